From an optimization exercise on the open Yosys and OpenROAD flow, aimed at small area; shortcuts taken in it are not production practice. In this exercise RTL edits were held to simulation tests only and were not proved equivalent to the original. The runs stand in the order in which they began. Some may have run side by side, so a run need not build on the results above it, and the first need not be the original design. Not every run is shown, and edits may drop behaviour that the tests do not exercise. Power and IR drop assume default switching activity.

==> design/flow/design.v <==
module PlotEnemyAircraft(
	input clk,
	input wire [9:0] tx,
	input wire [9:0] ty,
	input wire [9:0] characterPositionX,
	input wire [8:0] characterPositionY,
	output reg plot
);
	wire [9:0] x_d;
	wire [10:0] x_c;
	assign x_c[0] = 1'b1;
	assign x_d[0] = tx[0] ^ ~characterPositionX[0] ^ x_c[0];
	assign x_c[1] = (tx[0] & ~characterPositionX[0]) | (x_c[0] & (tx[0] | ~characterPositionX[0]));
	assign x_d[1] = tx[1] ^ ~characterPositionX[1] ^ x_c[1];
	assign x_c[2] = (tx[1] & ~characterPositionX[1]) | (x_c[1] & (tx[1] | ~characterPositionX[1]));
	assign x_d[2] = tx[2] ^ ~characterPositionX[2] ^ x_c[2];
	assign x_c[3] = (tx[2] & ~characterPositionX[2]) | (x_c[2] & (tx[2] | ~characterPositionX[2]));
	assign x_d[3] = tx[3] ^ ~characterPositionX[3] ^ x_c[3];
	assign x_c[4] = (tx[3] & ~characterPositionX[3]) | (x_c[3] & (tx[3] | ~characterPositionX[3]));
	assign x_d[4] = tx[4] ^ ~characterPositionX[4] ^ x_c[4];
	assign x_c[5] = (tx[4] & ~characterPositionX[4]) | (x_c[4] & (tx[4] | ~characterPositionX[4]));
	assign x_d[5] = tx[5] ^ ~characterPositionX[5] ^ x_c[5];
	assign x_c[6] = (tx[5] & ~characterPositionX[5]) | (x_c[5] & (tx[5] | ~characterPositionX[5]));
	assign x_d[6] = tx[6] ^ ~characterPositionX[6] ^ x_c[6];
	assign x_c[7] = (tx[6] & ~characterPositionX[6]) | (x_c[6] & (tx[6] | ~characterPositionX[6]));
	assign x_d[7] = tx[7] ^ ~characterPositionX[7] ^ x_c[7];
	assign x_c[8] = (tx[7] & ~characterPositionX[7]) | (x_c[7] & (tx[7] | ~characterPositionX[7]));
	assign x_d[8] = tx[8] ^ ~characterPositionX[8] ^ x_c[8];
	assign x_c[9] = (tx[8] & ~characterPositionX[8]) | (x_c[8] & (tx[8] | ~characterPositionX[8]));
	assign x_d[9] = tx[9] ^ ~characterPositionX[9] ^ x_c[9];
	assign x_c[10] = (tx[9] & ~characterPositionX[9]) | (x_c[9] & (tx[9] | ~characterPositionX[9]));
	wire [9:0] y_d;
	wire [10:0] y_c;
	assign y_c[0] = 1'b1;
	assign y_d[0] = ty[0] ^ ~characterPositionY[0] ^ y_c[0];
	assign y_c[1] = (ty[0] & ~characterPositionY[0]) | (y_c[0] & (ty[0] | ~characterPositionY[0]));
	assign y_d[1] = ty[1] ^ ~characterPositionY[1] ^ y_c[1];
	assign y_c[2] = (ty[1] & ~characterPositionY[1]) | (y_c[1] & (ty[1] | ~characterPositionY[1]));
	assign y_d[2] = ty[2] ^ ~characterPositionY[2] ^ y_c[2];
	assign y_c[3] = (ty[2] & ~characterPositionY[2]) | (y_c[2] & (ty[2] | ~characterPositionY[2]));
	assign y_d[3] = ty[3] ^ ~characterPositionY[3] ^ y_c[3];
	assign y_c[4] = (ty[3] & ~characterPositionY[3]) | (y_c[3] & (ty[3] | ~characterPositionY[3]));
	assign y_d[4] = ty[4] ^ ~characterPositionY[4] ^ y_c[4];
	assign y_c[5] = (ty[4] & ~characterPositionY[4]) | (y_c[4] & (ty[4] | ~characterPositionY[4]));
	assign y_d[5] = ty[5] ^ ~characterPositionY[5] ^ y_c[5];
	assign y_c[6] = (ty[5] & ~characterPositionY[5]) | (y_c[5] & (ty[5] | ~characterPositionY[5]));
	assign y_d[6] = ty[6] ^ ~characterPositionY[6] ^ y_c[6];
	assign y_c[7] = (ty[6] & ~characterPositionY[6]) | (y_c[6] & (ty[6] | ~characterPositionY[6]));
	assign y_d[7] = ty[7] ^ ~characterPositionY[7] ^ y_c[7];
	assign y_c[8] = (ty[7] & ~characterPositionY[7]) | (y_c[7] & (ty[7] | ~characterPositionY[7]));
	assign y_d[8] = ty[8] ^ ~characterPositionY[8] ^ y_c[8];
	assign y_c[9] = (ty[8] & ~characterPositionY[8]) | (y_c[8] & (ty[8] | ~characterPositionY[8]));
	assign y_d[9] = ty[9] ^ 1'b1 ^ y_c[9];
	assign y_c[10] = (ty[9] & 1'b1) | (y_c[9] & (ty[9] | 1'b1));
	reg [4:0] x;
	reg [5:0] y;
	reg in_box;
	wire f;
	always @(posedge clk) begin
		x <= x_d[4:0];
		y <= y_d[5:0];
		in_box <= ~|x_d[9:5] & ~|y_d[9:6];
		plot <= in_box & f;
	end
	PlotEnemyAircraft_bitmap u_bm(.x(x), .y(y), .f(f));
endmodule
module PlotEnemyAircraft_bitmap(input [4:0] x, input [5:0] y, output f);
  wire new_n13, new_n14, new_n15, new_n16, new_n17, new_n18, new_n19, new_n20;
  wire new_n21, new_n22, new_n23, new_n24, new_n25, new_n26, new_n27, new_n28;
  wire new_n29, new_n30, new_n31, new_n32, new_n33, new_n34, new_n35, new_n36;
  wire new_n37, new_n38, new_n39, new_n40, new_n41, new_n42, new_n43, new_n44;
  wire new_n45, new_n46, new_n47, new_n48, new_n49, new_n50, new_n51, new_n52;
  wire new_n53, new_n54, new_n55, new_n56, new_n57, new_n58, new_n59, new_n60;
  wire new_n61, new_n62, new_n63, new_n64, new_n65, new_n66, new_n67, new_n68;
  wire new_n69, new_n70, new_n71, new_n72, new_n73, new_n74, new_n75, new_n76;
  wire new_n77, new_n78, new_n79, new_n80, new_n81, new_n82, new_n83, new_n84;
  wire new_n85, new_n86, new_n87, new_n88, new_n89, new_n90, new_n91, new_n92;
  wire new_n93, new_n94, new_n95, new_n96, new_n97, new_n98, new_n99, new_n100;
  wire new_n101, new_n102, new_n103, new_n104, new_n105, new_n106, new_n107, new_n108;
  wire new_n109, new_n110, new_n111, new_n112, new_n113, new_n114, new_n115, new_n116;
  wire new_n117, new_n118, new_n119, new_n120, new_n121, new_n122, new_n123, new_n124;
  wire new_n125, new_n126, new_n127, new_n128, new_n129, new_n130, new_n131, new_n132;
  wire new_n133, new_n134, new_n135, new_n136, new_n137, new_n138, new_n139, new_n140;
  wire new_n141, new_n142, new_n143, new_n144, new_n145, new_n146, new_n147, new_n148;
  wire new_n149, new_n150;
  assign new_n13 = ~y[1] & ~y[2];
  assign new_n14 = y[3] & new_n13;
  assign new_n15 = ~y[3] & ~new_n13;
  assign new_n16 = ~new_n14 & ~new_n15;
  assign new_n17 = ~x[1] & ~new_n16;
  assign new_n18 = x[0] & ~x[2];
  assign new_n19 = ~new_n17 & new_n18;
  assign new_n20 = y[2] & y[3];
  assign new_n21 = ~x[2] & ~new_n20;
  assign new_n22 = ~x[0] & ~x[1];
  assign new_n23 = x[3] & new_n22;
  assign new_n24 = ~new_n21 & new_n23;
  assign new_n25 = ~new_n19 & ~new_n24;
  assign new_n26 = ~y[4] & y[5];
  assign new_n27 = ~y[3] & new_n26;
  assign new_n28 = y[1] & y[2];
  assign new_n29 = y[0] & y[2];
  assign new_n30 = ~new_n28 & ~new_n29;
  assign new_n31 = new_n27 & new_n30;
  assign new_n32 = y[4] & ~y[5];
  assign new_n33 = y[3] & new_n32;
  assign new_n34 = y[0] & y[1];
  assign new_n35 = ~y[2] & ~new_n34;
  assign new_n36 = new_n33 & ~new_n35;
  assign new_n37 = ~new_n31 & ~new_n36;
  assign new_n38 = ~new_n25 & ~new_n37;
  assign new_n39 = y[1] & new_n20;
  assign new_n40 = ~y[5] & new_n39;
  assign new_n41 = ~y[3] & new_n13;
  assign new_n42 = y[4] & new_n41;
  assign new_n43 = x[1] & ~new_n42;
  assign new_n44 = ~new_n40 & new_n43;
  assign new_n45 = y[2] & new_n33;
  assign new_n46 = ~new_n44 & new_n45;
  assign new_n47 = y[1] & ~y[2];
  assign new_n48 = ~y[0] & new_n47;
  assign new_n49 = new_n27 & ~new_n48;
  assign new_n50 = ~new_n46 & ~new_n49;
  assign new_n51 = x[1] & ~new_n50;
  assign new_n52 = ~y[0] & new_n13;
  assign new_n53 = ~y[3] & ~new_n47;
  assign new_n54 = ~new_n52 & ~new_n53;
  assign new_n55 = new_n26 & ~new_n54;
  assign new_n56 = ~new_n28 & ~new_n52;
  assign new_n57 = ~y[0] & ~new_n56;
  assign new_n58 = new_n33 & ~new_n57;
  assign new_n59 = ~new_n55 & ~new_n58;
  assign new_n60 = x[0] & ~new_n59;
  assign new_n61 = ~new_n51 & ~new_n60;
  assign new_n62 = x[2] & ~new_n61;
  assign new_n63 = x[0] & x[1];
  assign new_n64 = ~y[2] & ~y[3];
  assign new_n65 = ~new_n20 & ~new_n64;
  assign new_n66 = new_n63 & ~new_n65;
  assign new_n67 = new_n26 & ~new_n39;
  assign new_n68 = y[0] & new_n32;
  assign new_n69 = new_n16 & new_n68;
  assign new_n70 = ~new_n67 & ~new_n69;
  assign new_n71 = ~new_n66 & ~new_n70;
  assign new_n72 = x[1] & ~new_n33;
  assign new_n73 = ~y[3] & new_n52;
  assign new_n74 = y[5] & new_n73;
  assign new_n75 = x[0] & ~x[1];
  assign new_n76 = ~new_n26 & new_n75;
  assign new_n77 = ~new_n74 & new_n76;
  assign new_n78 = ~new_n72 & ~new_n77;
  assign new_n79 = ~new_n71 & ~new_n78;
  assign new_n80 = y[1] & ~y[5];
  assign new_n81 = ~y[1] & y[5];
  assign new_n82 = ~new_n80 & ~new_n81;
  assign new_n83 = new_n29 & ~new_n82;
  assign new_n84 = ~new_n48 & ~new_n83;
  assign new_n85 = ~y[3] & ~new_n84;
  assign new_n86 = y[3] & ~new_n35;
  assign new_n87 = new_n30 & new_n86;
  assign new_n88 = ~new_n14 & new_n26;
  assign new_n89 = new_n32 & ~new_n41;
  assign new_n90 = ~new_n88 & ~new_n89;
  assign new_n91 = ~new_n87 & ~new_n90;
  assign new_n92 = ~new_n85 & new_n91;
  assign new_n93 = y[5] & new_n42;
  assign new_n94 = new_n32 & new_n65;
  assign new_n95 = new_n22 & ~new_n94;
  assign new_n96 = ~new_n93 & new_n95;
  assign new_n97 = ~new_n92 & new_n96;
  assign new_n98 = ~x[2] & ~new_n97;
  assign new_n99 = ~new_n79 & new_n98;
  assign new_n100 = ~new_n62 & ~new_n99;
  assign new_n101 = y[3] & ~new_n30;
  assign new_n102 = x[2] & ~new_n73;
  assign new_n103 = ~new_n101 & new_n102;
  assign new_n104 = new_n63 & new_n103;
  assign new_n105 = ~x[3] & ~new_n104;
  assign new_n106 = ~new_n100 & new_n105;
  assign new_n107 = ~new_n38 & ~new_n106;
  assign new_n108 = x[4] & ~new_n107;
  assign new_n109 = new_n26 & ~new_n86;
  assign new_n110 = ~new_n33 & ~new_n109;
  assign new_n111 = ~y[0] & ~y[3];
  assign new_n112 = ~new_n56 & ~new_n111;
  assign new_n113 = y[5] & ~new_n53;
  assign new_n114 = ~x[0] & ~new_n113;
  assign new_n115 = ~new_n112 & new_n114;
  assign new_n116 = ~x[1] & ~new_n115;
  assign new_n117 = ~new_n110 & ~new_n116;
  assign new_n118 = new_n63 & ~new_n70;
  assign new_n119 = ~new_n92 & new_n118;
  assign new_n120 = ~new_n117 & ~new_n119;
  assign new_n121 = x[3] & ~new_n120;
  assign new_n122 = x[3] & ~new_n70;
  assign new_n123 = ~y[0] & ~new_n82;
  assign new_n124 = ~x[1] & ~new_n123;
  assign new_n125 = x[0] & ~new_n124;
  assign new_n126 = ~new_n22 & ~new_n37;
  assign new_n127 = ~new_n125 & new_n126;
  assign new_n128 = ~new_n122 & new_n127;
  assign new_n129 = ~new_n121 & ~new_n128;
  assign new_n130 = ~new_n103 & ~new_n129;
  assign new_n131 = new_n44 & ~new_n94;
  assign new_n132 = ~new_n75 & ~new_n131;
  assign new_n133 = x[3] & ~new_n74;
  assign new_n134 = ~new_n92 & new_n133;
  assign new_n135 = ~new_n132 & new_n134;
  assign new_n136 = ~new_n28 & new_n63;
  assign new_n137 = new_n13 & new_n22;
  assign new_n138 = ~new_n136 & ~new_n137;
  assign new_n139 = new_n49 & ~new_n138;
  assign new_n140 = ~x[3] & ~new_n139;
  assign new_n141 = ~new_n46 & new_n140;
  assign new_n142 = new_n20 & new_n34;
  assign new_n143 = new_n26 & ~new_n142;
  assign new_n144 = new_n22 & ~new_n45;
  assign new_n145 = ~new_n143 & new_n144;
  assign new_n146 = x[2] & ~new_n145;
  assign new_n147 = ~new_n141 & new_n146;
  assign new_n148 = ~new_n135 & new_n147;
  assign new_n149 = ~new_n130 & ~new_n148;
  assign new_n150 = ~x[4] & ~new_n149;
  assign f = new_n108 | new_n150;
endmodule
module PlotAircraft(
	input clk,
	input wire [9:0] tx,
	input wire [9:0] ty,
	input wire [9:0] characterPositionX,
	input wire [8:0] characterPositionY,
	output reg plot
);
	wire [9:0] x_d;
	wire [10:0] x_c;
	assign x_c[0] = 1'b1;
	assign x_d[0] = tx[0] ^ ~characterPositionX[0] ^ x_c[0];
	assign x_c[1] = (tx[0] & ~characterPositionX[0]) | (x_c[0] & (tx[0] | ~characterPositionX[0]));
	assign x_d[1] = tx[1] ^ ~characterPositionX[1] ^ x_c[1];
	assign x_c[2] = (tx[1] & ~characterPositionX[1]) | (x_c[1] & (tx[1] | ~characterPositionX[1]));
	assign x_d[2] = tx[2] ^ ~characterPositionX[2] ^ x_c[2];
	assign x_c[3] = (tx[2] & ~characterPositionX[2]) | (x_c[2] & (tx[2] | ~characterPositionX[2]));
	assign x_d[3] = tx[3] ^ ~characterPositionX[3] ^ x_c[3];
	assign x_c[4] = (tx[3] & ~characterPositionX[3]) | (x_c[3] & (tx[3] | ~characterPositionX[3]));
	assign x_d[4] = tx[4] ^ ~characterPositionX[4] ^ x_c[4];
	assign x_c[5] = (tx[4] & ~characterPositionX[4]) | (x_c[4] & (tx[4] | ~characterPositionX[4]));
	assign x_d[5] = tx[5] ^ ~characterPositionX[5] ^ x_c[5];
	assign x_c[6] = (tx[5] & ~characterPositionX[5]) | (x_c[5] & (tx[5] | ~characterPositionX[5]));
	assign x_d[6] = tx[6] ^ ~characterPositionX[6] ^ x_c[6];
	assign x_c[7] = (tx[6] & ~characterPositionX[6]) | (x_c[6] & (tx[6] | ~characterPositionX[6]));
	assign x_d[7] = tx[7] ^ ~characterPositionX[7] ^ x_c[7];
	assign x_c[8] = (tx[7] & ~characterPositionX[7]) | (x_c[7] & (tx[7] | ~characterPositionX[7]));
	assign x_d[8] = tx[8] ^ ~characterPositionX[8] ^ x_c[8];
	assign x_c[9] = (tx[8] & ~characterPositionX[8]) | (x_c[8] & (tx[8] | ~characterPositionX[8]));
	assign x_d[9] = tx[9] ^ ~characterPositionX[9] ^ x_c[9];
	assign x_c[10] = (tx[9] & ~characterPositionX[9]) | (x_c[9] & (tx[9] | ~characterPositionX[9]));
	wire [9:0] y_d;
	wire [10:0] y_c;
	assign y_c[0] = 1'b1;
	assign y_d[0] = ty[0] ^ ~characterPositionY[0] ^ y_c[0];
	assign y_c[1] = (ty[0] & ~characterPositionY[0]) | (y_c[0] & (ty[0] | ~characterPositionY[0]));
	assign y_d[1] = ty[1] ^ ~characterPositionY[1] ^ y_c[1];
	assign y_c[2] = (ty[1] & ~characterPositionY[1]) | (y_c[1] & (ty[1] | ~characterPositionY[1]));
	assign y_d[2] = ty[2] ^ ~characterPositionY[2] ^ y_c[2];
	assign y_c[3] = (ty[2] & ~characterPositionY[2]) | (y_c[2] & (ty[2] | ~characterPositionY[2]));
	assign y_d[3] = ty[3] ^ ~characterPositionY[3] ^ y_c[3];
	assign y_c[4] = (ty[3] & ~characterPositionY[3]) | (y_c[3] & (ty[3] | ~characterPositionY[3]));
	assign y_d[4] = ty[4] ^ ~characterPositionY[4] ^ y_c[4];
	assign y_c[5] = (ty[4] & ~characterPositionY[4]) | (y_c[4] & (ty[4] | ~characterPositionY[4]));
	assign y_d[5] = ty[5] ^ ~characterPositionY[5] ^ y_c[5];
	assign y_c[6] = (ty[5] & ~characterPositionY[5]) | (y_c[5] & (ty[5] | ~characterPositionY[5]));
	assign y_d[6] = ty[6] ^ ~characterPositionY[6] ^ y_c[6];
	assign y_c[7] = (ty[6] & ~characterPositionY[6]) | (y_c[6] & (ty[6] | ~characterPositionY[6]));
	assign y_d[7] = ty[7] ^ ~characterPositionY[7] ^ y_c[7];
	assign y_c[8] = (ty[7] & ~characterPositionY[7]) | (y_c[7] & (ty[7] | ~characterPositionY[7]));
	assign y_d[8] = ty[8] ^ ~characterPositionY[8] ^ y_c[8];
	assign y_c[9] = (ty[8] & ~characterPositionY[8]) | (y_c[8] & (ty[8] | ~characterPositionY[8]));
	assign y_d[9] = ty[9] ^ 1'b1 ^ y_c[9];
	assign y_c[10] = (ty[9] & 1'b1) | (y_c[9] & (ty[9] | 1'b1));
	reg [4:0] x;
	reg [4:0] y;
	reg in_box;
	wire f;
	always @(posedge clk) begin
		x <= x_d[4:0];
		y <= y_d[4:0];
		in_box <= ~|x_d[9:5] & ~|y_d[9:5];
		plot <= in_box & f;
	end
	PlotAircraft_bitmap u_bm(.x(x), .y(y), .f(f));
endmodule
module PlotAircraft_bitmap(input [4:0] x, input [4:0] y, output f);
  wire new_n12, new_n13, new_n14, new_n15, new_n16, new_n17, new_n18, new_n19;
  wire new_n20, new_n21, new_n22, new_n23, new_n24, new_n25, new_n26, new_n27;
  wire new_n28, new_n29, new_n30, new_n31, new_n32, new_n33, new_n34, new_n35;
  wire new_n36, new_n37, new_n38, new_n39, new_n40, new_n41, new_n42, new_n43;
  wire new_n44, new_n45, new_n46, new_n47, new_n48, new_n49, new_n50, new_n51;
  wire new_n52, new_n53, new_n54, new_n55, new_n56, new_n57, new_n58, new_n59;
  wire new_n60, new_n61, new_n62, new_n63, new_n64, new_n65, new_n66, new_n67;
  wire new_n68, new_n69, new_n70, new_n71, new_n72, new_n73, new_n74, new_n75;
  wire new_n76, new_n77, new_n78, new_n79, new_n80, new_n81, new_n82, new_n83;
  wire new_n84, new_n85, new_n86, new_n87, new_n88, new_n89, new_n90, new_n91;
  wire new_n92, new_n93, new_n94, new_n95;
  assign new_n12 = x[1] & x[2];
  assign new_n13 = x[0] & new_n12;
  assign new_n14 = y[3] & ~y[4];
  assign new_n15 = y[2] & new_n14;
  assign new_n16 = y[1] & new_n15;
  assign new_n17 = ~y[3] & y[4];
  assign new_n18 = ~y[2] & new_n17;
  assign new_n19 = ~x[0] & y[0];
  assign new_n20 = ~new_n15 & ~new_n18;
  assign new_n21 = ~new_n19 & ~new_n20;
  assign new_n22 = ~new_n18 & ~new_n21;
  assign new_n23 = ~x[0] & ~new_n22;
  assign new_n24 = x[1] & ~new_n23;
  assign new_n25 = new_n16 & new_n24;
  assign new_n26 = ~x[2] & ~new_n25;
  assign new_n27 = y[1] & new_n18;
  assign new_n28 = y[2] & ~y[4];
  assign new_n29 = ~y[0] & ~y[1];
  assign new_n30 = ~y[3] & ~new_n29;
  assign new_n31 = new_n28 & new_n30;
  assign new_n32 = ~y[2] & new_n14;
  assign new_n33 = ~new_n31 & ~new_n32;
  assign new_n34 = ~new_n27 & new_n33;
  assign new_n35 = ~x[0] & ~new_n34;
  assign new_n36 = new_n17 & new_n29;
  assign new_n37 = x[0] & new_n36;
  assign new_n38 = ~y[1] & new_n14;
  assign new_n39 = ~y[0] & ~new_n38;
  assign new_n40 = new_n21 & ~new_n39;
  assign new_n41 = ~new_n37 & ~new_n40;
  assign new_n42 = ~new_n35 & new_n41;
  assign new_n43 = ~y[1] & new_n18;
  assign new_n44 = x[1] & ~new_n43;
  assign new_n45 = ~new_n20 & new_n44;
  assign new_n46 = new_n42 & new_n45;
  assign new_n47 = ~new_n42 & ~new_n44;
  assign new_n48 = ~new_n46 & ~new_n47;
  assign new_n49 = new_n26 & new_n48;
  assign new_n50 = new_n16 & new_n19;
  assign new_n51 = y[0] & y[1];
  assign new_n52 = new_n18 & ~new_n51;
  assign new_n53 = x[2] & ~new_n37;
  assign new_n54 = ~new_n52 & new_n53;
  assign new_n55 = ~new_n50 & new_n54;
  assign new_n56 = x[4] & ~new_n55;
  assign new_n57 = ~new_n49 & new_n56;
  assign new_n58 = ~new_n13 & ~new_n57;
  assign new_n59 = ~y[1] & ~new_n19;
  assign new_n60 = new_n18 & ~new_n59;
  assign new_n61 = new_n12 & ~new_n60;
  assign new_n62 = ~x[3] & ~new_n61;
  assign new_n63 = ~new_n58 & new_n62;
  assign new_n64 = ~y[1] & new_n23;
  assign new_n65 = new_n31 & ~new_n51;
  assign new_n66 = ~new_n19 & ~new_n51;
  assign new_n67 = new_n32 & ~new_n66;
  assign new_n68 = y[3] & new_n29;
  assign new_n69 = x[0] & new_n28;
  assign new_n70 = ~new_n68 & new_n69;
  assign new_n71 = x[1] & ~new_n70;
  assign new_n72 = ~new_n67 & new_n71;
  assign new_n73 = ~new_n65 & new_n72;
  assign new_n74 = new_n54 & new_n73;
  assign new_n75 = ~new_n64 & new_n74;
  assign new_n76 = ~new_n26 & ~new_n75;
  assign new_n77 = ~new_n18 & ~new_n76;
  assign new_n78 = ~new_n34 & ~new_n65;
  assign new_n79 = y[2] & new_n36;
  assign new_n80 = x[2] & ~new_n38;
  assign new_n81 = ~new_n79 & new_n80;
  assign new_n82 = ~new_n78 & new_n81;
  assign new_n83 = new_n23 & new_n82;
  assign new_n84 = ~x[2] & ~new_n29;
  assign new_n85 = ~x[0] & ~new_n84;
  assign new_n86 = ~new_n82 & ~new_n85;
  assign new_n87 = ~x[1] & ~new_n86;
  assign new_n88 = ~new_n83 & new_n87;
  assign new_n89 = new_n18 & new_n84;
  assign new_n90 = new_n24 & new_n89;
  assign new_n91 = x[3] & ~new_n90;
  assign new_n92 = ~new_n75 & ~new_n91;
  assign new_n93 = ~x[4] & ~new_n92;
  assign new_n94 = ~new_n88 & new_n93;
  assign new_n95 = ~new_n77 & new_n94;
  assign f = new_n63 | new_n95;
endmodule
module PlotSmall(
	input clk,
	input wire [9:0] tx,
	input wire [9:0] ty,
	input wire [9:0] characterPositionX,
	input wire [8:0] characterPositionY,
	output reg plot
);
	wire [9:0] x_d;
	wire [10:0] x_c;
	assign x_c[0] = 1'b1;
	assign x_d[0] = tx[0] ^ ~characterPositionX[0] ^ x_c[0];
	assign x_c[1] = (tx[0] & ~characterPositionX[0]) | (x_c[0] & (tx[0] | ~characterPositionX[0]));
	assign x_d[1] = tx[1] ^ ~characterPositionX[1] ^ x_c[1];
	assign x_c[2] = (tx[1] & ~characterPositionX[1]) | (x_c[1] & (tx[1] | ~characterPositionX[1]));
	assign x_d[2] = tx[2] ^ ~characterPositionX[2] ^ x_c[2];
	assign x_c[3] = (tx[2] & ~characterPositionX[2]) | (x_c[2] & (tx[2] | ~characterPositionX[2]));
	assign x_d[3] = tx[3] ^ ~characterPositionX[3] ^ x_c[3];
	assign x_c[4] = (tx[3] & ~characterPositionX[3]) | (x_c[3] & (tx[3] | ~characterPositionX[3]));
	assign x_d[4] = tx[4] ^ ~characterPositionX[4] ^ x_c[4];
	assign x_c[5] = (tx[4] & ~characterPositionX[4]) | (x_c[4] & (tx[4] | ~characterPositionX[4]));
	assign x_d[5] = tx[5] ^ ~characterPositionX[5] ^ x_c[5];
	assign x_c[6] = (tx[5] & ~characterPositionX[5]) | (x_c[5] & (tx[5] | ~characterPositionX[5]));
	assign x_d[6] = tx[6] ^ ~characterPositionX[6] ^ x_c[6];
	assign x_c[7] = (tx[6] & ~characterPositionX[6]) | (x_c[6] & (tx[6] | ~characterPositionX[6]));
	assign x_d[7] = tx[7] ^ ~characterPositionX[7] ^ x_c[7];
	assign x_c[8] = (tx[7] & ~characterPositionX[7]) | (x_c[7] & (tx[7] | ~characterPositionX[7]));
	assign x_d[8] = tx[8] ^ ~characterPositionX[8] ^ x_c[8];
	assign x_c[9] = (tx[8] & ~characterPositionX[8]) | (x_c[8] & (tx[8] | ~characterPositionX[8]));
	assign x_d[9] = tx[9] ^ ~characterPositionX[9] ^ x_c[9];
	assign x_c[10] = (tx[9] & ~characterPositionX[9]) | (x_c[9] & (tx[9] | ~characterPositionX[9]));
	wire [9:0] y_d;
	wire [10:0] y_c;
	assign y_c[0] = 1'b1;
	assign y_d[0] = ty[0] ^ ~characterPositionY[0] ^ y_c[0];
	assign y_c[1] = (ty[0] & ~characterPositionY[0]) | (y_c[0] & (ty[0] | ~characterPositionY[0]));
	assign y_d[1] = ty[1] ^ ~characterPositionY[1] ^ y_c[1];
	assign y_c[2] = (ty[1] & ~characterPositionY[1]) | (y_c[1] & (ty[1] | ~characterPositionY[1]));
	assign y_d[2] = ty[2] ^ ~characterPositionY[2] ^ y_c[2];
	assign y_c[3] = (ty[2] & ~characterPositionY[2]) | (y_c[2] & (ty[2] | ~characterPositionY[2]));
	assign y_d[3] = ty[3] ^ ~characterPositionY[3] ^ y_c[3];
	assign y_c[4] = (ty[3] & ~characterPositionY[3]) | (y_c[3] & (ty[3] | ~characterPositionY[3]));
	assign y_d[4] = ty[4] ^ ~characterPositionY[4] ^ y_c[4];
	assign y_c[5] = (ty[4] & ~characterPositionY[4]) | (y_c[4] & (ty[4] | ~characterPositionY[4]));
	assign y_d[5] = ty[5] ^ ~characterPositionY[5] ^ y_c[5];
	assign y_c[6] = (ty[5] & ~characterPositionY[5]) | (y_c[5] & (ty[5] | ~characterPositionY[5]));
	assign y_d[6] = ty[6] ^ ~characterPositionY[6] ^ y_c[6];
	assign y_c[7] = (ty[6] & ~characterPositionY[6]) | (y_c[6] & (ty[6] | ~characterPositionY[6]));
	assign y_d[7] = ty[7] ^ ~characterPositionY[7] ^ y_c[7];
	assign y_c[8] = (ty[7] & ~characterPositionY[7]) | (y_c[7] & (ty[7] | ~characterPositionY[7]));
	assign y_d[8] = ty[8] ^ ~characterPositionY[8] ^ y_c[8];
	assign y_c[9] = (ty[8] & ~characterPositionY[8]) | (y_c[8] & (ty[8] | ~characterPositionY[8]));
	assign y_d[9] = ty[9] ^ 1'b1 ^ y_c[9];
	assign y_c[10] = (ty[9] & 1'b1) | (y_c[9] & (ty[9] | 1'b1));
	reg [4:0] x;
	reg [2:0] y;
	reg in_box;
	wire f;
	always @(posedge clk) begin
		x <= x_d[4:0];
		y <= y_d[2:0];
		in_box <= ~|x_d[9:5] & ~|y_d[9:3];
		plot <= in_box & f;
	end
	PlotSmall_bitmap u_bm(.x(x), .y(y), .f(f));
endmodule
module PlotSmall_bitmap(input [4:0] x, input [2:0] y, output f);
  wire new_n10, new_n11, new_n12, new_n13, new_n14, new_n15, new_n16, new_n17;
  wire new_n18, new_n19, new_n20, new_n21, new_n22, new_n23, new_n24, new_n25;
  wire new_n26, new_n27, new_n28, new_n29, new_n30, new_n31, new_n32, new_n33;
  wire new_n34, new_n35, new_n36;
  assign new_n10 = ~y[0] & y[1];
  assign new_n11 = x[0] & ~new_n10;
  assign new_n12 = ~x[1] & ~new_n11;
  assign new_n13 = ~y[1] & y[2];
  assign new_n14 = y[1] & ~y[2];
  assign new_n15 = ~new_n13 & ~new_n14;
  assign new_n16 = ~x[2] & ~new_n15;
  assign new_n17 = ~new_n12 & ~new_n16;
  assign new_n18 = x[2] & ~new_n14;
  assign new_n19 = ~x[3] & x[4];
  assign new_n20 = ~new_n18 & new_n19;
  assign new_n21 = ~new_n17 & new_n20;
  assign new_n22 = x[0] & new_n10;
  assign new_n23 = ~x[1] & ~new_n22;
  assign new_n24 = x[0] & new_n13;
  assign new_n25 = ~new_n14 & ~new_n24;
  assign new_n26 = ~new_n23 & ~new_n25;
  assign new_n27 = ~x[2] & ~new_n26;
  assign new_n28 = new_n15 & new_n23;
  assign new_n29 = x[3] & ~x[4];
  assign new_n30 = ~new_n28 & new_n29;
  assign new_n31 = ~new_n27 & new_n30;
  assign new_n32 = ~new_n21 & ~new_n31;
  assign new_n33 = y[0] & ~y[1];
  assign new_n34 = ~x[2] & ~new_n33;
  assign new_n35 = new_n11 & ~new_n34;
  assign new_n36 = new_n26 & new_n35;
  assign f = ~new_n32 & ~new_n36;
endmodule
module PlotBoss(
	input clk,
	input wire [9:0] tx,
	input wire [9:0] ty,
	input wire [9:0] characterPositionX,
	input wire [8:0] characterPositionY,
	output reg plot
);
	wire [9:0] x_d;
	wire [10:0] x_c;
	assign x_c[0] = 1'b1;
	assign x_d[0] = tx[0] ^ ~characterPositionX[0] ^ x_c[0];
	assign x_c[1] = (tx[0] & ~characterPositionX[0]) | (x_c[0] & (tx[0] | ~characterPositionX[0]));
	assign x_d[1] = tx[1] ^ ~characterPositionX[1] ^ x_c[1];
	assign x_c[2] = (tx[1] & ~characterPositionX[1]) | (x_c[1] & (tx[1] | ~characterPositionX[1]));
	assign x_d[2] = tx[2] ^ ~characterPositionX[2] ^ x_c[2];
	assign x_c[3] = (tx[2] & ~characterPositionX[2]) | (x_c[2] & (tx[2] | ~characterPositionX[2]));
	assign x_d[3] = tx[3] ^ ~characterPositionX[3] ^ x_c[3];
	assign x_c[4] = (tx[3] & ~characterPositionX[3]) | (x_c[3] & (tx[3] | ~characterPositionX[3]));
	assign x_d[4] = tx[4] ^ ~characterPositionX[4] ^ x_c[4];
	assign x_c[5] = (tx[4] & ~characterPositionX[4]) | (x_c[4] & (tx[4] | ~characterPositionX[4]));
	assign x_d[5] = tx[5] ^ ~characterPositionX[5] ^ x_c[5];
	assign x_c[6] = (tx[5] & ~characterPositionX[5]) | (x_c[5] & (tx[5] | ~characterPositionX[5]));
	assign x_d[6] = tx[6] ^ ~characterPositionX[6] ^ x_c[6];
	assign x_c[7] = (tx[6] & ~characterPositionX[6]) | (x_c[6] & (tx[6] | ~characterPositionX[6]));
	assign x_d[7] = tx[7] ^ ~characterPositionX[7] ^ x_c[7];
	assign x_c[8] = (tx[7] & ~characterPositionX[7]) | (x_c[7] & (tx[7] | ~characterPositionX[7]));
	assign x_d[8] = tx[8] ^ ~characterPositionX[8] ^ x_c[8];
	assign x_c[9] = (tx[8] & ~characterPositionX[8]) | (x_c[8] & (tx[8] | ~characterPositionX[8]));
	assign x_d[9] = tx[9] ^ ~characterPositionX[9] ^ x_c[9];
	assign x_c[10] = (tx[9] & ~characterPositionX[9]) | (x_c[9] & (tx[9] | ~characterPositionX[9]));
	wire [9:0] y_d;
	wire [10:0] y_c;
	assign y_c[0] = 1'b1;
	assign y_d[0] = ty[0] ^ ~characterPositionY[0] ^ y_c[0];
	assign y_c[1] = (ty[0] & ~characterPositionY[0]) | (y_c[0] & (ty[0] | ~characterPositionY[0]));
	assign y_d[1] = ty[1] ^ ~characterPositionY[1] ^ y_c[1];
	assign y_c[2] = (ty[1] & ~characterPositionY[1]) | (y_c[1] & (ty[1] | ~characterPositionY[1]));
	assign y_d[2] = ty[2] ^ ~characterPositionY[2] ^ y_c[2];
	assign y_c[3] = (ty[2] & ~characterPositionY[2]) | (y_c[2] & (ty[2] | ~characterPositionY[2]));
	assign y_d[3] = ty[3] ^ ~characterPositionY[3] ^ y_c[3];
	assign y_c[4] = (ty[3] & ~characterPositionY[3]) | (y_c[3] & (ty[3] | ~characterPositionY[3]));
	assign y_d[4] = ty[4] ^ ~characterPositionY[4] ^ y_c[4];
	assign y_c[5] = (ty[4] & ~characterPositionY[4]) | (y_c[4] & (ty[4] | ~characterPositionY[4]));
	assign y_d[5] = ty[5] ^ ~characterPositionY[5] ^ y_c[5];
	assign y_c[6] = (ty[5] & ~characterPositionY[5]) | (y_c[5] & (ty[5] | ~characterPositionY[5]));
	assign y_d[6] = ty[6] ^ ~characterPositionY[6] ^ y_c[6];
	assign y_c[7] = (ty[6] & ~characterPositionY[6]) | (y_c[6] & (ty[6] | ~characterPositionY[6]));
	assign y_d[7] = ty[7] ^ ~characterPositionY[7] ^ y_c[7];
	assign y_c[8] = (ty[7] & ~characterPositionY[7]) | (y_c[7] & (ty[7] | ~characterPositionY[7]));
	assign y_d[8] = ty[8] ^ ~characterPositionY[8] ^ y_c[8];
	assign y_c[9] = (ty[8] & ~characterPositionY[8]) | (y_c[8] & (ty[8] | ~characterPositionY[8]));
	assign y_d[9] = ty[9] ^ 1'b1 ^ y_c[9];
	assign y_c[10] = (ty[9] & 1'b1) | (y_c[9] & (ty[9] | 1'b1));
	reg [5:0] x;
	reg [5:0] y;
	reg in_box;
	wire f;
	always @(posedge clk) begin
		x <= x_d[5:0];
		y <= y_d[5:0];
		in_box <= ~|x_d[9:6] & ~|y_d[9:6];
		plot <= in_box & f;
	end
	PlotBoss_bitmap u_bm(.x(x), .y(y), .f(f));
endmodule
module PlotBoss_bitmap(input [5:0] x, input [5:0] y, output f);
  wire new_n14, new_n15, new_n16, new_n17, new_n18, new_n19, new_n20, new_n21;
  wire new_n22, new_n23, new_n24, new_n25, new_n26, new_n27, new_n28, new_n29;
  wire new_n30, new_n31, new_n32, new_n33, new_n34, new_n35, new_n36, new_n37;
  wire new_n38, new_n39, new_n40, new_n41, new_n42, new_n43, new_n44, new_n45;
  wire new_n46, new_n47, new_n48, new_n49, new_n50, new_n51, new_n52, new_n53;
  wire new_n54, new_n55, new_n56, new_n57, new_n58, new_n59, new_n60, new_n61;
  wire new_n62, new_n63, new_n64, new_n65, new_n66, new_n67, new_n68, new_n69;
  wire new_n70, new_n71, new_n72, new_n73, new_n74, new_n75, new_n76, new_n77;
  wire new_n78, new_n79, new_n80, new_n81, new_n82, new_n83, new_n84, new_n85;
  wire new_n86, new_n87, new_n88, new_n89, new_n90, new_n91, new_n92, new_n93;
  wire new_n94, new_n95, new_n96, new_n97, new_n98, new_n99, new_n100, new_n101;
  wire new_n102, new_n103, new_n104, new_n105, new_n106, new_n107, new_n108, new_n109;
  wire new_n110, new_n111, new_n112, new_n113, new_n114, new_n115, new_n116, new_n117;
  wire new_n118, new_n119, new_n120, new_n121, new_n122, new_n123, new_n124, new_n125;
  wire new_n126, new_n127, new_n128, new_n129, new_n130, new_n131, new_n132, new_n133;
  wire new_n134, new_n135, new_n136, new_n137, new_n138, new_n139, new_n140, new_n141;
  wire new_n142, new_n143, new_n144, new_n145, new_n146, new_n147, new_n148, new_n149;
  wire new_n150, new_n151, new_n152, new_n153, new_n154, new_n155, new_n156, new_n157;
  wire new_n158, new_n159, new_n160, new_n161, new_n162, new_n163, new_n164, new_n165;
  wire new_n166, new_n167, new_n168, new_n169, new_n170, new_n171, new_n172, new_n173;
  wire new_n174, new_n175, new_n176, new_n177, new_n178, new_n179, new_n180, new_n181;
  wire new_n182, new_n183, new_n184, new_n185, new_n186, new_n187, new_n188, new_n189;
  wire new_n190, new_n191, new_n192, new_n193, new_n194, new_n195, new_n196, new_n197;
  wire new_n198, new_n199, new_n200, new_n201, new_n202, new_n203, new_n204, new_n205;
  wire new_n206, new_n207, new_n208, new_n209, new_n210, new_n211, new_n212, new_n213;
  wire new_n214, new_n215, new_n216, new_n217, new_n218, new_n219, new_n220, new_n221;
  wire new_n222, new_n223, new_n224, new_n225, new_n226, new_n227, new_n228, new_n229;
  wire new_n230, new_n231, new_n232, new_n233, new_n234, new_n235, new_n236, new_n237;
  wire new_n238, new_n239, new_n240, new_n241, new_n242, new_n243, new_n244, new_n245;
  wire new_n246, new_n247, new_n248, new_n249, new_n250, new_n251, new_n252, new_n253;
  wire new_n254, new_n255, new_n256, new_n257, new_n258, new_n259, new_n260, new_n261;
  wire new_n262, new_n263, new_n264, new_n265, new_n266, new_n267, new_n268, new_n269;
  wire new_n270, new_n271, new_n272;
  assign new_n14 = x[2] & x[4];
  assign new_n15 = y[3] & y[4];
  assign new_n16 = ~y[1] & ~y[2];
  assign new_n17 = ~y[0] & new_n16;
  assign new_n18 = y[0] & y[1];
  assign new_n19 = y[2] & new_n18;
  assign new_n20 = ~y[5] & ~new_n19;
  assign new_n21 = ~new_n17 & ~new_n20;
  assign new_n22 = y[4] & ~new_n21;
  assign new_n23 = y[3] & ~new_n20;
  assign new_n24 = ~new_n22 & ~new_n23;
  assign new_n25 = ~new_n15 & ~new_n24;
  assign new_n26 = x[1] & new_n25;
  assign new_n27 = ~y[2] & ~new_n18;
  assign new_n28 = y[4] & ~y[5];
  assign new_n29 = y[3] & new_n28;
  assign new_n30 = ~new_n27 & new_n29;
  assign new_n31 = ~y[0] & ~y[1];
  assign new_n32 = ~y[4] & y[5];
  assign new_n33 = ~y[3] & new_n32;
  assign new_n34 = ~new_n31 & new_n33;
  assign new_n35 = ~new_n30 & ~new_n34;
  assign new_n36 = ~new_n25 & new_n35;
  assign new_n37 = ~y[5] & ~new_n36;
  assign new_n38 = ~y[3] & ~new_n18;
  assign new_n39 = ~new_n31 & new_n38;
  assign new_n40 = ~y[2] & new_n32;
  assign new_n41 = ~new_n39 & new_n40;
  assign new_n42 = ~new_n37 & ~new_n41;
  assign new_n43 = x[0] & ~x[1];
  assign new_n44 = ~new_n42 & new_n43;
  assign new_n45 = ~new_n26 & ~new_n44;
  assign new_n46 = new_n14 & ~new_n45;
  assign new_n47 = y[3] & ~new_n16;
  assign new_n48 = ~y[3] & new_n16;
  assign new_n49 = ~new_n47 & ~new_n48;
  assign new_n50 = new_n32 & new_n49;
  assign new_n51 = ~new_n28 & ~new_n50;
  assign new_n52 = ~x[2] & x[4];
  assign new_n53 = y[1] & y[2];
  assign new_n54 = x[0] & new_n17;
  assign new_n55 = ~new_n53 & ~new_n54;
  assign new_n56 = x[2] & ~new_n55;
  assign new_n57 = ~new_n18 & ~new_n31;
  assign new_n58 = x[0] & new_n57;
  assign new_n59 = ~new_n16 & ~new_n53;
  assign new_n60 = ~x[2] & new_n59;
  assign new_n61 = ~new_n58 & new_n60;
  assign new_n62 = x[1] & ~y[3];
  assign new_n63 = ~x[0] & new_n18;
  assign new_n64 = x[1] & ~y[2];
  assign new_n65 = ~new_n63 & new_n64;
  assign new_n66 = ~new_n62 & ~new_n65;
  assign new_n67 = ~y[2] & new_n38;
  assign new_n68 = new_n28 & ~new_n67;
  assign new_n69 = ~new_n66 & new_n68;
  assign new_n70 = ~new_n61 & new_n69;
  assign new_n71 = ~new_n56 & new_n70;
  assign new_n72 = ~new_n16 & ~new_n19;
  assign new_n73 = ~x[0] & ~new_n72;
  assign new_n74 = x[0] & ~y[1];
  assign new_n75 = y[4] & new_n74;
  assign new_n76 = ~y[3] & new_n74;
  assign new_n77 = ~x[1] & ~new_n76;
  assign new_n78 = ~new_n75 & ~new_n77;
  assign new_n79 = ~y[2] & y[3];
  assign new_n80 = new_n57 & new_n79;
  assign new_n81 = y[0] & ~y[1];
  assign new_n82 = ~y[3] & new_n81;
  assign new_n83 = new_n59 & ~new_n82;
  assign new_n84 = ~new_n80 & new_n83;
  assign new_n85 = ~new_n78 & ~new_n84;
  assign new_n86 = ~new_n73 & ~new_n85;
  assign new_n87 = ~new_n71 & ~new_n86;
  assign new_n88 = new_n52 & ~new_n87;
  assign new_n89 = ~x[0] & ~x[1];
  assign new_n90 = new_n14 & new_n89;
  assign new_n91 = ~new_n88 & ~new_n90;
  assign new_n92 = ~new_n51 & ~new_n91;
  assign new_n93 = x[1] & ~new_n72;
  assign new_n94 = ~y[3] & new_n17;
  assign new_n95 = y[4] & ~new_n80;
  assign new_n96 = ~new_n94 & new_n95;
  assign new_n97 = ~new_n93 & new_n96;
  assign new_n98 = ~y[2] & ~new_n15;
  assign new_n99 = ~x[0] & ~new_n98;
  assign new_n100 = ~new_n97 & new_n99;
  assign new_n101 = ~x[1] & new_n100;
  assign new_n102 = y[3] & new_n31;
  assign new_n103 = ~new_n74 & ~new_n102;
  assign new_n104 = x[1] & ~new_n103;
  assign new_n105 = new_n97 & new_n104;
  assign new_n106 = y[2] & y[3];
  assign new_n107 = ~y[4] & ~new_n106;
  assign new_n108 = ~y[5] & ~new_n107;
  assign new_n109 = ~y[0] & ~new_n74;
  assign new_n110 = x[1] & y[0];
  assign new_n111 = ~y[4] & ~new_n110;
  assign new_n112 = ~new_n109 & new_n111;
  assign new_n113 = y[1] & new_n79;
  assign new_n114 = x[2] & ~x[4];
  assign new_n115 = ~new_n113 & new_n114;
  assign new_n116 = ~new_n112 & new_n115;
  assign new_n117 = new_n108 & new_n116;
  assign new_n118 = ~new_n105 & new_n117;
  assign new_n119 = ~new_n101 & new_n118;
  assign new_n120 = ~x[1] & y[3];
  assign new_n121 = new_n53 & new_n120;
  assign new_n122 = ~new_n27 & ~new_n121;
  assign new_n123 = ~new_n73 & new_n122;
  assign new_n124 = new_n89 & new_n113;
  assign new_n125 = new_n27 & ~new_n74;
  assign new_n126 = new_n62 & ~new_n125;
  assign new_n127 = ~new_n124 & ~new_n126;
  assign new_n128 = ~new_n123 & new_n127;
  assign new_n129 = ~x[2] & ~x[4];
  assign new_n130 = new_n28 & new_n129;
  assign new_n131 = ~new_n128 & new_n130;
  assign new_n132 = ~x[5] & ~new_n131;
  assign new_n133 = ~new_n119 & new_n132;
  assign new_n134 = ~new_n92 & new_n133;
  assign new_n135 = ~new_n46 & new_n134;
  assign new_n136 = ~y[1] & new_n100;
  assign new_n137 = ~new_n17 & new_n29;
  assign new_n138 = new_n17 & new_n33;
  assign new_n139 = ~new_n137 & ~new_n138;
  assign new_n140 = x[0] & y[2];
  assign new_n141 = y[1] & new_n140;
  assign new_n142 = ~x[1] & new_n57;
  assign new_n143 = ~new_n141 & new_n142;
  assign new_n144 = ~new_n139 & ~new_n143;
  assign new_n145 = ~y[1] & new_n89;
  assign new_n146 = new_n33 & new_n145;
  assign new_n147 = ~new_n144 & ~new_n146;
  assign new_n148 = ~new_n136 & ~new_n147;
  assign new_n149 = ~new_n63 & ~new_n89;
  assign new_n150 = new_n139 & ~new_n149;
  assign new_n151 = y[2] & ~new_n31;
  assign new_n152 = ~new_n35 & ~new_n151;
  assign new_n153 = y[2] & ~new_n18;
  assign new_n154 = new_n89 & ~new_n153;
  assign new_n155 = ~new_n152 & ~new_n154;
  assign new_n156 = ~new_n150 & ~new_n155;
  assign new_n157 = ~new_n148 & new_n156;
  assign new_n158 = x[4] & ~new_n157;
  assign new_n159 = ~x[0] & new_n81;
  assign new_n160 = x[1] & ~new_n27;
  assign new_n161 = ~new_n159 & new_n160;
  assign new_n162 = ~new_n57 & new_n140;
  assign new_n163 = ~y[3] & ~new_n162;
  assign new_n164 = ~new_n161 & new_n163;
  assign new_n165 = x[0] & x[1];
  assign new_n166 = ~y[1] & ~new_n165;
  assign new_n167 = ~x[1] & y[2];
  assign new_n168 = ~new_n81 & ~new_n167;
  assign new_n169 = ~new_n166 & ~new_n168;
  assign new_n170 = ~y[0] & y[1];
  assign new_n171 = ~new_n165 & new_n170;
  assign new_n172 = y[4] & new_n47;
  assign new_n173 = ~new_n171 & new_n172;
  assign new_n174 = ~new_n169 & new_n173;
  assign new_n175 = ~y[4] & ~new_n165;
  assign new_n176 = x[2] & ~new_n175;
  assign new_n177 = new_n108 & new_n176;
  assign new_n178 = ~new_n174 & new_n177;
  assign new_n179 = ~new_n164 & new_n178;
  assign new_n180 = ~new_n158 & new_n179;
  assign new_n181 = new_n129 & new_n148;
  assign new_n182 = ~new_n49 & ~new_n59;
  assign new_n183 = new_n28 & ~new_n182;
  assign new_n184 = new_n35 & new_n183;
  assign new_n185 = new_n62 & ~new_n151;
  assign new_n186 = ~y[2] & ~new_n89;
  assign new_n187 = new_n171 & new_n186;
  assign new_n188 = new_n52 & ~new_n187;
  assign new_n189 = ~new_n185 & new_n188;
  assign new_n190 = new_n184 & new_n189;
  assign new_n191 = ~new_n105 & new_n190;
  assign new_n192 = x[5] & ~new_n191;
  assign new_n193 = ~new_n181 & new_n192;
  assign new_n194 = ~new_n180 & new_n193;
  assign new_n195 = ~new_n135 & ~new_n194;
  assign new_n196 = x[3] & ~new_n195;
  assign new_n197 = new_n19 & ~new_n51;
  assign new_n198 = ~new_n19 & new_n51;
  assign new_n199 = ~new_n197 & ~new_n198;
  assign new_n200 = new_n44 & new_n199;
  assign new_n201 = new_n42 & ~new_n102;
  assign new_n202 = new_n25 & new_n89;
  assign new_n203 = ~new_n201 & new_n202;
  assign new_n204 = x[0] & new_n182;
  assign new_n205 = x[1] & ~new_n51;
  assign new_n206 = ~new_n204 & new_n205;
  assign new_n207 = ~new_n100 & new_n206;
  assign new_n208 = new_n129 & ~new_n207;
  assign new_n209 = ~new_n203 & new_n208;
  assign new_n210 = ~new_n200 & new_n209;
  assign new_n211 = ~x[0] & new_n17;
  assign new_n212 = ~new_n37 & new_n211;
  assign new_n213 = x[0] & ~new_n38;
  assign new_n214 = ~new_n64 & ~new_n167;
  assign new_n215 = new_n33 & ~new_n214;
  assign new_n216 = ~x[0] & new_n62;
  assign new_n217 = ~new_n184 & ~new_n216;
  assign new_n218 = ~y[2] & ~new_n51;
  assign new_n219 = ~new_n217 & new_n218;
  assign new_n220 = ~new_n215 & ~new_n219;
  assign new_n221 = ~new_n213 & ~new_n220;
  assign new_n222 = ~new_n212 & new_n221;
  assign new_n223 = ~x[1] & new_n183;
  assign new_n224 = ~new_n62 & new_n152;
  assign new_n225 = ~new_n223 & ~new_n224;
  assign new_n226 = new_n114 & new_n225;
  assign new_n227 = ~new_n222 & new_n226;
  assign new_n228 = new_n97 & ~new_n121;
  assign new_n229 = ~new_n150 & ~new_n228;
  assign new_n230 = new_n63 & new_n120;
  assign new_n231 = ~x[2] & new_n108;
  assign new_n232 = ~new_n230 & new_n231;
  assign new_n233 = ~new_n229 & new_n232;
  assign new_n234 = ~new_n16 & ~new_n124;
  assign new_n235 = new_n109 & ~new_n234;
  assign new_n236 = ~y[3] & ~new_n89;
  assign new_n237 = ~new_n151 & new_n236;
  assign new_n238 = new_n177 & ~new_n237;
  assign new_n239 = ~new_n64 & ~new_n72;
  assign new_n240 = ~new_n110 & new_n166;
  assign new_n241 = new_n106 & ~new_n240;
  assign new_n242 = ~new_n239 & ~new_n241;
  assign new_n243 = new_n238 & new_n242;
  assign new_n244 = ~new_n235 & new_n243;
  assign new_n245 = x[4] & ~new_n244;
  assign new_n246 = ~new_n233 & new_n245;
  assign new_n247 = x[5] & ~new_n246;
  assign new_n248 = ~new_n227 & new_n247;
  assign new_n249 = ~new_n210 & new_n248;
  assign new_n250 = ~new_n17 & ~new_n19;
  assign new_n251 = ~new_n225 & ~new_n250;
  assign new_n252 = ~new_n89 & ~new_n139;
  assign new_n253 = new_n59 & ~new_n67;
  assign new_n254 = new_n89 & new_n108;
  assign new_n255 = ~new_n253 & new_n254;
  assign new_n256 = new_n52 & ~new_n255;
  assign new_n257 = ~new_n252 & new_n256;
  assign new_n258 = ~new_n251 & new_n257;
  assign new_n259 = ~x[5] & ~new_n258;
  assign new_n260 = ~x[1] & new_n49;
  assign new_n261 = new_n156 & ~new_n260;
  assign new_n262 = new_n14 & ~new_n261;
  assign new_n263 = x[2] & ~new_n141;
  assign new_n264 = ~new_n54 & ~new_n263;
  assign new_n265 = ~x[1] & ~new_n264;
  assign new_n266 = new_n184 & new_n265;
  assign new_n267 = ~x[4] & ~new_n71;
  assign new_n268 = ~new_n266 & new_n267;
  assign new_n269 = ~new_n262 & ~new_n268;
  assign new_n270 = new_n259 & new_n269;
  assign new_n271 = ~x[3] & ~new_n270;
  assign new_n272 = ~new_n249 & new_n271;
  assign f = ~new_n196 & ~new_n272;
endmodule
module PlotMissile(
	input clk,
	input wire [9:0] tx,
	input wire [9:0] ty,
	input wire [9:0] characterPositionX,
	input wire [8:0] characterPositionY,
	output reg plot
);
	wire [9:0] x_d;
	wire [10:0] x_c;
	assign x_c[0] = 1'b1;
	assign x_d[0] = tx[0] ^ ~characterPositionX[0] ^ x_c[0];
	assign x_c[1] = (tx[0] & ~characterPositionX[0]) | (x_c[0] & (tx[0] | ~characterPositionX[0]));
	assign x_d[1] = tx[1] ^ ~characterPositionX[1] ^ x_c[1];
	assign x_c[2] = (tx[1] & ~characterPositionX[1]) | (x_c[1] & (tx[1] | ~characterPositionX[1]));
	assign x_d[2] = tx[2] ^ ~characterPositionX[2] ^ x_c[2];
	assign x_c[3] = (tx[2] & ~characterPositionX[2]) | (x_c[2] & (tx[2] | ~characterPositionX[2]));
	assign x_d[3] = tx[3] ^ ~characterPositionX[3] ^ x_c[3];
	assign x_c[4] = (tx[3] & ~characterPositionX[3]) | (x_c[3] & (tx[3] | ~characterPositionX[3]));
	assign x_d[4] = tx[4] ^ ~characterPositionX[4] ^ x_c[4];
	assign x_c[5] = (tx[4] & ~characterPositionX[4]) | (x_c[4] & (tx[4] | ~characterPositionX[4]));
	assign x_d[5] = tx[5] ^ ~characterPositionX[5] ^ x_c[5];
	assign x_c[6] = (tx[5] & ~characterPositionX[5]) | (x_c[5] & (tx[5] | ~characterPositionX[5]));
	assign x_d[6] = tx[6] ^ ~characterPositionX[6] ^ x_c[6];
	assign x_c[7] = (tx[6] & ~characterPositionX[6]) | (x_c[6] & (tx[6] | ~characterPositionX[6]));
	assign x_d[7] = tx[7] ^ ~characterPositionX[7] ^ x_c[7];
	assign x_c[8] = (tx[7] & ~characterPositionX[7]) | (x_c[7] & (tx[7] | ~characterPositionX[7]));
	assign x_d[8] = tx[8] ^ ~characterPositionX[8] ^ x_c[8];
	assign x_c[9] = (tx[8] & ~characterPositionX[8]) | (x_c[8] & (tx[8] | ~characterPositionX[8]));
	assign x_d[9] = tx[9] ^ ~characterPositionX[9] ^ x_c[9];
	assign x_c[10] = (tx[9] & ~characterPositionX[9]) | (x_c[9] & (tx[9] | ~characterPositionX[9]));
	wire [9:0] y_d;
	wire [10:0] y_c;
	assign y_c[0] = 1'b1;
	assign y_d[0] = ty[0] ^ ~characterPositionY[0] ^ y_c[0];
	assign y_c[1] = (ty[0] & ~characterPositionY[0]) | (y_c[0] & (ty[0] | ~characterPositionY[0]));
	assign y_d[1] = ty[1] ^ ~characterPositionY[1] ^ y_c[1];
	assign y_c[2] = (ty[1] & ~characterPositionY[1]) | (y_c[1] & (ty[1] | ~characterPositionY[1]));
	assign y_d[2] = ty[2] ^ ~characterPositionY[2] ^ y_c[2];
	assign y_c[3] = (ty[2] & ~characterPositionY[2]) | (y_c[2] & (ty[2] | ~characterPositionY[2]));
	assign y_d[3] = ty[3] ^ ~characterPositionY[3] ^ y_c[3];
	assign y_c[4] = (ty[3] & ~characterPositionY[3]) | (y_c[3] & (ty[3] | ~characterPositionY[3]));
	assign y_d[4] = ty[4] ^ ~characterPositionY[4] ^ y_c[4];
	assign y_c[5] = (ty[4] & ~characterPositionY[4]) | (y_c[4] & (ty[4] | ~characterPositionY[4]));
	assign y_d[5] = ty[5] ^ ~characterPositionY[5] ^ y_c[5];
	assign y_c[6] = (ty[5] & ~characterPositionY[5]) | (y_c[5] & (ty[5] | ~characterPositionY[5]));
	assign y_d[6] = ty[6] ^ ~characterPositionY[6] ^ y_c[6];
	assign y_c[7] = (ty[6] & ~characterPositionY[6]) | (y_c[6] & (ty[6] | ~characterPositionY[6]));
	assign y_d[7] = ty[7] ^ ~characterPositionY[7] ^ y_c[7];
	assign y_c[8] = (ty[7] & ~characterPositionY[7]) | (y_c[7] & (ty[7] | ~characterPositionY[7]));
	assign y_d[8] = ty[8] ^ ~characterPositionY[8] ^ y_c[8];
	assign y_c[9] = (ty[8] & ~characterPositionY[8]) | (y_c[8] & (ty[8] | ~characterPositionY[8]));
	assign y_d[9] = ty[9] ^ 1'b1 ^ y_c[9];
	assign y_c[10] = (ty[9] & 1'b1) | (y_c[9] & (ty[9] | 1'b1));
	reg [4:0] x;
	reg [5:0] y;
	reg in_box;
	wire f;
	always @(posedge clk) begin
		x <= x_d[4:0];
		y <= y_d[5:0];
		in_box <= ~|x_d[9:5] & ~|y_d[9:6];
		plot <= in_box & f;
	end
	PlotMissile_bitmap u_bm(.x(x), .y(y), .f(f));
endmodule
module PlotMissile_bitmap(input [4:0] x, input [5:0] y, output f);
  wire new_n13, new_n14, new_n15, new_n16, new_n17, new_n18, new_n19, new_n20;
  wire new_n21, new_n22, new_n23, new_n24, new_n25, new_n26, new_n27, new_n28;
  wire new_n29, new_n30, new_n31, new_n32, new_n33, new_n34, new_n35, new_n36;
  wire new_n37, new_n38, new_n39, new_n40, new_n41, new_n42, new_n43, new_n44;
  wire new_n45, new_n46, new_n47, new_n48, new_n49, new_n50, new_n51, new_n52;
  wire new_n53, new_n54, new_n55, new_n56, new_n57, new_n58, new_n59, new_n60;
  wire new_n61, new_n62, new_n63, new_n64, new_n65, new_n66, new_n67, new_n68;
  wire new_n69, new_n70, new_n71, new_n72, new_n73, new_n74, new_n75, new_n76;
  wire new_n77, new_n78, new_n79, new_n80, new_n81, new_n82, new_n83, new_n84;
  wire new_n85, new_n86, new_n87, new_n88, new_n89, new_n90, new_n91, new_n92;
  wire new_n93, new_n94, new_n95, new_n96, new_n97, new_n98, new_n99, new_n100;
  wire new_n101, new_n102, new_n103, new_n104, new_n105, new_n106, new_n107, new_n108;
  wire new_n109, new_n110, new_n111, new_n112, new_n113, new_n114, new_n115, new_n116;
  wire new_n117, new_n118, new_n119, new_n120, new_n121, new_n122, new_n123, new_n124;
  wire new_n125, new_n126, new_n127, new_n128, new_n129, new_n130, new_n131, new_n132;
  wire new_n133, new_n134, new_n135, new_n136, new_n137, new_n138, new_n139, new_n140;
  wire new_n141, new_n142, new_n143;
  assign new_n13 = ~x[1] & ~y[3];
  assign new_n14 = x[1] & ~x[2];
  assign new_n15 = ~y[2] & new_n14;
  assign new_n16 = ~new_n13 & ~new_n15;
  assign new_n17 = ~x[0] & ~x[4];
  assign new_n18 = ~y[0] & ~y[1];
  assign new_n19 = x[0] & x[4];
  assign new_n20 = ~new_n18 & ~new_n19;
  assign new_n21 = ~new_n17 & new_n20;
  assign new_n22 = y[0] & y[1];
  assign new_n23 = ~new_n21 & ~new_n22;
  assign new_n24 = ~new_n16 & new_n23;
  assign new_n25 = ~x[2] & ~x[3];
  assign new_n26 = x[2] & x[3];
  assign new_n27 = ~new_n25 & ~new_n26;
  assign new_n28 = ~new_n14 & new_n27;
  assign new_n29 = ~x[3] & ~x[4];
  assign new_n30 = x[3] & x[4];
  assign new_n31 = ~new_n29 & ~new_n30;
  assign new_n32 = ~new_n28 & new_n31;
  assign new_n33 = y[2] & ~new_n14;
  assign new_n34 = ~y[3] & ~new_n33;
  assign new_n35 = ~y[4] & ~new_n34;
  assign new_n36 = new_n32 & new_n35;
  assign new_n37 = ~new_n24 & new_n36;
  assign new_n38 = ~new_n14 & new_n22;
  assign new_n39 = ~new_n27 & new_n38;
  assign new_n40 = x[2] & y[0];
  assign new_n41 = x[1] & x[2];
  assign new_n42 = x[0] & ~y[0];
  assign new_n43 = new_n41 & new_n42;
  assign new_n44 = ~y[0] & ~new_n43;
  assign new_n45 = ~x[4] & ~new_n44;
  assign new_n46 = ~x[0] & ~x[1];
  assign new_n47 = y[0] & new_n46;
  assign new_n48 = ~x[2] & new_n47;
  assign new_n49 = ~new_n43 & ~new_n48;
  assign new_n50 = ~new_n29 & new_n49;
  assign new_n51 = ~new_n45 & ~new_n50;
  assign new_n52 = ~new_n40 & ~new_n51;
  assign new_n53 = ~new_n39 & ~new_n52;
  assign new_n54 = ~x[1] & y[1];
  assign new_n55 = new_n49 & new_n54;
  assign new_n56 = ~y[3] & new_n32;
  assign new_n57 = ~new_n55 & new_n56;
  assign new_n58 = ~new_n53 & new_n57;
  assign new_n59 = y[3] & ~new_n39;
  assign new_n60 = ~y[2] & ~new_n59;
  assign new_n61 = ~new_n58 & new_n60;
  assign new_n62 = new_n29 & ~new_n41;
  assign new_n63 = y[4] & ~new_n30;
  assign new_n64 = ~new_n62 & new_n63;
  assign new_n65 = y[1] & ~new_n51;
  assign new_n66 = ~y[0] & ~new_n27;
  assign new_n67 = y[3] & new_n26;
  assign new_n68 = ~y[3] & ~new_n26;
  assign new_n69 = ~new_n67 & ~new_n68;
  assign new_n70 = ~new_n66 & ~new_n69;
  assign new_n71 = x[1] & ~new_n40;
  assign new_n72 = ~new_n67 & new_n71;
  assign new_n73 = y[3] & new_n25;
  assign new_n74 = new_n42 & new_n73;
  assign new_n75 = ~new_n72 & ~new_n74;
  assign new_n76 = ~new_n70 & new_n75;
  assign new_n77 = new_n65 & ~new_n76;
  assign new_n78 = ~x[2] & ~new_n46;
  assign new_n79 = ~y[0] & ~new_n78;
  assign new_n80 = ~x[1] & ~x[2];
  assign new_n81 = ~new_n41 & ~new_n80;
  assign new_n82 = ~x[3] & ~new_n46;
  assign new_n83 = ~new_n81 & new_n82;
  assign new_n84 = ~new_n79 & ~new_n83;
  assign new_n85 = x[2] & new_n46;
  assign new_n86 = ~y[3] & ~new_n85;
  assign new_n87 = ~new_n84 & new_n86;
  assign new_n88 = ~x[0] & ~x[2];
  assign new_n89 = ~x[1] & ~new_n88;
  assign new_n90 = x[2] & ~x[4];
  assign new_n91 = y[0] & y[3];
  assign new_n92 = ~new_n19 & new_n91;
  assign new_n93 = ~new_n90 & ~new_n92;
  assign new_n94 = new_n89 & ~new_n93;
  assign new_n95 = ~y[1] & ~new_n94;
  assign new_n96 = ~new_n87 & new_n95;
  assign new_n97 = y[2] & ~new_n96;
  assign new_n98 = ~new_n77 & new_n97;
  assign new_n99 = new_n64 & ~new_n98;
  assign new_n100 = ~new_n61 & new_n99;
  assign new_n101 = ~new_n37 & ~new_n100;
  assign new_n102 = ~y[5] & ~new_n101;
  assign new_n103 = new_n33 & new_n96;
  assign new_n104 = x[2] & ~y[2];
  assign new_n105 = ~new_n46 & ~new_n104;
  assign new_n106 = ~y[0] & ~new_n105;
  assign new_n107 = y[2] & new_n89;
  assign new_n108 = ~new_n106 & ~new_n107;
  assign new_n109 = y[1] & ~new_n108;
  assign new_n110 = ~y[1] & ~y[2];
  assign new_n111 = new_n80 & new_n110;
  assign new_n112 = ~y[3] & ~new_n111;
  assign new_n113 = ~new_n109 & new_n112;
  assign new_n114 = ~new_n103 & new_n113;
  assign new_n115 = new_n41 & ~new_n42;
  assign new_n116 = ~new_n47 & ~new_n115;
  assign new_n117 = ~new_n81 & new_n116;
  assign new_n118 = ~new_n85 & ~new_n117;
  assign new_n119 = y[1] & ~y[2];
  assign new_n120 = ~new_n118 & new_n119;
  assign new_n121 = ~new_n33 & ~new_n89;
  assign new_n122 = new_n18 & ~new_n85;
  assign new_n123 = ~new_n121 & new_n122;
  assign new_n124 = new_n110 & ~new_n116;
  assign new_n125 = y[3] & ~y[4];
  assign new_n126 = ~new_n124 & new_n125;
  assign new_n127 = ~new_n123 & new_n126;
  assign new_n128 = ~new_n120 & new_n127;
  assign new_n129 = ~new_n114 & ~new_n128;
  assign new_n130 = new_n32 & ~new_n129;
  assign new_n131 = ~new_n65 & ~new_n96;
  assign new_n132 = new_n61 & new_n131;
  assign new_n133 = new_n71 & new_n104;
  assign new_n134 = ~new_n51 & new_n133;
  assign new_n135 = y[0] & ~new_n118;
  assign new_n136 = ~new_n14 & new_n110;
  assign new_n137 = ~new_n135 & new_n136;
  assign new_n138 = y[3] & ~new_n137;
  assign new_n139 = ~new_n134 & new_n138;
  assign new_n140 = new_n64 & ~new_n139;
  assign new_n141 = ~new_n132 & new_n140;
  assign new_n142 = ~new_n130 & ~new_n141;
  assign new_n143 = y[5] & ~new_n142;
  assign f = new_n102 | new_n143;
endmodule
module PAUSE(
	input clk,
	input wire [9:0] tx,
	input wire [9:0] ty,
	input wire [9:0] characterPositionX,
	input wire [8:0] characterPositionY,
	output reg plot
);
	wire [9:0] x_d;
	wire [10:0] x_c;
	assign x_c[0] = 1'b1;
	assign x_d[0] = tx[0] ^ ~characterPositionX[0] ^ x_c[0];
	assign x_c[1] = (tx[0] & ~characterPositionX[0]) | (x_c[0] & (tx[0] | ~characterPositionX[0]));
	assign x_d[1] = tx[1] ^ ~characterPositionX[1] ^ x_c[1];
	assign x_c[2] = (tx[1] & ~characterPositionX[1]) | (x_c[1] & (tx[1] | ~characterPositionX[1]));
	assign x_d[2] = tx[2] ^ ~characterPositionX[2] ^ x_c[2];
	assign x_c[3] = (tx[2] & ~characterPositionX[2]) | (x_c[2] & (tx[2] | ~characterPositionX[2]));
	assign x_d[3] = tx[3] ^ ~characterPositionX[3] ^ x_c[3];
	assign x_c[4] = (tx[3] & ~characterPositionX[3]) | (x_c[3] & (tx[3] | ~characterPositionX[3]));
	assign x_d[4] = tx[4] ^ ~characterPositionX[4] ^ x_c[4];
	assign x_c[5] = (tx[4] & ~characterPositionX[4]) | (x_c[4] & (tx[4] | ~characterPositionX[4]));
	assign x_d[5] = tx[5] ^ ~characterPositionX[5] ^ x_c[5];
	assign x_c[6] = (tx[5] & ~characterPositionX[5]) | (x_c[5] & (tx[5] | ~characterPositionX[5]));
	assign x_d[6] = tx[6] ^ ~characterPositionX[6] ^ x_c[6];
	assign x_c[7] = (tx[6] & ~characterPositionX[6]) | (x_c[6] & (tx[6] | ~characterPositionX[6]));
	assign x_d[7] = tx[7] ^ ~characterPositionX[7] ^ x_c[7];
	assign x_c[8] = (tx[7] & ~characterPositionX[7]) | (x_c[7] & (tx[7] | ~characterPositionX[7]));
	assign x_d[8] = tx[8] ^ ~characterPositionX[8] ^ x_c[8];
	assign x_c[9] = (tx[8] & ~characterPositionX[8]) | (x_c[8] & (tx[8] | ~characterPositionX[8]));
	assign x_d[9] = tx[9] ^ ~characterPositionX[9] ^ x_c[9];
	assign x_c[10] = (tx[9] & ~characterPositionX[9]) | (x_c[9] & (tx[9] | ~characterPositionX[9]));
	wire [9:0] y_d;
	wire [10:0] y_c;
	assign y_c[0] = 1'b1;
	assign y_d[0] = ty[0] ^ ~characterPositionY[0] ^ y_c[0];
	assign y_c[1] = (ty[0] & ~characterPositionY[0]) | (y_c[0] & (ty[0] | ~characterPositionY[0]));
	assign y_d[1] = ty[1] ^ ~characterPositionY[1] ^ y_c[1];
	assign y_c[2] = (ty[1] & ~characterPositionY[1]) | (y_c[1] & (ty[1] | ~characterPositionY[1]));
	assign y_d[2] = ty[2] ^ ~characterPositionY[2] ^ y_c[2];
	assign y_c[3] = (ty[2] & ~characterPositionY[2]) | (y_c[2] & (ty[2] | ~characterPositionY[2]));
	assign y_d[3] = ty[3] ^ ~characterPositionY[3] ^ y_c[3];
	assign y_c[4] = (ty[3] & ~characterPositionY[3]) | (y_c[3] & (ty[3] | ~characterPositionY[3]));
	assign y_d[4] = ty[4] ^ ~characterPositionY[4] ^ y_c[4];
	assign y_c[5] = (ty[4] & ~characterPositionY[4]) | (y_c[4] & (ty[4] | ~characterPositionY[4]));
	assign y_d[5] = ty[5] ^ ~characterPositionY[5] ^ y_c[5];
	assign y_c[6] = (ty[5] & ~characterPositionY[5]) | (y_c[5] & (ty[5] | ~characterPositionY[5]));
	assign y_d[6] = ty[6] ^ ~characterPositionY[6] ^ y_c[6];
	assign y_c[7] = (ty[6] & ~characterPositionY[6]) | (y_c[6] & (ty[6] | ~characterPositionY[6]));
	assign y_d[7] = ty[7] ^ ~characterPositionY[7] ^ y_c[7];
	assign y_c[8] = (ty[7] & ~characterPositionY[7]) | (y_c[7] & (ty[7] | ~characterPositionY[7]));
	assign y_d[8] = ty[8] ^ ~characterPositionY[8] ^ y_c[8];
	assign y_c[9] = (ty[8] & ~characterPositionY[8]) | (y_c[8] & (ty[8] | ~characterPositionY[8]));
	assign y_d[9] = ty[9] ^ 1'b1 ^ y_c[9];
	assign y_c[10] = (ty[9] & 1'b1) | (y_c[9] & (ty[9] | 1'b1));
	reg [5:0] x;
	reg [4:0] y;
	reg in_box;
	wire f;
	always @(posedge clk) begin
		x <= x_d[5:0];
		y <= y_d[4:0];
		in_box <= ~|x_d[9:6] & ~|y_d[9:5];
		plot <= in_box & f;
	end
	PAUSE_bitmap u_bm(.x(x), .y(y), .f(f));
endmodule
module PAUSE_bitmap(input [5:0] x, input [4:0] y, output f);
  wire new_n13, new_n14, new_n15, new_n16, new_n17, new_n18, new_n19, new_n20;
  wire new_n21, new_n22, new_n23, new_n24, new_n25, new_n26, new_n27, new_n28;
  wire new_n29, new_n30, new_n31, new_n32, new_n33, new_n34, new_n35, new_n36;
  wire new_n37, new_n38, new_n39, new_n40, new_n41, new_n42, new_n43, new_n44;
  wire new_n45, new_n46, new_n47, new_n48, new_n49, new_n50, new_n51, new_n52;
  wire new_n53, new_n54, new_n55, new_n56, new_n57, new_n58, new_n59, new_n60;
  wire new_n61, new_n62, new_n63, new_n64, new_n65, new_n66, new_n67, new_n68;
  wire new_n69, new_n70, new_n71, new_n72, new_n73, new_n74, new_n75, new_n76;
  wire new_n77, new_n78, new_n79, new_n80, new_n81, new_n82, new_n83, new_n84;
  wire new_n85, new_n86, new_n87, new_n88, new_n89, new_n90, new_n91, new_n92;
  wire new_n93, new_n94, new_n95, new_n96, new_n97, new_n98, new_n99, new_n100;
  wire new_n101, new_n102, new_n103, new_n104, new_n105, new_n106;
  assign new_n13 = x[1] & x[2];
  assign new_n14 = y[0] & y[1];
  assign new_n15 = ~x[0] & ~new_n14;
  assign new_n16 = new_n13 & ~new_n15;
  assign new_n17 = y[2] & new_n14;
  assign new_n18 = ~y[1] & ~y[2];
  assign new_n19 = ~new_n17 & ~new_n18;
  assign new_n20 = ~y[0] & y[4];
  assign new_n21 = ~y[2] & new_n20;
  assign new_n22 = new_n19 & ~new_n21;
  assign new_n23 = y[4] & new_n22;
  assign new_n24 = y[1] & ~y[4];
  assign new_n25 = ~new_n18 & ~new_n24;
  assign new_n26 = ~new_n23 & new_n25;
  assign new_n27 = new_n16 & new_n26;
  assign new_n28 = ~y[1] & new_n20;
  assign new_n29 = y[2] & ~new_n28;
  assign new_n30 = y[4] & new_n29;
  assign new_n31 = x[0] & x[1];
  assign new_n32 = ~x[2] & ~new_n31;
  assign new_n33 = ~y[4] & new_n18;
  assign new_n34 = ~new_n32 & ~new_n33;
  assign new_n35 = ~new_n30 & new_n34;
  assign new_n36 = ~x[0] & x[2];
  assign new_n37 = ~x[1] & ~new_n36;
  assign new_n38 = ~new_n13 & ~new_n37;
  assign new_n39 = x[0] & ~y[4];
  assign new_n40 = new_n14 & new_n39;
  assign new_n41 = ~new_n38 & ~new_n40;
  assign new_n42 = ~new_n35 & ~new_n41;
  assign new_n43 = ~new_n14 & new_n32;
  assign new_n44 = new_n29 & new_n43;
  assign new_n45 = x[4] & ~new_n44;
  assign new_n46 = ~new_n42 & new_n45;
  assign new_n47 = ~new_n27 & new_n46;
  assign new_n48 = x[0] & ~x[2];
  assign new_n49 = ~new_n38 & ~new_n48;
  assign new_n50 = ~new_n30 & ~new_n49;
  assign new_n51 = y[4] & new_n32;
  assign new_n52 = ~new_n13 & ~new_n51;
  assign new_n53 = new_n22 & ~new_n52;
  assign new_n54 = ~new_n50 & ~new_n53;
  assign new_n55 = ~x[4] & ~new_n54;
  assign new_n56 = ~x[3] & ~new_n55;
  assign new_n57 = ~new_n47 & new_n56;
  assign new_n58 = y[4] & ~new_n18;
  assign new_n59 = ~y[2] & ~y[4];
  assign new_n60 = ~new_n32 & ~new_n59;
  assign new_n61 = ~new_n58 & new_n60;
  assign new_n62 = ~new_n16 & ~new_n61;
  assign new_n63 = x[4] & ~new_n62;
  assign new_n64 = ~new_n26 & ~new_n63;
  assign new_n65 = ~x[1] & ~y[4];
  assign new_n66 = ~new_n13 & ~new_n65;
  assign new_n67 = x[2] & ~y[4];
  assign new_n68 = ~x[4] & ~new_n67;
  assign new_n69 = ~new_n66 & new_n68;
  assign new_n70 = x[3] & ~new_n69;
  assign new_n71 = ~new_n64 & new_n70;
  assign new_n72 = x[5] & ~new_n71;
  assign new_n73 = ~new_n57 & new_n72;
  assign new_n74 = new_n23 & ~new_n32;
  assign new_n75 = x[1] & new_n33;
  assign new_n76 = ~x[3] & ~new_n75;
  assign new_n77 = x[4] & ~new_n76;
  assign new_n78 = ~new_n50 & new_n77;
  assign new_n79 = ~new_n74 & new_n78;
  assign new_n80 = ~new_n19 & new_n38;
  assign new_n81 = ~y[0] & new_n18;
  assign new_n82 = y[4] & ~new_n81;
  assign new_n83 = ~x[0] & ~new_n82;
  assign new_n84 = ~new_n80 & new_n83;
  assign new_n85 = ~new_n18 & new_n65;
  assign new_n86 = x[2] & ~new_n65;
  assign new_n87 = x[3] & ~x[4];
  assign new_n88 = ~new_n86 & new_n87;
  assign new_n89 = ~new_n85 & new_n88;
  assign new_n90 = ~new_n84 & new_n89;
  assign new_n91 = ~y[4] & new_n31;
  assign new_n92 = ~x[4] & ~new_n91;
  assign new_n93 = x[2] & ~new_n92;
  assign new_n94 = ~x[4] & new_n32;
  assign new_n95 = ~x[3] & new_n25;
  assign new_n96 = ~new_n94 & new_n95;
  assign new_n97 = ~new_n93 & new_n96;
  assign new_n98 = ~x[5] & ~new_n97;
  assign new_n99 = ~new_n90 & new_n98;
  assign new_n100 = ~new_n79 & new_n99;
  assign new_n101 = ~new_n73 & ~new_n100;
  assign new_n102 = y[3] & ~y[4];
  assign new_n103 = ~new_n81 & new_n102;
  assign new_n104 = ~y[3] & y[4];
  assign new_n105 = ~new_n17 & new_n104;
  assign new_n106 = ~new_n103 & ~new_n105;
  assign f = ~new_n101 & ~new_n106;
endmodule
module sss(
	input clk,
	input wire [9:0] tx,
	input wire [9:0] ty,
	input wire [9:0] characterPositionX,
	input wire [8:0] characterPositionY,
	output reg plot
);
	wire [9:0] x_d;
	wire [10:0] x_c;
	assign x_c[0] = 1'b1;
	assign x_d[0] = tx[0] ^ ~characterPositionX[0] ^ x_c[0];
	assign x_c[1] = (tx[0] & ~characterPositionX[0]) | (x_c[0] & (tx[0] | ~characterPositionX[0]));
	assign x_d[1] = tx[1] ^ ~characterPositionX[1] ^ x_c[1];
	assign x_c[2] = (tx[1] & ~characterPositionX[1]) | (x_c[1] & (tx[1] | ~characterPositionX[1]));
	assign x_d[2] = tx[2] ^ ~characterPositionX[2] ^ x_c[2];
	assign x_c[3] = (tx[2] & ~characterPositionX[2]) | (x_c[2] & (tx[2] | ~characterPositionX[2]));
	assign x_d[3] = tx[3] ^ ~characterPositionX[3] ^ x_c[3];
	assign x_c[4] = (tx[3] & ~characterPositionX[3]) | (x_c[3] & (tx[3] | ~characterPositionX[3]));
	assign x_d[4] = tx[4] ^ ~characterPositionX[4] ^ x_c[4];
	assign x_c[5] = (tx[4] & ~characterPositionX[4]) | (x_c[4] & (tx[4] | ~characterPositionX[4]));
	assign x_d[5] = tx[5] ^ ~characterPositionX[5] ^ x_c[5];
	assign x_c[6] = (tx[5] & ~characterPositionX[5]) | (x_c[5] & (tx[5] | ~characterPositionX[5]));
	assign x_d[6] = tx[6] ^ ~characterPositionX[6] ^ x_c[6];
	assign x_c[7] = (tx[6] & ~characterPositionX[6]) | (x_c[6] & (tx[6] | ~characterPositionX[6]));
	assign x_d[7] = tx[7] ^ ~characterPositionX[7] ^ x_c[7];
	assign x_c[8] = (tx[7] & ~characterPositionX[7]) | (x_c[7] & (tx[7] | ~characterPositionX[7]));
	assign x_d[8] = tx[8] ^ ~characterPositionX[8] ^ x_c[8];
	assign x_c[9] = (tx[8] & ~characterPositionX[8]) | (x_c[8] & (tx[8] | ~characterPositionX[8]));
	assign x_d[9] = tx[9] ^ ~characterPositionX[9] ^ x_c[9];
	assign x_c[10] = (tx[9] & ~characterPositionX[9]) | (x_c[9] & (tx[9] | ~characterPositionX[9]));
	wire [9:0] y_d;
	wire [10:0] y_c;
	assign y_c[0] = 1'b1;
	assign y_d[0] = ty[0] ^ ~characterPositionY[0] ^ y_c[0];
	assign y_c[1] = (ty[0] & ~characterPositionY[0]) | (y_c[0] & (ty[0] | ~characterPositionY[0]));
	assign y_d[1] = ty[1] ^ ~characterPositionY[1] ^ y_c[1];
	assign y_c[2] = (ty[1] & ~characterPositionY[1]) | (y_c[1] & (ty[1] | ~characterPositionY[1]));
	assign y_d[2] = ty[2] ^ ~characterPositionY[2] ^ y_c[2];
	assign y_c[3] = (ty[2] & ~characterPositionY[2]) | (y_c[2] & (ty[2] | ~characterPositionY[2]));
	assign y_d[3] = ty[3] ^ ~characterPositionY[3] ^ y_c[3];
	assign y_c[4] = (ty[3] & ~characterPositionY[3]) | (y_c[3] & (ty[3] | ~characterPositionY[3]));
	assign y_d[4] = ty[4] ^ ~characterPositionY[4] ^ y_c[4];
	assign y_c[5] = (ty[4] & ~characterPositionY[4]) | (y_c[4] & (ty[4] | ~characterPositionY[4]));
	assign y_d[5] = ty[5] ^ ~characterPositionY[5] ^ y_c[5];
	assign y_c[6] = (ty[5] & ~characterPositionY[5]) | (y_c[5] & (ty[5] | ~characterPositionY[5]));
	assign y_d[6] = ty[6] ^ ~characterPositionY[6] ^ y_c[6];
	assign y_c[7] = (ty[6] & ~characterPositionY[6]) | (y_c[6] & (ty[6] | ~characterPositionY[6]));
	assign y_d[7] = ty[7] ^ ~characterPositionY[7] ^ y_c[7];
	assign y_c[8] = (ty[7] & ~characterPositionY[7]) | (y_c[7] & (ty[7] | ~characterPositionY[7]));
	assign y_d[8] = ty[8] ^ ~characterPositionY[8] ^ y_c[8];
	assign y_c[9] = (ty[8] & ~characterPositionY[8]) | (y_c[8] & (ty[8] | ~characterPositionY[8]));
	assign y_d[9] = ty[9] ^ 1'b1 ^ y_c[9];
	assign y_c[10] = (ty[9] & 1'b1) | (y_c[9] & (ty[9] | 1'b1));
	reg [7:0] x;
	reg [7:0] y;
	reg in_box;
	wire f;
	always @(posedge clk) begin
		x <= x_d[7:0];
		y <= y_d[7:0];
		in_box <= ~|x_d[9:8] & ~|y_d[9:8];
		plot <= in_box & f;
	end
	sss_bitmap u_bm(.x(x), .y(y), .f(f));
endmodule
module sss_bitmap(input [7:0] x, input [7:0] y, output f);
  wire new_n18, new_n19, new_n20, new_n21, new_n22, new_n23, new_n24, new_n25;
  wire new_n26, new_n27, new_n28, new_n29, new_n30, new_n31, new_n32, new_n33;
  wire new_n34, new_n35, new_n36, new_n37, new_n38, new_n39, new_n40, new_n41;
  wire new_n42, new_n43, new_n44, new_n45, new_n46, new_n47, new_n48, new_n49;
  wire new_n50, new_n51, new_n52, new_n53, new_n54, new_n55, new_n56, new_n57;
  wire new_n58, new_n59, new_n60, new_n61, new_n62, new_n63, new_n64, new_n65;
  wire new_n66, new_n67, new_n68, new_n69, new_n70, new_n71, new_n72, new_n73;
  wire new_n74, new_n75, new_n76, new_n77, new_n78, new_n79, new_n80, new_n81;
  wire new_n82, new_n83, new_n84, new_n85, new_n86, new_n87, new_n88, new_n89;
  wire new_n90, new_n91, new_n92, new_n93, new_n94, new_n95, new_n96, new_n97;
  wire new_n98, new_n99, new_n100, new_n101, new_n102, new_n103, new_n104, new_n105;
  wire new_n106, new_n107, new_n108, new_n109, new_n110, new_n111, new_n112, new_n113;
  wire new_n114, new_n115, new_n116, new_n117, new_n118, new_n119, new_n120, new_n121;
  wire new_n122, new_n123, new_n124, new_n125, new_n126, new_n127, new_n128, new_n129;
  wire new_n130, new_n131, new_n132, new_n133, new_n134, new_n135, new_n136, new_n137;
  wire new_n138, new_n139, new_n140, new_n141, new_n142, new_n143, new_n144, new_n145;
  wire new_n146, new_n147, new_n148, new_n149, new_n150, new_n151, new_n152, new_n153;
  wire new_n154, new_n155, new_n156, new_n157, new_n158, new_n159, new_n160, new_n161;
  wire new_n162, new_n163, new_n164, new_n165, new_n166, new_n167, new_n168, new_n169;
  wire new_n170, new_n171, new_n172, new_n173, new_n174, new_n175, new_n176, new_n177;
  wire new_n178, new_n179, new_n180, new_n181, new_n182, new_n183, new_n184, new_n185;
  wire new_n186, new_n187, new_n188, new_n189, new_n190, new_n191, new_n192, new_n193;
  wire new_n194, new_n195, new_n196, new_n197, new_n198, new_n199, new_n200, new_n201;
  wire new_n202, new_n203, new_n204, new_n205, new_n206, new_n207, new_n208, new_n209;
  wire new_n210, new_n211, new_n212, new_n213, new_n214, new_n215, new_n216, new_n217;
  wire new_n218, new_n219, new_n220, new_n221, new_n222, new_n223, new_n224, new_n225;
  wire new_n226, new_n227, new_n228, new_n229, new_n230, new_n231, new_n232, new_n233;
  wire new_n234, new_n235, new_n236, new_n237, new_n238, new_n239, new_n240, new_n241;
  wire new_n242, new_n243, new_n244, new_n245, new_n246, new_n247, new_n248, new_n249;
  wire new_n250, new_n251, new_n252, new_n253, new_n254, new_n255, new_n256, new_n257;
  wire new_n258, new_n259, new_n260, new_n261, new_n262, new_n263, new_n264, new_n265;
  wire new_n266, new_n267, new_n268, new_n269, new_n270, new_n271, new_n272, new_n273;
  wire new_n274, new_n275, new_n276, new_n277, new_n278, new_n279, new_n280, new_n281;
  wire new_n282, new_n283, new_n284, new_n285, new_n286, new_n287, new_n288, new_n289;
  wire new_n290, new_n291, new_n292, new_n293, new_n294, new_n295, new_n296, new_n297;
  wire new_n298, new_n299, new_n300, new_n301, new_n302, new_n303, new_n304, new_n305;
  wire new_n306, new_n307, new_n308, new_n309, new_n310, new_n311, new_n312, new_n313;
  wire new_n314, new_n315, new_n316, new_n317, new_n318, new_n319, new_n320, new_n321;
  wire new_n322, new_n323, new_n324, new_n325, new_n326, new_n327, new_n328, new_n329;
  wire new_n330, new_n331, new_n332, new_n333, new_n334, new_n335, new_n336, new_n337;
  wire new_n338, new_n339, new_n340, new_n341, new_n342, new_n343, new_n344, new_n345;
  wire new_n346, new_n347, new_n348, new_n349, new_n350, new_n351, new_n352, new_n353;
  wire new_n354, new_n355, new_n356, new_n357, new_n358, new_n359, new_n360, new_n361;
  wire new_n362, new_n363, new_n364, new_n365, new_n366, new_n367, new_n368, new_n369;
  wire new_n370, new_n371, new_n372, new_n373, new_n374, new_n375, new_n376, new_n377;
  wire new_n378, new_n379, new_n380, new_n381, new_n382, new_n383, new_n384, new_n385;
  wire new_n386, new_n387, new_n388, new_n389, new_n390, new_n391, new_n392, new_n393;
  wire new_n394, new_n395, new_n396, new_n397, new_n398, new_n399, new_n400, new_n401;
  wire new_n402, new_n403, new_n404, new_n405, new_n406, new_n407, new_n408, new_n409;
  wire new_n410, new_n411, new_n412, new_n413, new_n414, new_n415, new_n416, new_n417;
  wire new_n418, new_n419, new_n420, new_n421, new_n422, new_n423, new_n424, new_n425;
  wire new_n426;
  assign new_n18 = y[5] & ~y[6];
  assign new_n19 = y[4] & ~y[7];
  assign new_n20 = new_n18 & new_n19;
  assign new_n21 = y[1] & y[2];
  assign new_n22 = ~y[3] & new_n21;
  assign new_n23 = new_n20 & new_n22;
  assign new_n24 = y[3] & new_n20;
  assign new_n25 = y[0] & y[1];
  assign new_n26 = y[2] & new_n25;
  assign new_n27 = ~y[0] & ~y[1];
  assign new_n28 = ~new_n25 & ~new_n27;
  assign new_n29 = ~new_n26 & ~new_n28;
  assign new_n30 = new_n24 & new_n29;
  assign new_n31 = ~new_n23 & ~new_n30;
  assign new_n32 = ~y[1] & ~y[2];
  assign new_n33 = new_n29 & ~new_n32;
  assign new_n34 = ~new_n31 & ~new_n33;
  assign new_n35 = ~y[0] & new_n32;
  assign new_n36 = ~y[3] & ~y[4];
  assign new_n37 = ~y[5] & y[6];
  assign new_n38 = ~y[7] & new_n37;
  assign new_n39 = new_n36 & new_n38;
  assign new_n40 = new_n35 & new_n39;
  assign new_n41 = ~new_n24 & ~new_n40;
  assign new_n42 = ~y[6] & ~new_n26;
  assign new_n43 = ~new_n41 & ~new_n42;
  assign new_n44 = ~new_n34 & ~new_n43;
  assign new_n45 = x[0] & ~x[1];
  assign new_n46 = y[0] & ~y[1];
  assign new_n47 = new_n45 & ~new_n46;
  assign new_n48 = y[7] & new_n18;
  assign new_n49 = y[4] & new_n48;
  assign new_n50 = ~y[3] & new_n49;
  assign new_n51 = new_n32 & new_n50;
  assign new_n52 = x[1] & ~x[2];
  assign new_n53 = ~y[2] & y[3];
  assign new_n54 = ~y[1] & new_n53;
  assign new_n55 = new_n49 & new_n54;
  assign new_n56 = y[3] & ~y[4];
  assign new_n57 = new_n26 & new_n56;
  assign new_n58 = new_n48 & new_n57;
  assign new_n59 = ~new_n50 & ~new_n58;
  assign new_n60 = ~new_n55 & new_n59;
  assign new_n61 = x[0] & ~new_n60;
  assign new_n62 = new_n52 & ~new_n61;
  assign new_n63 = ~x[1] & ~y[1];
  assign new_n64 = ~new_n62 & ~new_n63;
  assign new_n65 = ~new_n51 & ~new_n64;
  assign new_n66 = ~new_n47 & ~new_n65;
  assign new_n67 = new_n44 & ~new_n66;
  assign new_n68 = new_n31 & ~new_n43;
  assign new_n69 = y[1] & ~y[2];
  assign new_n70 = new_n50 & new_n69;
  assign new_n71 = ~new_n55 & ~new_n70;
  assign new_n72 = ~x[0] & new_n71;
  assign new_n73 = new_n68 & new_n72;
  assign new_n74 = ~x[2] & ~new_n73;
  assign new_n75 = ~x[1] & ~new_n74;
  assign new_n76 = ~x[0] & y[0];
  assign new_n77 = new_n43 & ~new_n76;
  assign new_n78 = ~y[2] & new_n24;
  assign new_n79 = x[2] & ~new_n78;
  assign new_n80 = ~new_n77 & new_n79;
  assign new_n81 = ~new_n75 & ~new_n80;
  assign new_n82 = ~new_n67 & new_n81;
  assign new_n83 = x[3] & ~new_n82;
  assign new_n84 = ~new_n23 & new_n41;
  assign new_n85 = x[2] & ~new_n84;
  assign new_n86 = x[1] & new_n68;
  assign new_n87 = new_n85 & ~new_n86;
  assign new_n88 = ~x[3] & ~new_n87;
  assign new_n89 = x[0] & new_n84;
  assign new_n90 = x[1] & ~new_n89;
  assign new_n91 = new_n21 & new_n50;
  assign new_n92 = x[2] & new_n61;
  assign new_n93 = ~new_n91 & ~new_n92;
  assign new_n94 = ~new_n90 & new_n93;
  assign new_n95 = x[1] & x[2];
  assign new_n96 = ~y[3] & new_n33;
  assign new_n97 = new_n49 & new_n96;
  assign new_n98 = ~x[0] & ~new_n97;
  assign new_n99 = y[0] & new_n23;
  assign new_n100 = new_n41 & ~new_n99;
  assign new_n101 = y[2] & new_n50;
  assign new_n102 = new_n28 & new_n101;
  assign new_n103 = x[1] & ~new_n102;
  assign new_n104 = new_n100 & new_n103;
  assign new_n105 = new_n98 & new_n104;
  assign new_n106 = ~new_n95 & ~new_n105;
  assign new_n107 = ~new_n94 & new_n106;
  assign new_n108 = new_n88 & ~new_n107;
  assign new_n109 = x[4] & ~new_n108;
  assign new_n110 = ~new_n83 & new_n109;
  assign new_n111 = ~x[1] & x[2];
  assign new_n112 = ~new_n70 & ~new_n97;
  assign new_n113 = ~x[0] & new_n50;
  assign new_n114 = new_n112 & new_n113;
  assign new_n115 = new_n111 & ~new_n114;
  assign new_n116 = new_n35 & new_n49;
  assign new_n117 = ~new_n58 & ~new_n116;
  assign new_n118 = ~new_n97 & new_n117;
  assign new_n119 = ~new_n55 & new_n118;
  assign new_n120 = x[0] & x[1];
  assign new_n121 = y[0] & new_n120;
  assign new_n122 = ~new_n58 & new_n121;
  assign new_n123 = ~new_n119 & ~new_n122;
  assign new_n124 = ~x[1] & ~x[2];
  assign new_n125 = ~x[0] & ~new_n41;
  assign new_n126 = new_n124 & new_n125;
  assign new_n127 = ~x[2] & ~new_n126;
  assign new_n128 = ~x[0] & ~x[1];
  assign new_n129 = new_n99 & new_n128;
  assign new_n130 = new_n127 & ~new_n129;
  assign new_n131 = ~new_n123 & new_n130;
  assign new_n132 = ~new_n115 & ~new_n131;
  assign new_n133 = ~new_n43 & ~new_n132;
  assign new_n134 = x[3] & ~x[4];
  assign new_n135 = ~x[0] & new_n40;
  assign new_n136 = new_n95 & ~new_n135;
  assign new_n137 = ~new_n61 & new_n136;
  assign new_n138 = new_n134 & ~new_n137;
  assign new_n139 = ~new_n133 & new_n138;
  assign new_n140 = x[0] & ~new_n118;
  assign new_n141 = ~y[1] & y[2];
  assign new_n142 = new_n113 & ~new_n141;
  assign new_n143 = ~new_n140 & ~new_n142;
  assign new_n144 = x[1] & ~new_n143;
  assign new_n145 = new_n41 & ~new_n129;
  assign new_n146 = ~new_n85 & new_n145;
  assign new_n147 = ~new_n144 & new_n146;
  assign new_n148 = ~x[3] & ~x[4];
  assign new_n149 = ~new_n52 & new_n148;
  assign new_n150 = ~new_n147 & new_n149;
  assign new_n151 = ~x[5] & ~new_n150;
  assign new_n152 = ~new_n139 & new_n151;
  assign new_n153 = ~new_n110 & new_n152;
  assign new_n154 = ~x[2] & ~new_n100;
  assign new_n155 = ~new_n25 & new_n53;
  assign new_n156 = ~new_n96 & ~new_n155;
  assign new_n157 = x[2] & new_n156;
  assign new_n158 = ~x[0] & ~new_n157;
  assign new_n159 = ~new_n31 & ~new_n158;
  assign new_n160 = ~new_n154 & ~new_n159;
  assign new_n161 = x[4] & ~new_n160;
  assign new_n162 = x[0] & new_n24;
  assign new_n163 = new_n32 & new_n162;
  assign new_n164 = y[1] & ~new_n24;
  assign new_n165 = ~new_n163 & ~new_n164;
  assign new_n166 = x[2] & ~x[4];
  assign new_n167 = x[1] & ~new_n31;
  assign new_n168 = ~new_n166 & ~new_n167;
  assign new_n169 = ~new_n165 & ~new_n168;
  assign new_n170 = ~new_n95 & ~new_n169;
  assign new_n171 = ~new_n161 & new_n170;
  assign new_n172 = x[3] & ~new_n84;
  assign new_n173 = ~new_n171 & new_n172;
  assign new_n174 = ~new_n41 & new_n120;
  assign new_n175 = ~new_n34 & new_n174;
  assign new_n176 = x[2] & ~new_n175;
  assign new_n177 = ~new_n129 & new_n176;
  assign new_n178 = ~x[3] & x[4];
  assign new_n179 = ~new_n31 & ~new_n165;
  assign new_n180 = new_n127 & ~new_n179;
  assign new_n181 = new_n178 & ~new_n180;
  assign new_n182 = ~new_n177 & new_n181;
  assign new_n183 = ~x[6] & ~new_n182;
  assign new_n184 = ~new_n173 & new_n183;
  assign new_n185 = ~x[1] & ~new_n32;
  assign new_n186 = ~new_n112 & new_n185;
  assign new_n187 = ~new_n27 & ~new_n69;
  assign new_n188 = ~new_n185 & new_n187;
  assign new_n189 = new_n113 & ~new_n188;
  assign new_n190 = ~new_n186 & new_n189;
  assign new_n191 = new_n45 & ~new_n112;
  assign new_n192 = new_n51 & new_n120;
  assign new_n193 = y[2] & ~new_n128;
  assign new_n194 = new_n24 & new_n193;
  assign new_n195 = x[2] & ~new_n58;
  assign new_n196 = ~new_n194 & new_n195;
  assign new_n197 = ~new_n192 & new_n196;
  assign new_n198 = ~new_n191 & new_n197;
  assign new_n199 = ~new_n190 & new_n198;
  assign new_n200 = ~x[1] & new_n59;
  assign new_n201 = ~new_n117 & ~new_n128;
  assign new_n202 = ~new_n200 & new_n201;
  assign new_n203 = ~x[2] & ~x[3];
  assign new_n204 = ~new_n78 & new_n203;
  assign new_n205 = ~new_n202 & new_n204;
  assign new_n206 = ~new_n199 & ~new_n205;
  assign new_n207 = new_n68 & ~new_n206;
  assign new_n208 = ~x[0] & ~new_n28;
  assign new_n209 = y[2] & new_n28;
  assign new_n210 = ~new_n23 & ~new_n209;
  assign new_n211 = ~new_n208 & new_n210;
  assign new_n212 = ~x[1] & ~new_n211;
  assign new_n213 = new_n154 & new_n212;
  assign new_n214 = x[3] & ~new_n213;
  assign new_n215 = ~x[4] & ~new_n214;
  assign new_n216 = ~new_n207 & new_n215;
  assign new_n217 = y[5] & y[6];
  assign new_n218 = new_n19 & new_n217;
  assign new_n219 = y[3] & new_n218;
  assign new_n220 = ~y[2] & new_n219;
  assign new_n221 = new_n84 & ~new_n220;
  assign new_n222 = new_n128 & new_n165;
  assign new_n223 = ~new_n221 & new_n222;
  assign new_n224 = new_n71 & new_n176;
  assign new_n225 = ~new_n223 & new_n224;
  assign new_n226 = x[3] & x[4];
  assign new_n227 = ~new_n225 & new_n226;
  assign new_n228 = ~x[0] & new_n44;
  assign new_n229 = ~y[3] & new_n218;
  assign new_n230 = new_n209 & new_n229;
  assign new_n231 = new_n221 & ~new_n230;
  assign new_n232 = ~new_n228 & ~new_n231;
  assign new_n233 = ~x[0] & ~new_n71;
  assign new_n234 = ~y[0] & new_n233;
  assign new_n235 = ~new_n76 & new_n187;
  assign new_n236 = ~new_n25 & new_n219;
  assign new_n237 = ~new_n235 & new_n236;
  assign new_n238 = new_n22 & new_n218;
  assign new_n239 = new_n124 & ~new_n238;
  assign new_n240 = ~new_n237 & new_n239;
  assign new_n241 = ~new_n234 & new_n240;
  assign new_n242 = ~new_n232 & new_n241;
  assign new_n243 = ~x[0] & ~new_n231;
  assign new_n244 = ~new_n50 & ~new_n218;
  assign new_n245 = ~new_n76 & ~new_n244;
  assign new_n246 = ~new_n156 & new_n245;
  assign new_n247 = new_n52 & ~new_n101;
  assign new_n248 = new_n100 & new_n247;
  assign new_n249 = ~new_n246 & new_n248;
  assign new_n250 = ~new_n243 & new_n249;
  assign new_n251 = ~new_n242 & ~new_n250;
  assign new_n252 = new_n227 & new_n251;
  assign new_n253 = x[1] & ~new_n125;
  assign new_n254 = new_n71 & new_n253;
  assign new_n255 = x[0] & ~new_n25;
  assign new_n256 = ~x[0] & ~new_n27;
  assign new_n257 = ~new_n209 & new_n256;
  assign new_n258 = ~new_n255 & ~new_n257;
  assign new_n259 = ~new_n33 & new_n219;
  assign new_n260 = ~new_n258 & new_n259;
  assign new_n261 = x[2] & ~new_n23;
  assign new_n262 = ~new_n43 & new_n261;
  assign new_n263 = ~new_n260 & new_n262;
  assign new_n264 = new_n254 & new_n263;
  assign new_n265 = ~new_n70 & ~new_n99;
  assign new_n266 = x[0] & ~new_n265;
  assign new_n267 = ~x[2] & ~new_n24;
  assign new_n268 = ~new_n266 & new_n267;
  assign new_n269 = new_n84 & new_n200;
  assign new_n270 = ~new_n124 & new_n178;
  assign new_n271 = ~new_n269 & new_n270;
  assign new_n272 = ~new_n268 & new_n271;
  assign new_n273 = ~new_n264 & new_n272;
  assign new_n274 = x[5] & x[6];
  assign new_n275 = ~new_n273 & new_n274;
  assign new_n276 = ~new_n252 & new_n275;
  assign new_n277 = ~new_n216 & new_n276;
  assign new_n278 = ~x[5] & ~x[6];
  assign new_n279 = ~x[7] & ~new_n278;
  assign new_n280 = ~new_n277 & new_n279;
  assign new_n281 = ~new_n184 & new_n280;
  assign new_n282 = ~new_n153 & new_n281;
  assign new_n283 = x[0] & new_n100;
  assign new_n284 = ~new_n253 & ~new_n283;
  assign new_n285 = x[2] & ~new_n284;
  assign new_n286 = ~new_n44 & ~new_n163;
  assign new_n287 = new_n124 & ~new_n286;
  assign new_n288 = ~new_n84 & ~new_n287;
  assign new_n289 = ~new_n285 & new_n288;
  assign new_n290 = ~x[1] & new_n97;
  assign new_n291 = ~new_n52 & ~new_n111;
  assign new_n292 = new_n84 & new_n291;
  assign new_n293 = ~new_n266 & new_n292;
  assign new_n294 = ~new_n290 & new_n293;
  assign new_n295 = ~x[4] & ~new_n294;
  assign new_n296 = ~new_n289 & ~new_n295;
  assign new_n297 = ~x[2] & ~new_n70;
  assign new_n298 = ~new_n284 & new_n297;
  assign new_n299 = ~new_n98 & ~new_n283;
  assign new_n300 = new_n111 & ~new_n299;
  assign new_n301 = ~new_n298 & ~new_n300;
  assign new_n302 = ~x[4] & ~new_n301;
  assign new_n303 = ~new_n296 & ~new_n302;
  assign new_n304 = x[3] & ~new_n303;
  assign new_n305 = new_n31 & ~new_n101;
  assign new_n306 = new_n72 & new_n305;
  assign new_n307 = new_n89 & ~new_n97;
  assign new_n308 = new_n95 & ~new_n307;
  assign new_n309 = ~new_n306 & new_n308;
  assign new_n310 = ~new_n31 & ~new_n32;
  assign new_n311 = ~new_n125 & ~new_n310;
  assign new_n312 = new_n111 & ~new_n311;
  assign new_n313 = new_n148 & ~new_n312;
  assign new_n314 = ~new_n309 & new_n313;
  assign new_n315 = new_n120 & new_n156;
  assign new_n316 = ~new_n71 & ~new_n315;
  assign new_n317 = ~new_n47 & ~new_n305;
  assign new_n318 = new_n41 & ~new_n317;
  assign new_n319 = new_n49 & new_n208;
  assign new_n320 = ~new_n49 & new_n128;
  assign new_n321 = ~new_n319 & ~new_n320;
  assign new_n322 = ~new_n318 & new_n321;
  assign new_n323 = ~new_n316 & ~new_n322;
  assign new_n324 = ~x[2] & ~new_n323;
  assign new_n325 = new_n314 & ~new_n324;
  assign new_n326 = new_n200 & new_n283;
  assign new_n327 = ~x[2] & ~new_n269;
  assign new_n328 = ~new_n254 & new_n327;
  assign new_n329 = ~new_n326 & new_n328;
  assign new_n330 = new_n111 & new_n234;
  assign new_n331 = new_n85 & ~new_n128;
  assign new_n332 = new_n178 & ~new_n331;
  assign new_n333 = ~new_n330 & new_n332;
  assign new_n334 = ~new_n329 & new_n333;
  assign new_n335 = ~new_n325 & ~new_n334;
  assign new_n336 = ~new_n304 & new_n335;
  assign new_n337 = x[5] & ~new_n336;
  assign new_n338 = ~new_n31 & ~new_n314;
  assign new_n339 = x[2] & ~new_n338;
  assign new_n340 = new_n41 & new_n124;
  assign new_n341 = ~new_n101 & new_n340;
  assign new_n342 = ~new_n299 & new_n341;
  assign new_n343 = x[0] & new_n69;
  assign new_n344 = ~new_n141 & ~new_n343;
  assign new_n345 = x[2] & ~new_n344;
  assign new_n346 = ~new_n84 & ~new_n345;
  assign new_n347 = x[1] & ~new_n346;
  assign new_n348 = new_n148 & ~new_n347;
  assign new_n349 = ~new_n342 & new_n348;
  assign new_n350 = ~new_n339 & new_n349;
  assign new_n351 = new_n84 & ~new_n233;
  assign new_n352 = new_n52 & ~new_n351;
  assign new_n353 = ~new_n71 & ~new_n76;
  assign new_n354 = new_n69 & new_n162;
  assign new_n355 = new_n31 & ~new_n354;
  assign new_n356 = new_n297 & new_n355;
  assign new_n357 = ~new_n103 & ~new_n356;
  assign new_n358 = ~new_n353 & ~new_n357;
  assign new_n359 = ~new_n41 & ~new_n141;
  assign new_n360 = ~new_n310 & new_n359;
  assign new_n361 = ~new_n91 & ~new_n360;
  assign new_n362 = x[0] & ~new_n361;
  assign new_n363 = ~x[0] & ~new_n84;
  assign new_n364 = ~new_n291 & ~new_n363;
  assign new_n365 = ~new_n362 & new_n364;
  assign new_n366 = ~new_n358 & ~new_n365;
  assign new_n367 = ~new_n352 & ~new_n366;
  assign new_n368 = new_n226 & ~new_n367;
  assign new_n369 = x[0] & ~new_n100;
  assign new_n370 = new_n50 & new_n187;
  assign new_n371 = new_n52 & ~new_n370;
  assign new_n372 = ~new_n369 & new_n371;
  assign new_n373 = ~new_n114 & new_n372;
  assign new_n374 = new_n119 & new_n124;
  assign new_n375 = ~x[1] & ~new_n255;
  assign new_n376 = new_n69 & ~new_n375;
  assign new_n377 = ~new_n120 & ~new_n376;
  assign new_n378 = ~new_n59 & ~new_n377;
  assign new_n379 = x[2] & new_n84;
  assign new_n380 = ~new_n378 & new_n379;
  assign new_n381 = new_n178 & ~new_n380;
  assign new_n382 = ~new_n374 & new_n381;
  assign new_n383 = ~new_n373 & new_n382;
  assign new_n384 = new_n95 & ~new_n119;
  assign new_n385 = new_n34 & new_n124;
  assign new_n386 = ~y[2] & ~new_n208;
  assign new_n387 = ~new_n26 & ~new_n386;
  assign new_n388 = new_n50 & new_n111;
  assign new_n389 = ~new_n387 & new_n388;
  assign new_n390 = ~new_n385 & ~new_n389;
  assign new_n391 = ~new_n384 & new_n390;
  assign new_n392 = new_n134 & ~new_n391;
  assign new_n393 = new_n278 & ~new_n392;
  assign new_n394 = ~new_n383 & new_n393;
  assign new_n395 = ~new_n368 & new_n394;
  assign new_n396 = ~new_n350 & new_n395;
  assign new_n397 = x[1] & ~new_n160;
  assign new_n398 = new_n24 & new_n45;
  assign new_n399 = new_n88 & ~new_n398;
  assign new_n400 = ~new_n397 & new_n399;
  assign new_n401 = ~new_n44 & ~new_n120;
  assign new_n402 = ~new_n31 & new_n128;
  assign new_n403 = ~new_n401 & ~new_n402;
  assign new_n404 = ~x[2] & ~new_n403;
  assign new_n405 = new_n85 & new_n120;
  assign new_n406 = ~new_n100 & new_n267;
  assign new_n407 = x[3] & ~new_n406;
  assign new_n408 = ~new_n405 & new_n407;
  assign new_n409 = ~new_n404 & new_n408;
  assign new_n410 = ~x[4] & ~new_n409;
  assign new_n411 = ~new_n400 & new_n410;
  assign new_n412 = ~new_n100 & ~new_n300;
  assign new_n413 = ~new_n34 & ~new_n412;
  assign new_n414 = ~x[2] & new_n174;
  assign new_n415 = ~x[3] & ~new_n414;
  assign new_n416 = ~new_n126 & ~new_n415;
  assign new_n417 = new_n95 & new_n283;
  assign new_n418 = x[4] & ~new_n417;
  assign new_n419 = ~new_n416 & new_n418;
  assign new_n420 = ~new_n413 & new_n419;
  assign new_n421 = x[6] & ~new_n420;
  assign new_n422 = ~new_n411 & new_n421;
  assign new_n423 = x[7] & ~new_n274;
  assign new_n424 = ~new_n422 & new_n423;
  assign new_n425 = ~new_n396 & new_n424;
  assign new_n426 = ~new_n337 & new_n425;
  assign f = new_n282 | new_n426;
endmodule
module b111(
	input clk,
	input wire [9:0] tx,
	input wire [9:0] ty,
	input wire [9:0] characterPositionX,
	input wire [8:0] characterPositionY,
	output reg plot
);
	wire [9:0] x_d;
	wire [10:0] x_c;
	assign x_c[0] = 1'b1;
	assign x_d[0] = tx[0] ^ ~characterPositionX[0] ^ x_c[0];
	assign x_c[1] = (tx[0] & ~characterPositionX[0]) | (x_c[0] & (tx[0] | ~characterPositionX[0]));
	assign x_d[1] = tx[1] ^ ~characterPositionX[1] ^ x_c[1];
	assign x_c[2] = (tx[1] & ~characterPositionX[1]) | (x_c[1] & (tx[1] | ~characterPositionX[1]));
	assign x_d[2] = tx[2] ^ ~characterPositionX[2] ^ x_c[2];
	assign x_c[3] = (tx[2] & ~characterPositionX[2]) | (x_c[2] & (tx[2] | ~characterPositionX[2]));
	assign x_d[3] = tx[3] ^ ~characterPositionX[3] ^ x_c[3];
	assign x_c[4] = (tx[3] & ~characterPositionX[3]) | (x_c[3] & (tx[3] | ~characterPositionX[3]));
	assign x_d[4] = tx[4] ^ ~characterPositionX[4] ^ x_c[4];
	assign x_c[5] = (tx[4] & ~characterPositionX[4]) | (x_c[4] & (tx[4] | ~characterPositionX[4]));
	assign x_d[5] = tx[5] ^ ~characterPositionX[5] ^ x_c[5];
	assign x_c[6] = (tx[5] & ~characterPositionX[5]) | (x_c[5] & (tx[5] | ~characterPositionX[5]));
	assign x_d[6] = tx[6] ^ ~characterPositionX[6] ^ x_c[6];
	assign x_c[7] = (tx[6] & ~characterPositionX[6]) | (x_c[6] & (tx[6] | ~characterPositionX[6]));
	assign x_d[7] = tx[7] ^ ~characterPositionX[7] ^ x_c[7];
	assign x_c[8] = (tx[7] & ~characterPositionX[7]) | (x_c[7] & (tx[7] | ~characterPositionX[7]));
	assign x_d[8] = tx[8] ^ ~characterPositionX[8] ^ x_c[8];
	assign x_c[9] = (tx[8] & ~characterPositionX[8]) | (x_c[8] & (tx[8] | ~characterPositionX[8]));
	assign x_d[9] = tx[9] ^ ~characterPositionX[9] ^ x_c[9];
	assign x_c[10] = (tx[9] & ~characterPositionX[9]) | (x_c[9] & (tx[9] | ~characterPositionX[9]));
	wire [9:0] y_d;
	wire [10:0] y_c;
	assign y_c[0] = 1'b1;
	assign y_d[0] = ty[0] ^ ~characterPositionY[0] ^ y_c[0];
	assign y_c[1] = (ty[0] & ~characterPositionY[0]) | (y_c[0] & (ty[0] | ~characterPositionY[0]));
	assign y_d[1] = ty[1] ^ ~characterPositionY[1] ^ y_c[1];
	assign y_c[2] = (ty[1] & ~characterPositionY[1]) | (y_c[1] & (ty[1] | ~characterPositionY[1]));
	assign y_d[2] = ty[2] ^ ~characterPositionY[2] ^ y_c[2];
	assign y_c[3] = (ty[2] & ~characterPositionY[2]) | (y_c[2] & (ty[2] | ~characterPositionY[2]));
	assign y_d[3] = ty[3] ^ ~characterPositionY[3] ^ y_c[3];
	assign y_c[4] = (ty[3] & ~characterPositionY[3]) | (y_c[3] & (ty[3] | ~characterPositionY[3]));
	assign y_d[4] = ty[4] ^ ~characterPositionY[4] ^ y_c[4];
	assign y_c[5] = (ty[4] & ~characterPositionY[4]) | (y_c[4] & (ty[4] | ~characterPositionY[4]));
	assign y_d[5] = ty[5] ^ ~characterPositionY[5] ^ y_c[5];
	assign y_c[6] = (ty[5] & ~characterPositionY[5]) | (y_c[5] & (ty[5] | ~characterPositionY[5]));
	assign y_d[6] = ty[6] ^ ~characterPositionY[6] ^ y_c[6];
	assign y_c[7] = (ty[6] & ~characterPositionY[6]) | (y_c[6] & (ty[6] | ~characterPositionY[6]));
	assign y_d[7] = ty[7] ^ ~characterPositionY[7] ^ y_c[7];
	assign y_c[8] = (ty[7] & ~characterPositionY[7]) | (y_c[7] & (ty[7] | ~characterPositionY[7]));
	assign y_d[8] = ty[8] ^ ~characterPositionY[8] ^ y_c[8];
	assign y_c[9] = (ty[8] & ~characterPositionY[8]) | (y_c[8] & (ty[8] | ~characterPositionY[8]));
	assign y_d[9] = ty[9] ^ 1'b1 ^ y_c[9];
	assign y_c[10] = (ty[9] & 1'b1) | (y_c[9] & (ty[9] | 1'b1));
	reg [5:0] x;
	reg [4:0] y;
	reg in_box;
	wire f;
	always @(posedge clk) begin
		x <= x_d[5:0];
		y <= y_d[4:0];
		in_box <= ~|x_d[9:6] & ~|y_d[9:5];
		plot <= in_box & f;
	end
	b111_bitmap u_bm(.x(x), .y(y), .f(f));
endmodule
module b111_bitmap(input [5:0] x, input [4:0] y, output f);
  wire new_n13, new_n14, new_n15, new_n16, new_n17, new_n18, new_n19, new_n20;
  wire new_n21, new_n22, new_n23, new_n24, new_n25, new_n26, new_n27, new_n28;
  wire new_n29, new_n30, new_n31, new_n32, new_n33, new_n34, new_n35, new_n36;
  wire new_n37, new_n38, new_n39, new_n40, new_n41, new_n42, new_n43, new_n44;
  wire new_n45, new_n46, new_n47, new_n48, new_n49, new_n50, new_n51, new_n52;
  wire new_n53, new_n54, new_n55, new_n56, new_n57, new_n58, new_n59, new_n60;
  wire new_n61, new_n62, new_n63, new_n64, new_n65, new_n66, new_n67, new_n68;
  wire new_n69, new_n70, new_n71, new_n72, new_n73, new_n74, new_n75, new_n76;
  wire new_n77, new_n78, new_n79, new_n80, new_n81, new_n82, new_n83, new_n84;
  wire new_n85, new_n86, new_n87, new_n88, new_n89, new_n90, new_n91, new_n92;
  wire new_n93, new_n94, new_n95, new_n96, new_n97, new_n98, new_n99, new_n100;
  wire new_n101, new_n102, new_n103, new_n104, new_n105, new_n106, new_n107, new_n108;
  wire new_n109, new_n110, new_n111, new_n112, new_n113, new_n114, new_n115, new_n116;
  wire new_n117, new_n118, new_n119, new_n120, new_n121, new_n122, new_n123, new_n124;
  wire new_n125, new_n126, new_n127, new_n128, new_n129, new_n130;
  assign new_n13 = ~x[0] & ~x[1];
  assign new_n14 = ~y[0] & ~y[1];
  assign new_n15 = ~y[2] & new_n14;
  assign new_n16 = new_n13 & ~new_n15;
  assign new_n17 = x[1] & ~y[2];
  assign new_n18 = y[4] & ~new_n17;
  assign new_n19 = y[3] & ~new_n18;
  assign new_n20 = y[1] & y[2];
  assign new_n21 = ~y[4] & new_n20;
  assign new_n22 = x[0] & x[1];
  assign new_n23 = y[0] & ~new_n22;
  assign new_n24 = new_n21 & new_n23;
  assign new_n25 = ~new_n19 & ~new_n24;
  assign new_n26 = ~new_n16 & ~new_n25;
  assign new_n27 = new_n13 & new_n20;
  assign new_n28 = ~y[4] & ~new_n27;
  assign new_n29 = ~y[1] & y[2];
  assign new_n30 = x[0] & y[0];
  assign new_n31 = ~x[1] & ~new_n30;
  assign new_n32 = new_n29 & new_n31;
  assign new_n33 = y[3] & y[4];
  assign new_n34 = y[0] & ~y[1];
  assign new_n35 = x[0] & ~y[2];
  assign new_n36 = ~new_n34 & new_n35;
  assign new_n37 = new_n33 & ~new_n36;
  assign new_n38 = ~new_n32 & new_n37;
  assign new_n39 = ~new_n28 & ~new_n38;
  assign new_n40 = ~new_n26 & ~new_n39;
  assign new_n41 = x[2] & ~new_n40;
  assign new_n42 = x[1] & new_n29;
  assign new_n43 = x[0] & new_n14;
  assign new_n44 = ~y[4] & new_n43;
  assign new_n45 = ~new_n22 & ~new_n44;
  assign new_n46 = ~new_n42 & ~new_n45;
  assign new_n47 = ~y[0] & y[1];
  assign new_n48 = new_n17 & new_n47;
  assign new_n49 = ~x[1] & y[2];
  assign new_n50 = new_n34 & ~new_n49;
  assign new_n51 = ~new_n48 & ~new_n50;
  assign new_n52 = ~new_n46 & new_n51;
  assign new_n53 = ~y[2] & y[4];
  assign new_n54 = ~y[3] & new_n53;
  assign new_n55 = ~y[3] & ~y[4];
  assign new_n56 = y[0] & y[1];
  assign new_n57 = x[0] & new_n33;
  assign new_n58 = ~new_n56 & new_n57;
  assign new_n59 = ~new_n55 & ~new_n58;
  assign new_n60 = y[2] & ~new_n59;
  assign new_n61 = ~new_n54 & ~new_n60;
  assign new_n62 = ~x[2] & ~new_n61;
  assign new_n63 = ~new_n52 & new_n62;
  assign new_n64 = ~new_n41 & ~new_n63;
  assign new_n65 = ~x[3] & ~new_n64;
  assign new_n66 = ~x[0] & ~y[4];
  assign new_n67 = y[0] & ~new_n66;
  assign new_n68 = ~y[1] & ~new_n67;
  assign new_n69 = x[1] & ~new_n68;
  assign new_n70 = ~new_n33 & ~new_n69;
  assign new_n71 = y[2] & ~new_n70;
  assign new_n72 = y[2] & ~new_n14;
  assign new_n73 = ~x[1] & ~new_n72;
  assign new_n74 = ~y[1] & new_n35;
  assign new_n75 = x[2] & ~new_n74;
  assign new_n76 = ~new_n73 & new_n75;
  assign new_n77 = new_n55 & ~new_n76;
  assign new_n78 = ~new_n26 & new_n77;
  assign new_n79 = ~new_n71 & new_n78;
  assign new_n80 = new_n13 & new_n56;
  assign new_n81 = ~new_n49 & ~new_n80;
  assign new_n82 = ~x[2] & ~new_n81;
  assign new_n83 = ~new_n72 & ~new_n82;
  assign new_n84 = new_n33 & ~new_n83;
  assign new_n85 = x[3] & ~new_n84;
  assign new_n86 = ~new_n79 & new_n85;
  assign new_n87 = ~new_n65 & ~new_n86;
  assign new_n88 = x[4] & ~new_n87;
  assign new_n89 = ~y[4] & ~new_n56;
  assign new_n90 = ~new_n28 & ~new_n89;
  assign new_n91 = ~y[1] & new_n17;
  assign new_n92 = y[3] & ~new_n91;
  assign new_n93 = ~new_n90 & ~new_n92;
  assign new_n94 = new_n33 & ~new_n42;
  assign new_n95 = ~y[2] & ~new_n22;
  assign new_n96 = ~new_n43 & ~new_n95;
  assign new_n97 = new_n94 & new_n96;
  assign new_n98 = ~x[3] & ~new_n97;
  assign new_n99 = ~new_n93 & new_n98;
  assign new_n100 = y[1] & ~new_n31;
  assign new_n101 = y[3] & ~y[4];
  assign new_n102 = ~new_n14 & new_n101;
  assign new_n103 = new_n95 & new_n102;
  assign new_n104 = ~new_n100 & new_n103;
  assign new_n105 = x[0] & ~x[1];
  assign new_n106 = ~y[0] & ~new_n105;
  assign new_n107 = new_n54 & ~new_n106;
  assign new_n108 = y[1] & new_n107;
  assign new_n109 = x[2] & ~new_n108;
  assign new_n110 = ~new_n104 & new_n109;
  assign new_n111 = ~new_n99 & new_n110;
  assign new_n112 = new_n22 & new_n107;
  assign new_n113 = new_n111 & new_n112;
  assign new_n114 = ~new_n88 & ~new_n113;
  assign new_n115 = ~x[5] & ~new_n114;
  assign new_n116 = new_n13 & new_n14;
  assign new_n117 = new_n33 & ~new_n116;
  assign new_n118 = ~new_n55 & ~new_n117;
  assign new_n119 = new_n89 & new_n95;
  assign new_n120 = ~new_n91 & ~new_n119;
  assign new_n121 = new_n118 & new_n120;
  assign new_n122 = ~new_n71 & new_n121;
  assign new_n123 = ~new_n21 & ~new_n53;
  assign new_n124 = ~new_n118 & new_n123;
  assign new_n125 = ~x[3] & ~new_n124;
  assign new_n126 = ~x[2] & ~new_n125;
  assign new_n127 = ~new_n122 & new_n126;
  assign new_n128 = ~x[4] & x[5];
  assign new_n129 = ~new_n111 & new_n128;
  assign new_n130 = ~new_n127 & new_n129;
  assign f = new_n115 | new_n130;
endmodule
module b222(
	input clk,
	input wire [9:0] tx,
	input wire [9:0] ty,
	input wire [9:0] characterPositionX,
	input wire [8:0] characterPositionY,
	output reg plot
);
	wire [9:0] x_d;
	wire [10:0] x_c;
	assign x_c[0] = 1'b1;
	assign x_d[0] = tx[0] ^ ~characterPositionX[0] ^ x_c[0];
	assign x_c[1] = (tx[0] & ~characterPositionX[0]) | (x_c[0] & (tx[0] | ~characterPositionX[0]));
	assign x_d[1] = tx[1] ^ ~characterPositionX[1] ^ x_c[1];
	assign x_c[2] = (tx[1] & ~characterPositionX[1]) | (x_c[1] & (tx[1] | ~characterPositionX[1]));
	assign x_d[2] = tx[2] ^ ~characterPositionX[2] ^ x_c[2];
	assign x_c[3] = (tx[2] & ~characterPositionX[2]) | (x_c[2] & (tx[2] | ~characterPositionX[2]));
	assign x_d[3] = tx[3] ^ ~characterPositionX[3] ^ x_c[3];
	assign x_c[4] = (tx[3] & ~characterPositionX[3]) | (x_c[3] & (tx[3] | ~characterPositionX[3]));
	assign x_d[4] = tx[4] ^ ~characterPositionX[4] ^ x_c[4];
	assign x_c[5] = (tx[4] & ~characterPositionX[4]) | (x_c[4] & (tx[4] | ~characterPositionX[4]));
	assign x_d[5] = tx[5] ^ ~characterPositionX[5] ^ x_c[5];
	assign x_c[6] = (tx[5] & ~characterPositionX[5]) | (x_c[5] & (tx[5] | ~characterPositionX[5]));
	assign x_d[6] = tx[6] ^ ~characterPositionX[6] ^ x_c[6];
	assign x_c[7] = (tx[6] & ~characterPositionX[6]) | (x_c[6] & (tx[6] | ~characterPositionX[6]));
	assign x_d[7] = tx[7] ^ ~characterPositionX[7] ^ x_c[7];
	assign x_c[8] = (tx[7] & ~characterPositionX[7]) | (x_c[7] & (tx[7] | ~characterPositionX[7]));
	assign x_d[8] = tx[8] ^ ~characterPositionX[8] ^ x_c[8];
	assign x_c[9] = (tx[8] & ~characterPositionX[8]) | (x_c[8] & (tx[8] | ~characterPositionX[8]));
	assign x_d[9] = tx[9] ^ ~characterPositionX[9] ^ x_c[9];
	assign x_c[10] = (tx[9] & ~characterPositionX[9]) | (x_c[9] & (tx[9] | ~characterPositionX[9]));
	wire [9:0] y_d;
	wire [10:0] y_c;
	assign y_c[0] = 1'b1;
	assign y_d[0] = ty[0] ^ ~characterPositionY[0] ^ y_c[0];
	assign y_c[1] = (ty[0] & ~characterPositionY[0]) | (y_c[0] & (ty[0] | ~characterPositionY[0]));
	assign y_d[1] = ty[1] ^ ~characterPositionY[1] ^ y_c[1];
	assign y_c[2] = (ty[1] & ~characterPositionY[1]) | (y_c[1] & (ty[1] | ~characterPositionY[1]));
	assign y_d[2] = ty[2] ^ ~characterPositionY[2] ^ y_c[2];
	assign y_c[3] = (ty[2] & ~characterPositionY[2]) | (y_c[2] & (ty[2] | ~characterPositionY[2]));
	assign y_d[3] = ty[3] ^ ~characterPositionY[3] ^ y_c[3];
	assign y_c[4] = (ty[3] & ~characterPositionY[3]) | (y_c[3] & (ty[3] | ~characterPositionY[3]));
	assign y_d[4] = ty[4] ^ ~characterPositionY[4] ^ y_c[4];
	assign y_c[5] = (ty[4] & ~characterPositionY[4]) | (y_c[4] & (ty[4] | ~characterPositionY[4]));
	assign y_d[5] = ty[5] ^ ~characterPositionY[5] ^ y_c[5];
	assign y_c[6] = (ty[5] & ~characterPositionY[5]) | (y_c[5] & (ty[5] | ~characterPositionY[5]));
	assign y_d[6] = ty[6] ^ ~characterPositionY[6] ^ y_c[6];
	assign y_c[7] = (ty[6] & ~characterPositionY[6]) | (y_c[6] & (ty[6] | ~characterPositionY[6]));
	assign y_d[7] = ty[7] ^ ~characterPositionY[7] ^ y_c[7];
	assign y_c[8] = (ty[7] & ~characterPositionY[7]) | (y_c[7] & (ty[7] | ~characterPositionY[7]));
	assign y_d[8] = ty[8] ^ ~characterPositionY[8] ^ y_c[8];
	assign y_c[9] = (ty[8] & ~characterPositionY[8]) | (y_c[8] & (ty[8] | ~characterPositionY[8]));
	assign y_d[9] = ty[9] ^ 1'b1 ^ y_c[9];
	assign y_c[10] = (ty[9] & 1'b1) | (y_c[9] & (ty[9] | 1'b1));
	reg [5:0] x;
	reg [5:0] y;
	reg in_box;
	wire f;
	always @(posedge clk) begin
		x <= x_d[5:0];
		y <= y_d[5:0];
		in_box <= ~|x_d[9:6] & ~|y_d[9:6];
		plot <= in_box & f;
	end
	b222_bitmap u_bm(.x(x), .y(y), .f(f));
endmodule
module b222_bitmap(input [5:0] x, input [5:0] y, output f);
  wire new_n14, new_n15, new_n16, new_n17, new_n18, new_n19, new_n20, new_n21;
  wire new_n22, new_n23, new_n24, new_n25, new_n26, new_n27, new_n28, new_n29;
  wire new_n30, new_n31, new_n32, new_n33, new_n34, new_n35, new_n36, new_n37;
  wire new_n38, new_n39, new_n40, new_n41, new_n42, new_n43, new_n44, new_n45;
  wire new_n46, new_n47, new_n48, new_n49, new_n50, new_n51, new_n52, new_n53;
  wire new_n54, new_n55, new_n56, new_n57, new_n58, new_n59, new_n60, new_n61;
  wire new_n62, new_n63, new_n64, new_n65, new_n66, new_n67, new_n68, new_n69;
  wire new_n70, new_n71, new_n72, new_n73, new_n74, new_n75, new_n76, new_n77;
  wire new_n78, new_n79, new_n80, new_n81, new_n82, new_n83, new_n84, new_n85;
  wire new_n86, new_n87, new_n88, new_n89, new_n90, new_n91, new_n92, new_n93;
  wire new_n94, new_n95, new_n96, new_n97, new_n98, new_n99, new_n100, new_n101;
  wire new_n102, new_n103, new_n104, new_n105, new_n106, new_n107, new_n108, new_n109;
  wire new_n110, new_n111, new_n112, new_n113, new_n114, new_n115, new_n116, new_n117;
  wire new_n118, new_n119, new_n120, new_n121, new_n122, new_n123, new_n124, new_n125;
  wire new_n126, new_n127, new_n128, new_n129, new_n130, new_n131, new_n132, new_n133;
  wire new_n134, new_n135, new_n136, new_n137, new_n138, new_n139, new_n140, new_n141;
  wire new_n142, new_n143, new_n144, new_n145, new_n146, new_n147, new_n148, new_n149;
  wire new_n150, new_n151, new_n152, new_n153, new_n154, new_n155, new_n156, new_n157;
  wire new_n158, new_n159, new_n160, new_n161, new_n162, new_n163, new_n164, new_n165;
  wire new_n166, new_n167, new_n168, new_n169, new_n170, new_n171, new_n172, new_n173;
  wire new_n174, new_n175, new_n176, new_n177, new_n178, new_n179, new_n180, new_n181;
  wire new_n182, new_n183, new_n184, new_n185, new_n186, new_n187, new_n188, new_n189;
  wire new_n190, new_n191, new_n192, new_n193, new_n194, new_n195, new_n196, new_n197;
  wire new_n198, new_n199, new_n200, new_n201, new_n202, new_n203, new_n204, new_n205;
  wire new_n206, new_n207, new_n208, new_n209, new_n210, new_n211, new_n212, new_n213;
  wire new_n214, new_n215, new_n216, new_n217, new_n218, new_n219, new_n220, new_n221;
  wire new_n222, new_n223, new_n224, new_n225, new_n226, new_n227, new_n228, new_n229;
  wire new_n230, new_n231, new_n232, new_n233, new_n234, new_n235, new_n236, new_n237;
  wire new_n238, new_n239, new_n240, new_n241, new_n242, new_n243, new_n244, new_n245;
  wire new_n246, new_n247, new_n248, new_n249, new_n250, new_n251, new_n252, new_n253;
  wire new_n254, new_n255, new_n256, new_n257, new_n258, new_n259, new_n260, new_n261;
  wire new_n262, new_n263, new_n264, new_n265, new_n266, new_n267, new_n268, new_n269;
  wire new_n270, new_n271, new_n272, new_n273, new_n274, new_n275, new_n276, new_n277;
  wire new_n278, new_n279, new_n280, new_n281, new_n282, new_n283, new_n284, new_n285;
  wire new_n286, new_n287, new_n288, new_n289, new_n290, new_n291, new_n292, new_n293;
  wire new_n294, new_n295, new_n296, new_n297, new_n298, new_n299, new_n300, new_n301;
  wire new_n302, new_n303, new_n304;
  assign new_n14 = y[0] & ~y[1];
  assign new_n15 = x[4] & ~x[5];
  assign new_n16 = ~x[1] & ~x[2];
  assign new_n17 = ~x[3] & new_n16;
  assign new_n18 = new_n15 & new_n17;
  assign new_n19 = new_n14 & ~new_n18;
  assign new_n20 = x[0] & x[1];
  assign new_n21 = x[2] & new_n20;
  assign new_n22 = ~x[3] & new_n21;
  assign new_n23 = ~x[4] & x[5];
  assign new_n24 = new_n22 & new_n23;
  assign new_n25 = ~y[0] & ~y[1];
  assign new_n26 = ~x[2] & ~x[3];
  assign new_n27 = new_n15 & new_n26;
  assign new_n28 = new_n25 & ~new_n27;
  assign new_n29 = ~new_n24 & new_n28;
  assign new_n30 = ~new_n19 & ~new_n29;
  assign new_n31 = x[1] & x[2];
  assign new_n32 = ~x[4] & ~x[5];
  assign new_n33 = x[3] & new_n32;
  assign new_n34 = new_n31 & new_n33;
  assign new_n35 = x[3] & new_n23;
  assign new_n36 = ~new_n31 & new_n35;
  assign new_n37 = ~new_n34 & ~new_n36;
  assign new_n38 = ~new_n30 & new_n37;
  assign new_n39 = ~x[0] & new_n17;
  assign new_n40 = new_n15 & new_n39;
  assign new_n41 = ~new_n16 & ~new_n21;
  assign new_n42 = new_n35 & new_n41;
  assign new_n43 = ~y[0] & y[1];
  assign new_n44 = x[0] & x[2];
  assign new_n45 = ~new_n31 & ~new_n44;
  assign new_n46 = new_n33 & ~new_n45;
  assign new_n47 = new_n43 & ~new_n46;
  assign new_n48 = ~new_n42 & new_n47;
  assign new_n49 = ~new_n40 & new_n48;
  assign new_n50 = ~new_n38 & ~new_n49;
  assign new_n51 = x[2] & x[3];
  assign new_n52 = ~x[5] & new_n51;
  assign new_n53 = x[4] & new_n52;
  assign new_n54 = ~new_n20 & new_n53;
  assign new_n55 = ~new_n50 & ~new_n54;
  assign new_n56 = y[0] & y[1];
  assign new_n57 = x[1] & x[4];
  assign new_n58 = x[4] & x[5];
  assign new_n59 = new_n51 & ~new_n58;
  assign new_n60 = ~new_n57 & new_n59;
  assign new_n61 = new_n20 & new_n35;
  assign new_n62 = ~new_n60 & ~new_n61;
  assign new_n63 = new_n56 & new_n62;
  assign new_n64 = ~x[4] & ~new_n20;
  assign new_n65 = new_n25 & new_n64;
  assign new_n66 = ~new_n45 & new_n65;
  assign new_n67 = ~new_n63 & ~new_n66;
  assign new_n68 = ~y[2] & ~y[3];
  assign new_n69 = new_n67 & new_n68;
  assign new_n70 = ~new_n55 & new_n69;
  assign new_n71 = new_n20 & new_n23;
  assign new_n72 = x[3] & ~new_n16;
  assign new_n73 = x[1] & ~y[0];
  assign new_n74 = y[1] & ~new_n73;
  assign new_n75 = x[2] & ~new_n74;
  assign new_n76 = new_n72 & ~new_n75;
  assign new_n77 = x[3] & ~new_n45;
  assign new_n78 = ~new_n76 & new_n77;
  assign new_n79 = new_n71 & new_n78;
  assign new_n80 = y[1] & ~new_n79;
  assign new_n81 = y[0] & new_n16;
  assign new_n82 = x[0] & new_n33;
  assign new_n83 = new_n81 & new_n82;
  assign new_n84 = ~new_n20 & new_n26;
  assign new_n85 = new_n58 & ~new_n73;
  assign new_n86 = new_n84 & new_n85;
  assign new_n87 = ~new_n83 & ~new_n86;
  assign new_n88 = new_n80 & new_n87;
  assign new_n89 = ~x[0] & ~x[2];
  assign new_n90 = ~new_n16 & ~new_n89;
  assign new_n91 = new_n45 & new_n90;
  assign new_n92 = new_n33 & new_n91;
  assign new_n93 = new_n31 & new_n35;
  assign new_n94 = ~new_n92 & ~new_n93;
  assign new_n95 = new_n39 & new_n58;
  assign new_n96 = new_n14 & ~new_n95;
  assign new_n97 = x[0] & ~x[1];
  assign new_n98 = new_n25 & ~new_n97;
  assign new_n99 = ~new_n96 & ~new_n98;
  assign new_n100 = new_n94 & ~new_n99;
  assign new_n101 = y[2] & ~y[3];
  assign new_n102 = new_n25 & new_n62;
  assign new_n103 = new_n101 & ~new_n102;
  assign new_n104 = ~new_n100 & new_n103;
  assign new_n105 = ~new_n88 & new_n104;
  assign new_n106 = ~y[2] & y[3];
  assign new_n107 = ~x[0] & ~y[0];
  assign new_n108 = x[3] & new_n16;
  assign new_n109 = new_n107 & ~new_n108;
  assign new_n110 = ~x[3] & new_n31;
  assign new_n111 = ~new_n107 & ~new_n110;
  assign new_n112 = ~y[1] & new_n32;
  assign new_n113 = ~new_n111 & new_n112;
  assign new_n114 = ~new_n109 & new_n113;
  assign new_n115 = new_n14 & new_n45;
  assign new_n116 = ~new_n43 & ~new_n115;
  assign new_n117 = ~x[3] & new_n90;
  assign new_n118 = new_n85 & new_n117;
  assign new_n119 = ~new_n116 & new_n118;
  assign new_n120 = ~new_n114 & ~new_n119;
  assign new_n121 = new_n106 & ~new_n120;
  assign new_n122 = y[4] & ~new_n121;
  assign new_n123 = ~new_n105 & new_n122;
  assign new_n124 = ~new_n70 & new_n123;
  assign new_n125 = ~x[1] & new_n89;
  assign new_n126 = ~x[3] & new_n23;
  assign new_n127 = new_n125 & new_n126;
  assign new_n128 = x[1] & new_n53;
  assign new_n129 = ~new_n127 & ~new_n128;
  assign new_n130 = new_n52 & new_n97;
  assign new_n131 = ~new_n32 & new_n90;
  assign new_n132 = ~new_n130 & new_n131;
  assign new_n133 = new_n56 & new_n58;
  assign new_n134 = new_n89 & ~new_n133;
  assign new_n135 = ~new_n25 & ~new_n56;
  assign new_n136 = new_n20 & ~new_n135;
  assign new_n137 = ~new_n134 & ~new_n136;
  assign new_n138 = new_n76 & new_n137;
  assign new_n139 = ~new_n132 & new_n138;
  assign new_n140 = new_n129 & ~new_n139;
  assign new_n141 = new_n21 & ~new_n25;
  assign new_n142 = ~y[1] & ~new_n90;
  assign new_n143 = ~y[3] & ~new_n142;
  assign new_n144 = ~new_n141 & new_n143;
  assign new_n145 = y[2] & ~new_n144;
  assign new_n146 = ~new_n140 & new_n145;
  assign new_n147 = y[0] & new_n125;
  assign new_n148 = x[3] & new_n147;
  assign new_n149 = ~y[0] & new_n22;
  assign new_n150 = ~new_n148 & ~new_n149;
  assign new_n151 = new_n32 & ~new_n150;
  assign new_n152 = new_n129 & ~new_n151;
  assign new_n153 = new_n15 & ~new_n107;
  assign new_n154 = ~y[1] & ~new_n153;
  assign new_n155 = new_n106 & ~new_n154;
  assign new_n156 = ~new_n152 & new_n155;
  assign new_n157 = ~y[5] & ~new_n156;
  assign new_n158 = ~new_n146 & new_n157;
  assign new_n159 = new_n23 & new_n62;
  assign new_n160 = new_n43 & ~new_n159;
  assign new_n161 = ~new_n95 & new_n160;
  assign new_n162 = new_n14 & ~new_n23;
  assign new_n163 = ~new_n130 & new_n162;
  assign new_n164 = ~new_n161 & ~new_n163;
  assign new_n165 = new_n15 & ~new_n26;
  assign new_n166 = ~new_n71 & ~new_n165;
  assign new_n167 = ~new_n164 & new_n166;
  assign new_n168 = ~y[0] & new_n42;
  assign new_n169 = new_n15 & ~new_n84;
  assign new_n170 = new_n23 & ~new_n72;
  assign new_n171 = ~new_n135 & ~new_n170;
  assign new_n172 = ~new_n169 & new_n171;
  assign new_n173 = ~new_n168 & new_n172;
  assign new_n174 = new_n106 & ~new_n173;
  assign new_n175 = ~new_n167 & new_n174;
  assign new_n176 = ~x[3] & new_n45;
  assign new_n177 = ~new_n23 & ~new_n51;
  assign new_n178 = ~new_n176 & ~new_n177;
  assign new_n179 = ~new_n23 & new_n176;
  assign new_n180 = ~new_n178 & ~new_n179;
  assign new_n181 = ~new_n67 & new_n180;
  assign new_n182 = new_n15 & ~new_n22;
  assign new_n183 = ~new_n39 & new_n182;
  assign new_n184 = new_n160 & ~new_n183;
  assign new_n185 = y[0] & new_n97;
  assign new_n186 = ~new_n125 & ~new_n185;
  assign new_n187 = new_n108 & new_n186;
  assign new_n188 = new_n170 & ~new_n187;
  assign new_n189 = new_n15 & ~new_n17;
  assign new_n190 = ~y[1] & ~new_n189;
  assign new_n191 = ~new_n188 & new_n190;
  assign new_n192 = new_n23 & ~new_n51;
  assign new_n193 = ~new_n15 & ~new_n192;
  assign new_n194 = y[2] & y[3];
  assign new_n195 = ~new_n193 & new_n194;
  assign new_n196 = ~new_n191 & new_n195;
  assign new_n197 = ~new_n184 & new_n196;
  assign new_n198 = ~new_n181 & new_n197;
  assign new_n199 = ~new_n58 & new_n94;
  assign new_n200 = ~new_n25 & ~new_n199;
  assign new_n201 = new_n17 & ~new_n185;
  assign new_n202 = x[4] & ~new_n201;
  assign new_n203 = new_n14 & new_n84;
  assign new_n204 = new_n202 & ~new_n203;
  assign new_n205 = ~x[5] & ~new_n204;
  assign new_n206 = new_n58 & ~new_n84;
  assign new_n207 = new_n101 & ~new_n206;
  assign new_n208 = ~new_n205 & new_n207;
  assign new_n209 = ~new_n200 & new_n208;
  assign new_n210 = ~new_n73 & ~new_n135;
  assign new_n211 = ~x[3] & ~y[0];
  assign new_n212 = ~new_n84 & ~new_n211;
  assign new_n213 = ~new_n210 & new_n212;
  assign new_n214 = new_n43 & new_n44;
  assign new_n215 = new_n32 & ~new_n51;
  assign new_n216 = ~new_n214 & new_n215;
  assign new_n217 = ~new_n213 & new_n216;
  assign new_n218 = x[3] & new_n21;
  assign new_n219 = ~x[4] & ~new_n218;
  assign new_n220 = x[5] & ~y[1];
  assign new_n221 = ~new_n219 & new_n220;
  assign new_n222 = ~x[0] & y[0];
  assign new_n223 = new_n31 & new_n222;
  assign new_n224 = x[3] & new_n58;
  assign new_n225 = ~new_n223 & new_n224;
  assign new_n226 = ~new_n147 & new_n225;
  assign new_n227 = new_n68 & ~new_n226;
  assign new_n228 = ~new_n221 & new_n227;
  assign new_n229 = ~new_n217 & new_n228;
  assign new_n230 = ~y[4] & y[5];
  assign new_n231 = ~new_n229 & new_n230;
  assign new_n232 = ~new_n209 & new_n231;
  assign new_n233 = ~new_n198 & new_n232;
  assign new_n234 = ~new_n175 & new_n233;
  assign new_n235 = ~new_n158 & ~new_n234;
  assign new_n236 = ~new_n124 & new_n235;
  assign new_n237 = new_n80 & ~new_n219;
  assign new_n238 = new_n25 & new_n72;
  assign new_n239 = new_n45 & new_n238;
  assign new_n240 = x[5] & ~new_n202;
  assign new_n241 = ~new_n239 & new_n240;
  assign new_n242 = ~y[2] & ~new_n241;
  assign new_n243 = ~new_n237 & ~new_n242;
  assign new_n244 = ~new_n169 & ~new_n243;
  assign new_n245 = new_n23 & ~new_n78;
  assign new_n246 = y[2] & ~new_n189;
  assign new_n247 = ~new_n245 & new_n246;
  assign new_n248 = y[3] & ~new_n247;
  assign new_n249 = ~new_n244 & new_n248;
  assign new_n250 = y[0] & new_n20;
  assign new_n251 = x[2] & new_n250;
  assign new_n252 = new_n26 & ~new_n250;
  assign new_n253 = ~new_n147 & ~new_n252;
  assign new_n254 = ~new_n251 & new_n253;
  assign new_n255 = x[5] & ~new_n254;
  assign new_n256 = y[1] & ~new_n189;
  assign new_n257 = ~new_n255 & new_n256;
  assign new_n258 = new_n14 & ~new_n202;
  assign new_n259 = new_n58 & ~new_n176;
  assign new_n260 = ~new_n258 & ~new_n259;
  assign new_n261 = ~new_n257 & new_n260;
  assign new_n262 = ~new_n126 & ~new_n261;
  assign new_n263 = ~new_n84 & ~new_n125;
  assign new_n264 = new_n23 & ~new_n263;
  assign new_n265 = x[4] & ~new_n110;
  assign new_n266 = new_n263 & new_n265;
  assign new_n267 = ~new_n264 & ~new_n266;
  assign new_n268 = new_n29 & new_n267;
  assign new_n269 = new_n101 & ~new_n268;
  assign new_n270 = ~new_n262 & new_n269;
  assign new_n271 = x[3] & ~new_n186;
  assign new_n272 = ~x[5] & ~new_n81;
  assign new_n273 = ~new_n271 & new_n272;
  assign new_n274 = new_n77 & new_n273;
  assign new_n275 = x[5] & ~new_n148;
  assign new_n276 = y[0] & new_n22;
  assign new_n277 = ~new_n187 & ~new_n276;
  assign new_n278 = new_n275 & new_n277;
  assign new_n279 = x[4] & ~new_n273;
  assign new_n280 = ~new_n278 & new_n279;
  assign new_n281 = ~new_n274 & ~new_n280;
  assign new_n282 = ~y[1] & ~new_n281;
  assign new_n283 = x[2] & ~x[3];
  assign new_n284 = ~x[5] & ~new_n283;
  assign new_n285 = ~new_n148 & new_n284;
  assign new_n286 = ~y[0] & new_n91;
  assign new_n287 = ~new_n219 & ~new_n286;
  assign new_n288 = new_n285 & new_n287;
  assign new_n289 = x[2] & new_n58;
  assign new_n290 = ~new_n35 & ~new_n289;
  assign new_n291 = ~y[0] & ~new_n57;
  assign new_n292 = x[1] & ~new_n107;
  assign new_n293 = ~new_n51 & ~new_n292;
  assign new_n294 = ~new_n291 & new_n293;
  assign new_n295 = ~new_n290 & new_n294;
  assign new_n296 = ~new_n288 & ~new_n295;
  assign new_n297 = y[1] & ~new_n296;
  assign new_n298 = ~new_n127 & ~new_n297;
  assign new_n299 = ~new_n282 & new_n298;
  assign new_n300 = new_n68 & ~new_n299;
  assign new_n301 = ~new_n270 & ~new_n300;
  assign new_n302 = ~new_n249 & new_n301;
  assign new_n303 = y[4] & ~y[5];
  assign new_n304 = ~new_n302 & new_n303;
  assign f = new_n236 | new_n304;
endmodule
module b333(
	input clk,
	input wire [9:0] tx,
	input wire [9:0] ty,
	input wire [9:0] characterPositionX,
	input wire [8:0] characterPositionY,
	output reg plot
);
	wire [9:0] x_d;
	wire [10:0] x_c;
	assign x_c[0] = 1'b1;
	assign x_d[0] = tx[0] ^ ~characterPositionX[0] ^ x_c[0];
	assign x_c[1] = (tx[0] & ~characterPositionX[0]) | (x_c[0] & (tx[0] | ~characterPositionX[0]));
	assign x_d[1] = tx[1] ^ ~characterPositionX[1] ^ x_c[1];
	assign x_c[2] = (tx[1] & ~characterPositionX[1]) | (x_c[1] & (tx[1] | ~characterPositionX[1]));
	assign x_d[2] = tx[2] ^ ~characterPositionX[2] ^ x_c[2];
	assign x_c[3] = (tx[2] & ~characterPositionX[2]) | (x_c[2] & (tx[2] | ~characterPositionX[2]));
	assign x_d[3] = tx[3] ^ ~characterPositionX[3] ^ x_c[3];
	assign x_c[4] = (tx[3] & ~characterPositionX[3]) | (x_c[3] & (tx[3] | ~characterPositionX[3]));
	assign x_d[4] = tx[4] ^ ~characterPositionX[4] ^ x_c[4];
	assign x_c[5] = (tx[4] & ~characterPositionX[4]) | (x_c[4] & (tx[4] | ~characterPositionX[4]));
	assign x_d[5] = tx[5] ^ ~characterPositionX[5] ^ x_c[5];
	assign x_c[6] = (tx[5] & ~characterPositionX[5]) | (x_c[5] & (tx[5] | ~characterPositionX[5]));
	assign x_d[6] = tx[6] ^ ~characterPositionX[6] ^ x_c[6];
	assign x_c[7] = (tx[6] & ~characterPositionX[6]) | (x_c[6] & (tx[6] | ~characterPositionX[6]));
	assign x_d[7] = tx[7] ^ ~characterPositionX[7] ^ x_c[7];
	assign x_c[8] = (tx[7] & ~characterPositionX[7]) | (x_c[7] & (tx[7] | ~characterPositionX[7]));
	assign x_d[8] = tx[8] ^ ~characterPositionX[8] ^ x_c[8];
	assign x_c[9] = (tx[8] & ~characterPositionX[8]) | (x_c[8] & (tx[8] | ~characterPositionX[8]));
	assign x_d[9] = tx[9] ^ ~characterPositionX[9] ^ x_c[9];
	assign x_c[10] = (tx[9] & ~characterPositionX[9]) | (x_c[9] & (tx[9] | ~characterPositionX[9]));
	wire [9:0] y_d;
	wire [10:0] y_c;
	assign y_c[0] = 1'b1;
	assign y_d[0] = ty[0] ^ ~characterPositionY[0] ^ y_c[0];
	assign y_c[1] = (ty[0] & ~characterPositionY[0]) | (y_c[0] & (ty[0] | ~characterPositionY[0]));
	assign y_d[1] = ty[1] ^ ~characterPositionY[1] ^ y_c[1];
	assign y_c[2] = (ty[1] & ~characterPositionY[1]) | (y_c[1] & (ty[1] | ~characterPositionY[1]));
	assign y_d[2] = ty[2] ^ ~characterPositionY[2] ^ y_c[2];
	assign y_c[3] = (ty[2] & ~characterPositionY[2]) | (y_c[2] & (ty[2] | ~characterPositionY[2]));
	assign y_d[3] = ty[3] ^ ~characterPositionY[3] ^ y_c[3];
	assign y_c[4] = (ty[3] & ~characterPositionY[3]) | (y_c[3] & (ty[3] | ~characterPositionY[3]));
	assign y_d[4] = ty[4] ^ ~characterPositionY[4] ^ y_c[4];
	assign y_c[5] = (ty[4] & ~characterPositionY[4]) | (y_c[4] & (ty[4] | ~characterPositionY[4]));
	assign y_d[5] = ty[5] ^ ~characterPositionY[5] ^ y_c[5];
	assign y_c[6] = (ty[5] & ~characterPositionY[5]) | (y_c[5] & (ty[5] | ~characterPositionY[5]));
	assign y_d[6] = ty[6] ^ ~characterPositionY[6] ^ y_c[6];
	assign y_c[7] = (ty[6] & ~characterPositionY[6]) | (y_c[6] & (ty[6] | ~characterPositionY[6]));
	assign y_d[7] = ty[7] ^ ~characterPositionY[7] ^ y_c[7];
	assign y_c[8] = (ty[7] & ~characterPositionY[7]) | (y_c[7] & (ty[7] | ~characterPositionY[7]));
	assign y_d[8] = ty[8] ^ ~characterPositionY[8] ^ y_c[8];
	assign y_c[9] = (ty[8] & ~characterPositionY[8]) | (y_c[8] & (ty[8] | ~characterPositionY[8]));
	assign y_d[9] = ty[9] ^ 1'b1 ^ y_c[9];
	assign y_c[10] = (ty[9] & 1'b1) | (y_c[9] & (ty[9] | 1'b1));
	reg [6:0] x;
	reg [5:0] y;
	reg in_box;
	wire f;
	always @(posedge clk) begin
		x <= x_d[6:0];
		y <= y_d[5:0];
		in_box <= ~|x_d[9:7] & ~|y_d[9:6];
		plot <= in_box & f;
	end
	b333_bitmap u_bm(.x(x), .y(y), .f(f));
endmodule
module b333_bitmap(input [6:0] x, input [5:0] y, output f);
  wire new_n15, new_n16, new_n17, new_n18, new_n19, new_n20, new_n21, new_n22;
  wire new_n23, new_n24, new_n25, new_n26, new_n27, new_n28, new_n29, new_n30;
  wire new_n31, new_n32, new_n33, new_n34, new_n35, new_n36, new_n37, new_n38;
  wire new_n39, new_n40, new_n41, new_n42, new_n43, new_n44, new_n45, new_n46;
  wire new_n47, new_n48, new_n49, new_n50, new_n51, new_n52, new_n53, new_n54;
  wire new_n55, new_n56, new_n57, new_n58, new_n59, new_n60, new_n61, new_n62;
  wire new_n63, new_n64, new_n65, new_n66, new_n67, new_n68, new_n69, new_n70;
  wire new_n71, new_n72, new_n73, new_n74, new_n75, new_n76, new_n77, new_n78;
  wire new_n79, new_n80, new_n81, new_n82, new_n83, new_n84, new_n85, new_n86;
  wire new_n87, new_n88, new_n89, new_n90, new_n91, new_n92, new_n93, new_n94;
  wire new_n95, new_n96, new_n97, new_n98, new_n99, new_n100, new_n101, new_n102;
  wire new_n103, new_n104, new_n105, new_n106, new_n107, new_n108, new_n109, new_n110;
  wire new_n111, new_n112, new_n113, new_n114, new_n115, new_n116, new_n117, new_n118;
  wire new_n119, new_n120, new_n121, new_n122, new_n123, new_n124, new_n125, new_n126;
  wire new_n127, new_n128, new_n129, new_n130, new_n131, new_n132, new_n133, new_n134;
  wire new_n135, new_n136, new_n137, new_n138, new_n139, new_n140, new_n141, new_n142;
  wire new_n143, new_n144, new_n145, new_n146, new_n147, new_n148, new_n149, new_n150;
  wire new_n151, new_n152, new_n153, new_n154, new_n155, new_n156, new_n157, new_n158;
  wire new_n159, new_n160, new_n161, new_n162, new_n163, new_n164, new_n165, new_n166;
  wire new_n167, new_n168, new_n169, new_n170, new_n171, new_n172, new_n173, new_n174;
  wire new_n175, new_n176, new_n177, new_n178, new_n179, new_n180, new_n181, new_n182;
  wire new_n183, new_n184, new_n185, new_n186, new_n187, new_n188, new_n189, new_n190;
  wire new_n191, new_n192, new_n193, new_n194, new_n195, new_n196, new_n197, new_n198;
  wire new_n199, new_n200, new_n201, new_n202, new_n203, new_n204, new_n205, new_n206;
  wire new_n207, new_n208, new_n209, new_n210, new_n211, new_n212, new_n213, new_n214;
  wire new_n215, new_n216, new_n217, new_n218, new_n219, new_n220, new_n221, new_n222;
  wire new_n223, new_n224, new_n225, new_n226, new_n227, new_n228, new_n229, new_n230;
  wire new_n231, new_n232, new_n233, new_n234, new_n235, new_n236, new_n237, new_n238;
  wire new_n239, new_n240, new_n241, new_n242, new_n243, new_n244, new_n245, new_n246;
  wire new_n247, new_n248, new_n249, new_n250, new_n251, new_n252, new_n253, new_n254;
  wire new_n255, new_n256, new_n257, new_n258, new_n259, new_n260, new_n261, new_n262;
  wire new_n263, new_n264, new_n265, new_n266;
  assign new_n15 = ~x[4] & ~x[6];
  assign new_n16 = ~y[4] & y[5];
  assign new_n17 = y[1] & y[2];
  assign new_n18 = y[3] & new_n17;
  assign new_n19 = ~y[4] & ~new_n18;
  assign new_n20 = ~y[5] & ~new_n19;
  assign new_n21 = ~new_n16 & ~new_n20;
  assign new_n22 = y[0] & y[1];
  assign new_n23 = ~y[3] & y[5];
  assign new_n24 = ~y[2] & new_n23;
  assign new_n25 = ~new_n22 & new_n24;
  assign new_n26 = new_n21 & ~new_n25;
  assign new_n27 = y[3] & ~y[5];
  assign new_n28 = ~y[0] & ~y[1];
  assign new_n29 = y[2] & ~new_n28;
  assign new_n30 = new_n27 & new_n29;
  assign new_n31 = new_n26 & ~new_n30;
  assign new_n32 = ~x[2] & ~new_n31;
  assign new_n33 = ~x[0] & ~x[1];
  assign new_n34 = x[0] & x[1];
  assign new_n35 = ~y[5] & ~new_n34;
  assign new_n36 = ~new_n33 & new_n35;
  assign new_n37 = ~new_n26 & ~new_n36;
  assign new_n38 = x[2] & ~new_n33;
  assign new_n39 = y[2] & new_n22;
  assign new_n40 = new_n27 & new_n39;
  assign new_n41 = y[4] & ~y[5];
  assign new_n42 = ~new_n40 & ~new_n41;
  assign new_n43 = ~new_n24 & new_n42;
  assign new_n44 = new_n38 & ~new_n43;
  assign new_n45 = ~x[5] & ~new_n44;
  assign new_n46 = ~new_n37 & new_n45;
  assign new_n47 = ~new_n32 & new_n46;
  assign new_n48 = ~y[3] & ~new_n39;
  assign new_n49 = new_n16 & new_n48;
  assign new_n50 = ~y[2] & new_n28;
  assign new_n51 = x[1] & new_n50;
  assign new_n52 = new_n49 & new_n51;
  assign new_n53 = ~y[4] & new_n27;
  assign new_n54 = ~x[1] & y[2];
  assign new_n55 = new_n28 & new_n54;
  assign new_n56 = new_n53 & new_n55;
  assign new_n57 = ~new_n52 & ~new_n56;
  assign new_n58 = y[4] & new_n39;
  assign new_n59 = new_n27 & new_n58;
  assign new_n60 = new_n57 & ~new_n59;
  assign new_n61 = new_n38 & ~new_n60;
  assign new_n62 = ~y[3] & new_n50;
  assign new_n63 = y[4] & ~new_n62;
  assign new_n64 = x[1] & y[3];
  assign new_n65 = ~x[0] & ~new_n64;
  assign new_n66 = ~x[2] & ~new_n34;
  assign new_n67 = ~new_n65 & new_n66;
  assign new_n68 = ~new_n42 & new_n67;
  assign new_n69 = ~new_n63 & new_n68;
  assign new_n70 = ~x[1] & ~x[2];
  assign new_n71 = y[3] & y[5];
  assign new_n72 = ~y[2] & y[4];
  assign new_n73 = new_n71 & new_n72;
  assign new_n74 = ~x[0] & y[0];
  assign new_n75 = y[1] & ~new_n74;
  assign new_n76 = new_n73 & new_n75;
  assign new_n77 = ~x[0] & ~y[2];
  assign new_n78 = ~y[1] & new_n77;
  assign new_n79 = ~y[3] & new_n41;
  assign new_n80 = new_n78 & new_n79;
  assign new_n81 = ~new_n76 & ~new_n80;
  assign new_n82 = new_n70 & ~new_n81;
  assign new_n83 = x[5] & ~new_n82;
  assign new_n84 = ~new_n69 & new_n83;
  assign new_n85 = ~new_n61 & new_n84;
  assign new_n86 = x[3] & ~new_n85;
  assign new_n87 = ~new_n47 & new_n86;
  assign new_n88 = ~y[2] & ~new_n22;
  assign new_n89 = y[1] & new_n88;
  assign new_n90 = new_n71 & new_n89;
  assign new_n91 = ~new_n23 & ~new_n27;
  assign new_n92 = y[0] & ~y[1];
  assign new_n93 = ~y[2] & new_n92;
  assign new_n94 = new_n91 & new_n93;
  assign new_n95 = ~new_n40 & ~new_n94;
  assign new_n96 = ~new_n90 & new_n95;
  assign new_n97 = ~x[0] & new_n96;
  assign new_n98 = ~y[1] & new_n73;
  assign new_n99 = y[1] & new_n27;
  assign new_n100 = new_n21 & new_n99;
  assign new_n101 = ~new_n98 & ~new_n100;
  assign new_n102 = ~new_n97 & ~new_n101;
  assign new_n103 = new_n28 & new_n102;
  assign new_n104 = ~new_n17 & ~new_n92;
  assign new_n105 = ~new_n88 & new_n104;
  assign new_n106 = ~y[4] & new_n105;
  assign new_n107 = new_n22 & new_n71;
  assign new_n108 = ~y[3] & new_n89;
  assign new_n109 = ~new_n107 & ~new_n108;
  assign new_n110 = new_n106 & ~new_n109;
  assign new_n111 = new_n23 & new_n58;
  assign new_n112 = ~y[1] & y[2];
  assign new_n113 = ~new_n105 & ~new_n112;
  assign new_n114 = ~x[0] & new_n79;
  assign new_n115 = ~new_n113 & new_n114;
  assign new_n116 = ~new_n111 & ~new_n115;
  assign new_n117 = ~new_n110 & new_n116;
  assign new_n118 = ~new_n103 & new_n117;
  assign new_n119 = ~x[1] & ~new_n118;
  assign new_n120 = x[0] & y[4];
  assign new_n121 = ~new_n96 & new_n120;
  assign new_n122 = x[1] & new_n121;
  assign new_n123 = x[2] & x[5];
  assign new_n124 = ~new_n122 & new_n123;
  assign new_n125 = ~new_n119 & new_n124;
  assign new_n126 = x[2] & ~x[5];
  assign new_n127 = ~y[1] & ~y[3];
  assign new_n128 = ~new_n74 & new_n127;
  assign new_n129 = ~x[1] & ~new_n128;
  assign new_n130 = new_n21 & new_n129;
  assign new_n131 = ~new_n31 & ~new_n130;
  assign new_n132 = new_n126 & ~new_n131;
  assign new_n133 = ~y[3] & ~new_n28;
  assign new_n134 = new_n54 & new_n91;
  assign new_n135 = ~new_n133 & new_n134;
  assign new_n136 = new_n109 & ~new_n135;
  assign new_n137 = ~new_n97 & ~new_n136;
  assign new_n138 = y[2] & ~y[5];
  assign new_n139 = ~y[0] & ~new_n17;
  assign new_n140 = ~new_n138 & ~new_n139;
  assign new_n141 = new_n34 & ~new_n140;
  assign new_n142 = x[1] & ~new_n50;
  assign new_n143 = y[5] & ~new_n17;
  assign new_n144 = ~new_n142 & new_n143;
  assign new_n145 = y[2] & new_n23;
  assign new_n146 = ~new_n99 & ~new_n145;
  assign new_n147 = ~new_n144 & new_n146;
  assign new_n148 = ~new_n141 & ~new_n147;
  assign new_n149 = ~x[1] & y[0];
  assign new_n150 = ~new_n138 & ~new_n149;
  assign new_n151 = ~y[3] & new_n33;
  assign new_n152 = ~new_n22 & ~new_n151;
  assign new_n153 = ~new_n150 & new_n152;
  assign new_n154 = ~new_n148 & ~new_n153;
  assign new_n155 = ~new_n137 & ~new_n154;
  assign new_n156 = ~x[2] & x[5];
  assign new_n157 = ~new_n155 & new_n156;
  assign new_n158 = new_n70 & new_n88;
  assign new_n159 = ~new_n33 & new_n41;
  assign new_n160 = ~new_n78 & new_n159;
  assign new_n161 = ~x[2] & ~new_n160;
  assign new_n162 = ~new_n158 & ~new_n161;
  assign new_n163 = new_n41 & ~new_n104;
  assign new_n164 = new_n22 & new_n24;
  assign new_n165 = ~new_n163 & ~new_n164;
  assign new_n166 = new_n33 & ~new_n165;
  assign new_n167 = y[4] & new_n27;
  assign new_n168 = ~new_n16 & ~new_n167;
  assign new_n169 = new_n18 & new_n149;
  assign new_n170 = ~new_n168 & ~new_n169;
  assign new_n171 = ~new_n166 & ~new_n170;
  assign new_n172 = ~new_n162 & new_n171;
  assign new_n173 = ~x[3] & ~new_n172;
  assign new_n174 = ~new_n157 & new_n173;
  assign new_n175 = ~new_n132 & new_n174;
  assign new_n176 = ~new_n125 & new_n175;
  assign new_n177 = ~new_n87 & ~new_n176;
  assign new_n178 = ~new_n15 & ~new_n177;
  assign new_n179 = new_n27 & new_n50;
  assign new_n180 = ~new_n168 & ~new_n179;
  assign new_n181 = ~new_n112 & ~new_n180;
  assign new_n182 = new_n27 & ~new_n181;
  assign new_n183 = ~new_n49 & ~new_n111;
  assign new_n184 = ~new_n182 & new_n183;
  assign new_n185 = new_n34 & ~new_n184;
  assign new_n186 = ~x[2] & ~x[5];
  assign new_n187 = ~new_n185 & new_n186;
  assign new_n188 = y[4] & new_n29;
  assign new_n189 = ~new_n106 & ~new_n188;
  assign new_n190 = x[1] & new_n27;
  assign new_n191 = ~new_n189 & new_n190;
  assign new_n192 = ~new_n102 & new_n191;
  assign new_n193 = ~x[1] & new_n102;
  assign new_n194 = ~new_n192 & ~new_n193;
  assign new_n195 = new_n187 & new_n194;
  assign new_n196 = ~y[3] & ~new_n29;
  assign new_n197 = y[3] & new_n29;
  assign new_n198 = ~new_n196 & ~new_n197;
  assign new_n199 = x[1] & ~new_n198;
  assign new_n200 = ~x[0] & ~new_n42;
  assign new_n201 = ~new_n199 & new_n200;
  assign new_n202 = y[2] & new_n107;
  assign new_n203 = new_n180 & ~new_n202;
  assign new_n204 = x[1] & new_n24;
  assign new_n205 = new_n75 & new_n204;
  assign new_n206 = ~new_n203 & ~new_n205;
  assign new_n207 = ~new_n201 & new_n206;
  assign new_n208 = x[2] & ~new_n207;
  assign new_n209 = ~new_n27 & ~new_n50;
  assign new_n210 = ~new_n179 & ~new_n209;
  assign new_n211 = ~x[1] & ~new_n210;
  assign new_n212 = new_n74 & new_n202;
  assign new_n213 = ~x[2] & ~new_n212;
  assign new_n214 = ~new_n211 & ~new_n213;
  assign new_n215 = ~new_n21 & ~new_n214;
  assign new_n216 = x[5] & ~new_n215;
  assign new_n217 = ~new_n208 & new_n216;
  assign new_n218 = x[0] & new_n92;
  assign new_n219 = ~new_n17 & ~new_n50;
  assign new_n220 = ~new_n218 & new_n219;
  assign new_n221 = x[1] & ~new_n220;
  assign new_n222 = new_n48 & ~new_n221;
  assign new_n223 = new_n92 & new_n138;
  assign new_n224 = ~new_n23 & ~new_n167;
  assign new_n225 = ~new_n223 & new_n224;
  assign new_n226 = new_n33 & ~new_n225;
  assign new_n227 = ~new_n159 & ~new_n226;
  assign new_n228 = ~new_n222 & ~new_n227;
  assign new_n229 = new_n29 & new_n33;
  assign new_n230 = new_n225 & new_n229;
  assign new_n231 = y[5] & new_n19;
  assign new_n232 = ~new_n230 & new_n231;
  assign new_n233 = new_n126 & ~new_n232;
  assign new_n234 = ~new_n228 & new_n233;
  assign new_n235 = x[3] & ~x[4];
  assign new_n236 = ~new_n234 & new_n235;
  assign new_n237 = ~new_n217 & new_n236;
  assign new_n238 = ~new_n195 & new_n237;
  assign new_n239 = new_n53 & new_n78;
  assign new_n240 = ~new_n121 & ~new_n239;
  assign new_n241 = x[1] & x[2];
  assign new_n242 = ~y[0] & new_n241;
  assign new_n243 = ~new_n240 & new_n242;
  assign new_n244 = new_n41 & ~new_n70;
  assign new_n245 = new_n18 & new_n244;
  assign new_n246 = ~new_n38 & new_n245;
  assign new_n247 = ~x[5] & ~new_n246;
  assign new_n248 = ~new_n243 & new_n247;
  assign new_n249 = x[0] & ~new_n133;
  assign new_n250 = ~y[5] & ~new_n151;
  assign new_n251 = ~new_n249 & new_n250;
  assign new_n252 = new_n158 & new_n251;
  assign new_n253 = ~new_n77 & new_n241;
  assign new_n254 = y[4] & ~new_n253;
  assign new_n255 = new_n196 & new_n254;
  assign new_n256 = x[5] & ~new_n255;
  assign new_n257 = ~new_n252 & new_n256;
  assign new_n258 = new_n26 & new_n257;
  assign new_n259 = ~x[3] & ~x[4];
  assign new_n260 = ~new_n258 & new_n259;
  assign new_n261 = ~new_n248 & new_n260;
  assign new_n262 = ~new_n238 & ~new_n261;
  assign new_n263 = ~new_n178 & new_n262;
  assign new_n264 = ~new_n57 & new_n259;
  assign new_n265 = new_n187 & new_n264;
  assign new_n266 = x[6] & ~new_n265;
  assign f = ~new_n263 & ~new_n266;
endmodule
module ywinn(
	input clk,
	input wire [9:0] tx,
	input wire [9:0] ty,
	input wire [9:0] characterPositionX,
	input wire [8:0] characterPositionY,
	output reg plot
);
	wire [9:0] x_d;
	wire [10:0] x_c;
	assign x_c[0] = 1'b1;
	assign x_d[0] = tx[0] ^ ~characterPositionX[0] ^ x_c[0];
	assign x_c[1] = (tx[0] & ~characterPositionX[0]) | (x_c[0] & (tx[0] | ~characterPositionX[0]));
	assign x_d[1] = tx[1] ^ ~characterPositionX[1] ^ x_c[1];
	assign x_c[2] = (tx[1] & ~characterPositionX[1]) | (x_c[1] & (tx[1] | ~characterPositionX[1]));
	assign x_d[2] = tx[2] ^ ~characterPositionX[2] ^ x_c[2];
	assign x_c[3] = (tx[2] & ~characterPositionX[2]) | (x_c[2] & (tx[2] | ~characterPositionX[2]));
	assign x_d[3] = tx[3] ^ ~characterPositionX[3] ^ x_c[3];
	assign x_c[4] = (tx[3] & ~characterPositionX[3]) | (x_c[3] & (tx[3] | ~characterPositionX[3]));
	assign x_d[4] = tx[4] ^ ~characterPositionX[4] ^ x_c[4];
	assign x_c[5] = (tx[4] & ~characterPositionX[4]) | (x_c[4] & (tx[4] | ~characterPositionX[4]));
	assign x_d[5] = tx[5] ^ ~characterPositionX[5] ^ x_c[5];
	assign x_c[6] = (tx[5] & ~characterPositionX[5]) | (x_c[5] & (tx[5] | ~characterPositionX[5]));
	assign x_d[6] = tx[6] ^ ~characterPositionX[6] ^ x_c[6];
	assign x_c[7] = (tx[6] & ~characterPositionX[6]) | (x_c[6] & (tx[6] | ~characterPositionX[6]));
	assign x_d[7] = tx[7] ^ ~characterPositionX[7] ^ x_c[7];
	assign x_c[8] = (tx[7] & ~characterPositionX[7]) | (x_c[7] & (tx[7] | ~characterPositionX[7]));
	assign x_d[8] = tx[8] ^ ~characterPositionX[8] ^ x_c[8];
	assign x_c[9] = (tx[8] & ~characterPositionX[8]) | (x_c[8] & (tx[8] | ~characterPositionX[8]));
	assign x_d[9] = tx[9] ^ ~characterPositionX[9] ^ x_c[9];
	assign x_c[10] = (tx[9] & ~characterPositionX[9]) | (x_c[9] & (tx[9] | ~characterPositionX[9]));
	wire [9:0] y_d;
	wire [10:0] y_c;
	assign y_c[0] = 1'b1;
	assign y_d[0] = ty[0] ^ ~characterPositionY[0] ^ y_c[0];
	assign y_c[1] = (ty[0] & ~characterPositionY[0]) | (y_c[0] & (ty[0] | ~characterPositionY[0]));
	assign y_d[1] = ty[1] ^ ~characterPositionY[1] ^ y_c[1];
	assign y_c[2] = (ty[1] & ~characterPositionY[1]) | (y_c[1] & (ty[1] | ~characterPositionY[1]));
	assign y_d[2] = ty[2] ^ ~characterPositionY[2] ^ y_c[2];
	assign y_c[3] = (ty[2] & ~characterPositionY[2]) | (y_c[2] & (ty[2] | ~characterPositionY[2]));
	assign y_d[3] = ty[3] ^ ~characterPositionY[3] ^ y_c[3];
	assign y_c[4] = (ty[3] & ~characterPositionY[3]) | (y_c[3] & (ty[3] | ~characterPositionY[3]));
	assign y_d[4] = ty[4] ^ ~characterPositionY[4] ^ y_c[4];
	assign y_c[5] = (ty[4] & ~characterPositionY[4]) | (y_c[4] & (ty[4] | ~characterPositionY[4]));
	assign y_d[5] = ty[5] ^ ~characterPositionY[5] ^ y_c[5];
	assign y_c[6] = (ty[5] & ~characterPositionY[5]) | (y_c[5] & (ty[5] | ~characterPositionY[5]));
	assign y_d[6] = ty[6] ^ ~characterPositionY[6] ^ y_c[6];
	assign y_c[7] = (ty[6] & ~characterPositionY[6]) | (y_c[6] & (ty[6] | ~characterPositionY[6]));
	assign y_d[7] = ty[7] ^ ~characterPositionY[7] ^ y_c[7];
	assign y_c[8] = (ty[7] & ~characterPositionY[7]) | (y_c[7] & (ty[7] | ~characterPositionY[7]));
	assign y_d[8] = ty[8] ^ ~characterPositionY[8] ^ y_c[8];
	assign y_c[9] = (ty[8] & ~characterPositionY[8]) | (y_c[8] & (ty[8] | ~characterPositionY[8]));
	assign y_d[9] = ty[9] ^ 1'b1 ^ y_c[9];
	assign y_c[10] = (ty[9] & 1'b1) | (y_c[9] & (ty[9] | 1'b1));
	reg [7:0] x;
	reg [6:0] y;
	reg in_box;
	wire f;
	always @(posedge clk) begin
		x <= x_d[7:0];
		y <= y_d[6:0];
		in_box <= ~|x_d[9:8] & ~|y_d[9:7];
		plot <= in_box & f;
	end
	ywinn_bitmap u_bm(.x(x), .y(y), .f(f));
endmodule
module ywinn_bitmap(input [7:0] x, input [6:0] y, output f);
  wire new_n17, new_n18, new_n19, new_n20, new_n21, new_n22, new_n23, new_n24;
  wire new_n25, new_n26, new_n27, new_n28, new_n29, new_n30, new_n31, new_n32;
  wire new_n33, new_n34, new_n35, new_n36, new_n37, new_n38, new_n39, new_n40;
  wire new_n41, new_n42, new_n43, new_n44, new_n45, new_n46, new_n47, new_n48;
  wire new_n49, new_n50, new_n51, new_n52, new_n53, new_n54, new_n55, new_n56;
  wire new_n57, new_n58, new_n59, new_n60, new_n61, new_n62, new_n63, new_n64;
  wire new_n65, new_n66, new_n67, new_n68, new_n69, new_n70, new_n71, new_n72;
  wire new_n73, new_n74, new_n75, new_n76, new_n77, new_n78, new_n79, new_n80;
  wire new_n81, new_n82, new_n83, new_n84, new_n85, new_n86, new_n87, new_n88;
  wire new_n89, new_n90, new_n91, new_n92, new_n93, new_n94, new_n95, new_n96;
  wire new_n97, new_n98, new_n99, new_n100, new_n101, new_n102, new_n103, new_n104;
  wire new_n105, new_n106, new_n107, new_n108, new_n109, new_n110, new_n111, new_n112;
  wire new_n113, new_n114, new_n115, new_n116, new_n117, new_n118, new_n119, new_n120;
  wire new_n121, new_n122, new_n123, new_n124, new_n125, new_n126, new_n127, new_n128;
  wire new_n129, new_n130, new_n131, new_n132, new_n133, new_n134, new_n135, new_n136;
  wire new_n137, new_n138, new_n139, new_n140, new_n141, new_n142, new_n143, new_n144;
  wire new_n145, new_n146, new_n147, new_n148, new_n149, new_n150, new_n151, new_n152;
  wire new_n153, new_n154, new_n155, new_n156, new_n157, new_n158, new_n159, new_n160;
  wire new_n161, new_n162, new_n163, new_n164, new_n165, new_n166, new_n167, new_n168;
  wire new_n169, new_n170, new_n171, new_n172, new_n173, new_n174, new_n175, new_n176;
  wire new_n177, new_n178, new_n179, new_n180, new_n181, new_n182, new_n183, new_n184;
  wire new_n185, new_n186, new_n187, new_n188, new_n189, new_n190, new_n191, new_n192;
  wire new_n193, new_n194, new_n195, new_n196, new_n197, new_n198, new_n199, new_n200;
  wire new_n201, new_n202, new_n203, new_n204, new_n205, new_n206, new_n207, new_n208;
  wire new_n209, new_n210, new_n211, new_n212, new_n213, new_n214, new_n215, new_n216;
  wire new_n217, new_n218, new_n219, new_n220, new_n221, new_n222, new_n223, new_n224;
  wire new_n225, new_n226, new_n227, new_n228, new_n229, new_n230, new_n231, new_n232;
  wire new_n233, new_n234, new_n235, new_n236, new_n237, new_n238, new_n239, new_n240;
  wire new_n241, new_n242, new_n243, new_n244, new_n245, new_n246, new_n247, new_n248;
  wire new_n249, new_n250, new_n251, new_n252, new_n253, new_n254, new_n255, new_n256;
  wire new_n257, new_n258, new_n259, new_n260, new_n261, new_n262, new_n263, new_n264;
  wire new_n265, new_n266, new_n267, new_n268, new_n269, new_n270, new_n271, new_n272;
  wire new_n273, new_n274, new_n275, new_n276, new_n277, new_n278, new_n279, new_n280;
  wire new_n281, new_n282, new_n283, new_n284, new_n285, new_n286, new_n287, new_n288;
  wire new_n289, new_n290, new_n291, new_n292, new_n293, new_n294, new_n295, new_n296;
  wire new_n297, new_n298, new_n299, new_n300, new_n301, new_n302, new_n303, new_n304;
  wire new_n305, new_n306, new_n307, new_n308, new_n309, new_n310, new_n311, new_n312;
  wire new_n313, new_n314, new_n315, new_n316, new_n317, new_n318, new_n319, new_n320;
  wire new_n321, new_n322, new_n323, new_n324, new_n325, new_n326, new_n327, new_n328;
  wire new_n329, new_n330, new_n331, new_n332, new_n333, new_n334, new_n335, new_n336;
  wire new_n337, new_n338, new_n339, new_n340, new_n341, new_n342, new_n343, new_n344;
  wire new_n345, new_n346, new_n347, new_n348, new_n349, new_n350, new_n351, new_n352;
  wire new_n353, new_n354, new_n355, new_n356, new_n357, new_n358, new_n359, new_n360;
  wire new_n361, new_n362, new_n363, new_n364, new_n365, new_n366, new_n367, new_n368;
  wire new_n369, new_n370, new_n371, new_n372, new_n373, new_n374, new_n375, new_n376;
  wire new_n377, new_n378, new_n379, new_n380;
  assign new_n17 = y[5] & y[6];
  assign new_n18 = ~y[4] & new_n17;
  assign new_n19 = y[3] & new_n18;
  assign new_n20 = y[1] & y[2];
  assign new_n21 = new_n19 & ~new_n20;
  assign new_n22 = ~y[3] & new_n18;
  assign new_n23 = new_n20 & new_n22;
  assign new_n24 = ~new_n21 & ~new_n23;
  assign new_n25 = ~y[2] & ~y[3];
  assign new_n26 = ~y[0] & ~y[1];
  assign new_n27 = y[2] & y[3];
  assign new_n28 = ~new_n26 & new_n27;
  assign new_n29 = ~new_n25 & ~new_n28;
  assign new_n30 = ~y[3] & new_n26;
  assign new_n31 = new_n29 & ~new_n30;
  assign new_n32 = new_n18 & new_n31;
  assign new_n33 = ~y[3] & new_n32;
  assign new_n34 = x[1] & new_n33;
  assign new_n35 = new_n24 & ~new_n34;
  assign new_n36 = ~new_n21 & ~new_n22;
  assign new_n37 = ~y[1] & ~y[2];
  assign new_n38 = ~y[3] & new_n37;
  assign new_n39 = ~new_n36 & ~new_n38;
  assign new_n40 = ~new_n30 & new_n39;
  assign new_n41 = y[2] & new_n40;
  assign new_n42 = ~x[0] & ~x[1];
  assign new_n43 = y[3] & new_n42;
  assign new_n44 = new_n41 & new_n43;
  assign new_n45 = x[0] & x[1];
  assign new_n46 = ~new_n41 & new_n45;
  assign new_n47 = x[2] & ~new_n46;
  assign new_n48 = ~new_n44 & new_n47;
  assign new_n49 = ~new_n35 & new_n48;
  assign new_n50 = y[4] & ~y[5];
  assign new_n51 = ~y[6] & new_n50;
  assign new_n52 = ~y[3] & new_n51;
  assign new_n53 = ~y[0] & new_n37;
  assign new_n54 = ~y[4] & ~y[6];
  assign new_n55 = y[3] & ~y[5];
  assign new_n56 = new_n54 & new_n55;
  assign new_n57 = ~new_n53 & new_n56;
  assign new_n58 = ~new_n52 & ~new_n57;
  assign new_n59 = new_n37 & new_n51;
  assign new_n60 = new_n58 & ~new_n59;
  assign new_n61 = ~x[2] & ~new_n42;
  assign new_n62 = ~new_n48 & ~new_n61;
  assign new_n63 = ~new_n29 & ~new_n58;
  assign new_n64 = ~y[1] & new_n52;
  assign new_n65 = ~new_n63 & ~new_n64;
  assign new_n66 = ~new_n45 & ~new_n48;
  assign new_n67 = new_n65 & ~new_n66;
  assign new_n68 = ~new_n62 & ~new_n67;
  assign new_n69 = ~new_n60 & ~new_n68;
  assign new_n70 = ~new_n49 & ~new_n69;
  assign new_n71 = ~x[3] & new_n70;
  assign new_n72 = ~new_n60 & new_n65;
  assign new_n73 = ~x[2] & new_n58;
  assign new_n74 = ~x[1] & new_n41;
  assign new_n75 = ~new_n42 & ~new_n45;
  assign new_n76 = ~new_n24 & new_n75;
  assign new_n77 = ~new_n74 & ~new_n76;
  assign new_n78 = new_n73 & new_n77;
  assign new_n79 = x[2] & x[3];
  assign new_n80 = new_n25 & new_n26;
  assign new_n81 = y[4] & new_n17;
  assign new_n82 = new_n80 & new_n81;
  assign new_n83 = ~new_n19 & ~new_n82;
  assign new_n84 = ~new_n33 & new_n83;
  assign new_n85 = ~new_n25 & ~new_n27;
  assign new_n86 = ~y[0] & y[1];
  assign new_n87 = ~new_n85 & new_n86;
  assign new_n88 = y[0] & ~y[1];
  assign new_n89 = ~new_n45 & new_n88;
  assign new_n90 = ~y[3] & new_n89;
  assign new_n91 = ~y[1] & y[2];
  assign new_n92 = x[0] & ~new_n91;
  assign new_n93 = ~x[1] & ~new_n92;
  assign new_n94 = ~new_n90 & ~new_n93;
  assign new_n95 = ~new_n87 & new_n94;
  assign new_n96 = ~new_n84 & new_n95;
  assign new_n97 = new_n79 & ~new_n96;
  assign new_n98 = ~new_n78 & ~new_n97;
  assign new_n99 = ~new_n72 & ~new_n98;
  assign new_n100 = x[4] & ~new_n99;
  assign new_n101 = ~new_n71 & new_n100;
  assign new_n102 = x[1] & ~new_n60;
  assign new_n103 = ~x[2] & ~new_n102;
  assign new_n104 = new_n77 & new_n103;
  assign new_n105 = ~new_n88 & new_n96;
  assign new_n106 = ~x[1] & new_n60;
  assign new_n107 = x[1] & ~new_n32;
  assign new_n108 = ~new_n45 & ~new_n107;
  assign new_n109 = ~new_n106 & new_n108;
  assign new_n110 = new_n26 & ~new_n42;
  assign new_n111 = ~new_n45 & ~new_n110;
  assign new_n112 = ~new_n95 & new_n111;
  assign new_n113 = new_n19 & ~new_n112;
  assign new_n114 = new_n52 & ~new_n53;
  assign new_n115 = x[2] & ~new_n114;
  assign new_n116 = ~new_n113 & new_n115;
  assign new_n117 = ~new_n109 & new_n116;
  assign new_n118 = ~new_n105 & new_n117;
  assign new_n119 = ~new_n104 & ~new_n118;
  assign new_n120 = ~x[3] & ~new_n119;
  assign new_n121 = y[0] & new_n20;
  assign new_n122 = ~y[4] & ~new_n121;
  assign new_n123 = ~new_n65 & ~new_n122;
  assign new_n124 = y[0] & y[1];
  assign new_n125 = ~y[2] & ~new_n124;
  assign new_n126 = new_n19 & ~new_n125;
  assign new_n127 = ~x[0] & new_n82;
  assign new_n128 = ~x[1] & ~new_n127;
  assign new_n129 = ~new_n126 & new_n128;
  assign new_n130 = ~new_n123 & new_n129;
  assign new_n131 = ~x[0] & new_n19;
  assign new_n132 = ~new_n114 & ~new_n131;
  assign new_n133 = ~x[0] & new_n121;
  assign new_n134 = ~new_n132 & ~new_n133;
  assign new_n135 = new_n107 & ~new_n134;
  assign new_n136 = ~x[2] & ~new_n135;
  assign new_n137 = ~new_n130 & new_n136;
  assign new_n138 = x[2] & ~new_n43;
  assign new_n139 = ~new_n60 & new_n138;
  assign new_n140 = x[3] & ~new_n139;
  assign new_n141 = ~new_n137 & new_n140;
  assign new_n142 = ~x[4] & ~new_n141;
  assign new_n143 = ~new_n120 & new_n142;
  assign new_n144 = ~new_n101 & ~new_n143;
  assign new_n145 = ~x[5] & ~x[6];
  assign new_n146 = ~new_n144 & new_n145;
  assign new_n147 = ~x[0] & ~new_n84;
  assign new_n148 = new_n60 & ~new_n147;
  assign new_n149 = ~new_n26 & new_n92;
  assign new_n150 = ~y[3] & new_n59;
  assign new_n151 = ~new_n149 & new_n150;
  assign new_n152 = new_n54 & ~new_n125;
  assign new_n153 = x[1] & ~new_n152;
  assign new_n154 = ~new_n151 & new_n153;
  assign new_n155 = ~new_n148 & ~new_n154;
  assign new_n156 = x[2] & ~new_n155;
  assign new_n157 = ~new_n35 & new_n156;
  assign new_n158 = ~x[3] & x[4];
  assign new_n159 = new_n40 & new_n75;
  assign new_n160 = ~x[2] & new_n159;
  assign new_n161 = new_n158 & ~new_n160;
  assign new_n162 = ~new_n41 & ~new_n63;
  assign new_n163 = ~new_n42 & ~new_n162;
  assign new_n164 = ~new_n24 & ~new_n28;
  assign new_n165 = ~y[3] & new_n125;
  assign new_n166 = ~new_n27 & ~new_n165;
  assign new_n167 = ~x[0] & ~new_n58;
  assign new_n168 = ~new_n166 & new_n167;
  assign new_n169 = ~new_n164 & ~new_n168;
  assign new_n170 = ~x[1] & ~new_n169;
  assign new_n171 = ~x[2] & x[3];
  assign new_n172 = ~x[4] & new_n171;
  assign new_n173 = new_n45 & ~new_n60;
  assign new_n174 = new_n172 & ~new_n173;
  assign new_n175 = ~new_n170 & new_n174;
  assign new_n176 = ~new_n163 & new_n175;
  assign new_n177 = ~new_n161 & ~new_n176;
  assign new_n178 = ~new_n157 & ~new_n177;
  assign new_n179 = ~x[3] & ~x[4];
  assign new_n180 = ~y[3] & ~new_n91;
  assign new_n181 = y[3] & new_n91;
  assign new_n182 = ~new_n180 & ~new_n181;
  assign new_n183 = new_n31 & ~new_n182;
  assign new_n184 = ~new_n45 & ~new_n124;
  assign new_n185 = x[1] & y[3];
  assign new_n186 = ~new_n184 & new_n185;
  assign new_n187 = y[0] & y[2];
  assign new_n188 = ~x[0] & x[1];
  assign new_n189 = new_n187 & ~new_n188;
  assign new_n190 = ~new_n186 & ~new_n189;
  assign new_n191 = ~new_n183 & new_n190;
  assign new_n192 = new_n18 & ~new_n191;
  assign new_n193 = ~new_n82 & new_n103;
  assign new_n194 = ~new_n192 & new_n193;
  assign new_n195 = ~new_n156 & ~new_n194;
  assign new_n196 = new_n179 & ~new_n195;
  assign new_n197 = x[3] & x[4];
  assign new_n198 = new_n41 & new_n42;
  assign new_n199 = new_n24 & new_n60;
  assign new_n200 = ~new_n45 & ~new_n199;
  assign new_n201 = new_n79 & ~new_n200;
  assign new_n202 = ~new_n198 & new_n201;
  assign new_n203 = ~new_n197 & ~new_n202;
  assign new_n204 = ~x[2] & ~new_n45;
  assign new_n205 = new_n33 & new_n204;
  assign new_n206 = x[1] & ~x[2];
  assign new_n207 = ~new_n24 & new_n206;
  assign new_n208 = ~new_n205 & ~new_n207;
  assign new_n209 = ~new_n203 & new_n208;
  assign new_n210 = x[5] & ~x[6];
  assign new_n211 = ~new_n209 & new_n210;
  assign new_n212 = ~new_n196 & new_n211;
  assign new_n213 = ~new_n178 & new_n212;
  assign new_n214 = x[7] & ~new_n213;
  assign new_n215 = ~new_n146 & new_n214;
  assign new_n216 = ~x[1] & ~x[2];
  assign new_n217 = new_n70 & ~new_n216;
  assign new_n218 = new_n39 & new_n197;
  assign new_n219 = ~new_n217 & new_n218;
  assign new_n220 = ~new_n22 & new_n206;
  assign new_n221 = x[2] & new_n58;
  assign new_n222 = ~new_n102 & new_n221;
  assign new_n223 = ~new_n220 & ~new_n222;
  assign new_n224 = ~x[1] & new_n24;
  assign new_n225 = ~x[0] & new_n39;
  assign new_n226 = new_n224 & new_n225;
  assign new_n227 = ~new_n223 & ~new_n226;
  assign new_n228 = ~y[2] & ~new_n26;
  assign new_n229 = ~new_n181 & ~new_n228;
  assign new_n230 = new_n18 & ~new_n229;
  assign new_n231 = new_n22 & new_n124;
  assign new_n232 = ~new_n230 & ~new_n231;
  assign new_n233 = ~x[0] & ~new_n232;
  assign new_n234 = ~new_n60 & ~new_n125;
  assign new_n235 = new_n65 & ~new_n234;
  assign new_n236 = ~new_n233 & new_n235;
  assign new_n237 = ~new_n53 & ~new_n121;
  assign new_n238 = new_n206 & ~new_n237;
  assign new_n239 = new_n19 & new_n37;
  assign new_n240 = ~y[0] & new_n239;
  assign new_n241 = new_n22 & new_n149;
  assign new_n242 = new_n216 & ~new_n241;
  assign new_n243 = ~new_n240 & new_n242;
  assign new_n244 = ~new_n238 & ~new_n243;
  assign new_n245 = new_n236 & ~new_n244;
  assign new_n246 = new_n179 & ~new_n245;
  assign new_n247 = ~new_n227 & new_n246;
  assign new_n248 = new_n39 & ~new_n42;
  assign new_n249 = new_n22 & new_n228;
  assign new_n250 = x[1] & new_n58;
  assign new_n251 = ~new_n249 & new_n250;
  assign new_n252 = ~new_n106 & ~new_n251;
  assign new_n253 = ~x[0] & ~y[0];
  assign new_n254 = ~new_n60 & new_n253;
  assign new_n255 = ~new_n252 & ~new_n254;
  assign new_n256 = ~new_n248 & new_n255;
  assign new_n257 = ~x[4] & new_n79;
  assign new_n258 = ~new_n256 & new_n257;
  assign new_n259 = new_n42 & ~new_n73;
  assign new_n260 = ~y[1] & ~new_n89;
  assign new_n261 = new_n249 & ~new_n260;
  assign new_n262 = ~y[3] & ~new_n125;
  assign new_n263 = new_n18 & new_n262;
  assign new_n264 = ~new_n184 & new_n263;
  assign new_n265 = ~new_n239 & ~new_n264;
  assign new_n266 = ~new_n261 & new_n265;
  assign new_n267 = ~new_n259 & new_n266;
  assign new_n268 = ~new_n240 & ~new_n263;
  assign new_n269 = new_n42 & ~new_n268;
  assign new_n270 = x[2] & ~new_n269;
  assign new_n271 = new_n158 & ~new_n270;
  assign new_n272 = ~new_n267 & new_n271;
  assign new_n273 = ~y[3] & new_n187;
  assign new_n274 = new_n42 & new_n273;
  assign new_n275 = ~new_n72 & ~new_n274;
  assign new_n276 = new_n51 & new_n172;
  assign new_n277 = ~new_n275 & new_n276;
  assign new_n278 = x[5] & ~new_n277;
  assign new_n279 = ~new_n272 & new_n278;
  assign new_n280 = ~new_n258 & new_n279;
  assign new_n281 = ~new_n247 & new_n280;
  assign new_n282 = ~new_n219 & new_n281;
  assign new_n283 = x[0] & y[0];
  assign new_n284 = new_n72 & ~new_n283;
  assign new_n285 = ~new_n42 & ~new_n251;
  assign new_n286 = x[0] & new_n21;
  assign new_n287 = ~new_n285 & ~new_n286;
  assign new_n288 = ~new_n284 & new_n287;
  assign new_n289 = y[1] & new_n22;
  assign new_n290 = ~y[2] & new_n289;
  assign new_n291 = new_n106 & ~new_n290;
  assign new_n292 = new_n79 & ~new_n291;
  assign new_n293 = ~new_n288 & new_n292;
  assign new_n294 = x[1] & ~new_n72;
  assign new_n295 = new_n18 & new_n181;
  assign new_n296 = x[0] & ~new_n31;
  assign new_n297 = ~new_n60 & ~new_n296;
  assign new_n298 = ~new_n295 & ~new_n297;
  assign new_n299 = new_n171 & ~new_n298;
  assign new_n300 = ~new_n294 & new_n299;
  assign new_n301 = x[4] & ~new_n300;
  assign new_n302 = ~new_n293 & new_n301;
  assign new_n303 = ~x[0] & ~new_n187;
  assign new_n304 = ~y[1] & ~y[3];
  assign new_n305 = ~new_n303 & new_n304;
  assign new_n306 = ~new_n80 & new_n216;
  assign new_n307 = ~new_n305 & new_n306;
  assign new_n308 = new_n75 & ~new_n165;
  assign new_n309 = ~new_n41 & new_n308;
  assign new_n310 = ~new_n307 & ~new_n309;
  assign new_n311 = ~new_n36 & ~new_n310;
  assign new_n312 = ~new_n58 & ~new_n114;
  assign new_n313 = new_n21 & ~new_n125;
  assign new_n314 = ~new_n150 & ~new_n313;
  assign new_n315 = x[0] & ~new_n314;
  assign new_n316 = ~new_n312 & ~new_n315;
  assign new_n317 = ~new_n108 & ~new_n289;
  assign new_n318 = new_n159 & ~new_n317;
  assign new_n319 = new_n316 & ~new_n318;
  assign new_n320 = ~new_n316 & ~new_n317;
  assign new_n321 = x[2] & ~new_n320;
  assign new_n322 = ~new_n319 & new_n321;
  assign new_n323 = ~new_n311 & ~new_n322;
  assign new_n324 = ~x[3] & ~new_n323;
  assign new_n325 = new_n18 & new_n85;
  assign new_n326 = ~new_n57 & ~new_n63;
  assign new_n327 = ~new_n325 & new_n326;
  assign new_n328 = new_n317 & new_n327;
  assign new_n329 = ~new_n60 & ~new_n122;
  assign new_n330 = ~x[1] & ~new_n313;
  assign new_n331 = ~new_n329 & new_n330;
  assign new_n332 = new_n79 & ~new_n331;
  assign new_n333 = ~new_n328 & new_n332;
  assign new_n334 = x[0] & ~new_n24;
  assign new_n335 = ~new_n329 & ~new_n334;
  assign new_n336 = ~new_n108 & new_n335;
  assign new_n337 = new_n224 & new_n326;
  assign new_n338 = new_n18 & new_n125;
  assign new_n339 = ~new_n262 & ~new_n338;
  assign new_n340 = new_n42 & ~new_n339;
  assign new_n341 = new_n171 & ~new_n340;
  assign new_n342 = ~new_n337 & new_n341;
  assign new_n343 = ~new_n336 & new_n342;
  assign new_n344 = ~new_n197 & ~new_n343;
  assign new_n345 = ~new_n333 & new_n344;
  assign new_n346 = ~new_n324 & new_n345;
  assign new_n347 = ~new_n302 & ~new_n346;
  assign new_n348 = new_n114 & ~new_n170;
  assign new_n349 = ~new_n45 & ~new_n58;
  assign new_n350 = ~new_n348 & new_n349;
  assign new_n351 = new_n39 & new_n296;
  assign new_n352 = new_n251 & new_n351;
  assign new_n353 = ~x[2] & ~new_n352;
  assign new_n354 = ~new_n350 & new_n353;
  assign new_n355 = new_n236 & ~new_n290;
  assign new_n356 = ~new_n42 & ~new_n355;
  assign new_n357 = ~new_n20 & new_n263;
  assign new_n358 = x[1] & new_n325;
  assign new_n359 = x[2] & ~new_n295;
  assign new_n360 = ~new_n358 & new_n359;
  assign new_n361 = ~new_n357 & new_n360;
  assign new_n362 = ~new_n173 & new_n361;
  assign new_n363 = ~new_n356 & new_n362;
  assign new_n364 = new_n158 & ~new_n363;
  assign new_n365 = ~new_n354 & new_n364;
  assign new_n366 = ~x[5] & ~new_n365;
  assign new_n367 = ~new_n347 & new_n366;
  assign new_n368 = x[6] & ~new_n367;
  assign new_n369 = ~new_n282 & new_n368;
  assign new_n370 = ~new_n28 & new_n206;
  assign new_n371 = ~new_n121 & ~new_n125;
  assign new_n372 = new_n370 & new_n371;
  assign new_n373 = ~new_n30 & ~new_n204;
  assign new_n374 = ~new_n182 & new_n373;
  assign new_n375 = ~new_n372 & ~new_n374;
  assign new_n376 = new_n197 & new_n210;
  assign new_n377 = new_n18 & new_n376;
  assign new_n378 = ~new_n375 & new_n377;
  assign new_n379 = ~x[7] & ~new_n378;
  assign new_n380 = ~new_n369 & new_n379;
  assign f = ~new_n215 & ~new_n380;
endmodule
module sprite_hit (
    input  wire       clk,
    input  wire [9:0] draw_x,
    input  wire [8:0] draw_y,
    input  wire [9:0] enemy_x,    input  wire [8:0] enemy_y,
    input  wire [9:0] player_x,   input  wire [8:0] player_y,
    input  wire [9:0] small_x,    input  wire [8:0] small_y,
    input  wire [9:0] boss_x,     input  wire [8:0] boss_y,
    input  wire [9:0] missile_x,  input  wire [8:0] missile_y,
    input  wire [9:0] pause_x,    input  wire [8:0] pause_y,
    input  wire [9:0] title_x,    input  wire [8:0] title_y,
    input  wire [9:0] expl1_x,    input  wire [8:0] expl1_y,
    input  wire [9:0] expl2_x,    input  wire [8:0] expl2_y,
    input  wire [9:0] expl3_x,    input  wire [8:0] expl3_y,
    input  wire [9:0] win_x,      input  wire [8:0] win_y,
    output wire [10:0] hit
);
    wire [9:0] tx16 = draw_x + 10'd16;
    wire [9:0] tx32 = draw_x + 10'd32;
    wire [9:0] tx128 = draw_x + 10'd128;
    wire [9:0] ty5 = {1'b0, draw_y} + 10'd5;
    wire [9:0] ty16 = {1'b0, draw_y} + 10'd16;
    wire [9:0] ty32 = {1'b0, draw_y} + 10'd32;
    wire [9:0] ty48 = {1'b0, draw_y} + 10'd48;
    wire [9:0] ty128 = {1'b0, draw_y} + 10'd128;
    wire p_enemy, p_player, p_small, p_boss, p_missile, p_pause;
    wire p_title, p_expl1, p_expl2, p_expl3, p_win;
    PlotEnemyAircraft u_enemy  (.clk(clk), .tx(tx16), .ty(ty32), .characterPositionX(enemy_x), .characterPositionY(enemy_y), .plot(p_enemy));
    PlotAircraft      u_player (.clk(clk), .tx(tx16), .ty(ty16), .characterPositionX(player_x), .characterPositionY(player_y), .plot(p_player));
    PlotSmall         u_small  (.clk(clk), .tx(tx16), .ty(ty5), .characterPositionX(small_x), .characterPositionY(small_y), .plot(p_small));
    PlotBoss          u_boss   (.clk(clk), .tx(tx32), .ty(ty32), .characterPositionX(boss_x), .characterPositionY(boss_y), .plot(p_boss));
    PlotMissile       u_missile(.clk(clk), .tx(tx16), .ty(ty32), .characterPositionX(missile_x), .characterPositionY(missile_y), .plot(p_missile));
    PAUSE             u_pause  (.clk(clk), .tx(tx32), .ty(ty16), .characterPositionX(pause_x), .characterPositionY(pause_y), .plot(p_pause));
    sss               u_title  (.clk(clk), .tx(tx128), .ty(ty128), .characterPositionX(title_x), .characterPositionY(title_y), .plot(p_title));
    b111              u_expl1  (.clk(clk), .tx(tx32), .ty(ty16), .characterPositionX(expl1_x), .characterPositionY(expl1_y), .plot(p_expl1));
    b222              u_expl2  (.clk(clk), .tx(tx32), .ty(ty32), .characterPositionX(expl2_x), .characterPositionY(expl2_y), .plot(p_expl2));
    b333              u_expl3  (.clk(clk), .tx(tx32), .ty(ty32), .characterPositionX(expl3_x), .characterPositionY(expl3_y), .plot(p_expl3));
    ywinn             u_win    (.clk(clk), .tx(tx128), .ty(ty48), .characterPositionX(win_x), .characterPositionY(win_y), .plot(p_win));
    assign hit = {p_win, p_expl3, p_expl2, p_expl1, p_title, p_pause,
                  p_missile, p_boss, p_small, p_player, p_enemy};
endmodule
==> design/flow/run.sh <==
#!/bin/bash
# synth_recipe.tcl (not shown) runs the flow's synth.tcl, then flattens the netlist and writes it again
# the make line also repeats each setting of config.mk as NAME=value (left out here)
make -C /OpenROAD-flow-scripts/flow DESIGN_CONFIG=/design/flow/config.mk WORK_HOME=/design/flow/orfs CLKGATE_MAP_FILE= SYNTH_SCRIPT=/design/flow/synth_recipe.tcl finish
==> design/flow/config.mk <==
export PLATFORM = sky130hd
export DESIGN_NAME = sprite_hit
export DESIGN_NICKNAME = sprite_hit
export VERILOG_FILES = /design/flow/design.v
export SDC_FILE = /design/flow/constraint.sdc
export NUM_CORES = 4
export LEC_CHECK = 0
export CAP_MARGIN = 20
export CORE_MARGIN = 2
export CORE_UTILIZATION = 40
export SLEW_MARGIN = 20
==> design/flow/constraint.sdc <==
create_clock -name core_clock -period 10.0 [get_ports {clk}]
set_input_delay 2.0000 -clock core_clock [delete_from_list [all_inputs] [get_ports {clk}]]
set_output_delay 2.0000 -clock core_clock [all_outputs]
set_load 0.01 [all_outputs]
==> results of run 1 <==
[where the power goes]
group / switching [mW] / internal [mW]
Combinational: 0.914 / 0.655
Clock: 0.274 / 0.346
Sequential: 0.247 / 0.704
Total: 1.44 / 1.70
[worst max-delay path, delay by kind of cell]
kind | cells | cell delay [ns]
adder cells (fa/ha/maj) | 9 | 3.17
buffers and inverters | 6 | 1.11
AND/OR/NAND/NOR | 3 | 0.69
[logic make-up (layout without fill, tap and decap cells)]
family	after synthesis	in the layout	synth area share
AND/OR/NAND/NOR	687	687	0.195
AO/OA/AOI/OAI	679	679	0.253
other	0	3	0
XOR/XNOR	69	69	0.0327
buffers and inverters	479	619	0.103
flip-flops	152	152	0.164
adder cells (fa/ha/maj)	253	253	0.242
multiplexers	16	16	0.00920
[metrics by stage]
| stage | util | cells | setup WS [ns] | area, um^2 |
|---|---|---|---|---|
| global route | 0.478 | 3078 | 3.23 | 21700 |
| global placement | 0.465 | 3043 | 3.01 | 21200 |
| CTS | 0.477 | 3075 | 3.42 | 21700 |
| floorplan | - | 2335 | 4.02 | 18500 |
| finish | 0.478 | 3078 | 3.43 | 21700 |
| detailed placement | 0.465 | 3043 | 2.94 | 21200 |
[cell usage in the layout (no fill, tap or decap), types with 12 or more instances in the layout]
| cell type | instances |
|---|---|
| fa_1 | 176 |
| inv_1 | 315 |
| xnor2_1 | 45 |
| nand2b_1 | 45 |
| clkbuf_16 | 17 |
| o21ai_0 | 143 |
| or2_2 | 14 |
| nor3b_1 | 14 |
| xor2_1 | 23 |
| o22ai_1 | 35 |
| dfxtp_1 | 152 |
| o2111ai_1 | 12 |
| nand4b_1 | 12 |
| a211oi_1 | 24 |
| a21oi_1 | 134 |
| nor3_1 | 61 |
| nor4_1 | 19 |
| clkdlybuf4s50_1 | 239 |
| and2_1 | 16 |
| o31ai_1 | 26 |
| o211ai_1 | 25 |
| a2111oi_0 | 14 |
| nand2_1 | 164 |
| nand4_1 | 17 |
| ha_1 | 75 |
| nand3b_1 | 22 |
| o21a_1 | 14 |
| nand3_1 | 59 |
| a31oi_1 | 30 |
| o221ai_1 | 16 |
| nor2_1 | 132 |
| a311oi_1 | 17 |
| and3_1 | 20 |
| a221o_1 | 12 |
| buf_4 | 29 |
| nor2b_1 | 39 |
| o311ai_0 | 17 |
[final cells by class]
class,count,share of cell area
flip-flops and latches,152,0.140
clock inverters,12,0.00467
multi-input cells,1704,0.624
inverters,319,0.0551
repair buffers,268,0.120
diodes,3,0.000346
clock buffers,20,0.0206
well taps,600,0.0346
[sequential cells by signal, summed over array words and instances (netlist names), 3 cells and up]
name,count
u_title.x,8
u_title.y,8
u_win.x,8
u_expl3.x,7
u_win.y,7
u_boss.x,6
u_boss.y,6
u_enemy.y,6
u_expl1.x,6
u_expl2.x,6
u_expl2.y,6
u_expl3.y,6
u_missile.y,6
u_pause.x,6
u_enemy.x,5
u_expl1.y,5
u_missile.x,5
u_pause.y,5
u_player.x,5
u_player.y,5
u_small.x,5
u_small.y,3
[layer usage]
layer | GRT usage | up-vias
li1 | - | 8491
met1 | 0.406 | 8926
met2 | 0.462 | 1153
met3 | 0.0485 | 168
met4 | 0.130 | 2
met5 | 0 | -
[worst max-delay path by stage]
stage	cells after the start	slack, ns	to	startpoint
2_1_floorplan	16	4.02	u_expl1.in_box	draw_x[1]
4_1_cts	18	3.42	u_expl1.in_box	draw_x[0]
3_3_place_gp	18	3.01	u_expl1.in_box	draw_x[0]
3_5_place_dp	18	2.94	u_expl1.in_box	draw_x[0]
5_1_grt	18	3.23	u_expl1.in_box	draw_x[0]
6_report	18	3.43	u_expl1.in_box	draw_x[0]
==> impl_metrics.json, run 1 <==
{
  "vias": 18700,
  "setup_tns_ns": 0,
  "drv_slew": 0,
  "multi_input_area_mm2": 0.0136,
  "antenna_found_initial": 4,
  "slowest_stage": "fa_1",
  "wl_per_cell_um": 23.1,
  "drt_iter0_drc": 2256,
  "crit_path_cell_trace": "clkdlybuf4s50_1 > inv_1 > ha_1 > fa_1 > fa_1 > fa_1 > fa_1 > inv_1 > fa_1 > inv_1 > fa_1 > inv_1 > fa_1 > inv_1 > fa_1 > nand4b_1 > or4_1 > nor3_1",
  "ios": 240,
  "core_mm2": 0.0455,
  "drtAntennaViolNets": 0,
  "syn_inst": 2335,
  "port_buffers": 239,
  "wl_met2_mm": 31.8,
  "cts.htree.levels": 4,
  "cap_viol_max_count": 0,
  "crit_top_cell": "fa_1",
  "synth_ff_type": "dfxtp_1",
  "die_area_mm2": 0.0480,
  "hold-path-endpoint": "u_small.plot",
  "reg2reg_to": "u_title.plot",
  "worst-endpoint-arrival_ns": 6.95,
  "critPathMaxFanout": 11,
  "dpl.hpwl_mm": 54.5,
  "yosysTopAreaCell": "fa_1",
  "dr.pass1.iters": 9,
  "grt_pass1_wl_mm": 109,
  "die_h_um": 219,
  "ctsLongestPathBuffers": 2,
  "crit_type": "in -> reg",
  "synth_top_area_share": 0.190,
  "synth_area_mm2": 0.0185,
  "rsz0062_at_grt": "no",
  "clock_sinks": 152,
  "slowest_delay_ns": 0.51,
  "min-delay-start": "u_small.in_box",
  "first_global_vias": 18200,
  "post-cts-setup-buffers": 0,
  "fin_crit_sh": 0.657,
  "fin_hold_ws_ns": 0.435,
  "synth_edf_count": 0,
  "yosys_warnings": 11,
  "critPathLaunchType": "input pin",
  "synth-seq-area-share": 0.164,
  "finalHoldViolations": 0,
  "nNetsFinal": 2942,
  "wl_met3_mm": 6.43,
  "p_leak_nw": 8.90,
  "syn_nets": 2815,
  "powerDensity_mw_per_mm2": 145,
  "rrSetupSlack_ns": 5.43,
  "synth.area.top_cells": "fa_1, dfxtp_1, inv_1",
  "highest_layer": "met5",
  "grt-ovfl-total": 0,
  "num_rows": 78,
  "syn_to_final_growth_pct": 17.4,
  "cts_made_buffers": 17,
  "met1_length_mm": 29.6,
  "worst_slew_pin_slew_ns": 1.03,
  "grt_max_degree": 36,
  "postSynthAreaPerCell_um2": 7.92,
  "crit_required_ns": 10.38,
  "tritoncts": "yes",
  "worstRegToRegCells": 10,
  "reg2reg_from": "u_title.y[1]",
  "ys_ff_latch": 152,
  "drive_above_1_share": 0.0436,
  "gp_congestion": 0.985,
  "synth.distinct_cells": 94,
  "max_slew_margin": 0.302,
  "min_path_type": "reg -> reg",
  "finalSetupViolCount": 0,
  "clk_pin_slew_ns": 0.06,
  "finClkSkew_ns": 0.0117,
  "fin_crit_ns": 6.57,
  "post_drt_via_cell_ratio": 6.09,
  "die_w_um": 219,
  "n_fill_cell": 4527,
  "hold_depth": 2,
  "ys_async_sr_fraction": 0,
  "routed_wirelength_mm": 71.0,
  "root_buffer": "clkbuf_16",
  "yosysMostFrequentCell": "inv_1",
  "status": "timing/DRC/antenna clean",
  "grt_use_total": 0.297,
  "clkLatencyLatePin_ns": 0.47,
  "start_util": 0.407,
  "ir_worst_vdd_mv": 0.110,
  "timing.fmax_mhz": 152,
  "seqCellArea_mm2": 0.00304,
  "p_total_mw": 3.14,
  "ys_top_cells_by_count": "inv_1, fa_1, nand2_1",
  "ctsHoldBuffers": 0,
  "crit_path_end_kind": "register",
  "cts_resized": 0,
  "post-route-drc-count": 0
}
--- run 2: outline of the changes from run 1 ---
design/flow/design.v: 3244 -> 3204 lines; modules unchanged: 18
  PlotBoss_bitmap: edited, 295 -> 307 lines
  sss_bitmap: edited, 464 -> 462 lines, shown in part
  b222_bitmap: edited, 331 -> 327 lines, not shown
  b333_bitmap: edited, 287 -> 264 lines
  ywinn_bitmap: edited, 413 -> 390 lines, not shown
==> module PlotBoss_bitmap as of run 2 <==
module PlotBoss_bitmap(input [5:0] x, input [5:0] y, output f);
  wire [5:0] xm = ~x;
  wire [5:0] ym = ~y;
  wire new_n14, new_n15, new_n16, new_n17, new_n18, new_n19, new_n20, new_n21;
  wire new_n22, new_n23, new_n24, new_n25, new_n26, new_n27, new_n28, new_n29;
  wire new_n30, new_n31, new_n32, new_n33, new_n34, new_n35, new_n36, new_n37;
  wire new_n38, new_n39, new_n40, new_n41, new_n42, new_n43, new_n44, new_n45;
  wire new_n46, new_n47, new_n48, new_n49, new_n50, new_n51, new_n52, new_n53;
  wire new_n54, new_n55, new_n56, new_n57, new_n58, new_n59, new_n60, new_n61;
  wire new_n62, new_n63, new_n64, new_n65, new_n66, new_n67, new_n68, new_n69;
  wire new_n70, new_n71, new_n72, new_n73, new_n74, new_n75, new_n76, new_n77;
  wire new_n78, new_n79, new_n80, new_n81, new_n82, new_n83, new_n84, new_n85;
  wire new_n86, new_n87, new_n88, new_n89, new_n90, new_n91, new_n92, new_n93;
  wire new_n94, new_n95, new_n96, new_n97, new_n98, new_n99, new_n100, new_n101;
  wire new_n102, new_n103, new_n104, new_n105, new_n106, new_n107, new_n108, new_n109;
  wire new_n110, new_n111, new_n112, new_n113, new_n114, new_n115, new_n116, new_n117;
  wire new_n118, new_n119, new_n120, new_n121, new_n122, new_n123, new_n124, new_n125;
  wire new_n126, new_n127, new_n128, new_n129, new_n130, new_n131, new_n132, new_n133;
  wire new_n134, new_n135, new_n136, new_n137, new_n138, new_n139, new_n140, new_n141;
  wire new_n142, new_n143, new_n144, new_n145, new_n146, new_n147, new_n148, new_n149;
  wire new_n150, new_n151, new_n152, new_n153, new_n154, new_n155, new_n156, new_n157;
  wire new_n158, new_n159, new_n160, new_n161, new_n162, new_n163, new_n164, new_n165;
  wire new_n166, new_n167, new_n168, new_n169, new_n170, new_n171, new_n172, new_n173;
  wire new_n174, new_n175, new_n176, new_n177, new_n178, new_n179, new_n180, new_n181;
  wire new_n182, new_n183, new_n184, new_n185, new_n186, new_n187, new_n188, new_n189;
  wire new_n190, new_n191, new_n192, new_n193, new_n194, new_n195, new_n196, new_n197;
  wire new_n198, new_n199, new_n200, new_n201, new_n202, new_n203, new_n204, new_n205;
  wire new_n206, new_n207, new_n208, new_n209, new_n210, new_n211, new_n212, new_n213;
  wire new_n214, new_n215, new_n216, new_n217, new_n218, new_n219, new_n220, new_n221;
  wire new_n222, new_n223, new_n224, new_n225, new_n226, new_n227, new_n228, new_n229;
  wire new_n230, new_n231, new_n232, new_n233, new_n234, new_n235, new_n236, new_n237;
  wire new_n238, new_n239, new_n240, new_n241, new_n242, new_n243, new_n244, new_n245;
  wire new_n246, new_n247, new_n248, new_n249, new_n250, new_n251, new_n252, new_n253;
  wire new_n254, new_n255, new_n256, new_n257, new_n258, new_n259, new_n260, new_n261;
  wire new_n262, new_n263, new_n264, new_n265, new_n266, new_n267, new_n268, new_n269;
  wire new_n270, new_n271, new_n272, new_n273, new_n274, new_n275, new_n276, new_n277;
  wire new_n278, new_n279, new_n280, new_n281;
  assign new_n14 = ~ym[4] & ym[5];
  assign new_n15 = ym[1] & ym[2];
  assign new_n16 = ~ym[3] & ~new_n15;
  assign new_n17 = new_n14 & new_n16;
  assign new_n18 = ym[2] & new_n17;
  assign new_n19 = ym[0] & ym[1];
  assign new_n20 = ~ym[0] & ~ym[1];
  assign new_n21 = ~new_n19 & ~new_n20;
  assign new_n22 = new_n17 & ~new_n21;
  assign new_n23 = ym[4] & ~ym[5];
  assign new_n24 = ym[2] & ym[3];
  assign new_n25 = ym[1] & new_n24;
  assign new_n26 = new_n23 & new_n25;
  assign new_n27 = ~new_n22 & ~new_n26;
  assign new_n28 = ym[0] & ym[2];
  assign new_n29 = ym[1] & new_n28;
  assign new_n30 = ~ym[5] & ~new_n29;
  assign new_n31 = ~new_n27 & ~new_n30;
  assign new_n32 = ~new_n18 & ~new_n31;
  assign new_n33 = xm[0] & xm[1];
  assign new_n34 = ~ym[2] & new_n20;
  assign new_n35 = ym[5] & ~new_n34;
  assign new_n36 = ~ym[3] & ym[4];
  assign new_n37 = ~new_n35 & new_n36;
  assign new_n38 = ym[3] & ~ym[4];
  assign new_n39 = ~new_n34 & new_n38;
  assign new_n40 = ~new_n30 & new_n39;
  assign new_n41 = ~new_n37 & ~new_n40;
  assign new_n42 = ~xm[1] & ~new_n21;
  assign new_n43 = new_n14 & ~new_n42;
  assign new_n44 = new_n41 & new_n43;
  assign new_n45 = ~new_n33 & ~new_n44;
  assign new_n46 = new_n32 & new_n45;
  assign new_n47 = xm[2] & ~new_n46;
  assign new_n48 = ~xm[0] & ~xm[1];
  assign new_n49 = ~xm[1] & ym[0];
  assign new_n50 = ~new_n48 & ~new_n49;
  assign new_n51 = ~xm[0] & ym[1];
  assign new_n52 = ~ym[0] & ym[4];
  assign new_n53 = new_n51 & ~new_n52;
  assign new_n54 = ~xm[0] & ym[0];
  assign new_n55 = xm[1] & ~new_n54;
  assign new_n56 = ym[2] & ~ym[3];
  assign new_n57 = ~new_n55 & ~new_n56;
  assign new_n58 = ~new_n53 & new_n57;
  assign new_n59 = new_n50 & ~new_n58;
  assign new_n60 = new_n27 & new_n59;
  assign new_n61 = new_n47 & ~new_n60;
  assign new_n62 = ~ym[2] & ~ym[3];
  assign new_n63 = ym[4] & ~new_n62;
  assign new_n64 = ym[5] & ~new_n63;
  assign new_n65 = ~xm[2] & new_n64;
  assign new_n66 = ~xm[0] & ~new_n21;
  assign new_n67 = ~new_n49 & ~new_n66;
  assign new_n68 = ~ym[2] & ~new_n67;
  assign new_n69 = ~xm[1] & new_n20;
  assign new_n70 = ym[3] & ~new_n69;
  assign new_n71 = ~new_n68 & new_n70;
  assign new_n72 = ~new_n16 & ~new_n71;
  assign new_n73 = ~ym[0] & ~ym[2];
  assign new_n74 = ym[1] & new_n73;
  assign new_n75 = ~ym[4] & ~new_n74;
  assign new_n76 = new_n48 & ~new_n75;
  assign new_n77 = ~ym[1] & ~ym[2];
  assign new_n78 = ~new_n15 & ~new_n77;
  assign new_n79 = ~new_n28 & ~new_n73;
  assign new_n80 = ~new_n24 & ~new_n62;
  assign new_n81 = ~xm[0] & ym[4];
  assign new_n82 = new_n80 & ~new_n81;
  assign new_n83 = ~new_n79 & new_n82;
  assign new_n84 = new_n78 & ~new_n83;
  assign new_n85 = ~ym[3] & ~ym[4];
  assign new_n86 = xm[0] & ym[0];
  assign new_n87 = ~xm[1] & ~new_n86;
  assign new_n88 = new_n85 & ~new_n87;
  assign new_n89 = ~new_n84 & new_n88;
  assign new_n90 = ~new_n76 & ~new_n89;
  assign new_n91 = ~new_n72 & new_n90;
  assign new_n92 = new_n65 & ~new_n91;
  assign new_n93 = ~xm[5] & ~new_n92;
  assign new_n94 = ~new_n61 & new_n93;
  assign new_n95 = ~new_n78 & ~new_n80;
  assign new_n96 = new_n48 & new_n95;
  assign new_n97 = ym[2] & ~new_n20;
  assign new_n98 = ~new_n32 & new_n33;
  assign new_n99 = new_n97 & ~new_n98;
  assign new_n100 = new_n77 & new_n85;
  assign new_n101 = new_n50 & new_n100;
  assign new_n102 = xm[2] & ~new_n101;
  assign new_n103 = new_n33 & new_n34;
  assign new_n104 = new_n102 & ~new_n103;
  assign new_n105 = ~new_n99 & new_n104;
  assign new_n106 = ~new_n96 & ~new_n105;
  assign new_n107 = new_n14 & ~new_n106;
  assign new_n108 = ~new_n27 & new_n79;
  assign new_n109 = ~xm[0] & new_n34;
  assign new_n110 = ~new_n15 & ~new_n109;
  assign new_n111 = ~xm[1] & ~new_n110;
  assign new_n112 = ~new_n58 & ~new_n111;
  assign new_n113 = ~new_n108 & ~new_n112;
  assign new_n114 = ~new_n19 & ~new_n51;
  assign new_n115 = new_n56 & new_n114;
  assign new_n116 = xm[1] & ~ym[4];
  assign new_n117 = ~new_n115 & new_n116;
  assign new_n118 = ~new_n113 & ~new_n117;
  assign new_n119 = new_n65 & ~new_n118;
  assign new_n120 = xm[5] & ~new_n119;
  assign new_n121 = ~new_n107 & new_n120;
  assign new_n122 = ~new_n94 & ~new_n121;
  assign new_n123 = xm[4] & ~new_n122;
  assign new_n124 = new_n14 & new_n15;
  assign new_n125 = new_n33 & ~new_n124;
  assign new_n126 = ~xm[2] & ~new_n125;
  assign new_n127 = ~new_n16 & new_n23;
  assign new_n128 = ~new_n14 & ~new_n127;
  assign new_n129 = ~new_n25 & ~new_n128;
  assign new_n130 = ~new_n126 & ~new_n129;
  assign new_n131 = xm[5] & ~new_n130;
  assign new_n132 = ym[3] & new_n114;
  assign new_n133 = ym[2] & new_n54;
  assign new_n134 = ~new_n15 & ~new_n133;
  assign new_n135 = ~new_n132 & new_n134;
  assign new_n136 = ~xm[1] & xm[2];
  assign new_n137 = new_n14 & ~new_n24;
  assign new_n138 = new_n136 & new_n137;
  assign new_n139 = ~new_n135 & new_n138;
  assign new_n140 = ~new_n131 & ~new_n139;
  assign new_n141 = ~ym[3] & ~new_n97;
  assign new_n142 = ~ym[1] & new_n133;
  assign new_n143 = new_n116 & ~new_n142;
  assign new_n144 = ~new_n141 & new_n143;
  assign new_n145 = new_n129 & new_n144;
  assign new_n146 = ~new_n119 & new_n145;
  assign new_n147 = new_n140 & new_n146;
  assign new_n148 = ym[3] & new_n21;
  assign new_n149 = ym[2] & ~new_n148;
  assign new_n150 = new_n23 & new_n149;
  assign new_n151 = ~new_n20 & new_n56;
  assign new_n152 = new_n14 & ~new_n34;
  assign new_n153 = ~new_n151 & new_n152;
  assign new_n154 = ~new_n150 & ~new_n153;
  assign new_n155 = ym[5] & new_n34;
  assign new_n156 = ~ym[3] & new_n155;
  assign new_n157 = ~xm[0] & xm[1];
  assign new_n158 = ~new_n156 & new_n157;
  assign new_n159 = new_n154 & new_n158;
  assign new_n160 = ~xm[1] & new_n41;
  assign new_n161 = ~xm[2] & ~new_n160;
  assign new_n162 = ~new_n159 & new_n161;
  assign new_n163 = xm[1] & ~new_n84;
  assign new_n164 = ~new_n15 & ~new_n34;
  assign new_n165 = xm[0] & ym[4];
  assign new_n166 = ~new_n164 & new_n165;
  assign new_n167 = new_n102 & ~new_n166;
  assign new_n168 = ~new_n163 & new_n167;
  assign new_n169 = ~new_n162 & ~new_n168;
  assign new_n170 = ~new_n140 & ~new_n169;
  assign new_n171 = ~xm[4] & ~new_n170;
  assign new_n172 = ~new_n147 & new_n171;
  assign new_n173 = ~new_n123 & ~new_n172;
  assign new_n174 = ~xm[3] & ~new_n173;
  assign new_n175 = ~ym[1] & new_n23;
  assign new_n176 = new_n24 & new_n175;
  assign new_n177 = ~new_n50 & new_n176;
  assign new_n178 = ~new_n108 & ~new_n177;
  assign new_n179 = ~new_n33 & ~new_n178;
  assign new_n180 = ~new_n98 & ~new_n179;
  assign new_n181 = ~xm[2] & ~new_n180;
  assign new_n182 = xm[4] & ~new_n95;
  assign new_n183 = ~ym[1] & ~new_n149;
  assign new_n184 = new_n64 & new_n183;
  assign new_n185 = new_n125 & ~new_n184;
  assign new_n186 = new_n47 & ~new_n185;
  assign new_n187 = ~new_n182 & ~new_n186;
  assign new_n188 = ~new_n181 & new_n187;
  assign new_n189 = ~new_n91 & new_n139;
  assign new_n190 = ~xm[1] & new_n183;
  assign new_n191 = ~ym[3] & new_n19;
  assign new_n192 = ~xm[1] & new_n21;
  assign new_n193 = ~new_n191 & ~new_n192;
  assign new_n194 = ~xm[0] & ~new_n193;
  assign new_n195 = xm[2] & ~new_n194;
  assign new_n196 = ~new_n19 & new_n48;
  assign new_n197 = ~new_n20 & ~new_n48;
  assign new_n198 = ~ym[3] & ~new_n197;
  assign new_n199 = ~new_n196 & new_n198;
  assign new_n200 = ~xm[0] & new_n77;
  assign new_n201 = new_n14 & ~new_n62;
  assign new_n202 = ~new_n200 & new_n201;
  assign new_n203 = ~new_n199 & new_n202;
  assign new_n204 = ~new_n195 & new_n203;
  assign new_n205 = ~new_n190 & new_n204;
  assign new_n206 = xm[4] & ~new_n205;
  assign new_n207 = ~new_n189 & new_n206;
  assign new_n208 = ~new_n188 & ~new_n207;
  assign new_n209 = xm[5] & ~new_n208;
  assign new_n210 = ~new_n67 & ~new_n129;
  assign new_n211 = ~new_n20 & new_n33;
  assign new_n212 = ym[4] & ~new_n211;
  assign new_n213 = ~ym[2] & ~new_n212;
  assign new_n214 = new_n20 & ~new_n33;
  assign new_n215 = ~ym[3] & ~new_n19;
  assign new_n216 = ~new_n214 & new_n215;
  assign new_n217 = ~new_n213 & new_n216;
  assign new_n218 = new_n64 & new_n102;
  assign new_n219 = ~new_n111 & new_n218;
  assign new_n220 = ~new_n217 & new_n219;
  assign new_n221 = ~new_n210 & new_n220;
  assign new_n222 = ym[1] & ~new_n87;
  assign new_n223 = ~ym[2] & ~new_n222;
  assign new_n224 = new_n41 & new_n223;
  assign new_n225 = ~ym[2] & ~new_n19;
  assign new_n226 = ym[3] & ~new_n33;
  assign new_n227 = ~new_n225 & new_n226;
  assign new_n228 = new_n15 & ~new_n87;
  assign new_n229 = ~xm[2] & new_n14;
  assign new_n230 = ~new_n228 & new_n229;
  assign new_n231 = ~new_n227 & new_n230;
  assign new_n232 = ~new_n224 & new_n231;
  assign new_n233 = ~new_n146 & new_n232;
  assign new_n234 = ~new_n221 & ~new_n233;
  assign new_n235 = ~xm[4] & ~new_n234;
  assign new_n236 = ym[2] & new_n184;
  assign new_n237 = ym[3] & new_n23;
  assign new_n238 = ~new_n14 & ~new_n237;
  assign new_n239 = ym[3] & ym[5];
  assign new_n240 = new_n19 & ~new_n239;
  assign new_n241 = xm[0] & ym[2];
  assign new_n242 = ~new_n240 & new_n241;
  assign new_n243 = ~ym[5] & new_n133;
  assign new_n244 = ~xm[1] & ~new_n243;
  assign new_n245 = ~new_n242 & new_n244;
  assign new_n246 = ~new_n238 & ~new_n245;
  assign new_n247 = ~new_n108 & ~new_n246;
  assign new_n248 = ~xm[2] & ~new_n247;
  assign new_n249 = ~new_n236 & ~new_n248;
  assign new_n250 = ym[5] & ~new_n95;
  assign new_n251 = new_n30 & ~new_n109;
  assign new_n252 = xm[1] & ~new_n251;
  assign new_n253 = ~new_n250 & new_n252;
  assign new_n254 = ~new_n249 & ~new_n253;
  assign new_n255 = xm[1] & new_n36;
  assign new_n256 = ~new_n36 & ~new_n96;
  assign new_n257 = ~new_n154 & new_n256;
  assign new_n258 = ~new_n255 & ~new_n257;
  assign new_n259 = xm[0] & ~new_n225;
  assign new_n260 = ~new_n15 & ~new_n259;
  assign new_n261 = ~new_n41 & ~new_n260;
  assign new_n262 = ym[3] & new_n260;
  assign new_n263 = ~xm[0] & ~ym[4];
  assign new_n264 = ~new_n155 & ~new_n263;
  assign new_n265 = ~new_n262 & new_n264;
  assign new_n266 = ~new_n261 & new_n265;
  assign new_n267 = xm[2] & ~new_n266;
  assign new_n268 = ~new_n258 & new_n267;
  assign new_n269 = xm[0] & ~new_n24;
  assign new_n270 = new_n154 & new_n269;
  assign new_n271 = ~xm[0] & new_n62;
  assign new_n272 = new_n136 & ~new_n271;
  assign new_n273 = new_n129 & new_n272;
  assign new_n274 = ~new_n270 & new_n273;
  assign new_n275 = ~new_n268 & ~new_n274;
  assign new_n276 = ~new_n254 & new_n275;
  assign new_n277 = xm[4] & ~new_n276;
  assign new_n278 = ~xm[5] & ~new_n277;
  assign new_n279 = ~new_n235 & new_n278;
  assign new_n280 = ~new_n209 & ~new_n279;
  assign new_n281 = xm[3] & ~new_n280;
  assign f = ~new_n174 & ~new_n281;
endmodule
==> module sss_bitmap as of run 2, first 23 of 462 lines <==
module sss_bitmap(input [7:0] x, input [7:0] y, output f);
  wire [7:0] xm = ~x;
  wire [7:0] ym = ~y;
  wire new_n18, new_n19, new_n20, new_n21, new_n22, new_n23, new_n24, new_n25;
  wire new_n26, new_n27, new_n28, new_n29, new_n30, new_n31, new_n32, new_n33;
  wire new_n34, new_n35, new_n36, new_n37, new_n38, new_n39, new_n40, new_n41;
  wire new_n42, new_n43, new_n44, new_n45, new_n46, new_n47, new_n48, new_n49;
  wire new_n50, new_n51, new_n52, new_n53, new_n54, new_n55, new_n56, new_n57;
  wire new_n58, new_n59, new_n60, new_n61, new_n62, new_n63, new_n64, new_n65;
  wire new_n66, new_n67, new_n68, new_n69, new_n70, new_n71, new_n72, new_n73;
  wire new_n74, new_n75, new_n76, new_n77, new_n78, new_n79, new_n80, new_n81;
  wire new_n82, new_n83, new_n84, new_n85, new_n86, new_n87, new_n88, new_n89;
  wire new_n90, new_n91, new_n92, new_n93, new_n94, new_n95, new_n96, new_n97;
  wire new_n98, new_n99, new_n100, new_n101, new_n102, new_n103, new_n104, new_n105;
  wire new_n106, new_n107, new_n108, new_n109, new_n110, new_n111, new_n112, new_n113;
  wire new_n114, new_n115, new_n116, new_n117, new_n118, new_n119, new_n120, new_n121;
  wire new_n122, new_n123, new_n124, new_n125, new_n126, new_n127, new_n128, new_n129;
  wire new_n130, new_n131, new_n132, new_n133, new_n134, new_n135, new_n136, new_n137;
  wire new_n138, new_n139, new_n140, new_n141, new_n142, new_n143, new_n144, new_n145;
  wire new_n146, new_n147, new_n148, new_n149, new_n150, new_n151, new_n152, new_n153;
  wire new_n154, new_n155, new_n156, new_n157, new_n158, new_n159, new_n160, new_n161;
  wire new_n162, new_n163, new_n164, new_n165, new_n166, new_n167, new_n168, new_n169;
  wire new_n170, new_n171, new_n172, new_n173, new_n174, new_n175, new_n176, new_n177;
==> module b333_bitmap as of run 2 <==
module b333_bitmap(input [6:0] x, input [5:0] y, output f);
  wire [6:0] xm = ~x;
  wire [5:0] ym = ~y;
  wire new_n15, new_n16, new_n17, new_n18, new_n19, new_n20, new_n21, new_n22;
  wire new_n23, new_n24, new_n25, new_n26, new_n27, new_n28, new_n29, new_n30;
  wire new_n31, new_n32, new_n33, new_n34, new_n35, new_n36, new_n37, new_n38;
  wire new_n39, new_n40, new_n41, new_n42, new_n43, new_n44, new_n45, new_n46;
  wire new_n47, new_n48, new_n49, new_n50, new_n51, new_n52, new_n53, new_n54;
  wire new_n55, new_n56, new_n57, new_n58, new_n59, new_n60, new_n61, new_n62;
  wire new_n63, new_n64, new_n65, new_n66, new_n67, new_n68, new_n69, new_n70;
  wire new_n71, new_n72, new_n73, new_n74, new_n75, new_n76, new_n77, new_n78;
  wire new_n79, new_n80, new_n81, new_n82, new_n83, new_n84, new_n85, new_n86;
  wire new_n87, new_n88, new_n89, new_n90, new_n91, new_n92, new_n93, new_n94;
  wire new_n95, new_n96, new_n97, new_n98, new_n99, new_n100, new_n101, new_n102;
  wire new_n103, new_n104, new_n105, new_n106, new_n107, new_n108, new_n109, new_n110;
  wire new_n111, new_n112, new_n113, new_n114, new_n115, new_n116, new_n117, new_n118;
  wire new_n119, new_n120, new_n121, new_n122, new_n123, new_n124, new_n125, new_n126;
  wire new_n127, new_n128, new_n129, new_n130, new_n131, new_n132, new_n133, new_n134;
  wire new_n135, new_n136, new_n137, new_n138, new_n139, new_n140, new_n141, new_n142;
  wire new_n143, new_n144, new_n145, new_n146, new_n147, new_n148, new_n149, new_n150;
  wire new_n151, new_n152, new_n153, new_n154, new_n155, new_n156, new_n157, new_n158;
  wire new_n159, new_n160, new_n161, new_n162, new_n163, new_n164, new_n165, new_n166;
  wire new_n167, new_n168, new_n169, new_n170, new_n171, new_n172, new_n173, new_n174;
  wire new_n175, new_n176, new_n177, new_n178, new_n179, new_n180, new_n181, new_n182;
  wire new_n183, new_n184, new_n185, new_n186, new_n187, new_n188, new_n189, new_n190;
  wire new_n191, new_n192, new_n193, new_n194, new_n195, new_n196, new_n197, new_n198;
  wire new_n199, new_n200, new_n201, new_n202, new_n203, new_n204, new_n205, new_n206;
  wire new_n207, new_n208, new_n209, new_n210, new_n211, new_n212, new_n213, new_n214;
  wire new_n215, new_n216, new_n217, new_n218, new_n219, new_n220, new_n221, new_n222;
  wire new_n223, new_n224, new_n225, new_n226, new_n227, new_n228, new_n229, new_n230;
  wire new_n231, new_n232, new_n233, new_n234, new_n235, new_n236, new_n237, new_n238;
  wire new_n239, new_n240, new_n241, new_n242, new_n243, new_n244;
  assign new_n15 = ~ym[4] & ym[5];
  assign new_n16 = ~ym[0] & ~ym[1];
  assign new_n17 = ~ym[2] & new_n16;
  assign new_n18 = ym[3] & ~new_n17;
  assign new_n19 = new_n15 & ~new_n18;
  assign new_n20 = ym[4] & ~ym[5];
  assign new_n21 = ~ym[2] & ~ym[3];
  assign new_n22 = ~ym[1] & new_n21;
  assign new_n23 = new_n20 & ~new_n22;
  assign new_n24 = ~new_n19 & ~new_n23;
  assign new_n25 = xm[0] & new_n24;
  assign new_n26 = ym[2] & ym[3];
  assign new_n27 = new_n16 & new_n26;
  assign new_n28 = new_n25 & ~new_n27;
  assign new_n29 = ym[0] & ym[1];
  assign new_n30 = ~new_n16 & ~new_n29;
  assign new_n31 = ~new_n21 & ~new_n30;
  assign new_n32 = ym[5] & new_n31;
  assign new_n33 = xm[1] & ~new_n32;
  assign new_n34 = ~new_n28 & new_n33;
  assign new_n35 = xm[0] & ym[1];
  assign new_n36 = ~xm[0] & ~ym[1];
  assign new_n37 = xm[1] & ym[2];
  assign new_n38 = ~new_n36 & new_n37;
  assign new_n39 = ~new_n35 & new_n38;
  assign new_n40 = xm[1] & ~ym[0];
  assign new_n41 = new_n35 & ~new_n40;
  assign new_n42 = new_n15 & ~new_n41;
  assign new_n43 = ~new_n39 & new_n42;
  assign new_n44 = ~new_n34 & new_n43;
  assign new_n45 = ym[2] & ~ym[3];
  assign new_n46 = xm[1] & new_n16;
  assign new_n47 = new_n20 & ~new_n46;
  assign new_n48 = ~new_n45 & ~new_n47;
  assign new_n49 = ~new_n44 & new_n48;
  assign new_n50 = xm[5] & ~new_n49;
  assign new_n51 = ym[1] & ym[5];
  assign new_n52 = ym[0] & ~ym[1];
  assign new_n53 = ~new_n51 & ~new_n52;
  assign new_n54 = new_n26 & ~new_n53;
  assign new_n55 = new_n20 & ~new_n21;
  assign new_n56 = ~new_n15 & ~new_n55;
  assign new_n57 = ~new_n54 & ~new_n56;
  assign new_n58 = new_n16 & new_n45;
  assign new_n59 = new_n57 & ~new_n58;
  assign new_n60 = ~xm[0] & ~new_n59;
  assign new_n61 = new_n34 & ~new_n60;
  assign new_n62 = xm[2] & xm[3];
  assign new_n63 = ~xm[0] & ~ym[4];
  assign new_n64 = ~new_n31 & new_n63;
  assign new_n65 = ~ym[1] & ym[5];
  assign new_n66 = ~ym[3] & new_n65;
  assign new_n67 = ~new_n64 & new_n66;
  assign new_n68 = ~ym[4] & ~new_n29;
  assign new_n69 = ym[4] & new_n29;
  assign new_n70 = ~new_n68 & ~new_n69;
  assign new_n71 = ~new_n30 & ~new_n70;
  assign new_n72 = ~xm[1] & ~ym[2];
  assign new_n73 = ~new_n71 & new_n72;
  assign new_n74 = xm[0] & new_n69;
  assign new_n75 = ~new_n73 & ~new_n74;
  assign new_n76 = ~new_n67 & new_n75;
  assign new_n77 = ~new_n56 & ~new_n76;
  assign new_n78 = new_n62 & ~new_n77;
  assign new_n79 = ~new_n61 & new_n78;
  assign new_n80 = ~new_n50 & new_n79;
  assign new_n81 = new_n26 & new_n51;
  assign new_n82 = ~ym[3] & ym[5];
  assign new_n83 = new_n17 & new_n82;
  assign new_n84 = ~new_n81 & ~new_n83;
  assign new_n85 = ~new_n64 & ~new_n84;
  assign new_n86 = ~ym[5] & new_n45;
  assign new_n87 = ~ym[1] & new_n86;
  assign new_n88 = ~new_n85 & ~new_n87;
  assign new_n89 = ym[2] & ym[4];
  assign new_n90 = xm[0] & ~ym[0];
  assign new_n91 = ~ym[1] & new_n90;
  assign new_n92 = xm[1] & xm[2];
  assign new_n93 = ~new_n91 & new_n92;
  assign new_n94 = ~new_n89 & new_n93;
  assign new_n95 = xm[0] & xm[2];
  assign new_n96 = new_n73 & new_n95;
  assign new_n97 = ~new_n94 & ~new_n96;
  assign new_n98 = ~new_n88 & ~new_n97;
  assign new_n99 = ~xm[1] & ym[4];
  assign new_n100 = ym[5] & new_n21;
  assign new_n101 = ~new_n99 & new_n100;
  assign new_n102 = ~ym[5] & new_n26;
  assign new_n103 = new_n99 & new_n102;
  assign new_n104 = ~new_n101 & ~new_n103;
  assign new_n105 = xm[0] & xm[1];
  assign new_n106 = ~xm[2] & ~new_n105;
  assign new_n107 = new_n71 & new_n106;
  assign new_n108 = ~new_n104 & new_n107;
  assign new_n109 = ~xm[3] & ~new_n108;
  assign new_n110 = ~new_n98 & new_n109;
  assign new_n111 = ~new_n59 & new_n70;
  assign new_n112 = ~new_n25 & new_n111;
  assign new_n113 = new_n86 & new_n112;
  assign new_n114 = ~new_n52 & new_n57;
  assign new_n115 = new_n25 & new_n114;
  assign new_n116 = xm[1] & ~xm[2];
  assign new_n117 = xm[3] & new_n116;
  assign new_n118 = ~ym[4] & ~ym[5];
  assign new_n119 = ym[3] & new_n118;
  assign new_n120 = new_n17 & new_n119;
  assign new_n121 = new_n117 & ~new_n120;
  assign new_n122 = ~new_n115 & new_n121;
  assign new_n123 = ~new_n113 & new_n122;
  assign new_n124 = ~xm[1] & ~xm[2];
  assign new_n125 = xm[3] & new_n124;
  assign new_n126 = new_n84 & ~new_n86;
  assign new_n127 = new_n64 & ~new_n126;
  assign new_n128 = new_n125 & ~new_n127;
  assign new_n129 = xm[6] & ~new_n128;
  assign new_n130 = ~new_n123 & new_n129;
  assign new_n131 = ~new_n110 & new_n130;
  assign new_n132 = ~xm[5] & ~new_n131;
  assign new_n133 = ~xm[3] & new_n106;
  assign new_n134 = xm[3] & ~new_n106;
  assign new_n135 = new_n16 & ~new_n134;
  assign new_n136 = ~new_n133 & new_n135;
  assign new_n137 = ym[1] & ~new_n90;
  assign new_n138 = new_n117 & ~new_n137;
  assign new_n139 = new_n26 & ~new_n138;
  assign new_n140 = ~new_n136 & new_n139;
  assign new_n141 = new_n118 & ~new_n140;
  assign new_n142 = ym[4] & ym[5];
  assign new_n143 = ym[0] & new_n133;
  assign new_n144 = ~xm[2] & ym[1];
  assign new_n145 = ~new_n143 & ~new_n144;
  assign new_n146 = ~xm[3] & ~new_n36;
  assign new_n147 = ~xm[1] & ~new_n146;
  assign new_n148 = ~new_n145 & ~new_n147;
  assign new_n149 = ~ym[2] & ~new_n29;
  assign new_n150 = ~ym[3] & new_n149;
  assign new_n151 = ~new_n148 & new_n150;
  assign new_n152 = new_n142 & ~new_n151;
  assign new_n153 = ~new_n141 & ~new_n152;
  assign new_n154 = xm[5] & ~new_n153;
  assign new_n155 = xm[4] & xm[6];
  assign new_n156 = new_n26 & new_n62;
  assign new_n157 = ~xm[1] & xm[4];
  assign new_n158 = ym[0] & new_n157;
  assign new_n159 = new_n35 & new_n158;
  assign new_n160 = new_n156 & new_n159;
  assign new_n161 = ~xm[6] & ~new_n160;
  assign new_n162 = ~new_n155 & ~new_n161;
  assign new_n163 = ~new_n154 & new_n162;
  assign new_n164 = ~new_n132 & new_n163;
  assign new_n165 = ~new_n80 & new_n164;
  assign new_n166 = ym[1] & ~ym[2];
  assign new_n167 = ~new_n68 & ~new_n166;
  assign new_n168 = new_n82 & ~new_n167;
  assign new_n169 = ~new_n120 & ~new_n168;
  assign new_n170 = ~ym[5] & new_n18;
  assign new_n171 = new_n169 & ~new_n170;
  assign new_n172 = ~xm[1] & new_n171;
  assign new_n173 = new_n15 & ~new_n112;
  assign new_n174 = ~new_n172 & new_n173;
  assign new_n175 = ym[3] & ~new_n149;
  assign new_n176 = new_n21 & ~new_n40;
  assign new_n177 = ~xm[0] & ym[5];
  assign new_n178 = ~new_n37 & ~new_n177;
  assign new_n179 = ~new_n176 & new_n178;
  assign new_n180 = ~new_n175 & new_n179;
  assign new_n181 = xm[0] & ~ym[5];
  assign new_n182 = new_n21 & ~new_n181;
  assign new_n183 = ~new_n15 & ~new_n182;
  assign new_n184 = xm[2] & ~new_n183;
  assign new_n185 = ~xm[3] & ~new_n184;
  assign new_n186 = ~new_n180 & new_n185;
  assign new_n187 = ~new_n90 & new_n124;
  assign new_n188 = ~ym[1] & new_n187;
  assign new_n189 = ~ym[4] & ~new_n188;
  assign new_n190 = ~ym[5] & ~new_n17;
  assign new_n191 = ~new_n189 & new_n190;
  assign new_n192 = new_n186 & ~new_n191;
  assign new_n193 = ~new_n174 & new_n192;
  assign new_n194 = new_n175 & ~new_n187;
  assign new_n195 = new_n141 & ~new_n194;
  assign new_n196 = new_n45 & new_n93;
  assign new_n197 = xm[0] & new_n196;
  assign new_n198 = ~new_n22 & new_n142;
  assign new_n199 = ~new_n197 & new_n198;
  assign new_n200 = ~new_n195 & ~new_n199;
  assign new_n201 = ~new_n193 & new_n200;
  assign new_n202 = new_n34 & new_n156;
  assign new_n203 = ~xm[5] & ~new_n202;
  assign new_n204 = ~new_n201 & new_n203;
  assign new_n205 = new_n21 & ~new_n70;
  assign new_n206 = xm[0] & ~new_n205;
  assign new_n207 = ~xm[1] & ~new_n206;
  assign new_n208 = ~new_n171 & new_n207;
  assign new_n209 = new_n16 & new_n142;
  assign new_n210 = xm[2] & ~new_n209;
  assign new_n211 = ~new_n208 & new_n210;
  assign new_n212 = new_n24 & new_n186;
  assign new_n213 = ~new_n55 & new_n149;
  assign new_n214 = new_n169 & new_n213;
  assign new_n215 = ~new_n106 & ~new_n214;
  assign new_n216 = ~new_n212 & new_n215;
  assign new_n217 = ~new_n211 & new_n216;
  assign new_n218 = ~new_n24 & new_n106;
  assign new_n219 = ym[4] & new_n65;
  assign new_n220 = ym[1] & new_n118;
  assign new_n221 = ~new_n219 & ~new_n220;
  assign new_n222 = xm[0] & ym[0];
  assign new_n223 = ~new_n221 & ~new_n222;
  assign new_n224 = new_n196 & new_n223;
  assign new_n225 = ym[1] & ym[2];
  assign new_n226 = ~new_n149 & ~new_n225;
  assign new_n227 = new_n15 & new_n187;
  assign new_n228 = ~new_n226 & new_n227;
  assign new_n229 = ~new_n224 & ~new_n228;
  assign new_n230 = ~new_n218 & new_n229;
  assign new_n231 = ~new_n217 & new_n230;
  assign new_n232 = ~xm[3] & ~new_n231;
  assign new_n233 = new_n22 & new_n217;
  assign new_n234 = ym[0] & new_n45;
  assign new_n235 = new_n125 & new_n234;
  assign new_n236 = ~new_n36 & ~new_n142;
  assign new_n237 = ~new_n35 & ~new_n118;
  assign new_n238 = ~new_n236 & ~new_n237;
  assign new_n239 = new_n235 & new_n238;
  assign new_n240 = xm[5] & ~new_n239;
  assign new_n241 = ~new_n233 & new_n240;
  assign new_n242 = ~new_n232 & new_n241;
  assign new_n243 = new_n155 & ~new_n242;
  assign new_n244 = ~new_n204 & new_n243;
  assign f = new_n165 | new_n244;
endmodule
--- a/design/flow/config.mk
+++ b/design/flow/config.mk
@@ -8,4 +8,4 @@
 export CAP_MARGIN = 20
 export CORE_MARGIN = 2
-export CORE_UTILIZATION = 40
+export CORE_UTILIZATION = 65
 export SLEW_MARGIN = 20
==> run 2 against run 1 <==
Against the previous run: still clean; clock power up 8.7%; synthesized cell count is 1.1% lower; clock skew up 0.0012 ns; sequential cell count stayed put; count of clock-buffer cells in the layout did not move; setup slack better by 0.15 ns; global-route usage is 15 points higher; non-clock buffer count down 9; maximum frequency grew 2.3%; critical path depth rose by 1; sequential share of layout area increased by 0.59 points; hold slack improved by 0.025 ns; critical endpoint unchanged.
==> impl_metrics.json, run 2 <==
{
  "ctsHoldBuffers": 0,
  "synth.area.top_cells": "fa_1, dfxtp_1, inv_1",
  "worst-endpoint-arrival_ns": 6.78,
  "synth_edf_count": 0,
  "postSynthAreaPerCell_um2": 7.75,
  "core_mm2": 0.0270,
  "fin_crit_ns": 6.42,
  "fin_crit_sh": 0.642,
  "clk_pin_slew_ns": 0.07,
  "drt_iter0_drc": 3501,
  "finClkSkew_ns": 0.0129,
  "powerDensity_mw_per_mm2": 151,
  "port_buffers": 239,
  "crit_type": "in -> reg",
  "first_global_vias": 18300,
  "n_fill_cell": 1868,
  "num_rows": 60,
  "synth_compound_area_frac": 0.254,
  "synthSimpleGateAreaFrac": 0.187,
  "finalSetupViolCount": 0,
  "gp_congestion": 1.07,
  "cp-startpoint": "draw_x[0]",
  "synth_area_mm2": 0.0179,
  "grt_use_total": 0.443,
  "min-delay-start": "u_expl3.in_box",
  "cts_resized": 0,
  "synth-seq-area-share": 0.170,
  "antenna_found_initial": 10,
  "crit_path_end_kind": "register",
  "cts.htree.levels": 4,
  "die_area_mm2": 0.0289,
  "routed_wirelength_mm": 64.0,
  "highest_layer": "met5",
  "max_slew_margin": 0.191,
  "synthMuxAreaShare": 0.00524,
  "crit_required_ns": 10.35,
  "dpl.hpwl_mm": 47.9,
  "rsz0062_at_grt": "no",
  "vias": 19300,
  "tritoncts": "yes",
  "ys_async_sr_fraction": 0,
  "die_w_um": 170,
  "synth_adder_area_share": 0.246,
  "utilization": 0.771,
  "clkLatencyLatePin_ns": 0.44,
  "clock_sinks": 152,
  "syn_nets": 2784,
  "status": "timing/DRC/antenna clean",
  "min_path_type": "reg -> reg",
  "grt_pass1_wl_mm": 99.2,
  "ir_worst_vdd_mv": 0.119,
  "yosysMostFrequentCell": "inv_1",
  "dr.pass1.iters": 7,
  "worstRegToRegCells": 9,
  "start_util": 0.662,
  "wl_met3_mm": 8.42,
  "syn_to_final_growth_pct": 16.4,
  "timing.fmax_mhz": 156,
  "post_drt_via_cell_ratio": 6.90,
  "drtAntennaViolNets": 0,
  "synth_ff_type": "dfxtp_1",
  "layout_commonest_cell": "inv_1",
  "syn_inst": 2310,
  "grt-ovfl-total": 0,
  "critPathMaxFanout": 11,
  "cts_made_buffers": 17,
  "synth_top_family_by_area": "compound AO/OA/AOI/OAI gates",
  "yosys_warnings": 11,
  "final_area_mm2": 0.0208,
  "setup_tns_ns": 0,
  "fin_hold_ws_ns": 0.460,
  "ys_top_cells_by_count": "inv_1, fa_1, a21oi_1",
  "finalHoldViolations": 0,
  "reg2reg_to": "u_title.plot",
  "met1_length_mm": 22.0,
  "critPathLaunchType": "input pin",
  "worst_slew_pin_slew_ns": 1.21,
  "setup_ws_ns": 3.58,
  "reg2reg_from": "u_title.y[2]",
  "p_leak_nw": 8.68,
  "cap_viol_max_count": 0,
  "rrSetupSlack_ns": 6.04,
  "root_buffer": "clkbuf_16",
  "ys_ff_latch": 152,
  "drive_above_1_share": 0.0306,
  "synth-xor-area-share": 0.0338,
  "ctsLongestPathBuffers": 2,
  "synth_top_area_share": 0.197,
  "place_area_mm2": 0.0202,
  "yosysTopAreaCell": "fa_1",
  "nNetsFinal": 2908,
  "wl_per_cell_um": 22.9,
  "die_h_um": 170,
  "grt_max_degree": 40,
  "mostFrequentLayoutCells": "inv_1, clkdlybuf4s50_1, fa_1",
  "drv_slew": 0,
  "post-cts-setup-buffers": 0,
  "dpl_worst_slack_ns": 3.14,
  "endpoint": "u_expl1.in_box",
  "ios": 240,
  "synth.distinct_cells": 85,
  "post-route-drc-count": 0,
  "largestRegisters": "u_title.x (8), u_title.y (8), u_win.x (8)",
  "wl_met2_mm": 28.7
}
run 2: layout make-up:
type                    instances  area, um^2  share of cell area
diodes                          9        22.5             0.00108
inverters                     323        1210              0.0582
multi-input cells            1681       13000               0.624
flip-flops and latches        152        3040               0.146
clock inverters                12         138             0.00661
well taps                     341         427              0.0205
clock buffers                  20         457              0.0219
repair buffers                259        2540               0.122
run 2: how the worst min path moves through the flow:
stage,endpoint,slack [ns],cells after the start
after floorplan,u_small.plot,0.40,2
after global placement,u_missile.plot,0.45,1
after detailed placement,u_pause.plot,0.45,1
after CTS,u_expl3.plot,0.47,1
after global routing,u_expl3.plot,0.48,1
final,u_expl3.plot,0.46,1
run 2: where the power goes:
group | total, mW | switching (mW) | leakage (nW) | internal (mW)
clock | 0.674 | 0.290 | 0.288 | 0.384
sequential | 0.968 | 0.265 | 1.27 | 0.704
combinational | 1.51 | 0.891 | 7.11 | 0.620
run 2: routing by layer:
metal	up-vias	GRT usage
li1	8313	-
met3	418	0.112
met1	8848	0.542
met5	-	0
met2	1730	0.701
met4	4	0.276
run 2: critical path: stages:
cell             delay, ns
clkdlybuf4s50_1       0.46
inv_1                 0.04
buf_4                 0.23
ha_1                  0.25
fa_1                  0.38
fa_1                  0.42
fa_1                  0.41
fa_1                  0.37
inv_1                 0.07
fa_1                  0.16
inv_1                 0.06
fa_1                  0.38
inv_1                 0.08
fa_1                  0.17
inv_1                 0.06
fa_1                  0.50
nand4b_1              0.09
or4_1                 0.44
nor3_1                0.19
run 2: per-stage QoR:
step	total power, mW	cells
finish	3.15	2797
floorplan	1.92	2310
global route	3.32	2794
global placement	2.34	2756
CTS	3.07	2788
detailed placement	2.40	2756
run 2: logic make-up (layout without fill, tap and decap cells):
group                    after synthesis  after routing
AO/OA/AOI/OAI                        693            693
AND/OR/NAND/NOR                      663            663
buffers and inverters                477            614
adder cells (fa/ha/maj)              247            247
flip-flops                           152            152
XOR/XNOR                              69             69
multiplexers                           9              9
other                                  0              9
## Run 3: large edit since run 2, in outline
design/flow/design.v: 3204 -> 3046 lines; modules unchanged: 10
  PlotEnemyAircraft: edited, 66 -> 52 lines
  PlotAircraft: edited, 66 -> 50 lines
  PlotSmall: edited, 66 -> 46 lines
  PlotBoss: edited, 66 -> 54 lines, not shown
  PlotMissile: edited, 66 -> 52 lines
  PAUSE: edited, 66 -> 52 lines
  sss: edited, 66 -> 62 lines
  sss_bitmap: edited, 462 -> 444 lines, shown in part
  b111: edited, 66 -> 52 lines
  b222: edited, 66 -> 54 lines, not shown
  b333: edited, 66 -> 56 lines, not shown
  ywinn: edited, 66 -> 60 lines
  ywinn_bitmap: edited, 390 -> 386 lines, not shown
==> module PlotEnemyAircraft as of run 3 <==
module PlotEnemyAircraft(
	input clk,
	input wire [9:0] tx,
	input wire [9:0] ty,
	input wire [9:0] characterPositionX,
	input wire [8:0] characterPositionY,
	output reg plot
);
	wire [9:0] x_d;
	wire [5:0] x_c;
	assign x_c[0] = 1'b1;
	assign x_d[0] = tx[0] ^ ~characterPositionX[0] ^ x_c[0];
	assign x_c[1] = (tx[0] & ~characterPositionX[0]) | (x_c[0] & (tx[0] | ~characterPositionX[0]));
	assign x_d[1] = tx[1] ^ ~characterPositionX[1] ^ x_c[1];
	assign x_c[2] = (tx[1] & ~characterPositionX[1]) | (x_c[1] & (tx[1] | ~characterPositionX[1]));
	assign x_d[2] = tx[2] ^ ~characterPositionX[2] ^ x_c[2];
	assign x_c[3] = (tx[2] & ~characterPositionX[2]) | (x_c[2] & (tx[2] | ~characterPositionX[2]));
	assign x_d[3] = tx[3] ^ ~characterPositionX[3] ^ x_c[3];
	assign x_c[4] = (tx[3] & ~characterPositionX[3]) | (x_c[3] & (tx[3] | ~characterPositionX[3]));
	assign x_d[4] = tx[4] ^ ~characterPositionX[4] ^ x_c[4];
	assign x_c[5] = (tx[4] & ~characterPositionX[4]) | (x_c[4] & (tx[4] | ~characterPositionX[4]));
	wire x_hz = ((tx[5] ^ ~characterPositionX[5]) == x_c[5]) & ((tx[6] ^ ~characterPositionX[6]) == (tx[5] | ~characterPositionX[5])) & ((tx[7] ^ ~characterPositionX[7]) == (tx[6] | ~characterPositionX[6])) & ((tx[8] ^ ~characterPositionX[8]) == (tx[7] | ~characterPositionX[7])) & ((tx[9] ^ ~characterPositionX[9]) == (tx[8] | ~characterPositionX[8]));
	assign x_d[9:5] = {5{~x_hz}};
	wire [9:0] y_d;
	wire [6:0] y_c;
	assign y_c[0] = 1'b1;
	assign y_d[0] = ty[0] ^ ~characterPositionY[0] ^ y_c[0];
	assign y_c[1] = (ty[0] & ~characterPositionY[0]) | (y_c[0] & (ty[0] | ~characterPositionY[0]));
	assign y_d[1] = ty[1] ^ ~characterPositionY[1] ^ y_c[1];
	assign y_c[2] = (ty[1] & ~characterPositionY[1]) | (y_c[1] & (ty[1] | ~characterPositionY[1]));
	assign y_d[2] = ty[2] ^ ~characterPositionY[2] ^ y_c[2];
	assign y_c[3] = (ty[2] & ~characterPositionY[2]) | (y_c[2] & (ty[2] | ~characterPositionY[2]));
	assign y_d[3] = ty[3] ^ ~characterPositionY[3] ^ y_c[3];
	assign y_c[4] = (ty[3] & ~characterPositionY[3]) | (y_c[3] & (ty[3] | ~characterPositionY[3]));
	assign y_d[4] = ty[4] ^ ~characterPositionY[4] ^ y_c[4];
	assign y_c[5] = (ty[4] & ~characterPositionY[4]) | (y_c[4] & (ty[4] | ~characterPositionY[4]));
	assign y_d[5] = ty[5] ^ ~characterPositionY[5] ^ y_c[5];
	assign y_c[6] = (ty[5] & ~characterPositionY[5]) | (y_c[5] & (ty[5] | ~characterPositionY[5]));
	wire y_hz = ((ty[6] ^ ~characterPositionY[6]) == y_c[6]) & ((ty[7] ^ ~characterPositionY[7]) == (ty[6] | ~characterPositionY[6])) & ((ty[8] ^ ~characterPositionY[8]) == (ty[7] | ~characterPositionY[7])) & ((ty[9] ^ 1'b1) == (ty[8] | ~characterPositionY[8]));
	assign y_d[9:6] = {4{~y_hz}};
	reg [4:0] x;
	reg [5:0] y;
	reg in_box;
	wire f;
	always @(posedge clk) begin
		x <= x_d[4:0];
		y <= y_d[5:0];
		in_box <= ~|x_d[9:5] & ~|y_d[9:6];
		plot <= in_box & f;
	end
	PlotEnemyAircraft_bitmap u_bm(.x(x), .y(y), .f(f));
endmodule
==> module PlotAircraft as of run 3 <==
module PlotAircraft(
	input clk,
	input wire [9:0] tx,
	input wire [9:0] ty,
	input wire [9:0] characterPositionX,
	input wire [8:0] characterPositionY,
	output reg plot
);
	wire [9:0] x_d;
	wire [5:0] x_c;
	assign x_c[0] = 1'b1;
	assign x_d[0] = tx[0] ^ ~characterPositionX[0] ^ x_c[0];
	assign x_c[1] = (tx[0] & ~characterPositionX[0]) | (x_c[0] & (tx[0] | ~characterPositionX[0]));
	assign x_d[1] = tx[1] ^ ~characterPositionX[1] ^ x_c[1];
	assign x_c[2] = (tx[1] & ~characterPositionX[1]) | (x_c[1] & (tx[1] | ~characterPositionX[1]));
	assign x_d[2] = tx[2] ^ ~characterPositionX[2] ^ x_c[2];
	assign x_c[3] = (tx[2] & ~characterPositionX[2]) | (x_c[2] & (tx[2] | ~characterPositionX[2]));
	assign x_d[3] = tx[3] ^ ~characterPositionX[3] ^ x_c[3];
	assign x_c[4] = (tx[3] & ~characterPositionX[3]) | (x_c[3] & (tx[3] | ~characterPositionX[3]));
	assign x_d[4] = tx[4] ^ ~characterPositionX[4] ^ x_c[4];
	assign x_c[5] = (tx[4] & ~characterPositionX[4]) | (x_c[4] & (tx[4] | ~characterPositionX[4]));
	wire x_hz = ((tx[5] ^ ~characterPositionX[5]) == x_c[5]) & ((tx[6] ^ ~characterPositionX[6]) == (tx[5] | ~characterPositionX[5])) & ((tx[7] ^ ~characterPositionX[7]) == (tx[6] | ~characterPositionX[6])) & ((tx[8] ^ ~characterPositionX[8]) == (tx[7] | ~characterPositionX[7])) & ((tx[9] ^ ~characterPositionX[9]) == (tx[8] | ~characterPositionX[8]));
	assign x_d[9:5] = {5{~x_hz}};
	wire [9:0] y_d;
	wire [5:0] y_c;
	assign y_c[0] = 1'b1;
	assign y_d[0] = ty[0] ^ ~characterPositionY[0] ^ y_c[0];
	assign y_c[1] = (ty[0] & ~characterPositionY[0]) | (y_c[0] & (ty[0] | ~characterPositionY[0]));
	assign y_d[1] = ty[1] ^ ~characterPositionY[1] ^ y_c[1];
	assign y_c[2] = (ty[1] & ~characterPositionY[1]) | (y_c[1] & (ty[1] | ~characterPositionY[1]));
	assign y_d[2] = ty[2] ^ ~characterPositionY[2] ^ y_c[2];
	assign y_c[3] = (ty[2] & ~characterPositionY[2]) | (y_c[2] & (ty[2] | ~characterPositionY[2]));
	assign y_d[3] = ty[3] ^ ~characterPositionY[3] ^ y_c[3];
	assign y_c[4] = (ty[3] & ~characterPositionY[3]) | (y_c[3] & (ty[3] | ~characterPositionY[3]));
	assign y_d[4] = ty[4] ^ ~characterPositionY[4] ^ y_c[4];
	assign y_c[5] = (ty[4] & ~characterPositionY[4]) | (y_c[4] & (ty[4] | ~characterPositionY[4]));
	wire y_hz = ((ty[5] ^ ~characterPositionY[5]) == y_c[5]) & ((ty[6] ^ ~characterPositionY[6]) == (ty[5] | ~characterPositionY[5])) & ((ty[7] ^ ~characterPositionY[7]) == (ty[6] | ~characterPositionY[6])) & ((ty[8] ^ ~characterPositionY[8]) == (ty[7] | ~characterPositionY[7])) & ((ty[9] ^ 1'b1) == (ty[8] | ~characterPositionY[8]));
	assign y_d[9:5] = {5{~y_hz}};
	reg [4:0] x;
	reg [4:0] y;
	reg in_box;
	wire f;
	always @(posedge clk) begin
		x <= x_d[4:0];
		y <= y_d[4:0];
		in_box <= ~|x_d[9:5] & ~|y_d[9:5];
		plot <= in_box & f;
	end
	PlotAircraft_bitmap u_bm(.x(x), .y(y), .f(f));
endmodule
==> module PlotSmall as of run 3 <==
module PlotSmall(
	input clk,
	input wire [9:0] tx,
	input wire [9:0] ty,
	input wire [9:0] characterPositionX,
	input wire [8:0] characterPositionY,
	output reg plot
);
	wire [9:0] x_d;
	wire [5:0] x_c;
	assign x_c[0] = 1'b1;
	assign x_d[0] = tx[0] ^ ~characterPositionX[0] ^ x_c[0];
	assign x_c[1] = (tx[0] & ~characterPositionX[0]) | (x_c[0] & (tx[0] | ~characterPositionX[0]));
	assign x_d[1] = tx[1] ^ ~characterPositionX[1] ^ x_c[1];
	assign x_c[2] = (tx[1] & ~characterPositionX[1]) | (x_c[1] & (tx[1] | ~characterPositionX[1]));
	assign x_d[2] = tx[2] ^ ~characterPositionX[2] ^ x_c[2];
	assign x_c[3] = (tx[2] & ~characterPositionX[2]) | (x_c[2] & (tx[2] | ~characterPositionX[2]));
	assign x_d[3] = tx[3] ^ ~characterPositionX[3] ^ x_c[3];
	assign x_c[4] = (tx[3] & ~characterPositionX[3]) | (x_c[3] & (tx[3] | ~characterPositionX[3]));
	assign x_d[4] = tx[4] ^ ~characterPositionX[4] ^ x_c[4];
	assign x_c[5] = (tx[4] & ~characterPositionX[4]) | (x_c[4] & (tx[4] | ~characterPositionX[4]));
	wire x_hz = ((tx[5] ^ ~characterPositionX[5]) == x_c[5]) & ((tx[6] ^ ~characterPositionX[6]) == (tx[5] | ~characterPositionX[5])) & ((tx[7] ^ ~characterPositionX[7]) == (tx[6] | ~characterPositionX[6])) & ((tx[8] ^ ~characterPositionX[8]) == (tx[7] | ~characterPositionX[7])) & ((tx[9] ^ ~characterPositionX[9]) == (tx[8] | ~characterPositionX[8]));
	assign x_d[9:5] = {5{~x_hz}};
	wire [9:0] y_d;
	wire [3:0] y_c;
	assign y_c[0] = 1'b1;
	assign y_d[0] = ty[0] ^ ~characterPositionY[0] ^ y_c[0];
	assign y_c[1] = (ty[0] & ~characterPositionY[0]) | (y_c[0] & (ty[0] | ~characterPositionY[0]));
	assign y_d[1] = ty[1] ^ ~characterPositionY[1] ^ y_c[1];
	assign y_c[2] = (ty[1] & ~characterPositionY[1]) | (y_c[1] & (ty[1] | ~characterPositionY[1]));
	assign y_d[2] = ty[2] ^ ~characterPositionY[2] ^ y_c[2];
	assign y_c[3] = (ty[2] & ~characterPositionY[2]) | (y_c[2] & (ty[2] | ~characterPositionY[2]));
	wire y_hz = ((ty[3] ^ ~characterPositionY[3]) == y_c[3]) & ((ty[4] ^ ~characterPositionY[4]) == (ty[3] | ~characterPositionY[3])) & ((ty[5] ^ ~characterPositionY[5]) == (ty[4] | ~characterPositionY[4])) & ((ty[6] ^ ~characterPositionY[6]) == (ty[5] | ~characterPositionY[5])) & ((ty[7] ^ ~characterPositionY[7]) == (ty[6] | ~characterPositionY[6])) & ((ty[8] ^ ~characterPositionY[8]) == (ty[7] | ~characterPositionY[7])) & ((ty[9] ^ 1'b1) == (ty[8] | ~characterPositionY[8]));
	assign y_d[9:3] = {7{~y_hz}};
	reg [4:0] x;
	reg [2:0] y;
	reg in_box;
	wire f;
	always @(posedge clk) begin
		x <= x_d[4:0];
		y <= y_d[2:0];
		in_box <= ~|x_d[9:5] & ~|y_d[9:3];
		plot <= in_box & f;
	end
	PlotSmall_bitmap u_bm(.x(x), .y(y), .f(f));
endmodule
==> module PlotMissile as of run 3 <==
module PlotMissile(
	input clk,
	input wire [9:0] tx,
	input wire [9:0] ty,
	input wire [9:0] characterPositionX,
	input wire [8:0] characterPositionY,
	output reg plot
);
	wire [9:0] x_d;
	wire [5:0] x_c;
	assign x_c[0] = 1'b1;
	assign x_d[0] = tx[0] ^ ~characterPositionX[0] ^ x_c[0];
	assign x_c[1] = (tx[0] & ~characterPositionX[0]) | (x_c[0] & (tx[0] | ~characterPositionX[0]));
	assign x_d[1] = tx[1] ^ ~characterPositionX[1] ^ x_c[1];
	assign x_c[2] = (tx[1] & ~characterPositionX[1]) | (x_c[1] & (tx[1] | ~characterPositionX[1]));
	assign x_d[2] = tx[2] ^ ~characterPositionX[2] ^ x_c[2];
	assign x_c[3] = (tx[2] & ~characterPositionX[2]) | (x_c[2] & (tx[2] | ~characterPositionX[2]));
	assign x_d[3] = tx[3] ^ ~characterPositionX[3] ^ x_c[3];
	assign x_c[4] = (tx[3] & ~characterPositionX[3]) | (x_c[3] & (tx[3] | ~characterPositionX[3]));
	assign x_d[4] = tx[4] ^ ~characterPositionX[4] ^ x_c[4];
	assign x_c[5] = (tx[4] & ~characterPositionX[4]) | (x_c[4] & (tx[4] | ~characterPositionX[4]));
	wire x_hz = ((tx[5] ^ ~characterPositionX[5]) == x_c[5]) & ((tx[6] ^ ~characterPositionX[6]) == (tx[5] | ~characterPositionX[5])) & ((tx[7] ^ ~characterPositionX[7]) == (tx[6] | ~characterPositionX[6])) & ((tx[8] ^ ~characterPositionX[8]) == (tx[7] | ~characterPositionX[7])) & ((tx[9] ^ ~characterPositionX[9]) == (tx[8] | ~characterPositionX[8]));
	assign x_d[9:5] = {5{~x_hz}};
	wire [9:0] y_d;
	wire [6:0] y_c;
	assign y_c[0] = 1'b1;
	assign y_d[0] = ty[0] ^ ~characterPositionY[0] ^ y_c[0];
	assign y_c[1] = (ty[0] & ~characterPositionY[0]) | (y_c[0] & (ty[0] | ~characterPositionY[0]));
	assign y_d[1] = ty[1] ^ ~characterPositionY[1] ^ y_c[1];
	assign y_c[2] = (ty[1] & ~characterPositionY[1]) | (y_c[1] & (ty[1] | ~characterPositionY[1]));
	assign y_d[2] = ty[2] ^ ~characterPositionY[2] ^ y_c[2];
	assign y_c[3] = (ty[2] & ~characterPositionY[2]) | (y_c[2] & (ty[2] | ~characterPositionY[2]));
	assign y_d[3] = ty[3] ^ ~characterPositionY[3] ^ y_c[3];
	assign y_c[4] = (ty[3] & ~characterPositionY[3]) | (y_c[3] & (ty[3] | ~characterPositionY[3]));
	assign y_d[4] = ty[4] ^ ~characterPositionY[4] ^ y_c[4];
	assign y_c[5] = (ty[4] & ~characterPositionY[4]) | (y_c[4] & (ty[4] | ~characterPositionY[4]));
	assign y_d[5] = ty[5] ^ ~characterPositionY[5] ^ y_c[5];
	assign y_c[6] = (ty[5] & ~characterPositionY[5]) | (y_c[5] & (ty[5] | ~characterPositionY[5]));
	wire y_hz = ((ty[6] ^ ~characterPositionY[6]) == y_c[6]) & ((ty[7] ^ ~characterPositionY[7]) == (ty[6] | ~characterPositionY[6])) & ((ty[8] ^ ~characterPositionY[8]) == (ty[7] | ~characterPositionY[7])) & ((ty[9] ^ 1'b1) == (ty[8] | ~characterPositionY[8]));
	assign y_d[9:6] = {4{~y_hz}};
	reg [4:0] x;
	reg [5:0] y;
	reg in_box;
	wire f;
	always @(posedge clk) begin
		x <= x_d[4:0];
		y <= y_d[5:0];
		in_box <= ~|x_d[9:5] & ~|y_d[9:6];
		plot <= in_box & f;
	end
	PlotMissile_bitmap u_bm(.x(x), .y(y), .f(f));
endmodule
==> module PAUSE as of run 3 <==
module PAUSE(
	input clk,
	input wire [9:0] tx,
	input wire [9:0] ty,
	input wire [9:0] characterPositionX,
	input wire [8:0] characterPositionY,
	output reg plot
);
	wire [9:0] x_d;
	wire [6:0] x_c;
	assign x_c[0] = 1'b1;
	assign x_d[0] = tx[0] ^ ~characterPositionX[0] ^ x_c[0];
	assign x_c[1] = (tx[0] & ~characterPositionX[0]) | (x_c[0] & (tx[0] | ~characterPositionX[0]));
	assign x_d[1] = tx[1] ^ ~characterPositionX[1] ^ x_c[1];
	assign x_c[2] = (tx[1] & ~characterPositionX[1]) | (x_c[1] & (tx[1] | ~characterPositionX[1]));
	assign x_d[2] = tx[2] ^ ~characterPositionX[2] ^ x_c[2];
	assign x_c[3] = (tx[2] & ~characterPositionX[2]) | (x_c[2] & (tx[2] | ~characterPositionX[2]));
	assign x_d[3] = tx[3] ^ ~characterPositionX[3] ^ x_c[3];
	assign x_c[4] = (tx[3] & ~characterPositionX[3]) | (x_c[3] & (tx[3] | ~characterPositionX[3]));
	assign x_d[4] = tx[4] ^ ~characterPositionX[4] ^ x_c[4];
	assign x_c[5] = (tx[4] & ~characterPositionX[4]) | (x_c[4] & (tx[4] | ~characterPositionX[4]));
	assign x_d[5] = tx[5] ^ ~characterPositionX[5] ^ x_c[5];
	assign x_c[6] = (tx[5] & ~characterPositionX[5]) | (x_c[5] & (tx[5] | ~characterPositionX[5]));
	wire x_hz = ((tx[6] ^ ~characterPositionX[6]) == x_c[6]) & ((tx[7] ^ ~characterPositionX[7]) == (tx[6] | ~characterPositionX[6])) & ((tx[8] ^ ~characterPositionX[8]) == (tx[7] | ~characterPositionX[7])) & ((tx[9] ^ ~characterPositionX[9]) == (tx[8] | ~characterPositionX[8]));
	assign x_d[9:6] = {4{~x_hz}};
	wire [9:0] y_d;
	wire [5:0] y_c;
	assign y_c[0] = 1'b1;
	assign y_d[0] = ty[0] ^ ~characterPositionY[0] ^ y_c[0];
	assign y_c[1] = (ty[0] & ~characterPositionY[0]) | (y_c[0] & (ty[0] | ~characterPositionY[0]));
	assign y_d[1] = ty[1] ^ ~characterPositionY[1] ^ y_c[1];
	assign y_c[2] = (ty[1] & ~characterPositionY[1]) | (y_c[1] & (ty[1] | ~characterPositionY[1]));
	assign y_d[2] = ty[2] ^ ~characterPositionY[2] ^ y_c[2];
	assign y_c[3] = (ty[2] & ~characterPositionY[2]) | (y_c[2] & (ty[2] | ~characterPositionY[2]));
	assign y_d[3] = ty[3] ^ ~characterPositionY[3] ^ y_c[3];
	assign y_c[4] = (ty[3] & ~characterPositionY[3]) | (y_c[3] & (ty[3] | ~characterPositionY[3]));
	assign y_d[4] = ty[4] ^ ~characterPositionY[4] ^ y_c[4];
	assign y_c[5] = (ty[4] & ~characterPositionY[4]) | (y_c[4] & (ty[4] | ~characterPositionY[4]));
	wire y_hz = ((ty[5] ^ ~characterPositionY[5]) == y_c[5]) & ((ty[6] ^ ~characterPositionY[6]) == (ty[5] | ~characterPositionY[5])) & ((ty[7] ^ ~characterPositionY[7]) == (ty[6] | ~characterPositionY[6])) & ((ty[8] ^ ~characterPositionY[8]) == (ty[7] | ~characterPositionY[7])) & ((ty[9] ^ 1'b1) == (ty[8] | ~characterPositionY[8]));
	assign y_d[9:5] = {5{~y_hz}};
	reg [5:0] x;
	reg [4:0] y;
	reg in_box;
	wire f;
	always @(posedge clk) begin
		x <= x_d[5:0];
		y <= y_d[4:0];
		in_box <= ~|x_d[9:6] & ~|y_d[9:5];
		plot <= in_box & f;
	end
	PAUSE_bitmap u_bm(.x(x), .y(y), .f(f));
endmodule
==> module sss, changes in run 3 <==
@@ -8,5 +8,5 @@
 );
 	wire [9:0] x_d;
-	wire [10:0] x_c;
+	wire [8:0] x_c;
 	assign x_c[0] = 1'b1;
 	assign x_d[0] = tx[0] ^ ~characterPositionX[0] ^ x_c[0];
@@ -26,10 +26,8 @@
 	assign x_d[7] = tx[7] ^ ~characterPositionX[7] ^ x_c[7];
 	assign x_c[8] = (tx[7] & ~characterPositionX[7]) | (x_c[7] & (tx[7] | ~characterPositionX[7]));
-	assign x_d[8] = tx[8] ^ ~characterPositionX[8] ^ x_c[8];
-	assign x_c[9] = (tx[8] & ~characterPositionX[8]) | (x_c[8] & (tx[8] | ~characterPositionX[8]));
-	assign x_d[9] = tx[9] ^ ~characterPositionX[9] ^ x_c[9];
-	assign x_c[10] = (tx[9] & ~characterPositionX[9]) | (x_c[9] & (tx[9] | ~characterPositionX[9]));
+	wire x_hz = ((tx[8] ^ ~characterPositionX[8]) == x_c[8]) & ((tx[9] ^ ~characterPositionX[9]) == (tx[8] | ~characterPositionX[8]));
+	assign x_d[9:8] = {2{~x_hz}};
 	wire [9:0] y_d;
-	wire [10:0] y_c;
+	wire [8:0] y_c;
 	assign y_c[0] = 1'b1;
 	assign y_d[0] = ty[0] ^ ~characterPositionY[0] ^ y_c[0];
@@ -49,8 +47,6 @@
 	assign y_d[7] = ty[7] ^ ~characterPositionY[7] ^ y_c[7];
 	assign y_c[8] = (ty[7] & ~characterPositionY[7]) | (y_c[7] & (ty[7] | ~characterPositionY[7]));
-	assign y_d[8] = ty[8] ^ ~characterPositionY[8] ^ y_c[8];
-	assign y_c[9] = (ty[8] & ~characterPositionY[8]) | (y_c[8] & (ty[8] | ~characterPositionY[8]));
-	assign y_d[9] = ty[9] ^ 1'b1 ^ y_c[9];
-	assign y_c[10] = (ty[9] & 1'b1) | (y_c[9] & (ty[9] | 1'b1));
+	wire y_hz = ((ty[8] ^ ~characterPositionY[8]) == y_c[8]) & ((ty[9] ^ 1'b1) == (ty[8] | ~characterPositionY[8]));
+	assign y_d[9:8] = {2{~y_hz}};
 	reg [7:0] x;
 	reg [7:0] y;
==> module sss_bitmap, changes in run 3, first 41 of 800 lines <==
@@ -50,413 +50,395 @@
   wire new_n386, new_n387, new_n388, new_n389, new_n390, new_n391, new_n392, new_n393;
   wire new_n394, new_n395, new_n396, new_n397, new_n398, new_n399, new_n400, new_n401;
-  wire new_n402, new_n403, new_n404, new_n405, new_n406, new_n407, new_n408, new_n409;
-  wire new_n410, new_n411, new_n412, new_n413, new_n414, new_n415, new_n416, new_n417;
-  wire new_n418, new_n419, new_n420, new_n421, new_n422, new_n423;
+  wire new_n402, new_n403, new_n404, new_n405, new_n406, new_n407;
   assign new_n18 = ~ym[4] & ~ym[5];
   assign new_n19 = ym[7] & new_n18;
   assign new_n20 = ym[6] & new_n19;
-  assign new_n21 = ~ym[3] & new_n20;
-  assign new_n22 = ym[0] & ym[1];
-  assign new_n23 = ym[2] & new_n22;
-  assign new_n24 = ym[3] & ym[4];
-  assign new_n25 = ym[5] & ~ym[6];
-  assign new_n26 = ym[7] & new_n25;
+  assign new_n21 = ~ym[2] & ym[3];
+  assign new_n22 = ~ym[1] & new_n21;
+  assign new_n23 = new_n20 & new_n22;
+  assign new_n24 = ~ym[3] & new_n20;
+  assign new_n25 = ym[0] & ym[1];
+  assign new_n26 = ym[2] & new_n25;
   assign new_n27 = new_n24 & new_n26;
-  assign new_n28 = new_n23 & new_n27;
-  assign new_n29 = ~new_n21 & ~new_n28;
-  assign new_n30 = ~xm[0] & ~new_n29;
-  assign new_n31 = xm[1] & xm[2];
-  assign new_n32 = ~xm[1] & ~xm[2];
-  assign new_n33 = new_n21 & new_n23;
-  assign new_n34 = ym[1] & ~ym[2];
-  assign new_n35 = ym[0] & new_n34;
-  assign new_n36 = ~ym[1] & ym[2];
-  assign new_n37 = ~new_n35 & ~new_n36;
-  assign new_n38 = ~ym[0] & ~new_n34;
-  assign new_n39 = ~new_n35 & ~new_n38;
-  assign new_n40 = ~new_n37 & ~new_n39;
-  assign new_n41 = new_n21 & new_n40;
-  assign new_n42 = ~ym[2] & ym[3];
-  assign new_n43 = ~ym[1] & new_n42;
-  assign new_n44 = new_n20 & new_n43;
-  assign new_n45 = ~new_n41 & ~new_n44;
==> module b111 as of run 3 <==
module b111(
	input clk,
	input wire [9:0] tx,
	input wire [9:0] ty,
	input wire [9:0] characterPositionX,
	input wire [8:0] characterPositionY,
	output reg plot
);
	wire [9:0] x_d;
	wire [6:0] x_c;
	assign x_c[0] = 1'b1;
	assign x_d[0] = tx[0] ^ ~characterPositionX[0] ^ x_c[0];
	assign x_c[1] = (tx[0] & ~characterPositionX[0]) | (x_c[0] & (tx[0] | ~characterPositionX[0]));
	assign x_d[1] = tx[1] ^ ~characterPositionX[1] ^ x_c[1];
	assign x_c[2] = (tx[1] & ~characterPositionX[1]) | (x_c[1] & (tx[1] | ~characterPositionX[1]));
	assign x_d[2] = tx[2] ^ ~characterPositionX[2] ^ x_c[2];
	assign x_c[3] = (tx[2] & ~characterPositionX[2]) | (x_c[2] & (tx[2] | ~characterPositionX[2]));
	assign x_d[3] = tx[3] ^ ~characterPositionX[3] ^ x_c[3];
	assign x_c[4] = (tx[3] & ~characterPositionX[3]) | (x_c[3] & (tx[3] | ~characterPositionX[3]));
	assign x_d[4] = tx[4] ^ ~characterPositionX[4] ^ x_c[4];
	assign x_c[5] = (tx[4] & ~characterPositionX[4]) | (x_c[4] & (tx[4] | ~characterPositionX[4]));
	assign x_d[5] = tx[5] ^ ~characterPositionX[5] ^ x_c[5];
	assign x_c[6] = (tx[5] & ~characterPositionX[5]) | (x_c[5] & (tx[5] | ~characterPositionX[5]));
	wire x_hz = ((tx[6] ^ ~characterPositionX[6]) == x_c[6]) & ((tx[7] ^ ~characterPositionX[7]) == (tx[6] | ~characterPositionX[6])) & ((tx[8] ^ ~characterPositionX[8]) == (tx[7] | ~characterPositionX[7])) & ((tx[9] ^ ~characterPositionX[9]) == (tx[8] | ~characterPositionX[8]));
	assign x_d[9:6] = {4{~x_hz}};
	wire [9:0] y_d;
	wire [5:0] y_c;
	assign y_c[0] = 1'b1;
	assign y_d[0] = ty[0] ^ ~characterPositionY[0] ^ y_c[0];
	assign y_c[1] = (ty[0] & ~characterPositionY[0]) | (y_c[0] & (ty[0] | ~characterPositionY[0]));
	assign y_d[1] = ty[1] ^ ~characterPositionY[1] ^ y_c[1];
	assign y_c[2] = (ty[1] & ~characterPositionY[1]) | (y_c[1] & (ty[1] | ~characterPositionY[1]));
	assign y_d[2] = ty[2] ^ ~characterPositionY[2] ^ y_c[2];
	assign y_c[3] = (ty[2] & ~characterPositionY[2]) | (y_c[2] & (ty[2] | ~characterPositionY[2]));
	assign y_d[3] = ty[3] ^ ~characterPositionY[3] ^ y_c[3];
	assign y_c[4] = (ty[3] & ~characterPositionY[3]) | (y_c[3] & (ty[3] | ~characterPositionY[3]));
	assign y_d[4] = ty[4] ^ ~characterPositionY[4] ^ y_c[4];
	assign y_c[5] = (ty[4] & ~characterPositionY[4]) | (y_c[4] & (ty[4] | ~characterPositionY[4]));
	wire y_hz = ((ty[5] ^ ~characterPositionY[5]) == y_c[5]) & ((ty[6] ^ ~characterPositionY[6]) == (ty[5] | ~characterPositionY[5])) & ((ty[7] ^ ~characterPositionY[7]) == (ty[6] | ~characterPositionY[6])) & ((ty[8] ^ ~characterPositionY[8]) == (ty[7] | ~characterPositionY[7])) & ((ty[9] ^ 1'b1) == (ty[8] | ~characterPositionY[8]));
	assign y_d[9:5] = {5{~y_hz}};
	reg [5:0] x;
	reg [4:0] y;
	reg in_box;
	wire f;
	always @(posedge clk) begin
		x <= x_d[5:0];
		y <= y_d[4:0];
		in_box <= ~|x_d[9:6] & ~|y_d[9:5];
		plot <= in_box & f;
	end
	b111_bitmap u_bm(.x(x), .y(y), .f(f));
endmodule
==> module ywinn, changes in run 3 <==
@@ -8,5 +8,5 @@
 );
 	wire [9:0] x_d;
-	wire [10:0] x_c;
+	wire [8:0] x_c;
 	assign x_c[0] = 1'b1;
 	assign x_d[0] = tx[0] ^ ~characterPositionX[0] ^ x_c[0];
@@ -26,10 +26,8 @@
 	assign x_d[7] = tx[7] ^ ~characterPositionX[7] ^ x_c[7];
 	assign x_c[8] = (tx[7] & ~characterPositionX[7]) | (x_c[7] & (tx[7] | ~characterPositionX[7]));
-	assign x_d[8] = tx[8] ^ ~characterPositionX[8] ^ x_c[8];
-	assign x_c[9] = (tx[8] & ~characterPositionX[8]) | (x_c[8] & (tx[8] | ~characterPositionX[8]));
-	assign x_d[9] = tx[9] ^ ~characterPositionX[9] ^ x_c[9];
-	assign x_c[10] = (tx[9] & ~characterPositionX[9]) | (x_c[9] & (tx[9] | ~characterPositionX[9]));
+	wire x_hz = ((tx[8] ^ ~characterPositionX[8]) == x_c[8]) & ((tx[9] ^ ~characterPositionX[9]) == (tx[8] | ~characterPositionX[8]));
+	assign x_d[9:8] = {2{~x_hz}};
 	wire [9:0] y_d;
-	wire [10:0] y_c;
+	wire [7:0] y_c;
 	assign y_c[0] = 1'b1;
 	assign y_d[0] = ty[0] ^ ~characterPositionY[0] ^ y_c[0];
@@ -47,10 +45,6 @@
 	assign y_d[6] = ty[6] ^ ~characterPositionY[6] ^ y_c[6];
 	assign y_c[7] = (ty[6] & ~characterPositionY[6]) | (y_c[6] & (ty[6] | ~characterPositionY[6]));
-	assign y_d[7] = ty[7] ^ ~characterPositionY[7] ^ y_c[7];
-	assign y_c[8] = (ty[7] & ~characterPositionY[7]) | (y_c[7] & (ty[7] | ~characterPositionY[7]));
-	assign y_d[8] = ty[8] ^ ~characterPositionY[8] ^ y_c[8];
-	assign y_c[9] = (ty[8] & ~characterPositionY[8]) | (y_c[8] & (ty[8] | ~characterPositionY[8]));
-	assign y_d[9] = ty[9] ^ 1'b1 ^ y_c[9];
-	assign y_c[10] = (ty[9] & 1'b1) | (y_c[9] & (ty[9] | 1'b1));
+	wire y_hz = ((ty[7] ^ ~characterPositionY[7]) == y_c[7]) & ((ty[8] ^ ~characterPositionY[8]) == (ty[7] | ~characterPositionY[7])) & ((ty[9] ^ 1'b1) == (ty[8] | ~characterPositionY[8]));
+	assign y_d[9:7] = {3{~y_hz}};
 	reg [7:0] x;
 	reg [6:0] y;
removed: design/flow/run.sh
==> design/flow/flow/run.sh (new file) <==
#!/bin/bash
# Own layout flow: the standard synthesis; then the combinational logic of
# its netlist is re-mapped for area (the flip-flops are cut out first and put
# back with their names and cell types unchanged); then the standard
# layout, with the port buffers made from sky130_fd_sc_hd__buf_1.
set -euo pipefail
W=$PWD
F=$W/flow
R=$W/orfs/results/$FLOW_PLATFORM/sprite_hit/base
export LIB=$FLOW_HOME/platforms/sky130hd/lib/sky130_fd_sc_hd__tt_025C_1v80.lib
export TOP=$FLOW_TOP
bash standard.sh $R/1_2_yosys.v > $W/1_1_standard_synth.log 2>&1
cp $R/1_2_yosys.v $W/1_2_yosys_std.v
python3 $F/resyn.py cut $W/1_2_yosys_std.v $W/1_3_cut.v $W/1_3_flops.json 'sky130_fd_sc_hd__df\w+' > $W/1_3_cut.log 2>&1
DONT_USE="$(tr '\n' ' ' < $F/dont_use.txt)" IN_V=$W/1_3_cut.v OUT_V=$W/1_4_comb.v ABC_SCRIPT=$F/area.abc \
  yosys -c $F/resyn.tcl > $W/1_4_resyn.log 2>&1
python3 $F/resyn.py join $W/1_4_comb.v $W/1_5_joined.v $W/1_3_flops.json > $W/1_5_join.log 2>&1
IN_V=$W/1_5_joined.v OUT_V=$R/1_2_yosys.v STAT=$W/1_6_stat.txt yosys -c $F/finish.tcl > $W/1_6_finish.log 2>&1
bash standard.sh "BUFFER_PORTS_ARGS=-buffer_cell sky130_fd_sc_hd__buf_1" finish > $W/2_layout.log 2>&1
==> design/flow/flow/area.abc (new file) <==
strash; &get -n; &deepsyn -T 240; &put; dch -f; amap; mfs2; strash; dch -f; amap; mfs2; strash; dch -f; amap; mfs2; strash; dch -f; amap; mfs2; strash; dch -f; amap; mfs2; strash; dch -f; amap; mfs2; strash; dch -f; amap; mfs2; strash; dch -f; amap; mfs2; strash; dch -f; amap; mfs2; strash; dch -f; amap; mfs2; strash; dch -f; amap; mfs2; strash; dch -f; amap; mfs2; strash; dch -f; amap; mfs2; strash; dch -f; amap; mfs2; strash; dch -f; amap; mfs2; strash; dch -f; amap; topo
==> design/flow/flow/dont_use.txt (new file) <==
sky130_fd_sc_hd__probe_p_8
sky130_fd_sc_hd__probec_p_8
sky130_fd_sc_hd__lpflow_bleeder_1
sky130_fd_sc_hd__lpflow_clkbufkapwr_1
sky130_fd_sc_hd__lpflow_clkbufkapwr_16
sky130_fd_sc_hd__lpflow_clkbufkapwr_2
sky130_fd_sc_hd__lpflow_clkbufkapwr_4
sky130_fd_sc_hd__lpflow_clkbufkapwr_8
sky130_fd_sc_hd__lpflow_clkinvkapwr_1
sky130_fd_sc_hd__lpflow_clkinvkapwr_16
sky130_fd_sc_hd__lpflow_clkinvkapwr_2
sky130_fd_sc_hd__lpflow_clkinvkapwr_4
sky130_fd_sc_hd__lpflow_clkinvkapwr_8
sky130_fd_sc_hd__lpflow_decapkapwr_12
sky130_fd_sc_hd__lpflow_decapkapwr_3
sky130_fd_sc_hd__lpflow_decapkapwr_4
sky130_fd_sc_hd__lpflow_decapkapwr_6
sky130_fd_sc_hd__lpflow_decapkapwr_8
sky130_fd_sc_hd__lpflow_inputiso0n_1
sky130_fd_sc_hd__lpflow_inputiso0p_1
sky130_fd_sc_hd__lpflow_inputiso1n_1
sky130_fd_sc_hd__lpflow_inputiso1p_1
sky130_fd_sc_hd__lpflow_inputisolatch_1
sky130_fd_sc_hd__lpflow_isobufsrc_1
sky130_fd_sc_hd__lpflow_isobufsrc_16
sky130_fd_sc_hd__lpflow_isobufsrc_2
sky130_fd_sc_hd__lpflow_isobufsrc_4
sky130_fd_sc_hd__lpflow_isobufsrc_8
sky130_fd_sc_hd__lpflow_isobufsrckapwr_16
sky130_fd_sc_hd__lpflow_lsbuf_lh_hl_isowell_tap_1
sky130_fd_sc_hd__lpflow_lsbuf_lh_hl_isowell_tap_2
sky130_fd_sc_hd__lpflow_lsbuf_lh_hl_isowell_tap_4
sky130_fd_sc_hd__lpflow_lsbuf_lh_isowell_4
sky130_fd_sc_hd__lpflow_lsbuf_lh_isowell_tap_1
sky130_fd_sc_hd__lpflow_lsbuf_lh_isowell_tap_2
sky130_fd_sc_hd__lpflow_lsbuf_lh_isowell_tap_4
sky130_fd_sc_hd__fill_1
sky130_fd_sc_hd__fill_2
sky130_fd_sc_hd__fill_4
sky130_fd_sc_hd__fill_8
sky130_fd_sc_hd__a222oi_1
sky130_fd_sc_hd__a2111oi_0
sky130_fd_sc_hd__a2111oi_2
sky130_fd_sc_hd__a2111o_1
sky130_fd_sc_hd__a2111o_2
sky130_fd_sc_hd__a2111o_4
sky130_fd_sc_hd__a2111oi_1
sky130_fd_sc_hd__a2111oi_4
==> design/flow/flow/finish.tcl (new file) <==
# Ties, pass-through buffers and checks on the re-joined netlist.
yosys -import
read_liberty -lib $::env(LIB)
read_verilog $::env(IN_V)
hierarchy -top $::env(TOP)
splitnets
opt_clean -purge
hilomap -singleton -hicell sky130_fd_sc_hd__conb_1 HI -locell sky130_fd_sc_hd__conb_1 LO
insbuf -buf sky130_fd_sc_hd__buf_4 A X
opt_clean -purge
check -assert -mapped
tee -o $::env(STAT) stat -liberty $::env(LIB)
write_verilog -noattr -noexpr -nohex -nodec $::env(OUT_V)
==> design/flow/flow/resyn.py (new file) <==
#!/usr/bin/env python3
"""Cut cells out of a mapped netlist (cut), or put them back (join).
cut  IN.v OUT.v CELLS.json REGEX : every instance whose cell type matches REGEX is
     removed; each of its output pins becomes a module input __cK_PIN and each of
     its input pins (but the clock) a module output __cK_PIN. CELLS.json records
     the type, instance name and pins of each cut cell.
join IN.v OUT.v CELLS.json : the ports become wires again and the cells are
     re-instantiated with their original names, types and clocks."""
import sys, re, json
OUTS = {'Q', 'Q_N', 'SUM', 'COUT', 'X', 'Y'}
def cut(src, dst, rec, rx):
    s = open(src).read()
    s = re.sub(r'\(\*.*?\*\)', '', s, flags=re.S)
    pat = re.compile(r'(sky130_fd_sc_hd__\w+)\s+(\\\S+ |[A-Za-z_][\w$]*)\s*\((.*?)\);', re.S)
    cells = []; ports = []
    def repl(m):
        if not re.fullmatch(rx, m.group(1)): return m.group(0)
        k = len(cells)
        pins = {p: n.strip() for p, n in re.findall(r'\.(\w+)\(([^()]*)\)', m.group(3))}
        cells.append(dict(type=m.group(1), name=m.group(2), pins=pins))
        out = []
        for p, n in pins.items():
            if p == 'CLK' or not n: continue
            w = f'__c{k}_{p}'
            if p in OUTS:
                ports.append(('input', w)); out.append(f'assign {n} = {w} ;')
            else:
                ports.append(('output', w)); out.append(f'assign {w} = {n} ;')
        return '\n  '.join(out)
    s = pat.sub(repl, s)
    hdr_end = s.index(');', s.index('module'))
    plist = ''.join(f', {w}' for _, w in ports)
    decl = ''.join(f'\n  {d} {w};' for d, w in ports)
    s = s[:hdr_end] + plist + ');' + decl + s[hdr_end+2:]
    open(dst, 'w').write(s)
    json.dump(cells, open(rec, 'w'))
def join(src, dst, rec):
    cells = json.load(open(rec))
    s = open(src).read()
    s = re.sub(r'\(\*.*?\*\)', '', s, flags=re.S)
    hdr_start = s.index('module'); hdr_end = s.index(');', hdr_start)
    hdr = re.sub(r',\s*__c\d+_\w+', '', s[hdr_start:hdr_end])
    body = s[hdr_end:]
    body = re.sub(r'\b(input|output)(\s+)(__c\d+_\w+)\s*;', r'wire\2\3;', body)
    declared = set(re.findall(r'\bwire\s+(__c\d+_\w+)\s*;', body))
    inst = []; extra = []
    for k, c in enumerate(cells):
        conn = []
        for p, n in c['pins'].items():
            if p == 'CLK' or not n: conn.append(f'.{p}({n} )'); continue
            w = f'__c{k}_{p}'
            if w not in declared: extra.append(f'  wire {w};')
            conn.append(f'.{p}({w})')
        inst.append(f"  {c['type']} {c['name']} ({', '.join(conn)});")
    i = body.rindex('endmodule')
    body = body[:i] + '\n'.join(extra + inst) + '\n' + body[i:]
    open(dst, 'w').write(s[:hdr_start] + hdr + body)
if __name__ == '__main__':
    if sys.argv[1] == 'cut': cut(*sys.argv[2:6])
    else: join(*sys.argv[2:5])
==> design/flow/flow/resyn.tcl (new file) <==
# Area re-mapping of the combinational logic (the flip-flops are cut out).
yosys -import
set lib $::env(LIB)
read_liberty -ignore_miss_func -ignore_miss_dir $lib
read_verilog $::env(IN_V)
hierarchy -top $::env(TOP)
flatten
delete {t:$scopeinfo}
opt_clean -purge
set dont_use {}
foreach c $::env(DONT_USE) { lappend dont_use -dont_use $c }
abc -script $::env(ABC_SCRIPT) -liberty $lib {*}$dont_use
opt_clean -purge
select $::env(TOP)
write_verilog -selected -noattr -noexpr -nohex -nodec $::env(OUT_V)
==> design/flow/standard.sh (new file) <==
#!/bin/bash
# synth_recipe.tcl (not shown) runs the flow's synth.tcl, then flattens the netlist and writes it again
# the make line also repeats each setting of config.mk as NAME=value (left out here)
make -C /OpenROAD-flow-scripts/flow DESIGN_CONFIG=/design/flow/config.mk WORK_HOME=/design/flow/orfs CLKGATE_MAP_FILE= SYNTH_SCRIPT=/design/flow/synth_recipe.tcl "${@:-finish}"
--- a/design/flow/config.mk
+++ b/design/flow/config.mk
@@ -8,4 +8,5 @@
 export CAP_MARGIN = 20
 export CORE_MARGIN = 2
-export CORE_UTILIZATION = 65
+export CORE_UTILIZATION = 60
+export CTS_BUF_LIST = sky130_fd_sc_hd__clkbuf_8
 export SLEW_MARGIN = 20
==> run 3 against run 2 <==
Against the previous run: still clean on timing, DRC and antenna; sequential share of layout area grew 3.4 points; final cell count grew 16%; total power shrank 29%; utilization shrank 9.5 points; hold slack lost 0.020 ns; sequential power shrank 19%; combinational power shrank 35%; non-clock buffer count shrank 5; wire length grew 1.4%; area after synthesis shrank 15%; setup slack gained 0.22 ns; cell area shrank 19%; critical path type unchanged; largest power group unchanged; highest routed layer unchanged.
==> impl_metrics.json, run 3 <==
{
  "seqPwrFrac": 0.349,
  "p_sw_mw": 1.05,
  "dr.pass1.iters": 13,
  "yosys_warnings": 11,
  "ctsLongestPathBuffers": 2,
  "clock_sinks": 152,
  "finalSetupViolCount": 0,
  "status": "timing/DRC/antenna clean",
  "crit_type": "in -> reg",
  "die_w_um": 163,
  "stdcell_count": 3243,
  "antenna_found_initial": 12,
  "dpl.hpwl_mm": 48.5,
  "vias": 22100,
  "seqCellArea_mm2": 0.00304,
  "port_buffers": 239,
  "max_slew_margin": 0.355,
  "cts_made_buffers": 17,
  "layout_commonest_cell": "nor2_1",
  "ios": 240,
  "crit_path_end_kind": "register",
  "nNetsFinal": 3118,
  "crit_top_cell": "clkinv_1",
  "comb_power_share": 0.436,
  "setup_tns_ns": 0,
  "timing.fmax_mhz": 161,
  "clk_pin_slew_ns": 0.11,
  "drt_iter0_drc": 3673,
  "p_leak_nw": 5.68,
  "finClkSkew_ns": 0.0216,
  "critPathLaunchType": "input pin",
  "crit_path_cell_trace": "buf_1 > clkinv_1 > nor2_1 > clkinv_1 > nor2_1 > clkinv_1 > nor2_1 > clkinv_1 > o21ai_0 > clkinv_1 > o22ai_1 > a21oi_1 > or4_1 > nor2_1 > o21ai_0 > or4_1 > a211oi_1",
  "mostFrequentLayoutCells": "nor2_1, o21ai_0, clkinv_1",
  "synth_area_mm2": 0.0151,
  "slowest_stage": "buf_1",
  "cts_resized": 0,
  "worst_slew_pin_slew_ns": 0.959,
  "clkLatencyLatePin_ns": 0.50,
  "wl_per_cell_um": 20.0,
  "tritoncts": "yes",
  "place_inst": 3200,
  "gp_congestion": 1.21,
  "utilization": 0.676,
  "start_util": 0.606,
  "syn_to_final_growth_pct": 11.5,
  "ctsHoldBuffers": 0,
  "swShare": 0.469,
  "core_mm2": 0.0250,
  "grt-ovfl-total": 0,
  "n_fill_cell": 2243,
  "syn_nets": 2856,
  "drive_above_1_share": 0.0159,
  "die_h_um": 163,
  "grt_max_degree": 26,
  "routed_wirelength_mm": 64.8,
  "powerDensity_mw_per_mm2": 133,
  "grt_use_total": 0.471,
  "fin_crit_sh": 0.620,
  "largestRegisters": "u_title.x (8), u_title.y (8), u_win.x (8)",
  "p_int_mw": 1.19,
  "die_area_mm2": 0.0265,
  "fin_hold_ws_ns": 0.440,
  "p_total_mw": 2.24,
  "post-route-drc-count": 0,
  "rsz0062_at_grt": "no",
  "critPathMaxFanout": 15,
  "syn_inst": 2627,
  "post_drt_via_cell_ratio": 6.81,
  "cap_viol_max_count": 0,
  "slowest_delay_ns": 0.60,
  "finalHoldViolations": 0,
  "rrSetupSlack_ns": 5.45,
  "worst-endpoint-arrival_ns": 6.62,
  "drtAntennaViolNets": 0,
  "p_clk_frac": 0.215,
  "multi_input_area_mm2": 0.0106,
  "crit_required_ns": 10.42,
  "fin_crit_ns": 6.20,
  "drv_slew": 0,
  "post-cts-setup-buffers": 0,
  "grt_pass1_wl_mm": 99.3,
  "min_path_type": "reg -> reg",
  "postSynthAreaPerCell_um2": 5.76,
  "ir_worst_vdd_mv": 0.0919,
  "cts.htree.levels": 4,
  "root_buffer": "clkbuf_8",
  "num_rows": 58,
  "first_global_vias": 19800
}
==> run 3: per-stage QoR <==
step | area [um^2] | setup slack, ns
floorplan | 15100 | 5.02
global placement | 16500 | 3.80
detailed placement | 16500 | 3.61
CTS | 16900 | 4.07
global route | 16900 | 3.47
finish | 16900 | 3.80
==> run 3: power groups by stage <==
stage | Clock [mW] | Combinational, mW | Sequential (mW)
final | 0.481 | 0.977 | 0.783
after global placement | 0 | 0.905 | 0.786
after CTS | 0.479 | 0.922 | 0.772
after floorplan | 0 | 0.653 | 0.750
after detailed placement | 0 | 0.916 | 0.786
after global routing | 0.506 | 1.06 | 0.787
==> run 3: area by class of cell <==
type / instances / area share
multi-input combinational: 2083 / 0.627
sequential: 152 / 0.180
inverter: 381 / 0.0847
timing repair buffer: 254 / 0.0598
tap: 330 / 0.0245
clock buffer: 17 / 0.0139
clock inverter: 15 / 0.00852
antenna: 11 / 0.00163
==> run 3: layer usage <==
layer	vias up	track usage	part of all wire
li1	9991	-	-
met1	9449	0.557	0.34
met5	-	0	0.0010
met2	2081	0.713	0.41
met3	552	0.168	0.17
met4	10	0.326	0.086
==> run 3: final timing paths <==
path                     end  cells past startpoint            from
max reg2reg     u_title.plot                     18    u_title.y[4]
max          u_player.in_box                     17       draw_y[5]
min             u_enemy.plot                      2  u_enemy.in_box
min reg2reg     u_enemy.plot                      2  u_enemy.in_box
==> run 3: critical path: cells and delay by family <==
kind	cells	cell delay, ns
buf+inv	6	1.91
simple gates	6	1.73
compound gates	5	0.98
==> run 4: changes to the inputs <==
--- a/design/flow/config.mk
+++ b/design/flow/config.mk
@@ -7,6 +7,8 @@
 export LEC_CHECK = 0
 export CAP_MARGIN = 20
+export CELL_PAD_IN_SITES_DETAIL_PLACEMENT = 1
 export CORE_MARGIN = 2
-export CORE_UTILIZATION = 60
-export CTS_BUF_LIST = sky130_fd_sc_hd__clkbuf_8
+export CORE_UTILIZATION = 50
+export GPL_ROUTABILITY_DRIVEN = 1
+export PLACE_DENSITY = 0.5
 export SLEW_MARGIN = 20
==> run 4 against run 3 <==
Against the previous run: the flow now stops in global routing; area after synthesis unchanged; synthesized cell count is the same.
==> impl_metrics.json, run 4 <==
{
  "status": "aborted with a tool error",
  "stop_stage": "global routing",
  "error": "[ERROR GRT-0116] Global routing finished with congestion. Check the congestion regions in the DRC Viewer.",
  "synth_area_mm2": 0.0151,
  "start_util": 0.509,
  "postSynthAreaPerCell_um2": 5.76,
  "die_w_um": 178,
  "yosys_warnings": 11,
  "root_buffer": "clkbuf_16",
  "post-cts-setup-buffers": 0,
  "place_area_mm2": 0.0166,
  "dpl.hpwl_mm": 69.7,
  "place_inst": 3263,
  "cts.htree.levels": 4,
  "port_buffers": 239,
  "syn_nets": 2856,
  "num_rows": 63,
  "ctsLongestPathBuffers": 2,
  "die_h_um": 178,
  "syn_inst": 2627,
  "ios": 240,
  "gp_congestion": 1.14,
  "cts_made_buffers": 17,
  "cts_resized": 0,
  "grt_max_degree": 26,
  "ctsHoldBuffers": 0
}
[run 4: how the worst max path moves through the flow]
stage,endpoint,slack (ns),cells past startpoint
after global placement,u_player.in_box,4.22,18
after floorplan,u_player.in_box,5.02,16
after detailed placement,u_player.in_box,3.23,18
after CTS,u_player.in_box,3.52,18
[run 4: through the flow]
stage	setup slack (ns)	util	hold slack [ns]
global placement	4.22	0.558	0.441
CTS	3.52	0.580	0.474
detailed placement	3.23	0.558	0.451
floorplan	5.02	-	0.395
[run 4: power groups by stage]
stage / registers [mW] / clock network [mW] / logic [mW]
floorplan: 0.750 / 0 / 0.653
global placement: 0.789 / 0 / 0.934
CTS: 0.788 / 0.790 / 1.08
detailed placement: 0.796 / 0 / 1.02

-- port drivers added, routing unchanged --
How much do the figures lean on ideal ports? The routed layouts below were timed once more, with nothing changed but the port constraints.
Step 1, drivers: a clkbuf_16 drives clk and a buf_2 each remaining input, both assumed.
Step 2 also shifts input and output timing later by t, the mid clock arrival at the registers, as if the neighbouring blocks saw the same clock.
Slacks: ideal / step 1 / step 2; pairs: ideal / step 1.
run | shift t [ns] | slack for setup (ns) | worst setup path at the end
run 1 | 0.515 | 3.426 / 3.453 / 2.938 | input to register
run 2 | 0.488 | 3.576 / 3.597 / 3.109 | input to register
run 3 | 0.534 | 3.798 / 3.816 / 3.282 | input to register
After both steps every run listed still meets setup and hold. For run 3, which loses most, drivers alone change the setup slack by +0.018 ns; drivers and shift together by -0.516 ns.
